Background: an optimization exercise with open tools, aiming at small area and a short achievable clock period. Do not read the settings as production practice. Where RTL was checked, it was by simulation tests only, not by an equivalence proof against the original. The runs stand in the order in which they began. Some may have run side by side, so a run need not build on the results above it, and the first need not be the original design. Some runs may be left out. An edit can pass the tests and still lose a function that they never use. Only the layout flow was run in runs 3, 6, 9, 10 and 13; the RTL was not checked for function there. Power and IR drop assume default switching activity.

===== design/flow/run.sh =====
#!/bin/bash
# synth_recipe.tcl (not shown) runs the flow's synth.tcl, then flattens the netlist and writes it again
# the make line also repeats each setting of config.mk as NAME=value (left out here)
make -C /OpenROAD-flow-scripts/flow DESIGN_CONFIG=/design/flow/config.mk WORK_HOME=/design/flow/orfs CLKGATE_MAP_FILE= SYNTH_SCRIPT=/design/flow/synth_recipe.tcl finish

===== design/flow/config.mk =====
export PLATFORM = sky130hd
export DESIGN_NAME = fir_filter
export DESIGN_NICKNAME = fir_filter
export VERILOG_FILES = /design/flow/design.v
export SDC_FILE = /design/flow/constraint.sdc
export NUM_CORES = 4
export LEC_CHECK = 0
export CAP_MARGIN = 20
export CORE_MARGIN = 2
export CORE_UTILIZATION = 40
export SLEW_MARGIN = 20

===== design/flow/constraint.sdc =====
create_clock -name core_clock -period 65.0 [get_ports {clk}]
set_input_delay 13.0000 -clock core_clock [delete_from_list [all_inputs] [get_ports {clk}]]
set_output_delay 13.0000 -clock core_clock [all_outputs]
set_load 0.01 [all_outputs]

===== design/flow/design.v =====
`timescale 1ns / 1ps
module fa(a, b, c, sum, carry);
  input a, b, c;
  output sum, carry;
  assign sum = a ^ b ^ c;
  assign carry = (a & b) + (b & c) + (c & a);
endmodule
`timescale 1ns / 1ps
module rca_8bit(
    input  signed [7:0] A, B,
    input  Cin,
    output signed [7:0] sum,
    output Cout
);
  wire [6:0] carry;
    fa fa0(A[0], B[0], Cin,     sum[0], carry[0]);
    fa fa1(A[1], B[1], carry[0], sum[1], carry[1]);
    fa fa2(A[2], B[2], carry[1], sum[2], carry[2]);
    fa fa3(A[3], B[3], carry[2], sum[3], carry[3]);
    fa fa4(A[4], B[4], carry[3], sum[4], carry[4]);
    fa fa5(A[5], B[5], carry[4], sum[5], carry[5]);
    fa fa6(A[6], B[6], carry[5], sum[6], carry[6]);
    fa fa7(A[7], B[7], carry[6], sum[7], Cout);
endmodule
`timescale 1ns / 1ps
module rca_16bit(
    input  signed [15:0] a,
    input  signed [15:0] b,
    input  c,
    output signed [15:0] sum,
    output carry
);
    wire x;
    rca_8bit b1(a[7:0], b[7:0], c,     sum[7:0],  x);
    rca_8bit b2(a[15:8], b[15:8], x,   sum[15:8], carry);
endmodule
`timescale 1ns / 1ps
module rca_32bit(
  input signed [31:0] a, b,
  input c,
  output signed [31:0] sum,
  output carry
);
    wire x;
    rca_16bit b1(a[15:0],  b[15:0],  c, sum[15:0],  x);
    rca_16bit b2(a[31:16], b[31:16], x, sum[31:16], carry);
endmodule
`timescale 1ns / 1ps
module mul_16bit(A, B, P);
input signed [15:0] A, B;
output signed [31:0] P;
assign P = A * B;
endmodule
`timescale 1ns / 1ps
module dff_16bit (
    input clk,
    input reset,
    input [15:0] d,
    output reg [15:0] q
);
    always @(posedge clk or posedge reset) begin
        if (reset)
            q <= 16'b0;
        else
            q <= d;
    end
endmodule
`timescale 1ns / 1ps
module fir_filter (
    input clk,
    input reset,
    input [15:0] xin,
    output [31:0] yout
);
wire signed [15:0] x[0:63];
wire signed [31:0] p[0:63];
wire signed [31:0] s[0:63];
function signed [15:0] coef;
    input [5:0] idx;
    begin
        case (idx)
        6'd0: coef = 16'h0000;
        6'd1: coef = 16'h0005;
        6'd2: coef = 16'h0000;
        6'd3: coef = 16'hFFFD;
        6'd4: coef = 16'hFFF9;
        6'd5: coef = 16'hFFFA;
        6'd6: coef = 16'h0000;
        6'd7: coef = 16'h000A;
        6'd8: coef = 16'h0012;
        6'd9: coef = 16'h001F;
        6'd10: coef = 16'h0014;
        6'd11: coef = 16'hFFE3;
        6'd12: coef = 16'hFFB6;
        6'd13: coef = 16'hFFA3;
        6'd14: coef = 16'hFFCD;
        6'd15: coef = 16'h0000;
        6'd16: coef = 16'h004C;
        6'd17: coef = 16'h0095;
        6'd18: coef = 16'h0085;
        6'd19: coef = 16'h0000;
        6'd20: coef = 16'hFEAD;
        6'd21: coef = 16'hFCBC;
        6'd22: coef = 16'h17D3;
        6'd23: coef = 16'h17F6;
        6'd24: coef = 16'h17F6;
        6'd25: coef = 16'h17D3;
        6'd26: coef = 16'hFCBC;
        6'd27: coef = 16'hFEAD;
        6'd28: coef = 16'h0000;
        6'd29: coef = 16'h0085;
        6'd30: coef = 16'h0095;
        6'd31: coef = 16'h004C;
        6'd32: coef = 16'h0000;
        6'd33: coef = 16'hFFCD;
        6'd34: coef = 16'hFFA3;
        6'd35: coef = 16'hFFB6;
        6'd36: coef = 16'hFFE3;
        6'd37: coef = 16'h0014;
        6'd38: coef = 16'h001F;
        6'd39: coef = 16'h0012;
        6'd40: coef = 16'h000A;
        6'd41: coef = 16'h0000;
        6'd42: coef = 16'hFFFA;
        6'd43: coef = 16'hFFF9;
        6'd44: coef = 16'hFFFD;
        6'd45: coef = 16'h0000;
        6'd46: coef = 16'h0005;
        6'd47: coef = 16'h0000;
        6'd48: coef = 16'h0000;
        6'd49: coef = 16'h0005;
        6'd50: coef = 16'h0000;
        6'd51: coef = 16'hFFFD;
        6'd52: coef = 16'hFFF9;
        6'd53: coef = 16'hFFFA;
        6'd54: coef = 16'h0000;
        6'd55: coef = 16'h000A;
        6'd56: coef = 16'h0012;
        6'd57: coef = 16'h001F;
        6'd58: coef = 16'h0014;
        6'd59: coef = 16'hFFE3;
        6'd60: coef = 16'h0000;
        6'd61: coef = 16'h0000;
        6'd62: coef = 16'h0000;
        6'd63: coef = 16'h0000;
        default: coef = 16'h0000;
        endcase
    end
endfunction
assign x[0] = xin;
genvar i;
generate
    for (i = 1; i < 64; i = i + 1) begin : shift
        dff_16bit dff_inst (.clk(clk), .reset(reset), .d(x[i-1]), .q(x[i]));
    end
endgenerate
generate
    for (i = 0; i < 64; i = i + 1) begin : muls
        mul_16bit mul_inst (.A(x[i]), .B(coef(i)), .P(p[i]));
    end
endgenerate
assign s[0] = p[0];
generate
    for (i = 1; i < 64; i = i + 1) begin : adders
        rca_32bit add_inst (.a(s[i-1]), .b(p[i]), .c(1'b0), .sum(s[i]), .carry());
    end
endgenerate
assign yout = s[63];
endmodule

==> flow_summary.yaml, run 1 <==
place:
  dpl_cell_area_um2: 149000
  hpwlAfterDp_mm: 261
  place_congestion: 0.854
  port_buffers: 49
min_path:
  hold_depth: 0
  hold_start: "shift[41].dff_inst.q[9]"
  min_path_type: "flip-flop to flip-flop"
  min_to: "shift[42].dff_inst.q[9]"
die:
  io_pins: 50
  dieArea_um2: 360000
  die_w_um: 600
  rows: 218
  die_h_um: 600
  initial_core_util: 0.402
  core-area_um2: 353000
setup_path:
  required_ns: 52.00
  max_stage_delay_ns: 0.69
  timing.rr.end: "shift[2].dff_inst.q[15]"
  critPathSlowestCell: "clkdlybuf4s50_1"
  r2r_setup_slack_ns: 63.94
  crit_path_start_kind: "flip-flop"
  worstPathArrival_ns: 42.66
  crit_path_max_fanout: 4
  critPathKind: "flip-flop to output pin"
  worstRegToRegCells: 0
  cp_common_cell: "fa_1"
  reg2reg_from: "shift[1].dff_inst.q[15]"
  crit_path_end_kind: "output pin"
yosys:
  ys_seq_elements: 944
  yosysTopAreaCellShare: 0.355
  synth_area_leader_cell: "fa_1"
  syn_area_per_cell_um2: 11.1
  synth-main-ff-cell: "dfrtp_1"
  async_flop_share: 1.00
  netlist_instances: 12781
  ys_types: 84
  synth_warnings: 2
  yosysSeqAreaShare: 0.166
  synth_area_um2: 142000
  synth-edff-count: 0
  synth_area_leaders: "fa_1, ha_1, dfrtp_1"
global_route:
  grt_usage: 0.177
  grt_overflow_total: 0
  grt_pass1_wl_mm: 502
  grt_antenna_before_repair: 6
  grt_start_max_net_pins: 170
  grt_pass1_vias: 91647
sta:
  min_period_ns: 55.66
  rsz0062_at_grt: "false"
  finalCritPeriodShare: 0.856
  fmax_mhz: 18.0
  setup-violations-final: 0
  final_max_slew_viol_count: 0
  fin_setup_tns_ns: 0
  worst_slew_pin_slew_ns: 0.994
  fin_skew_ns: 0.0549
  hold_viol_final: 0
  slew_headroom: 0.337
  holdWs_ns: 0.316
route:
  routedWlPerCell_um: 16.9
  drtAntennaViolNets: 0
  wl_met1_mm: 137
  wl_met3_mm: 6.87
  post_drt_via_cell_ratio: 4.70
  drc: 0
  vias: 83668
  highest_layer: "met4"
  drt_iter0_markers: 3439
  dr.pass1.iters: 8
  drt_wl_total_mm: 301
  met2WireLength_mm: 150
layout:
  top_register: "shift.dff_inst.q"
  finish.instance_area_um2: 154000
  fillCellCount: 33347
  reg.largest.list: "shift.dff_inst.q (944)"
  post-route-util: 0.435
  layout.nets: 18187
  syn2layout_area_growth_pct: 8.08
  drive_gt1_frac: 0.0284
  largest_reg_flops: 944
clocking:
  clk_path_buf_depth: 4
  cts_hold_buf: 0
  post_cts_buffers: 0
  cts.clk_slew.worst_paths_ns: 0.06
  clockRootBuffer: "clkbuf_16"
  post_cts_resized: 0
  cts_made_buffers: 134
  htree_levels: 4
  cts.sinks: 944
  clock_latency_ns: 0.86
  cts_tree: "yes"
status:
  status: "timing/DRC/antenna clean"
run:
  maxCapViolCount: 0
==> cell usage after synthesis, types with 7 or more instances <==
cell	n
nand3b_1	11
a211o_1	12
a31o_1	8
and2_1	24
xor2_1	337
o21bai_1	118
a21o_1	124
and3_1	32
o21ai_0	264
fa_1	2519
buf_4	32
or2_2	32
o31a_1	14
xnor2_1	510
clkbuf_1	13
a211oi_1	16
or3_1	45
nor2b_1	100
o2111ai_1	12
o41a_1	7
a21boi_1	22
o31ai_1	18
a311oi_1	7
ha_1	2675
o211ai_1	18
a21oi_1	481
a21boi_0	35
mux2i_1	17
a31oi_1	30
o21ai_1	109
nor2_1	275
nor4_1	7
nor3_1	118
dfrtp_1	944
o41ai_1	9
nand3_1	115
xnor3_1	7
a41oi_1	8
o211a_1	7
o21a_1	73
inv_1	3097
nand2_1	236
nand2b_1	138
==> logic make-up (layout without fill, tap and decap cells) <==
kind of cell / after synthesis / after routing / synth area share
other: 0 / 2 / 0
muxes: 19 / 19 / 0.00136
DFF: 944 / 944 / 0.166
and+or+nand+nor: 1156 / 1156 / 0.0403
buffers and inverters: 3152 / 3449 / 0.0841
adders and majority gates: 5194 / 5194 / 0.590
AOI/OAI and AO/OA: 1456 / 1456 / 0.0636
xor gates and xnor gates: 860 / 860 / 0.0543
==> worst max-delay path by stage <==
stage,slack [ns],endpoint,from
after floorplan,13.08,yout[31],shift[3].dff_inst.q[0]
after global placement,9.90,yout[31],shift[3].dff_inst.q[0]
after detailed placement,9.79,yout[31],shift[3].dff_inst.q[0]
after CTS,8.86,yout[31],shift[3].dff_inst.q[0]
after global routing,7.74,yout[31],shift[3].dff_inst.q[0]
final,9.34,yout[31],shift[3].dff_inst.q[0]
==> routing by layer <==
| layer | global-route usage | vias to the layer above |
|---|---|---|
| li1 | - | 40676 |
| met4 | 0.0378 | 0 |
| met3 | 0.0152 | 291 |
| met2 | 0.310 | 766 |
| met5 | 0 | - |
| met1 | 0.239 | 41935 |
==> worst max-delay path, delay by kind of cell, from the launching register on <==
| kind | cells | cell delay [ns] |
|---|---|---|
| adder cells (fa/ha/maj) | 76 | 36.69 |
| XOR/XNOR | 16 | 3.53 |
| buffers and inverters | 9 | 1.17 |
| flip-flops | 1 | 0.39 |
==> final cells by class <==
cell class	instances	area, um2	share of cell area
Inverter	3107	11700	0.0760
Sequential cell	944	23600	0.154
Tap cell	4730	5920	0.0385
Antenna cell	2	5.00	0.0000326
Clock inverter	73	953	0.00621
Clock buffer	166	3620	0.0236
Timing Repair Buffer	103	928	0.00604
Multi-Input combinational cell	8685	107000	0.696
==> metrics by stage <==
step / setup WS, ns / instances
floorplan: 13.08 / 12781
global placement: 9.90 / 17568
detailed placement: 9.79 / 17568
CTS: 8.86 / 17807
global route: 7.74 / 17810
finish: 9.34 / 17810
==> placed cells by master, fill, tap and decap left out, types with 20 or more instances in the layout <==
cell / n
clkinv_2: 32
fa_1: 2519
xor2_1: 327
nand2_1: 236
or3_1: 45
nor3_1: 118
nand2b_1: 138
a21o_1: 124
dfrtp_1: 944
nor2b_1: 100
nor2_1: 275
a21boi_1: 22
clkbuf_16: 135
ha_1: 2675
o21ai_0: 264
and2_1: 24
or2_2: 32
buf_4: 52
xnor2_1: 488
nand3_1: 115
clkdlybuf4s50_1: 49
inv_1: 3096
o21ai_1: 108
a21boi_0: 35
xnor2_2: 20
a31oi_1: 30
and3_1: 32
o21bai_1: 118
a21oi_1: 481
o21a_1: 73
Power of run 1 is not shown: default switching activity piles up to over one toggle a cycle in this logic, so the estimate is an artifact.
--- run 2: outline of the changes from run 1 ---
design/flow/design.v: 169 -> 3000 lines; modules unchanged: 6
  fir_filter: edited, 101 -> 2927 lines, shown in part
  ha: new, 6 lines
  code outside the modules changed too, not shown
==> module fir_filter as of run 2, first 81 of 2927 lines <==
module fir_filter (
    input clk,
    input reset,
    input [15:0] xin,
    output [31:0] yout
);
  reg [15:0] d1;
  reg [15:0] d2;
  reg [15:0] d3;
  reg [15:0] d4;
  reg [15:0] d5;
  reg [15:0] d6;
  reg [15:0] d7;
  reg [15:0] d8;
  reg [15:0] d9;
  reg [15:0] d10;
  reg [15:0] d11;
  reg [15:0] d12;
  reg [15:0] d13;
  reg [15:0] d14;
  reg [15:0] d15;
  reg [15:0] d16;
  reg [15:0] d17;
  reg [15:0] d18;
  reg [15:0] d19;
  reg [15:0] d20;
  reg [15:0] d21;
  reg [15:0] d22;
  reg [15:0] d23;
  reg [15:0] d24;
  reg [15:0] d25;
  reg [15:0] d26;
  reg [15:0] d27;
  reg [15:0] d28;
  reg [15:0] d29;
  reg [15:0] d30;
  reg [15:0] d31;
  reg [15:0] d32;
  reg [15:0] d33;
  reg [15:0] d34;
  reg [15:0] d35;
  reg [15:0] d36;
  reg [15:0] d37;
  reg [15:0] d38;
  reg [15:0] d39;
  reg [15:0] d40;
  reg [15:0] d41;
  reg [15:0] d42;
  reg [15:0] d43;
  reg [15:0] d44;
  reg [15:0] d45;
  reg [15:0] d46;
  reg [15:0] d47;
  reg [15:0] d48;
  reg [15:0] d49;
  reg [16:0] e2;
  reg [16:0] e3;
  reg [16:0] e4;
  reg [16:0] e5;
  reg [16:0] e6;
  reg [16:0] e7;
  reg [16:0] e8;
  reg [16:0] e9;
  reg [31:0] rr;
  reg [31:0] yr;
  wire s1, c2;
  ha us1 (.a(d1[0]), .b(d49[0]), .sum(s1), .carry(c2));
  wire s3, c4;
  fa us3 (.a(d1[1]), .b(d49[1]), .c(c2), .sum(s3), .carry(c4));
  wire s5, c6;
  fa us5 (.a(d1[2]), .b(d49[2]), .c(c4), .sum(s5), .carry(c6));
  wire s7, c8;
  fa us7 (.a(d1[3]), .b(d49[3]), .c(c6), .sum(s7), .carry(c8));
  wire s9, c10;
  fa us9 (.a(d1[4]), .b(d49[4]), .c(c8), .sum(s9), .carry(c10));
  wire s11, c12;
  fa us11 (.a(d1[5]), .b(d49[5]), .c(c10), .sum(s11), .carry(c12));
  wire s13, c14;
  fa us13 (.a(d1[6]), .b(d49[6]), .c(c12), .sum(s13), .carry(c14));
  wire s15, c16;
  fa us15 (.a(d1[7]), .b(d49[7]), .c(c14), .sum(s15), .carry(c16));
==> module ha as of run 2 <==
module ha (a, b, sum, carry);
  input a, b;
  output sum, carry;
  assign sum = a ^ b;
  assign carry = a & b;
endmodule
--- a/design/flow/config.mk
+++ b/design/flow/config.mk
@@ -7,5 +7,7 @@
 export LEC_CHECK = 0
 export CAP_MARGIN = 20
 export CORE_MARGIN = 2
-export CORE_UTILIZATION = 40
+export CORE_UTILIZATION = 50
 export SLEW_MARGIN = 20
+export SYNTH_HIERARCHICAL = 1
+export SYNTH_MINIMUM_KEEP_SIZE = 0
==> flow_summary.yaml, run 2 <==
min_path:
  min_to: "d31[5]"
  min_path_type: "flip-flop to flip-flop"
  hold_start: "d30[5]"
  hold_depth: 0
setup_path:
  timing.rr.end: "rr[29]"
  max_stage_delay_ns: 0.67
  required_ns: 65.55
  critPathSlowestCell: "a211oi_1"
  critPathTopFamily: "compound AO/OA/AOI/OAI gates"
  r2r_setup_slack_ns: 50.14
  crit_path_end_kind: "flip-flop"
  crit_path_max_fanout: 4
  worstPathArrival_ns: 16.42
  reg2reg_from: "d21[0]"
  worst-path-buf-inv: 1
  critPathKind: "input port to flip-flop"
  worst_setup_path_startpoint: "xin[4]"
  worstRegToRegCells: 34
  worstPathCellList: "clkdlybuf4s50_1 -> fa_1 -> ha_1 -> and3_1 -> a211oi_1 -> o21a_1 -> o31ai_1 -> a31oi_1 -> o21ai_0 -> xor2_1"
  crit_path_start_kind: "input port"
yosys:
  yosys-top-cells-count: "fa_1, dfrtp_1, inv_1"
  synth_area_leader_cell: "fa_1"
  synth_area_leaders: "fa_1, dfrtp_1, ha_1"
  synth-main-ff-cell: "dfrtp_1"
  synth_area_um2: 54400
  netlist_instances: 2814
  synth_warnings: 7
  synth-edff-count: 0
  ys_types: 49
  ys_seq_elements: 984
  syn_area_per_cell_um2: 19.3
  async_flop_share: 1.00
  yosysSeqAreaShare: 0.453
  yosysMostFrequentCell: "fa_1"
  yosysTopAreaCellShare: 0.479
route:
  drtAntennaViolNets: 0
  drt_wl_total_mm: 147
  vias: 24190
  post_drt_via_cell_ratio: 5.42
  drc: 0
  drt_iter0_markers: 1695
  routedWlPerCell_um: 32.9
  dr.pass1.iters: 5
sta:
  holdWs_ns: 0.293
  slew_headroom: 0.266
  setup-violations-final: 0
  rsz0062_at_grt: "false"
  min_period_ns: 15.87
  fin_skew_ns: 0.0658
  hold_viol_final: 0
  worst_slew_pin_slew_ns: 1.09
  fin_setup_tns_ns: 0
  finalCritPeriodShare: 0.244
  fmax_mhz: 63.0
  final_max_slew_viol_count: 0
clocking:
  clk_path_buf_depth: 3
  cts_hold_buf: 0
  cts_tree: "yes"
  htree_levels: 3
  cts.clk_slew.worst_paths_ns: 0.06
  cts.sinks: 984
  cts_made_buffers: 103
  clock_latency_ns: 0.72
  clockRootBuffer: "clkbuf_16"
  post_cts_buffers: 0
  post_cts_resized: 0
layout:
  syn2layout_area_growth_pct: 11.1
  post-route-util: 0.562
  final_cell_mix: "fa_1, dfrtp_1, clkbuf_16, inv_1, ha_1"
  multi_input_area_um2: 29400
  reg.largest.list: "rr (32), yr (32)"
  final_common_cell: "fa_1"
  fin_cells: 4467
  fillCellCount: 8240
  seqCellArea_um2: 24600
  layout.nets: 4381
  drive_gt1_frac: 0.0630
place:
  hpwlAfterDp_mm: 127
  place_congestion: 1.00
  dp.cells: 4277
  port_buffers: 49
global_route:
  grt_start_max_net_pins: 202
  grt_usage: 0.288
  grt_pass1_wl_mm: 220
  grt_antenna_before_repair: 2
  grt_pass1_vias: 30064
  grt_overflow_total: 0
die:
  die_w_um: 334
  dieArea_um2: 111000
  initial_core_util: 0.506
  die_h_um: 334
  io_pins: 50
  rows: 120
  core-area_um2: 108000
status:
  status: "timing/DRC/antenna clean"
run:
  maxCapViolCount: 0
==> run 2: metal layers <==
layer  vias to the layer above  global-route usage  wire, um  part of all wire
met2                       732               0.488     77300              0.53
met5                         -                   0         0                 0
met1                     14032               0.361     53800              0.37
li1                       9127                   -         -                 -
met3                       299              0.0515      7040             0.048
met4                         0               0.143      8820             0.060
==> run 2: cell type report <==
cell class                      count  share of cell area
Antenna cell                        1           0.0000414
Multi-Input combinational cell   1732               0.487
Timing Repair Buffer               65              0.0110
Inverter                           94             0.00597
Tap cell                         1403              0.0291
Clock inverter                     44              0.0111
Clock buffer                      144              0.0485
Sequential cell                   984               0.408
==> run 2: Yosys stat by module (local to each module, per instance) <==
module	flops+latches	cells inside	times used	area, um2
ha	0	1	21	12.5
fir_filter	984	1494	1	28100
fa	0	1	1299	20.0
==> run 2: how the worst max path moves through the flow <==
stage / cells past startpoint / to / slack [ns]
CTS: 10 / yr[25] / 49.25
finish: 10 / yr[25] / 49.13
global placement: 10 / yr[25] / 48.62
detailed placement: 10 / yr[25] / 48.53
global route: 10 / yr[25] / 49.02
floorplan: 1 / d10[0] / 24.32
==> run 2: cell families after synthesis <==
family          Yosys count  share of synthesized area
compound gates          140                     0.0171
xor+xnor                 95                     0.0153
fa+ha+maj              1383                      0.498
buf+inv                  98                    0.00677
flops                   984                      0.453
mux                       1                   0.000184
simple gates            113                    0.00983
==> run 2: metrics by stage <==
step	setup WS (ns)	cell area, um2
floorplan	24.32	54400
global placement	48.62	56700
detailed placement	48.53	56700
CTS	49.25	60300
global route	49.02	60400
finish	49.13	60400
Power of run 2 is left out for the same reason.
## Run 3: large edit since run 2, in outline
design/flow/design.v: 3000 -> 4261 lines; modules unchanged: 7
  fir_filter: edited, 2927 -> 4153 lines, shown in part
  p_aoi21: new, 5 lines
  p_maj3: new, 5 lines
  p_nand2: new, 5 lines
  p_nor2: new, 5 lines
  p_oai21: new, 5 lines
  p_xnor2: new, 5 lines
  p_xor2: new, 5 lines
==> module fir_filter, changes in run 3, first 91 of 5813 lines <==
@@ -4,63 +4,64 @@
     input [15:0] xin,
     output [31:0] yout
 );
-  reg [15:0] d1;
-  reg [15:0] d2;
-  reg [15:0] d3;
-  reg [15:0] d4;
-  reg [15:0] d5;
-  reg [15:0] d6;
-  reg [15:0] d7;
-  reg [15:0] d8;
-  reg [15:0] d9;
-  reg [15:0] d10;
-  reg [15:0] d11;
-  reg [15:0] d12;
-  reg [15:0] d13;
-  reg [15:0] d14;
-  reg [15:0] d15;
-  reg [15:0] d16;
-  reg [15:0] d17;
-  reg [15:0] d18;
-  reg [15:0] d19;
-  reg [15:0] d20;
-  reg [15:0] d21;
-  reg [15:0] d22;
-  reg [15:0] d23;
-  reg [15:0] d24;
-  reg [15:0] d25;
-  reg [15:0] d26;
-  reg [15:0] d27;
-  reg [15:0] d28;
-  reg [15:0] d29;
-  reg [15:0] d30;
-  reg [15:0] d31;
-  reg [15:0] d32;
-  reg [15:0] d33;
-  reg [15:0] d34;
-  reg [15:0] d35;
-  reg [15:0] d36;
-  reg [15:0] d37;
-  reg [15:0] d38;
-  reg [15:0] d39;
-  reg [15:0] d40;
-  reg [15:0] d41;
-  reg [15:0] d42;
-  reg [15:0] d43;
-  reg [15:0] d44;
-  reg [15:0] d45;
-  reg [15:0] d46;
-  reg [15:0] d47;
-  reg [15:0] d48;
-  reg [15:0] d49;
-  reg [16:0] e2;
-  reg [16:0] e3;
-  reg [16:0] e4;
-  reg [16:0] e5;
-  reg [16:0] e6;
-  reg [16:0] e7;
-  reg [16:0] e8;
-  reg [16:0] e9;
+  reg clr, clr_n;
+  reg [15:0] d1;   
+  reg [15:0] d2;   
+  reg [15:0] d3;   
+  reg [15:0] d4;   
+  reg [15:0] d5;   
+  reg [15:0] d6;   
+  reg [15:0] d7;   
+  reg [15:0] d8;   
+  reg [15:0] d9;   
+  reg [15:0] d10;   
+  reg [15:0] d11;   
+  reg [15:0] d12;   
+  reg [15:0] d13;   
+  reg [15:0] d14;   
+  reg [15:0] d15;   
+  reg [15:0] d16;   
+  reg [15:0] d17;   
+  reg [15:0] d18;   
+  reg [15:0] d19;   
+  reg [15:0] d20;   
+  reg [15:0] d21;   
+  reg [15:0] d22;   
+  reg [15:0] d23;   
+  reg [15:0] d24;   
+  reg [15:0] d25;   
+  reg [15:0] d26;   
+  reg [15:0] d27;   
+  reg [15:0] d28;   
+  reg [15:0] d29;   
==> module p_aoi21 as of run 3 <==
module p_aoi21 (a, b, c, y);
  input a, b, c;
  output y;
  assign y = ~((a & b) | c);
endmodule
==> module p_maj3 as of run 3 <==
module p_maj3 (a, b, c, y);
  input a, b, c;
  output y;
  assign y = (a & b) | (a & c) | (b & c);
endmodule
==> module p_nand2 as of run 3 <==
module p_nand2 (a, b, y);
  input a, b;
  output y;
  assign y = ~(a & b);
endmodule
==> module p_nor2 as of run 3 <==
module p_nor2 (a, b, y);
  input a, b;
  output y;
  assign y = ~(a | b);
endmodule
==> module p_oai21 as of run 3 <==
module p_oai21 (a, b, c, y);
  input a, b, c;
  output y;
  assign y = ~((a | b) & c);
endmodule
==> module p_xnor2 as of run 3 <==
module p_xnor2 (a, b, y);
  input a, b;
  output y;
  assign y = ~(a ^ b);
endmodule
==> module p_xor2 as of run 3 <==
module p_xor2 (a, b, y);
  input a, b;
  output y;
  assign y = a ^ b;
endmodule
==> flow_summary.yaml, run 3 <==
route:
  drt_wl_total_mm: 142
  drt_iter0_markers: 2068
  routedWlPerCell_um: 24.4
  dr.pass1.iters: 5
  post_drt_via_cell_ratio: 5.06
  drc: 0
  vias: 29457
  drtAntennaViolNets: 0
setup_path:
  worstPathCellList: "buf_2 -> xor2_1 -> xor2_1 -> nor2_1 -> nor2_1 -> nand2_1 -> nor2_1 -> nand2_1 -> o21ai_1 -> xor2_1"
  worst-path-buf-inv: 1
  critPathSlowestCell: "buf_2"
  required_ns: 65.60
  crit_path_max_fanout: 45
  critPathTopFamily: "simple AND/OR/NAND/NOR gates"
  worstPathArrival_ns: 15.58
  crit_path_end_kind: "flip-flop"
  max_stage_delay_ns: 0.72
  critPathKind: "input port to flip-flop"
  crit_path_start_kind: "input port"
status:
  status: "timing/DRC/antenna clean"
yosys:
  synth-edff-count: 0
  ys_seq_elements: 986
  synth_warnings: 7
  yosysMostFrequentCell: "fa_1"
  yosysSeqAreaShare: 0.364
  yosys-top-cells-count: "fa_1, dfxtp_1, nor2_1"
  synth_area_leaders: "fa_1, dfxtp_1, nor2_1"
  synth_area_um2: 55200
  syn_area_per_cell_um2: 13.2
  netlist_instances: 4172
  synth-main-ff-cell: "dfxtp_1"
  ys_types: 21
  synth_area_leader_cell: "fa_1"
  yosysTopAreaCellShare: 0.463
  async_flop_share: 0.0669
sta:
  worst_slew_pin_slew_ns: 1.07
  fin_setup_tns_ns: 0
  fmax_mhz: 66.8
  min_period_ns: 14.98
  final_max_slew_viol_count: 0
  holdWs_ns: 0.329
  slew_headroom: 0.279
  fin_skew_ns: 0.0570
  finalCritPeriodShare: 0.230
  hold_viol_final: 0
  rsz0062_at_grt: "false"
  setup-violations-final: 0
die:
  dieArea_um2: 113000
  die_w_um: 336
  rows: 121
  io_pins: 50
  die_h_um: 336
  core-area_um2: 109000
  initial_core_util: 0.505
global_route:
  grt_pass1_vias: 33523
  grt_pass1_wl_mm: 213
  grt_usage: 0.265
  grt_start_max_net_pins: 188
  grt_overflow_total: 0
  grt_antenna_before_repair: 1
layout:
  fillCellCount: 9009
  reg.largest.list: "rr (32), yr (32)"
  drive_gt1_frac: 0.0682
  syn2layout_area_growth_pct: 10.0
  final_cell_mix: "fa_1, dfxtp_1, nor2_1, nand2_1, inv_1"
  layout.nets: 5593
  final_common_cell: "fa_1"
place:
  place_congestion: 0.982
  port_buffers: 49
  hpwlAfterDp_mm: 119
clocking:
  clockRootBuffer: "clkbuf_16"
  htree_levels: 3
  cts.clk_slew.worst_paths_ns: 0.06
  clock_latency_ns: 0.72
  cts_hold_buf: 0
  cts_made_buffers: 101
  cts.sinks: 986
  cts_tree: "yes"
  post_cts_buffers: 0
  post_cts_resized: 0
  clk_path_buf_depth: 3
pwr:
  leakage_uw: 0.0240
  ir_drop_mv: 0.0771
  power_density_nw_per_um2: 42.4
min_path:
  min_path_type: "flip-flop to flip-flop"
run:
  maxCapViolCount: 0
[run 3: cell types whose count changed after synthesis, moves of 38 or more]
cell / delta
a21oi_1: -38
a21oi_2: +77
and2_1: +45
buf_2: +64
dfrtp_1: -919
dfxtp_1: +920
ha_1: -40
inv_1: +57
nand2_1: +525
nor2_1: +541
o21ai_1: +121
xor2_1: +123
[run 3: path summary, 6_finish.rpt]
| kind | from | slack [ns] | cells after the start | endpoint |
|---|---|---|---|---|
| max reg2reg | d21[0] | 50.93 | 35 | rr[25] |
| max in group asynchronous | reset | 51.48 | 3 | clr_n |
| min reg2reg | d17[5] | 0.33 | 1 | d18[5] |
| min in group asynchronous | reset | 12.89 | 3 | rr[12] |
| max | xin[15] | 50.02 | 10 | yr[26] |
| min | d17[5] | 0.33 | 1 | d18[5] |
[run 3: logic make-up after synthesis]
family                   after synthesis  share of synthesized area
other                                  2                   0.000136
AND/OR/NAND/NOR                     1197                     0.0843
buffers and inverters                255                     0.0207
adder cells (fa/ha/maj)             1333                      0.476
XOR/XNOR                             200                     0.0322
flip-flops                           986                      0.364
AO/OA/AOI/OAI                        199                     0.0233
[run 3: metrics by stage]
stage | instances | total power [uW] | setup WS [ns] | utilization | instance area, um2
3_5_place_dp | 5630 | 1990 | 49.35 | 0.524 | 57200
2_1_floorplan | 4191 | 1630 | 50.35 | - | 55200
6_report | 5819 | 2570 | 50.02 | 0.556 | 60700
5_1_grt | 5818 | 2760 | 49.77 | 0.556 | 60700
3_3_place_gp | 5630 | 1980 | 49.39 | 0.524 | 57200
4_1_cts | 5818 | 2600 | 50.08 | 0.556 | 60700
[run 3: final cells by class]
class,count,area (um2),area share
multi-input cells,2950,34000,0.561
flip-flops and latches,986,20100,0.331
clock buffers,141,2840,0.0468
well taps,1476,1850,0.0304
clock inverters,47,689,0.0114
repair buffers,67,646,0.0106
inverters,151,567,0.00934
diodes,1,2.50,0.0000412
[run 3: power breakdown]
group | switching (uW) | total (uW) | internal [uW] | leakage, uW
combinational | 790 | 1310 | 518 | 0.0140
clock | 255 | 608 | 354 | 0.00171
sequential | 18.3 | 657 | 639 | 0.00826
total | 1060 | 2570 | 1510 | 0.0240
[run 3: layer usage]
layer,share of wire,vias to the layer above,global-route usage
li1,-,12840,-
met1,0.42,15488,0.362
met2,0.46,934,0.408
met3,0.094,195,0.0921
met4,0.025,0,0.0655
met5,0,-,0
[run 3: worst reg2reg max path, delay by kind of cell (launching register included)]
family	cells	cell delay (ns)
AND/OR/NAND/NOR	6	0.94
buffers and inverters	1	0.09
adder cells (fa/ha/maj)	25	12.07
flip-flops	1	0.31
AO/OA/AOI/OAI	2	0.43
XOR/XNOR	1	0.19
[run 3: Yosys stat by module, one instance, submodules excluded]
module	cells inside	flops+latches
fir_filter	2242	986
fa	1	0
ha	1	0
p_maj3	1	0
p_aoi21	1	0
p_xnor2	1	0
p_xor2	1	0
p_oai21	1	0
p_nand2	1	0
p_nor2	1	0
==> run 4: too many edits to list; what changed since run 3 <==
design/flow/design.v: 4261 -> 3901 lines; modules unchanged: 14
  fir_filter: edited, 4153 -> 3793 lines, shown in part
==> module fir_filter, changes in run 4, first 80 of 5880 lines <==
@@ -62,7 +62,61 @@
   reg [16:0] e7;   
   reg [16:0] e8;   
   reg [16:0] e9;   
-  reg [31:0] rr;
+  reg ra0;
+  reg ra1;
+  reg rb1;
+  reg ra2;
+  reg rb2;
+  reg ra3;
+  reg rb3;
+  reg ra4;
+  reg rb4;
+  reg ra5;
+  reg ra6;
+  reg ra7;
+  reg ra8;
+  reg ra9;
+  reg rb9;
+  reg ra10;
+  reg rb10;
+  reg ra11;
+  reg rb11;
+  reg ra12;
+  reg rb12;
+  reg ra13;
+  reg ra14;
+  reg rb14;
+  reg ra15;
+  reg rb15;
+  reg ra16;
+  reg rb16;
+  reg ra17;
+  reg rb17;
+  reg ra18;
+  reg rb18;
+  reg ra19;
+  reg rb19;
+  reg ra20;
+  reg ra21;
+  reg ra22;
+  reg rb22;
+  reg ra23;
+  reg ra24;
+  reg rb24;
+  reg ra25;
+  reg ra26;
+  reg rb26;
+  reg ra27;
+  reg rb27;
+  reg ra28;
+  reg rb28;
+  reg ra29;
+  reg rb29;
+  reg ra30;
+  reg rb30;
+  reg clr2;
+  wire rmask = clr | clr2;
+  wire rmask_n = ~rmask;
   reg [31:0] yr;
   wire s1, c2;
   ha us1 (.a(d1[0]), .b(d49[0]), .sum(s1), .carry(c2));
@@ -794,3304 +848,2890 @@
   fa us726 (.a(s643), .b(n693), .c(c725), .sum(s726), .carry(c727));
   wire s728 = s643 ^ n693 ^ c727;
   wire s729, c730;
-  fa us729 (.a(s102), .b(s413), .c(s512), .sum(s729), .carry(c730));
+  ha us729 (.a(s611), .b(s380), .sum(s729), .carry(c730));
   wire s731, c732;
-  fa us731 (.a(s545), .b(s242), .c(s312), .sum(s731), .carry(c732));
+  fa us731 (.a(c730), .b(s613), .c(s382), .sum(s731), .carry(c732));
   wire s733, c734;
-  fa us733 (.a(s380), .b(s611), .c(s694), .sum(s733), .carry(c734));
+  fa us733 (.a(c732), .b(s615), .c(s384), .sum(s733), .carry(c734));
   wire s735, c736;
-  ha us735 (.a(s729), .b(s731), .sum(s735), .carry(c736));
+  fa us735 (.a(s617), .b(s386), .c(c734), .sum(s735), .carry(c736));
   wire s737, c738;
-  fa us737 (.a(s207), .b(c730), .c(c732), .sum(s737), .carry(c738));
removed: design/flow/run.sh
==> design/flow/flow/run.sh (new file) <==
#!/bin/bash
# The standard layout (standard.sh), unchanged except that the port
# buffers that global placement inserts are buf_2 cells instead of the
# weakest (delay) buffer: flow/port_buffers.tcl runs before global placement
# and only marks the delay buffers and buf_1/clkbuf_1 don't-use for that step.
set -euo pipefail
export PRE_GLOBAL_PLACE_TCL="$(pwd)/flow/port_buffers.tcl"
bash standard.sh > standard_flow.log 2>&1
==> design/flow/flow/port_buffers.tcl (new file) <==
# Sourced by ORFS global_place.tcl just before buffer_ports: buffer_ports takes
# the weakest buffer that is not don't-use, so hide the delay cells and the
# size-1 buffers for this step; it then inserts sky130_fd_sc_hd__buf_2.
set_dont_use [get_lib_cells {sky130_fd_sc_hd__clkdlybuf4s* sky130_fd_sc_hd__dlygate* sky130_fd_sc_hd__dlymetal* sky130_fd_sc_hd__clkbuf_1 sky130_fd_sc_hd__buf_1}]
==> design/flow/standard.sh (new file) <==
#!/bin/bash
# synth_recipe.tcl (not shown) runs the flow's synth.tcl, then flattens the netlist and writes it again
# the make line also repeats each setting of config.mk as NAME=value (left out here)
make -C /OpenROAD-flow-scripts/flow DESIGN_CONFIG=/design/flow/config.mk WORK_HOME=/design/flow/orfs CLKGATE_MAP_FILE= SYNTH_SCRIPT=/design/flow/synth_recipe.tcl "${@:-finish}"
==> flow_summary.yaml, run 4 <==
yosys:
  synth-compound-area-share: 0.0186
  syn_area_per_cell_um2: 12.6
  synth_area_um2: 50600
  yosysSeqAreaShare: 0.402
  synth_area_leader_cell: "fa_1"
  async_flop_share: 0.0348
  synth-simple-area-share: 0.0888
  yosys-top-cells-count: "fa_1, dfxtp_1, nor2_1"
  netlist_instances: 4002
  synth_top_family_by_area: "adder cells"
  ys_seq_elements: 1007
  yosysMostFrequentCell: "fa_1"
  synth-main-ff-cell: "dfxtp_1"
  yosysTopAreaCellShare: 0.404
  synth-edff-count: 0
  synth_mux_area_frac: 0
  ys_types: 21
  synth_area_leaders: "fa_1, dfxtp_1, nor2_1"
  synthAdderAreaFrac: 0.423
  synth_xor_xnor_area_share: 0.0378
  synth_warnings: 7
global_route:
  grt_pass1_wl_mm: 190
  top_usage_layer: "met2"
  met1_usage: 0.346
  grt_usage: 0.253
  grt_pass1_vias: 29888
  use_met3: 0.0405
  grt_start_max_net_pins: 204
  met2_usage: 0.416
  grt_overflow_total: 0
  grt_antenna_before_repair: 1
place:
  place_congestion: 0.926
  port_buffers: 49
  dp.cells: 5261
  hpwlAfterDp_mm: 102
  post-place-ws_ns: 49.83
layout:
  multi_input_area_um2: 28700
  seqCellArea_um2: 20300
  layout.nets: 5170
  fin_cells: 5454
  syn2layout_area_growth_pct: 10.4
  largest_reg_flops: 32
  n_antenna_cell: 0
  final_cell_mix: "fa_1, dfxtp_1, nor2_1, nand2_1, inv_1"
  top_register: "yr"
  drive_gt1_frac: 0.0794
  fillCellCount: 8435
  final_common_cell: "fa_1"
clocking:
  cts_tree: "yes"
  cts.clk_slew.worst_paths_ns: 0.06
  clockRootBuffer: "clkbuf_16"
  clk_path_buf_depth: 3
  cts_made_buffers: 103
  post_cts_resized: 0
  cts.sinks: 1007
  cts_hold_buf: 0
  clock_latency_ns: 0.71
  post_cts_buffers: 0
  htree_levels: 3
die:
  die_w_um: 322
  core-area_um2: 100000
  io_pins: 50
  dieArea_um2: 104000
  rows: 116
  die_h_um: 322
  initial_core_util: 0.505
pwr:
  power_density_nw_per_um2: 31.6
  intPower_uw: 1190
  power_frac_clock: 0.354
  seq_power_share: 0.381
  combPwrFrac: 0.265
  leakage_uw: 0.0241
  ir_drop_mv: 0.0266
  finalPower_uw: 1760
  swShare: 0.327
  switching_power_uw: 577
route:
  post_drt_via_cell_ratio: 4.94
  drtAntennaViolNets: 0
  routedWlPerCell_um: 22.5
  drt_iter0_markers: 1661
  drc: 0
  vias: 26921
  drt_wl_total_mm: 123
  dr.pass1.iters: 6
setup_path:
  reg2reg_from: "d1[0]"
  worst-path-stages: 10
  critPathKind: "input port to flip-flop"
  crit_path_max_fanout: 5
  crit_path_end: "yr[21]"
  worst_setup_path_startpoint: "xin[14]"
  worstPathArrival_ns: 15.17
  worstPathCellList: "buf_2 -> xor2_1 -> xor2_1 -> nor2_1 -> nor2_1 -> nand2_1 -> nor2_1 -> nand2_1 -> o21ai_1 -> xor2_1"
  critPathSlowestCell: "o21ai_1"
  required_ns: 65.63
  max_stage_delay_ns: 0.42
  timing.rr.end: "ra23"
  r2r_setup_slack_ns: 51.97
  critPathTopFamily: "simple AND/OR/NAND/NOR gates"
  worst-path-buf-inv: 1
  worstRegToRegCells: 32
  crit_path_end_kind: "flip-flop"
  crit_path_start_kind: "input port"
sta:
  finalCritPeriodShare: 0.224
  worst_slew_pin_slew_ns: 1.11
  fin_ws_ns: 50.45
  rsz0062_at_grt: "false"
  slew_headroom: 0.260
  min_period_ns: 14.55
  hold_viol_final: 0
  setup-violations-final: 0
  fmax_mhz: 68.7
  final_max_slew_viol_count: 0
  fin_setup_tns_ns: 0
  fin_skew_ns: 0.0475
min_path:
  min_path_type: "flip-flop to flip-flop"
run:
  maxCapViolCount: 0
status:
  status: "timing/DRC/antenna clean"
run 4: cell count changes in the layout (fill, tap and decap cells not counted), sizes merged, moves of 32 or more:
cell,previous run,this run
dfrtp,65,33
o21ai,122,88
buf,19,61
inv,162,305
and2,48,16
fa,1276,1021
dfxtp,920,972
clkdlybuf4s50,48,0
run 4: kinds of logic (layout without fill, tap and decap cells):
family,after synthesis,after routing
and+or+nand+nor,1174,1174
buffers and inverters,398,552
DFF,1007,1007
AOI/OAI and AO/OA,145,145
adders and majority gates,1099,1099
other,2,2
xor gates and xnor gates,177,177
run 4: how the worst min path moves through the flow:
stage                     slack, ns      end    start  depth (start not counted)
after floorplan                0.35   d10[0]    d9[0]                          1
after global placement         0.35   d6[10]   d5[10]                          1
after detailed placement       0.35   d6[11]   d5[11]                          1
after CTS                      0.36    d4[8]    d3[8]                          1
after global routing           0.37  d14[15]  d13[15]                          1
final                          0.36  d47[10]  d46[10]                          1
run 4: metrics by stage:
step | util | hold slack, ns | instance area (um2)
after global routing | 0.558 | 0.372 | 55800
final | 0.558 | 0.362 | 55800
after floorplan | - | 0.352 | 50600
after global placement | 0.521 | 0.353 | 52200
after detailed placement | 0.521 | 0.355 | 52200
after CTS | 0.558 | 0.361 | 55800
run 4: routing by layer:
metal / part of all wire / vias up
met5: 0.00011 / -
met4: 0.035 / 2
met3: 0.045 / 186
met2: 0.48 / 584
met1: 0.44 / 13998
li1: - / 12151
run 4: cell type report:
| cell class | count | share of cell area |
|---|---|---|
| sequential | 1007 | 0.364 |
| multi-input combinational | 2597 | 0.515 |
| inverter | 298 | 0.0200 |
| timing repair buffer | 61 | 0.00618 |
| tap | 1298 | 0.0291 |
| clock buffer | 148 | 0.0539 |
| clock inverter | 45 | 0.0117 |
run 4: power groups by stage:
stage | registers (uW) | logic [uW] | clock network [uW]
floorplan | 681 | 308 | 0
global placement | 685 | 473 | 0
detailed placement | 685 | 475 | 0
CTS | 671 | 477 | 638
global route | 674 | 525 | 665
finish | 671 | 468 | 624
run 4: per-module statistics from Yosys (local to each module, per instance):
| module | flops+latches | cells inside | cell area (um2) | copies in the design |
|---|---|---|---|---|
| fa | 0 | 1 | 20.0 | 1021 |
| fir_filter | 1007 | 2389 | 26500 | 1 |
| ha | 0 | 1 | 12.5 | 34 |
| p_aoi21 | 0 | 1 | 8.76 | 57 |
| p_maj3 | 0 | 1 | 11.3 | 15 |
| p_nand2 | 0 | 1 | 3.75 | 124 |
| p_nor2 | 0 | 1 | 3.75 | 145 |
| p_oai21 | 0 | 1 | 5.00 | 88 |
| p_xnor2 | 0 | 1 | 8.76 | 16 |
| p_xor2 | 0 | 1 | 8.76 | 113 |
==> inputs of run 5 (changes only) <==
==> design/flow/run.sh (new file) <==
#!/bin/bash
# synth_recipe.tcl (not shown) runs the flow's synth.tcl, then flattens the netlist and writes it again
# the make line also repeats each setting of config.mk as NAME=value (left out here)
make -C /OpenROAD-flow-scripts/flow DESIGN_CONFIG=/design/flow/config.mk WORK_HOME=/design/flow/orfs CLKGATE_MAP_FILE= SYNTH_SCRIPT=/design/flow/synth_recipe.tcl finish
removed: design/flow/flow/run.sh
removed: design/flow/flow/port_buffers.tcl
removed: design/flow/standard.sh
==> flow_summary.yaml, run 5 <==
status:
  status: "timing/DRC/antenna clean"
sta:
  fmax_mhz: 66.6
  setup-violations-final: 0
  slew_headroom: 0.336
  final_max_slew_viol_count: 0
  min_period_ns: 15.03
  rsz0062_at_grt: "false"
  hold_viol_final: 0
  worst_slew_pin_slew_ns: 0.997
  finalCritPeriodShare: 0.231
  fin_setup_tns_ns: 0
  fin_skew_ns: 0.0308
route:
  drtAntennaViolNets: 0
  drt_iter0_markers: 1790
  post_drt_via_cell_ratio: 4.92
  dr.pass1.iters: 5
  drt_wl_total_mm: 122
  drc: 0
  vias: 26834
  routedWlPerCell_um: 22.3
clocking:
  htree_levels: 3
  post_cts_buffers: 0
  clk_path_buf_depth: 3
  clockRootBuffer: "clkbuf_16"
  clock_latency_ns: 0.71
  cts.clk_slew.worst_paths_ns: 0.07
  cts.sinks: 1007
  cts_tree: "yes"
  post_cts_resized: 0
  cts_made_buffers: 103
  cts_hold_buf: 0
global_route:
  grt_antenna_before_repair: 1
  use_met3: 0.0418
  grt_usage: 0.252
  top_usage_layer: "met2"
  grt_start_max_net_pins: 157
  met2_usage: 0.417
  grt_pass1_vias: 30200
  grt_pass1_wl_mm: 190
  grt_overflow_total: 0
  met1_usage: 0.338
die:
  dieArea_um2: 104000
  io_pins: 50
  die_w_um: 322
  core-area_um2: 100000
  rows: 116
  initial_core_util: 0.505
  die_h_um: 322
pwr:
  switching_power_uw: 568
  power_density_nw_per_um2: 31.5
  swShare: 0.321
  seq_power_share: 0.380
  intPower_uw: 1200
  power_frac_clock: 0.355
  leakage_uw: 0.0242
  ir_drop_mv: 0.0238
  finalPower_uw: 1770
  combPwrFrac: 0.265
layout:
  largest_reg_flops: 32
  fin_cells: 5453
  final_cell_mix: "fa_1, dfxtp_1, nor2_1, nand2_1, inv_1"
  top_register: "yr"
  drive_gt1_frac: 0.0693
  layout.nets: 5168
  syn2layout_area_growth_pct: 11.0
  n_antenna_cell: 0
  final_common_cell: "fa_1"
setup_path:
  critPathKind: "input port to flip-flop"
  crit_path_end_kind: "flip-flop"
  worstPathCellList: "clkdlybuf4s50_1 -> xor2_1 -> xor2_1 -> nor2_1 -> nor2_1 -> nand2_1 -> o21ai_1 -> a21oi_2 -> o21ai_1 -> xor2_1"
  critPathSlowestCell: "clkdlybuf4s50_1"
  worst-path-stages: 10
  cp_common_cell: "xor2_1"
  worst_setup_path_startpoint: "xin[4]"
  critPathTopFamily: "compound AO/OA/AOI/OAI gates"
  crit_path_max_fanout: 5
  reg2reg_from: "d21[0]"
  required_ns: 65.63
  crit_path_start_kind: "input port"
  timing.rr.end: "ra23"
  max_stage_delay_ns: 0.63
  worst-path-buf-inv: 1
  worstRegToRegCells: 30
  worstPathArrival_ns: 15.66
  r2r_setup_slack_ns: 51.92
yosys:
  synth_area_leader_cell: "fa_1"
  yosysTopAreaCellShare: 0.404
  yosysMostFrequentCell: "fa_1"
  synth_warnings: 7
  ys_types: 21
  netlist_instances: 4002
  syn_area_per_cell_um2: 12.6
  synth-main-ff-cell: "dfxtp_1"
  yosysSeqAreaShare: 0.402
  yosys-top-cells-count: "fa_1, dfxtp_1, nor2_1"
  async_flop_share: 0.0348
  ys_seq_elements: 1007
  synth_area_leaders: "fa_1, dfxtp_1, nor2_1"
  synth-edff-count: 0
  synth_area_um2: 50600
run:
  maxCapViolCount: 0
place:
  place_congestion: 0.926
  hpwlAfterDp_mm: 102
  port_buffers: 49
  dp.cells: 5259
min_path:
  hold_depth: 1
  hold_start: "d30[8]"
  min_to: "d31[8]"
  min_path_type: "flip-flop to flip-flop"
run 5: cell count changes in the layout (fill, tap and decap cells not counted), moves of 2 or more:
cell             delta
buf_2              -56
clkdlybuf4s50_1    +49
clkinv_2           +10
buf_4               +8
clkbuf_1            -7
buf_6               -4
bufinv_16           +2
clkinvlp_4          -2
run 5: routing by layer:
layer,part of all wire,vias to the layer above
met1,0.43,13937
li1,-,12170
met2,0.49,534
met4,0.037,0
met5,0,-
met3,0.042,193
run 5: area by class of cell:
type	count	area, um2
clock inverters	54	738
inverters	298	1120
clock buffers	140	2960
well taps	1298	1620
repair buffers	59	591
multi-input cells	2597	28800
fillers	8423	44000
flip-flops and latches	1007	20300
run 5: per-module statistics from Yosys, one instance, submodules excluded, a selection:
module,flip-flops and latches,cells inside,cell area [um2]
ha,0,1,12.5
p_xor2,0,1,8.76
p_nor2,0,1,3.75
fa,0,1,20.0
p_aoi21,0,1,8.76
fir_filter,1007,2389,26500
p_nand2,0,1,3.75
p_oai21,0,1,5.00
p_maj3,0,1,11.3
run 5: kinds of logic (layout without fill, tap and decap cells):
kind of cell	after synthesis	count (layout)	share of synthesized area
compound gates	145	145	0.0186
xor+xnor	177	177	0.0378
fa+ha+maj	1099	1099	0.423
buf+inv	398	551	0.0295
flops	1007	1007	0.402
other cells	2	2	0.000148
simple gates	1174	1174	0.0888
run 5: power by group through the flow:
stage	Clock [uW]	Combinational, uW	Sequential [uW]
5_1_grt	667	525	674
3_5_place_dp	0	475	685
6_report	627	468	671
4_1_cts	642	477	672
3_3_place_gp	0	474	685
2_1_floorplan	0	308	681
run 5: how the worst max path moves through the flow:
stage and endpoint:
2_1_floorplan yr[31], 5_1_grt yr[30], 3_5_place_dp yr[30], 3_3_place_gp yr[30], 4_1_cts yr[30], 6_report yr[30]
run 5: through the flow:
step	hold slack (ns)	setup slack (ns)	util	instance area, um2
6_report	0.360	49.97	0.560	56100
5_1_grt	0.371	49.81	0.560	56100
4_1_cts	0.360	50.06	0.560	56100
3_5_place_dp	0.355	49.29	0.523	52400
3_3_place_gp	0.352	49.35	0.523	52400
2_1_floorplan	0.352	50.52	-	50600
run 5: worst register-to-register path, delay by kind of cell, from the launching register on:
| family | cells | cell delay [ns] |
|---|---|---|
| adders and majority gates | 29 | 12.62 |
| buffers and inverters | 1 | 0.05 |
| DFF | 1 | 0.31 |
==> run 6: too many edits to list; what changed since run 5 <==
design/flow/design.v: 3901 -> 3851 lines; modules unchanged: 14
  fir_filter: edited, 3793 -> 3743 lines, shown in part
==> module fir_filter, changes in run 6, first 91 of 4294 lines <==
@@ -66,12 +66,11 @@
   reg ra1;
   reg rb1;
   reg ra2;
-  reg rb2;
   reg ra3;
   reg rb3;
   reg ra4;
-  reg rb4;
   reg ra5;
+  reg rb5;
   reg ra6;
   reg ra7;
   reg ra8;
@@ -84,6 +83,7 @@
   reg ra12;
   reg rb12;
   reg ra13;
+  reg rb13;
   reg ra14;
   reg rb14;
   reg ra15;
@@ -97,13 +97,16 @@
   reg ra19;
   reg rb19;
   reg ra20;
+  reg rb20;
   reg ra21;
+  reg rb21;
   reg ra22;
-  reg rb22;
   reg ra23;
+  reg rb23;
   reg ra24;
   reg rb24;
   reg ra25;
+  reg rb25;
   reg ra26;
   reg rb26;
   reg ra27;
@@ -113,7 +116,8 @@
   reg ra29;
   reg rb29;
   reg ra30;
-  reg rb30;
+  reg ra31;
+  reg rb31;
   reg clr2;
   wire rmask = clr | clr2;
   wire rmask_n = ~rmask;
@@ -1246,2426 +1250,2368 @@
   wire s1125, c1126;
   fa us1125 (.a(s171), .b(s101), .c(c1124), .sum(s1125), .carry(c1126));
   wire s1127 = s101 ^ s171 ^ c1126;
-  wire n1128 = ~s764;
-  wire n1129 = ~s766;
-  wire n1130 = ~s768;
-  wire n1131 = ~s770;
-  wire n1132 = ~s772;
-  wire n1133 = ~s774;
-  wire n1134 = ~s776;
-  wire n1135 = ~s778;
-  wire n1136 = ~s780;
-  wire n1137 = ~s782;
-  wire n1138 = ~s784;
-  wire n1139 = ~s786;
-  wire n1140 = ~s788;
-  wire n1141 = ~s790;
-  wire n1142 = ~s792;
-  wire n1143 = ~s794;
-  wire n1144 = ~s796;
-  wire n1145 = ~s798;
-  wire s1146, c1147;
-  ha us1146 (.a(s67), .b(n1128), .sum(s1146), .carry(c1147));
-  wire s1148, c1149;
-  fa us1148 (.a(c1147), .b(n1129), .c(s1091), .sum(s1148), .carry(c1149));
+  wire n1128 = ~s886;
+  wire n1129 = ~s888;
+  wire n1130 = ~s890;
+  wire n1131 = ~s892;
+  wire n1132 = ~s894;
+  wire n1133 = ~s896;
+  wire n1134 = ~s898;
+  wire n1135 = ~s900;
+  wire n1136 = ~s902;
+  wire n1137 = ~s904;
+  wire n1138 = ~s906;
+  wire n1139 = ~s908;
+  wire n1140 = ~s910;
+  wire n1141 = ~s912;
+  wire n1142 = ~s914;
removed: design/flow/run.sh
==> design/flow/flow/run.sh (new file) <==
#!/bin/bash
# The standard layout (standard.sh) with two changes to how it is made:
#  * the port buffers that global placement inserts are buf_2 cells instead of
#    the weakest (delay) buffer: flow/port_buffers.tcl runs before global
#    placement and marks the delay buffers and buf_1/clkbuf_1 don't-use there;
#  * ORFS's repair_timing aims for a larger setup slack than the constraint
#    needs (SETUP_SLACK_MARGIN), so it sizes up the cells of the slowest paths;
#    it may not remove buffers (the port buffers stay).
# The SDC, clock period and every other setting are the standard flow's own.
set -euo pipefail
export PRE_GLOBAL_PLACE_TCL="$(pwd)/flow/port_buffers.tcl"
export SETUP_SLACK_MARGIN=50.8
export SKIP_BUFFER_REMOVAL=1
bash standard.sh > standard_flow.log 2>&1
==> design/flow/flow/port_buffers.tcl (new file) <==
# Sourced by ORFS global_place.tcl just before buffer_ports: buffer_ports takes
# the weakest buffer that is not don't-use, so hide the delay cells and the
# size-1 buffers for this step; it then inserts sky130_fd_sc_hd__buf_2.
set_dont_use [get_lib_cells {sky130_fd_sc_hd__clkdlybuf4s* sky130_fd_sc_hd__dlygate* sky130_fd_sc_hd__dlymetal* sky130_fd_sc_hd__clkbuf_1 sky130_fd_sc_hd__buf_1}]
==> design/flow/standard.sh (new file) <==
#!/bin/bash
# synth_recipe.tcl (not shown) runs the flow's synth.tcl, then flattens the netlist and writes it again
# the make line also repeats each setting of config.mk as NAME=value (left out here)
make -C /OpenROAD-flow-scripts/flow DESIGN_CONFIG=/design/flow/config.mk WORK_HOME=/design/flow/orfs CLKGATE_MAP_FILE= SYNTH_SCRIPT=/design/flow/synth_recipe.tcl "${@:-finish}"
--- a/design/flow/config.mk
+++ b/design/flow/config.mk
@@ -7,7 +7,7 @@
 export LEC_CHECK = 0
 export CAP_MARGIN = 20
 export CORE_MARGIN = 2
-export CORE_UTILIZATION = 50
+export CORE_UTILIZATION = 60
 export SLEW_MARGIN = 20
 export SYNTH_HIERARCHICAL = 1
 export SYNTH_MINIMUM_KEEP_SIZE = 0
==> flow_summary.yaml, run 6 <==
status:
  status: "timing/DRC/antenna clean"
route:
  drtAntennaViolNets: 0
  routedWlPerCell_um: 24.0
  dr.pass1.iters: 5
  drt_wl_total_mm: 125
  drt_iter0_markers: 1745
  post_drt_via_cell_ratio: 5.28
  drc: 0
  vias: 27555
yosys:
  synth-main-ff-cell: "dfxtp_1"
  ys_seq_elements: 1011
  synth_area_um2: 49800
  synth_warnings: 7
  yosysTopAreaCellShare: 0.395
  synth_mux_area_frac: 0
  yosysSeqAreaShare: 0.410
  synth_top_family_by_area: "adder cells"
  synthAdderAreaFrac: 0.414
  synth-simple-area-share: 0.0902
  synth-edff-count: 0
  synth_area_leaders: "fa_1, dfxtp_1, nor2_1"
  ys_types: 21
  synth_xor_xnor_area_share: 0.0378
  async_flop_share: 0.0346
  syn_area_per_cell_um2: 12.5
  synth-compound-area-share: 0.0191
  synth_area_leader_cell: "fa_1"
  yosys-top-cells-count: "fa_1, dfxtp_1, nor2_1"
  yosysMostFrequentCell: "fa_1"
  netlist_instances: 3980
place:
  hpwlAfterDp_mm: 104
  port_buffers: 49
  place_congestion: 0.940
pwr:
  leakage_uw: 0.0230
  ir_drop_mv: 0.0265
  power_density_nw_per_um2: 32.3
clocking:
  cts_made_buffers: 101
  cts_tree: "yes"
  cts.sinks: 1011
  clk_path_buf_depth: 3
  cts_hold_buf: 0
  htree_levels: 3
  clock_latency_ns: 0.70
  clockRootBuffer: "clkbuf_16"
  cts.clk_slew.worst_paths_ns: 0.06
run:
  maxCapViolCount: 0
layout:
  fillCellCount: 5890
  layout.nets: 5129
  final_common_cell: "fa_1"
  drive_gt1_frac: 0.109
  syn2layout_area_growth_pct: 11.1
  largest_reg_flops: 32
  n_antenna_cell: 0
  top_register: "yr"
  final_cell_mix: "fa_1, dfxtp_1, nand2_1, nor2_1, inv_1"
die:
  die_h_um: 292
  core-area_um2: 82100
  rows: 105
  die_w_um: 292
  initial_core_util: 0.607
  dieArea_um2: 85400
  io_pins: 50
setup_path:
  crit_path_max_fanout: 1
  required_ns: 52.00
  critPathSlowestCell: "dfrtp_1"
  max_stage_delay_ns: 0.42
  critPathKind: "flip-flop to output pin"
  worstPathArrival_ns: 1.26
  critPathTopFamily: "flip-flops"
  worst-path-buf-inv: 1
  worstPathCellList: "buf_2"
  crit_path_end_kind: "output pin"
  crit_path_start_kind: "flip-flop"
sta:
  holdWs_ns: 0.349
  setup-violations-final: 0
  fin_skew_ns: 0.0496
  hold_viol_final: 0
  rsz0062_at_grt: "true"
  fin_setup_tns_ns: 0
  slew_headroom: 0.254
  fmax_mhz: 70.1
  worst_slew_pin_slew_ns: 1.12
  finalCritPeriodShare: 0.219
  final_max_slew_viol_count: 0
  min_period_ns: 14.26
min_path:
  min_path_type: "flip-flop to flip-flop"
global_route:
  grt_antenna_before_repair: 1
  grt_usage: 0.309
  grt_pass1_wl_mm: 192
  grt_pass1_vias: 31454
  grt_start_max_net_pins: 142
  grt_overflow_total: 0
[run 6: changes by cell type after synthesis, sizes merged]
cell,previous run,this run
xnor2,38,88
fa,1021,984
inv,298,282
xnor3,19,5
xor2,114,107
xor3,6,1
dfxtp,972,976
a21oi,57,59
nand2,560,561
nor2,581,582
o21ai,88,87
[run 6: through the flow]
stage / instances / worst slack (ns) / utilization / area (um2) / power, uW
2_1_floorplan: 3980 / 50.59 / - / 50000 / 997
3_3_place_gp: 5011 / 49.95 / 0.625 / 51300 / 1160
3_5_place_dp: 5011 / 49.98 / 0.625 / 51300 / 1170
4_1_cts: 5205 / 50.69 / 0.670 / 55000 / 1780
5_1_grt: 5216 / 50.68 / 0.675 / 55400 / 1870
6_report: 5216 / 50.74 / 0.675 / 55400 / 1790
[run 6: what timing repair did]
| action | in CTS | in global routing |
|---|---|---|
| buffers inserted | 9 | 11 |
| endpoints found under the setup margin | 31 | 46 |
| pin swaps | 1 | 5 |
| resized for setup | 12 | 62 |
[run 6: kinds of logic (layout without fill, tap and decap cells)]
kind of cell | after synthesis | after routing
simple gates | 1176 | 1176
fa+ha+maj | 1062 | 1062
flops | 1011 | 1011
buf+inv | 382 | 548
xor+xnor | 201 | 201
compound gates | 146 | 146
other cells | 2 | 2
[run 6: modules after synthesis, one instance, submodules excluded, a selection]
module | flops+latches | cells inside | area, um2
fir_filter | 1011 | 2395 | 26400
p_aoi21 | 0 | 1 | 8.76
p_maj3 | 0 | 1 | 11.3
p_nand2 | 0 | 1 | 3.75
p_oai21 | 0 | 1 | 5.00
p_xnor2 | 0 | 1 | 8.76
p_xor2 | 0 | 1 | 8.76
[run 6: layout make-up]
type / instances / area [um2] / area share
repair buffers: 81 / 509 / 0.00919
multi-input cells: 2587 / 28600 / 0.516
clock inverters: 47 / 619 / 0.0112
inverters: 282 / 1060 / 0.0191
flip-flops and latches: 1011 / 20400 / 0.369
clock buffers: 138 / 2890 / 0.0521
well taps: 1070 / 1340 / 0.0242
[run 6: final timing paths]
path	from	to	slack [ns]	cells after the start
hold / removal	d3[10]	d4[10]	0.35	1
setup reg to reg	d21[0]	ra22	51.33	30
setup / recovery	yr[30]	yout[30]	50.74	1
min in group asynchronous	reset	yr[22]	12.63	3
max in group asynchronous	reset	clr_n	51.67	3
hold reg to reg	d3[10]	d4[10]	0.35	1
[run 6: where the power goes]
part,switching [uW],leakage (uW),internal (uW),total (uW)
Clock,255,0.00171,350,606
Combinational,314,0.0130,191,506
Sequential,23.8,0.00831,653,676
Total,593,0.0230,1190,1790
[run 6: metal layers]
| layer | wire length [um] | global-route usage |
|---|---|---|
| met5 | 0 | 0 |
| met4 | 4460 | 0.101 |
| met3 | 7210 | 0.0562 |
| met2 | 61800 | 0.511 |
| met1 | 52000 | 0.419 |
## Run 7: large edit since run 6, in outline
design/flow/design.v: 3851 -> 3853 lines; modules unchanged: 14
  fir_filter: edited, 3743 -> 3745 lines, shown in part
==> module fir_filter as of run 7, first 106 of 3745 lines <==
module fir_filter (
    input clk,
    input reset,
    input [15:0] xin,
    output [31:0] yout
);
  reg clr, clr_n;
  reg [15:0] d1;   
  reg [15:0] d2;   
  reg [15:0] d3;   
  reg [15:0] d4;   
  reg [15:0] d5;   
  reg [15:0] d6;   
  reg [15:0] d7;   
  reg [15:0] d8;   
  reg [15:0] d9;   
  reg [15:0] d10;   
  reg [15:0] d11;   
  reg [15:0] d12;   
  reg [15:0] d13;   
  reg [15:0] d14;   
  reg [15:0] d15;   
  reg [15:0] d16;   
  reg [15:0] d17;   
  reg [15:0] d18;   
  reg [15:0] d19;   
  reg [15:0] d20;   
  reg [15:0] d21;   
  reg [15:0] d22;   
  reg [15:0] d23;   
  reg [15:0] d24;   
  reg [15:0] d25;   
  reg [15:0] d26;   
  reg [15:0] d27;   
  reg [15:0] d28;   
  reg [15:0] d29;   
  reg [15:0] d30;   
  reg [15:0] d31;   
  reg [15:0] d32;   
  reg [15:0] d33;   
  reg [15:0] d34;   
  reg [15:0] d35;   
  reg [15:0] d36;   
  reg [15:0] d37;   
  reg [15:0] d38;   
  reg [15:0] d39;   
  reg [15:0] d40;   
  reg [15:0] d41;   
  reg [15:0] d42;   
  reg [15:0] d43;   
  reg [15:0] d44;   
  reg [15:0] d45;   
  reg [15:0] d46;   
  reg [15:0] d47;   
  reg [15:0] d48;   
  reg [15:0] d49;   
  reg [16:0] e2;   
  reg [16:0] e3;   
  reg [16:0] e4;   
  reg [16:0] e5;   
  reg [16:0] e6;   
  reg [16:0] e7;   
  reg [16:0] e8;   
  reg [16:0] e9;   
  reg ra0;
  reg ra1;
  reg rb1;
  reg ra2;
  reg ra3;
  reg rb3;
  reg ra4;
  reg ra5;
  reg rb5;
  reg ra6;
  reg ra7;
  reg ra8;
  reg ra9;
  reg rb9;
  reg ra10;
  reg rb10;
  reg ra11;
  reg rb11;
  reg ra12;
  reg rb12;
  reg ra13;
  reg rb13;
  reg ra14;
  reg rb14;
  reg ra15;
  reg rb15;
  reg ra16;
  reg rb16;
  reg ra17;
  reg rb17;
  reg ra18;
  reg rb18;
  reg ra19;
  reg rb19;
  reg ra20;
  reg rb20;
  reg ra21;
  reg rb21;
  reg ra22;
  reg ra23;
  reg rb23;
  reg ra24;
==> design/flow/flow/run.sh (replaced) <==
#!/bin/bash
# The standard layout (standard.sh), unchanged except that the port
# buffers that global placement inserts are buf_2 cells instead of the
# weakest (delay) buffer: flow/port_buffers.tcl runs before global placement
# and only marks the delay buffers and buf_1/clkbuf_1 don't-use for that step.
set -euo pipefail
export PRE_GLOBAL_PLACE_TCL="$(pwd)/flow/port_buffers.tcl"
bash standard.sh > standard_flow.log 2>&1
==> flow_summary.yaml, run 7 <==
pwr:
  switching_power_uw: 589
  intPower_uw: 1190
  power_frac_clock: 0.336
  power_density_nw_per_um2: 32.5
  combPwrFrac: 0.283
  ir_drop_mv: 0.0267
  swShare: 0.331
  leakage_uw: 0.0229
  seq_power_share: 0.381
yosys:
  yosysMostFrequentCell: "fa_1"
  ys_seq_elements: 1011
  netlist_instances: 3994
  async_flop_share: 0.0346
  syn_area_per_cell_um2: 12.5
  yosys-top-cells-count: "fa_1, dfxtp_1, nor2_1"
  synth_warnings: 7
  yosysSeqAreaShare: 0.409
  ys_types: 21
  synth_area_leader_cell: "fa_1"
  synth_area_um2: 49900
  synth-edff-count: 0
  yosysTopAreaCellShare: 0.395
  synth_area_leaders: "fa_1, dfxtp_1, nor2_1"
  synth-main-ff-cell: "dfxtp_1"
sta:
  holdWs_ns: 0.350
  final_max_slew_viol_count: 0
  fmax_mhz: 69.2
  setup-violations-final: 0
  fin_setup_tns_ns: 0
  hold_viol_final: 0
  fin_skew_ns: 0.0377
  finalCritPeriodShare: 0.222
  worst_slew_pin_slew_ns: 1.09
  min_period_ns: 14.45
  slew_headroom: 0.274
  rsz0062_at_grt: "false"
layout:
  largest_reg_flops: 32
  layout.nets: 5123
  fin_cells: 5211
  drive_gt1_frac: 0.0776
  final_cell_mix: "fa_1, dfxtp_1, nor2_1, nand2_1, inv_1"
  final_common_cell: "fa_1"
  finish.instance_area_um2: 54600
  post-route-util: 0.664
  syn2layout_area_growth_pct: 9.56
  top_register: "yr"
min_path:
  hold_depth: 1
  min_to: "d31[2]"
  min_path_type: "flip-flop to flip-flop"
  hold_start: "d30[2]"
clocking:
  cts_hold_buf: 0
  clockRootBuffer: "clkbuf_16"
  post_cts_resized: 0
  cts_made_buffers: 99
  cts.clk_slew.worst_paths_ns: 0.07
  post_cts_buffers: 0
  cts.sinks: 1011
  htree_levels: 3
  clock_latency_ns: 0.69
  cts_tree: "yes"
  clk_path_buf_depth: 3
setup_path:
  worstRegToRegCells: 33
  critPathSlowestCell: "o21ai_1"
  worstPathCellList: "buf_2 -> xor2_1 -> xor2_1 -> nor2_1 -> nor2_1 -> nand2_1 -> o21ai_1 -> a21oi_2 -> o21ai_1 -> xor2_1"
  worst_setup_path_startpoint: "xin[3]"
  crit_path_max_fanout: 5
  reg2reg_from: "d44[0]"
  crit_path_start_kind: "input port"
  timing.rr.end: "ra22"
  required_ns: 65.61
  worstPathArrival_ns: 15.06
  max_stage_delay_ns: 0.41
  crit_path_end_kind: "flip-flop"
  r2r_setup_slack_ns: 51.55
  cp_common_cell: "xor2_1"
  critPathKind: "input port to flip-flop"
global_route:
  grt_usage: 0.304
  grt_antenna_before_repair: 2
  grt_pass1_wl_mm: 189
  grt_pass1_vias: 30928
  grt_start_max_net_pins: 160
  grt_overflow_total: 0
place:
  port_buffers: 49
  dp.cells: 5025
  dpl_cell_area_um2: 51200
  place_congestion: 0.954
  hpwlAfterDp_mm: 102
route:
  drc: 0
  post_drt_via_cell_ratio: 5.24
  drtAntennaViolNets: 0
  vias: 27323
  routedWlPerCell_um: 23.5
  drt_wl_total_mm: 123
  drt_iter0_markers: 1704
  dr.pass1.iters: 7
die:
  die_h_um: 292
  initial_core_util: 0.606
  rows: 105
  die_w_um: 292
  io_pins: 50
  dieArea_um2: 85400
  core-area_um2: 82200
status:
  status: "timing/DRC/antenna clean"
run:
  maxCapViolCount: 0
-- run 7: final cells by class --
cell class                      count  area (um2)
Inverter                          296        1110
Timing Repair Buffer               63         385
Tap cell                         1070        1340
Clock buffer                      138        2820
Clock inverter                     44         593
Sequential cell                  1011       20400
Antenna cell                        2        5.00
Multi-Input combinational cell   2587       28000
Fill cell                        6048       27600
-- run 7: kinds of logic (layout without fill, tap and decap cells) --
kind of cell	after synthesis	count (layout)	share of synthesized area
fa+ha+maj	1062	1062	0.414
xor+xnor	201	201	0.0372
flops	1011	1011	0.409
compound gates	146	146	0.0191
buf+inv	396	541	0.0298
simple gates	1176	1176	0.0902
other cells	2	4	0.000151
-- run 7: how the worst max path moves through the flow --
stage	to
after floorplan	yr[31]
after global placement	yr[29]
after detailed placement	yr[29]
after CTS	yr[29]
after global routing	yr[20]
final	yr[29]
-- run 7: critical path: cells and delay by family --
| family | cells | cell delay, ns |
|---|---|---|
| xor gates and xnor gates | 3 | 0.64 |
| and+or+nand+nor | 3 | 0.46 |
| buffers and inverters | 1 | 0.16 |
| AOI/OAI and AO/OA | 3 | 0.80 |
-- run 7: Yosys stat by module, one instance, submodules excluded --
module      flops+latches  copies in the design
fir_filter           1011                     1
p_xnor2                 0                    36
fa                      0                   984
p_oai21                 0                    87
p_aoi21                 0                    59
ha                      0                    35
p_xor2                  0                    97
p_nor2                  0                   146
p_nand2                 0                   125
p_maj3                  0                    15
-- run 7: layer usage --
metal	global-route usage	up-vias	share of wire
li1	-	12121	-
met1	0.408	14252	0.41
met2	0.497	741	0.49
met3	0.0680	209	0.064
met4	0.0989	0	0.036
met5	0	-	0
-- run 7: through the flow --
step	total power [uW]	setup WS (ns)
after detailed placement	1200	49.89
after global placement	1200	49.98
after CTS	1800	50.63
final	1780	50.55
after global routing	1870	50.40
after floorplan	1020	50.52
-- run 7: power groups by stage --
stage | Combinational, uW | Sequential, uW | Clock (uW)
after global routing | 556 | 681 | 633
after CTS | 509 | 679 | 607
after detailed placement | 506 | 692 | 0
after floorplan | 333 | 687 | 0
after global placement | 503 | 692 | 0
final | 502 | 678 | 597
## Run 8: large edit since run 7, in outline
design/flow/design.v: 3853 -> 3821 lines; modules unchanged: 14
  fir_filter: edited, 3745 -> 3713 lines, shown in part
==> module fir_filter as of run 8, first 106 of 3713 lines <==
module fir_filter (
    input clk,
    input reset,
    input [15:0] xin,
    output [31:0] yout
);
  reg clr, clr_n;
  reg [15:0] d1;   
  reg [15:0] d2;   
  reg [15:0] d3;   
  reg [15:0] d4;   
  reg [15:0] d5;   
  reg [15:0] d6;   
  reg [15:0] d7;   
  reg [15:0] d8;   
  reg [15:0] d9;   
  reg [15:0] d10;   
  reg [15:0] d11;   
  reg [15:0] d12;   
  reg [15:0] d13;   
  reg [15:0] d14;   
  reg [15:0] d15;   
  reg [15:0] d16;   
  reg [15:0] d17;   
  reg [15:0] d18;   
  reg [15:0] d19;   
  reg [15:0] d20;   
  reg [15:0] d21;   
  reg [15:0] d22;   
  reg [15:0] d23;   
  reg [15:0] d24;   
  reg [15:0] d25;   
  reg [15:0] d26;   
  reg [15:0] d27;   
  reg [15:0] d28;   
  reg [15:0] d29;   
  reg [15:0] d30;   
  reg [15:0] d31;   
  reg [15:0] d32;   
  reg [15:0] d33;   
  reg [15:0] d34;   
  reg [15:0] d35;   
  reg [15:0] d36;   
  reg [15:0] d37;   
  reg [15:0] d38;   
  reg [15:0] d39;   
  reg [15:0] d40;   
  reg [15:0] d41;   
  reg [15:0] d42;   
  reg [15:0] d43;   
  reg [15:0] d44;   
  reg [15:0] d45;   
  reg [15:0] d46;   
  reg [15:0] d47;   
  reg [15:0] d48;   
  reg [15:0] d49;   
  reg [16:0] e2;   
  reg [16:0] e3;   
  reg [16:0] e4;   
  reg [16:0] e5;   
  reg [16:0] e6;   
  reg [16:0] e7;   
  reg [16:0] e8;   
  reg [16:0] e9;   
  reg ra0;
  reg ra1;
  reg rb1;
  reg ra2;
  reg ra3;
  reg rb3;
  reg ra4;
  reg ra5;
  reg rb5;
  reg ra6;
  reg ra7;
  reg ra8;
  reg ra9;
  reg rb9;
  reg ra10;
  reg rb10;
  reg ra11;
  reg rb11;
  reg ra12;
  reg rb12;
  reg ra13;
  reg rb13;
  reg ra14;
  reg rb14;
  reg ra15;
  reg rb15;
  reg ra16;
  reg rb16;
  reg ra17;
  reg rb17;
  reg ra18;
  reg rb18;
  reg ra19;
  reg rb19;
  reg ra20;
  reg rb20;
  reg ra21;
  reg rb21;
  reg ra22;
  reg ra23;
  reg rb23;
  reg ra24;
--- a/design/flow/config.mk
+++ b/design/flow/config.mk
@@ -8,6 +8,9 @@
 export CAP_MARGIN = 20
 export CORE_MARGIN = 2
 export CORE_UTILIZATION = 60
+export CTS_BUF_LIST = sky130_fd_sc_hd__clkbuf_16
+export CTS_CLUSTER_DIAMETER = 60
+export CTS_CLUSTER_SIZE = 28
 export SLEW_MARGIN = 20
 export SYNTH_HIERARCHICAL = 1
 export SYNTH_MINIMUM_KEEP_SIZE = 0
==> flow_summary.yaml, run 8 <==
status:
  status: "timing/DRC/antenna clean"
place:
  dp.cells: 4988
  post-place-ws_ns: 49.81
  port_buffers: 49
  place_congestion: 0.957
  hpwlAfterDp_mm: 103
clocking:
  clock_latency_ns: 0.68
  cts.clk_slew.worst_paths_ns: 0.10
  clk_path_buf_depth: 3
  cts_hold_buf: 0
  post_cts_resized: 0
  cts_made_buffers: 70
  post_cts_buffers: 0
  clockRootBuffer: "clkbuf_16"
  cts.sinks: 1008
  htree_levels: 3
  cts_tree: "yes"
pwr:
  power_density_nw_per_um2: 30.2
  power_frac_clock: 0.308
  switching_power_uw: 568
  combPwrFrac: 0.279
  finalPower_uw: 1620
  ir_drop_mv: 0.0280
  swShare: 0.350
  intPower_uw: 1050
  leakage_uw: 0.0223
  seq_power_share: 0.413
die:
  die_h_um: 292
  rows: 105
  io_pins: 50
  dieArea_um2: 85200
  die_w_um: 292
  core-area_um2: 82100
  initial_core_util: 0.605
route:
  vias: 26843
  post_drt_via_cell_ratio: 5.24
  routedWlPerCell_um: 23.9
  drt_wl_total_mm: 123
  drc: 0
  dr.pass1.iters: 5
  drtAntennaViolNets: 0
  drt_iter0_markers: 1713
yosys:
  synth-main-ff-cell: "dfxtp_1"
  syn_area_per_cell_um2: 12.6
  yosysMostFrequentCell: "fa_1"
  async_flop_share: 0.0337
  yosysTopAreaCellShare: 0.396
  synth-edff-count: 0
  yosys-top-cells-count: "fa_1, dfxtp_1, nor2_1"
  synth_area_leaders: "fa_1, dfxtp_1, nor2_1"
  ys_types: 22
  synth_area_um2: 49700
  synth_warnings: 7
  ys_seq_elements: 1008
  synth_area_leader_cell: "fa_1"
  yosysSeqAreaShare: 0.409
  netlist_instances: 3960
global_route:
  grt_usage: 0.307
  grt_pass1_vias: 31068
  grt_start_max_net_pins: 208
  grt_overflow_total: 0
  grt_antenna_before_repair: 0
  grt_pass1_wl_mm: 190
sta:
  rsz0062_at_grt: "false"
  setup-violations-final: 0
  fin_ws_ns: 50.39
  fmax_mhz: 68.5
  min_period_ns: 14.61
  slew_headroom: 0.184
  hold_viol_final: 0
  finalCritPeriodShare: 0.225
  worst_slew_pin_slew_ns: 1.22
  fin_skew_ns: 0.0321
  final_max_slew_viol_count: 0
  fin_setup_tns_ns: 0
layout:
  largest_reg_flops: 31
  fin_cells: 5118
  post-route-util: 0.654
  layout.nets: 5055
  fillCellCount: 5938
  final_common_cell: "fa_1"
  drive_gt1_frac: 0.0707
  syn2layout_area_growth_pct: 7.97
  final_cell_mix: "fa_1, dfxtp_1, nor2_1, nand2_1, inv_1"
  top_register: "yr"
min_path:
  min_path_type: "flip-flop to flip-flop"
  hold_depth: 1
setup_path:
  crit_path_end_kind: "flip-flop"
  worstPathArrival_ns: 15.19
  critPathKind: "input port to flip-flop"
  worstRegToRegCells: 30
  max_stage_delay_ns: 0.56
  worstPathCellList: "buf_2 -> xor2_1 -> xor2_1 -> nor2_1 -> nor2_1 -> nand2_1 -> o21ai_1 -> a21oi_2 -> o21ai_1 -> xor2_1"
  cp_common_cell: "xor2_1"
  critPathSlowestCell: "o21ai_1"
  crit_path_max_fanout: 5
  required_ns: 65.58
  crit_path_start_kind: "input port"
run:
  maxCapViolCount: 0
## run 8: cell types whose count changed after synthesis, sizes merged, moves of 2 or more
cell | before | now
nor2 | 582 | 579
xor2 | 107 | 105
inv | 296 | 275
dfxtp | 976 | 974
nand2 | 561 | 557
## run 8: logic make-up after synthesis
logic type	count (synthesis)	share of synthesized area
AO/OA/AOI/OAI	145	0.0191
XOR/XNOR	199	0.0376
adder cells (fa/ha/maj)	1061	0.415
buffers and inverters	376	0.0285
flip-flops	1008	0.409
other	2	0.000151
AND/OR/NAND/NOR	1169	0.0899
## run 8: critical path: cells and delay by family
family          cells  cell delay (ns)
buf+inv             1             0.15
compound gates      3             0.91
xor+xnor            3             0.64
simple gates        3             0.48
## run 8: cell type report
class,count,area [um2],share of cell area
Inverter,275,1030,0.0192
Multi-Input combinational cell,2576,27900,0.521
Tap cell,1070,1340,0.0249
Clock inverter,57,858,0.0160
Antenna cell,1,2.50,0.0000466
Sequential cell,1008,20400,0.379
Timing Repair Buffer,60,354,0.00660
Clock buffer,71,1780,0.0331
## run 8: power by group through the flow
stage | registers [uW] | clock network, uW | logic, uW
5_1_grt | 674 | 530 | 501
3_5_place_dp | 685 | 0 | 459
4_1_cts | 671 | 510 | 461
6_report | 670 | 499 | 453
3_3_place_gp | 685 | 0 | 453
2_1_floorplan | 682 | 0 | 296
## run 8: worst paths after layout
path                       startpoint  endpoint  slack, ns
hold / removal                d26[11]   d27[11]       0.37
setup / recovery               xin[4]    yr[30]      50.39
max in group asynchronous       reset     clr_n      51.69
hold reg to reg               d26[11]   d27[11]       0.37
min in group asynchronous       reset    yr[28]      12.62
setup reg to reg               d21[0]      ra22      51.46
## run 8: modules after synthesis (local to each module, per instance), excerpt
module   cell area [um2]  flops+latches  cells inside  copies in the design
fa                  20.0              0             1                   984
ha                  12.5              0             1                    36
p_maj3              11.3              0             1                    15
p_nand2             3.75              0             1                   121
p_oai21             5.00              0             1                    86
p_xnor2             8.76              0             1                    35
p_xor2              8.76              0             1                    95
## run 8: stage by stage
stage,hold slack [ns],cell area (um2)
6_report,0.366,53700
3_3_place_gp,0.353,51000
5_1_grt,0.375,53700
2_1_floorplan,0.352,49700
3_5_place_dp,0.355,51000
4_1_cts,0.367,53600
## run 8: per-layer routing
layer	up-vias	global-route usage	routed length, um
met5	-	0	0
met4	0	0.122	5640
met3	235	0.0643	7190
met2	700	0.501	59900
met1	13963	0.406	49800
li1	11945	-	-
==> inputs of run 9 (changes only) <==
--- a/design/flow/design.v
+++ b/design/flow/design.v
@@ -1074,7 +1074,7 @@
   fa us883 (.a(n850), .b(s728), .c(c882), .sum(s883), .carry(c884));
   wire s885 = s728 ^ n850 ^ c884;
   wire s886, c887;
-  ha us886 (.a(s694), .b(s312), .sum(s886), .carry(c887));
+  ha us886 (.a(s312), .b(s694), .sum(s886), .carry(c887));
   wire s888, c889;
   fa us888 (.a(s314), .b(c887), .c(s696), .sum(s888), .carry(c889));
   wire s890, c891;
@@ -1111,7 +1111,7 @@
   fa us920 (.a(s346), .b(s881), .c(c919), .sum(s920), .carry(c921));
   wire s922, c923;
   fa us922 (.a(s346), .b(s883), .c(c921), .sum(s922), .carry(c923));
-  wire s924 = s885 ^ s346 ^ c923;
+  wire s924 = s346 ^ s885 ^ c923;
   wire s925, c926;
   ha us925 (.a(s729), .b(s242), .sum(s925), .carry(c926));
   wire s927, c928;
@@ -1466,7 +1466,7 @@
   fa us1275 (.a(n1240), .b(s1219), .c(c1274), .sum(s1275), .carry(c1276));
   wire s1277, c1278;
   fa us1277 (.a(n1240), .b(s1221), .c(c1276), .sum(s1277), .carry(c1278));
-  wire s1279 = s1223 ^ n1240 ^ c1278;
+  wire s1279 = n1240 ^ s1223 ^ c1278;
   wire n1280 = ~s512;
   wire n1281 = ~s514;
   wire n1282 = ~s516;
@@ -1485,7 +1485,7 @@
   wire n1295 = ~s542;
   wire n1296 = ~s544;
   wire s1297, c1298;
-  ha us1297 (.a(s34), .b(n1280), .sum(s1297), .carry(c1298));
+  ha us1297 (.a(n1280), .b(s34), .sum(s1297), .carry(c1298));
   wire s1299, c1300;
   fa us1299 (.a(c1298), .b(n1281), .c(s997), .sum(s1299), .carry(c1300));
   wire s1301, c1302;
@@ -1526,7 +1526,7 @@
   fa us1335 (.a(n1296), .b(s1088), .c(c1334), .sum(s1335), .carry(c1336));
   wire s1337, c1338;
   fa us1337 (.a(n1296), .b(s1090), .c(c1336), .sum(s1337), .carry(c1338));
-  wire s1339 = s1090 ^ n1296 ^ c1338;
+  wire s1339 = n1296 ^ s1090 ^ c1338;
   wire n1340 = ~s578;
   wire n1341 = ~s580;
   wire n1342 = ~s582;
--- a/design/flow/config.mk
+++ b/design/flow/config.mk
@@ -8,9 +8,9 @@
 export CAP_MARGIN = 20
 export CORE_MARGIN = 2
 export CORE_UTILIZATION = 60
-export CTS_BUF_LIST = sky130_fd_sc_hd__clkbuf_16
+export CTS_BUF_LIST = sky130_fd_sc_hd__clkbuf_8
 export CTS_CLUSTER_DIAMETER = 60
-export CTS_CLUSTER_SIZE = 28
+export CTS_CLUSTER_SIZE = 16
 export SLEW_MARGIN = 20
 export SYNTH_HIERARCHICAL = 1
 export SYNTH_MINIMUM_KEEP_SIZE = 0
==> flow_summary.yaml, run 9 <==
sta:
  hold_viol_final: 0
  fin_skew_ns: 0.0442
  slew_headroom: 0.168
  setup-violations-final: 0
  fmax_mhz: 69.5
  fin_ws_ns: 50.60
  fin_setup_tns_ns: 0
  worst_slew_pin_slew_ns: 1.25
  finalCritPeriodShare: 0.222
  final_max_slew_viol_count: 0
  min_period_ns: 14.40
  rsz0062_at_grt: "false"
global_route:
  grt_pass1_vias: 30900
  grt_antenna_before_repair: 2
  grt_overflow_total: 0
  grt_usage: 0.303
  grt_start_max_net_pins: 228
  grt_pass1_wl_mm: 189
layout:
  drive_gt1_frac: 0.0710
  finish.instance_area_um2: 52700
  top_register: "yr"
  syn2layout_area_growth_pct: 5.90
  final_cell_mix: "fa_1, dfxtp_1, nor2_1, nand2_1, inv_1"
  layout.nets: 5069
  largest_reg_flops: 31
  post-route-util: 0.641
  final_common_cell: "fa_1"
pwr:
  finalPower_uw: 1470
  power_density_nw_per_um2: 28.0
  ir_drop_mv: 0.0242
  leakage_uw: 0.0219
yosys:
  synth-edff-count: 0
  syn_area_per_cell_um2: 12.6
  ys_types: 26
  synth-main-ff-cell: "dfxtp_1"
  yosysSeqAreaShare: 0.409
  synth_area_leader_cell: "fa_1"
  yosys-top-cells-count: "fa_1, dfxtp_1, nor2_1"
  synth_area_um2: 49700
  netlist_instances: 3958
  synth_area_leaders: "fa_1, dfxtp_1, nor2_1"
  async_flop_share: 0.0337
  yosysMostFrequentCell: "fa_1"
  yosysTopAreaCellShare: 0.396
  ys_seq_elements: 1008
  synth_warnings: 7
clocking:
  post_cts_buffers: 0
  htree_levels: 3
  cts_made_buffers: 86
  cts_hold_buf: 0
  post_cts_resized: 0
  cts.clk_slew.worst_paths_ns: 0.09
  clk_path_buf_depth: 3
  cts.sinks: 1008
  clockRootBuffer: "clkbuf_8"
  cts_tree: "yes"
  clock_latency_ns: 0.76
setup_path:
  worstRegToRegCells: 35
  worst_setup_path_startpoint: "xin[4]"
  crit_path_end_kind: "flip-flop"
  critPathKind: "input port to flip-flop"
  crit_path_start_kind: "input port"
  required_ns: 65.66
  reg2reg_from: "d21[0]"
  r2r_setup_slack_ns: 51.36
  crit_path_max_fanout: 5
  timing.rr.end: "ra22"
  worstPathArrival_ns: 15.06
  crit_path_end: "yr[24]"
min_path:
  hold_depth: 1
  hold_start: "d3[15]"
  min_path_type: "flip-flop to flip-flop"
die:
  die_w_um: 292
  rows: 105
  core-area_um2: 82100
  die_h_um: 292
  initial_core_util: 0.606
  io_pins: 50
  dieArea_um2: 85200
route:
  routedWlPerCell_um: 23.8
  post_drt_via_cell_ratio: 5.28
  drt_iter0_markers: 1802
  drc: 0
  dr.pass1.iters: 5
  drtAntennaViolNets: 0
  vias: 26998
  drt_wl_total_mm: 122
place:
  post-place-ws_ns: 49.87
  hpwlAfterDp_mm: 103
  dpl_cell_area_um2: 51000
  place_congestion: 0.931
  port_buffers: 49
run:
  maxCapViolCount: 0
status:
  status: "timing/DRC/antenna clean"
==> run 9: changes by cell type after synthesis, sizes merged <==
cell   delta
xor2      +1
xnor3     -1
xor3      +2
xnor2     -4
==> run 9: Yosys stat by module, one instance, submodules excluded <==
| module | cell area, um2 | copies in the design |
|---|---|---|
| p_xor2 | 8.76 | 95 |
| p_maj3 | 11.3 | 15 |
| fir_filter | 26300 | 1 |
| ha | 12.5 | 36 |
| p_nor2 | 3.75 | 143 |
| p_nand2 | 3.75 | 121 |
| fa | 20.0 | 984 |
| p_aoi21 | 8.76 | 59 |
| p_oai21 | 5.00 | 86 |
| p_xnor2 | 8.76 | 35 |
==> run 9: metrics by stage <==
step                hold slack (ns)  std cells
CTS                           0.364       5113
global placement              0.354       4987
floorplan                     0.352       3958
global route                  0.375       5115
detailed placement            0.355       4987
finish                        0.365       5115
==> run 9: area by class of cell <==
cell class / instances / area [um2]
Fill cell: 6237 / 29500
Multi-Input combinational cell: 2574 / 28000
Sequential cell: 1008 / 20400
Tap cell: 1070 / 1340
Clock buffer: 89 / 1220
Inverter: 275 / 1030
Clock inverter: 37 / 400
Timing Repair Buffer: 60 / 330
Antenna cell: 2 / 5.00
==> run 9: cells by family after synthesis <==
kind of cell,share of synthesized area
other,0.000151
and+or+nand+nor,0.0899
buffers and inverters,0.0285
adders and majority gates,0.415
DFF,0.409
xor gates and xnor gates,0.0380
AOI/OAI and AO/OA,0.0190
==> run 9: how the worst min path moves through the flow <==
stage / endpoint
floorplan: d10[0]
global placement: d27[0]
detailed placement: d4[6]
CTS: d40[3]
global route: d40[3]
finish: d4[15]
==> run 9: metal layers <==
| layer | up-vias | part of all wire | GRT usage |
|---|---|---|---|
| li1 | 11938 | - | - |
| met2 | 631 | 0.50 | 0.506 |
| met4 | 0 | 0.031 | 0.0917 |
| met5 | - | 0 | 0 |
| met1 | 14237 | 0.42 | 0.411 |
| met3 | 192 | 0.049 | 0.0529 |
==> run 9: report_power, final <==
part | total, uW | switching, uW | internal [uW]
clock network | 360 | 222 | 139
logic | 443 | 277 | 166
registers | 671 | 21.8 | 650
total | 1470 | 521 | 954
==> run 9: worst max-delay path, cell delays in order <==
cell	delay [ns]
buf_2	0.15
xor2_1	0.20
xor2_1	0.29
nor2_1	0.12
nor2_1	0.23
nand2_1	0.18
o21ai_1	0.47
inv_1	0.08
o21ai_1	0.17
xor2_1	0.16
==> run 10: too many edits to list; what changed since run 9 <==
design/flow/design.v: 3821 -> 3810 lines; modules unchanged: 14
  fir_filter: edited, 3713 -> 3702 lines, shown in part
==> module fir_filter, changes in run 10, first 67 of 5845 lines <==
@@ -63,17 +63,22 @@
   reg [16:0] e8;   
   reg [16:0] e9;   
   reg ra0;
+  reg rb0;
   reg ra1;
   reg rb1;
   reg ra2;
+  reg rb2;
   reg ra3;
   reg rb3;
   reg ra4;
   reg ra5;
   reg rb5;
   reg ra6;
+  reg rb6;
   reg ra7;
+  reg rb7;
   reg ra8;
+  reg rb8;
   reg ra9;
   reg rb9;
   reg ra10;
@@ -89,18 +94,16 @@
   reg ra15;
   reg rb15;
   reg ra16;
-  reg rb16;
   reg ra17;
   reg rb17;
   reg ra18;
-  reg rb18;
   reg ra19;
   reg rb19;
   reg ra20;
   reg rb20;
   reg ra21;
-  reg rb21;
   reg ra22;
+  reg rb22;
   reg ra23;
   reg rb23;
   reg ra24;
@@ -154,3436 +157,3419 @@
   fa us31 (.a(d1[15]), .b(d49[15]), .c(c30), .sum(s31), .carry(c32));
   wire s33 = d1[15] ^ d49[15] ^ c32;
   wire [16:0] e1 = {s33, s31, s29, s27, s25, s23, s21, s19, s17, s15, s13, s11, s9, s7, s5, s3, s1};
-  wire s34, c35;
-  ha us34 (.a(d44[0]), .b(d47[0]), .sum(s34), .carry(c35));
+  wire s34 = ~(d23[0] ^ d20[0]);
+  wire c35 = d23[0] | d20[0];
   wire s36, c37;
-  fa us36 (.a(d44[1]), .b(d47[1]), .c(c35), .sum(s36), .carry(c37));
+  fa us36 (.a(d23[1]), .b(d20[1]), .c(c35), .sum(s36), .carry(c37));
   wire s38, c39;
-  fa us38 (.a(d44[2]), .b(d47[2]), .c(c37), .sum(s38), .carry(c39));
+  fa us38 (.a(d23[2]), .b(d20[2]), .c(c37), .sum(s38), .carry(c39));
   wire s40, c41;
-  fa us40 (.a(d44[3]), .b(d47[3]), .c(c39), .sum(s40), .carry(c41));
+  fa us40 (.a(d23[3]), .b(d20[3]), .c(c39), .sum(s40), .carry(c41));
   wire s42, c43;
-  fa us42 (.a(d44[4]), .b(d47[4]), .c(c41), .sum(s42), .carry(c43));
+  fa us42 (.a(d23[4]), .b(d20[4]), .c(c41), .sum(s42), .carry(c43));
   wire s44, c45;
-  fa us44 (.a(d44[5]), .b(d47[5]), .c(c43), .sum(s44), .carry(c45));
+  fa us44 (.a(d23[5]), .b(d20[5]), .c(c43), .sum(s44), .carry(c45));
   wire s46, c47;
==> flow_summary.yaml, run 10 <==
status:
  status: "timing/DRC/antenna clean"
sta:
  final_max_slew_viol_count: 0
  setup-violations-final: 0
  hold_viol_final: 0
  worst_slew_pin_slew_ns: 1.18
  fin_ws_ns: 50.54
  rsz0062_at_grt: "false"
  slew_headroom: 0.212
  fin_skew_ns: 0.0587
  min_period_ns: 14.46
  finalCritPeriodShare: 0.223
  fin_setup_tns_ns: 0
  fmax_mhz: 69.1
die:
  initial_core_util: 0.606
  core-area_um2: 82000
  die_w_um: 292
  io_pins: 50
  dieArea_um2: 85100
  rows: 105
  die_h_um: 292
yosys:
  async_flop_share: 0.0336
  netlist_instances: 3981
  syn_area_per_cell_um2: 12.5
  synth_area_um2: 49700
  synth_warnings: 7
  synth_area_leader_cell: "dfxtp_1"
  yosysMostFrequentCell: "dfxtp_1"
  yosys-top-cells-count: "dfxtp_1, fa_1, nor2_1"
  ys_types: 24
  synth_area_leaders: "dfxtp_1, fa_1, nor2_1"
  synth-main-ff-cell: "dfxtp_1"
  yosysTopAreaCellShare: 0.394
  synth-edff-count: 0
  yosysSeqAreaShare: 0.411
  ys_seq_elements: 1011
setup_path:
  worstRegToRegCells: 38
  required_ns: 65.61
  crit_path_end_kind: "flip-flop"
  crit_path_start_kind: "input port"
  crit_path_max_fanout: 5
  timing.rr.end: "rb22"
  worst-path-stages: 10
  worst_setup_path_startpoint: "xin[4]"
  critPathSlowestCell: "o21ai_1"
  cp_common_cell: "xor2_1"
  worst-path-buf-inv: 1
  worstPathCellList: "buf_2 -> xor2_1 -> xor2_1 -> nor2_1 -> nor2_1 -> nand2_1 -> o21ai_1 -> a21oi_2 -> o21ai_1 -> xor2_1"
  critPathTopFamily: "compound AO/OA/AOI/OAI gates"
  max_stage_delay_ns: 0.42
  crit_path_end: "yr[30]"
  reg2reg_from: "d20[0]"
  r2r_setup_slack_ns: 50.68
  critPathKind: "input port to flip-flop"
  worstPathArrival_ns: 15.07
layout:
  top_register: "yr"
  drive_gt1_frac: 0.0693
  final_common_cell: "dfxtp_1"
  largest_reg_flops: 31
  final_cell_mix: "dfxtp_1, fa_1, nor2_1, nand2_1, inv_1"
  syn2layout_area_growth_pct: 5.90
  layout.nets: 5077
global_route:
  grt_usage: 0.297
  grt_start_max_net_pins: 205
  grt_pass1_vias: 30320
  grt_pass1_wl_mm: 185
  grt_overflow_total: 0
  grt_antenna_before_repair: 2
clocking:
  cts_hold_buf: 0
  cts.sinks: 1011
  htree_levels: 3
  cts_tree: "yes"
  clock_latency_ns: 0.74
  cts.clk_slew.worst_paths_ns: 0.09
  clockRootBuffer: "clkbuf_8"
  post_cts_buffers: 0
  clk_path_buf_depth: 3
  post_cts_resized: 0
  cts_made_buffers: 85
place:
  place_congestion: 0.923
  post-place-ws_ns: 49.91
  port_buffers: 49
  hpwlAfterDp_mm: 100
route:
  dr.pass1.iters: 7
  post_drt_via_cell_ratio: 5.22
  drc: 0
  drt_iter0_markers: 1629
  drt_wl_total_mm: 120
  drtAntennaViolNets: 0
  routedWlPerCell_um: 23.4
  vias: 26844
min_path:
  min_path_type: "flip-flop to flip-flop"
  hold_start: "d17[12]"
pwr:
  leakage_uw: 0.0213
  ir_drop_mv: 0.0242
  power_density_nw_per_um2: 30.7
run:
  maxCapViolCount: 0
## run 10: per-layer routing
metal,part of all wire,track usage
met5,0.00011,0
met4,0.023,0.0681
met3,0.052,0.0481
met2,0.49,0.490
met1,0.43,0.418
## run 10: modules after synthesis (local to each module, per instance)
module | area (um2) | flops+latches
p_xnor2 | 8.76 | 0
p_nor2 | 3.75 | 0
fa | 20.0 | 0
ha | 12.5 | 0
fir_filter | 26600 | 1011
p_maj3 | 11.3 | 0
p_xor2 | 8.76 | 0
p_oai21 | 5.00 | 0
p_aoi21 | 8.76 | 0
p_nand2 | 3.75 | 0
## run 10: kinds of logic (layout without fill, tap and decap cells)
group	count (synthesis)	in the layout	share of synthesized area
xor+xnor	206	206	0.0395
other cells	2	4	0.000151
fa+ha+maj	1048	1048	0.410
simple gates	1173	1173	0.0903
flops	1011	1011	0.411
buf+inv	390	479	0.0295
compound gates	151	151	0.0198
## run 10: how the worst min path moves through the flow
stage | endpoint | cells past startpoint
5_1_grt | d10[7] | 1
6_report | d18[12] | 1
2_1_floorplan | d10[0] | 1
4_1_cts | d18[12] | 1
3_5_place_dp | d27[2] | 1
3_3_place_gp | d4[14] | 1
## run 10: metrics by stage
stage / hold WS, ns / util / std cells / area, um2 / power (uW)
6_report: 0.365 / 0.642 / 5142 / 52600 / 1610
5_1_grt: 0.378 / 0.642 / 5141 / 52600 / 1720
4_1_cts: 0.361 / 0.641 / 5139 / 52600 / 1640
3_5_place_dp: 0.355 / 0.622 / 5008 / 51000 / 1280
3_3_place_gp: 0.353 / 0.622 / 5008 / 51000 / 1280
2_1_floorplan: 0.352 / - / 3981 / 49700 / 1090
## run 10: cell type report
cell class	count	area [um2]
timing repair buffer	59	368
antenna	2	5.00
clock inverter	42	370
tap	1070	1340
inverter	289	1080
clock buffer	89	1220
fill	6282	29400
multi-input combinational	2580	27800
sequential	1011	20400
## run 10: power by group
part	switching, uW	internal, uW	total, uW
Clock	221	137	358
Combinational	348	227	575
Sequential	22.7	657	680
Total	591	1020	1610
==> inputs of run 11 (changes only) <==
==> design/flow/design.v: back to that of run 8 <==
--- a/design/flow/config.mk
+++ b/design/flow/config.mk
@@ -7,7 +7,7 @@
 export LEC_CHECK = 0
 export CAP_MARGIN = 20
 export CORE_MARGIN = 2
-export CORE_UTILIZATION = 60
+export CORE_UTILIZATION = 70
 export CTS_BUF_LIST = sky130_fd_sc_hd__clkbuf_8
 export CTS_CLUSTER_DIAMETER = 60
 export CTS_CLUSTER_SIZE = 16
==> flow_summary.yaml, run 11 <==
status:
  status: "timing/DRC/antenna clean"
min_path:
  min_path_type: "flip-flop to flip-flop"
pwr:
  combPwrFrac: 0.307
  power_density_nw_per_um2: 28.0
  ir_drop_mv: 0.0252
  swShare: 0.352
  leakage_uw: 0.0218
  power_frac_clock: 0.236
  intPower_uw: 950
  seq_power_share: 0.457
  switching_power_uw: 516
route:
  drt_wl_total_mm: 123
  vias: 27868
  post_drt_via_cell_ratio: 5.60
  dr.pass1.iters: 5
  drc: 0
  drt_iter0_markers: 2275
  routedWlPerCell_um: 24.8
  drtAntennaViolNets: 0
layout:
  syn2layout_area_growth_pct: 5.21
  drive_gt1_frac: 0.0665
  final_cell_mix: "fa_1, dfxtp_1, nor2_1, nand2_1, inv_1"
  largest_reg_flops: 31
  layout.nets: 5065
  post-route-util: 0.745
  top_register: "yr"
  fin_cells: 4972
  final_common_cell: "fa_1"
global_route:
  met1_usage: 0.458
  grt_pass1_vias: 31897
  grt_usage: 0.357
  grt_pass1_wl_mm: 190
  grt_start_max_net_pins: 212
  top_usage_layer: "met2"
  met2_usage: 0.587
  grt_antenna_before_repair: 3
  grt_overflow_total: 0
  use_met3: 0.0833
sta:
  slew_headroom: 0.268
  holdWs_ns: 0.371
  finalCritPeriodShare: 0.221
  fmax_mhz: 69.7
  final_max_slew_viol_count: 0
  hold_viol_final: 0
  fin_setup_tns_ns: 0
  rsz0062_at_grt: "false"
  fin_skew_ns: 0.0523
  fin_ws_ns: 50.65
  min_period_ns: 14.35
  setup-violations-final: 0
  worst_slew_pin_slew_ns: 1.10
yosys:
  synth_area_leader_cell: "fa_1"
  netlist_instances: 3960
  async_flop_share: 0.0337
  yosysTopAreaCellShare: 0.396
  yosys-top-cells-count: "fa_1, dfxtp_1, nor2_1"
  yosysMostFrequentCell: "fa_1"
  ys_seq_elements: 1008
  synth_area_um2: 49700
  synth-edff-count: 0
  syn_area_per_cell_um2: 12.6
  synth-main-ff-cell: "dfxtp_1"
  ys_types: 22
  synth_area_leaders: "fa_1, dfxtp_1, nor2_1"
  yosysSeqAreaShare: 0.409
  synth_warnings: 7
die:
  rows: 97
  dieArea_um2: 73200
  core-area_um2: 70100
  die_h_um: 270
  initial_core_util: 0.709
  io_pins: 50
  die_w_um: 270
clocking:
  clock_latency_ns: 0.75
  post_cts_resized: 0
  clk_path_buf_depth: 3
  cts.clk_slew.worst_paths_ns: 0.09
  post_cts_buffers: 0
  clockRootBuffer: "clkbuf_8"
  cts.sinks: 1008
  cts_tree: "yes"
  cts_hold_buf: 0
  cts_made_buffers: 80
  htree_levels: 3
place:
  post-place-ws_ns: 49.92
  place_congestion: 0.984
  dp.cells: 4859
  port_buffers: 49
  hpwlAfterDp_mm: 103
setup_path:
  crit_path_end_kind: "flip-flop"
  crit_path_max_fanout: 5
  critPathKind: "input port to flip-flop"
  required_ns: 65.63
  worstPathArrival_ns: 14.98
  crit_path_start_kind: "input port"
run:
  maxCapViolCount: 0
-- run 11: power by group through the flow --
stage               Sequential, uW  Clock (uW)  Combinational [uW]
floorplan                      682           0                 296
global placement               686           0                 441
detailed placement             686           0                 451
CTS                            671         351                 453
global route                   674         373                 493
finish                         671         346                 450
-- run 11: path summary, 6_finish.rpt --
check | from | end | slack (ns) | cells past startpoint
max in group asynchronous | reset | clr_n | 51.84 | 3
max reg2reg | d21[0] | ra22 | 51.35 | 30
min in group asynchronous | reset | yr[20] | 12.53 | 3
min | d6[9] | d7[9] | 0.37 | 1
max | xin[6] | yr[24] | 50.65 | 10
min reg2reg | d6[9] | d7[9] | 0.37 | 1
-- run 11: Yosys stat by module (local to each module, per instance), excerpt --
module,flops+latches,cells inside,times used
p_oai21,0,1,86
p_xnor2,0,1,35
p_maj3,0,1,15
p_nor2,0,1,143
fa,0,1,984
p_aoi21,0,1,59
ha,0,1,36
p_nand2,0,1,121
-- run 11: metal layers --
metal,vias up,part of all wire
li1,11901,-
met1,14591,0.38
met2,1024,0.49
met3,352,0.071
met4,0,0.055
met5,-,0
-- run 11: metrics by stage --
step           cell area [um2]  power (uW)
6_report                 52300        1470
4_1_cts                  52300        1480
3_5_place_dp             50800        1140
5_1_grt                  52300        1540
3_3_place_gp             50800        1130
2_1_floorplan            49700         978
-- run 11: logic make-up after synthesis --
group / count (synthesis) / synth area share
other: 2 / 0.000151
flip-flops: 1008 / 0.409
XOR/XNOR: 199 / 0.0376
buffers and inverters: 376 / 0.0285
AND/OR/NAND/NOR: 1169 / 0.0899
AO/OA/AOI/OAI: 145 / 0.0191
adder cells (fa/ha/maj): 1061 / 0.415
-- run 11: cell type report --
cell class / instances / area, um2
multi-input cells: 2576 / 27900
flip-flops and latches: 1008 / 20400
fillers: 4326 / 17900
well taps: 940 / 1180
clock buffers: 82 / 1130
inverters: 275 / 1030
repair buffers: 60 / 328
clock inverters: 29 / 322
diodes: 2 / 5.00
-- run 11: critical path, cell delays in order --
cell and delay [ns]:
buf_2 0.18, xor2_1 0.20, xor2_1 0.28, nor2_1 0.12, nor2_1 0.24, nand2_1 0.15, o21ai_1 0.37, inv_1 0.08
o21ai_1 0.17, xor2_1 0.17
==> inputs of run 12 (changes only) <==
--- a/design/flow/config.mk
+++ b/design/flow/config.mk
@@ -7,7 +7,7 @@
 export LEC_CHECK = 0
 export CAP_MARGIN = 20
 export CORE_MARGIN = 2
-export CORE_UTILIZATION = 70
+export CORE_UTILIZATION = 80
 export CTS_BUF_LIST = sky130_fd_sc_hd__clkbuf_8
 export CTS_CLUSTER_DIAMETER = 60
 export CTS_CLUSTER_SIZE = 16
==> flow_summary.yaml, run 12 <==
yosys:
  yosysSeqAreaShare: 0.409
  async_flop_share: 0.0337
  synth-main-ff-cell: "dfxtp_1"
  synth_area_leaders: "fa_1, dfxtp_1, nor2_1"
  ys_types: 22
  synth_area_leader_cell: "fa_1"
  netlist_instances: 3960
  ys_seq_elements: 1008
  synth_area_um2: 49700
  yosysTopAreaCellShare: 0.396
  syn_area_per_cell_um2: 12.6
  yosys-top-cells-count: "fa_1, dfxtp_1, nor2_1"
  synth_warnings: 7
  synth-edff-count: 0
  yosysMostFrequentCell: "fa_1"
place:
  dpl_cell_area_um2: 50700
  port_buffers: 49
  hpwlAfterDp_mm: 121
  post-place-ws_ns: 49.97
  place_congestion: 1.01
status:
  stop_error: "[ERROR GRT-0232] Routing congestion too high. Check the congestion heatmap in the GUI."
  failing_step: "5_1_grt"
  status: "stopped before the end"
clocking:
  clockRootBuffer: "clkbuf_8"
  post_cts_buffers: 0
  post_cts_resized: 0
  cts_made_buffers: 78
  clk_path_buf_depth: 3
  htree_levels: 3
  cts.sinks: 1008
  cts_hold_buf: 0
die:
  initial_core_util: 0.807
  die_w_um: 253
  die_h_um: 253
  io_pins: 50
  rows: 91
global_route:
  grt_start_max_net_pins: 242
==> run 12: per-stage QoR <==
stage                util  cells
detailed placement  0.823   4755
CTS                 0.845   4861
global placement    0.823   4755
floorplan               -   3960
==> run 12: worst max-delay path by stage <==
stage | from | to | slack (ns)
3_3_place_gp | xin[5] | yr[24] | 50.00
2_1_floorplan | xin[2] | yr[30] | 50.52
3_5_place_dp | xin[5] | yr[30] | 49.97
4_1_cts | d10[0] | rb24 | 50.57
==> run 12: cell families after synthesis <==
kind of cell / Yosys count / share of synthesized area
and+or+nand+nor: 1169 / 0.0899
adders and majority gates: 1061 / 0.415
DFF: 1008 / 0.409
buffers and inverters: 376 / 0.0285
xor gates and xnor gates: 199 / 0.0376
AOI/OAI and AO/OA: 145 / 0.0191
other: 2 / 0.000151
==> run 12: per-module statistics from Yosys, one instance, submodules excluded <==
module      copies in the design  flops+latches  cell area [um2]  cells inside
fa                           984              0             20.0             1
fir_filter                     1           1008            26300          2386
ha                            36              0             12.5             1
p_aoi21                       59              0             8.76             1
p_maj3                        15              0             11.3             1
p_nand2                      121              0             3.75             1
p_nor2                       143              0             3.75             1
p_oai21                       86              0             5.00             1
p_xnor2                       35              0             8.76             1
p_xor2                        95              0             8.76             1
==> run 13: too many edits to list; what changed since run 12 <==
design/flow/design.v: 3821 -> 3737 lines; modules unchanged: 14
  fir_filter: edited, 3713 -> 3629 lines, shown in part
==> module fir_filter, changes in run 13, first 61 of 6016 lines <==
@@ -64,14 +64,15 @@
   reg [16:0] e9;   
   reg ra0;
   reg ra1;
-  reg rb1;
   reg ra2;
   reg ra3;
   reg rb3;
   reg ra4;
+  reg rb4;
   reg ra5;
   reg rb5;
   reg ra6;
+  reg rb6;
   reg ra7;
   reg ra8;
   reg ra9;
@@ -91,16 +92,14 @@
   reg ra16;
   reg rb16;
   reg ra17;
-  reg rb17;
   reg ra18;
-  reg rb18;
   reg ra19;
   reg rb19;
   reg ra20;
   reg rb20;
   reg ra21;
-  reg rb21;
   reg ra22;
+  reg rb22;
   reg ra23;
   reg rb23;
   reg ra24;
@@ -154,3436 +153,3354 @@
   fa us31 (.a(d1[15]), .b(d49[15]), .c(c30), .sum(s31), .carry(c32));
   wire s33 = d1[15] ^ d49[15] ^ c32;
   wire [16:0] e1 = {s33, s31, s29, s27, s25, s23, s21, s19, s17, s15, s13, s11, s9, s7, s5, s3, s1};
-  wire s34, c35;
-  ha us34 (.a(d44[0]), .b(d47[0]), .sum(s34), .carry(c35));
+  wire s34 = ~(d23[0] ^ d20[0]);
+  wire c35 = d23[0] | d20[0];
   wire s36, c37;
-  fa us36 (.a(d44[1]), .b(d47[1]), .c(c35), .sum(s36), .carry(c37));
+  fa us36 (.a(d23[1]), .b(d20[1]), .c(c35), .sum(s36), .carry(c37));
   wire s38, c39;
-  fa us38 (.a(d44[2]), .b(d47[2]), .c(c37), .sum(s38), .carry(c39));
+  fa us38 (.a(d23[2]), .b(d20[2]), .c(c37), .sum(s38), .carry(c39));
   wire s40, c41;
-  fa us40 (.a(d44[3]), .b(d47[3]), .c(c39), .sum(s40), .carry(c41));
+  fa us40 (.a(d23[3]), .b(d20[3]), .c(c39), .sum(s40), .carry(c41));
   wire s42, c43;
-  fa us42 (.a(d44[4]), .b(d47[4]), .c(c41), .sum(s42), .carry(c43));
+  fa us42 (.a(d23[4]), .b(d20[4]), .c(c41), .sum(s42), .carry(c43));
   wire s44, c45;
-  fa us44 (.a(d44[5]), .b(d47[5]), .c(c43), .sum(s44), .carry(c45));
+  fa us44 (.a(d23[5]), .b(d20[5]), .c(c43), .sum(s44), .carry(c45));
   wire s46, c47;
-  fa us46 (.a(d44[6]), .b(d47[6]), .c(c45), .sum(s46), .carry(c47));
+  fa us46 (.a(d23[6]), .b(d20[6]), .c(c45), .sum(s46), .carry(c47));
--- a/design/flow/config.mk
+++ b/design/flow/config.mk
@@ -7,7 +7,7 @@
 export LEC_CHECK = 0
 export CAP_MARGIN = 20
 export CORE_MARGIN = 2
-export CORE_UTILIZATION = 80
+export CORE_UTILIZATION = 70
 export CTS_BUF_LIST = sky130_fd_sc_hd__clkbuf_8
 export CTS_CLUSTER_DIAMETER = 60
 export CTS_CLUSTER_SIZE = 16
==> flow_summary.yaml, run 13 <==
setup_path:
  worst-path-buf-inv: 1
  crit_path_start_kind: "input port"
  crit_path_max_fanout: 5
  cp_common_cell: "xor2_1"
  worstRegToRegCells: 34
  worstPathArrival_ns: 15.02
  worstPathCellList: "buf_2 -> xor2_1 -> xor2_1 -> nor2_1 -> nor2_1 -> nand2_1 -> o21ai_1 -> a21oi_2 -> o21ai_1 -> xor2_1"
  critPathSlowestCell: "o21ai_1"
  critPathTopFamily: "compound AO/OA/AOI/OAI gates"
  r2r_setup_slack_ns: 51.12
  crit_path_end_kind: "flip-flop"
  critPathKind: "input port to flip-flop"
  timing.rr.end: "ra21"
  reg2reg_from: "d23[0]"
  max_stage_delay_ns: 0.34
  required_ns: 65.61
route:
  routedWlPerCell_um: 24.8
  met2WireLength_mm: 61.0
  drt_wl_total_mm: 123
  drtAntennaViolNets: 0
  post_drt_via_cell_ratio: 5.63
  wl_met1_mm: 47.5
  highest_layer: "met4"
  vias: 27861
  wl_met3_mm: 7.99
  drc: 0
  dr.pass1.iters: 5
  drt_iter0_markers: 2215
sta:
  final_max_slew_viol_count: 0
  finalCritPeriodShare: 0.222
  worst_slew_pin_slew_ns: 1.09
  fmax_mhz: 69.4
  rsz0062_at_grt: "false"
  fin_setup_tns_ns: 0
  setup-violations-final: 0
  min_period_ns: 14.41
  fin_skew_ns: 0.0833
  slew_headroom: 0.271
  hold_viol_final: 0
layout:
  final_cell_mix: "dfxtp_1, fa_1, nor2_1, nand2_1, inv_1"
  fillCellCount: 4267
  top_register: "yr"
  post-route-util: 0.744
  syn2layout_area_growth_pct: 5.54
  final_common_cell: "dfxtp_1"
  layout.nets: 5011
  fin_cells: 4950
  largest_reg_flops: 31
  finish.instance_area_um2: 51900
  drive_gt1_frac: 0.0681
yosys:
  synth_top_family_by_area: "adder cells"
  yosys-top-cells-count: "dfxtp_1, fa_1, nor2_1"
  synth-compound-area-share: 0.0192
  syn_area_per_cell_um2: 12.5
  synth_area_leader_cell: "dfxtp_1"
  ys_types: 23
  synth-simple-area-share: 0.0904
  synth_xor_xnor_area_share: 0.0386
  synth_mux_area_frac: 0
  synth_area_um2: 49200
  yosysSeqAreaShare: 0.413
  synthAdderAreaFrac: 0.409
  async_flop_share: 0.0338
  ys_seq_elements: 1007
  synth-main-ff-cell: "dfxtp_1"
  synth_area_leaders: "dfxtp_1, fa_1, nor2_1"
  synth-edff-count: 0
  netlist_instances: 3933
  yosysTopAreaCellShare: 0.396
  synth_warnings: 7
  yosysMostFrequentCell: "dfxtp_1"
pwr:
  leakage_uw: 0.0213
  switching_power_uw: 577
  ir_drop_mv: 0.0269
  intPower_uw: 1010
  seq_power_share: 0.425
  swShare: 0.364
  power_frac_clock: 0.223
  finalPower_uw: 1590
  power_density_nw_per_um2: 30.6
  combPwrFrac: 0.352
clocking:
  clock_latency_ns: 0.77
  cts.clk_slew.worst_paths_ns: 0.09
  cts.sinks: 1007
  htree_levels: 3
  cts_made_buffers: 82
  post_cts_buffers: 0
  cts_tree: "yes"
  cts_hold_buf: 0
  clockRootBuffer: "clkbuf_8"
  clk_path_buf_depth: 3
  post_cts_resized: 0
place:
  port_buffers: 49
  dpl_cell_area_um2: 50300
  hpwlAfterDp_mm: 101
  place_congestion: 0.937
  dp.cells: 4830
die:
  dieArea_um2: 72400
  core-area_um2: 69800
  die_w_um: 269
  die_h_um: 269
  initial_core_util: 0.705
  io_pins: 50
  rows: 97
run:
  maxCapViolCount: 0
min_path:
  hold_start: "d43[8]"
  min_to: "d44[8]"
  min_path_type: "flip-flop to flip-flop"
  hold_depth: 1
global_route:
  grt_antenna_before_repair: 2
  grt_pass1_vias: 31039
  grt_start_max_net_pins: 174
  grt_overflow_total: 0
  grt_pass1_wl_mm: 185
  grt_usage: 0.356
status:
  status: "timing/DRC/antenna clean"
[run 13: cell types whose count changed after synthesis, sizes merged]
cell   before  now
fa        984  960
inv       275  283
ha         62   57
nand2     557  553
nor2      579  576
xor2      105  107
dfxtp     974  973
o21ai      86   85
xnor2      88   89
[run 13: worst max path at each step]
stage	to	cells past startpoint	slack [ns]	startpoint
5_1_grt	yr[18]	10	50.45	xin[11]
4_1_cts	yr[18]	10	50.55	xin[10]
6_report	yr[30]	10	50.59	xin[2]
3_5_place_dp	yr[18]	10	49.80	xin[10]
2_1_floorplan	yr[30]	9	50.52	xin[2]
3_3_place_gp	yr[18]	10	49.84	xin[10]
[run 13: area by class of cell]
cell class	instances	area, um2	area share
multi-input combinational	2542	27400	0.528
tap	940	1180	0.0227
antenna	1	2.50	0.0000482
timing repair buffer	60	377	0.00726
clock inverter	31	359	0.00692
clock buffer	86	1180	0.0228
inverter	283	1060	0.0205
sequential	1007	20300	0.392
[run 13: routing by layer]
metal,up-vias,global-route usage
li1,11837,-
met1,14504,0.460
met2,1162,0.595
met3,358,0.0702
met4,0,0.148
met5,-,0
[run 13: stage by stage]
step                hold slack, ns  setup slack (ns)
floorplan                    0.352             50.52
finish                       0.338             50.59
detailed placement           0.356             49.80
global route                 0.363             50.45
global placement             0.353             49.84
CTS                          0.342             50.55
[run 13: power by group through the flow]
| stage | Combinational [uW] | Clock, uW | Sequential [uW] |
|---|---|---|---|
| 6_report | 558 | 354 | 675 |
| 5_1_grt | 618 | 379 | 679 |
| 4_1_cts | 566 | 359 | 675 |
| 3_5_place_dp | 563 | 0 | 690 |
| 3_3_place_gp | 544 | 0 | 689 |
| 2_1_floorplan | 373 | 0 | 685 |
[run 13: modules after synthesis (local to each module, per instance)]
module,times used,cell area (um2),cells
fir_filter,1,26500,2406
fa,960,20.0,1
ha,24,12.5,1
p_maj3,15,11.3,1
p_aoi21,59,8.76,1
p_xnor2,33,8.76,1
p_xor2,94,8.76,1
p_oai21,85,5.00,1
p_nand2,117,3.75,1
p_nor2,140,3.75,1
[run 13: kinds of logic after synthesis]
family,Yosys count
AND/OR/NAND/NOR,1162
XOR/XNOR,202
buffers and inverters,384
other,2
flip-flops,1007
adder cells (fa/ha/maj),1032
AO/OA/AOI/OAI,144
==> inputs of run 14 (changes only) <==
--- a/design/flow/design.v
+++ b/design/flow/design.v
@@ -2920,654 +2920,684 @@
   wire g2496;
   p_xor2 ug2496 (.a(g2495), .b(g2466), .y(g2496));
   wire g2497;
-  p_maj3 ug2497 (.a(xin[2]), .b(xin[0]), .c(g2466), .y(g2497));
+  p_xor2 ug2497 (.a(g2495), .b(g2466), .y(g2497));
   wire g2498;
-  p_xor2 ug2498 (.a(xin[3]), .b(xin[1]), .y(g2498));
+  p_maj3 ug2498 (.a(xin[2]), .b(xin[0]), .c(g2466), .y(g2498));
   wire g2499;
-  p_xor2 ug2499 (.a(g2498), .b(g2467), .y(g2499));
+  p_xor2 ug2499 (.a(xin[3]), .b(xin[1]), .y(g2499));
   wire g2500;
-  p_maj3 ug2500 (.a(xin[3]), .b(xin[1]), .c(g2467), .y(g2500));
+  p_xor2 ug2500 (.a(g2499), .b(g2467), .y(g2500));
   wire g2501;
-  p_xor2 ug2501 (.a(xin[4]), .b(xin[2]), .y(g2501));
+  p_xor2 ug2501 (.a(g2499), .b(g2467), .y(g2501));
   wire g2502;
-  p_xor2 ug2502 (.a(g2501), .b(g2468), .y(g2502));
+  p_maj3 ug2502 (.a(xin[3]), .b(xin[1]), .c(g2467), .y(g2502));
   wire g2503;
-  p_maj3 ug2503 (.a(xin[4]), .b(xin[2]), .c(g2468), .y(g2503));
+  p_xor2 ug2503 (.a(xin[4]), .b(xin[2]), .y(g2503));
   wire g2504;
-  p_xor2 ug2504 (.a(xin[5]), .b(xin[3]), .y(g2504));
+  p_xor2 ug2504 (.a(g2503), .b(g2468), .y(g2504));
   wire g2505;
-  p_xor2 ug2505 (.a(g2504), .b(g2469), .y(g2505));
+  p_xor2 ug2505 (.a(g2503), .b(g2468), .y(g2505));
   wire g2506;
-  p_maj3 ug2506 (.a(xin[5]), .b(xin[3]), .c(g2469), .y(g2506));
+  p_maj3 ug2506 (.a(xin[4]), .b(xin[2]), .c(g2468), .y(g2506));
   wire g2507;
-  p_xor2 ug2507 (.a(xin[6]), .b(xin[4]), .y(g2507));
+  p_xor2 ug2507 (.a(xin[5]), .b(xin[3]), .y(g2507));
   wire g2508;
-  p_xor2 ug2508 (.a(g2507), .b(g2470), .y(g2508));
+  p_xor2 ug2508 (.a(g2507), .b(g2469), .y(g2508));
   wire g2509;
-  p_maj3 ug2509 (.a(xin[6]), .b(xin[4]), .c(g2470), .y(g2509));
+  p_xor2 ug2509 (.a(g2507), .b(g2469), .y(g2509));
   wire g2510;
-  p_xor2 ug2510 (.a(xin[7]), .b(xin[5]), .y(g2510));
+  p_maj3 ug2510 (.a(xin[5]), .b(xin[3]), .c(g2469), .y(g2510));
   wire g2511;
-  p_xor2 ug2511 (.a(g2510), .b(g2471), .y(g2511));
+  p_xor2 ug2511 (.a(xin[6]), .b(xin[4]), .y(g2511));
   wire g2512;
-  p_maj3 ug2512 (.a(xin[7]), .b(xin[5]), .c(g2471), .y(g2512));
+  p_xor2 ug2512 (.a(g2511), .b(g2470), .y(g2512));
   wire g2513;
-  p_xor2 ug2513 (.a(xin[8]), .b(xin[6]), .y(g2513));
+  p_xor2 ug2513 (.a(g2511), .b(g2470), .y(g2513));
   wire g2514;
-  p_xor2 ug2514 (.a(g2513), .b(g2472), .y(g2514));
+  p_maj3 ug2514 (.a(xin[6]), .b(xin[4]), .c(g2470), .y(g2514));
   wire g2515;
-  p_maj3 ug2515 (.a(xin[8]), .b(xin[6]), .c(g2472), .y(g2515));
+  p_xor2 ug2515 (.a(xin[7]), .b(xin[5]), .y(g2515));
   wire g2516;
-  p_xor2 ug2516 (.a(xin[9]), .b(xin[7]), .y(g2516));
+  p_xor2 ug2516 (.a(g2515), .b(g2471), .y(g2516));
   wire g2517;
-  p_xor2 ug2517 (.a(g2516), .b(g2473), .y(g2517));
+  p_xor2 ug2517 (.a(g2515), .b(g2471), .y(g2517));
   wire g2518;
-  p_maj3 ug2518 (.a(xin[9]), .b(xin[7]), .c(g2473), .y(g2518));
+  p_maj3 ug2518 (.a(xin[7]), .b(xin[5]), .c(g2471), .y(g2518));
   wire g2519;
-  p_xor2 ug2519 (.a(xin[10]), .b(xin[8]), .y(g2519));
+  p_xor2 ug2519 (.a(xin[8]), .b(xin[6]), .y(g2519));
   wire g2520;
-  p_xor2 ug2520 (.a(g2519), .b(g2474), .y(g2520));
+  p_xor2 ug2520 (.a(g2519), .b(g2472), .y(g2520));
   wire g2521;
-  p_maj3 ug2521 (.a(xin[10]), .b(xin[8]), .c(g2474), .y(g2521));
+  p_xor2 ug2521 (.a(g2519), .b(g2472), .y(g2521));
   wire g2522;
-  p_xor2 ug2522 (.a(xin[11]), .b(xin[9]), .y(g2522));
+  p_maj3 ug2522 (.a(xin[8]), .b(xin[6]), .c(g2472), .y(g2522));
   wire g2523;
-  p_xor2 ug2523 (.a(g2522), .b(g2475), .y(g2523));
+  p_xor2 ug2523 (.a(xin[9]), .b(xin[7]), .y(g2523));
   wire g2524;
-  p_maj3 ug2524 (.a(xin[11]), .b(xin[9]), .c(g2475), .y(g2524));
+  p_xor2 ug2524 (.a(g2523), .b(g2473), .y(g2524));
   wire g2525;
-  p_xor2 ug2525 (.a(xin[12]), .b(xin[10]), .y(g2525));
+  p_xor2 ug2525 (.a(g2523), .b(g2473), .y(g2525));
   wire g2526;
-  p_xor2 ug2526 (.a(g2525), .b(g2476), .y(g2526));
+  p_maj3 ug2526 (.a(xin[9]), .b(xin[7]), .c(g2473), .y(g2526));
   wire g2527;
-  p_maj3 ug2527 (.a(xin[12]), .b(xin[10]), .c(g2476), .y(g2527));
+  p_xor2 ug2527 (.a(xin[10]), .b(xin[8]), .y(g2527));
   wire g2528;
-  p_xor2 ug2528 (.a(xin[13]), .b(xin[11]), .y(g2528));
+  p_xor2 ug2528 (.a(g2527), .b(g2474), .y(g2528));
   wire g2529;
-  p_xor2 ug2529 (.a(g2528), .b(g2477), .y(g2529));
+  p_xor2 ug2529 (.a(g2527), .b(g2474), .y(g2529));
   wire g2530;
-  p_maj3 ug2530 (.a(xin[13]), .b(xin[11]), .c(g2477), .y(g2530));
+  p_maj3 ug2530 (.a(xin[10]), .b(xin[8]), .c(g2474), .y(g2530));
   wire g2531;
-  p_xor2 ug2531 (.a(xin[14]), .b(xin[12]), .y(g2531));
+  p_xor2 ug2531 (.a(xin[11]), .b(xin[9]), .y(g2531));
   wire g2532;
-  p_xor2 ug2532 (.a(g2531), .b(g2478), .y(g2532));
+  p_xor2 ug2532 (.a(g2531), .b(g2475), .y(g2532));
   wire g2533;
-  p_maj3 ug2533 (.a(xin[14]), .b(xin[12]), .c(g2478), .y(g2533));
+  p_xor2 ug2533 (.a(g2531), .b(g2475), .y(g2533));
   wire g2534;
-  p_xor2 ug2534 (.a(xin[15]), .b(xin[13]), .y(g2534));
+  p_maj3 ug2534 (.a(xin[11]), .b(xin[9]), .c(g2475), .y(g2534));
   wire g2535;
-  p_xor2 ug2535 (.a(g2534), .b(g2479), .y(g2535));
+  p_xor2 ug2535 (.a(xin[12]), .b(xin[10]), .y(g2535));
   wire g2536;
-  p_maj3 ug2536 (.a(xin[15]), .b(xin[13]), .c(g2479), .y(g2536));
+  p_xor2 ug2536 (.a(g2535), .b(g2476), .y(g2536));
   wire g2537;
-  p_xor2 ug2537 (.a(xin[15]), .b(xin[14]), .y(g2537));
+  p_xor2 ug2537 (.a(g2535), .b(g2476), .y(g2537));
   wire g2538;
-  p_xor2 ug2538 (.a(g2537), .b(g2480), .y(g2538));
+  p_maj3 ug2538 (.a(xin[12]), .b(xin[10]), .c(g2476), .y(g2538));
   wire g2539;
-  p_maj3 ug2539 (.a(xin[15]), .b(xin[14]), .c(g2480), .y(g2539));
-  wire n2540 = ~xin[15];
+  p_xor2 ug2539 (.a(xin[13]), .b(xin[11]), .y(g2539));
+  wire g2540;
+  p_xor2 ug2540 (.a(g2539), .b(g2477), .y(g2540));
   wire g2541;
-  p_xor2 ug2541 (.a(g2464), .b(xin[0]), .y(g2541));
+  p_xor2 ug2541 (.a(g2539), .b(g2477), .y(g2541));
   wire g2542;
-  p_xor2 ug2542 (.a(g2465), .b(xin[1]), .y(g2542));
+  p_maj3 ug2542 (.a(xin[13]), .b(xin[11]), .c(g2477), .y(g2542));
   wire g2543;
-  p_xor2 ug2543 (.a(g2499), .b(g2497), .y(g2543));
+  p_xor2 ug2543 (.a(xin[14]), .b(xin[12]), .y(g2543));
   wire g2544;
-  p_xor2 ug2544 (.a(g2502), .b(g2500), .y(g2544));
+  p_xor2 ug2544 (.a(g2543), .b(g2478), .y(g2544));
   wire g2545;
-  p_xor2 ug2545 (.a(g2505), .b(g2503), .y(g2545));
+  p_xor2 ug2545 (.a(g2543), .b(g2478), .y(g2545));
   wire g2546;
-  p_xor2 ug2546 (.a(g2508), .b(g2506), .y(g2546));
+  p_maj3 ug2546 (.a(xin[14]), .b(xin[12]), .c(g2478), .y(g2546));
   wire g2547;
-  p_xor2 ug2547 (.a(g2511), .b(g2509), .y(g2547));
+  p_xor2 ug2547 (.a(xin[15]), .b(xin[13]), .y(g2547));
   wire g2548;
-  p_xor2 ug2548 (.a(g2514), .b(g2512), .y(g2548));
+  p_xor2 ug2548 (.a(g2547), .b(g2479), .y(g2548));
   wire g2549;
-  p_xor2 ug2549 (.a(g2517), .b(g2515), .y(g2549));
+  p_xor2 ug2549 (.a(g2547), .b(g2479), .y(g2549));
   wire g2550;
-  p_xor2 ug2550 (.a(g2520), .b(g2518), .y(g2550));
+  p_maj3 ug2550 (.a(xin[15]), .b(xin[13]), .c(g2479), .y(g2550));
   wire g2551;
-  p_xor2 ug2551 (.a(g2523), .b(g2521), .y(g2551));
+  p_xor2 ug2551 (.a(xin[15]), .b(xin[14]), .y(g2551));
   wire g2552;
-  p_xor2 ug2552 (.a(g2526), .b(g2524), .y(g2552));
+  p_xor2 ug2552 (.a(g2551), .b(g2480), .y(g2552));
   wire g2553;
-  p_xor2 ug2553 (.a(g2529), .b(g2527), .y(g2553));
+  p_xor2 ug2553 (.a(g2551), .b(g2480), .y(g2553));
   wire g2554;
-  p_xor2 ug2554 (.a(g2532), .b(g2530), .y(g2554));
-  wire g2555;
-  p_xor2 ug2555 (.a(g2535), .b(g2533), .y(g2555));
+  p_maj3 ug2554 (.a(xin[15]), .b(xin[14]), .c(g2480), .y(g2554));
+  wire n2555 = ~xin[15];
   wire g2556;
-  p_xor2 ug2556 (.a(g2538), .b(g2536), .y(g2556));
+  p_xor2 ug2556 (.a(g2464), .b(xin[0]), .y(g2556));
   wire g2557;
-  p_xor2 ug2557 (.a(g2481), .b(g2539), .y(g2557));
+  p_xor2 ug2557 (.a(g2465), .b(xin[1]), .y(g2557));
   wire g2558;
-  p_xor2 ug2558 (.a(g2482), .b(n2540), .y(g2558));
+  p_xor2 ug2558 (.a(g2500), .b(g2498), .y(g2558));
   wire g2559;
-  p_nand2 ug2559 (.a(g2464), .b(xin[0]), .y(g2559));
+  p_xor2 ug2559 (.a(g2504), .b(g2502), .y(g2559));
   wire g2560;
-  p_nand2 ug2560 (.a(g2465), .b(xin[1]), .y(g2560));
+  p_xor2 ug2560 (.a(g2508), .b(g2506), .y(g2560));
   wire g2561;
-  p_nand2 ug2561 (.a(g2499), .b(g2497), .y(g2561));
+  p_xor2 ug2561 (.a(g2512), .b(g2510), .y(g2561));
   wire g2562;
-  p_nand2 ug2562 (.a(g2502), .b(g2500), .y(g2562));
+  p_xor2 ug2562 (.a(g2516), .b(g2514), .y(g2562));
   wire g2563;
-  p_nand2 ug2563 (.a(g2505), .b(g2503), .y(g2563));
+  p_xor2 ug2563 (.a(g2520), .b(g2518), .y(g2563));
   wire g2564;
-  p_nand2 ug2564 (.a(g2508), .b(g2506), .y(g2564));
+  p_xor2 ug2564 (.a(g2524), .b(g2522), .y(g2564));
   wire g2565;
-  p_nand2 ug2565 (.a(g2511), .b(g2509), .y(g2565));
+  p_xor2 ug2565 (.a(g2528), .b(g2526), .y(g2565));
   wire g2566;
-  p_nand2 ug2566 (.a(g2514), .b(g2512), .y(g2566));
+  p_xor2 ug2566 (.a(g2532), .b(g2530), .y(g2566));
   wire g2567;
-  p_nand2 ug2567 (.a(g2517), .b(g2515), .y(g2567));
+  p_xor2 ug2567 (.a(g2536), .b(g2534), .y(g2567));
   wire g2568;
-  p_nand2 ug2568 (.a(g2520), .b(g2518), .y(g2568));
+  p_xor2 ug2568 (.a(g2540), .b(g2538), .y(g2568));
   wire g2569;
-  p_nand2 ug2569 (.a(g2523), .b(g2521), .y(g2569));
+  p_xor2 ug2569 (.a(g2544), .b(g2542), .y(g2569));
   wire g2570;
-  p_nand2 ug2570 (.a(g2526), .b(g2524), .y(g2570));
+  p_xor2 ug2570 (.a(g2548), .b(g2546), .y(g2570));
   wire g2571;
-  p_nand2 ug2571 (.a(g2529), .b(g2527), .y(g2571));
+  p_xor2 ug2571 (.a(g2552), .b(g2550), .y(g2571));
   wire g2572;
-  p_nand2 ug2572 (.a(g2532), .b(g2530), .y(g2572));
+  p_xor2 ug2572 (.a(g2481), .b(g2554), .y(g2572));
   wire g2573;
-  p_nand2 ug2573 (.a(g2535), .b(g2533), .y(g2573));
+  p_xor2 ug2573 (.a(g2482), .b(n2555), .y(g2573));
   wire g2574;
-  p_nand2 ug2574 (.a(g2538), .b(g2536), .y(g2574));
+  p_nand2 ug2574 (.a(g2464), .b(xin[0]), .y(g2574));
   wire g2575;
-  p_nand2 ug2575 (.a(g2481), .b(g2539), .y(g2575));
+  p_nand2 ug2575 (.a(g2465), .b(xin[1]), .y(g2575));
   wire g2576;
-  p_nand2 ug2576 (.a(g2482), .b(n2540), .y(g2576));
+  p_nand2 ug2576 (.a(g2501), .b(g2498), .y(g2576));
   wire g2577;
-  p_nor2 ug2577 (.a(g2464), .b(xin[0]), .y(g2577));
+  p_nand2 ug2577 (.a(g2505), .b(g2502), .y(g2577));
   wire g2578;
-  p_nor2 ug2578 (.a(g2465), .b(xin[1]), .y(g2578));
-  wire n2579 = ~g2496;
+  p_nand2 ug2578 (.a(g2509), .b(g2506), .y(g2578));
+  wire g2579;
+  p_nand2 ug2579 (.a(g2513), .b(g2510), .y(g2579));
   wire g2580;
-  p_nor2 ug2580 (.a(g2499), .b(g2497), .y(g2580));
+  p_nand2 ug2580 (.a(g2517), .b(g2514), .y(g2580));
   wire g2581;
-  p_nor2 ug2581 (.a(g2502), .b(g2500), .y(g2581));
+  p_nand2 ug2581 (.a(g2521), .b(g2518), .y(g2581));
   wire g2582;
-  p_nor2 ug2582 (.a(g2505), .b(g2503), .y(g2582));
+  p_nand2 ug2582 (.a(g2525), .b(g2522), .y(g2582));
   wire g2583;
-  p_nor2 ug2583 (.a(g2508), .b(g2506), .y(g2583));
+  p_nand2 ug2583 (.a(g2529), .b(g2526), .y(g2583));
   wire g2584;
-  p_nor2 ug2584 (.a(g2511), .b(g2509), .y(g2584));
+  p_nand2 ug2584 (.a(g2533), .b(g2530), .y(g2584));
   wire g2585;
-  p_nor2 ug2585 (.a(g2514), .b(g2512), .y(g2585));
+  p_nand2 ug2585 (.a(g2537), .b(g2534), .y(g2585));
   wire g2586;
-  p_nor2 ug2586 (.a(g2517), .b(g2515), .y(g2586));
+  p_nand2 ug2586 (.a(g2541), .b(g2538), .y(g2586));
   wire g2587;
-  p_nor2 ug2587 (.a(g2520), .b(g2518), .y(g2587));
+  p_nand2 ug2587 (.a(g2545), .b(g2542), .y(g2587));
   wire g2588;
-  p_nor2 ug2588 (.a(g2523), .b(g2521), .y(g2588));
+  p_nand2 ug2588 (.a(g2549), .b(g2546), .y(g2588));
   wire g2589;
-  p_nor2 ug2589 (.a(g2526), .b(g2524), .y(g2589));
+  p_nand2 ug2589 (.a(g2553), .b(g2550), .y(g2589));
   wire g2590;
-  p_nor2 ug2590 (.a(g2529), .b(g2527), .y(g2590));
+  p_nand2 ug2590 (.a(g2481), .b(g2554), .y(g2590));
   wire g2591;
-  p_nor2 ug2591 (.a(g2532), .b(g2530), .y(g2591));
+  p_nand2 ug2591 (.a(g2482), .b(n2555), .y(g2591));
   wire g2592;
-  p_nor2 ug2592 (.a(g2535), .b(g2533), .y(g2592));
+  p_nor2 ug2592 (.a(g2464), .b(xin[0]), .y(g2592));
   wire g2593;
-  p_nor2 ug2593 (.a(g2538), .b(g2536), .y(g2593));
-  wire g2594;
-  p_nor2 ug2594 (.a(g2481), .b(g2539), .y(g2594));
+  p_nor2 ug2593 (.a(g2465), .b(xin[1]), .y(g2593));
+  wire n2594 = ~g2497;
   wire g2595;
-  p_nor2 ug2595 (.a(g2482), .b(n2540), .y(g2595));
-  wire n2596 = ~g2483;
-  wire n2597 = ~g2484;
-  wire n2598 = ~g2485;
-  wire n2599 = ~g2486;
-  wire n2600 = ~g2487;
-  wire n2601 = ~g2488;
-  wire n2602 = ~g2489;
-  wire n2603 = ~g2490;
-  wire n2604 = ~g2491;
-  wire n2605 = ~g2492;
-  wire n2606 = ~g2493;
+  p_nor2 ug2595 (.a(g2501), .b(g2498), .y(g2595));
+  wire g2596;
+  p_nor2 ug2596 (.a(g2505), .b(g2502), .y(g2596));
+  wire g2597;
+  p_nor2 ug2597 (.a(g2509), .b(g2506), .y(g2597));
+  wire g2598;
+  p_nor2 ug2598 (.a(g2513), .b(g2510), .y(g2598));
+  wire g2599;
+  p_nor2 ug2599 (.a(g2517), .b(g2514), .y(g2599));
+  wire g2600;
+  p_nor2 ug2600 (.a(g2521), .b(g2518), .y(g2600));
+  wire g2601;
+  p_nor2 ug2601 (.a(g2525), .b(g2522), .y(g2601));
+  wire g2602;
+  p_nor2 ug2602 (.a(g2529), .b(g2526), .y(g2602));
+  wire g2603;
+  p_nor2 ug2603 (.a(g2533), .b(g2530), .y(g2603));
+  wire g2604;
+  p_nor2 ug2604 (.a(g2537), .b(g2534), .y(g2604));
+  wire g2605;
+  p_nor2 ug2605 (.a(g2541), .b(g2538), .y(g2605));
+  wire g2606;
+  p_nor2 ug2606 (.a(g2545), .b(g2542), .y(g2606));
   wire g2607;
-  p_oai21 ug2607 (.a(g2578), .b(g2559), .c(g2560), .y(g2607));
+  p_nor2 ug2607 (.a(g2549), .b(g2546), .y(g2607));
   wire g2608;
-  p_nor2 ug2608 (.a(n2579), .b(g2560), .y(g2608));
+  p_nor2 ug2608 (.a(g2553), .b(g2550), .y(g2608));
   wire g2609;
-  p_nor2 ug2609 (.a(n2579), .b(g2578), .y(g2609));
-  wire n2610 = ~g2561;
-  wire g2611;
-  p_nor2 ug2611 (.a(g2580), .b(n2579), .y(g2611));
-  wire g2612;
-  p_oai21 ug2612 (.a(g2581), .b(g2561), .c(g2562), .y(g2612));
-  wire g2613;
-  p_nor2 ug2613 (.a(g2581), .b(g2580), .y(g2613));
-  wire g2614;
-  p_oai21 ug2614 (.a(g2582), .b(g2562), .c(g2563), .y(g2614));
-  wire g2615;
-  p_nor2 ug2615 (.a(g2582), .b(g2581), .y(g2615));
-  wire g2616;
-  p_oai21 ug2616 (.a(g2583), .b(g2563), .c(g2564), .y(g2616));
-  wire g2617;
-  p_nor2 ug2617 (.a(g2583), .b(g2582), .y(g2617));
-  wire g2618;
-  p_oai21 ug2618 (.a(g2584), .b(g2564), .c(g2565), .y(g2618));
-  wire g2619;
-  p_nor2 ug2619 (.a(g2584), .b(g2583), .y(g2619));
-  wire g2620;
-  p_oai21 ug2620 (.a(g2585), .b(g2565), .c(g2566), .y(g2620));
-  wire g2621;
-  p_nor2 ug2621 (.a(g2585), .b(g2584), .y(g2621));
+  p_nor2 ug2609 (.a(g2481), .b(g2554), .y(g2609));
+  wire g2610;
+  p_nor2 ug2610 (.a(g2482), .b(n2555), .y(g2610));
+  wire n2611 = ~g2483;
+  wire n2612 = ~g2484;
+  wire n2613 = ~g2485;
+  wire n2614 = ~g2486;
+  wire n2615 = ~g2487;
+  wire n2616 = ~g2488;
+  wire n2617 = ~g2489;
+  wire n2618 = ~g2490;
+  wire n2619 = ~g2491;
+  wire n2620 = ~g2492;
+  wire n2621 = ~g2493;
   wire g2622;
-  p_oai21 ug2622 (.a(g2586), .b(g2566), .c(g2567), .y(g2622));
+  p_oai21 ug2622 (.a(g2593), .b(g2574), .c(g2575), .y(g2622));
   wire g2623;
-  p_nor2 ug2623 (.a(g2586), .b(g2585), .y(g2623));
+  p_nor2 ug2623 (.a(n2594), .b(g2575), .y(g2623));
   wire g2624;
-  p_oai21 ug2624 (.a(g2587), .b(g2567), .c(g2568), .y(g2624));
-  wire g2625;
-  p_nor2 ug2625 (.a(g2587), .b(g2586), .y(g2625));
+  p_nor2 ug2624 (.a(n2594), .b(g2593), .y(g2624));
+  wire n2625 = ~g2576;
   wire g2626;
-  p_oai21 ug2626 (.a(g2588), .b(g2568), .c(g2569), .y(g2626));
+  p_nor2 ug2626 (.a(g2595), .b(n2594), .y(g2626));
   wire g2627;
-  p_nor2 ug2627 (.a(g2588), .b(g2587), .y(g2627));
+  p_oai21 ug2627 (.a(g2596), .b(g2576), .c(g2577), .y(g2627));
   wire g2628;
-  p_oai21 ug2628 (.a(g2589), .b(g2569), .c(g2570), .y(g2628));
+  p_nor2 ug2628 (.a(g2596), .b(g2595), .y(g2628));
   wire g2629;
-  p_nor2 ug2629 (.a(g2589), .b(g2588), .y(g2629));
+  p_oai21 ug2629 (.a(g2597), .b(g2577), .c(g2578), .y(g2629));
   wire g2630;
-  p_oai21 ug2630 (.a(g2590), .b(g2570), .c(g2571), .y(g2630));
+  p_nor2 ug2630 (.a(g2597), .b(g2596), .y(g2630));
   wire g2631;
-  p_nor2 ug2631 (.a(g2590), .b(g2589), .y(g2631));
+  p_oai21 ug2631 (.a(g2598), .b(g2578), .c(g2579), .y(g2631));
   wire g2632;
-  p_oai21 ug2632 (.a(g2591), .b(g2571), .c(g2572), .y(g2632));
+  p_nor2 ug2632 (.a(g2598), .b(g2597), .y(g2632));
   wire g2633;
-  p_nor2 ug2633 (.a(g2591), .b(g2590), .y(g2633));
+  p_oai21 ug2633 (.a(g2599), .b(g2579), .c(g2580), .y(g2633));
   wire g2634;
-  p_oai21 ug2634 (.a(g2592), .b(g2572), .c(g2573), .y(g2634));
+  p_nor2 ug2634 (.a(g2599), .b(g2598), .y(g2634));
   wire g2635;
-  p_nor2 ug2635 (.a(g2592), .b(g2591), .y(g2635));
+  p_oai21 ug2635 (.a(g2600), .b(g2580), .c(g2581), .y(g2635));
   wire g2636;
-  p_oai21 ug2636 (.a(g2593), .b(g2573), .c(g2574), .y(g2636));
+  p_nor2 ug2636 (.a(g2600), .b(g2599), .y(g2636));
   wire g2637;
-  p_nor2 ug2637 (.a(g2593), .b(g2592), .y(g2637));
+  p_oai21 ug2637 (.a(g2601), .b(g2581), .c(g2582), .y(g2637));
   wire g2638;
-  p_oai21 ug2638 (.a(g2594), .b(g2574), .c(g2575), .y(g2638));
+  p_nor2 ug2638 (.a(g2601), .b(g2600), .y(g2638));
   wire g2639;
-  p_nor2 ug2639 (.a(g2594), .b(g2593), .y(g2639));
+  p_oai21 ug2639 (.a(g2602), .b(g2582), .c(g2583), .y(g2639));
   wire g2640;
-  p_oai21 ug2640 (.a(g2595), .b(g2575), .c(g2576), .y(g2640));
+  p_nor2 ug2640 (.a(g2602), .b(g2601), .y(g2640));
   wire g2641;
-  p_nor2 ug2641 (.a(g2595), .b(g2594), .y(g2641));
+  p_oai21 ug2641 (.a(g2603), .b(g2583), .c(g2584), .y(g2641));
   wire g2642;
-  p_nor2 ug2642 (.a(n2596), .b(g2576), .y(g2642));
+  p_nor2 ug2642 (.a(g2603), .b(g2602), .y(g2642));
   wire g2643;
-  p_nor2 ug2643 (.a(n2596), .b(g2595), .y(g2643));
+  p_oai21 ug2643 (.a(g2604), .b(g2584), .c(g2585), .y(g2643));
   wire g2644;
-  p_nor2 ug2644 (.a(n2597), .b(n2596), .y(g2644));
+  p_nor2 ug2644 (.a(g2604), .b(g2603), .y(g2644));
   wire g2645;
-  p_nor2 ug2645 (.a(n2598), .b(n2597), .y(g2645));
+  p_oai21 ug2645 (.a(g2605), .b(g2585), .c(g2586), .y(g2645));
   wire g2646;
-  p_nor2 ug2646 (.a(n2599), .b(n2598), .y(g2646));
+  p_nor2 ug2646 (.a(g2605), .b(g2604), .y(g2646));
   wire g2647;
-  p_nor2 ug2647 (.a(n2600), .b(n2599), .y(g2647));
+  p_oai21 ug2647 (.a(g2606), .b(g2586), .c(g2587), .y(g2647));
   wire g2648;
-  p_nor2 ug2648 (.a(n2601), .b(n2600), .y(g2648));
+  p_nor2 ug2648 (.a(g2606), .b(g2605), .y(g2648));
   wire g2649;
-  p_nor2 ug2649 (.a(n2602), .b(n2601), .y(g2649));
+  p_oai21 ug2649 (.a(g2607), .b(g2587), .c(g2588), .y(g2649));
   wire g2650;
-  p_nor2 ug2650 (.a(n2603), .b(n2602), .y(g2650));
+  p_nor2 ug2650 (.a(g2607), .b(g2606), .y(g2650));
   wire g2651;
-  p_nor2 ug2651 (.a(n2604), .b(n2603), .y(g2651));
+  p_oai21 ug2651 (.a(g2608), .b(g2588), .c(g2589), .y(g2651));
   wire g2652;
-  p_nor2 ug2652 (.a(n2605), .b(n2604), .y(g2652));
+  p_nor2 ug2652 (.a(g2608), .b(g2607), .y(g2652));
   wire g2653;
-  p_nor2 ug2653 (.a(n2606), .b(n2605), .y(g2653));
-  wire n2654 = ~g2559;
+  p_oai21 ug2653 (.a(g2609), .b(g2589), .c(g2590), .y(g2653));
+  wire g2654;
+  p_nor2 ug2654 (.a(g2609), .b(g2608), .y(g2654));
   wire g2655;
-  p_aoi21 ug2655 (.a(g2609), .b(n2654), .c(g2608), .y(g2655));
+  p_oai21 ug2655 (.a(g2610), .b(g2590), .c(g2591), .y(g2655));
   wire g2656;
-  p_aoi21 ug2656 (.a(g2611), .b(g2607), .c(n2610), .y(g2656));
+  p_nor2 ug2656 (.a(g2610), .b(g2609), .y(g2656));
   wire g2657;
-  p_aoi21 ug2657 (.a(g2613), .b(g2608), .c(g2612), .y(g2657));
+  p_nor2 ug2657 (.a(n2611), .b(g2591), .y(g2657));
   wire g2658;
-  p_nand2 ug2658 (.a(g2613), .b(g2609), .y(g2658));
+  p_nor2 ug2658 (.a(n2611), .b(g2610), .y(g2658));
   wire g2659;
-  p_aoi21 ug2659 (.a(g2615), .b(n2610), .c(g2614), .y(g2659));
+  p_nor2 ug2659 (.a(n2612), .b(n2611), .y(g2659));
   wire g2660;
-  p_nand2 ug2660 (.a(g2615), .b(g2611), .y(g2660));
+  p_nor2 ug2660 (.a(n2613), .b(n2612), .y(g2660));
   wire g2661;
-  p_aoi21 ug2661 (.a(g2617), .b(g2612), .c(g2616), .y(g2661));
+  p_nor2 ug2661 (.a(n2614), .b(n2613), .y(g2661));
   wire g2662;
-  p_nand2 ug2662 (.a(g2617), .b(g2613), .y(g2662));
+  p_nor2 ug2662 (.a(n2615), .b(n2614), .y(g2662));
   wire g2663;
-  p_aoi21 ug2663 (.a(g2619), .b(g2614), .c(g2618), .y(g2663));
+  p_nor2 ug2663 (.a(n2616), .b(n2615), .y(g2663));
   wire g2664;
-  p_nand2 ug2664 (.a(g2619), .b(g2615), .y(g2664));
+  p_nor2 ug2664 (.a(n2617), .b(n2616), .y(g2664));
   wire g2665;
-  p_aoi21 ug2665 (.a(g2621), .b(g2616), .c(g2620), .y(g2665));
+  p_nor2 ug2665 (.a(n2618), .b(n2617), .y(g2665));
   wire g2666;
-  p_nand2 ug2666 (.a(g2621), .b(g2617), .y(g2666));
+  p_nor2 ug2666 (.a(n2619), .b(n2618), .y(g2666));
   wire g2667;
-  p_aoi21 ug2667 (.a(g2623), .b(g2618), .c(g2622), .y(g2667));
+  p_nor2 ug2667 (.a(n2620), .b(n2619), .y(g2667));
   wire g2668;
-  p_nand2 ug2668 (.a(g2623), .b(g2619), .y(g2668));
-  wire g2669;
-  p_aoi21 ug2669 (.a(g2625), .b(g2620), .c(g2624), .y(g2669));
+  p_nor2 ug2668 (.a(n2621), .b(n2620), .y(g2668));
+  wire n2669 = ~g2574;
   wire g2670;
-  p_nand2 ug2670 (.a(g2625), .b(g2621), .y(g2670));
+  p_aoi21 ug2670 (.a(g2624), .b(n2669), .c(g2623), .y(g2670));
   wire g2671;
-  p_aoi21 ug2671 (.a(g2627), .b(g2622), .c(g2626), .y(g2671));
+  p_aoi21 ug2671 (.a(g2626), .b(g2622), .c(n2625), .y(g2671));
   wire g2672;
-  p_nand2 ug2672 (.a(g2627), .b(g2623), .y(g2672));
+  p_aoi21 ug2672 (.a(g2628), .b(g2623), .c(g2627), .y(g2672));
   wire g2673;
-  p_aoi21 ug2673 (.a(g2629), .b(g2624), .c(g2628), .y(g2673));
+  p_nand2 ug2673 (.a(g2628), .b(g2624), .y(g2673));
   wire g2674;
-  p_nand2 ug2674 (.a(g2629), .b(g2625), .y(g2674));
+  p_aoi21 ug2674 (.a(g2630), .b(n2625), .c(g2629), .y(g2674));
   wire g2675;
-  p_aoi21 ug2675 (.a(g2631), .b(g2626), .c(g2630), .y(g2675));
+  p_nand2 ug2675 (.a(g2630), .b(g2626), .y(g2675));
   wire g2676;
-  p_nand2 ug2676 (.a(g2631), .b(g2627), .y(g2676));
+  p_aoi21 ug2676 (.a(g2632), .b(g2627), .c(g2631), .y(g2676));
   wire g2677;
-  p_aoi21 ug2677 (.a(g2633), .b(g2628), .c(g2632), .y(g2677));
+  p_nand2 ug2677 (.a(g2632), .b(g2628), .y(g2677));
   wire g2678;
-  p_nand2 ug2678 (.a(g2633), .b(g2629), .y(g2678));
+  p_aoi21 ug2678 (.a(g2634), .b(g2629), .c(g2633), .y(g2678));
   wire g2679;
-  p_aoi21 ug2679 (.a(g2635), .b(g2630), .c(g2634), .y(g2679));
+  p_nand2 ug2679 (.a(g2634), .b(g2630), .y(g2679));
   wire g2680;
-  p_nand2 ug2680 (.a(g2635), .b(g2631), .y(g2680));
+  p_aoi21 ug2680 (.a(g2636), .b(g2631), .c(g2635), .y(g2680));
   wire g2681;
-  p_aoi21 ug2681 (.a(g2637), .b(g2632), .c(g2636), .y(g2681));
+  p_nand2 ug2681 (.a(g2636), .b(g2632), .y(g2681));
   wire g2682;
-  p_nand2 ug2682 (.a(g2637), .b(g2633), .y(g2682));
+  p_aoi21 ug2682 (.a(g2638), .b(g2633), .c(g2637), .y(g2682));
   wire g2683;
-  p_aoi21 ug2683 (.a(g2639), .b(g2634), .c(g2638), .y(g2683));
+  p_nand2 ug2683 (.a(g2638), .b(g2634), .y(g2683));
   wire g2684;
-  p_nand2 ug2684 (.a(g2639), .b(g2635), .y(g2684));
+  p_aoi21 ug2684 (.a(g2640), .b(g2635), .c(g2639), .y(g2684));
   wire g2685;
-  p_aoi21 ug2685 (.a(g2641), .b(g2636), .c(g2640), .y(g2685));
+  p_nand2 ug2685 (.a(g2640), .b(g2636), .y(g2685));
   wire g2686;
-  p_nand2 ug2686 (.a(g2641), .b(g2637), .y(g2686));
+  p_aoi21 ug2686 (.a(g2642), .b(g2637), .c(g2641), .y(g2686));
   wire g2687;
-  p_aoi21 ug2687 (.a(g2643), .b(g2638), .c(g2642), .y(g2687));
+  p_nand2 ug2687 (.a(g2642), .b(g2638), .y(g2687));
   wire g2688;
-  p_nand2 ug2688 (.a(g2643), .b(g2639), .y(g2688));
+  p_aoi21 ug2688 (.a(g2644), .b(g2639), .c(g2643), .y(g2688));
   wire g2689;
   p_nand2 ug2689 (.a(g2644), .b(g2640), .y(g2689));
   wire g2690;
-  p_nand2 ug2690 (.a(g2644), .b(g2641), .y(g2690));
+  p_aoi21 ug2690 (.a(g2646), .b(g2641), .c(g2645), .y(g2690));
   wire g2691;
-  p_nand2 ug2691 (.a(g2645), .b(g2642), .y(g2691));
+  p_nand2 ug2691 (.a(g2646), .b(g2642), .y(g2691));
   wire g2692;
-  p_nand2 ug2692 (.a(g2645), .b(g2643), .y(g2692));
+  p_aoi21 ug2692 (.a(g2648), .b(g2643), .c(g2647), .y(g2692));
   wire g2693;
-  p_nand2 ug2693 (.a(g2646), .b(g2644), .y(g2693));
+  p_nand2 ug2693 (.a(g2648), .b(g2644), .y(g2693));
   wire g2694;
-  p_nand2 ug2694 (.a(g2647), .b(g2645), .y(g2694));
+  p_aoi21 ug2694 (.a(g2650), .b(g2645), .c(g2649), .y(g2694));
   wire g2695;
-  p_nand2 ug2695 (.a(g2648), .b(g2646), .y(g2695));
+  p_nand2 ug2695 (.a(g2650), .b(g2646), .y(g2695));
   wire g2696;
-  p_nand2 ug2696 (.a(g2649), .b(g2647), .y(g2696));
+  p_aoi21 ug2696 (.a(g2652), .b(g2647), .c(g2651), .y(g2696));
   wire g2697;
-  p_nand2 ug2697 (.a(g2650), .b(g2648), .y(g2697));
+  p_nand2 ug2697 (.a(g2652), .b(g2648), .y(g2697));
   wire g2698;
-  p_nand2 ug2698 (.a(g2651), .b(g2649), .y(g2698));
+  p_aoi21 ug2698 (.a(g2654), .b(g2649), .c(g2653), .y(g2698));
   wire g2699;
-  p_nand2 ug2699 (.a(g2652), .b(g2650), .y(g2699));
+  p_nand2 ug2699 (.a(g2654), .b(g2650), .y(g2699));
   wire g2700;
-  p_nand2 ug2700 (.a(g2653), .b(g2651), .y(g2700));
+  p_aoi21 ug2700 (.a(g2656), .b(g2651), .c(g2655), .y(g2700));
   wire g2701;
-  p_oai21 ug2701 (.a(g2658), .b(g2559), .c(g2657), .y(g2701));
-  wire n2702 = ~g2607;
+  p_nand2 ug2701 (.a(g2656), .b(g2652), .y(g2701));
+  wire g2702;
+  p_aoi21 ug2702 (.a(g2658), .b(g2653), .c(g2657), .y(g2702));
   wire g2703;
-  p_oai21 ug2703 (.a(g2660), .b(n2702), .c(g2659), .y(g2703));
+  p_nand2 ug2703 (.a(g2658), .b(g2654), .y(g2703));
   wire g2704;
-  p_oai21 ug2704 (.a(g2662), .b(g2655), .c(g2661), .y(g2704));
+  p_nand2 ug2704 (.a(g2659), .b(g2655), .y(g2704));
   wire g2705;
-  p_oai21 ug2705 (.a(g2664), .b(g2656), .c(g2663), .y(g2705));
+  p_nand2 ug2705 (.a(g2659), .b(g2656), .y(g2705));
   wire g2706;
-  p_oai21 ug2706 (.a(g2666), .b(g2657), .c(g2665), .y(g2706));
+  p_nand2 ug2706 (.a(g2660), .b(g2657), .y(g2706));
   wire g2707;
-  p_nor2 ug2707 (.a(g2666), .b(g2658), .y(g2707));
+  p_nand2 ug2707 (.a(g2660), .b(g2658), .y(g2707));
   wire g2708;
-  p_oai21 ug2708 (.a(g2668), .b(g2659), .c(g2667), .y(g2708));
+  p_nand2 ug2708 (.a(g2661), .b(g2659), .y(g2708));
   wire g2709;
-  p_nor2 ug2709 (.a(g2668), .b(g2660), .y(g2709));
+  p_nand2 ug2709 (.a(g2662), .b(g2660), .y(g2709));
   wire g2710;
-  p_oai21 ug2710 (.a(g2670), .b(g2661), .c(g2669), .y(g2710));
+  p_nand2 ug2710 (.a(g2663), .b(g2661), .y(g2710));
   wire g2711;
-  p_nor2 ug2711 (.a(g2670), .b(g2662), .y(g2711));
+  p_nand2 ug2711 (.a(g2664), .b(g2662), .y(g2711));
   wire g2712;
-  p_oai21 ug2712 (.a(g2672), .b(g2663), .c(g2671), .y(g2712));
+  p_nand2 ug2712 (.a(g2665), .b(g2663), .y(g2712));
   wire g2713;
-  p_nor2 ug2713 (.a(g2672), .b(g2664), .y(g2713));
+  p_nand2 ug2713 (.a(g2666), .b(g2664), .y(g2713));
   wire g2714;
-  p_oai21 ug2714 (.a(g2674), .b(g2665), .c(g2673), .y(g2714));
+  p_nand2 ug2714 (.a(g2667), .b(g2665), .y(g2714));
   wire g2715;
-  p_nor2 ug2715 (.a(g2674), .b(g2666), .y(g2715));
+  p_nand2 ug2715 (.a(g2668), .b(g2666), .y(g2715));
   wire g2716;
-  p_oai21 ug2716 (.a(g2676), .b(g2667), .c(g2675), .y(g2716));
-  wire g2717;
-  p_nor2 ug2717 (.a(g2676), .b(g2668), .y(g2717));
+  p_oai21 ug2716 (.a(g2673), .b(g2574), .c(g2672), .y(g2716));
+  wire n2717 = ~g2622;
   wire g2718;
-  p_oai21 ug2718 (.a(g2678), .b(g2669), .c(g2677), .y(g2718));
+  p_oai21 ug2718 (.a(g2675), .b(n2717), .c(g2674), .y(g2718));
   wire g2719;
-  p_nor2 ug2719 (.a(g2678), .b(g2670), .y(g2719));
+  p_oai21 ug2719 (.a(g2677), .b(g2670), .c(g2676), .y(g2719));
   wire g2720;
-  p_oai21 ug2720 (.a(g2680), .b(g2671), .c(g2679), .y(g2720));
+  p_oai21 ug2720 (.a(g2679), .b(g2671), .c(g2678), .y(g2720));
   wire g2721;
-  p_nor2 ug2721 (.a(g2680), .b(g2672), .y(g2721));
+  p_oai21 ug2721 (.a(g2681), .b(g2672), .c(g2680), .y(g2721));
   wire g2722;
-  p_oai21 ug2722 (.a(g2682), .b(g2673), .c(g2681), .y(g2722));
+  p_nor2 ug2722 (.a(g2681), .b(g2673), .y(g2722));
   wire g2723;
-  p_nor2 ug2723 (.a(g2682), .b(g2674), .y(g2723));
+  p_oai21 ug2723 (.a(g2683), .b(g2674), .c(g2682), .y(g2723));
   wire g2724;
-  p_oai21 ug2724 (.a(g2684), .b(g2675), .c(g2683), .y(g2724));
+  p_nor2 ug2724 (.a(g2683), .b(g2675), .y(g2724));
   wire g2725;
-  p_nor2 ug2725 (.a(g2684), .b(g2676), .y(g2725));
+  p_oai21 ug2725 (.a(g2685), .b(g2676), .c(g2684), .y(g2725));
   wire g2726;
-  p_oai21 ug2726 (.a(g2686), .b(g2677), .c(g2685), .y(g2726));
+  p_nor2 ug2726 (.a(g2685), .b(g2677), .y(g2726));
   wire g2727;
-  p_nor2 ug2727 (.a(g2686), .b(g2678), .y(g2727));
+  p_oai21 ug2727 (.a(g2687), .b(g2678), .c(g2686), .y(g2727));
   wire g2728;
-  p_oai21 ug2728 (.a(g2688), .b(g2679), .c(g2687), .y(g2728));
+  p_nor2 ug2728 (.a(g2687), .b(g2679), .y(g2728));
   wire g2729;
-  p_nor2 ug2729 (.a(g2688), .b(g2680), .y(g2729));
+  p_oai21 ug2729 (.a(g2689), .b(g2680), .c(g2688), .y(g2729));
   wire g2730;
-  p_oai21 ug2730 (.a(g2690), .b(g2681), .c(g2689), .y(g2730));
+  p_nor2 ug2730 (.a(g2689), .b(g2681), .y(g2730));
   wire g2731;
-  p_nor2 ug2731 (.a(g2690), .b(g2682), .y(g2731));
+  p_oai21 ug2731 (.a(g2691), .b(g2682), .c(g2690), .y(g2731));
   wire g2732;
-  p_oai21 ug2732 (.a(g2692), .b(g2683), .c(g2691), .y(g2732));
+  p_nor2 ug2732 (.a(g2691), .b(g2683), .y(g2732));
   wire g2733;
-  p_nor2 ug2733 (.a(g2692), .b(g2684), .y(g2733));
+  p_oai21 ug2733 (.a(g2693), .b(g2684), .c(g2692), .y(g2733));
   wire g2734;
   p_nor2 ug2734 (.a(g2693), .b(g2685), .y(g2734));
   wire g2735;
-  p_nor2 ug2735 (.a(g2693), .b(g2686), .y(g2735));
+  p_oai21 ug2735 (.a(g2695), .b(g2686), .c(g2694), .y(g2735));
   wire g2736;
-  p_nor2 ug2736 (.a(g2694), .b(g2687), .y(g2736));
+  p_nor2 ug2736 (.a(g2695), .b(g2687), .y(g2736));
   wire g2737;
-  p_nor2 ug2737 (.a(g2694), .b(g2688), .y(g2737));
+  p_oai21 ug2737 (.a(g2697), .b(g2688), .c(g2696), .y(g2737));
   wire g2738;
-  p_nor2 ug2738 (.a(g2695), .b(g2689), .y(g2738));
+  p_nor2 ug2738 (.a(g2697), .b(g2689), .y(g2738));
   wire g2739;
-  p_nor2 ug2739 (.a(g2695), .b(g2690), .y(g2739));
+  p_oai21 ug2739 (.a(g2699), .b(g2690), .c(g2698), .y(g2739));
   wire g2740;
-  p_nor2 ug2740 (.a(g2696), .b(g2691), .y(g2740));
+  p_nor2 ug2740 (.a(g2699), .b(g2691), .y(g2740));
   wire g2741;
-  p_nor2 ug2741 (.a(g2696), .b(g2692), .y(g2741));
+  p_oai21 ug2741 (.a(g2701), .b(g2692), .c(g2700), .y(g2741));
   wire g2742;
-  p_nor2 ug2742 (.a(g2697), .b(g2693), .y(g2742));
+  p_nor2 ug2742 (.a(g2701), .b(g2693), .y(g2742));
   wire g2743;
-  p_nor2 ug2743 (.a(g2698), .b(g2694), .y(g2743));
+  p_oai21 ug2743 (.a(g2703), .b(g2694), .c(g2702), .y(g2743));
   wire g2744;
-  p_nor2 ug2744 (.a(g2699), .b(g2695), .y(g2744));
+  p_nor2 ug2744 (.a(g2703), .b(g2695), .y(g2744));
   wire g2745;
-  p_nor2 ug2745 (.a(g2700), .b(g2696), .y(g2745));
+  p_oai21 ug2745 (.a(g2705), .b(g2696), .c(g2704), .y(g2745));
   wire g2746;
-  p_aoi21 ug2746 (.a(g2707), .b(n2654), .c(g2706), .y(g2746));
+  p_nor2 ug2746 (.a(g2705), .b(g2697), .y(g2746));
   wire g2747;
-  p_aoi21 ug2747 (.a(g2709), .b(g2607), .c(g2708), .y(g2747));
-  wire n2748 = ~g2655;
+  p_oai21 ug2747 (.a(g2707), .b(g2698), .c(g2706), .y(g2747));
+  wire g2748;
+  p_nor2 ug2748 (.a(g2707), .b(g2699), .y(g2748));
   wire g2749;
-  p_aoi21 ug2749 (.a(g2711), .b(n2748), .c(g2710), .y(g2749));
-  wire n2750 = ~g2656;
+  p_nor2 ug2749 (.a(g2708), .b(g2700), .y(g2749));
+  wire g2750;
+  p_nor2 ug2750 (.a(g2708), .b(g2701), .y(g2750));
   wire g2751;
-  p_aoi21 ug2751 (.a(g2713), .b(n2750), .c(g2712), .y(g2751));
+  p_nor2 ug2751 (.a(g2709), .b(g2702), .y(g2751));
   wire g2752;
-  p_aoi21 ug2752 (.a(g2715), .b(g2701), .c(g2714), .y(g2752));
+  p_nor2 ug2752 (.a(g2709), .b(g2703), .y(g2752));
   wire g2753;
-  p_aoi21 ug2753 (.a(g2717), .b(g2703), .c(g2716), .y(g2753));
+  p_nor2 ug2753 (.a(g2710), .b(g2704), .y(g2753));
   wire g2754;
-  p_aoi21 ug2754 (.a(g2719), .b(g2704), .c(g2718), .y(g2754));
+  p_nor2 ug2754 (.a(g2710), .b(g2705), .y(g2754));
   wire g2755;
-  p_aoi21 ug2755 (.a(g2721), .b(g2705), .c(g2720), .y(g2755));
+  p_nor2 ug2755 (.a(g2711), .b(g2706), .y(g2755));
   wire g2756;
-  p_aoi21 ug2756 (.a(g2723), .b(g2706), .c(g2722), .y(g2756));
+  p_nor2 ug2756 (.a(g2711), .b(g2707), .y(g2756));
   wire g2757;
-  p_nand2 ug2757 (.a(g2723), .b(g2707), .y(g2757));
+  p_nor2 ug2757 (.a(g2712), .b(g2708), .y(g2757));
   wire g2758;
-  p_aoi21 ug2758 (.a(g2725), .b(g2708), .c(g2724), .y(g2758));
+  p_nor2 ug2758 (.a(g2713), .b(g2709), .y(g2758));
   wire g2759;
-  p_nand2 ug2759 (.a(g2725), .b(g2709), .y(g2759));
+  p_nor2 ug2759 (.a(g2714), .b(g2710), .y(g2759));
   wire g2760;
-  p_aoi21 ug2760 (.a(g2727), .b(g2710), .c(g2726), .y(g2760));
+  p_nor2 ug2760 (.a(g2715), .b(g2711), .y(g2760));
   wire g2761;
-  p_nand2 ug2761 (.a(g2727), .b(g2711), .y(g2761));
+  p_aoi21 ug2761 (.a(g2722), .b(n2669), .c(g2721), .y(g2761));
   wire g2762;
-  p_aoi21 ug2762 (.a(g2729), .b(g2712), .c(g2728), .y(g2762));
-  wire g2763;
-  p_nand2 ug2763 (.a(g2729), .b(g2713), .y(g2763));
+  p_aoi21 ug2762 (.a(g2724), .b(g2622), .c(g2723), .y(g2762));
+  wire n2763 = ~g2670;
   wire g2764;
-  p_aoi21 ug2764 (.a(g2731), .b(g2714), .c(g2730), .y(g2764));
-  wire g2765;
-  p_nand2 ug2765 (.a(g2731), .b(g2715), .y(g2765));
+  p_aoi21 ug2764 (.a(g2726), .b(n2763), .c(g2725), .y(g2764));
+  wire n2765 = ~g2671;
   wire g2766;
-  p_aoi21 ug2766 (.a(g2733), .b(g2716), .c(g2732), .y(g2766));
+  p_aoi21 ug2766 (.a(g2728), .b(n2765), .c(g2727), .y(g2766));
   wire g2767;
-  p_nand2 ug2767 (.a(g2733), .b(g2717), .y(g2767));
+  p_aoi21 ug2767 (.a(g2730), .b(g2716), .c(g2729), .y(g2767));
   wire g2768;
-  p_aoi21 ug2768 (.a(g2735), .b(g2718), .c(g2734), .y(g2768));
+  p_aoi21 ug2768 (.a(g2732), .b(g2718), .c(g2731), .y(g2768));
   wire g2769;
-  p_nand2 ug2769 (.a(g2735), .b(g2719), .y(g2769));
+  p_aoi21 ug2769 (.a(g2734), .b(g2719), .c(g2733), .y(g2769));
   wire g2770;
-  p_aoi21 ug2770 (.a(g2737), .b(g2720), .c(g2736), .y(g2770));
+  p_aoi21 ug2770 (.a(g2736), .b(g2720), .c(g2735), .y(g2770));
   wire g2771;
-  p_nand2 ug2771 (.a(g2737), .b(g2721), .y(g2771));
+  p_aoi21 ug2771 (.a(g2738), .b(g2721), .c(g2737), .y(g2771));
   wire g2772;
-  p_aoi21 ug2772 (.a(g2739), .b(g2722), .c(g2738), .y(g2772));
+  p_nand2 ug2772 (.a(g2738), .b(g2722), .y(g2772));
   wire g2773;
-  p_nand2 ug2773 (.a(g2739), .b(g2723), .y(g2773));
+  p_aoi21 ug2773 (.a(g2740), .b(g2723), .c(g2739), .y(g2773));
   wire g2774;
-  p_aoi21 ug2774 (.a(g2741), .b(g2724), .c(g2740), .y(g2774));
+  p_nand2 ug2774 (.a(g2740), .b(g2724), .y(g2774));
   wire g2775;
-  p_nand2 ug2775 (.a(g2741), .b(g2725), .y(g2775));
+  p_aoi21 ug2775 (.a(g2742), .b(g2725), .c(g2741), .y(g2775));
   wire g2776;
   p_nand2 ug2776 (.a(g2742), .b(g2726), .y(g2776));
   wire g2777;
-  p_nand2 ug2777 (.a(g2742), .b(g2727), .y(g2777));
+  p_aoi21 ug2777 (.a(g2744), .b(g2727), .c(g2743), .y(g2777));
   wire g2778;
-  p_nand2 ug2778 (.a(g2743), .b(g2728), .y(g2778));
+  p_nand2 ug2778 (.a(g2744), .b(g2728), .y(g2778));
   wire g2779;
-  p_nand2 ug2779 (.a(g2743), .b(g2729), .y(g2779));
+  p_aoi21 ug2779 (.a(g2746), .b(g2729), .c(g2745), .y(g2779));
   wire g2780;
-  p_nand2 ug2780 (.a(g2744), .b(g2730), .y(g2780));
+  p_nand2 ug2780 (.a(g2746), .b(g2730), .y(g2780));
   wire g2781;
-  p_nand2 ug2781 (.a(g2744), .b(g2731), .y(g2781));
+  p_aoi21 ug2781 (.a(g2748), .b(g2731), .c(g2747), .y(g2781));
   wire g2782;
-  p_nand2 ug2782 (.a(g2745), .b(g2732), .y(g2782));
+  p_nand2 ug2782 (.a(g2748), .b(g2732), .y(g2782));
   wire g2783;
-  p_nand2 ug2783 (.a(g2745), .b(g2733), .y(g2783));
+  p_aoi21 ug2783 (.a(g2750), .b(g2733), .c(g2749), .y(g2783));
   wire g2784;
-  p_oai21 ug2784 (.a(g2757), .b(g2559), .c(g2756), .y(g2784));
+  p_nand2 ug2784 (.a(g2750), .b(g2734), .y(g2784));
   wire g2785;
-  p_oai21 ug2785 (.a(g2759), .b(n2702), .c(g2758), .y(g2785));
+  p_aoi21 ug2785 (.a(g2752), .b(g2735), .c(g2751), .y(g2785));
   wire g2786;
-  p_oai21 ug2786 (.a(g2761), .b(g2655), .c(g2760), .y(g2786));
+  p_nand2 ug2786 (.a(g2752), .b(g2736), .y(g2786));
   wire g2787;
-  p_oai21 ug2787 (.a(g2763), .b(g2656), .c(g2762), .y(g2787));
-  wire n2788 = ~g2701;
+  p_aoi21 ug2787 (.a(g2754), .b(g2737), .c(g2753), .y(g2787));
+  wire g2788;
+  p_nand2 ug2788 (.a(g2754), .b(g2738), .y(g2788));
   wire g2789;
-  p_oai21 ug2789 (.a(g2765), .b(n2788), .c(g2764), .y(g2789));
-  wire n2790 = ~g2703;
+  p_aoi21 ug2789 (.a(g2756), .b(g2739), .c(g2755), .y(g2789));
+  wire g2790;
+  p_nand2 ug2790 (.a(g2756), .b(g2740), .y(g2790));
   wire g2791;
-  p_oai21 ug2791 (.a(g2767), .b(n2790), .c(g2766), .y(g2791));
-  wire n2792 = ~g2704;
+  p_nand2 ug2791 (.a(g2757), .b(g2741), .y(g2791));
+  wire g2792;
+  p_nand2 ug2792 (.a(g2757), .b(g2742), .y(g2792));
   wire g2793;
-  p_oai21 ug2793 (.a(g2769), .b(n2792), .c(g2768), .y(g2793));
-  wire n2794 = ~g2705;
+  p_nand2 ug2793 (.a(g2758), .b(g2743), .y(g2793));
+  wire g2794;
+  p_nand2 ug2794 (.a(g2758), .b(g2744), .y(g2794));
   wire g2795;
-  p_oai21 ug2795 (.a(g2771), .b(n2794), .c(g2770), .y(g2795));
+  p_nand2 ug2795 (.a(g2759), .b(g2745), .y(g2795));
   wire g2796;
-  p_oai21 ug2796 (.a(g2773), .b(g2746), .c(g2772), .y(g2796));
+  p_nand2 ug2796 (.a(g2759), .b(g2746), .y(g2796));
   wire g2797;
-  p_oai21 ug2797 (.a(g2775), .b(g2747), .c(g2774), .y(g2797));
+  p_nand2 ug2797 (.a(g2760), .b(g2747), .y(g2797));
   wire g2798;
-  p_oai21 ug2798 (.a(g2777), .b(g2749), .c(g2776), .y(g2798));
+  p_nand2 ug2798 (.a(g2760), .b(g2748), .y(g2798));
   wire g2799;
-  p_oai21 ug2799 (.a(g2779), .b(g2751), .c(g2778), .y(g2799));
+  p_oai21 ug2799 (.a(g2772), .b(g2574), .c(g2771), .y(g2799));
   wire g2800;
-  p_oai21 ug2800 (.a(g2781), .b(g2752), .c(g2780), .y(g2800));
+  p_oai21 ug2800 (.a(g2774), .b(n2717), .c(g2773), .y(g2800));
   wire g2801;
-  p_oai21 ug2801 (.a(g2783), .b(g2753), .c(g2782), .y(g2801));
+  p_oai21 ug2801 (.a(g2776), .b(g2670), .c(g2775), .y(g2801));
   wire g2802;
-  p_xnor2 ug2802 (.a(g2542), .b(g2559), .y(g2802));
-  wire g2803;
-  p_xor2 ug2803 (.a(g2496), .b(g2607), .y(g2803));
+  p_oai21 ug2802 (.a(g2778), .b(g2671), .c(g2777), .y(g2802));
+  wire n2803 = ~g2716;
   wire g2804;
-  p_xnor2 ug2804 (.a(g2543), .b(g2655), .y(g2804));
-  wire g2805;
-  p_xnor2 ug2805 (.a(g2544), .b(g2656), .y(g2805));
+  p_oai21 ug2804 (.a(g2780), .b(n2803), .c(g2779), .y(g2804));
+  wire n2805 = ~g2718;
   wire g2806;
-  p_xor2 ug2806 (.a(g2545), .b(g2701), .y(g2806));
-  wire g2807;
-  p_xor2 ug2807 (.a(g2546), .b(g2703), .y(g2807));
+  p_oai21 ug2806 (.a(g2782), .b(n2805), .c(g2781), .y(g2806));
+  wire n2807 = ~g2719;
   wire g2808;
-  p_xor2 ug2808 (.a(g2547), .b(g2704), .y(g2808));
-  wire g2809;
-  p_xor2 ug2809 (.a(g2548), .b(g2705), .y(g2809));
+  p_oai21 ug2808 (.a(g2784), .b(n2807), .c(g2783), .y(g2808));
+  wire n2809 = ~g2720;
   wire g2810;
-  p_xnor2 ug2810 (.a(g2549), .b(g2746), .y(g2810));
+  p_oai21 ug2810 (.a(g2786), .b(n2809), .c(g2785), .y(g2810));
   wire g2811;
-  p_xnor2 ug2811 (.a(g2550), .b(g2747), .y(g2811));
+  p_oai21 ug2811 (.a(g2788), .b(g2761), .c(g2787), .y(g2811));
   wire g2812;
-  p_xnor2 ug2812 (.a(g2551), .b(g2749), .y(g2812));
+  p_oai21 ug2812 (.a(g2790), .b(g2762), .c(g2789), .y(g2812));
   wire g2813;
-  p_xnor2 ug2813 (.a(g2552), .b(g2751), .y(g2813));
+  p_oai21 ug2813 (.a(g2792), .b(g2764), .c(g2791), .y(g2813));
   wire g2814;
-  p_xnor2 ug2814 (.a(g2553), .b(g2752), .y(g2814));
+  p_oai21 ug2814 (.a(g2794), .b(g2766), .c(g2793), .y(g2814));
   wire g2815;
-  p_xnor2 ug2815 (.a(g2554), .b(g2753), .y(g2815));
+  p_oai21 ug2815 (.a(g2796), .b(g2767), .c(g2795), .y(g2815));
   wire g2816;
-  p_xnor2 ug2816 (.a(g2555), .b(g2754), .y(g2816));
+  p_oai21 ug2816 (.a(g2798), .b(g2768), .c(g2797), .y(g2816));
   wire g2817;
-  p_xnor2 ug2817 (.a(g2556), .b(g2755), .y(g2817));
+  p_xnor2 ug2817 (.a(g2557), .b(g2574), .y(g2817));
   wire g2818;
-  p_xor2 ug2818 (.a(g2557), .b(g2784), .y(g2818));
+  p_xor2 ug2818 (.a(g2496), .b(g2622), .y(g2818));
   wire g2819;
-  p_xor2 ug2819 (.a(g2558), .b(g2785), .y(g2819));
+  p_xnor2 ug2819 (.a(g2558), .b(g2670), .y(g2819));
   wire g2820;
-  p_xor2 ug2820 (.a(g2483), .b(g2786), .y(g2820));
+  p_xnor2 ug2820 (.a(g2559), .b(g2671), .y(g2820));
   wire g2821;
-  p_xor2 ug2821 (.a(g2484), .b(g2787), .y(g2821));
+  p_xor2 ug2821 (.a(g2560), .b(g2716), .y(g2821));
   wire g2822;
-  p_xor2 ug2822 (.a(g2485), .b(g2789), .y(g2822));
+  p_xor2 ug2822 (.a(g2561), .b(g2718), .y(g2822));
   wire g2823;
-  p_xor2 ug2823 (.a(g2486), .b(g2791), .y(g2823));
+  p_xor2 ug2823 (.a(g2562), .b(g2719), .y(g2823));
   wire g2824;
-  p_xor2 ug2824 (.a(g2487), .b(g2793), .y(g2824));
+  p_xor2 ug2824 (.a(g2563), .b(g2720), .y(g2824));
   wire g2825;
-  p_xor2 ug2825 (.a(g2488), .b(g2795), .y(g2825));
+  p_xnor2 ug2825 (.a(g2564), .b(g2761), .y(g2825));
   wire g2826;
-  p_xor2 ug2826 (.a(g2489), .b(g2796), .y(g2826));
+  p_xnor2 ug2826 (.a(g2565), .b(g2762), .y(g2826));
   wire g2827;
-  p_xor2 ug2827 (.a(g2490), .b(g2797), .y(g2827));
+  p_xnor2 ug2827 (.a(g2566), .b(g2764), .y(g2827));
   wire g2828;
-  p_xor2 ug2828 (.a(g2491), .b(g2798), .y(g2828));
+  p_xnor2 ug2828 (.a(g2567), .b(g2766), .y(g2828));
   wire g2829;
-  p_xor2 ug2829 (.a(g2492), .b(g2799), .y(g2829));
+  p_xnor2 ug2829 (.a(g2568), .b(g2767), .y(g2829));
   wire g2830;
-  p_xor2 ug2830 (.a(g2493), .b(g2800), .y(g2830));
+  p_xnor2 ug2830 (.a(g2569), .b(g2768), .y(g2830));
   wire g2831;
-  p_xor2 ug2831 (.a(g2494), .b(g2801), .y(g2831));
-  wire [30:0] ysum = {g2831, g2830, g2829, g2828, g2827, g2826, g2825, g2824, g2823, g2822, g2821, g2820, g2819, g2818, g2817, g2816, g2815, g2814, g2813, g2812, g2811, g2810, g2809, g2808, g2807, g2806, g2805, g2804, g2803, g2802, g2541};
+  p_xnor2 ug2831 (.a(g2570), .b(g2769), .y(g2831));
+  wire g2832;
+  p_xnor2 ug2832 (.a(g2571), .b(g2770), .y(g2832));
+  wire g2833;
+  p_xor2 ug2833 (.a(g2572), .b(g2799), .y(g2833));
+  wire g2834;
+  p_xor2 ug2834 (.a(g2573), .b(g2800), .y(g2834));
+  wire g2835;
+  p_xor2 ug2835 (.a(g2483), .b(g2801), .y(g2835));
+  wire g2836;
+  p_xor2 ug2836 (.a(g2484), .b(g2802), .y(g2836));
+  wire g2837;
+  p_xor2 ug2837 (.a(g2485), .b(g2804), .y(g2837));
+  wire g2838;
+  p_xor2 ug2838 (.a(g2486), .b(g2806), .y(g2838));
+  wire g2839;
+  p_xor2 ug2839 (.a(g2487), .b(g2808), .y(g2839));
+  wire g2840;
+  p_xor2 ug2840 (.a(g2488), .b(g2810), .y(g2840));
+  wire g2841;
+  p_xor2 ug2841 (.a(g2489), .b(g2811), .y(g2841));
+  wire g2842;
+  p_xor2 ug2842 (.a(g2490), .b(g2812), .y(g2842));
+  wire g2843;
+  p_xor2 ug2843 (.a(g2491), .b(g2813), .y(g2843));
+  wire g2844;
+  p_xor2 ug2844 (.a(g2492), .b(g2814), .y(g2844));
+  wire g2845;
+  p_xor2 ug2845 (.a(g2493), .b(g2815), .y(g2845));
+  wire g2846;
+  p_xor2 ug2846 (.a(g2494), .b(g2816), .y(g2846));
+  wire [30:0] ysum = {g2846, g2845, g2844, g2843, g2842, g2841, g2840, g2839, g2838, g2837, g2836, g2835, g2834, g2833, g2832, g2831, g2830, g2829, g2828, g2827, g2826, g2825, g2824, g2823, g2822, g2821, g2820, g2819, g2818, g2817, g2556};
   always @(posedge clk or posedge reset)
     if (reset) begin
       clr <= 1'b1;
==> flow_summary.yaml, run 14 <==
status:
  status: "timing/DRC/antenna clean"
pwr:
  leakage_uw: 0.0213
  power_density_nw_per_um2: 30.2
  finalPower_uw: 1560
  switching_power_uw: 570
  power_frac_clock: 0.212
  swShare: 0.364
  ir_drop_mv: 0.0244
  intPower_uw: 994
  combPwrFrac: 0.356
  seq_power_share: 0.432
die:
  die_h_um: 269
  rows: 97
  initial_core_util: 0.705
  dieArea_um2: 72600
  io_pins: 50
  core-area_um2: 69900
  die_w_um: 269
yosys:
  synth_mux_area_frac: 0
  synth_area_um2: 49300
  yosys-top-cells-count: "dfxtp_1, fa_1, nor2_1"
  synth-edff-count: 0
  async_flop_share: 0.0338
  synth-simple-area-share: 0.0901
  synth_warnings: 7
  synth_area_leader_cell: "dfxtp_1"
  synth-main-ff-cell: "dfxtp_1"
  yosysMostFrequentCell: "dfxtp_1"
  yosysSeqAreaShare: 0.412
  synth_xor_xnor_area_share: 0.0412
  synth_top_family_by_area: "adder cells"
  synth_area_leaders: "dfxtp_1, fa_1, nor2_1"
  yosysTopAreaCellShare: 0.395
  syn_area_per_cell_um2: 12.5
  ys_seq_elements: 1007
  ys_types: 23
  netlist_instances: 3948
  synth-compound-area-share: 0.0191
  synthAdderAreaFrac: 0.408
clocking:
  clock_latency_ns: 0.75
  clockRootBuffer: "clkbuf_8"
  post_cts_resized: 0
  clk_path_buf_depth: 3
  cts.sinks: 1007
  post_cts_buffers: 0
  cts_hold_buf: 0
  cts_tree: "yes"
  cts_made_buffers: 79
  htree_levels: 3
  cts.clk_slew.worst_paths_ns: 0.10
layout:
  layout.nets: 5021
  largest_reg_flops: 31
  final_common_cell: "dfxtp_1"
  fin_cells: 4951
  drive_gt1_frac: 0.0651
  final_cell_mix: "dfxtp_1, fa_1, nor2_1, nand2_1, inv_1"
  top_register: "yr"
  syn2layout_area_growth_pct: 5.01
sta:
  final_max_slew_viol_count: 0
  fin_setup_tns_ns: 0
  slew_headroom: 0.259
  fin_skew_ns: 0.0551
  finalCritPeriodShare: 0.221
  holdWs_ns: 0.357
  rsz0062_at_grt: "false"
  min_period_ns: 14.38
  setup-violations-final: 0
  worst_slew_pin_slew_ns: 1.11
  hold_viol_final: 0
  fin_ws_ns: 50.62
  fmax_mhz: 69.5
route:
  drt_iter0_markers: 2319
  drc: 0
  vias: 27477
  routedWlPerCell_um: 24.4
  drtAntennaViolNets: 0
  drt_wl_total_mm: 121
  dr.pass1.iters: 7
  post_drt_via_cell_ratio: 5.55
setup_path:
  critPathKind: "flip-flop to output pin"
  max_stage_delay_ns: 0.47
  required_ns: 52.00
  crit_path_start_kind: "flip-flop"
  critPathTopFamily: "flip-flops"
  critPathSlowestCell: "dfrtp_1"
  crit_path_max_fanout: 1
  worst-path-buf-inv: 1
  crit_path_end_kind: "output pin"
  worstPathArrival_ns: 1.38
  worstPathCellList: "buf_2"
place:
  port_buffers: 49
  place_congestion: 0.972
  post-place-ws_ns: 50.04
  dp.cells: 4845
  hpwlAfterDp_mm: 99.9
global_route:
  grt_pass1_vias: 31362
  grt_usage: 0.350
  grt_start_max_net_pins: 136
  grt_pass1_wl_mm: 186
  grt_overflow_total: 0
  grt_antenna_before_repair: 4
min_path:
  min_path_type: "flip-flop to flip-flop"
run:
  maxCapViolCount: 0
## run 14: changes by cell type after synthesis, sizes merged
cell and delta:
xor2 +15
## run 14: worst paths after layout
check,from,end,slack (ns),depth (start not counted)
max,yr[29],yout[29],50.62,1
min,d6[10],d7[10],0.36,1
max reg2reg,d23[0],ra21,51.10,34
min reg2reg,d6[10],d7[10],0.36,1
max in group asynchronous,reset,clr_n,51.85,3
min in group asynchronous,reset,yr[28],12.53,3
## run 14: final cells by class
type	instances	area, um2
diodes	2	5.00
clock buffers	82	1130
clock inverters	22	219
fillers	4447	18100
inverters	283	1060
multi-input cells	2557	27500
flip-flops and latches	1007	20300
well taps	940	1180
repair buffers	58	318
## run 14: per-module statistics from Yosys, one instance, submodules excluded
module / flip-flops and latches / cells
p_nand2: 0 / 1
p_xnor2: 0 / 1
p_aoi21: 0 / 1
fa: 0 / 1
p_maj3: 0 / 1
fir_filter: 1007 / 2406
p_oai21: 0 / 1
p_xor2: 0 / 1
ha: 0 / 1
p_nor2: 0 / 1
## run 14: power groups by stage
stage          clock network, uW  registers [uW]  logic, uW
3_3_place_gp                   0             690        548
3_5_place_dp                   0             691        562
5_1_grt                      358             679        617
6_report                     331             676        557
2_1_floorplan                  0             685        377
4_1_cts                      335             676        564
## run 14: kinds of logic (layout without fill, tap and decap cells)
group | after synthesis | count (layout)
xor gates and xnor gates | 217 | 217
DFF | 1007 | 1007
other | 2 | 4
AOI/OAI and AO/OA | 144 | 144
adders and majority gates | 1032 | 1032
and+or+nand+nor | 1162 | 1162
buffers and inverters | 384 | 445
## run 14: routing by layer
layer	vias to the layer above	track usage	part of all wire
met1	14224	0.449	0.38
met2	1065	0.572	0.49
met3	331	0.0906	0.080
met4	0	0.151	0.049
met5	-	0	0
li1	11857	-	-
## run 14: metrics by stage
| stage | area, um2 | util |
|---|---|---|
| finish | 51800 | 0.741 |
| global route | 51800 | 0.741 |
| CTS | 51800 | 0.740 |
| detailed placement | 50400 | 0.721 |
| global placement | 50400 | 0.721 |
| floorplan | 49300 | - |
==> inputs of run 15 (changes only) <==
--- a/design/flow/design.v
+++ b/design/flow/design.v
@@ -2419,1185 +2419,843 @@
   fa us2229 (.a(n1777), .b(c2226), .c(c2228), .sum(s2229), .carry(c2230));
   wire s2231 = ~(n1778 ^ c2230);
   wire c2232 = n1778 | c2230;
-  wire g2233;
-  p_xor2 ug2233 (.a(ra3), .b(rb3), .y(g2233));
-  wire g2234;
-  p_xor2 ug2234 (.a(ra4), .b(rb4), .y(g2234));
-  wire g2235;
-  p_xor2 ug2235 (.a(ra5), .b(rb5), .y(g2235));
-  wire g2236;
-  p_xor2 ug2236 (.a(ra6), .b(rb6), .y(g2236));
-  wire g2237;
-  p_xor2 ug2237 (.a(ra9), .b(rb9), .y(g2237));
-  wire g2238;
-  p_xor2 ug2238 (.a(ra10), .b(rb10), .y(g2238));
-  wire g2239;
-  p_xor2 ug2239 (.a(ra11), .b(rb11), .y(g2239));
-  wire g2240;
-  p_xor2 ug2240 (.a(ra12), .b(rb12), .y(g2240));
-  wire g2241;
-  p_xor2 ug2241 (.a(ra13), .b(rb13), .y(g2241));
-  wire g2242;
-  p_xor2 ug2242 (.a(ra14), .b(rb14), .y(g2242));
-  wire g2243;
-  p_xor2 ug2243 (.a(ra15), .b(rb15), .y(g2243));
-  wire g2244;
-  p_xor2 ug2244 (.a(ra16), .b(rb16), .y(g2244));
-  wire g2245;
-  p_xor2 ug2245 (.a(ra19), .b(rb19), .y(g2245));
-  wire g2246;
-  p_xor2 ug2246 (.a(ra20), .b(rb20), .y(g2246));
-  wire g2247;
-  p_xor2 ug2247 (.a(ra22), .b(rb22), .y(g2247));
-  wire g2248;
-  p_xor2 ug2248 (.a(ra23), .b(rb23), .y(g2248));
-  wire g2249;
-  p_xor2 ug2249 (.a(ra24), .b(rb24), .y(g2249));
-  wire g2250;
-  p_xor2 ug2250 (.a(ra25), .b(rb25), .y(g2250));
-  wire g2251;
-  p_xor2 ug2251 (.a(ra26), .b(rb26), .y(g2251));
-  wire g2252;
-  p_xor2 ug2252 (.a(ra27), .b(rb27), .y(g2252));
-  wire g2253;
-  p_xor2 ug2253 (.a(ra28), .b(rb28), .y(g2253));
-  wire g2254;
-  p_xor2 ug2254 (.a(ra29), .b(rb29), .y(g2254));
-  wire g2255;
-  p_nand2 ug2255 (.a(ra3), .b(rb3), .y(g2255));
-  wire g2256;
-  p_nand2 ug2256 (.a(ra4), .b(rb4), .y(g2256));
-  wire g2257;
-  p_nand2 ug2257 (.a(ra5), .b(rb5), .y(g2257));
-  wire g2258;
-  p_nand2 ug2258 (.a(ra6), .b(rb6), .y(g2258));
-  wire g2259;
-  p_nand2 ug2259 (.a(ra9), .b(rb9), .y(g2259));
-  wire g2260;
-  p_nand2 ug2260 (.a(ra10), .b(rb10), .y(g2260));
-  wire g2261;
-  p_nand2 ug2261 (.a(ra11), .b(rb11), .y(g2261));
-  wire g2262;
-  p_nand2 ug2262 (.a(ra12), .b(rb12), .y(g2262));
-  wire g2263;
-  p_nand2 ug2263 (.a(ra13), .b(rb13), .y(g2263));
-  wire g2264;
-  p_nand2 ug2264 (.a(ra14), .b(rb14), .y(g2264));
-  wire g2265;
-  p_nand2 ug2265 (.a(ra15), .b(rb15), .y(g2265));
-  wire g2266;
-  p_nand2 ug2266 (.a(ra16), .b(rb16), .y(g2266));
-  wire g2267;
-  p_nand2 ug2267 (.a(ra19), .b(rb19), .y(g2267));
-  wire g2268;
-  p_nand2 ug2268 (.a(ra20), .b(rb20), .y(g2268));
-  wire g2269;
-  p_nand2 ug2269 (.a(ra22), .b(rb22), .y(g2269));
-  wire g2270;
-  p_nand2 ug2270 (.a(ra23), .b(rb23), .y(g2270));
-  wire g2271;
-  p_nand2 ug2271 (.a(ra24), .b(rb24), .y(g2271));
-  wire g2272;
-  p_nand2 ug2272 (.a(ra25), .b(rb25), .y(g2272));
-  wire g2273;
-  p_nand2 ug2273 (.a(ra26), .b(rb26), .y(g2273));
-  wire g2274;
-  p_nand2 ug2274 (.a(ra27), .b(rb27), .y(g2274));
-  wire g2275;
-  p_nand2 ug2275 (.a(ra28), .b(rb28), .y(g2275));
-  wire g2276;
-  p_nand2 ug2276 (.a(ra29), .b(rb29), .y(g2276));
-  wire n2277 = ~ra0;
-  wire n2278 = ~ra1;
-  wire n2279 = ~ra2;
-  wire g2280;
-  p_nor2 ug2280 (.a(ra3), .b(rb3), .y(g2280));
-  wire g2281;
-  p_nor2 ug2281 (.a(ra4), .b(rb4), .y(g2281));
-  wire g2282;
-  p_nor2 ug2282 (.a(ra5), .b(rb5), .y(g2282));
-  wire g2283;
-  p_nor2 ug2283 (.a(ra6), .b(rb6), .y(g2283));
-  wire n2284 = ~ra7;
-  wire n2285 = ~ra8;
-  wire g2286;
-  p_nor2 ug2286 (.a(ra9), .b(rb9), .y(g2286));
-  wire g2287;
-  p_nor2 ug2287 (.a(ra10), .b(rb10), .y(g2287));
-  wire g2288;
-  p_nor2 ug2288 (.a(ra11), .b(rb11), .y(g2288));
-  wire g2289;
-  p_nor2 ug2289 (.a(ra12), .b(rb12), .y(g2289));
-  wire g2290;
-  p_nor2 ug2290 (.a(ra13), .b(rb13), .y(g2290));
-  wire g2291;
-  p_nor2 ug2291 (.a(ra14), .b(rb14), .y(g2291));
-  wire g2292;
-  p_nor2 ug2292 (.a(ra15), .b(rb15), .y(g2292));
-  wire g2293;
-  p_nor2 ug2293 (.a(ra16), .b(rb16), .y(g2293));
-  wire n2294 = ~ra17;
-  wire n2295 = ~ra18;
-  wire g2296;
-  p_nor2 ug2296 (.a(ra19), .b(rb19), .y(g2296));
-  wire g2297;
-  p_nor2 ug2297 (.a(ra20), .b(rb20), .y(g2297));
-  wire n2298 = ~ra21;
-  wire g2299;
-  p_nor2 ug2299 (.a(ra22), .b(rb22), .y(g2299));
-  wire g2300;
-  p_nor2 ug2300 (.a(ra23), .b(rb23), .y(g2300));
-  wire g2301;
-  p_nor2 ug2301 (.a(ra24), .b(rb24), .y(g2301));
-  wire g2302;
-  p_nor2 ug2302 (.a(ra25), .b(rb25), .y(g2302));
-  wire g2303;
-  p_nor2 ug2303 (.a(ra26), .b(rb26), .y(g2303));
-  wire g2304;
-  p_nor2 ug2304 (.a(ra27), .b(rb27), .y(g2304));
-  wire g2305;
-  p_nor2 ug2305 (.a(ra28), .b(rb28), .y(g2305));
-  wire g2306;
-  p_nor2 ug2306 (.a(ra29), .b(rb29), .y(g2306));
-  wire n2307 = ~g2255;
-  wire g2308;
-  p_nor2 ug2308 (.a(g2280), .b(n2279), .y(g2308));
-  wire g2309;
-  p_oai21 ug2309 (.a(g2282), .b(g2256), .c(g2257), .y(g2309));
-  wire g2310;
-  p_nor2 ug2310 (.a(g2282), .b(g2281), .y(g2310));
-  wire g2311;
-  p_nor2 ug2311 (.a(n2284), .b(g2258), .y(g2311));
-  wire g2312;
-  p_nor2 ug2312 (.a(n2284), .b(g2283), .y(g2312));
-  wire n2313 = ~g2259;
-  wire g2314;
-  p_nor2 ug2314 (.a(g2286), .b(n2285), .y(g2314));
-  wire g2315;
-  p_oai21 ug2315 (.a(g2288), .b(g2260), .c(g2261), .y(g2315));
-  wire g2316;
-  p_nor2 ug2316 (.a(g2288), .b(g2287), .y(g2316));
-  wire g2317;
-  p_oai21 ug2317 (.a(g2290), .b(g2262), .c(g2263), .y(g2317));
-  wire g2318;
-  p_nor2 ug2318 (.a(g2290), .b(g2289), .y(g2318));
-  wire g2319;
-  p_oai21 ug2319 (.a(g2292), .b(g2264), .c(g2265), .y(g2319));
-  wire g2320;
-  p_nor2 ug2320 (.a(g2292), .b(g2291), .y(g2320));
-  wire g2321;
-  p_nor2 ug2321 (.a(n2294), .b(g2266), .y(g2321));
-  wire g2322;
-  p_nor2 ug2322 (.a(n2294), .b(g2293), .y(g2322));
-  wire n2323 = ~g2267;
-  wire g2324;
-  p_nor2 ug2324 (.a(g2296), .b(n2295), .y(g2324));
+  wire s2233, c2234;
+  ha us2233 (.a(ra0), .b(1'b0), .sum(s2233), .carry(c2234));
+  wire s2235, c2236;
+  fa us2235 (.a(1'b0), .b(ra1), .c(c2234), .sum(s2235), .carry(c2236));
+  wire s2237, c2238;
+  fa us2237 (.a(1'b0), .b(ra2), .c(c2236), .sum(s2237), .carry(c2238));
+  wire s2239, c2240;
+  fa us2239 (.a(ra3), .b(rb3), .c(c2238), .sum(s2239), .carry(c2240));
+  wire s2241, c2242;
+  fa us2241 (.a(ra4), .b(rb4), .c(c2240), .sum(s2241), .carry(c2242));
+  wire s2243, c2244;
+  fa us2243 (.a(ra5), .b(rb5), .c(c2242), .sum(s2243), .carry(c2244));
+  wire s2245, c2246;
+  fa us2245 (.a(ra6), .b(rb6), .c(c2244), .sum(s2245), .carry(c2246));
+  wire s2247, c2248;
+  fa us2247 (.a(1'b0), .b(ra7), .c(c2246), .sum(s2247), .carry(c2248));
+  wire s2249, c2250;
+  fa us2249 (.a(1'b0), .b(ra8), .c(c2248), .sum(s2249), .carry(c2250));
+  wire s2251, c2252;
+  fa us2251 (.a(ra9), .b(rb9), .c(c2250), .sum(s2251), .carry(c2252));
+  wire s2253, c2254;
+  fa us2253 (.a(ra10), .b(rb10), .c(c2252), .sum(s2253), .carry(c2254));
+  wire s2255, c2256;
+  fa us2255 (.a(ra11), .b(rb11), .c(c2254), .sum(s2255), .carry(c2256));
+  wire s2257, c2258;
+  fa us2257 (.a(ra12), .b(rb12), .c(c2256), .sum(s2257), .carry(c2258));
+  wire s2259, c2260;
+  fa us2259 (.a(ra13), .b(rb13), .c(c2258), .sum(s2259), .carry(c2260));
+  wire s2261, c2262;
+  fa us2261 (.a(ra14), .b(rb14), .c(c2260), .sum(s2261), .carry(c2262));
+  wire s2263, c2264;
+  fa us2263 (.a(ra15), .b(rb15), .c(c2262), .sum(s2263), .carry(c2264));
+  wire s2265, c2266;
+  fa us2265 (.a(ra16), .b(rb16), .c(c2264), .sum(s2265), .carry(c2266));
+  wire s2267, c2268;
+  fa us2267 (.a(1'b0), .b(ra17), .c(c2266), .sum(s2267), .carry(c2268));
+  wire s2269, c2270;
+  fa us2269 (.a(1'b0), .b(ra18), .c(c2268), .sum(s2269), .carry(c2270));
+  wire s2271, c2272;
+  fa us2271 (.a(ra19), .b(rb19), .c(c2270), .sum(s2271), .carry(c2272));
+  wire s2273, c2274;
+  fa us2273 (.a(ra20), .b(rb20), .c(c2272), .sum(s2273), .carry(c2274));
+  wire s2275, c2276;
+  fa us2275 (.a(1'b0), .b(ra21), .c(c2274), .sum(s2275), .carry(c2276));
+  wire s2277, c2278;
+  fa us2277 (.a(ra22), .b(rb22), .c(c2276), .sum(s2277), .carry(c2278));
+  wire s2279, c2280;
+  fa us2279 (.a(ra23), .b(rb23), .c(c2278), .sum(s2279), .carry(c2280));
+  wire s2281, c2282;
+  fa us2281 (.a(ra24), .b(rb24), .c(c2280), .sum(s2281), .carry(c2282));
+  wire s2283, c2284;
+  fa us2283 (.a(ra25), .b(rb25), .c(c2282), .sum(s2283), .carry(c2284));
+  wire s2285, c2286;
+  fa us2285 (.a(ra26), .b(rb26), .c(c2284), .sum(s2285), .carry(c2286));
+  wire s2287, c2288;
+  fa us2287 (.a(ra27), .b(rb27), .c(c2286), .sum(s2287), .carry(c2288));
+  wire s2289, c2290;
+  fa us2289 (.a(ra28), .b(rb28), .c(c2288), .sum(s2289), .carry(c2290));
+  wire s2291, c2292;
+  fa us2291 (.a(ra29), .b(rb29), .c(c2290), .sum(s2291), .carry(c2292));
+  wire s2293 = ra30 ^ 1'b0 ^ c2292;
+  wire n2294 = ~s2233;
+  wire n2295 = ~s2235;
+  wire n2296 = ~s2237;
+  wire n2297 = ~s2239;
+  wire n2298 = ~s2241;
+  wire n2299 = ~s2243;
+  wire n2300 = ~s2245;
+  wire n2301 = ~s2247;
+  wire n2302 = ~s2249;
+  wire n2303 = ~s2251;
+  wire n2304 = ~s2253;
+  wire n2305 = ~s2255;
+  wire n2306 = ~s2257;
+  wire n2307 = ~s2259;
+  wire n2308 = ~s2261;
+  wire n2309 = ~s2263;
+  wire n2310 = ~s2265;
+  wire n2311 = ~s2267;
+  wire n2312 = ~s2269;
+  wire n2313 = ~s2271;
+  wire n2314 = ~s2273;
+  wire n2315 = ~s2275;
+  wire n2316 = ~s2277;
+  wire n2317 = ~s2279;
+  wire n2318 = ~s2281;
+  wire n2319 = ~s2283;
+  wire n2320 = ~s2285;
+  wire n2321 = ~s2287;
+  wire n2322 = ~s2289;
+  wire n2323 = ~s2291;
+  wire n2324 = ~s2293;
   wire g2325;
-  p_nor2 ug2325 (.a(n2298), .b(g2268), .y(g2325));
+  p_nor2 ug2325 (.a(n2294), .b(rmask), .y(g2325));
   wire g2326;
-  p_nor2 ug2326 (.a(n2298), .b(g2297), .y(g2326));
+  p_nor2 ug2326 (.a(n2295), .b(rmask), .y(g2326));
   wire g2327;
-  p_oai21 ug2327 (.a(g2300), .b(g2269), .c(g2270), .y(g2327));
+  p_nor2 ug2327 (.a(n2296), .b(rmask), .y(g2327));
   wire g2328;
-  p_nor2 ug2328 (.a(g2300), .b(g2299), .y(g2328));
+  p_nor2 ug2328 (.a(n2297), .b(rmask), .y(g2328));
   wire g2329;
-  p_oai21 ug2329 (.a(g2302), .b(g2271), .c(g2272), .y(g2329));
+  p_nor2 ug2329 (.a(n2298), .b(rmask), .y(g2329));
   wire g2330;
-  p_nor2 ug2330 (.a(g2302), .b(g2301), .y(g2330));
+  p_nor2 ug2330 (.a(n2299), .b(rmask), .y(g2330));
   wire g2331;
-  p_oai21 ug2331 (.a(g2304), .b(g2273), .c(g2274), .y(g2331));
+  p_nor2 ug2331 (.a(n2300), .b(rmask), .y(g2331));
   wire g2332;
-  p_nor2 ug2332 (.a(g2304), .b(g2303), .y(g2332));
+  p_nor2 ug2332 (.a(n2301), .b(rmask), .y(g2332));
   wire g2333;
-  p_oai21 ug2333 (.a(g2306), .b(g2275), .c(g2276), .y(g2333));
+  p_nor2 ug2333 (.a(n2302), .b(rmask), .y(g2333));
   wire g2334;
-  p_nor2 ug2334 (.a(g2306), .b(g2305), .y(g2334));
-  wire n2335 = ~n2307;
+  p_nor2 ug2334 (.a(n2303), .b(rmask), .y(g2334));
+  wire g2335;
+  p_nor2 ug2335 (.a(n2304), .b(rmask), .y(g2335));
   wire g2336;
-  p_aoi21 ug2336 (.a(g2310), .b(n2307), .c(g2309), .y(g2336));
+  p_nor2 ug2336 (.a(n2305), .b(rmask), .y(g2336));
   wire g2337;
-  p_nand2 ug2337 (.a(g2310), .b(g2308), .y(g2337));
+  p_nor2 ug2337 (.a(n2306), .b(rmask), .y(g2337));
   wire g2338;
-  p_aoi21 ug2338 (.a(g2312), .b(g2309), .c(g2311), .y(g2338));
+  p_nor2 ug2338 (.a(n2307), .b(rmask), .y(g2338));
   wire g2339;
-  p_nand2 ug2339 (.a(g2312), .b(g2310), .y(g2339));
+  p_nor2 ug2339 (.a(n2308), .b(rmask), .y(g2339));
   wire g2340;
-  p_aoi21 ug2340 (.a(g2314), .b(g2311), .c(n2313), .y(g2340));
+  p_nor2 ug2340 (.a(n2309), .b(rmask), .y(g2340));
   wire g2341;
-  p_nand2 ug2341 (.a(g2314), .b(g2312), .y(g2341));
+  p_nor2 ug2341 (.a(n2310), .b(rmask), .y(g2341));
   wire g2342;
-  p_aoi21 ug2342 (.a(g2316), .b(n2313), .c(g2315), .y(g2342));
+  p_nor2 ug2342 (.a(n2311), .b(rmask), .y(g2342));
   wire g2343;
-  p_nand2 ug2343 (.a(g2316), .b(g2314), .y(g2343));
+  p_nand2 ug2343 (.a(n2312), .b(rmask_n), .y(g2343));
   wire g2344;
-  p_aoi21 ug2344 (.a(g2318), .b(g2315), .c(g2317), .y(g2344));
+  p_nand2 ug2344 (.a(n2313), .b(rmask_n), .y(g2344));
   wire g2345;
-  p_nand2 ug2345 (.a(g2318), .b(g2316), .y(g2345));
+  p_nand2 ug2345 (.a(n2314), .b(rmask_n), .y(g2345));
   wire g2346;
-  p_aoi21 ug2346 (.a(g2320), .b(g2317), .c(g2319), .y(g2346));
+  p_nand2 ug2346 (.a(n2315), .b(rmask_n), .y(g2346));
   wire g2347;
-  p_nand2 ug2347 (.a(g2320), .b(g2318), .y(g2347));
+  p_nand2 ug2347 (.a(n2316), .b(rmask_n), .y(g2347));
   wire g2348;
-  p_aoi21 ug2348 (.a(g2322), .b(g2319), .c(g2321), .y(g2348));
+  p_nand2 ug2348 (.a(n2317), .b(rmask_n), .y(g2348));
   wire g2349;
-  p_nand2 ug2349 (.a(g2322), .b(g2320), .y(g2349));
+  p_nand2 ug2349 (.a(n2318), .b(rmask_n), .y(g2349));
   wire g2350;
-  p_aoi21 ug2350 (.a(g2324), .b(g2321), .c(n2323), .y(g2350));
+  p_nand2 ug2350 (.a(n2319), .b(rmask_n), .y(g2350));
   wire g2351;
-  p_nand2 ug2351 (.a(g2324), .b(g2322), .y(g2351));
+  p_nand2 ug2351 (.a(n2320), .b(rmask_n), .y(g2351));
   wire g2352;
-  p_aoi21 ug2352 (.a(g2326), .b(n2323), .c(g2325), .y(g2352));
+  p_nand2 ug2352 (.a(n2321), .b(rmask_n), .y(g2352));
   wire g2353;
-  p_nand2 ug2353 (.a(g2326), .b(g2324), .y(g2353));
+  p_nand2 ug2353 (.a(n2322), .b(rmask_n), .y(g2353));
   wire g2354;
-  p_aoi21 ug2354 (.a(g2328), .b(g2325), .c(g2327), .y(g2354));
+  p_nand2 ug2354 (.a(n2323), .b(rmask_n), .y(g2354));
   wire g2355;
-  p_nand2 ug2355 (.a(g2328), .b(g2326), .y(g2355));
+  p_nand2 ug2355 (.a(n2324), .b(rmask_n), .y(g2355));
   wire g2356;
-  p_aoi21 ug2356 (.a(g2330), .b(g2327), .c(g2329), .y(g2356));
+  p_xor2 ug2356 (.a(xin[2]), .b(xin[0]), .y(g2356));
   wire g2357;
-  p_nand2 ug2357 (.a(g2330), .b(g2328), .y(g2357));
+  p_xor2 ug2357 (.a(g2356), .b(g2327), .y(g2357));
   wire g2358;
-  p_aoi21 ug2358 (.a(g2332), .b(g2329), .c(g2331), .y(g2358));
+  p_xor2 ug2358 (.a(g2356), .b(g2327), .y(g2358));
   wire g2359;
-  p_nand2 ug2359 (.a(g2332), .b(g2330), .y(g2359));
+  p_maj3 ug2359 (.a(xin[2]), .b(xin[0]), .c(g2327), .y(g2359));
   wire g2360;
-  p_aoi21 ug2360 (.a(g2334), .b(g2331), .c(g2333), .y(g2360));
+  p_xor2 ug2360 (.a(xin[3]), .b(xin[1]), .y(g2360));
   wire g2361;
-  p_nand2 ug2361 (.a(g2334), .b(g2332), .y(g2361));
-  wire n2362 = ~g2336;
+  p_xor2 ug2361 (.a(g2360), .b(g2328), .y(g2361));
+  wire g2362;
+  p_xor2 ug2362 (.a(g2360), .b(g2328), .y(g2362));
   wire g2363;
-  p_oai21 ug2363 (.a(g2339), .b(n2335), .c(g2338), .y(g2363));
+  p_maj3 ug2363 (.a(xin[3]), .b(xin[1]), .c(g2328), .y(g2363));
   wire g2364;
-  p_oai21 ug2364 (.a(g2341), .b(g2336), .c(g2340), .y(g2364));
+  p_xor2 ug2364 (.a(xin[4]), .b(xin[2]), .y(g2364));
   wire g2365;
-  p_nor2 ug2365 (.a(g2341), .b(g2337), .y(g2365));
+  p_xor2 ug2365 (.a(g2364), .b(g2329), .y(g2365));
   wire g2366;
-  p_oai21 ug2366 (.a(g2343), .b(g2338), .c(g2342), .y(g2366));
+  p_xor2 ug2366 (.a(g2364), .b(g2329), .y(g2366));
   wire g2367;
-  p_nor2 ug2367 (.a(g2343), .b(g2339), .y(g2367));
+  p_maj3 ug2367 (.a(xin[4]), .b(xin[2]), .c(g2329), .y(g2367));
   wire g2368;
-  p_oai21 ug2368 (.a(g2345), .b(g2340), .c(g2344), .y(g2368));
+  p_xor2 ug2368 (.a(xin[5]), .b(xin[3]), .y(g2368));
   wire g2369;
-  p_nor2 ug2369 (.a(g2345), .b(g2341), .y(g2369));
+  p_xor2 ug2369 (.a(g2368), .b(g2330), .y(g2369));
   wire g2370;
-  p_oai21 ug2370 (.a(g2347), .b(g2342), .c(g2346), .y(g2370));
+  p_xor2 ug2370 (.a(g2368), .b(g2330), .y(g2370));
   wire g2371;
-  p_nor2 ug2371 (.a(g2347), .b(g2343), .y(g2371));
+  p_maj3 ug2371 (.a(xin[5]), .b(xin[3]), .c(g2330), .y(g2371));
   wire g2372;
-  p_oai21 ug2372 (.a(g2349), .b(g2344), .c(g2348), .y(g2372));
+  p_xor2 ug2372 (.a(xin[6]), .b(xin[4]), .y(g2372));
   wire g2373;
-  p_nor2 ug2373 (.a(g2349), .b(g2345), .y(g2373));
+  p_xor2 ug2373 (.a(g2372), .b(g2331), .y(g2373));
   wire g2374;
-  p_oai21 ug2374 (.a(g2351), .b(g2346), .c(g2350), .y(g2374));
+  p_xor2 ug2374 (.a(g2372), .b(g2331), .y(g2374));
   wire g2375;
-  p_nor2 ug2375 (.a(g2351), .b(g2347), .y(g2375));
+  p_maj3 ug2375 (.a(xin[6]), .b(xin[4]), .c(g2331), .y(g2375));
   wire g2376;
-  p_oai21 ug2376 (.a(g2353), .b(g2348), .c(g2352), .y(g2376));
+  p_xor2 ug2376 (.a(xin[7]), .b(xin[5]), .y(g2376));
   wire g2377;
-  p_nor2 ug2377 (.a(g2353), .b(g2349), .y(g2377));
+  p_xor2 ug2377 (.a(g2376), .b(g2332), .y(g2377));
   wire g2378;
-  p_oai21 ug2378 (.a(g2355), .b(g2350), .c(g2354), .y(g2378));
+  p_xor2 ug2378 (.a(g2376), .b(g2332), .y(g2378));
   wire g2379;
-  p_nor2 ug2379 (.a(g2355), .b(g2351), .y(g2379));
+  p_maj3 ug2379 (.a(xin[7]), .b(xin[5]), .c(g2332), .y(g2379));
   wire g2380;
-  p_oai21 ug2380 (.a(g2357), .b(g2352), .c(g2356), .y(g2380));
+  p_xor2 ug2380 (.a(xin[8]), .b(xin[6]), .y(g2380));
   wire g2381;
-  p_nor2 ug2381 (.a(g2357), .b(g2353), .y(g2381));
+  p_xor2 ug2381 (.a(g2380), .b(g2333), .y(g2381));
   wire g2382;
-  p_oai21 ug2382 (.a(g2359), .b(g2354), .c(g2358), .y(g2382));
+  p_xor2 ug2382 (.a(g2380), .b(g2333), .y(g2382));
   wire g2383;
-  p_nor2 ug2383 (.a(g2359), .b(g2355), .y(g2383));
+  p_maj3 ug2383 (.a(xin[8]), .b(xin[6]), .c(g2333), .y(g2383));
   wire g2384;
-  p_oai21 ug2384 (.a(g2361), .b(g2356), .c(g2360), .y(g2384));
+  p_xor2 ug2384 (.a(xin[9]), .b(xin[7]), .y(g2384));
   wire g2385;
-  p_nor2 ug2385 (.a(g2361), .b(g2357), .y(g2385));
-  wire n2386 = ~g2364;
-  wire n2387 = ~n2335;
+  p_xor2 ug2385 (.a(g2384), .b(g2334), .y(g2385));
+  wire g2386;
+  p_xor2 ug2386 (.a(g2384), .b(g2334), .y(g2386));
+  wire g2387;
+  p_maj3 ug2387 (.a(xin[9]), .b(xin[7]), .c(g2334), .y(g2387));
   wire g2388;
-  p_aoi21 ug2388 (.a(g2367), .b(n2387), .c(g2366), .y(g2388));
+  p_xor2 ug2388 (.a(xin[10]), .b(xin[8]), .y(g2388));
   wire g2389;
-  p_aoi21 ug2389 (.a(g2369), .b(n2362), .c(g2368), .y(g2389));
+  p_xor2 ug2389 (.a(g2388), .b(g2335), .y(g2389));
   wire g2390;
-  p_aoi21 ug2390 (.a(g2371), .b(g2363), .c(g2370), .y(g2390));
+  p_xor2 ug2390 (.a(g2388), .b(g2335), .y(g2390));
   wire g2391;
-  p_aoi21 ug2391 (.a(g2373), .b(g2364), .c(g2372), .y(g2391));
+  p_maj3 ug2391 (.a(xin[10]), .b(xin[8]), .c(g2335), .y(g2391));
   wire g2392;
-  p_nand2 ug2392 (.a(g2373), .b(g2365), .y(g2392));
+  p_xor2 ug2392 (.a(xin[11]), .b(xin[9]), .y(g2392));
   wire g2393;
-  p_aoi21 ug2393 (.a(g2375), .b(g2366), .c(g2374), .y(g2393));
+  p_xor2 ug2393 (.a(g2392), .b(g2336), .y(g2393));
   wire g2394;
-  p_nand2 ug2394 (.a(g2375), .b(g2367), .y(g2394));
+  p_xor2 ug2394 (.a(g2392), .b(g2336), .y(g2394));
   wire g2395;
-  p_aoi21 ug2395 (.a(g2377), .b(g2368), .c(g2376), .y(g2395));
+  p_maj3 ug2395 (.a(xin[11]), .b(xin[9]), .c(g2336), .y(g2395));
   wire g2396;
-  p_nand2 ug2396 (.a(g2377), .b(g2369), .y(g2396));
+  p_xor2 ug2396 (.a(xin[12]), .b(xin[10]), .y(g2396));
   wire g2397;
-  p_aoi21 ug2397 (.a(g2379), .b(g2370), .c(g2378), .y(g2397));
+  p_xor2 ug2397 (.a(g2396), .b(g2337), .y(g2397));
   wire g2398;
-  p_nand2 ug2398 (.a(g2379), .b(g2371), .y(g2398));
+  p_xor2 ug2398 (.a(g2396), .b(g2337), .y(g2398));
   wire g2399;
-  p_aoi21 ug2399 (.a(g2381), .b(g2372), .c(g2380), .y(g2399));
+  p_maj3 ug2399 (.a(xin[12]), .b(xin[10]), .c(g2337), .y(g2399));
   wire g2400;
-  p_nand2 ug2400 (.a(g2381), .b(g2373), .y(g2400));
+  p_xor2 ug2400 (.a(xin[13]), .b(xin[11]), .y(g2400));
   wire g2401;
-  p_aoi21 ug2401 (.a(g2383), .b(g2374), .c(g2382), .y(g2401));
+  p_xor2 ug2401 (.a(g2400), .b(g2338), .y(g2401));
   wire g2402;
-  p_nand2 ug2402 (.a(g2383), .b(g2375), .y(g2402));
+  p_xor2 ug2402 (.a(g2400), .b(g2338), .y(g2402));
   wire g2403;
-  p_aoi21 ug2403 (.a(g2385), .b(g2376), .c(g2384), .y(g2403));
+  p_maj3 ug2403 (.a(xin[13]), .b(xin[11]), .c(g2338), .y(g2403));
   wire g2404;
-  p_nand2 ug2404 (.a(g2385), .b(g2377), .y(g2404));
-  wire n2405 = ~g2391;
+  p_xor2 ug2404 (.a(xin[14]), .b(xin[12]), .y(g2404));
+  wire g2405;
+  p_xor2 ug2405 (.a(g2404), .b(g2339), .y(g2405));
   wire g2406;
-  p_oai21 ug2406 (.a(g2394), .b(n2335), .c(g2393), .y(g2406));
-  wire n2407 = ~n2362;
+  p_xor2 ug2406 (.a(g2404), .b(g2339), .y(g2406));
+  wire g2407;
+  p_maj3 ug2407 (.a(xin[14]), .b(xin[12]), .c(g2339), .y(g2407));
   wire g2408;
-  p_oai21 ug2408 (.a(g2396), .b(n2407), .c(g2395), .y(g2408));
-  wire n2409 = ~g2363;
+  p_xor2 ug2408 (.a(xin[15]), .b(xin[13]), .y(g2408));
+  wire g2409;
+  p_xor2 ug2409 (.a(g2408), .b(g2340), .y(g2409));
   wire g2410;
-  p_oai21 ug2410 (.a(g2398), .b(n2409), .c(g2397), .y(g2410));
+  p_xor2 ug2410 (.a(g2408), .b(g2340), .y(g2410));
   wire g2411;
-  p_oai21 ug2411 (.a(g2400), .b(n2386), .c(g2399), .y(g2411));
+  p_maj3 ug2411 (.a(xin[15]), .b(xin[13]), .c(g2340), .y(g2411));
   wire g2412;
-  p_oai21 ug2412 (.a(g2402), .b(g2388), .c(g2401), .y(g2412));
+  p_xor2 ug2412 (.a(xin[15]), .b(xin[14]), .y(g2412));
   wire g2413;
-  p_oai21 ug2413 (.a(g2404), .b(g2389), .c(g2403), .y(g2413));
+  p_xor2 ug2413 (.a(g2412), .b(g2341), .y(g2413));
   wire g2414;
-  p_oai21 ug2414 (.a(g2281), .b(n2335), .c(g2256), .y(g2414));
+  p_xor2 ug2414 (.a(g2412), .b(g2341), .y(g2414));
   wire g2415;
-  p_oai21 ug2415 (.a(g2283), .b(n2407), .c(g2258), .y(g2415));
-  wire g2416;
-  p_nor2 ug2416 (.a(n2285), .b(n2409), .y(g2416));
+  p_maj3 ug2415 (.a(xin[15]), .b(xin[14]), .c(g2341), .y(g2415));
+  wire n2416 = ~xin[15];
   wire g2417;
-  p_oai21 ug2417 (.a(g2287), .b(n2386), .c(g2260), .y(g2417));
+  p_xor2 ug2417 (.a(g2325), .b(xin[0]), .y(g2417));
   wire g2418;
-  p_oai21 ug2418 (.a(g2289), .b(g2388), .c(g2262), .y(g2418));
+  p_xor2 ug2418 (.a(g2326), .b(xin[1]), .y(g2418));
   wire g2419;
-  p_oai21 ug2419 (.a(g2291), .b(g2389), .c(g2264), .y(g2419));
+  p_xor2 ug2419 (.a(g2361), .b(g2359), .y(g2419));
   wire g2420;
-  p_oai21 ug2420 (.a(g2293), .b(g2390), .c(g2266), .y(g2420));
-  wire n2421 = ~n2405;
+  p_xor2 ug2420 (.a(g2365), .b(g2363), .y(g2420));
+  wire g2421;
+  p_xor2 ug2421 (.a(g2369), .b(g2367), .y(g2421));
   wire g2422;
-  p_nor2 ug2422 (.a(n2295), .b(n2421), .y(g2422));
-  wire n2423 = ~g2406;
+  p_xor2 ug2422 (.a(g2373), .b(g2371), .y(g2422));
+  wire g2423;
+  p_xor2 ug2423 (.a(g2377), .b(g2375), .y(g2423));
   wire g2424;
-  p_oai21 ug2424 (.a(g2297), .b(n2423), .c(g2268), .y(g2424));
-  wire n2425 = ~g2408;
+  p_xor2 ug2424 (.a(g2381), .b(g2379), .y(g2424));
+  wire g2425;
+  p_xor2 ug2425 (.a(g2385), .b(g2383), .y(g2425));
   wire g2426;
-  p_oai21 ug2426 (.a(g2299), .b(n2425), .c(g2269), .y(g2426));
-  wire n2427 = ~g2410;
+  p_xor2 ug2426 (.a(g2389), .b(g2387), .y(g2426));
+  wire g2427;
+  p_xor2 ug2427 (.a(g2393), .b(g2391), .y(g2427));
   wire g2428;
-  p_oai21 ug2428 (.a(g2301), .b(n2427), .c(g2271), .y(g2428));
-  wire n2429 = ~g2411;
+  p_xor2 ug2428 (.a(g2397), .b(g2395), .y(g2428));
+  wire g2429;
+  p_xor2 ug2429 (.a(g2401), .b(g2399), .y(g2429));
   wire g2430;
-  p_oai21 ug2430 (.a(g2303), .b(n2429), .c(g2273), .y(g2430));
-  wire n2431 = ~g2412;
+  p_xor2 ug2430 (.a(g2405), .b(g2403), .y(g2430));
+  wire g2431;
+  p_xor2 ug2431 (.a(g2409), .b(g2407), .y(g2431));
   wire g2432;
-  p_oai21 ug2432 (.a(g2305), .b(n2431), .c(g2275), .y(g2432));
-  wire n2433 = ~ra1;
-  wire n2434 = ~ra2;
-  wire n2435 = ~g2233;
+  p_xor2 ug2432 (.a(g2413), .b(g2411), .y(g2432));
+  wire g2433;
+  p_xor2 ug2433 (.a(g2342), .b(g2415), .y(g2433));
+  wire g2434;
+  p_xor2 ug2434 (.a(g2343), .b(n2416), .y(g2434));
+  wire g2435;
+  p_nand2 ug2435 (.a(g2325), .b(xin[0]), .y(g2435));
   wire g2436;
-  p_xor2 ug2436 (.a(g2234), .b(n2335), .y(g2436));
+  p_nand2 ug2436 (.a(g2326), .b(xin[1]), .y(g2436));
   wire g2437;
-  p_xnor2 ug2437 (.a(g2235), .b(g2414), .y(g2437));
+  p_nand2 ug2437 (.a(g2362), .b(g2359), .y(g2437));
   wire g2438;
-  p_xnor2 ug2438 (.a(g2236), .b(n2362), .y(g2438));
+  p_nand2 ug2438 (.a(g2366), .b(g2363), .y(g2438));
   wire g2439;
-  p_xnor2 ug2439 (.a(ra7), .b(g2415), .y(g2439));
+  p_nand2 ug2439 (.a(g2370), .b(g2367), .y(g2439));
   wire g2440;
-  p_xnor2 ug2440 (.a(ra8), .b(g2363), .y(g2440));
+  p_nand2 ug2440 (.a(g2374), .b(g2371), .y(g2440));
   wire g2441;
-  p_xnor2 ug2441 (.a(g2237), .b(g2416), .y(g2441));
+  p_nand2 ug2441 (.a(g2378), .b(g2375), .y(g2441));
   wire g2442;
-  p_xor2 ug2442 (.a(g2238), .b(n2386), .y(g2442));
+  p_nand2 ug2442 (.a(g2382), .b(g2379), .y(g2442));
   wire g2443;
-  p_xnor2 ug2443 (.a(g2239), .b(g2417), .y(g2443));
+  p_nand2 ug2443 (.a(g2386), .b(g2383), .y(g2443));
   wire g2444;
-  p_xor2 ug2444 (.a(g2240), .b(g2388), .y(g2444));
+  p_nand2 ug2444 (.a(g2390), .b(g2387), .y(g2444));
   wire g2445;
-  p_xnor2 ug2445 (.a(g2241), .b(g2418), .y(g2445));
+  p_nand2 ug2445 (.a(g2394), .b(g2391), .y(g2445));
   wire g2446;
-  p_xor2 ug2446 (.a(g2242), .b(g2389), .y(g2446));
+  p_nand2 ug2446 (.a(g2398), .b(g2395), .y(g2446));
   wire g2447;
-  p_xnor2 ug2447 (.a(g2243), .b(g2419), .y(g2447));
+  p_nand2 ug2447 (.a(g2402), .b(g2399), .y(g2447));
   wire g2448;
-  p_xor2 ug2448 (.a(g2244), .b(g2390), .y(g2448));
+  p_nand2 ug2448 (.a(g2406), .b(g2403), .y(g2448));
   wire g2449;
-  p_xnor2 ug2449 (.a(ra17), .b(g2420), .y(g2449));
+  p_nand2 ug2449 (.a(g2410), .b(g2407), .y(g2449));
   wire g2450;
-  p_xnor2 ug2450 (.a(ra18), .b(n2405), .y(g2450));
+  p_nand2 ug2450 (.a(g2414), .b(g2411), .y(g2450));
   wire g2451;
-  p_xnor2 ug2451 (.a(g2245), .b(g2422), .y(g2451));
+  p_nand2 ug2451 (.a(g2342), .b(g2415), .y(g2451));
   wire g2452;
-  p_xnor2 ug2452 (.a(g2246), .b(g2406), .y(g2452));
+  p_nand2 ug2452 (.a(g2343), .b(n2416), .y(g2452));
   wire g2453;
-  p_xnor2 ug2453 (.a(ra21), .b(g2424), .y(g2453));
+  p_nor2 ug2453 (.a(g2325), .b(xin[0]), .y(g2453));
   wire g2454;
-  p_xnor2 ug2454 (.a(g2247), .b(g2408), .y(g2454));
-  wire g2455;
-  p_xnor2 ug2455 (.a(g2248), .b(g2426), .y(g2455));
+  p_nor2 ug2454 (.a(g2326), .b(xin[1]), .y(g2454));
+  wire n2455 = ~g2358;
   wire g2456;
-  p_xnor2 ug2456 (.a(g2249), .b(g2410), .y(g2456));
+  p_nor2 ug2456 (.a(g2362), .b(g2359), .y(g2456));
   wire g2457;
-  p_xnor2 ug2457 (.a(g2250), .b(g2428), .y(g2457));
+  p_nor2 ug2457 (.a(g2366), .b(g2363), .y(g2457));
   wire g2458;
-  p_xnor2 ug2458 (.a(g2251), .b(g2411), .y(g2458));
+  p_nor2 ug2458 (.a(g2370), .b(g2367), .y(g2458));
   wire g2459;
-  p_xnor2 ug2459 (.a(g2252), .b(g2430), .y(g2459));
+  p_nor2 ug2459 (.a(g2374), .b(g2371), .y(g2459));
   wire g2460;
-  p_xnor2 ug2460 (.a(g2253), .b(g2412), .y(g2460));
+  p_nor2 ug2460 (.a(g2378), .b(g2375), .y(g2460));
   wire g2461;
-  p_xnor2 ug2461 (.a(g2254), .b(g2432), .y(g2461));
+  p_nor2 ug2461 (.a(g2382), .b(g2379), .y(g2461));
   wire g2462;
-  p_xnor2 ug2462 (.a(ra30), .b(g2413), .y(g2462));
-  wire n2463 = ~ra0;
+  p_nor2 ug2462 (.a(g2386), .b(g2383), .y(g2462));
+  wire g2463;
+  p_nor2 ug2463 (.a(g2390), .b(g2387), .y(g2463));
   wire g2464;
-  p_nor2 ug2464 (.a(n2463), .b(rmask), .y(g2464));
+  p_nor2 ug2464 (.a(g2394), .b(g2391), .y(g2464));
   wire g2465;
-  p_nor2 ug2465 (.a(n2433), .b(rmask), .y(g2465));
+  p_nor2 ug2465 (.a(g2398), .b(g2395), .y(g2465));
   wire g2466;
-  p_nor2 ug2466 (.a(n2434), .b(rmask), .y(g2466));
+  p_nor2 ug2466 (.a(g2402), .b(g2399), .y(g2466));
   wire g2467;
-  p_nor2 ug2467 (.a(n2435), .b(rmask), .y(g2467));
+  p_nor2 ug2467 (.a(g2406), .b(g2403), .y(g2467));
   wire g2468;
-  p_nor2 ug2468 (.a(g2436), .b(rmask), .y(g2468));
+  p_nor2 ug2468 (.a(g2410), .b(g2407), .y(g2468));
   wire g2469;
-  p_nor2 ug2469 (.a(g2437), .b(rmask), .y(g2469));
+  p_nor2 ug2469 (.a(g2414), .b(g2411), .y(g2469));
   wire g2470;
-  p_nor2 ug2470 (.a(g2438), .b(rmask), .y(g2470));
+  p_nor2 ug2470 (.a(g2342), .b(g2415), .y(g2470));
   wire g2471;
-  p_nor2 ug2471 (.a(g2439), .b(rmask), .y(g2471));
-  wire g2472;
-  p_nor2 ug2472 (.a(g2440), .b(rmask), .y(g2472));
-  wire g2473;
-  p_nor2 ug2473 (.a(g2441), .b(rmask), .y(g2473));
-  wire g2474;
-  p_nor2 ug2474 (.a(g2442), .b(rmask), .y(g2474));
-  wire g2475;
-  p_nor2 ug2475 (.a(g2443), .b(rmask), .y(g2475));
-  wire g2476;
-  p_nor2 ug2476 (.a(g2444), .b(rmask), .y(g2476));
-  wire g2477;
-  p_nor2 ug2477 (.a(g2445), .b(rmask), .y(g2477));
-  wire g2478;
-  p_nor2 ug2478 (.a(g2446), .b(rmask), .y(g2478));
-  wire g2479;
-  p_nor2 ug2479 (.a(g2447), .b(rmask), .y(g2479));
-  wire g2480;
-  p_nor2 ug2480 (.a(g2448), .b(rmask), .y(g2480));
-  wire g2481;
-  p_nor2 ug2481 (.a(g2449), .b(rmask), .y(g2481));
-  wire g2482;
-  p_nand2 ug2482 (.a(g2450), .b(rmask_n), .y(g2482));
+  p_nor2 ug2471 (.a(g2343), .b(n2416), .y(g2471));
+  wire n2472 = ~g2344;
+  wire n2473 = ~g2345;
+  wire n2474 = ~g2346;
+  wire n2475 = ~g2347;
+  wire n2476 = ~g2348;
+  wire n2477 = ~g2349;
+  wire n2478 = ~g2350;
+  wire n2479 = ~g2351;
+  wire n2480 = ~g2352;
+  wire n2481 = ~g2353;
+  wire n2482 = ~g2354;
   wire g2483;
-  p_nand2 ug2483 (.a(g2451), .b(rmask_n), .y(g2483));
+  p_oai21 ug2483 (.a(g2454), .b(g2435), .c(g2436), .y(g2483));
   wire g2484;
-  p_nand2 ug2484 (.a(g2452), .b(rmask_n), .y(g2484));
+  p_nor2 ug2484 (.a(n2455), .b(g2436), .y(g2484));
   wire g2485;
-  p_nand2 ug2485 (.a(g2453), .b(rmask_n), .y(g2485));
-  wire g2486;
-  p_nand2 ug2486 (.a(g2454), .b(rmask_n), .y(g2486));
+  p_nor2 ug2485 (.a(n2455), .b(g2454), .y(g2485));
+  wire n2486 = ~g2437;
   wire g2487;
-  p_nand2 ug2487 (.a(g2455), .b(rmask_n), .y(g2487));
+  p_nor2 ug2487 (.a(g2456), .b(n2455), .y(g2487));
   wire g2488;
-  p_nand2 ug2488 (.a(g2456), .b(rmask_n), .y(g2488));
+  p_oai21 ug2488 (.a(g2457), .b(g2437), .c(g2438), .y(g2488));
   wire g2489;
-  p_nand2 ug2489 (.a(g2457), .b(rmask_n), .y(g2489));
+  p_nor2 ug2489 (.a(g2457), .b(g2456), .y(g2489));
   wire g2490;
-  p_nand2 ug2490 (.a(g2458), .b(rmask_n), .y(g2490));
+  p_oai21 ug2490 (.a(g2458), .b(g2438), .c(g2439), .y(g2490));
   wire g2491;
-  p_nand2 ug2491 (.a(g2459), .b(rmask_n), .y(g2491));
+  p_nor2 ug2491 (.a(g2458), .b(g2457), .y(g2491));
   wire g2492;
-  p_nand2 ug2492 (.a(g2460), .b(rmask_n), .y(g2492));
+  p_oai21 ug2492 (.a(g2459), .b(g2439), .c(g2440), .y(g2492));
   wire g2493;
-  p_nand2 ug2493 (.a(g2461), .b(rmask_n), .y(g2493));
+  p_nor2 ug2493 (.a(g2459), .b(g2458), .y(g2493));
   wire g2494;
-  p_nand2 ug2494 (.a(g2462), .b(rmask_n), .y(g2494));
+  p_oai21 ug2494 (.a(g2460), .b(g2440), .c(g2441), .y(g2494));
   wire g2495;
-  p_xor2 ug2495 (.a(xin[2]), .b(xin[0]), .y(g2495));
+  p_nor2 ug2495 (.a(g2460), .b(g2459), .y(g2495));
   wire g2496;
-  p_xor2 ug2496 (.a(g2495), .b(g2466), .y(g2496));
+  p_oai21 ug2496 (.a(g2461), .b(g2441), .c(g2442), .y(g2496));
   wire g2497;
-  p_xor2 ug2497 (.a(g2495), .b(g2466), .y(g2497));
+  p_nor2 ug2497 (.a(g2461), .b(g2460), .y(g2497));
   wire g2498;
-  p_maj3 ug2498 (.a(xin[2]), .b(xin[0]), .c(g2466), .y(g2498));
+  p_oai21 ug2498 (.a(g2462), .b(g2442), .c(g2443), .y(g2498));
   wire g2499;
-  p_xor2 ug2499 (.a(xin[3]), .b(xin[1]), .y(g2499));
+  p_nor2 ug2499 (.a(g2462), .b(g2461), .y(g2499));
   wire g2500;
-  p_xor2 ug2500 (.a(g2499), .b(g2467), .y(g2500));
+  p_oai21 ug2500 (.a(g2463), .b(g2443), .c(g2444), .y(g2500));
   wire g2501;
-  p_xor2 ug2501 (.a(g2499), .b(g2467), .y(g2501));
+  p_nor2 ug2501 (.a(g2463), .b(g2462), .y(g2501));
   wire g2502;
-  p_maj3 ug2502 (.a(xin[3]), .b(xin[1]), .c(g2467), .y(g2502));
+  p_oai21 ug2502 (.a(g2464), .b(g2444), .c(g2445), .y(g2502));
   wire g2503;
-  p_xor2 ug2503 (.a(xin[4]), .b(xin[2]), .y(g2503));
+  p_nor2 ug2503 (.a(g2464), .b(g2463), .y(g2503));
   wire g2504;
-  p_xor2 ug2504 (.a(g2503), .b(g2468), .y(g2504));
+  p_oai21 ug2504 (.a(g2465), .b(g2445), .c(g2446), .y(g2504));
   wire g2505;
-  p_xor2 ug2505 (.a(g2503), .b(g2468), .y(g2505));
+  p_nor2 ug2505 (.a(g2465), .b(g2464), .y(g2505));
   wire g2506;
-  p_maj3 ug2506 (.a(xin[4]), .b(xin[2]), .c(g2468), .y(g2506));
+  p_oai21 ug2506 (.a(g2466), .b(g2446), .c(g2447), .y(g2506));
   wire g2507;
-  p_xor2 ug2507 (.a(xin[5]), .b(xin[3]), .y(g2507));
+  p_nor2 ug2507 (.a(g2466), .b(g2465), .y(g2507));
   wire g2508;
-  p_xor2 ug2508 (.a(g2507), .b(g2469), .y(g2508));
+  p_oai21 ug2508 (.a(g2467), .b(g2447), .c(g2448), .y(g2508));
   wire g2509;
-  p_xor2 ug2509 (.a(g2507), .b(g2469), .y(g2509));
+  p_nor2 ug2509 (.a(g2467), .b(g2466), .y(g2509));
   wire g2510;
-  p_maj3 ug2510 (.a(xin[5]), .b(xin[3]), .c(g2469), .y(g2510));
+  p_oai21 ug2510 (.a(g2468), .b(g2448), .c(g2449), .y(g2510));
   wire g2511;
-  p_xor2 ug2511 (.a(xin[6]), .b(xin[4]), .y(g2511));
+  p_nor2 ug2511 (.a(g2468), .b(g2467), .y(g2511));
   wire g2512;
-  p_xor2 ug2512 (.a(g2511), .b(g2470), .y(g2512));
+  p_oai21 ug2512 (.a(g2469), .b(g2449), .c(g2450), .y(g2512));
   wire g2513;
-  p_xor2 ug2513 (.a(g2511), .b(g2470), .y(g2513));
+  p_nor2 ug2513 (.a(g2469), .b(g2468), .y(g2513));
   wire g2514;
-  p_maj3 ug2514 (.a(xin[6]), .b(xin[4]), .c(g2470), .y(g2514));
+  p_oai21 ug2514 (.a(g2470), .b(g2450), .c(g2451), .y(g2514));
   wire g2515;
-  p_xor2 ug2515 (.a(xin[7]), .b(xin[5]), .y(g2515));
+  p_nor2 ug2515 (.a(g2470), .b(g2469), .y(g2515));
   wire g2516;
-  p_xor2 ug2516 (.a(g2515), .b(g2471), .y(g2516));
+  p_oai21 ug2516 (.a(g2471), .b(g2451), .c(g2452), .y(g2516));
   wire g2517;
-  p_xor2 ug2517 (.a(g2515), .b(g2471), .y(g2517));
+  p_nor2 ug2517 (.a(g2471), .b(g2470), .y(g2517));
   wire g2518;
-  p_maj3 ug2518 (.a(xin[7]), .b(xin[5]), .c(g2471), .y(g2518));
+  p_nor2 ug2518 (.a(n2472), .b(g2452), .y(g2518));
   wire g2519;
-  p_xor2 ug2519 (.a(xin[8]), .b(xin[6]), .y(g2519));
+  p_nor2 ug2519 (.a(n2472), .b(g2471), .y(g2519));
   wire g2520;
-  p_xor2 ug2520 (.a(g2519), .b(g2472), .y(g2520));
+  p_nor2 ug2520 (.a(n2473), .b(n2472), .y(g2520));
   wire g2521;
-  p_xor2 ug2521 (.a(g2519), .b(g2472), .y(g2521));
+  p_nor2 ug2521 (.a(n2474), .b(n2473), .y(g2521));
   wire g2522;
-  p_maj3 ug2522 (.a(xin[8]), .b(xin[6]), .c(g2472), .y(g2522));
+  p_nor2 ug2522 (.a(n2475), .b(n2474), .y(g2522));
   wire g2523;
-  p_xor2 ug2523 (.a(xin[9]), .b(xin[7]), .y(g2523));
+  p_nor2 ug2523 (.a(n2476), .b(n2475), .y(g2523));
   wire g2524;
-  p_xor2 ug2524 (.a(g2523), .b(g2473), .y(g2524));
+  p_nor2 ug2524 (.a(n2477), .b(n2476), .y(g2524));
   wire g2525;
-  p_xor2 ug2525 (.a(g2523), .b(g2473), .y(g2525));
+  p_nor2 ug2525 (.a(n2478), .b(n2477), .y(g2525));
   wire g2526;
-  p_maj3 ug2526 (.a(xin[9]), .b(xin[7]), .c(g2473), .y(g2526));
+  p_nor2 ug2526 (.a(n2479), .b(n2478), .y(g2526));
   wire g2527;
-  p_xor2 ug2527 (.a(xin[10]), .b(xin[8]), .y(g2527));
+  p_nor2 ug2527 (.a(n2480), .b(n2479), .y(g2527));
   wire g2528;
-  p_xor2 ug2528 (.a(g2527), .b(g2474), .y(g2528));
+  p_nor2 ug2528 (.a(n2481), .b(n2480), .y(g2528));
   wire g2529;
-  p_xor2 ug2529 (.a(g2527), .b(g2474), .y(g2529));
-  wire g2530;
-  p_maj3 ug2530 (.a(xin[10]), .b(xin[8]), .c(g2474), .y(g2530));
+  p_nor2 ug2529 (.a(n2482), .b(n2481), .y(g2529));
+  wire n2530 = ~g2435;
   wire g2531;
-  p_xor2 ug2531 (.a(xin[11]), .b(xin[9]), .y(g2531));
+  p_aoi21 ug2531 (.a(g2485), .b(n2530), .c(g2484), .y(g2531));
   wire g2532;
-  p_xor2 ug2532 (.a(g2531), .b(g2475), .y(g2532));
+  p_aoi21 ug2532 (.a(g2487), .b(g2483), .c(n2486), .y(g2532));
   wire g2533;
-  p_xor2 ug2533 (.a(g2531), .b(g2475), .y(g2533));
+  p_aoi21 ug2533 (.a(g2489), .b(g2484), .c(g2488), .y(g2533));
   wire g2534;
-  p_maj3 ug2534 (.a(xin[11]), .b(xin[9]), .c(g2475), .y(g2534));
+  p_nand2 ug2534 (.a(g2489), .b(g2485), .y(g2534));
   wire g2535;
-  p_xor2 ug2535 (.a(xin[12]), .b(xin[10]), .y(g2535));
+  p_aoi21 ug2535 (.a(g2491), .b(n2486), .c(g2490), .y(g2535));
   wire g2536;
-  p_xor2 ug2536 (.a(g2535), .b(g2476), .y(g2536));
+  p_nand2 ug2536 (.a(g2491), .b(g2487), .y(g2536));
   wire g2537;
-  p_xor2 ug2537 (.a(g2535), .b(g2476), .y(g2537));
+  p_aoi21 ug2537 (.a(g2493), .b(g2488), .c(g2492), .y(g2537));
   wire g2538;
-  p_maj3 ug2538 (.a(xin[12]), .b(xin[10]), .c(g2476), .y(g2538));
+  p_nand2 ug2538 (.a(g2493), .b(g2489), .y(g2538));
   wire g2539;
-  p_xor2 ug2539 (.a(xin[13]), .b(xin[11]), .y(g2539));
+  p_aoi21 ug2539 (.a(g2495), .b(g2490), .c(g2494), .y(g2539));
   wire g2540;
-  p_xor2 ug2540 (.a(g2539), .b(g2477), .y(g2540));
+  p_nand2 ug2540 (.a(g2495), .b(g2491), .y(g2540));
   wire g2541;
-  p_xor2 ug2541 (.a(g2539), .b(g2477), .y(g2541));
+  p_aoi21 ug2541 (.a(g2497), .b(g2492), .c(g2496), .y(g2541));
   wire g2542;
-  p_maj3 ug2542 (.a(xin[13]), .b(xin[11]), .c(g2477), .y(g2542));
+  p_nand2 ug2542 (.a(g2497), .b(g2493), .y(g2542));
   wire g2543;
-  p_xor2 ug2543 (.a(xin[14]), .b(xin[12]), .y(g2543));
+  p_aoi21 ug2543 (.a(g2499), .b(g2494), .c(g2498), .y(g2543));
   wire g2544;
-  p_xor2 ug2544 (.a(g2543), .b(g2478), .y(g2544));
+  p_nand2 ug2544 (.a(g2499), .b(g2495), .y(g2544));
   wire g2545;
-  p_xor2 ug2545 (.a(g2543), .b(g2478), .y(g2545));
+  p_aoi21 ug2545 (.a(g2501), .b(g2496), .c(g2500), .y(g2545));
   wire g2546;
-  p_maj3 ug2546 (.a(xin[14]), .b(xin[12]), .c(g2478), .y(g2546));
+  p_nand2 ug2546 (.a(g2501), .b(g2497), .y(g2546));
   wire g2547;
-  p_xor2 ug2547 (.a(xin[15]), .b(xin[13]), .y(g2547));
+  p_aoi21 ug2547 (.a(g2503), .b(g2498), .c(g2502), .y(g2547));
   wire g2548;
-  p_xor2 ug2548 (.a(g2547), .b(g2479), .y(g2548));
+  p_nand2 ug2548 (.a(g2503), .b(g2499), .y(g2548));
   wire g2549;
-  p_xor2 ug2549 (.a(g2547), .b(g2479), .y(g2549));
+  p_aoi21 ug2549 (.a(g2505), .b(g2500), .c(g2504), .y(g2549));
   wire g2550;
-  p_maj3 ug2550 (.a(xin[15]), .b(xin[13]), .c(g2479), .y(g2550));
+  p_nand2 ug2550 (.a(g2505), .b(g2501), .y(g2550));
   wire g2551;
-  p_xor2 ug2551 (.a(xin[15]), .b(xin[14]), .y(g2551));
+  p_aoi21 ug2551 (.a(g2507), .b(g2502), .c(g2506), .y(g2551));
   wire g2552;
-  p_xor2 ug2552 (.a(g2551), .b(g2480), .y(g2552));
+  p_nand2 ug2552 (.a(g2507), .b(g2503), .y(g2552));
   wire g2553;
-  p_xor2 ug2553 (.a(g2551), .b(g2480), .y(g2553));
+  p_aoi21 ug2553 (.a(g2509), .b(g2504), .c(g2508), .y(g2553));
   wire g2554;
-  p_maj3 ug2554 (.a(xin[15]), .b(xin[14]), .c(g2480), .y(g2554));
-  wire n2555 = ~xin[15];
+  p_nand2 ug2554 (.a(g2509), .b(g2505), .y(g2554));
+  wire g2555;
+  p_aoi21 ug2555 (.a(g2511), .b(g2506), .c(g2510), .y(g2555));
   wire g2556;
-  p_xor2 ug2556 (.a(g2464), .b(xin[0]), .y(g2556));
+  p_nand2 ug2556 (.a(g2511), .b(g2507), .y(g2556));
   wire g2557;
-  p_xor2 ug2557 (.a(g2465), .b(xin[1]), .y(g2557));
+  p_aoi21 ug2557 (.a(g2513), .b(g2508), .c(g2512), .y(g2557));
   wire g2558;
-  p_xor2 ug2558 (.a(g2500), .b(g2498), .y(g2558));
+  p_nand2 ug2558 (.a(g2513), .b(g2509), .y(g2558));
   wire g2559;
-  p_xor2 ug2559 (.a(g2504), .b(g2502), .y(g2559));
+  p_aoi21 ug2559 (.a(g2515), .b(g2510), .c(g2514), .y(g2559));
   wire g2560;
-  p_xor2 ug2560 (.a(g2508), .b(g2506), .y(g2560));
+  p_nand2 ug2560 (.a(g2515), .b(g2511), .y(g2560));
   wire g2561;
-  p_xor2 ug2561 (.a(g2512), .b(g2510), .y(g2561));
+  p_aoi21 ug2561 (.a(g2517), .b(g2512), .c(g2516), .y(g2561));
   wire g2562;
-  p_xor2 ug2562 (.a(g2516), .b(g2514), .y(g2562));
+  p_nand2 ug2562 (.a(g2517), .b(g2513), .y(g2562));
   wire g2563;
-  p_xor2 ug2563 (.a(g2520), .b(g2518), .y(g2563));
+  p_aoi21 ug2563 (.a(g2519), .b(g2514), .c(g2518), .y(g2563));
   wire g2564;
-  p_xor2 ug2564 (.a(g2524), .b(g2522), .y(g2564));
+  p_nand2 ug2564 (.a(g2519), .b(g2515), .y(g2564));
   wire g2565;
-  p_xor2 ug2565 (.a(g2528), .b(g2526), .y(g2565));
+  p_nand2 ug2565 (.a(g2520), .b(g2516), .y(g2565));
   wire g2566;
-  p_xor2 ug2566 (.a(g2532), .b(g2530), .y(g2566));
+  p_nand2 ug2566 (.a(g2520), .b(g2517), .y(g2566));
   wire g2567;
-  p_xor2 ug2567 (.a(g2536), .b(g2534), .y(g2567));
+  p_nand2 ug2567 (.a(g2521), .b(g2518), .y(g2567));
   wire g2568;
-  p_xor2 ug2568 (.a(g2540), .b(g2538), .y(g2568));
+  p_nand2 ug2568 (.a(g2521), .b(g2519), .y(g2568));
   wire g2569;
-  p_xor2 ug2569 (.a(g2544), .b(g2542), .y(g2569));
+  p_nand2 ug2569 (.a(g2522), .b(g2520), .y(g2569));
   wire g2570;
-  p_xor2 ug2570 (.a(g2548), .b(g2546), .y(g2570));
+  p_nand2 ug2570 (.a(g2523), .b(g2521), .y(g2570));
   wire g2571;
-  p_xor2 ug2571 (.a(g2552), .b(g2550), .y(g2571));
+  p_nand2 ug2571 (.a(g2524), .b(g2522), .y(g2571));
   wire g2572;
-  p_xor2 ug2572 (.a(g2481), .b(g2554), .y(g2572));
+  p_nand2 ug2572 (.a(g2525), .b(g2523), .y(g2572));
   wire g2573;
-  p_xor2 ug2573 (.a(g2482), .b(n2555), .y(g2573));
+  p_nand2 ug2573 (.a(g2526), .b(g2524), .y(g2573));
   wire g2574;
-  p_nand2 ug2574 (.a(g2464), .b(xin[0]), .y(g2574));
+  p_nand2 ug2574 (.a(g2527), .b(g2525), .y(g2574));
   wire g2575;
-  p_nand2 ug2575 (.a(g2465), .b(xin[1]), .y(g2575));
+  p_nand2 ug2575 (.a(g2528), .b(g2526), .y(g2575));
   wire g2576;
-  p_nand2 ug2576 (.a(g2501), .b(g2498), .y(g2576));
+  p_nand2 ug2576 (.a(g2529), .b(g2527), .y(g2576));
   wire g2577;
-  p_nand2 ug2577 (.a(g2505), .b(g2502), .y(g2577));
-  wire g2578;
-  p_nand2 ug2578 (.a(g2509), .b(g2506), .y(g2578));
+  p_oai21 ug2577 (.a(g2534), .b(g2435), .c(g2533), .y(g2577));
+  wire n2578 = ~g2483;
   wire g2579;
-  p_nand2 ug2579 (.a(g2513), .b(g2510), .y(g2579));
+  p_oai21 ug2579 (.a(g2536), .b(n2578), .c(g2535), .y(g2579));
   wire g2580;
-  p_nand2 ug2580 (.a(g2517), .b(g2514), .y(g2580));
+  p_oai21 ug2580 (.a(g2538), .b(g2531), .c(g2537), .y(g2580));
   wire g2581;
-  p_nand2 ug2581 (.a(g2521), .b(g2518), .y(g2581));
+  p_oai21 ug2581 (.a(g2540), .b(g2532), .c(g2539), .y(g2581));
   wire g2582;
-  p_nand2 ug2582 (.a(g2525), .b(g2522), .y(g2582));
+  p_oai21 ug2582 (.a(g2542), .b(g2533), .c(g2541), .y(g2582));
   wire g2583;
-  p_nand2 ug2583 (.a(g2529), .b(g2526), .y(g2583));
+  p_nor2 ug2583 (.a(g2542), .b(g2534), .y(g2583));
   wire g2584;
-  p_nand2 ug2584 (.a(g2533), .b(g2530), .y(g2584));
+  p_oai21 ug2584 (.a(g2544), .b(g2535), .c(g2543), .y(g2584));
   wire g2585;
-  p_nand2 ug2585 (.a(g2537), .b(g2534), .y(g2585));
+  p_nor2 ug2585 (.a(g2544), .b(g2536), .y(g2585));
   wire g2586;
-  p_nand2 ug2586 (.a(g2541), .b(g2538), .y(g2586));
+  p_oai21 ug2586 (.a(g2546), .b(g2537), .c(g2545), .y(g2586));
   wire g2587;
-  p_nand2 ug2587 (.a(g2545), .b(g2542), .y(g2587));
+  p_nor2 ug2587 (.a(g2546), .b(g2538), .y(g2587));
   wire g2588;
-  p_nand2 ug2588 (.a(g2549), .b(g2546), .y(g2588));
+  p_oai21 ug2588 (.a(g2548), .b(g2539), .c(g2547), .y(g2588));
   wire g2589;
-  p_nand2 ug2589 (.a(g2553), .b(g2550), .y(g2589));
+  p_nor2 ug2589 (.a(g2548), .b(g2540), .y(g2589));
   wire g2590;
-  p_nand2 ug2590 (.a(g2481), .b(g2554), .y(g2590));
+  p_oai21 ug2590 (.a(g2550), .b(g2541), .c(g2549), .y(g2590));
   wire g2591;
-  p_nand2 ug2591 (.a(g2482), .b(n2555), .y(g2591));
+  p_nor2 ug2591 (.a(g2550), .b(g2542), .y(g2591));
   wire g2592;
-  p_nor2 ug2592 (.a(g2464), .b(xin[0]), .y(g2592));
+  p_oai21 ug2592 (.a(g2552), .b(g2543), .c(g2551), .y(g2592));
   wire g2593;
-  p_nor2 ug2593 (.a(g2465), .b(xin[1]), .y(g2593));
-  wire n2594 = ~g2497;
+  p_nor2 ug2593 (.a(g2552), .b(g2544), .y(g2593));
+  wire g2594;
+  p_oai21 ug2594 (.a(g2554), .b(g2545), .c(g2553), .y(g2594));
   wire g2595;
-  p_nor2 ug2595 (.a(g2501), .b(g2498), .y(g2595));
+  p_nor2 ug2595 (.a(g2554), .b(g2546), .y(g2595));
   wire g2596;
-  p_nor2 ug2596 (.a(g2505), .b(g2502), .y(g2596));
+  p_oai21 ug2596 (.a(g2556), .b(g2547), .c(g2555), .y(g2596));
   wire g2597;
-  p_nor2 ug2597 (.a(g2509), .b(g2506), .y(g2597));
+  p_nor2 ug2597 (.a(g2556), .b(g2548), .y(g2597));
   wire g2598;
-  p_nor2 ug2598 (.a(g2513), .b(g2510), .y(g2598));
+  p_oai21 ug2598 (.a(g2558), .b(g2549), .c(g2557), .y(g2598));
   wire g2599;
-  p_nor2 ug2599 (.a(g2517), .b(g2514), .y(g2599));
+  p_nor2 ug2599 (.a(g2558), .b(g2550), .y(g2599));
   wire g2600;
-  p_nor2 ug2600 (.a(g2521), .b(g2518), .y(g2600));
+  p_oai21 ug2600 (.a(g2560), .b(g2551), .c(g2559), .y(g2600));
   wire g2601;
-  p_nor2 ug2601 (.a(g2525), .b(g2522), .y(g2601));
+  p_nor2 ug2601 (.a(g2560), .b(g2552), .y(g2601));
   wire g2602;
-  p_nor2 ug2602 (.a(g2529), .b(g2526), .y(g2602));
+  p_oai21 ug2602 (.a(g2562), .b(g2553), .c(g2561), .y(g2602));
   wire g2603;
-  p_nor2 ug2603 (.a(g2533), .b(g2530), .y(g2603));
+  p_nor2 ug2603 (.a(g2562), .b(g2554), .y(g2603));
   wire g2604;
-  p_nor2 ug2604 (.a(g2537), .b(g2534), .y(g2604));
+  p_oai21 ug2604 (.a(g2564), .b(g2555), .c(g2563), .y(g2604));
   wire g2605;
-  p_nor2 ug2605 (.a(g2541), .b(g2538), .y(g2605));
+  p_nor2 ug2605 (.a(g2564), .b(g2556), .y(g2605));
   wire g2606;
-  p_nor2 ug2606 (.a(g2545), .b(g2542), .y(g2606));
+  p_oai21 ug2606 (.a(g2566), .b(g2557), .c(g2565), .y(g2606));
   wire g2607;
-  p_nor2 ug2607 (.a(g2549), .b(g2546), .y(g2607));
+  p_nor2 ug2607 (.a(g2566), .b(g2558), .y(g2607));
   wire g2608;
-  p_nor2 ug2608 (.a(g2553), .b(g2550), .y(g2608));
+  p_oai21 ug2608 (.a(g2568), .b(g2559), .c(g2567), .y(g2608));
   wire g2609;
-  p_nor2 ug2609 (.a(g2481), .b(g2554), .y(g2609));
+  p_nor2 ug2609 (.a(g2568), .b(g2560), .y(g2609));
   wire g2610;
-  p_nor2 ug2610 (.a(g2482), .b(n2555), .y(g2610));
-  wire n2611 = ~g2483;
-  wire n2612 = ~g2484;
-  wire n2613 = ~g2485;
-  wire n2614 = ~g2486;
-  wire n2615 = ~g2487;
-  wire n2616 = ~g2488;
-  wire n2617 = ~g2489;
-  wire n2618 = ~g2490;
-  wire n2619 = ~g2491;
-  wire n2620 = ~g2492;
-  wire n2621 = ~g2493;
+  p_nor2 ug2610 (.a(g2569), .b(g2561), .y(g2610));
+  wire g2611;
+  p_nor2 ug2611 (.a(g2569), .b(g2562), .y(g2611));
+  wire g2612;
+  p_nor2 ug2612 (.a(g2570), .b(g2563), .y(g2612));
+  wire g2613;
+  p_nor2 ug2613 (.a(g2570), .b(g2564), .y(g2613));
+  wire g2614;
+  p_nor2 ug2614 (.a(g2571), .b(g2565), .y(g2614));
+  wire g2615;
+  p_nor2 ug2615 (.a(g2571), .b(g2566), .y(g2615));
+  wire g2616;
+  p_nor2 ug2616 (.a(g2572), .b(g2567), .y(g2616));
+  wire g2617;
+  p_nor2 ug2617 (.a(g2572), .b(g2568), .y(g2617));
+  wire g2618;
+  p_nor2 ug2618 (.a(g2573), .b(g2569), .y(g2618));
+  wire g2619;
+  p_nor2 ug2619 (.a(g2574), .b(g2570), .y(g2619));
+  wire g2620;
+  p_nor2 ug2620 (.a(g2575), .b(g2571), .y(g2620));
+  wire g2621;
+  p_nor2 ug2621 (.a(g2576), .b(g2572), .y(g2621));
   wire g2622;
-  p_oai21 ug2622 (.a(g2593), .b(g2574), .c(g2575), .y(g2622));
+  p_aoi21 ug2622 (.a(g2583), .b(n2530), .c(g2582), .y(g2622));
   wire g2623;
-  p_nor2 ug2623 (.a(n2594), .b(g2575), .y(g2623));
-  wire g2624;
-  p_nor2 ug2624 (.a(n2594), .b(g2593), .y(g2624));
-  wire n2625 = ~g2576;
-  wire g2626;
-  p_nor2 ug2626 (.a(g2595), .b(n2594), .y(g2626));
+  p_aoi21 ug2623 (.a(g2585), .b(g2483), .c(g2584), .y(g2623));
+  wire n2624 = ~g2531;
+  wire g2625;
+  p_aoi21 ug2625 (.a(g2587), .b(n2624), .c(g2586), .y(g2625));
+  wire n2626 = ~g2532;
   wire g2627;
-  p_oai21 ug2627 (.a(g2596), .b(g2576), .c(g2577), .y(g2627));
+  p_aoi21 ug2627 (.a(g2589), .b(n2626), .c(g2588), .y(g2627));
   wire g2628;
-  p_nor2 ug2628 (.a(g2596), .b(g2595), .y(g2628));
+  p_aoi21 ug2628 (.a(g2591), .b(g2577), .c(g2590), .y(g2628));
   wire g2629;
-  p_oai21 ug2629 (.a(g2597), .b(g2577), .c(g2578), .y(g2629));
+  p_aoi21 ug2629 (.a(g2593), .b(g2579), .c(g2592), .y(g2629));
   wire g2630;
-  p_nor2 ug2630 (.a(g2597), .b(g2596), .y(g2630));
+  p_aoi21 ug2630 (.a(g2595), .b(g2580), .c(g2594), .y(g2630));
   wire g2631;
-  p_oai21 ug2631 (.a(g2598), .b(g2578), .c(g2579), .y(g2631));
+  p_aoi21 ug2631 (.a(g2597), .b(g2581), .c(g2596), .y(g2631));
   wire g2632;
-  p_nor2 ug2632 (.a(g2598), .b(g2597), .y(g2632));
+  p_aoi21 ug2632 (.a(g2599), .b(g2582), .c(g2598), .y(g2632));
   wire g2633;
-  p_oai21 ug2633 (.a(g2599), .b(g2579), .c(g2580), .y(g2633));
+  p_nand2 ug2633 (.a(g2599), .b(g2583), .y(g2633));
   wire g2634;
-  p_nor2 ug2634 (.a(g2599), .b(g2598), .y(g2634));
+  p_aoi21 ug2634 (.a(g2601), .b(g2584), .c(g2600), .y(g2634));
   wire g2635;
-  p_oai21 ug2635 (.a(g2600), .b(g2580), .c(g2581), .y(g2635));
+  p_nand2 ug2635 (.a(g2601), .b(g2585), .y(g2635));
   wire g2636;
-  p_nor2 ug2636 (.a(g2600), .b(g2599), .y(g2636));
+  p_aoi21 ug2636 (.a(g2603), .b(g2586), .c(g2602), .y(g2636));
   wire g2637;
-  p_oai21 ug2637 (.a(g2601), .b(g2581), .c(g2582), .y(g2637));
+  p_nand2 ug2637 (.a(g2603), .b(g2587), .y(g2637));
   wire g2638;
-  p_nor2 ug2638 (.a(g2601), .b(g2600), .y(g2638));
+  p_aoi21 ug2638 (.a(g2605), .b(g2588), .c(g2604), .y(g2638));
   wire g2639;
-  p_oai21 ug2639 (.a(g2602), .b(g2582), .c(g2583), .y(g2639));
+  p_nand2 ug2639 (.a(g2605), .b(g2589), .y(g2639));
   wire g2640;
-  p_nor2 ug2640 (.a(g2602), .b(g2601), .y(g2640));
+  p_aoi21 ug2640 (.a(g2607), .b(g2590), .c(g2606), .y(g2640));
   wire g2641;
-  p_oai21 ug2641 (.a(g2603), .b(g2583), .c(g2584), .y(g2641));
+  p_nand2 ug2641 (.a(g2607), .b(g2591), .y(g2641));
   wire g2642;
-  p_nor2 ug2642 (.a(g2603), .b(g2602), .y(g2642));
+  p_aoi21 ug2642 (.a(g2609), .b(g2592), .c(g2608), .y(g2642));
   wire g2643;
-  p_oai21 ug2643 (.a(g2604), .b(g2584), .c(g2585), .y(g2643));
+  p_nand2 ug2643 (.a(g2609), .b(g2593), .y(g2643));
   wire g2644;
-  p_nor2 ug2644 (.a(g2604), .b(g2603), .y(g2644));
+  p_aoi21 ug2644 (.a(g2611), .b(g2594), .c(g2610), .y(g2644));
   wire g2645;
-  p_oai21 ug2645 (.a(g2605), .b(g2585), .c(g2586), .y(g2645));
+  p_nand2 ug2645 (.a(g2611), .b(g2595), .y(g2645));
   wire g2646;
-  p_nor2 ug2646 (.a(g2605), .b(g2604), .y(g2646));
+  p_aoi21 ug2646 (.a(g2613), .b(g2596), .c(g2612), .y(g2646));
   wire g2647;
-  p_oai21 ug2647 (.a(g2606), .b(g2586), .c(g2587), .y(g2647));
+  p_nand2 ug2647 (.a(g2613), .b(g2597), .y(g2647));
   wire g2648;
-  p_nor2 ug2648 (.a(g2606), .b(g2605), .y(g2648));
+  p_aoi21 ug2648 (.a(g2615), .b(g2598), .c(g2614), .y(g2648));
   wire g2649;
-  p_oai21 ug2649 (.a(g2607), .b(g2587), .c(g2588), .y(g2649));
+  p_nand2 ug2649 (.a(g2615), .b(g2599), .y(g2649));
   wire g2650;
-  p_nor2 ug2650 (.a(g2607), .b(g2606), .y(g2650));
+  p_aoi21 ug2650 (.a(g2617), .b(g2600), .c(g2616), .y(g2650));
   wire g2651;
-  p_oai21 ug2651 (.a(g2608), .b(g2588), .c(g2589), .y(g2651));
+  p_nand2 ug2651 (.a(g2617), .b(g2601), .y(g2651));
   wire g2652;
-  p_nor2 ug2652 (.a(g2608), .b(g2607), .y(g2652));
+  p_nand2 ug2652 (.a(g2618), .b(g2602), .y(g2652));
   wire g2653;
-  p_oai21 ug2653 (.a(g2609), .b(g2589), .c(g2590), .y(g2653));
+  p_nand2 ug2653 (.a(g2618), .b(g2603), .y(g2653));
   wire g2654;
-  p_nor2 ug2654 (.a(g2609), .b(g2608), .y(g2654));
+  p_nand2 ug2654 (.a(g2619), .b(g2604), .y(g2654));
   wire g2655;
-  p_oai21 ug2655 (.a(g2610), .b(g2590), .c(g2591), .y(g2655));
+  p_nand2 ug2655 (.a(g2619), .b(g2605), .y(g2655));
   wire g2656;
-  p_nor2 ug2656 (.a(g2610), .b(g2609), .y(g2656));
+  p_nand2 ug2656 (.a(g2620), .b(g2606), .y(g2656));
   wire g2657;
-  p_nor2 ug2657 (.a(n2611), .b(g2591), .y(g2657));
+  p_nand2 ug2657 (.a(g2620), .b(g2607), .y(g2657));
   wire g2658;
-  p_nor2 ug2658 (.a(n2611), .b(g2610), .y(g2658));
+  p_nand2 ug2658 (.a(g2621), .b(g2608), .y(g2658));
   wire g2659;
-  p_nor2 ug2659 (.a(n2612), .b(n2611), .y(g2659));
+  p_nand2 ug2659 (.a(g2621), .b(g2609), .y(g2659));
   wire g2660;
-  p_nor2 ug2660 (.a(n2613), .b(n2612), .y(g2660));
+  p_oai21 ug2660 (.a(g2633), .b(g2435), .c(g2632), .y(g2660));
   wire g2661;
-  p_nor2 ug2661 (.a(n2614), .b(n2613), .y(g2661));
+  p_oai21 ug2661 (.a(g2635), .b(n2578), .c(g2634), .y(g2661));
   wire g2662;
-  p_nor2 ug2662 (.a(n2615), .b(n2614), .y(g2662));
+  p_oai21 ug2662 (.a(g2637), .b(g2531), .c(g2636), .y(g2662));
   wire g2663;
-  p_nor2 ug2663 (.a(n2616), .b(n2615), .y(g2663));
-  wire g2664;
-  p_nor2 ug2664 (.a(n2617), .b(n2616), .y(g2664));
+  p_oai21 ug2663 (.a(g2639), .b(g2532), .c(g2638), .y(g2663));
+  wire n2664 = ~g2577;
   wire g2665;
-  p_nor2 ug2665 (.a(n2618), .b(n2617), .y(g2665));
-  wire g2666;
-  p_nor2 ug2666 (.a(n2619), .b(n2618), .y(g2666));
+  p_oai21 ug2665 (.a(g2641), .b(n2664), .c(g2640), .y(g2665));
+  wire n2666 = ~g2579;
   wire g2667;
-  p_nor2 ug2667 (.a(n2620), .b(n2619), .y(g2667));
-  wire g2668;
-  p_nor2 ug2668 (.a(n2621), .b(n2620), .y(g2668));
-  wire n2669 = ~g2574;
-  wire g2670;
-  p_aoi21 ug2670 (.a(g2624), .b(n2669), .c(g2623), .y(g2670));
+  p_oai21 ug2667 (.a(g2643), .b(n2666), .c(g2642), .y(g2667));
+  wire n2668 = ~g2580;
+  wire g2669;
+  p_oai21 ug2669 (.a(g2645), .b(n2668), .c(g2644), .y(g2669));
+  wire n2670 = ~g2581;
   wire g2671;
-  p_aoi21 ug2671 (.a(g2626), .b(g2622), .c(n2625), .y(g2671));
+  p_oai21 ug2671 (.a(g2647), .b(n2670), .c(g2646), .y(g2671));
   wire g2672;
-  p_aoi21 ug2672 (.a(g2628), .b(g2623), .c(g2627), .y(g2672));
+  p_oai21 ug2672 (.a(g2649), .b(g2622), .c(g2648), .y(g2672));
   wire g2673;
-  p_nand2 ug2673 (.a(g2628), .b(g2624), .y(g2673));
+  p_oai21 ug2673 (.a(g2651), .b(g2623), .c(g2650), .y(g2673));
   wire g2674;
-  p_aoi21 ug2674 (.a(g2630), .b(n2625), .c(g2629), .y(g2674));
+  p_oai21 ug2674 (.a(g2653), .b(g2625), .c(g2652), .y(g2674));
   wire g2675;
-  p_nand2 ug2675 (.a(g2630), .b(g2626), .y(g2675));
+  p_oai21 ug2675 (.a(g2655), .b(g2627), .c(g2654), .y(g2675));
   wire g2676;
-  p_aoi21 ug2676 (.a(g2632), .b(g2627), .c(g2631), .y(g2676));
+  p_oai21 ug2676 (.a(g2657), .b(g2628), .c(g2656), .y(g2676));
   wire g2677;
-  p_nand2 ug2677 (.a(g2632), .b(g2628), .y(g2677));
+  p_oai21 ug2677 (.a(g2659), .b(g2629), .c(g2658), .y(g2677));
   wire g2678;
-  p_aoi21 ug2678 (.a(g2634), .b(g2629), .c(g2633), .y(g2678));
+  p_xnor2 ug2678 (.a(g2418), .b(g2435), .y(g2678));
   wire g2679;
-  p_nand2 ug2679 (.a(g2634), .b(g2630), .y(g2679));
+  p_xor2 ug2679 (.a(g2357), .b(g2483), .y(g2679));
   wire g2680;
-  p_aoi21 ug2680 (.a(g2636), .b(g2631), .c(g2635), .y(g2680));
+  p_xnor2 ug2680 (.a(g2419), .b(g2531), .y(g2680));
   wire g2681;
-  p_nand2 ug2681 (.a(g2636), .b(g2632), .y(g2681));
+  p_xnor2 ug2681 (.a(g2420), .b(g2532), .y(g2681));
   wire g2682;
-  p_aoi21 ug2682 (.a(g2638), .b(g2633), .c(g2637), .y(g2682));
+  p_xor2 ug2682 (.a(g2421), .b(g2577), .y(g2682));
   wire g2683;
-  p_nand2 ug2683 (.a(g2638), .b(g2634), .y(g2683));
+  p_xor2 ug2683 (.a(g2422), .b(g2579), .y(g2683));
   wire g2684;
-  p_aoi21 ug2684 (.a(g2640), .b(g2635), .c(g2639), .y(g2684));
+  p_xor2 ug2684 (.a(g2423), .b(g2580), .y(g2684));
   wire g2685;
-  p_nand2 ug2685 (.a(g2640), .b(g2636), .y(g2685));
+  p_xor2 ug2685 (.a(g2424), .b(g2581), .y(g2685));
   wire g2686;
-  p_aoi21 ug2686 (.a(g2642), .b(g2637), .c(g2641), .y(g2686));
+  p_xnor2 ug2686 (.a(g2425), .b(g2622), .y(g2686));
   wire g2687;
-  p_nand2 ug2687 (.a(g2642), .b(g2638), .y(g2687));
+  p_xnor2 ug2687 (.a(g2426), .b(g2623), .y(g2687));
   wire g2688;
-  p_aoi21 ug2688 (.a(g2644), .b(g2639), .c(g2643), .y(g2688));
+  p_xnor2 ug2688 (.a(g2427), .b(g2625), .y(g2688));
   wire g2689;
-  p_nand2 ug2689 (.a(g2644), .b(g2640), .y(g2689));
+  p_xnor2 ug2689 (.a(g2428), .b(g2627), .y(g2689));
   wire g2690;
-  p_aoi21 ug2690 (.a(g2646), .b(g2641), .c(g2645), .y(g2690));
+  p_xnor2 ug2690 (.a(g2429), .b(g2628), .y(g2690));
   wire g2691;
-  p_nand2 ug2691 (.a(g2646), .b(g2642), .y(g2691));
+  p_xnor2 ug2691 (.a(g2430), .b(g2629), .y(g2691));
   wire g2692;
-  p_aoi21 ug2692 (.a(g2648), .b(g2643), .c(g2647), .y(g2692));
+  p_xnor2 ug2692 (.a(g2431), .b(g2630), .y(g2692));
   wire g2693;
-  p_nand2 ug2693 (.a(g2648), .b(g2644), .y(g2693));
+  p_xnor2 ug2693 (.a(g2432), .b(g2631), .y(g2693));
   wire g2694;
-  p_aoi21 ug2694 (.a(g2650), .b(g2645), .c(g2649), .y(g2694));
+  p_xor2 ug2694 (.a(g2433), .b(g2660), .y(g2694));
   wire g2695;
-  p_nand2 ug2695 (.a(g2650), .b(g2646), .y(g2695));
+  p_xor2 ug2695 (.a(g2434), .b(g2661), .y(g2695));
   wire g2696;
-  p_aoi21 ug2696 (.a(g2652), .b(g2647), .c(g2651), .y(g2696));
+  p_xor2 ug2696 (.a(g2344), .b(g2662), .y(g2696));
   wire g2697;
-  p_nand2 ug2697 (.a(g2652), .b(g2648), .y(g2697));
+  p_xor2 ug2697 (.a(g2345), .b(g2663), .y(g2697));
   wire g2698;
-  p_aoi21 ug2698 (.a(g2654), .b(g2649), .c(g2653), .y(g2698));
+  p_xor2 ug2698 (.a(g2346), .b(g2665), .y(g2698));
   wire g2699;
-  p_nand2 ug2699 (.a(g2654), .b(g2650), .y(g2699));
+  p_xor2 ug2699 (.a(g2347), .b(g2667), .y(g2699));
   wire g2700;
-  p_aoi21 ug2700 (.a(g2656), .b(g2651), .c(g2655), .y(g2700));
+  p_xor2 ug2700 (.a(g2348), .b(g2669), .y(g2700));
   wire g2701;
-  p_nand2 ug2701 (.a(g2656), .b(g2652), .y(g2701));
+  p_xor2 ug2701 (.a(g2349), .b(g2671), .y(g2701));
   wire g2702;
-  p_aoi21 ug2702 (.a(g2658), .b(g2653), .c(g2657), .y(g2702));
+  p_xor2 ug2702 (.a(g2350), .b(g2672), .y(g2702));
   wire g2703;
-  p_nand2 ug2703 (.a(g2658), .b(g2654), .y(g2703));
+  p_xor2 ug2703 (.a(g2351), .b(g2673), .y(g2703));
   wire g2704;
-  p_nand2 ug2704 (.a(g2659), .b(g2655), .y(g2704));
+  p_xor2 ug2704 (.a(g2352), .b(g2674), .y(g2704));
   wire g2705;
-  p_nand2 ug2705 (.a(g2659), .b(g2656), .y(g2705));
+  p_xor2 ug2705 (.a(g2353), .b(g2675), .y(g2705));
   wire g2706;
-  p_nand2 ug2706 (.a(g2660), .b(g2657), .y(g2706));
+  p_xor2 ug2706 (.a(g2354), .b(g2676), .y(g2706));
   wire g2707;
-  p_nand2 ug2707 (.a(g2660), .b(g2658), .y(g2707));
-  wire g2708;
-  p_nand2 ug2708 (.a(g2661), .b(g2659), .y(g2708));
-  wire g2709;
-  p_nand2 ug2709 (.a(g2662), .b(g2660), .y(g2709));
-  wire g2710;
-  p_nand2 ug2710 (.a(g2663), .b(g2661), .y(g2710));
-  wire g2711;
-  p_nand2 ug2711 (.a(g2664), .b(g2662), .y(g2711));
-  wire g2712;
-  p_nand2 ug2712 (.a(g2665), .b(g2663), .y(g2712));
-  wire g2713;
-  p_nand2 ug2713 (.a(g2666), .b(g2664), .y(g2713));
-  wire g2714;
-  p_nand2 ug2714 (.a(g2667), .b(g2665), .y(g2714));
-  wire g2715;
-  p_nand2 ug2715 (.a(g2668), .b(g2666), .y(g2715));
-  wire g2716;
-  p_oai21 ug2716 (.a(g2673), .b(g2574), .c(g2672), .y(g2716));
-  wire n2717 = ~g2622;
-  wire g2718;
-  p_oai21 ug2718 (.a(g2675), .b(n2717), .c(g2674), .y(g2718));
-  wire g2719;
-  p_oai21 ug2719 (.a(g2677), .b(g2670), .c(g2676), .y(g2719));
-  wire g2720;
-  p_oai21 ug2720 (.a(g2679), .b(g2671), .c(g2678), .y(g2720));
-  wire g2721;
-  p_oai21 ug2721 (.a(g2681), .b(g2672), .c(g2680), .y(g2721));
-  wire g2722;
-  p_nor2 ug2722 (.a(g2681), .b(g2673), .y(g2722));
-  wire g2723;
-  p_oai21 ug2723 (.a(g2683), .b(g2674), .c(g2682), .y(g2723));
-  wire g2724;
-  p_nor2 ug2724 (.a(g2683), .b(g2675), .y(g2724));
-  wire g2725;
-  p_oai21 ug2725 (.a(g2685), .b(g2676), .c(g2684), .y(g2725));
-  wire g2726;
-  p_nor2 ug2726 (.a(g2685), .b(g2677), .y(g2726));
-  wire g2727;
-  p_oai21 ug2727 (.a(g2687), .b(g2678), .c(g2686), .y(g2727));
-  wire g2728;
-  p_nor2 ug2728 (.a(g2687), .b(g2679), .y(g2728));
-  wire g2729;
-  p_oai21 ug2729 (.a(g2689), .b(g2680), .c(g2688), .y(g2729));
-  wire g2730;
-  p_nor2 ug2730 (.a(g2689), .b(g2681), .y(g2730));
-  wire g2731;
-  p_oai21 ug2731 (.a(g2691), .b(g2682), .c(g2690), .y(g2731));
-  wire g2732;
-  p_nor2 ug2732 (.a(g2691), .b(g2683), .y(g2732));
-  wire g2733;
-  p_oai21 ug2733 (.a(g2693), .b(g2684), .c(g2692), .y(g2733));
-  wire g2734;
-  p_nor2 ug2734 (.a(g2693), .b(g2685), .y(g2734));
-  wire g2735;
-  p_oai21 ug2735 (.a(g2695), .b(g2686), .c(g2694), .y(g2735));
-  wire g2736;
-  p_nor2 ug2736 (.a(g2695), .b(g2687), .y(g2736));
-  wire g2737;
-  p_oai21 ug2737 (.a(g2697), .b(g2688), .c(g2696), .y(g2737));
-  wire g2738;
-  p_nor2 ug2738 (.a(g2697), .b(g2689), .y(g2738));
-  wire g2739;
-  p_oai21 ug2739 (.a(g2699), .b(g2690), .c(g2698), .y(g2739));
-  wire g2740;
-  p_nor2 ug2740 (.a(g2699), .b(g2691), .y(g2740));
-  wire g2741;
-  p_oai21 ug2741 (.a(g2701), .b(g2692), .c(g2700), .y(g2741));
-  wire g2742;
-  p_nor2 ug2742 (.a(g2701), .b(g2693), .y(g2742));
-  wire g2743;
-  p_oai21 ug2743 (.a(g2703), .b(g2694), .c(g2702), .y(g2743));
-  wire g2744;
-  p_nor2 ug2744 (.a(g2703), .b(g2695), .y(g2744));
-  wire g2745;
-  p_oai21 ug2745 (.a(g2705), .b(g2696), .c(g2704), .y(g2745));
-  wire g2746;
-  p_nor2 ug2746 (.a(g2705), .b(g2697), .y(g2746));
-  wire g2747;
-  p_oai21 ug2747 (.a(g2707), .b(g2698), .c(g2706), .y(g2747));
-  wire g2748;
-  p_nor2 ug2748 (.a(g2707), .b(g2699), .y(g2748));
-  wire g2749;
-  p_nor2 ug2749 (.a(g2708), .b(g2700), .y(g2749));
-  wire g2750;
-  p_nor2 ug2750 (.a(g2708), .b(g2701), .y(g2750));
-  wire g2751;
-  p_nor2 ug2751 (.a(g2709), .b(g2702), .y(g2751));
-  wire g2752;
-  p_nor2 ug2752 (.a(g2709), .b(g2703), .y(g2752));
-  wire g2753;
-  p_nor2 ug2753 (.a(g2710), .b(g2704), .y(g2753));
-  wire g2754;
-  p_nor2 ug2754 (.a(g2710), .b(g2705), .y(g2754));
-  wire g2755;
-  p_nor2 ug2755 (.a(g2711), .b(g2706), .y(g2755));
-  wire g2756;
-  p_nor2 ug2756 (.a(g2711), .b(g2707), .y(g2756));
-  wire g2757;
-  p_nor2 ug2757 (.a(g2712), .b(g2708), .y(g2757));
-  wire g2758;
-  p_nor2 ug2758 (.a(g2713), .b(g2709), .y(g2758));
-  wire g2759;
-  p_nor2 ug2759 (.a(g2714), .b(g2710), .y(g2759));
-  wire g2760;
-  p_nor2 ug2760 (.a(g2715), .b(g2711), .y(g2760));
-  wire g2761;
-  p_aoi21 ug2761 (.a(g2722), .b(n2669), .c(g2721), .y(g2761));
-  wire g2762;
-  p_aoi21 ug2762 (.a(g2724), .b(g2622), .c(g2723), .y(g2762));
-  wire n2763 = ~g2670;
-  wire g2764;
-  p_aoi21 ug2764 (.a(g2726), .b(n2763), .c(g2725), .y(g2764));
-  wire n2765 = ~g2671;
-  wire g2766;
-  p_aoi21 ug2766 (.a(g2728), .b(n2765), .c(g2727), .y(g2766));
-  wire g2767;
-  p_aoi21 ug2767 (.a(g2730), .b(g2716), .c(g2729), .y(g2767));
-  wire g2768;
-  p_aoi21 ug2768 (.a(g2732), .b(g2718), .c(g2731), .y(g2768));
-  wire g2769;
-  p_aoi21 ug2769 (.a(g2734), .b(g2719), .c(g2733), .y(g2769));
-  wire g2770;
-  p_aoi21 ug2770 (.a(g2736), .b(g2720), .c(g2735), .y(g2770));
-  wire g2771;
-  p_aoi21 ug2771 (.a(g2738), .b(g2721), .c(g2737), .y(g2771));
-  wire g2772;
-  p_nand2 ug2772 (.a(g2738), .b(g2722), .y(g2772));
-  wire g2773;
-  p_aoi21 ug2773 (.a(g2740), .b(g2723), .c(g2739), .y(g2773));
-  wire g2774;
-  p_nand2 ug2774 (.a(g2740), .b(g2724), .y(g2774));
-  wire g2775;
-  p_aoi21 ug2775 (.a(g2742), .b(g2725), .c(g2741), .y(g2775));
-  wire g2776;
-  p_nand2 ug2776 (.a(g2742), .b(g2726), .y(g2776));
-  wire g2777;
-  p_aoi21 ug2777 (.a(g2744), .b(g2727), .c(g2743), .y(g2777));
-  wire g2778;
-  p_nand2 ug2778 (.a(g2744), .b(g2728), .y(g2778));
-  wire g2779;
-  p_aoi21 ug2779 (.a(g2746), .b(g2729), .c(g2745), .y(g2779));
-  wire g2780;
-  p_nand2 ug2780 (.a(g2746), .b(g2730), .y(g2780));
-  wire g2781;
-  p_aoi21 ug2781 (.a(g2748), .b(g2731), .c(g2747), .y(g2781));
-  wire g2782;
-  p_nand2 ug2782 (.a(g2748), .b(g2732), .y(g2782));
-  wire g2783;
-  p_aoi21 ug2783 (.a(g2750), .b(g2733), .c(g2749), .y(g2783));
-  wire g2784;
-  p_nand2 ug2784 (.a(g2750), .b(g2734), .y(g2784));
-  wire g2785;
-  p_aoi21 ug2785 (.a(g2752), .b(g2735), .c(g2751), .y(g2785));
-  wire g2786;
-  p_nand2 ug2786 (.a(g2752), .b(g2736), .y(g2786));
-  wire g2787;
-  p_aoi21 ug2787 (.a(g2754), .b(g2737), .c(g2753), .y(g2787));
-  wire g2788;
-  p_nand2 ug2788 (.a(g2754), .b(g2738), .y(g2788));
-  wire g2789;
-  p_aoi21 ug2789 (.a(g2756), .b(g2739), .c(g2755), .y(g2789));
-  wire g2790;
-  p_nand2 ug2790 (.a(g2756), .b(g2740), .y(g2790));
-  wire g2791;
-  p_nand2 ug2791 (.a(g2757), .b(g2741), .y(g2791));
-  wire g2792;
-  p_nand2 ug2792 (.a(g2757), .b(g2742), .y(g2792));
-  wire g2793;
-  p_nand2 ug2793 (.a(g2758), .b(g2743), .y(g2793));
-  wire g2794;
-  p_nand2 ug2794 (.a(g2758), .b(g2744), .y(g2794));
-  wire g2795;
-  p_nand2 ug2795 (.a(g2759), .b(g2745), .y(g2795));
-  wire g2796;
-  p_nand2 ug2796 (.a(g2759), .b(g2746), .y(g2796));
-  wire g2797;
-  p_nand2 ug2797 (.a(g2760), .b(g2747), .y(g2797));
-  wire g2798;
-  p_nand2 ug2798 (.a(g2760), .b(g2748), .y(g2798));
-  wire g2799;
-  p_oai21 ug2799 (.a(g2772), .b(g2574), .c(g2771), .y(g2799));
-  wire g2800;
-  p_oai21 ug2800 (.a(g2774), .b(n2717), .c(g2773), .y(g2800));
-  wire g2801;
-  p_oai21 ug2801 (.a(g2776), .b(g2670), .c(g2775), .y(g2801));
-  wire g2802;
-  p_oai21 ug2802 (.a(g2778), .b(g2671), .c(g2777), .y(g2802));
-  wire n2803 = ~g2716;
-  wire g2804;
-  p_oai21 ug2804 (.a(g2780), .b(n2803), .c(g2779), .y(g2804));
-  wire n2805 = ~g2718;
-  wire g2806;
-  p_oai21 ug2806 (.a(g2782), .b(n2805), .c(g2781), .y(g2806));
-  wire n2807 = ~g2719;
-  wire g2808;
-  p_oai21 ug2808 (.a(g2784), .b(n2807), .c(g2783), .y(g2808));
-  wire n2809 = ~g2720;
-  wire g2810;
-  p_oai21 ug2810 (.a(g2786), .b(n2809), .c(g2785), .y(g2810));
-  wire g2811;
-  p_oai21 ug2811 (.a(g2788), .b(g2761), .c(g2787), .y(g2811));
-  wire g2812;
-  p_oai21 ug2812 (.a(g2790), .b(g2762), .c(g2789), .y(g2812));
-  wire g2813;
-  p_oai21 ug2813 (.a(g2792), .b(g2764), .c(g2791), .y(g2813));
-  wire g2814;
-  p_oai21 ug2814 (.a(g2794), .b(g2766), .c(g2793), .y(g2814));
-  wire g2815;
-  p_oai21 ug2815 (.a(g2796), .b(g2767), .c(g2795), .y(g2815));
-  wire g2816;
-  p_oai21 ug2816 (.a(g2798), .b(g2768), .c(g2797), .y(g2816));
-  wire g2817;
-  p_xnor2 ug2817 (.a(g2557), .b(g2574), .y(g2817));
-  wire g2818;
-  p_xor2 ug2818 (.a(g2496), .b(g2622), .y(g2818));
-  wire g2819;
-  p_xnor2 ug2819 (.a(g2558), .b(g2670), .y(g2819));
-  wire g2820;
-  p_xnor2 ug2820 (.a(g2559), .b(g2671), .y(g2820));
-  wire g2821;
-  p_xor2 ug2821 (.a(g2560), .b(g2716), .y(g2821));
-  wire g2822;
-  p_xor2 ug2822 (.a(g2561), .b(g2718), .y(g2822));
-  wire g2823;
-  p_xor2 ug2823 (.a(g2562), .b(g2719), .y(g2823));
-  wire g2824;
-  p_xor2 ug2824 (.a(g2563), .b(g2720), .y(g2824));
-  wire g2825;
-  p_xnor2 ug2825 (.a(g2564), .b(g2761), .y(g2825));
-  wire g2826;
-  p_xnor2 ug2826 (.a(g2565), .b(g2762), .y(g2826));
-  wire g2827;
-  p_xnor2 ug2827 (.a(g2566), .b(g2764), .y(g2827));
-  wire g2828;
-  p_xnor2 ug2828 (.a(g2567), .b(g2766), .y(g2828));
-  wire g2829;
-  p_xnor2 ug2829 (.a(g2568), .b(g2767), .y(g2829));
-  wire g2830;
-  p_xnor2 ug2830 (.a(g2569), .b(g2768), .y(g2830));
-  wire g2831;
-  p_xnor2 ug2831 (.a(g2570), .b(g2769), .y(g2831));
-  wire g2832;
-  p_xnor2 ug2832 (.a(g2571), .b(g2770), .y(g2832));
-  wire g2833;
-  p_xor2 ug2833 (.a(g2572), .b(g2799), .y(g2833));
-  wire g2834;
-  p_xor2 ug2834 (.a(g2573), .b(g2800), .y(g2834));
-  wire g2835;
-  p_xor2 ug2835 (.a(g2483), .b(g2801), .y(g2835));
-  wire g2836;
-  p_xor2 ug2836 (.a(g2484), .b(g2802), .y(g2836));
-  wire g2837;
-  p_xor2 ug2837 (.a(g2485), .b(g2804), .y(g2837));
-  wire g2838;
-  p_xor2 ug2838 (.a(g2486), .b(g2806), .y(g2838));
-  wire g2839;
-  p_xor2 ug2839 (.a(g2487), .b(g2808), .y(g2839));
-  wire g2840;
-  p_xor2 ug2840 (.a(g2488), .b(g2810), .y(g2840));
-  wire g2841;
-  p_xor2 ug2841 (.a(g2489), .b(g2811), .y(g2841));
-  wire g2842;
-  p_xor2 ug2842 (.a(g2490), .b(g2812), .y(g2842));
-  wire g2843;
-  p_xor2 ug2843 (.a(g2491), .b(g2813), .y(g2843));
-  wire g2844;
-  p_xor2 ug2844 (.a(g2492), .b(g2814), .y(g2844));
-  wire g2845;
-  p_xor2 ug2845 (.a(g2493), .b(g2815), .y(g2845));
-  wire g2846;
-  p_xor2 ug2846 (.a(g2494), .b(g2816), .y(g2846));
-  wire [30:0] ysum = {g2846, g2845, g2844, g2843, g2842, g2841, g2840, g2839, g2838, g2837, g2836, g2835, g2834, g2833, g2832, g2831, g2830, g2829, g2828, g2827, g2826, g2825, g2824, g2823, g2822, g2821, g2820, g2819, g2818, g2817, g2556};
+  p_xor2 ug2707 (.a(g2355), .b(g2677), .y(g2707));
+  wire [30:0] ysum = {g2707, g2706, g2705, g2704, g2703, g2702, g2701, g2700, g2699, g2698, g2697, g2696, g2695, g2694, g2693, g2692, g2691, g2690, g2689, g2688, g2687, g2686, g2685, g2684, g2683, g2682, g2681, g2680, g2679, g2678, g2417};
   always @(posedge clk or posedge reset)
     if (reset) begin
       clr <= 1'b1;
==> flow_summary.yaml, run 15 <==
status:
  status: "timing/DRC/antenna clean"
route:
  drtAntennaViolNets: 0
  drc: 0
  vias: 26247
  drt_wl_total_mm: 115
  post_drt_via_cell_ratio: 5.46
  routedWlPerCell_um: 23.9
  dr.pass1.iters: 5
  drt_iter0_markers: 2067
yosys:
  yosys-top-cells-count: "fa_1, dfxtp_1, nor2_1"
  synth-edff-count: 0
  synth_warnings: 7
  synth_area_um2: 48800
  yosysSeqAreaShare: 0.417
  yosysMostFrequentCell: "fa_1"
  netlist_instances: 3790
  synth_xor_xnor_area_share: 0.0330
  synthAdderAreaFrac: 0.424
  synth-main-ff-cell: "dfxtp_1"
  synth_mux_area_frac: 0
  synth-compound-area-share: 0.0114
  synth_top_family_by_area: "adder cells"
  synth_area_leader_cell: "fa_1"
  ys_seq_elements: 1007
  async_flop_share: 0.0338
  synth_area_leaders: "fa_1, dfxtp_1, nor2_1"
  yosysTopAreaCellShare: 0.406
  ys_types: 23
  syn_area_per_cell_um2: 12.9
  synth-simple-area-share: 0.0842
setup_path:
  worstRegToRegCells: 35
  crit_path_start_kind: "flip-flop"
  r2r_setup_slack_ns: 51.22
  required_ns: 52.00
  reg2reg_from: "d20[0]"
  worstPathArrival_ns: 1.40
  critPathTopFamily: "flip-flops"
  critPathSlowestCell: "dfrtp_1"
  timing.rr.end: "rb22"
  critPathKind: "flip-flop to output pin"
  max_stage_delay_ns: 0.48
  crit_path_end_kind: "output pin"
  worstPathCellList: "buf_2"
  crit_path_max_fanout: 1
  worst-path-buf-inv: 1
layout:
  seqCellArea_um2: 20300
  fillCellCount: 4175
  multi_input_area_um2: 27000
  drive_gt1_frac: 0.0648
  largest_reg_flops: 31
  layout.nets: 4903
  finish.instance_area_um2: 51500
  final_common_cell: "fa_1"
  syn2layout_area_growth_pct: 5.61
  top_register: "yr"
  final_cell_mix: "fa_1, dfxtp_1, nor2_1, nand2_1, inv_1"
min_path:
  hold_start: "d8[11]"
  min_to: "d9[11]"
  hold_depth: 1
  min_path_type: "flip-flop to flip-flop"
clocking:
  cts_made_buffers: 81
  clock_latency_ns: 0.75
  htree_levels: 3
  cts.clk_slew.worst_paths_ns: 0.10
  post_cts_buffers: 0
  post_cts_resized: 0
  clockRootBuffer: "clkbuf_8"
  cts_hold_buf: 0
  clk_path_buf_depth: 3
  cts_tree: "yes"
  cts.sinks: 1007
sta:
  rsz0062_at_grt: "false"
  slew_headroom: 0.309
  hold_viol_final: 0
  fmax_mhz: 69.4
  min_period_ns: 14.40
  final_max_slew_viol_count: 0
  fin_setup_tns_ns: 0
  worst_slew_pin_slew_ns: 1.04
  finalCritPeriodShare: 0.222
  setup-violations-final: 0
  fin_skew_ns: 0.0504
global_route:
  grt_antenna_before_repair: 4
  grt_pass1_wl_mm: 176
  grt_pass1_vias: 29996
  grt_usage: 0.341
  grt_start_max_net_pins: 172
  grt_overflow_total: 0
die:
  rows: 96
  die_h_um: 268
  die_w_um: 268
  dieArea_um2: 71800
  initial_core_util: 0.709
  io_pins: 50
  core-area_um2: 68800
place:
  dpl_cell_area_um2: 49900
  hpwlAfterDp_mm: 95.0
  place_congestion: 0.959
  port_buffers: 49
pwr:
  power_density_nw_per_um2: 29.3
  leakage_uw: 0.0213
  ir_drop_mv: 0.0228
run:
  maxCapViolCount: 0
==> run 15: logic make-up (layout without fill, tap and decap cells) <==
logic type / count (synthesis) / count (layout)
compound gates: 84 / 84
xor+xnor: 169 / 169
fa+ha+maj: 1062 / 1062
buf+inv: 393 / 468
flops: 1007 / 1007
other cells: 2 / 12
simple gates: 1073 / 1073
==> run 15: per-layer routing <==
metal | vias up | share of wire | global-route usage | wire [um]
met4 | 4 | 0.039 | 0.122 | 4510
met1 | 13734 | 0.39 | 0.446 | 45200
met5 | - | 0.00023 | 0 | 27
met3 | 247 | 0.084 | 0.104 | 9660
li1 | 11338 | - | - | -
met2 | 924 | 0.48 | 0.547 | 55500
==> run 15: power breakdown <==
part           internal [uW]  leakage (uW)  switching [uW]  total [uW]
logic                    198        0.0122             287         485
clock network            137      0.000797             215         352
registers                653       0.00828            18.1         671
total                    988        0.0213             520        1510
==> run 15: how the worst max path moves through the flow <==
stage / from / depth (start not counted) / slack, ns / endpoint
after global placement: xin[9] / 10 / 50.01 / yr[27]
after global routing: xin[3] / 10 / 50.43 / yr[30]
after CTS: yr[26] / 1 / 50.53 / yout[26]
final: yr[26] / 1 / 50.60 / yout[26]
after floorplan: xin[2] / 9 / 50.53 / yr[30]
after detailed placement: xin[8] / 10 / 49.97 / yr[28]
==> run 15: metrics by stage <==
step           worst slack [ns]  instances  utilization  total power (uW)  hold slack, ns
3_3_place_gp              50.01       4684        0.725              1160           0.353
6_report                  50.60       4806        0.749              1510           0.341
2_1_floorplan             50.53       3798            -              1010           0.352
3_5_place_dp              49.97       4684        0.725              1170           0.355
5_1_grt                   50.43       4805        0.749              1600           0.340
4_1_cts                   50.53       4802        0.748              1520           0.322
==> run 15: final cells by class <==
class | count | area share
clock buffers | 87 | 0.0232
clock inverters | 31 | 0.00661
diodes | 2 | 0.0000971
repair buffers | 58 | 0.00726
flip-flops and latches | 1007 | 0.395
inverters | 292 | 0.0213
well taps | 931 | 0.0226
multi-input cells | 2398 | 0.524
==> run 15: per-module statistics from Yosys (local to each module, per instance) <==
module	cells inside	cell area [um2]
ha	1	12.5
fir_filter	2416	26500
p_nand2	1	3.75
fa	1	20.0
p_nor2	1	3.75
p_oai21	1	5.00
p_aoi21	1	8.76
p_xnor2	1	8.76
p_maj3	1	11.3
p_xor2	1	8.76
==> inputs of run 16 (changes only) <==
--- a/design/flow/config.mk
+++ b/design/flow/config.mk
@@ -7,7 +7,7 @@
 export LEC_CHECK = 0
 export CAP_MARGIN = 20
 export CORE_MARGIN = 2
-export CORE_UTILIZATION = 70
+export CORE_UTILIZATION = 75
 export CTS_BUF_LIST = sky130_fd_sc_hd__clkbuf_8
 export CTS_CLUSTER_DIAMETER = 60
 export CTS_CLUSTER_SIZE = 16
==> flow_summary.yaml, run 16 <==
place:
  post-place-ws_ns: 49.98
  place_congestion: 0.954
  hpwlAfterDp_mm: 103
  port_buffers: 49
  dpl_cell_area_um2: 49800
  dp.cells: 4611
sta:
  slew_headroom: 0.166
  finalCritPeriodShare: 0.221
  setup-violations-final: 0
  holdWs_ns: 0.373
  fin_setup_tns_ns: 0
  worst_slew_pin_slew_ns: 1.25
  fin_ws_ns: 50.64
  fin_skew_ns: 0.0328
  fmax_mhz: 69.6
  final_max_slew_viol_count: 0
  min_period_ns: 14.36
  hold_viol_final: 0
  rsz0062_at_grt: "false"
clocking:
  post_cts_resized: 0
  cts_tree: "yes"
  cts_hold_buf: 0
  post_cts_buffers: 0
  clk_path_buf_depth: 3
  cts.sinks: 1007
  cts_made_buffers: 77
  clockRootBuffer: "clkbuf_8"
  clock_latency_ns: 0.75
  cts.clk_slew.worst_paths_ns: 0.11
  htree_levels: 3
global_route:
  grt_antenna_before_repair: 2
  grt_pass1_wl_mm: 199
  grt_usage: 0.417
  grt_start_max_net_pins: 210
  grt_overflow_total: 0
  grt_pass1_vias: 33065
layout:
  finish.instance_area_um2: 51200
  layout.nets: 4900
  final_common_cell: "fa_1"
  top_register: "yr"
  fillCellCount: 3336
  fin_cells: 4713
  syn2layout_area_growth_pct: 4.87
  largest_reg_flops: 31
  final_cell_mix: "fa_1, dfxtp_1, nor2_1, nand2_1, inv_1"
  drive_gt1_frac: 0.0607
yosys:
  async_flop_share: 0.0338
  yosysMostFrequentCell: "fa_1"
  synth-edff-count: 0
  synth_warnings: 7
  ys_seq_elements: 1007
  syn_area_per_cell_um2: 12.9
  netlist_instances: 3790
  synth_area_um2: 48800
  yosys-top-cells-count: "fa_1, dfxtp_1, nor2_1"
  ys_types: 23
  yosysSeqAreaShare: 0.417
  yosysTopAreaCellShare: 0.406
  synth-main-ff-cell: "dfxtp_1"
  synth_area_leaders: "fa_1, dfxtp_1, nor2_1"
  synth_area_leader_cell: "fa_1"
min_path:
  hold_depth: 1
  min_path_type: "flip-flop to flip-flop"
  min_to: "d10[14]"
  hold_start: "d9[14]"
setup_path:
  worstRegToRegCells: 38
  reg2reg_from: "d28[0]"
  r2r_setup_slack_ns: 50.84
  worstPathCellList: "buf_2"
  worstPathArrival_ns: 1.36
  required_ns: 52.00
  critPathSlowestCell: "dfrtp_1"
  max_stage_delay_ns: 0.46
  critPathKind: "flip-flop to output pin"
  crit_path_max_fanout: 1
  crit_path_start_kind: "flip-flop"
  critPathTopFamily: "flip-flops"
  worst-path-buf-inv: 1
  crit_path_end_kind: "output pin"
  timing.rr.end: "rb22"
die:
  die_w_um: 259
  core-area_um2: 64300
  initial_core_util: 0.758
  rows: 93
  die_h_um: 259
  io_pins: 50
  dieArea_um2: 67100
route:
  drc: 0
  drt_iter0_markers: 2558
  vias: 28078
  routedWlPerCell_um: 28.0
  drt_wl_total_mm: 132
  dr.pass1.iters: 6
  post_drt_via_cell_ratio: 5.96
  drtAntennaViolNets: 0
pwr:
  power_density_nw_per_um2: 29.7
  leakage_uw: 0.0211
  ir_drop_mv: 0.0311
run:
  maxCapViolCount: 0
status:
  status: "timing/DRC/antenna clean"
==> run 16: cell types whose count changed in the layout (fill, tap and decap cells not counted), sizes merged <==
cell / delta
buf: +1
clkbuf: -9
clkinv: -10
diode: -1
inv: +2
==> run 16: power by group <==
group / switching (uW) / total, uW / internal (uW)
Sequential: 18.7 / 672 / 653
Combinational: 310 / 518 / 208
Clock: 210 / 332 / 122
Total: 539 / 1520 / 983
==> run 16: through the flow <==
stage / power [uW] / utilization
after CTS: 1520 / 0.795
after detailed placement: 1190 / 0.774
after global routing: 1600 / 0.795
after global placement: 1160 / 0.774
final: 1520 / 0.795
after floorplan: 1010 / -
==> run 16: cell families after synthesis <==
| kind of cell | after synthesis | synth area share |
|---|---|---|
| AO/OA/AOI/OAI | 84 | 0.0114 |
| buffers and inverters | 393 | 0.0303 |
| flip-flops | 1007 | 0.417 |
| other | 2 | 0.000154 |
| XOR/XNOR | 169 | 0.0330 |
| adder cells (fa/ha/maj) | 1062 | 0.424 |
| AND/OR/NAND/NOR | 1073 | 0.0842 |
==> run 16: worst reg2reg max path, delay by kind of cell (launching register included) <==
family | cells | cell delay [ns]
adder cells (fa/ha/maj) | 25 | 10.90
XOR/XNOR | 10 | 2.43
buffers and inverters | 3 | 0.41
flip-flops | 1 | 0.32
==> run 16: cell type report <==
cell class | count | area [um2] | share of cell area
clock inverter | 23 | 248 | 0.00484
clock buffer | 78 | 1070 | 0.0210
tap | 855 | 1070 | 0.0209
multi-input combinational | 2398 | 27000 | 0.528
sequential | 1007 | 20300 | 0.398
antenna | 1 | 2.50 | 0.0000489
timing repair buffer | 59 | 328 | 0.00641
inverter | 292 | 1100 | 0.0214
==> run 16: how the worst max path moves through the flow <==
stage,slack [ns],from,to,depth (start not counted)
after floorplan,50.53,xin[2],yr[30],9
after global placement,50.01,xin[9],yr[28],10
after detailed placement,49.98,xin[8],yr[28],10
after CTS,50.60,yr[28],yout[28],1
after global routing,50.51,xin[1],yr[24],10
final,50.64,yr[28],yout[28],1
==> run 16: Yosys stat by module, one instance, submodules excluded <==
module	copies in the design	area, um2	flops+latches
p_xor2	82	8.76	0
p_oai21	48	5.00	0
p_nand2	77	3.75	0
ha	25	12.5	0
p_nor2	91	3.75	0
p_aoi21	36	8.76	0
p_xnor2	11	8.76	0
p_maj3	15	11.3	0
fa	989	20.0	0
fir_filter	1	26500	1007
==> run 16: routing by layer <==
metal  up-vias  part of all wire  track usage
met2      1666              0.49        0.690
met5         -                 0            0
met1     14499              0.34        0.495
met3       605             0.092        0.110
li1      11308                 -            -
met4         0             0.074        0.254

## what the ideal ports hide
The results above use ideal ports. As a check the final layouts listed here were re-extracted and re-timed, cells and wires unchanged.
Step 1 assumes that a clkbuf_16 drives the clock port and a buf_2 every other input.
Step 2, shift: input delay + t, output delay - t, t = (earliest + latest rising clock arrival at the registers) / 2. This alone moves slack from input paths to output paths.
a / b / c = ideal / step 1 / step 2; a / b = the first two.
run | t (ns) | slack for setup (ns) | hold slack, ns | clock arrival spread, ns | cell pins on the clock port's net
run 1 | 0.923 | 9.337 / 9.233 / 10.156 | 0.316 / 0.316 / 0.316 | 0.081 / 0.080 | 1
run 2 | 0.766 | 49.134 / 49.184 / 48.418 | 0.293 / 0.293 / 0.293 | 0.066 / 0.067 | 1
run 3 | 0.757 | 50.023 / 50.066 / 49.309 | 0.329 / 0.329 / 0.329 | 0.060 / 0.060 | 1
run 4 | 0.759 | 50.452 / 50.467 / 49.708 | 0.362 / 0.362 / 0.362 | 0.050 / 0.050 | 1
run 5 | 0.768 | 49.974 / 50.017 / 49.250 | 0.360 / 0.360 / 0.360 | 0.036 / 0.035 | 1
run 6 | 0.745 | 50.736 / 50.664 / 50.086 | 0.349 / 0.349 / 0.349 | 0.054 / 0.054 | 1
run 7 | 0.738 | 50.550 / 50.586 / 49.848 | 0.350 / 0.350 / 0.350 | 0.040 / 0.040 | 1
run 8 | 0.724 | 50.394 / 50.444 / 49.721 | 0.366 / 0.366 / 0.366 | 0.046 / 0.047 | 1
run 9 | 0.800 | 50.602 / 50.598 / 49.839 | 0.365 / 0.365 / 0.365 | 0.045 / 0.044 | 1
run 10 | 0.785 | 50.535 / 50.576 / 49.790 | 0.365 / 0.365 / 0.365 | 0.068 / 0.069 | 1
run 11 | 0.786 | 50.654 / 50.603 / 49.886 | 0.371 / 0.371 / 0.371 | 0.052 / 0.052 | 1
run 13 | 0.791 | 50.590 / 50.620 / 49.832 | 0.338 / 0.338 / 0.338 | 0.092 / 0.091 | 1
run 14 | 0.788 | 50.621 / 50.551 / 49.962 | 0.357 / 0.357 / 0.357 | 0.058 / 0.058 | 1
run 15 | 0.791 | 50.601 / 50.529 / 49.938 | 0.341 / 0.341 / 0.341 | 0.053 / 0.053 | 1
run 16 | 0.792 | 50.638 / 50.575 / 49.956 | 0.373 / 0.373 / 0.373 | 0.044 / 0.044 | 1
After both steps setup and hold are still met in every run listed. For run 11, which loses most, drivers alone change the setup slack by -0.051 ns; drivers and shift together by -0.768 ns.
